From an optimization exercise on the open Yosys and OpenROAD flow, aimed at small area, a short achievable clock period and few clock cycles per item; shortcuts taken in it are not production practice.
Where RTL was checked, it was by simulation tests only, not by an equivalence proof against the original.
Runs are listed by start time; runs that overlapped did not see each other's results, and the first one shown may already differ from the original design.
The series may have gaps, and a smaller design here may also do less where the tests do not look.
The RTL of runs 2 to 6, 8, 14, 27, 32, 37 to 39, 41, 42, 46, 48, 50, 51, 58, 61 and 62 was laid out without a check of its function.
Power is estimated from default activity; no workload was simulated.

==> design/flow/design.v <==
`timescale 1ns / 1ps
module regn(
    input [n-1:0] R,
    input Rin, Clock,
    output reg [n-1:0] Q
    );
parameter n = 16;
always@(posedge Clock)
    if(Rin)
        Q <= R;
endmodule
`timescale 1ns / 1ps
module upcount(
    input Clear, Clock,
    output reg [1:0] Q
    );
always@(posedge Clock)
    if(Clear)
        Q <= 2'b0;
    else
        Q <= Q + 1'b1;      
endmodule
`timescale 1ns / 1ps
module dec3to8(
    input [2:0] W,
    input En,
    output reg [7:0] Y
    );
always@(W or En)
begin
    if(En)
        case(W)
            3'b000: Y = 8'b00000001;
            3'b001: Y = 8'b00000010;
            3'b010: Y = 8'b00000100;
            3'b011: Y = 8'b00001000;
            3'b100: Y = 8'b00010000;
            3'b101: Y = 8'b00100000;
            3'b110: Y = 8'b01000000;
            3'b111: Y = 8'b10000000;
        endcase
    else
        Y = 8'b00000000;                    
end            
endmodule
`timescale 1ns / 1ps
module addsub(
    input [15:0] A, Buswires,
    input addsub_signal,
    output reg [15:0] sumdiff
    );
always@(*)
    case(addsub_signal)
        1'b0 : sumdiff <= A + Buswires;
        1'b1 : sumdiff <= A - Buswires;
    endcase
endmodule
`timescale 1ns / 1ps
module processor(
    input [15:0] DIN,
    input Resetn, Clock, Run,
    output reg Done,
    output reg [15:0] BusWires
    );
parameter MV = 3'h0;
parameter MVI = 3'h1;
parameter ADD = 3'h2;
parameter SUB = 3'h3;
parameter T0 = 2'b00;
parameter T1 = 2'b01;
parameter T2 = 2'b10;
parameter T3 = 2'b11;
parameter TRUE = 1'b1;
parameter FALSE = 1'b0;
parameter CLEAR = 1'b0;
parameter DIN_OUT = 2'b00;
parameter GOUT = 2'b01;
parameter RXOUT = 2'b10;
parameter RYOUT = 2'b11;
parameter OP_ADD = 1'b0;
parameter OP_SUB = 1'b1;
parameter WRITE = TRUE;
parameter REG_RESET = 8'b11111111;
reg IRin, Ain, Gin;
reg [1:0] BUS;
reg [7:0] Rin;
reg AddSub;
wire [7:0] Xreg, Yreg; 
wire [8:0] IR;
wire [15:0] R0,R1,R2,R3,R4,R5,R6,R7;    
wire [15:0] A, G, addsub_output;
wire [1:0] Tstep_Q;
wire [2:0] Instruction;
wire Clear = Done | ~Resetn | ~Run&~Tstep_Q[0]&~Tstep_Q[1];
upcount Tstep(Clear,Clock,Tstep_Q);
assign Instruction = IR[8:6];
dec3to8 decX(IR[5:3],1'b1,Xreg);   
dec3to8 decY(IR[2:0],1'b1,Yreg);
addsub mux0(A,BusWires,AddSub,addsub_output);
always@(Tstep_Q or Instruction or Xreg or Yreg)
begin   
Done = FALSE;
BUS = DIN_OUT;
Rin = 0;
IRin = CLEAR; 
Ain = CLEAR;
Gin = CLEAR;
AddSub = CLEAR;
    case(Tstep_Q)
        T0 :  
        begin
            IRin = WRITE;
        end 
        T1 :  
        case(Instruction)
            MV : 
                begin
                    Rin = Xreg; 
                    BUS = RYOUT;
                    Done = TRUE;
                end
            MVI : 
                begin
                    Rin = Xreg;
                    BUS = DIN_OUT;
                    Done = TRUE;
                end
            ADD : 
                begin
                    BUS = RXOUT;
                    Ain = WRITE;
                end
            SUB : 
                begin
                    BUS = RXOUT;
                    Ain = WRITE;
                end
       endcase   
       T2 :  
       case(Instruction)
            ADD : 
                begin
                    AddSub = OP_ADD;
                    BUS = RYOUT;
                    Gin = WRITE;
                end
            SUB : 
                begin
                    AddSub = OP_SUB;
                    BUS = RYOUT;
                    Gin = WRITE;
                end
      endcase                  
      T3 :  
      case(Instruction)
            ADD : 
                begin
                    BUS = GOUT;
                    Rin = Xreg;
                    Done = TRUE;
                end
            SUB : 
                begin
                    BUS = GOUT;
                    Rin = Xreg;
                    Done = TRUE;
                end
      endcase 
    endcase
end  
regn reg_0(BusWires,Rin[0],Clock,R0);
regn reg_1(BusWires,Rin[1],Clock,R1);
regn reg_2(BusWires,Rin[2],Clock,R2);
regn reg_3(BusWires,Rin[3],Clock,R3);
regn reg_4(BusWires,Rin[4],Clock,R4);
regn reg_5(BusWires,Rin[5],Clock,R5);
regn reg_6(BusWires,Rin[6],Clock,R6);
regn reg_7(BusWires,Rin[7],Clock,R7);
regn reg_A(BusWires,Ain,Clock,A);
regn reg_G(addsub_output,Gin,Clock,G);
regn #(.n(9)) reg_IR(DIN[15:7],IRin,Clock,IR);   
always@(*)
    case(BUS)
        DIN_OUT : BusWires <= DIN;   
        GOUT : BusWires <= G;        
        RXOUT :                      
        case(Xreg)
            8'b00000001 : BusWires = R0;
            8'b00000010 : BusWires = R1;
            8'b00000100 : BusWires = R2;
            8'b00001000 : BusWires = R3;
            8'b00010000 : BusWires = R4;
            8'b00100000 : BusWires = R5;
            8'b01000000 : BusWires = R6;
            8'b10000000 : BusWires = R7;
            default : BusWires = 16'h0000;
        endcase
        RYOUT :  
        case(Yreg)
            8'b00000001 : BusWires = R0;
            8'b00000010 : BusWires = R1;
            8'b00000100 : BusWires = R2;
            8'b00001000 : BusWires = R3;
            8'b00010000 : BusWires = R4;
            8'b00100000 : BusWires = R5;
            8'b01000000 : BusWires = R6;
            8'b10000000 : BusWires = R7;
            default : BusWires = 16'h0000;
        endcase    
    endcase
endmodule
==> design/flow/run.sh <==
#!/bin/bash
# synth_recipe.tcl (not shown) runs the flow's synth.tcl, then flattens the netlist and writes it again
# the make line also repeats each setting of config.mk as NAME=value (left out here)
make -C /OpenROAD-flow-scripts/flow DESIGN_CONFIG=/design/flow/config.mk WORK_HOME=/design/flow/orfs CLKGATE_MAP_FILE= SYNTH_SCRIPT=/design/flow/synth_recipe.tcl finish
==> design/flow/config.mk <==
export PLATFORM = sky130hd
export DESIGN_NAME = processor
export DESIGN_NICKNAME = processor
export VERILOG_FILES = /design/flow/design.v
export SDC_FILE = /design/flow/constraint.sdc
export NUM_CORES = 4
export LEC_CHECK = 0
export CAP_MARGIN = 20
export CORE_MARGIN = 2
export CORE_UTILIZATION = 40
export SLEW_MARGIN = 20
==> design/flow/constraint.sdc <==
create_clock -name core_clock -period 10.0 [get_ports {Clock}]
set_input_delay 2.0000 -clock core_clock [delete_from_list [all_inputs] [get_ports {Clock}]]
set_output_delay 2.0000 -clock core_clock [all_outputs]
set_load 0.01 [all_outputs]
==> impl_metrics.json, run 1 <==
{
  "io_pins": 36,
  "yosysTopAreaCell": "edfxtp_1",
  "final_cell_mix": "edfxtp_1, a22oi_1, nor2_1",
  "grt_max_degree": 35,
  "ys_ff_latch": 187,
  "worstHoldPathType": "flip-flop to flip-flop",
  "outcome": "finished clean",
  "fin_crit_ns": 6.99,
  "gr-total-overflow": 0,
  "htreeDepth": 4,
  "tns_ns": 0,
  "grt_pass1_wl_um": 44800,
  "num_rows": 55,
  "synth_top_area_frac": 0.543,
  "avgSynthCellArea_um2": 12.2,
  "syn_area_mm2": 0.00934,
  "drtAntennaViolNets": 0,
  "hold_viol": 0,
  "die_y_um": 157,
  "gp_congestion": 0.966,
  "firstDrtPassIters": 6,
  "p_leak_nw": 3.42,
  "setup_viol": 0,
  "post-dp-hpwl_um": 20400,
  "drv_slew": 0,
  "drt-initial-drc-count": 1012,
  "core_mm2": 0.0228,
  "antenna_found_initial": 0,
  "synthArstFlopShare": 0,
  "whs_ns": 0.553,
  "drc_errors": 0,
  "root_buffer": "clkbuf_16",
  "grt_usage": 0.253,
  "place_area_mm2": 0.0100,
  "arrival_ns": 4.99,
  "vias": 7096,
  "worst_pin_slew_ns": 1.25,
  "cellPowerDensity_mw_per_mm2": 184,
  "startpoint_type": "flip-flop",
  "die_w_um": 157,
  "yosysWarnings": 6,
  "syn2layout_area_growth_pct": 13.8,
  "totalWireLength_um": 30200,
  "cts_hold_buf": 0,
  "cts.sinks": 187,
  "finalClockSkew_ns": 0.0100,
  "cts_tree": "yes",
  "timing.setup.critical_path_class": "flip-flop to output port",
  "num-nets-final": 832,
  "max_slew_margin": 0.163,
  "clockBufferDepth": 2,
  "synth-edff-count": 169,
  "cts_setup_buffers": 0,
  "rsz0062_at_grt": "no",
  "worstSetupEndpointType": "output port",
  "routed_via_density": 6.35,
  "finish.instance_area_mm2": 0.0106,
  "yosys-top-cells-area": "edfxtp_1, a22oi_1, dfxtp_1",
  "insertion_delay_ns": 0.45,
  "fmax_mhz": 143,
  "drive_gt1_frac": 0.0970,
  "max-vdd-ir-drop_v": 0.000100,
  "die-area_mm2": 0.0246,
  "num_antenna_cells": 0,
  "crit_fanout": 19,
  "grt_pass1_vias": 7148,
  "cap_viol_max_count": 0,
  "seq_area_frac_synth": 0.582,
  "ys_types": 80,
  "ys.flop_type": "edfxtp_1",
  "port-buffer-count": 35,
  "fin_crit_sh": 0.699,
  "cts-resized-gates": 0,
  "final_common_cell": "edfxtp_1",
  "wire_per_inst_um": 27.0,
  "start_util": 0.410,
  "crit_required_ns": 8.00,
  "cts_inserted_buffers": 17,
  "clk_pin_slew_ns": 0.07,
  "syn_inst": 767
}
-- path summary, 6_finish.rpt --
kind | from | to | slack (ns) | cells past startpoint
hold reg to reg | Tstep.Q[1] | Tstep.Q[0] | 0.55 | 2
hold / removal | Tstep.Q[1] | Tstep.Q[0] | 0.55 | 2
setup reg to reg | Tstep.Q[0] | reg_G.Q[14] | 3.63 | 23
setup / recovery | Tstep.Q[0] | BusWires[11] | 3.01 | 10
-- kinds of logic after synthesis --
| kind of cell | Yosys count | share of synthesized area |
|---|---|---|
| mux | 6 | 0.00697 |
| compound gates | 252 | 0.204 |
| xor+xnor | 24 | 0.0225 |
| simple gates | 212 | 0.125 |
| buf+inv | 64 | 0.0292 |
| flops | 187 | 0.582 |
| fa+ha+maj | 22 | 0.0303 |
-- cell type report --
type	instances	area [um2]
clock buffer	18	429
sequential	187	5440
timing repair buffer	42	403
tap	313	392
fill	1988	12200
clock inverter	14	173
inverter	27	101
multi-input combinational	516	3690
-- through the flow --
step,power [mW],util,cells,worst slack [ns]
finish,1.95,0.466,1117,3.01
detailed placement,1.25,0.440,1085,3.59
global placement,1.25,0.440,1085,3.65
floorplan,1.13,-,767,4.86
CTS,1.94,0.466,1117,3.08
global route,2.01,0.466,1117,2.71
-- routing by layer --
| layer | GRT usage | wire length [um] |
|---|---|---|
| met3 | 0.0656 | 3310 |
| met1 | 0.329 | 11800 |
| met2 | 0.398 | 13900 |
| met5 | 0 | 0 |
| met4 | 0.116 | 1190 |
-- worst max-delay path: stages (launching register included) --
cell and delay [ns]:
dfxtp_1 0.44, inv_1 0.10, ha_1 0.21, and3b_1 0.47, a31oi_2 0.61, nor2_1 0.25
o211ai_2 0.48, a31oi_1 0.16, o41ai_1 0.77, inv_1 0.45, clkdlybuf4s50_1 0.59
-- registers in the layout, summed over array words and instances, names as in the netlist --
name / flops
reg_0.Q: 16
reg_IR.Q: 9
reg_G.Q: 16
reg_A.Q: 16
Tstep.Q: 2
reg_6.Q: 16
Yreg: 8
reg_3.Q: 16
reg_4.Q: 16
reg_1.Q: 16
reg_2.Q: 16
reg_7.Q: 16
Xreg: 8
reg_5.Q: 16
-- cell usage after synthesis (15+ instances only) --
cell / number
a21oi_1: 20
a22oi_1: 88
a31oi_1: 18
clkbuf_1: 20
dfxtp_1: 18
edfxtp_1: 169
ha_1: 21
inv_1: 26
nand2_1: 32
nor2_1: 76
nor2b_1: 20
o21ai_0: 15
o22ai_1: 23
xnor2_1: 16
-- report_power, final --
part / switching (mW) / internal [mW]
clock: 0.325 / 0.380
sequential: 0.0198 / 0.882
combinational: 0.224 / 0.119
total: 0.569 / 1.38
Testbench counts, summed over its fixed seeds: cycles 24,092, items 8,000.
==> run 2, diff against run 1 <==
==> design/flow/design.v (replaced) <==
module processor(
    input [15:0] DIN,
    input Resetn, Clock, Run,
    output reg Done,
    output reg [15:0] BusWires
    );
reg [127:0] rf;         
reg         pend;       
reg [2:0]   mvi_rx;     
wire [2:0] rx = DIN[12:10];
wire [2:0] ry = DIN[9:7];
wire is_mvi = ~DIN[14] & DIN[13];    
wire use_x  = DIN[14];               
wire sub    = DIN[13];               
wire [15:0] X = rf[16*rx +: 16];
wire [15:0] Y = rf[16*ry +: 16];
wire [15:0] alu = (X & {16{use_x}}) + (Y ^ {16{sub}}) + {15'd0, sub};
always @(*) begin
    BusWires = pend ? DIN : alu;
    Done = Resetn & (pend | (Run & ~is_mvi));
end
wire [2:0] wa = pend ? mvi_rx : rx;
integer i;
always @(posedge Clock) begin
    if (!pend) mvi_rx <= rx;
    pend <= Resetn & ~pend & Run & is_mvi;
    for (i = 0; i < 8; i = i + 1)
        if (Done && wa == i) rf[16*i +: 16] <= BusWires;
end
endmodule
==> run 2 against run 1 <==
Effect of this change:
- fmax fell by 21%
- routed wire length fell by 46%
- combinational power fell by 7.0%
- global-route usage fell by 6.3 points
- still clean on timing, DRC and antenna
- critical path depth rose by 4
- count of clock-buffer cells in the layout rose by 3
- largest power group unchanged
- synthesized area fell by 24%
==> impl_metrics.json, run 2 <==
{
  "outcome": "finished clean",
  "syn_inst": 439,
  "path_common_cell": "clkdlybuf4s50_1",
  "insertion_delay_ns": 0.42,
  "reg_top3": "rf x128, mvi_rx x3, pend x1",
  "dp_slack_ns": 1.20,
  "ys_types": 46,
  "synth_top_area_frac": 0.544,
  "place_area_mm2": 0.00769,
  "routed_via_density": 5.61,
  "drive_gt1_frac": 0.269,
  "rsz0062_at_grt": "no",
  "antenna_found_initial": 0,
  "synth_commonest_cells": "edfxtp_1, mux4_2, mux2i_1, nand2_1, xnor2_1",
  "syn_area_mm2": 0.00706,
  "whs_ns": 0.489,
  "seq_area_frac_synth": 0.555,
  "finish.instance_area_mm2": 0.00830,
  "min_delay_path_depth": 1,
  "cts.sinks": 132,
  "startpoint_type": "input pin",
  "yosysTopAreaCell": "edfxtp_1",
  "worstHoldPathType": "flip-flop to flip-flop",
  "cellPowerDensity_mw_per_mm2": 196,
  "root_buffer": "clkbuf_16",
  "die-area_mm2": 0.0187,
  "finalClockSkew_ns": 0.00982,
  "drt-initial-drc-count": 244,
  "syn2layout_area_growth_pct": 17.5,
  "port-buffer-count": 35,
  "r2r-start": "rf[96]",
  "synthArstFlopShare": 0,
  "crit_fanout": 11,
  "cts_hold_buf": 0,
  "fillers": 1472,
  "setup_viol": 0,
  "critPathBufInv": 3,
  "largest-register": "rf",
  "avgSynthCellArea_um2": 16.1,
  "yosys-top-cells-area": "edfxtp_1, mux4_2, mux2i_1",
  "final_cell_mix": "edfxtp_1, mux4_2, mux2i_1, clkdlybuf4s50_1, nand2_1",
  "num-nets-final": 516,
  "num_rows": 48,
  "max_stage_delay_ns": 0.93,
  "p_leak_nw": 2.79,
  "grt_usage": 0.190,
  "yosysWarnings": 1,
  "final_common_cell": "edfxtp_1",
  "fmax_mhz": 114,
  "synthXorXnorAreaFrac": 0.0335,
  "io_pins": 36,
  "die_w_um": 137,
  "synth-simple-area-share": 0.0538,
  "ys.flop_type": "edfxtp_1",
  "totalWireLength_um": 16300,
  "gp_congestion": 0.806,
  "cts_inserted_buffers": 17,
  "worstSetupEndpointType": "output port",
  "timing.setup.critical_path_class": "input pin to output port",
  "fin_crit_ns": 8.81,
  "synthMuxAreaShare": 0.258,
  "num_antenna_cells": 0,
  "die_y_um": 137,
  "synth-compound-area-share": 0.0494,
  "vias": 4042,
  "clockBufferDepth": 2,
  "crit_required_ns": 8.00,
  "max-vdd-ir-drop_v": 0.000129,
  "cap_viol_max_count": 0,
  "gr-total-overflow": 0,
  "ys_ff_latch": 132,
  "core_mm2": 0.0173,
  "clk_pin_slew_ns": 0.06,
  "start_util": 0.408,
  "grt_pass1_vias": 4277,
  "post-dp-hpwl_um": 10500,
  "largest_register_ffs": 128,
  "cts_tree": "yes",
  "total_power_mw": 1.62,
  "synth-edff-count": 128,
  "fin_ws_ns": 1.19,
  "slowest_stage": "clkdlybuf4s50_1",
  "r2r_end": "rf[14]",
  "drc_errors": 0,
  "dp_cells": 688,
  "grt_max_degree": 23,
  "min_from": "mvi_rx[2]",
  "hold_path_end": "mvi_rx[2]",
  "cts_setup_buffers": 0,
  "path_delay_family": "buffers and inverters",
  "htreeDepth": 4,
  "synth.most_common_cell": "edfxtp_1",
  "synth-adder-area-share": 0.0276,
  "fin_crit_sh": 0.881,
  "finalNonFillerCells": 720,
  "drv_slew": 0,
  "final_util": 0.480,
  "hold_viol": 0,
  "max_slew_margin": 0.343,
  "cts-resized-gates": 0,
  "tns_ns": 0,
  "arrival_ns": 6.81
}
[run 2: changes by cell type after synthesis, sizes merged, moves of 10 or more]
cell and change:
a21oi -14, a221oi -11, a22oi -87, a31oi -18, and2 -12, and3 -10
dfxtp -14, edfxtp -41, inv -16, mux2i +30, mux4 +64, nor2 -60
o22ai -24
[run 2: area by class of cell]
cell class                      instances  area (um2)  share of cell area
Clock buffer                           21         480              0.0579
Clock inverter                         11         125              0.0151
Inverter                               10        37.5             0.00452
Multi-Input combinational cell        269        2990               0.361
Sequential cell                       132        3920               0.473
Tap cell                              225         282              0.0339
Timing Repair Buffer                   52         458              0.0552
[run 2: layer usage]
metal | track usage | vias up | wire length [um]
met5 | 0 | - | 0
met3 | 0.0370 | 14 | 681
li1 | - | 1850 | -
met1 | 0.263 | 2089 | 7400
met4 | 0.0659 | 0 | 239
met2 | 0.301 | 89 | 7960
[run 2: power breakdown]
group,leakage [nW],switching [mW],internal [mW]
Clock,0.284,0.234,0.393
Sequential,1.19,0.00511,0.674
Combinational,1.31,0.180,0.139
Total,2.79,0.419,1.21
[run 2: how the worst max path moves through the flow]
stage / start / depth (start not counted) / endpoint / slack, ns
detailed placement: DIN[9] / 14 / BusWires[14] / 1.20
global placement: DIN[9] / 14 / BusWires[14] / 1.38
floorplan: DIN[10] / 12 / BusWires[10] / 2.67
global route: DIN[9] / 12 / BusWires[10] / 0.89
finish: DIN[9] / 14 / BusWires[14] / 1.19
CTS: DIN[9] / 14 / BusWires[14] / 1.19
[run 2: worst register-to-register path: stages, from the launching register on]
cell and delay [ns]:
edfxtp_1 0.39, mux4_2 0.52, mux2i_4 0.19, mux2i_1 0.47
inv_1 0.13, fa_1 0.42, nor2b_1 0.16, o31a_1 0.19
o41ai_1 0.13, a211oi_1 0.35, o21bai_1 0.17, a2111o_1 0.38
nand3_1 0.25
==> run 3, diff against run 2 <==
--- a/design/flow/config.mk
+++ b/design/flow/config.mk
@@ -9,3 +9,4 @@
 export CORE_MARGIN = 2
 export CORE_UTILIZATION = 40
+export SETUP_SLACK_MARGIN = 5
 export SLEW_MARGIN = 20
==> run 3 against run 2 <==
Effect of this change:
- first-iteration DRC count is 35% higher
- clock power decreased by 8.5%
- non-clock buffer count is 88 higher
- largest cell class unchanged
- largest power group unchanged
==> impl_metrics.json, run 3 <==
{
  "outcome": "finished clean",
  "fillers": 1362,
  "grt_usage": 0.207,
  "synth.most_common_cell": "edfxtp_1",
  "startpoint_type": "input pin",
  "cts.sinks": 132,
  "num_tap_cells": 225,
  "sh_seq_area": 0.410,
  "firstDrtPassIters": 4,
  "hold_viol": 0,
  "timing.critical_path.from": "DIN[7]",
  "final_common_cell": "edfxtp_1",
  "cts-resized-gates": 149,
  "seq_cells": 132,
  "finalClockSkew_ns": 0.0143,
  "multi_input_area_share": 0.349,
  "rsz0062_at_grt": "yes",
  "grt_pass1_vias": 4807,
  "finish.instance_area_mm2": 0.00958,
  "avgSynthCellArea_um2": 16.1,
  "gr-total-overflow": 0,
  "post-dp-hpwl_um": 10700,
  "dr_wl_met2_um": 9720,
  "ys_ff_latch": 132,
  "wire_per_inst_um": 23.2,
  "multiInputGateArea_mm2": 0.00335,
  "drv_slew": 0,
  "grt_pass1_wl_um": 27600,
  "whs_ns": 0.500,
  "htreeDepth": 4,
  "insertion_delay_ns": 0.41,
  "synthArstFlopShare": 0,
  "ys_types": 46,
  "clkCellAreaFrac": 0.0558,
  "root_buffer": "clkbuf_16",
  "cts_setup_buffers": 63,
  "nonClkBufAreaFrac": 0.151,
  "clock_buffers": 24,
  "drc_errors": 0,
  "gp_congestion": 0.885,
  "io_pins": 36,
  "p_leak_nw": 3.44,
  "clk_pin_slew_ns": 0.05,
  "seq_area_frac_synth": 0.555,
  "crit_required_ns": 8.00,
  "dr_wl_met3_um": 709,
  "worst_pin_slew_ns": 1.04,
  "core_mm2": 0.0173,
  "num-nets-final": 604,
  "routed_via_density": 5.56,
  "crit_fanout": 4,
  "worstHoldPathType": "flip-flop to flip-flop",
  "cts_hold_buf": 0,
  "die-area_mm2": 0.0187,
  "largest_register_ffs": 128,
  "cts_inserted_buffers": 17,
  "fin_crit_ns": 7.11,
  "syn_inst": 439,
  "buffers": 140,
  "grt.busiest_layer": "met2",
  "syn_area_mm2": 0.00706,
  "yosysWarnings": 1,
  "grt_max_degree": 40,
  "use_met1": 0.271,
  "regArea_mm2": 0.00393,
  "cellPowerDensity_mw_per_mm2": 183,
  "grt_use_met3": 0.0374,
  "cts_tree": "yes",
  "r2r-start": "rf[114]",
  "min_from": "mvi_rx[2]",
  "yosysTopAreaCell": "edfxtp_1",
  "arrival_ns": 5.11,
  "antenna_found_initial": 0,
  "num_rows": 48,
  "ys.flop_type": "edfxtp_1",
  "reg_top3": "rf x128, mvi_rx x3, pend x1",
  "clockBufferDepth": 2,
  "biggestCellCategory": "registers",
  "setup_viol": 0,
  "drtAntennaViolNets": 0,
  "synth_commonest_cells": "edfxtp_1, mux4_2, mux2i_1, nand2_1, xnor2_1",
  "die_w_um": 137,
  "max-vdd-ir-drop_v": 0.000130,
  "top_layer": "met4",
  "port-buffer-count": 35,
  "drt-met1-wl_um": 8110,
  "tns_ns": 0,
  "syn2layout_area_growth_pct": 35.6,
  "place_area_mm2": 0.00781,
  "fin_crit_sh": 0.711,
  "drive_gt1_frac": 0.497,
  "fmax_mhz": 141,
  "vias": 4488,
  "synth_top_area_frac": 0.544,
  "n_all_inverters": 10,
  "grt_use_met2": 0.355,
  "cap_viol_max_count": 0,
  "totalWireLength_um": 18700,
  "max_slew_margin": 0.308,
  "worstSetupEndpointType": "output port",
  "synth-edff-count": 128,
  "largest-register": "rf",
  "yosys-top-cells-area": "edfxtp_1, mux4_2, mux2i_1",
  "num_antenna_cells": 0,
  "die_y_um": 137,
  "start_util": 0.408,
  "final_cell_mix": "edfxtp_1, buf_4, mux4_2",
  "timing.setup.critical_path_class": "input pin to output port",
  "multi_input_cells": 269,
  "drt-initial-drc-count": 330
}
==> run 3: cell types whose count changed in the layout (fill, tap and decap cells not counted), sizes merged <==
cell           delta
inv               -1
clkinv            +2
clkbuf            +4
buf             +103
dlygate4sd2       +2
clkinvlp          -5
dlymetal6s2s      +1
bufbuf            +2
clkdlybuf4s50    -21
==> run 3: worst max-delay path, stage by stage <==
cell and delay (ns):
buf_16 0.10, buf_12 0.11, mux4_2 0.49, mux2i_1 0.19
xnor2_1 0.14, ha_1 0.28, a21o_1 0.23, a21o_1 0.22
a221oi_4 0.35, buf_6 0.17, buf_6 0.10, buf_6 0.09
o21ai_4 0.06, xnor2_1 0.13, mux2_4 0.31, buf_6 0.13
==> run 3: power by group <==
group | leakage [nW] | internal (mW) | switching, mW
clock network | 0.261 | 0.362 | 0.212
registers | 1.19 | 0.673 | 0.00628
logic | 1.99 | 0.254 | 0.245
total | 3.44 | 1.29 | 0.463
==> run 3: worst paths after layout <==
kind	to	cells after the start	slack [ns]
max	BusWires[15]	16	2.89
min	mvi_rx[2]	1	0.50
max reg2reg	rf[63]	14	6.46
min reg2reg	mvi_rx[2]	1	0.50
==> run 3: cells by family after synthesis <==
family	Yosys count	share of synthesized area
XOR/XNOR	27	0.0335
buffers and inverters	38	0.0227
multiplexers	100	0.258
AO/OA/AOI/OAI	50	0.0494
adder cells (fa/ha/maj)	15	0.0276
flip-flops	132	0.555
AND/OR/NAND/NOR	77	0.0538
==> run 3: stage by stage <==
stage / utilization / setup slack [ns] / power [mW] / instances
global placement: 0.451 / 1.79 / 1.03 / 687
finish: 0.554 / 2.89 / 1.75 / 807
global route: 0.554 / 2.79 / 1.81 / 807
floorplan: - / 3.13 / 0.920 / 439
CTS: 0.532 / 2.85 / 1.70 / 784
detailed placement: 0.451 / 1.72 / 1.03 / 687
==> run 4, diff against run 3 <==
--- a/design/flow/config.mk
+++ b/design/flow/config.mk
@@ -9,4 +9,4 @@
 export CORE_MARGIN = 2
 export CORE_UTILIZATION = 40
-export SETUP_SLACK_MARGIN = 5
+export SETUP_SLACK_MARGIN = 2
 export SLEW_MARGIN = 20
==> run 4 against run 3 <==
Effect of this change:
- setup slack got worse by 0.81 ns
- combinational power decreased by 34%
- design area decreased by 12%
- via count decreased by 9.4%
- clock skew decreased by 0.0058 ns
- worst hold slack got worse by 0.0096 ns
- sequential power about the same
- critical path depth decreased by 2
- largest power group unchanged
==> impl_metrics.json, run 4 <==
{
  "grt_max_degree": 23,
  "fin_crit_ns": 7.92,
  "grt_pass1_wl_um": 25400,
  "fmax_mhz": 126,
  "num-nets-final": 516,
  "finalNonFillerCells": 720,
  "vias": 4068,
  "wire_per_inst_um": 22.6,
  "gr-total-overflow": 0,
  "grt.busiest_layer": "met2",
  "cts_setup_buffers": 0,
  "worstSetupEndpointType": "output port",
  "fin_ws_ns": 2.08,
  "reg_top3": "rf x128, mvi_rx x3, pend x1",
  "cts.sinks": 132,
  "grt_pass1_vias": 4283,
  "core_mm2": 0.0173,
  "finalClockSkew_ns": 0.00851,
  "root_buffer": "clkbuf_16",
  "seq_area_frac_synth": 0.555,
  "yosys-top-cells-area": "edfxtp_1, mux4_2, mux2i_1",
  "synth_commonest_cells": "edfxtp_1, mux4_2, mux2i_1, nand2_1, xnor2_1",
  "clockBufferDepth": 2,
  "grt_use_met2": 0.304,
  "htreeDepth": 4,
  "syn2layout_area_growth_pct": 18.7,
  "start_util": 0.408,
  "final_common_cell": "edfxtp_1",
  "die_y_um": 137,
  "clk_pin_slew_ns": 0.06,
  "drtAntennaViolNets": 0,
  "cts_tree": "yes",
  "fin_crit_sh": 0.792,
  "num_rows": 48,
  "dp_cells": 688,
  "finish.instance_area_mm2": 0.00838,
  "die_w_um": 137,
  "synth-edff-count": 128,
  "ys.flop_type": "edfxtp_1",
  "grt_usage": 0.190,
  "setup_viol": 0,
  "ys_ff_latch": 132,
  "hold_viol": 0,
  "die-area_mm2": 0.0187,
  "crit_fanout": 20,
  "final_util": 0.485,
  "syn_inst": 439,
  "total_power_mw": 1.63,
  "final_cell_mix": "edfxtp_1, mux4_2, mux2i_1",
  "antenna_found_initial": 0,
  "drc_errors": 0,
  "dp_slack_ns": 1.20,
  "routed_via_density": 5.65,
  "gp_congestion": 0.806,
  "use_met1": 0.263,
  "io_pins": 36,
  "crit_required_ns": 8.00,
  "slowest_stage": "mux4_2",
  "max-vdd-ir-drop_v": 0.000128,
  "totalWireLength_um": 16300,
  "yosysWarnings": 1,
  "drive_gt1_frac": 0.293,
  "tns_ns": 0,
  "cap_viol_max_count": 0,
  "port-buffer-count": 35,
  "whs_ns": 0.491,
  "cellPowerDensity_mw_per_mm2": 195,
  "avgSynthCellArea_um2": 16.1,
  "max_stage_delay_ns": 0.58,
  "yosysTopAreaCell": "edfxtp_1",
  "max_slew_margin": 0.366,
  "syn_area_mm2": 0.00706,
  "p_leak_nw": 2.82,
  "ys_types": 46,
  "insertion_delay_ns": 0.42,
  "critPathBufInv": 3,
  "arrival_ns": 5.92,
  "path_common_cell": "mux2i_4",
  "grt_use_met3": 0.0370,
  "synthArstFlopShare": 0,
  "synth_top_area_frac": 0.544,
  "drt-initial-drc-count": 255,
  "rsz0062_at_grt": "yes",
  "largest_register_ffs": 128,
  "cts_inserted_buffers": 17,
  "largest-register": "rf",
  "worst_pin_slew_ns": 0.941,
  "outcome": "finished clean",
  "worstHoldPathType": "flip-flop to flip-flop",
  "firstDrtPassIters": 4,
  "place_area_mm2": 0.00769,
  "post-dp-hpwl_um": 10500,
  "startpoint_type": "input pin",
  "synth.most_common_cell": "edfxtp_1",
  "cts_hold_buf": 0,
  "timing.setup.critical_path_class": "input pin to output port",
  "crit_chain": "buf_6, mux4_2, mux2i_4, mux2i_4, inv_1, fa_1, nor2b_1, o31a_1, o41ai_2, a211oi_2, o21bai_1, a2111o_1, nand3_2, clkdlybuf4s50_1",
  "drv_slew": 0,
  "num_antenna_cells": 0,
  "path_delay_family": "compound AO/OA/AOI/OAI gates"
}
-- run 4: cell counts after synthesis --
No cell type changed its count.
-- run 4: cell families after synthesis --
kind of cell / after synthesis / share of synthesized area
XOR/XNOR: 27 / 0.0335
multiplexers: 100 / 0.258
AO/OA/AOI/OAI: 50 / 0.0494
AND/OR/NAND/NOR: 77 / 0.0538
adder cells (fa/ha/maj): 15 / 0.0276
buffers and inverters: 38 / 0.0227
flip-flops: 132 / 0.555
-- run 4: power by group --
group	internal [mW]	leakage [nW]	switching (mW)
Combinational	0.144	1.35	0.184
Clock	0.393	0.284	0.235
Sequential	0.674	1.19	0.00510
-- run 4: worst paths after layout --
| kind | from | to | slack [ns] | cells past startpoint |
|---|---|---|---|---|
| max reg2reg | rf[80] | rf[14] | 6.38 | 12 |
| min | mvi_rx[2] | mvi_rx[2] | 0.49 | 1 |
| min reg2reg | mvi_rx[2] | mvi_rx[2] | 0.49 | 1 |
| max | DIN[8] | BusWires[14] | 2.08 | 14 |
-- run 4: what timing repair did --
| item | in CTS | in global routing |
|---|---|---|
| gates resized for setup | 16 | 13 |
| setup endpoints to repair | 13 | 9 |
| pin swaps | 0 | 0 |
-- run 4: metal layers --
| metal | up-vias | wire [um] |
|---|---|---|
| met5 | - | 0 |
| met1 | 2081 | 7300 |
| met3 | 14 | 795 |
| met2 | 122 | 7950 |
| met4 | 0 | 224 |
| li1 | 1851 | - |
-- run 4: layout make-up --
cell class	instances	area (um2)
Timing Repair Buffer	52	484
Sequential cell	132	3920
Multi-Input combinational cell	269	3050
Fill cell	1469	8910
Tap cell	225	282
Clock inverter	11	125
Clock buffer	21	480
Inverter	10	37.5
==> run 5, diff against run 4 <==
--- a/design/flow/config.mk
+++ b/design/flow/config.mk
@@ -9,4 +9,4 @@
 export CORE_MARGIN = 2
 export CORE_UTILIZATION = 40
-export SETUP_SLACK_MARGIN = 2
+export SETUP_SLACK_MARGIN = 4
 export SLEW_MARGIN = 20
==> run 5 against run 4 <==
Effect of this change:
- count of clock-buffer cells in the layout is 4 lower
- non-clock buffer count is 81 higher
- core utilization is 6.5 points higher
- highest routed layer unchanged
- sequential share of layout area is 5.6 points lower
- synthesized area stayed put
- still clean
- die area stayed put
- critical path depth stayed put
==> impl_metrics.json, run 5 <==
{
  "outcome": "finished clean",
  "port-buffer-count": 35,
  "max_slew_margin": 0.339,
  "synth.most_common_cell": "edfxtp_1",
  "synthArstFlopShare": 0,
  "fin_ws_ns": 3.02,
  "drt-initial-drc-count": 386,
  "crit_required_ns": 8.00,
  "r2r-start": "rf[112]",
  "synthXorXnorAreaFrac": 0.0335,
  "ys_types": 46,
  "ys.flop_type": "edfxtp_1",
  "clk_pin_slew_ns": 0.06,
  "path_delay_family": "compound AO/OA/AOI/OAI gates",
  "ff2ff_setup_slack_ns": 6.34,
  "slowest_stage": "mux4_2",
  "drive_gt1_frac": 0.488,
  "max-vdd-ir-drop_v": 0.0000986,
  "ys_ff_latch": 132,
  "worstSetupEndpointType": "output port",
  "whs_ns": 0.490,
  "yosys-top-cells-area": "edfxtp_1, mux4_2, mux2i_1",
  "cts.sinks": 132,
  "wire_per_inst_um": 22.9,
  "reg_top3": "rf x128, mvi_rx x3, pend x1",
  "cts_hold_buf": 0,
  "total_power_mw": 1.82,
  "finalClockSkew_ns": 0.0111,
  "io_pins": 36,
  "totalWireLength_um": 18300,
  "fin_crit_ns": 6.98,
  "final_cell_mix": "edfxtp_1, buf_4, mux4_2",
  "final_util": 0.550,
  "timing.critical_path.from": "DIN[8]",
  "htreeDepth": 4,
  "vias": 4568,
  "grt_usage": 0.208,
  "min_from": "mvi_rx[2]",
  "grt_max_degree": 40,
  "num_rows": 48,
  "start_util": 0.408,
  "grt_pass1_wl_um": 28000,
  "path_common_cell": "mux2i_4",
  "startpoint_type": "input pin",
  "regArea_mm2": 0.00393,
  "seqPwrFrac": 0.372,
  "switching_share": 0.260,
  "p_leak_nw": 3.38,
  "timing.setup.critical_path_class": "input pin to output port",
  "gr-total-overflow": 0,
  "comb_power_share": 0.259,
  "syn2layout_area_growth_pct": 34.7,
  "fin_crit_sh": 0.698,
  "yosysTopAreaCell": "edfxtp_1",
  "r2r_end": "rf[12]",
  "dp_slack_ns": 1.60,
  "crit_fanout": 3,
  "p_int_mw": 1.35,
  "cap_viol_max_count": 0,
  "core_mm2": 0.0173,
  "antenna_found_initial": 0,
  "cts_inserted_buffers": 17,
  "rr_worst_depth": 14,
  "root_buffer": "clkbuf_16",
  "clockBufferDepth": 2,
  "synthMuxAreaShare": 0.258,
  "fmax_mhz": 143,
  "drc_errors": 0,
  "worst_pin_slew_ns": 0.992,
  "synth_top_family_by_area": "multiplexers",
  "synth-simple-area-share": 0.0538,
  "clockPowerShare": 0.368,
  "die-area_mm2": 0.0187,
  "worstHoldPathType": "flip-flop to flip-flop",
  "post-dp-hpwl_um": 10400,
  "finish.instance_area_mm2": 0.00951,
  "fillers": 1375,
  "yosysWarnings": 1,
  "arrival_ns": 4.98,
  "dp_cells": 684,
  "synth-compound-area-share": 0.0494,
  "synth_commonest_cells": "edfxtp_1, mux4_2, mux2i_1, nand2_1, xnor2_1",
  "drv_slew": 0,
  "setup_viol": 0,
  "die_y_um": 137,
  "synth-adder-area-share": 0.0276,
  "place_area_mm2": 0.00778,
  "num_antenna_cells": 0,
  "synth_top_area_frac": 0.544,
  "avgSynthCellArea_um2": 16.1,
  "die_w_um": 137,
  "cp-endpoint": "BusWires[14]",
  "drtAntennaViolNets": 0,
  "cts_tree": "yes",
  "firstDrtPassIters": 5,
  "crit_chain": "buf_16, mux4_2, mux2i_4, mux2i_4, inv_2, fa_2, nor2b_4, o31a_1, o41ai_4, a211oi_2, o21bai_1, a2111o_1, nand3_4, buf_6",
  "max_stage_delay_ns": 0.53,
  "p_switching_mw": 0.474,
  "largest_register_ffs": 128,
  "hold_viol": 0,
  "syn_inst": 439,
  "finalNonFillerCells": 801
}
## run 5: layer usage
layer  global-route usage  part of all wire  vias to the layer above
li1                     -                 -                     2009
met1                0.280              0.43                     2404
met2                0.345              0.51                      134
met3               0.0344             0.045                       21
met4               0.0687             0.016                        0
met5                    0                 0                        -
## run 5: area by class of cell
| cell class | instances | area share |
|---|---|---|
| clock buffer | 17 | 0.0447 |
| clock inverter | 15 | 0.0224 |
| inverter | 10 | 0.00395 |
| multi-input combinational | 269 | 0.349 |
| sequential | 132 | 0.413 |
| tap | 225 | 0.0296 |
| timing repair buffer | 133 | 0.138 |
## run 5: timing repair
item	in CTS	in global routing
gates resized for setup	111	47
buffers inserted	63	19
cloned	3	0
setup endpoints to repair	17	16
pin swaps	40	32
## run 5: cells by family (layout without fill, tap and decap cells)
logic type               count (synthesis)  in the layout
AO/OA/AOI/OAI                           50             50
XOR/XNOR                                27             27
adder cells (fa/ha/maj)                 15             15
buffers and inverters                   38            175
flip-flops                             132            132
multiplexers                           100            100
AND/OR/NAND/NOR                         77             77
## run 5: worst min path at each step
| stage | cells past startpoint | endpoint | slack (ns) |
|---|---|---|---|
| detailed placement | 1 | mvi_rx[2] | 0.47 |
| global route | 1 | mvi_rx[2] | 0.51 |
| CTS | 1 | mvi_rx[2] | 0.49 |
| floorplan | 1 | mvi_rx[2] | 0.46 |
| global placement | 1 | mvi_rx[2] | 0.47 |
| finish | 1 | mvi_rx[2] | 0.49 |
## run 5: power by group through the flow
stage	Clock [mW]	Combinational, mW	Sequential [mW]
3_5_place_dp	0	0.340	0.691
5_1_grt	0.702	0.510	0.680
4_1_cts	0.679	0.427	0.679
3_3_place_gp	0	0.335	0.690
2_1_floorplan	0	0.231	0.687
6_report	0.671	0.473	0.679
==> run 6, diff against run 5 <==
--- a/design/flow/config.mk
+++ b/design/flow/config.mk
@@ -9,4 +9,4 @@
 export CORE_MARGIN = 2
 export CORE_UTILIZATION = 40
-export SETUP_SLACK_MARGIN = 4
+export SETUP_SLACK_MARGIN = 3
 export SLEW_MARGIN = 20
==> run 6 against run 5 <==
Effect of this change:
- register-to-register slack improved by 0.05 ns
- non-clock buffer count fell by 25
- design area fell by 5.2%
- synthesized area did not move
- still clean on timing, DRC and antenna
- combinational power fell by 9.5%
- flip-flop and latch count did not move
- sequential power barely moved
- critical path depth did not move
- largest cell class unchanged
- clock power fell by 12%
- critical endpoint unchanged
- fmax fell by 1.9%
==> impl_metrics.json, run 6 <==
{
  "final_cell_mix": "edfxtp_1, buf_4, mux4_2",
  "comb_power_share": 0.252,
  "cts_hold_buf": 0,
  "grt_use_met2": 0.343,
  "clockBufferDepth": 2,
  "max-vdd-ir-drop_v": 0.000137,
  "port-buffer-count": 35,
  "max_stage_delay_ns": 0.53,
  "cts_tree": "yes",
  "outcome": "finished clean",
  "synth.most_common_cell": "edfxtp_1",
  "worstSetupEndpointType": "output port",
  "p_int_mw": 1.24,
  "fin_crit_ns": 7.12,
  "seq_area_frac_synth": 0.555,
  "startpoint_type": "input pin",
  "grt_use_met3": 0.0411,
  "use_met1": 0.257,
  "switching_share": 0.267,
  "ff2ff_setup_slack_ns": 6.39,
  "grt_max_degree": 35,
  "timing.setup.critical_path_class": "input pin to output port",
  "grt.busiest_layer": "met2",
  "yosys-top-cells-area": "edfxtp_1, mux4_2, mux2i_1",
  "path_common_cell": "mux2i_4",
  "start_util": 0.408,
  "arrival_ns": 5.12,
  "yosysWarnings": 1,
  "path_delay_family": "compound AO/OA/AOI/OAI gates",
  "reg_top3": "rf x128, mvi_rx x3, pend x1",
  "top_layer": "met4",
  "die_y_um": 137,
  "vias": 4422,
  "avgSynthCellArea_um2": 16.1,
  "worstHoldPathType": "flip-flop to flip-flop",
  "seqPwrFrac": 0.400,
  "cap_viol_max_count": 0,
  "clk_pin_slew_ns": 0.05,
  "syn2layout_area_growth_pct": 27.7,
  "firstDrtPassIters": 4,
  "cts_inserted_buffers": 17,
  "num_antenna_cells": 0,
  "clockPowerShare": 0.349,
  "cts.sinks": 132,
  "slowest_stage": "mux4_2",
  "htreeDepth": 4,
  "hold_viol": 0,
  "crit_chain": "buf_16, mux4_2, mux2i_4, mux2i_4, inv_1, fa_2, nor2b_2, o31a_1, o41ai_4, a211oi_2, o21bai_2, a2111o_1, nand3_4, buf_6",
  "final_common_cell": "edfxtp_1",
  "syn_inst": 439,
  "fin_crit_sh": 0.712,
  "p_leak_nw": 3.18,
  "setup_viol": 0,
  "grt_pass1_wl_um": 27100,
  "worst_pin_slew_ns": 0.897,
  "synthArstFlopShare": 0,
  "dr_wl_met2_um": 9210,
  "drc_errors": 0,
  "crit_fanout": 4,
  "die-area_mm2": 0.0187,
  "synth_top_area_frac": 0.544,
  "yosysTopAreaCell": "edfxtp_1",
  "ys.flop_type": "edfxtp_1",
  "wire_per_inst_um": 23.2,
  "ys_ff_latch": 132,
  "crit_required_ns": 8.00,
  "gr-total-overflow": 0,
  "whs_ns": 0.507,
  "post-dp-hpwl_um": 10900,
  "fillers": 1398,
  "dr_wl_met3_um": 857
}
-- run 6: area by class of cell --
type | count | area [um2] | area share
inverters | 10 | 37.5 | 0.00416
flip-flops and latches | 132 | 3920 | 0.435
well taps | 225 | 282 | 0.0312
repair buffers | 108 | 1040 | 0.115
clock inverters | 13 | 136 | 0.0151
multi-input cells | 269 | 3170 | 0.351
clock buffers | 19 | 433 | 0.0480
-- run 6: path summary, 6_finish.rpt --
| kind | start | end | cells past startpoint |
|---|---|---|---|
| worst max-delay path | DIN[8] | BusWires[14] | 14 |
| worst min-delay path | mvi_rx[2] | mvi_rx[2] | 1 |
| worst max register to register | rf[96] | rf[124] | 13 |
| worst min register to register | mvi_rx[2] | mvi_rx[2] | 1 |
-- run 6: kinds of logic after synthesis --
group,Yosys count,share of synthesized area
AOI/OAI and AO/OA,50,0.0494
xor gates and xnor gates,27,0.0335
adders and majority gates,15,0.0276
buffers and inverters,38,0.0227
DFF,132,0.555
muxes,100,0.258
and+or+nand+nor,77,0.0538
-- run 6: repair_timing --
action / in CTS / in global routing
setup endpoints to repair: 15 / 14
setup buffers: 40 / 16
gates resized for setup: 88 / 28
pin swaps: 22 / 18
cloned: 1 / 1
-- run 6: per-stage QoR --
step	setup slack [ns]	instance area (um2)	util	total power, mW	std cells
6_report	2.88	9020	0.521	1.70	776
5_1_grt	2.81	9020	0.521	1.77	776
4_1_cts	2.77	8810	0.509	1.68	759
3_5_place_dp	1.51	7720	0.446	1.02	686
3_3_place_gp	1.69	7720	0.446	1.01	686
2_1_floorplan	3.02	7130	-	0.901	439
-- run 6: power by group through the flow --
stage          sequential (mW)  combinational (mW)  clock [mW]
3_5_place_dp             0.690               0.330           0
3_3_place_gp             0.689               0.325           0
5_1_grt                  0.679               0.460       0.626
4_1_cts                  0.678               0.394       0.603
6_report                 0.678               0.428       0.592
2_1_floorplan            0.688               0.214           0
==> run 7, diff against run 6 <==
--- a/design/flow/design.v
+++ b/design/flow/design.v
@@ -11,15 +11,21 @@
 wire [2:0] ry = DIN[9:7];
 wire is_mvi = ~DIN[14] & DIN[13];    
-wire use_x  = DIN[14];               
-wire sub    = DIN[13];               
-wire [15:0] X = rf[16*rx +: 16];
-wire [15:0] Y = rf[16*ry +: 16];
-wire [15:0] alu = (X & {16{use_x}}) + (Y ^ {16{sub}}) + {15'd0, sub};
+wire use_x  = ~pend & DIN[14];       
+wire sub    = ~pend & DIN[13];       
+reg [15:0] X, Y;
+integer i;
 always @(*) begin
-    BusWires = pend ? DIN : alu;
+    X = 16'd0;
+    Y = DIN & {16{pend}};
+    for (i = 0; i < 8; i = i + 1) begin
+        X = X | (rf[16*i +: 16] & {16{use_x && rx == i}});
+        Y = Y | (rf[16*i +: 16] & {16{!pend && ry == i}});
+    end
+end
+always @(*) begin
+    BusWires = X + (Y ^ {16{sub}}) + {15'd0, sub};
     Done = Resetn & (pend | (Run & ~is_mvi));
 end
 wire [2:0] wa = pend ? mvi_rx : rx;
-integer i;
 always @(posedge Clock) begin
     if (!pend) mvi_rx <= rx;
--- a/design/flow/config.mk
+++ b/design/flow/config.mk
@@ -9,4 +9,4 @@
 export CORE_MARGIN = 2
 export CORE_UTILIZATION = 40
-export SETUP_SLACK_MARGIN = 3
+export SETUP_SLACK_MARGIN = 2
 export SLEW_MARGIN = 20
==> run 7 against run 6 <==
Effect of this change:
- highest routed layer unchanged
- still clean on timing, DRC and antenna
- clock power rose by 3.4%
- routed wire length rose by 18%
- largest power group unchanged
- total power rose by 0.55%
==> impl_metrics.json, run 7 <==
{
  "rsz0062_at_grt": "yes",
  "worst_pin_slew_ns": 0.857,
  "totalWireLength_um": 21300,
  "gp_congestion": 0.925,
  "arrival_ns": 5.91,
  "cap_viol_max_count": 0,
  "cts_tree": "yes",
  "p_leak_nw": 2.84,
  "largest-register": "rf",
  "hold_viol": 0,
  "antenna_found_initial": 0,
  "worstSetupEndpointType": "output port",
  "synthArstFlopShare": 0,
  "yosys-top-cells-area": "edfxtp_1, a22oi_1, xnor2_1",
  "firstDrtPassIters": 7,
  "grt_pass1_vias": 5157,
  "cts_setup_buffers": 11,
  "yosysWarnings": 1,
  "max_stage_delay_ns": 0.61,
  "routed_via_density": 6.47,
  "synth_top_area_frac": 0.577,
  "critPathBufInv": 4,
  "cts-resized-gates": 44,
  "synth-edff-count": 128,
  "grt_max_degree": 20,
  "num-nets-final": 625,
  "syn2layout_area_growth_pct": 24.5,
  "avgSynthCellArea_um2": 13.0,
  "dp_cells": 775,
  "clockPowerShare": 0.358,
  "insertion_delay_ns": 0.43,
  "total_power_mw": 1.71,
  "root_buffer": "clkbuf_16",
  "synth.most_common_cell": "edfxtp_1",
  "crit_required_ns": 8.00,
  "clockBufferDepth": 2,
  "port-buffer-count": 35,
  "ys.flop_type": "edfxtp_1",
  "max-vdd-ir-drop_v": 0.000145,
  "comb_power_share": 0.232,
  "drv_slew": 0,
  "grt_usage": 0.244,
  "htreeDepth": 4,
  "path_delay_family": "buffers and inverters",
  "syn_area_mm2": 0.00666,
  "reg_top3": "rf x128, mvi_rx x3, pend x1",
  "tns_ns": 0,
  "cts_inserted_buffers": 17,
  "syn_inst": 513,
  "drtAntennaViolNets": 0,
  "synth_commonest_cells": "edfxtp_1, a22oi_1, nor2_1, xnor2_1",
  "ys_ff_latch": 132,
  "seqPwrFrac": 0.410,
  "switching_share": 0.280,
  "finalNonFillerCells": 824,
  "p_int_mw": 1.23,
  "ys_types": 58,
  "wire_per_inst_um": 25.9,
  "worstHoldPathType": "flip-flop to flip-flop",
  "clk_pin_slew_ns": 0.06,
  "whs_ns": 0.489,
  "cts_hold_buf": 0,
  "drive_gt1_frac": 0.243,
  "cts.sinks": 132,
  "crit_fanout": 9,
  "fin_crit_ns": 7.91,
  "slowest_stage": "clkdlybuf4s50_1",
  "largest_register_ffs": 128,
  "die_y_um": 133,
  "timing.setup.critical_path_class": "input pin to output port",
  "die-area_mm2": 0.0177,
  "grt_pass1_wl_um": 31100,
  "num_rows": 47,
  "fin_crit_sh": 0.791,
  "finalClockSkew_ns": 0.00815,
  "seq_area_frac_synth": 0.589,
  "max_slew_margin": 0.428,
  "fmax_mhz": 126,
  "start_util": 0.406,
  "startpoint_type": "input pin",
  "num_antenna_cells": 0,
  "final_cell_mix": "edfxtp_1, a22oi_1, buf_4",
  "vias": 5329,
  "yosysTopAreaCell": "edfxtp_1",
  "crit_chain": "clkdlybuf4s15_2, or3b_4, nor3b_4, buf_4, buf_4, a22oi_1, nand4_1, ha_1, a21o_1, a21oi_1, o21bai_1, a21o_1, a31oi_1, o21bai_1, xor2_2, clkdlybuf4s50_1",
  "p_switching_mw": 0.478,
  "drt-initial-drc-count": 696,
  "gr-total-overflow": 0,
  "cellPowerDensity_mw_per_mm2": 206,
  "outcome": "finished clean",
  "io_pins": 36,
  "post-dp-hpwl_um": 13300,
  "setup_viol": 0,
  "die_w_um": 133,
  "final_common_cell": "edfxtp_1",
  "core_mm2": 0.0164,
  "drc_errors": 0
}
-- run 7: worst paths after layout --
path | from | end | slack [ns] | cells after the start
worst min-delay path | mvi_rx[2] | mvi_rx[2] | 0.49 | 1
worst min register to register | mvi_rx[2] | mvi_rx[2] | 0.49 | 1
worst max register to register | pend | rf[79] | 5.42 | 16
worst max-delay path | DIN[14] | BusWires[13] | 2.09 | 16
-- run 7: power groups by stage --
stage / Sequential [mW] / Combinational (mW) / Clock [mW]
6_report: 0.699 / 0.396 / 0.612
2_1_floorplan: 0.707 / 0.201 / 0
3_3_place_gp: 0.711 / 0.345 / 0
4_1_cts: 0.699 / 0.371 / 0.617
3_5_place_dp: 0.711 / 0.349 / 0
5_1_grt: 0.700 / 0.428 / 0.644
-- run 7: cells by family after synthesis --
logic type	count (synthesis)	synth area share
simple gates	125	0.107
flops	132	0.589
buf+inv	41	0.0270
mux	10	0.0190
fa+ha+maj	15	0.0293
compound gates	163	0.194
xor+xnor	27	0.0355
-- run 7: metrics by stage --
step	area [um2]	worst slack (ns)	util
after CTS	8210	1.98	0.500
after global routing	8290	1.99	0.505
after global placement	7470	1.06	0.455
after detailed placement	7470	0.976	0.455
after floorplan	6660	2.45	-
final	8290	2.09	0.505
-- run 7: metal layers --
metal	vias to the layer above	track usage	share of wire
met3	73	0.0533	0.089
met5	-	0	0
met2	394	0.366	0.44
li1	2229	-	-
met4	0	0.133	0.045
met1	2633	0.330	0.42
-- run 7: cell type report --
| cell class | instances | area (um2) |
|---|---|---|
| Clock buffer | 18 | 429 |
| Fill cell | 1360 | 8120 |
| Inverter | 13 | 48.8 |
| Timing Repair Buffer | 87 | 747 |
| Sequential cell | 132 | 3920 |
| Multi-Input combinational cell | 340 | 2710 |
| Clock inverter | 14 | 155 |
| Tap cell | 220 | 275 |
Testbench counts for the RTL of run 7, summed over its fixed seeds: cycles 9,996, items 8,000.
==> run 8, diff against run 7 <==
--- a/design/flow/design.v
+++ b/design/flow/design.v
@@ -11,18 +11,19 @@
 wire [2:0] ry = DIN[9:7];
 wire is_mvi = ~DIN[14] & DIN[13];    
-wire use_x  = ~pend & DIN[14];       
-wire sub    = ~pend & DIN[13];       
+wire use_x  = DIN[14];               
+wire sub    = DIN[13];               
 reg [15:0] X, Y;
 integer i;
 always @(*) begin
     X = 16'd0;
-    Y = DIN & {16{pend}};
+    Y = 16'd0;
     for (i = 0; i < 8; i = i + 1) begin
         X = X | (rf[16*i +: 16] & {16{use_x && rx == i}});
-        Y = Y | (rf[16*i +: 16] & {16{!pend && ry == i}});
+        Y = Y | (rf[16*i +: 16] & {16{ry == i}});
     end
 end
+wire [15:0] alu = X + (Y ^ {16{sub}}) + {15'd0, sub};
 always @(*) begin
-    BusWires = X + (Y ^ {16{sub}}) + {15'd0, sub};
+    BusWires = pend ? DIN : alu;
     Done = Resetn & (pend | (Run & ~is_mvi));
 end
==> run 8 against run 7 <==
Effect of this change:
- still clean on timing, DRC and antenna
- critical path depth stayed put
- die area is 4.5% higher
- setup slack better by 0.064 ns
- synthesized area is 4.7% higher
- global-route usage is 0.53 points lower
- combinational power is 4% lower
- routed wire length is 1.6% higher
- sequential share of layout area is 2.1 points lower
- design area is 4.7% higher
- count of clock-buffer cells in the layout stayed put
- largest power group unchanged
- highest routed layer unchanged
==> impl_metrics.json, run 8 <==
{
  "root_buffer": "clkbuf_16",
  "io_pins": 36,
  "fin_ws_ns": 2.15,
  "largest_register_ffs": 128,
  "clock_power_mw": 0.668,
  "synth_top_area_frac": 0.551,
  "crit_chain": "clkdlybuf4s15_2, inv_4, mux4_2, a221o_1, nand2_1, inv_1, fa_1, nor2b_1, o21ai_0, a211o_1, a21boi_2, buf_4, nor3_1, o31ai_1, buf_4, clkdlybuf4s50_1",
  "tns_ns": 0,
  "path_depth": 16,
  "arrival_ns": 5.85,
  "ys.flop_type": "edfxtp_1",
  "drtAntennaViolNets": 0,
  "powerComb_mw": 0.380,
  "r2r_end": "rf[46]",
  "outcome": "finished clean",
  "critPathBufInv": 6,
  "path_delay_family": "buffers and inverters",
  "fmax_mhz": 127,
  "drt-initial-drc-count": 705,
  "p_switching_mw": 0.453,
  "startpoint_type": "input pin",
  "cp-endpoint": "BusWires[8]",
  "min_delay_path_depth": 1,
  "yosysWarnings": 1,
  "max_slew_margin": 0.386,
  "comb_power_share": 0.220,
  "gp_congestion": 0.978,
  "largest-register": "rf",
  "final_common_cell": "edfxtp_1",
  "p_leak_nw": 3.07,
  "die_y_um": 136,
  "firstDrtPassIters": 6,
  "htreeDepth": 4,
  "p_int_mw": 1.28,
  "seq_area_frac_synth": 0.563,
  "fillers": 1478,
  "max_stage_delay_ns": 0.56,
  "cellPowerDensity_mw_per_mm2": 199,
  "clk_pin_slew_ns": 0.06,
  "clockBufferDepth": 2,
  "num_rows": 48,
  "dp_slack_ns": 0.731,
  "antenna_found_initial": 0,
  "crit_fanout": 9,
  "synthArstFlopShare": 0,
  "grt_max_degree": 39,
  "insertion_delay_ns": 0.43,
  "vias": 5513,
  "grt_pass1_vias": 5388,
  "drv_slew": 0,
  "ys_ff_latch": 132,
  "post-dp-hpwl_um": 14100,
  "max-vdd-ir-drop_v": 0.000115,
  "die_w_um": 136,
  "r2r-start": "rf[32]",
  "dr_wl_met2_um": 9920,
  "min_from": "mvi_rx[2]",
  "top_layer": "met4",
  "yosys-top-cells-area": "edfxtp_1, a22oi_1, mux4_2",
  "timing.setup.critical_path_class": "input pin to output port",
  "port-buffer-count": 35,
  "rr_worst_depth": 15,
  "worstHoldPathType": "flip-flop to flip-flop",
  "slowest_stage": "mux4_2",
  "grt_usage": 0.239,
  "grt_pass1_wl_um": 31900,
  "cts_tree": "yes",
  "die-area_mm2": 0.0185,
  "final_cell_mix": "edfxtp_1, a22oi_1, buf_4",
  "hold_viol": 0,
  "switching_share": 0.261
}
[run 8: changes by cell type in the layout (fill, tap and decap cells not counted), moves of 7 or more]
cell and delta:
a222oi_1 -8, mux2i_1 +17, mux4_2 +12, a21oi_1 +17, a22oi_1 -33, mux2_2 +7
nand2_1 +13
[run 8: cells by family (layout without fill, tap and decap cells)]
logic type / Yosys count / in the layout / synth area share
AO/OA/AOI/OAI: 162 / 162 / 0.167
XOR/XNOR: 24 / 24 / 0.0301
adder cells (fa/ha/maj): 15 / 15 / 0.0280
buffers and inverters: 47 / 131 / 0.0271
flip-flops: 132 / 132 / 0.563
multiplexers: 46 / 46 / 0.0926
AND/OR/NAND/NOR: 135 / 135 / 0.0924
[run 8: stage by stage]
| stage | util | instances | hold slack [ns] | area, um2 | power (mW) |
|---|---|---|---|---|---|
| 5_1_grt | 0.505 | 870 | 0.516 | 8680 | 1.79 |
| 4_1_cts | 0.501 | 867 | 0.496 | 8600 | 1.73 |
| 3_5_place_dp | 0.450 | 821 | 0.483 | 7730 | 1.03 |
| 3_3_place_gp | 0.450 | 821 | 0.473 | 7730 | 1.03 |
| 6_report | 0.505 | 870 | 0.490 | 8680 | 1.73 |
| 2_1_floorplan | - | 561 | 0.458 | 6970 | 0.890 |
[run 8: timing repair]
action / 4_1_cts / 5_1_grt
setup endpoints to repair: 14 / 10
buffers inserted: 14 / 3
pin swaps: 7 / 4
gates resized for setup: 45 / 13
cloned: 1 / 0
[run 8: cell type report]
cell class	instances	area, um2	share of cell area
Timing Repair Buffer	85	783	0.0902
Clock inverter	13	209	0.0241
Tap cell	225	282	0.0324
Clock buffer	18	429	0.0494
Inverter	15	58.8	0.00677
Multi-Input combinational cell	382	3000	0.345
Sequential cell	132	3920	0.452
[run 8: per-layer routing]
layer  up-vias  GRT usage
met4         0      0.115
li1       2361          -
met3        64     0.0496
met1      2744      0.323
met2       344      0.366
met5         -          0
==> run 9, diff against run 8 <==
--- a/design/flow/design.v
+++ b/design/flow/design.v
@@ -11,19 +11,18 @@
 wire [2:0] ry = DIN[9:7];
 wire is_mvi = ~DIN[14] & DIN[13];    
-wire use_x  = DIN[14];               
-wire sub    = DIN[13];               
+wire use_x  = ~pend & DIN[14];       
+wire sub    = ~pend & DIN[13];       
 reg [15:0] X, Y;
 integer i;
 always @(*) begin
     X = 16'd0;
-    Y = 16'd0;
+    Y = DIN & {16{pend}};
     for (i = 0; i < 8; i = i + 1) begin
         X = X | (rf[16*i +: 16] & {16{use_x && rx == i}});
-        Y = Y | (rf[16*i +: 16] & {16{ry == i}});
+        Y = Y | (rf[16*i +: 16] & {16{!pend && ry == i}});
     end
 end
-wire [15:0] alu = X + (Y ^ {16{sub}}) + {15'd0, sub};
 always @(*) begin
-    BusWires = pend ? DIN : alu;
+    BusWires = X + (Y ^ {16{sub}}) + {15'd0, sub};
     Done = Resetn & (pend | (Run & ~is_mvi));
 end
--- a/design/flow/config.mk
+++ b/design/flow/config.mk
@@ -9,4 +9,4 @@
 export CORE_MARGIN = 2
 export CORE_UTILIZATION = 40
-export SETUP_SLACK_MARGIN = 2
+export SETUP_SLACK_MARGIN = 3
 export SLEW_MARGIN = 20
==> run 9 against run 8 <==
Effect of this change:
- still clean
- flip-flop and latch count unchanged
- clock power decreased by 7.3%
- via count is 0.65% lower
- sequential share of layout area shrank 2.6 points
- fmax grew 10%
- die area fell by 4.3%
- first-iteration DRC count is 14% higher
- synthesized cell count fell by 8.6%
- core utilization grew 5.6 points
- register-to-register slack got worse by 0.31 ns
- setup slack gained 0.74 ns
- largest power group unchanged
- highest routed layer unchanged
==> impl_metrics.json, run 9 <==
{
  "tns_ns": 0,
  "antenna_found_initial": 0,
  "htreeDepth": 4,
  "firstDrtPassIters": 9,
  "worstHoldPathType": "flip-flop to flip-flop",
  "crit_chain": "buf_12, or3b_4, buf_6, buf_4, nor2b_4, a31oi_2, nor2b_4, nor2_2, inv_1, fa_2, nor2b_4, o21ai_4, a21boi_2, o21ai_2, a21boi_4, o21ai_2, a21oi_2, xor2_2, buf_2",
  "crit_fanout": 4,
  "die_w_um": 133,
  "max_slew_margin": 0.530,
  "drc_errors": 0,
  "fin_ws_ns": 2.89,
  "die-area_mm2": 0.0177,
  "grt_pass1_wl_um": 33200,
  "root_buffer": "clkbuf_16",
  "slowest_stage": "fa_2",
  "io_pins": 36,
  "path_delay_family": "simple AND/OR/NAND/NOR gates",
  "yosysTopAreaCell": "edfxtp_1",
  "path_depth": 19,
  "dp_cells": 770,
  "total_power_mw": 1.83,
  "max-vdd-ir-drop_v": 0.000154,
  "min_delay_path_depth": 1,
  "critPathBufInv": 5,
  "final_util": 0.561,
  "largest-register": "rf",
  "synth_top_area_frac": 0.577,
  "totalWireLength_um": 22600,
  "drv_slew": 0,
  "grt_pass1_vias": 5494,
  "finish.instance_area_mm2": 0.00920,
  "ys_types": 58,
  "avgSynthCellArea_um2": 13.0,
  "fmax_mhz": 141,
  "final_common_cell": "edfxtp_1",
  "drt-initial-drc-count": 806,
  "timing.setup.critical_path_class": "input pin to output port",
  "final_cell_mix": "edfxtp_1, buf_4, a22oi_1",
  "cts_tree": "yes",
  "outcome": "finished clean",
  "yosys-top-cells-area": "edfxtp_1, a22oi_1, xnor2_1",
  "ys_ff_latch": 132,
  "gp_congestion": 0.845,
  "port-buffer-count": 35,
  "whs_ns": 0.486,
  "max_stage_delay_ns": 0.42,
  "hold_viol": 0,
  "cellPowerDensity_mw_per_mm2": 199,
  "drtAntennaViolNets": 0,
  "dp_slack_ns": 0.865,
  "gr-total-overflow": 0,
  "fillers": 1283,
  "finalNonFillerCells": 881,
  "num-nets-final": 685,
  "grt_max_degree": 34,
  "insertion_delay_ns": 0.43,
  "num_rows": 47,
  "multiInputGateArea_mm2": 0.00304,
  "clk_pin_slew_ns": 0.06,
  "synthArstFlopShare": 0,
  "startpoint_type": "input pin",
  "regArea_mm2": 0.00392,
  "seq_area_frac_synth": 0.589,
  "place_area_mm2": 0.00747,
  "largest_register_ffs": 128,
  "cts_inserted_buffers": 17,
  "grt_usage": 0.259,
  "routed_via_density": 6.22,
  "rr_worst_depth": 21,
  "ys.flop_type": "edfxtp_1",
  "arrival_ns": 5.11
}
run 9: changes by cell type in the layout (fill, tap and decap cells not counted), sizes merged, moves of 12 or more:
cell	previous run	this run
mux4	14	2
a22oi	50	83
buf	52	126
nand2	35	21
mux2i	24	7
a21oi	25	9
run 9: logic make-up after synthesis:
| group | after synthesis | synth area share |
|---|---|---|
| xor gates and xnor gates | 27 | 0.0355 |
| buffers and inverters | 41 | 0.0270 |
| muxes | 10 | 0.0190 |
| adders and majority gates | 15 | 0.0293 |
| and+or+nand+nor | 125 | 0.107 |
| AOI/OAI and AO/OA | 163 | 0.194 |
| DFF | 132 | 0.589 |
run 9: final cells by class:
class                           count  area share
Sequential cell                   132       0.426
Tap cell                          220      0.0299
Inverter                           13     0.00530
Clock buffer                       17      0.0462
Multi-Input combinational cell    340       0.330
Clock inverter                     12      0.0174
Timing Repair Buffer              147       0.145
run 9: what timing repair did:
action,4_1_cts,5_1_grt
pin swaps,61,45
buffers inserted,66,15
resized for setup,164,36
gates cloned,1,0
endpoints found under the hold margin,0,0
setup endpoints to repair,16,14
run 9: final timing paths:
| kind | start | slack [ns] | endpoint |
|---|---|---|---|
| worst min-delay path | mvi_rx[2] | 0.49 | mvi_rx[2] |
| worst max-delay path | DIN[10] | 2.89 | BusWires[14] |
| worst max register to register | pend | 5.85 | rf[24] |
| worst min register to register | mvi_rx[2] | 0.49 | mvi_rx[2] |
run 9: where the power goes:
part           internal, mW  leakage, nW  total (mW)  switching, mW
Sequential            0.691         1.19       0.698        0.00727
Combinational         0.244         1.86       0.517          0.273
Clock                 0.388        0.273       0.619          0.231
run 9: routing by layer:
metal  global-route usage  vias up  routed length, um
li1                     -     2349                  -
met1                0.336     2686               8890
met2                0.404      373              10700
met3               0.0739       69               2230
met4                0.118        0                766
met5                    0        -                  0
Testbench counts for the RTL of run 9, summed over its fixed seeds: cycles 9,996, items 8,000.
==> run 10, diff against run 9 <==
--- a/design/flow/config.mk
+++ b/design/flow/config.mk
@@ -9,4 +9,5 @@
 export CORE_MARGIN = 2
 export CORE_UTILIZATION = 40
+export CTS_BUF_LIST = sky130_fd_sc_hd__clkbuf_4 sky130_fd_sc_hd__clkbuf_8
 export SETUP_SLACK_MARGIN = 3
 export SLEW_MARGIN = 20
==> run 10 against run 9 <==
Effect of this change:
- sequential power about the same
- combinational power is 3% higher
- final cell count rose by 1.1%
- global-route usage decreased by 0.11 points
- worst hold slack better by 0.0045 ns
- via count is 0.60% higher
- die area unchanged
- non-clock buffer count grew 10
- count of clock-buffer cells in the layout did not move
==> impl_metrics.json, run 10 <==
{
  "cts-resized-gates": 167,
  "final_cell_mix": "edfxtp_1, buf_4, a22oi_1",
  "path_delay_family": "simple AND/OR/NAND/NOR gates",
  "finish.instance_area_mm2": 0.00907,
  "routed_via_density": 6.18,
  "worst_pin_slew_ns": 0.712,
  "drt-initial-drc-count": 730,
  "finalClockSkew_ns": 0.0128,
  "io_pins": 36,
  "grt_pass1_wl_um": 33000,
  "timing.setup.critical_path_class": "input pin to output port",
  "ys_types": 58,
  "p_leak_nw": 3.27,
  "avgSynthCellArea_um2": 13.0,
  "drv_slew": 0,
  "antenna_found_initial": 0,
  "post-dp-hpwl_um": 12700,
  "drive_gt1_frac": 0.392,
  "insertion_delay_ns": 0.47,
  "crit_chain": "buf_12, or3b_4, buf_4, nor3b_2, buf_6, a22oi_1, nand2_1, or3_4, inv_2, fa_2, nor2b_1, o21ai_2, a21boi_2, o21ai_2, a21boi_4, o21ai_2, a21oi_2, xor2_2, buf_2",
  "synth-edff-count": 128,
  "seq_area_frac_synth": 0.589,
  "cts_tree": "yes",
  "largest-register": "rf",
  "synth_commonest_cells": "edfxtp_1, a22oi_1, nor2_1, xnor2_1",
  "syn_area_mm2": 0.00666,
  "tns_ns": 0,
  "totalWireLength_um": 22700,
  "path_common_cell": "o21ai_2",
  "reg_top3": "rf x128, mvi_rx x3, pend x1",
  "grt_pass1_vias": 5497,
  "grt_max_degree": 34,
  "num-nets-final": 695,
  "gp_congestion": 0.845,
  "fmax_mhz": 140,
  "gr-total-overflow": 0,
  "start_util": 0.406,
  "die-area_mm2": 0.0177,
  "crit_fanout": 4,
  "final_common_cell": "edfxtp_1",
  "firstDrtPassIters": 7,
  "synth_top_area_frac": 0.577,
  "wire_per_inst_um": 25.5,
  "rsz0062_at_grt": "yes",
  "hold_viol": 0,
  "vias": 5510,
  "critPathBufInv": 5,
  "place_area_mm2": 0.00747,
  "cts.sinks": 132,
  "arrival_ns": 5.14,
  "yosysTopAreaCell": "edfxtp_1",
  "startpoint_type": "input pin",
  "worstSetupEndpointType": "output port",
  "synth.most_common_cell": "edfxtp_1",
  "cap_viol_max_count": 0,
  "syn_inst": 513,
  "syn2layout_area_growth_pct": 36.2,
  "yosysWarnings": 1,
  "fin_crit_ns": 7.14,
  "clockBufferDepth": 2,
  "cts_inserted_buffers": 17,
  "setup_viol": 0,
  "fin_crit_sh": 0.714,
  "synthArstFlopShare": 0,
  "num_rows": 47,
  "worstHoldPathType": "flip-flop to flip-flop",
  "port-buffer-count": 35,
  "die_w_um": 133,
  "htreeDepth": 4,
  "yosys-top-cells-area": "edfxtp_1, a22oi_1, xnor2_1",
  "grt_usage": 0.258,
  "cts_hold_buf": 0,
  "ys.flop_type": "edfxtp_1",
  "die_y_um": 133,
  "clk_pin_slew_ns": 0.07,
  "largest_register_ffs": 128,
  "drtAntennaViolNets": 0,
  "max-vdd-ir-drop_v": 0.000103,
  "slowest_stage": "or3b_4",
  "max_slew_margin": 0.524,
  "cellPowerDensity_mw_per_mm2": 186,
  "cts_setup_buffers": 70,
  "ys_ff_latch": 132,
  "crit_required_ns": 8.00,
  "num_antenna_cells": 0,
  "drc_errors": 0,
  "max_stage_delay_ns": 0.39,
  "root_buffer": "clkbuf_8",
  "core_mm2": 0.0164,
  "outcome": "finished clean"
}
==> run 10: cell type report <==
cell class / instances / area, um2
timing repair buffer: 157 / 1400
inverter: 13 / 48.8
clock buffer: 17 / 234
tap: 220 / 275
multi-input combinational: 340 / 3030
fill: 1303 / 7340
sequential: 132 / 3920
clock inverter: 12 / 160
==> run 10: final timing paths <==
kind | startpoint | end | slack (ns) | cells after the start
setup / recovery | DIN[10] | BusWires[14] | 2.86 | 19
hold / removal | mvi_rx[2] | mvi_rx[2] | 0.49 | 1
setup reg to reg | pend | rf[105] | 5.78 | 21
hold reg to reg | mvi_rx[2] | mvi_rx[2] | 0.49 | 1
==> run 10: cell families after synthesis <==
group / after synthesis / synth area share
AO/OA/AOI/OAI: 163 / 0.194
flip-flops: 132 / 0.589
AND/OR/NAND/NOR: 125 / 0.107
buffers and inverters: 41 / 0.0270
XOR/XNOR: 27 / 0.0355
adder cells (fa/ha/maj): 15 / 0.0293
multiplexers: 10 / 0.0190
==> run 10: power breakdown <==
part | internal (mW) | switching, mW | leakage, nW
logic | 0.252 | 0.279 | 1.89
clock network | 0.243 | 0.214 | 0.186
registers | 0.690 | 0.00717 | 1.19
total | 1.18 | 0.500 | 3.27
==> run 10: per-layer routing <==
metal  track usage  vias to the layer above  share of wire
met5             0                        -              0
met4         0.118                        0          0.037
met1         0.324                     2686           0.39
met2         0.406                      381           0.47
met3        0.0854                       74           0.10
li1              -                     2369              -
==> run 10: through the flow <==
step                      setup slack, ns  std cells  power (mW)  utilization  hold slack, ns
after floorplan                      2.94        513       0.917            -           0.458
after global placement              0.977        770        1.06        0.455           0.469
after detailed placement            0.865        770        1.07        0.455           0.474
after CTS                            2.91        870        1.62        0.534           0.491
after global routing                 2.75        891        1.75        0.553           0.523
final                                2.86        891        1.68        0.553           0.490
==> run 11, diff against run 10 <==
==> design/flow/flow/run.sh (new file) <==
#!/bin/bash
# Standard ORFS layout, with the port buffers made from plain buffers
# (sky130_fd_sc_hd__buf_2) instead of the delay buffers buffer_ports picks.
set -euo pipefail
bash standard.sh BUFFER_PORTS_ARGS="-buffer_cell sky130_fd_sc_hd__buf_2" finish > orfs_make.log 2>&1
==> design/flow/standard.sh (new file) <==
#!/bin/bash
# synth_recipe.tcl (not shown) runs the flow's synth.tcl, then flattens the netlist and writes it again
# the make line also repeats each setting of config.mk as NAME=value (left out here)
make -C /OpenROAD-flow-scripts/flow DESIGN_CONFIG=/design/flow/config.mk WORK_HOME=/design/flow/orfs CLKGATE_MAP_FILE= SYNTH_SCRIPT=/design/flow/synth_recipe.tcl "${@:-finish}"
--- a/design/flow/config.mk
+++ b/design/flow/config.mk
@@ -9,5 +9,4 @@
 export CORE_MARGIN = 2
 export CORE_UTILIZATION = 40
-export CTS_BUF_LIST = sky130_fd_sc_hd__clkbuf_4 sky130_fd_sc_hd__clkbuf_8
 export SETUP_SLACK_MARGIN = 3
 export SLEW_MARGIN = 20
removed: design/flow/run.sh
==> run 11 against run 10 <==
Effect of this change:
- routed wire length is 1.3% higher
- combinational power is 8.3% lower
- critical endpoint is now BusWires[8]
- global-route usage is 0.21 points lower
- still clean on timing, DRC and antenna
- synthesized area stayed put
- largest power group is now clock
- critical path depth stayed put
- critical path type unchanged
- worst hold slack better by 0.00092 ns
==> impl_metrics.json, run 11 <==
{
  "synthArstFlopShare": 0,
  "grt_pass1_vias": 5552,
  "insertion_delay_ns": 0.43,
  "drive_gt1_frac": 0.421,
  "antenna_found_initial": 0,
  "synth_commonest_cells": "edfxtp_1, a22oi_1, nor2_1, xnor2_1",
  "largest_register_ffs": 128,
  "crit_fanout": 5,
  "final_util": 0.564,
  "start_util": 0.406,
  "synth.most_common_cell": "edfxtp_1",
  "final_common_cell": "edfxtp_1",
  "hold_viol": 0,
  "synth_top_area_frac": 0.577,
  "syn_inst": 513,
  "routed_via_density": 6.41,
  "timing.critical_path.from": "DIN[9]",
  "fin_ws_ns": 2.82,
  "post-dp-hpwl_um": 13300,
  "largest-register": "rf",
  "max_slew_margin": 0.534,
  "ys_ff_latch": 132,
  "multiInputGateArea_mm2": 0.00303,
  "drc_errors": 0,
  "grt_usage": 0.256,
  "totalWireLength_um": 23000,
  "wire_per_inst_um": 25.9,
  "cts_inserted_buffers": 17,
  "synthXorXnorAreaFrac": 0.0355,
  "root_buffer": "clkbuf_16",
  "dp_cells": 766,
  "synth-adder-area-share": 0.0293,
  "fmax_mhz": 139,
  "gr-total-overflow": 0,
  "finalNonFillerCells": 888,
  "drtAntennaViolNets": 0,
  "num_rows": 47,
  "cellPowerDensity_mw_per_mm2": 204,
  "timing.setup.critical_path_class": "input pin to output port",
  "drv_slew": 0,
  "yosysWarnings": 1,
  "die-area_mm2": 0.0177,
  "synth_top_family_by_area": "compound AO/OA/AOI/OAI gates",
  "ys_types": 58,
  "htreeDepth": 4,
  "whs_ns": 0.491,
  "firstDrtPassIters": 6,
  "finish.instance_area_mm2": 0.00925,
  "synth-simple-area-share": 0.106,
  "port-buffer-count": 35,
  "p_leak_nw": 3.38,
  "worstSetupEndpointType": "output port",
  "gp_congestion": 0.870,
  "crit_required_ns": 8.00,
  "grt_pass1_wl_um": 32800,
  "clockBufferDepth": 2,
  "final_cell_mix": "edfxtp_1, buf_4, a22oi_1",
  "core_mm2": 0.0164,
  "synthMuxAreaShare": 0.0190,
  "rsz0062_at_grt": "yes",
  "yosys-top-cells-area": "edfxtp_1, a22oi_1, xnor2_1",
  "synth-compound-area-share": 0.194,
  "max-vdd-ir-drop_v": 0.000171,
  "finalClockSkew_ns": 0.0106,
  "worst_pin_slew_ns": 0.694,
  "outcome": "finished clean",
  "arrival_ns": 5.18,
  "setup_viol": 0,
  "reg_top3": "rf x128, mvi_rx x3, pend x1",
  "drt-initial-drc-count": 749,
  "syn_area_mm2": 0.00666,
  "avgSynthCellArea_um2": 13.0,
  "ys.flop_type": "edfxtp_1",
  "cts_tree": "yes",
  "num_antenna_cells": 0,
  "regArea_mm2": 0.00392,
  "syn2layout_area_growth_pct": 38.8,
  "synth-edff-count": 128,
  "total_power_mw": 1.89,
  "die_y_um": 133,
  "yosysTopAreaCell": "edfxtp_1",
  "clk_pin_slew_ns": 0.06,
  "seq_area_frac_synth": 0.589,
  "num-nets-final": 690,
  "cts.sinks": 132,
  "min_from": "mvi_rx[2]",
  "tns_ns": 0,
  "die_w_um": 133,
  "grt_max_degree": 34,
  "io_pins": 36,
  "fin_crit_sh": 0.718,
  "vias": 5689,
  "dp_slack_ns": 1.92,
  "fin_crit_ns": 7.18,
  "worstHoldPathType": "flip-flop to flip-flop",
  "place_area_mm2": 0.00726,
  "startpoint_type": "input pin",
  "fillers": 1277,
  "r2r-start": "pend",
  "cap_viol_max_count": 0
}
[run 11: routing by layer]
| layer | vias to the layer above | global-route usage | wire (um) |
|---|---|---|---|
| li1 | 2360 | - | - |
| met1 | 2797 | 0.327 | 9130 |
| met2 | 442 | 0.399 | 10600 |
| met3 | 90 | 0.0682 | 2340 |
| met4 | 0 | 0.136 | 930 |
| met5 | - | 0 | 0 |
[run 11: worst paths after layout]
path	endpoint	slack [ns]	depth (start not counted)
setup / recovery	BusWires[8]	2.82	19
setup reg to reg	rf[31]	5.59	20
hold / removal	mvi_rx[2]	0.49	1
hold reg to reg	mvi_rx[2]	0.49	1
[run 11: timing repair]
action                                  CTS  global route
endpoints found under the setup margin   14            11
cloned                                    1             1
pin swaps                                50            26
hold buffers                              0             0
buffers inserted                         60            29
resized for setup                        88            45
[run 11: report_power, final]
| part | switching, mW | internal, mW |
|---|---|---|
| sequential | 0.00757 | 0.691 |
| clock | 0.235 | 0.466 |
| combinational | 0.270 | 0.217 |
| total | 0.513 | 1.37 |
[run 11: critical path: stages]
cell	delay, ns
buf_16	0.12
nor4b_4	0.14
buf_4	0.18
a222oi_1	0.29
nand3_1	0.13
nor2_2	0.16
xnor2_2	0.15
inv_2	0.06
fa_2	0.39
nor2b_4	0.13
o21ai_2	0.07
a21boi_2	0.18
o21ai_2	0.08
a21boi_2	0.24
buf_4	0.15
o21a_1	0.21
nor2_2	0.07
xnor2_2	0.23
buf_2	0.19
[run 11: layout make-up]
class	instances	share of cell area
clock buffer	18	0.0464
clock inverter	13	0.0250
inverter	13	0.00528
tap	220	0.0298
sequential	132	0.424
multi-input combinational	340	0.328
timing repair buffer	152	0.142
==> run 12, diff against run 11 <==
==> design/flow/run.sh (new file) <==
#!/bin/bash
# synth_recipe.tcl (not shown) runs the flow's synth.tcl, then flattens the netlist and writes it again
# the make line also repeats each setting of config.mk as NAME=value (left out here)
make -C /OpenROAD-flow-scripts/flow DESIGN_CONFIG=/design/flow/config.mk WORK_HOME=/design/flow/orfs CLKGATE_MAP_FILE= SYNTH_SCRIPT=/design/flow/synth_recipe.tcl finish
--- a/design/flow/config.mk
+++ b/design/flow/config.mk
@@ -8,5 +8,6 @@
 export CAP_MARGIN = 20
 export CORE_MARGIN = 2
-export CORE_UTILIZATION = 40
-export SETUP_SLACK_MARGIN = 3
+export CORE_UTILIZATION = 60
+export CTS_BUF_LIST = sky130_fd_sc_hd__clkbuf_4 sky130_fd_sc_hd__clkbuf_8
+export SETUP_SLACK_MARGIN = 2
 export SLEW_MARGIN = 20
removed: design/flow/flow/run.sh
removed: design/flow/standard.sh
==> run 12 against run 11 <==
Effect of this change:
- still clean on timing, DRC and antenna
- total power fell by 17%
- core utilization rose by 17 points
- clock skew rose by 0.0016 ns
- worst hold slack improved by 0.0011 ns
- register-to-register slack improved by 0.14 ns
- first-iteration DRC count rose by 5.9%
- critical path depth rose by 1
- setup slack got worse by 0.69 ns
==> impl_metrics.json, run 12 <==
{
  "outcome": "finished clean",
  "max-vdd-ir-drop_v": 0.000181,
  "crit_required_ns": 8.00,
  "synth-compound-area-share": 0.194,
  "clockBufferDepth": 2,
  "ys_ff_latch": 132,
  "num-nets-final": 620,
  "multiInputGateArea_mm2": 0.00269,
  "fillers": 737,
  "routed_via_density": 7.08,
  "syn_area_mm2": 0.00666,
  "finalNonFillerCells": 739,
  "post-dp-hpwl_um": 12500,
  "synthMuxAreaShare": 0.0190,
  "vias": 5231,
  "grt_use_met3": 0.110,
  "max_slew_margin": 0.488,
  "path_common_cell": "buf_4",
  "fmax_mhz": 127,
  "hold_viol": 0,
  "die_w_um": 109,
  "arrival_ns": 5.87,
  "cellPowerDensity_mw_per_mm2": 196,
  "synth_commonest_cells": "edfxtp_1, a22oi_1, nor2_1, xnor2_1",
  "crit_chain": "buf_4, buf_4, nor4b_4, buf_6, a222oi_1, nand3_1, nor2_1, xnor2_1, inv_1, fa_1, nor2b_1, o21ai_1, a21boi_2, o21ai_2, a21boi_2, o21ai_0, a21oi_1, xor2_1, buf_4, clkdlybuf4s50_1",
  "p_leak_nw": 2.77,
  "synth_top_area_frac": 0.577,
  "synth-edff-count": 128,
  "yosysTopAreaCell": "edfxtp_1",
  "grt_max_degree": 34,
  "path_delay_family": "buffers and inverters",
  "finalClockSkew_ns": 0.0122,
  "largest_register_ffs": 128,
  "grt_use_met2": 0.550,
  "setup_viol": 0,
  "fin_ws_ns": 2.13,
  "root_buffer": "clkbuf_8",
  "timing.setup.critical_path_class": "input pin to output port",
  "num_antenna_cells": 0,
  "rsz0062_at_grt": "yes",
  "max_stage_delay_ns": 0.54,
  "worstSetupEndpointType": "output port",
  "drv_slew": 0,
  "port-buffer-count": 35,
  "worstHoldPathType": "flip-flop to flip-flop",
  "start_util": 0.614,
  "total_power_mw": 1.56,
  "die_y_um": 109,
  "syn2layout_area_growth_pct": 19.9,
  "reg_top3": "rf x128, mvi_rx x3, pend x1",
  "grt_pass1_vias": 5155,
  "cts_hold_buf": 0,
  "final_common_cell": "edfxtp_1",
  "synth.most_common_cell": "edfxtp_1",
  "syn_inst": 513,
  "synthArstFlopShare": 0,
  "gr-total-overflow": 0,
  "grt_usage": 0.356,
  "synth_top_family_by_area": "compound AO/OA/AOI/OAI gates",
  "synth-simple-area-share": 0.106,
  "cts_tree": "yes",
  "largest-register": "rf",
  "yosysWarnings": 1,
  "grt.busiest_layer": "met2",
  "firstDrtPassIters": 6,
  "critPathBufInv": 6,
  "num_rows": 38,
  "die-area_mm2": 0.0120,
  "dp_slack_ns": 0.897,
  "grt_pass1_wl_um": 29800,
  "final_cell_mix": "edfxtp_1, a22oi_1, buf_4"
}
==> run 12: cell counts after synthesis <==
No cell type changed its count.
==> run 12: metal layers <==
layer  share of wire  routed length [um]  vias to the layer above
met3            0.12                2440                       93
li1                -                   -                     2219
met1            0.38                7650                     2513
met2            0.45                9270                      406
met4           0.050                1020                        0
met5               0                   0                        -
==> run 12: logic make-up after synthesis <==
family                   after synthesis
multiplexers                          10
adder cells (fa/ha/maj)               15
buffers and inverters                 41
XOR/XNOR                              27
flip-flops                           132
AND/OR/NAND/NOR                      125
AO/OA/AOI/OAI                        163
==> run 12: final timing paths <==
check | start | to | slack (ns) | cells past startpoint
setup / recovery | DIN[7] | BusWires[14] | 2.13 | 20
hold / removal | mvi_rx[2] | mvi_rx[2] | 0.49 | 1
setup reg to reg | pend | rf[88] | 5.73 | 19
hold reg to reg | mvi_rx[2] | mvi_rx[2] | 0.49 | 1
==> run 12: stage by stage <==
step | area, um2 | hold WS (ns) | util
2_1_floorplan | 6660 | 0.458 | -
3_3_place_gp | 7340 | 0.465 | 0.677
3_5_place_dp | 7350 | 0.473 | 0.678
4_1_cts | 7900 | 0.491 | 0.729
5_1_grt | 7990 | 0.520 | 0.737
6_report | 7990 | 0.492 | 0.737
==> run 12: timing repair <==
action | 4_1_cts | 5_1_grt
pin swaps | 5 | 4
cloned | 0 | 0
gates resized for setup | 48 | 10
buffers inserted | 9 | 6
endpoints found under the setup margin | 12 | 10
==> run 12: where the power goes <==
group / leakage, nW / switching (mW) / internal [mW]
sequential: 1.19 / 0.00703 / 0.690
combinational: 1.36 / 0.217 / 0.163
clock: 0.215 / 0.229 / 0.256
==> run 12: final cells by class <==
type                    count  share of cell area
multi-input cells         340               0.337
repair buffers             82              0.0902
clock buffers              18              0.0302
flip-flops and latches    132               0.491
clock inverters            14              0.0235
inverters                  13             0.00611
well taps                 140              0.0219
==> run 13, diff against run 12 <==
--- a/design/flow/config.mk
+++ b/design/flow/config.mk
@@ -8,6 +8,8 @@
 export CAP_MARGIN = 20
 export CORE_MARGIN = 2
-export CORE_UTILIZATION = 60
+export CORE_UTILIZATION = 40
 export CTS_BUF_LIST = sky130_fd_sc_hd__clkbuf_4 sky130_fd_sc_hd__clkbuf_8
+export CTS_CLUSTER_DIAMETER = 100
+export CTS_CLUSTER_SIZE = 50
 export SETUP_SLACK_MARGIN = 2
 export SLEW_MARGIN = 20
==> run 13 against run 12 <==
Effect of this change:
- design area is 1.4% higher
- global-route usage shrank 11 points
- register-to-register slack got worse by 0.28 ns
- critical path type unchanged
- largest power group unchanged
==> impl_metrics.json, run 13 <==
{
  "outcome": "finished clean",
  "insertion_delay_ns": 0.46,
  "max-vdd-ir-drop_v": 0.000131,
  "largest_register_ffs": 128,
  "fin_ws_ns": 2.13,
  "cts_hold_buf": 0,
  "yosysWarnings": 1,
  "seq_area_frac_synth": 0.589,
  "fmax_mhz": 127,
  "p_leak_nw": 2.76,
  "vias": 5261,
  "max_slew_margin": 0.424,
  "cp-endpoint": "BusWires[13]",
  "synthArstFlopShare": 0,
  "crit_required_ns": 8.00,
  "final_cell_mix": "edfxtp_1, a22oi_1, buf_4",
  "synth-edff-count": 128,
  "gp_congestion": 0.925,
  "cap_viol_max_count": 0,
  "die-area_mm2": 0.0177,
  "fin_crit_ns": 7.87,
  "drtAntennaViolNets": 0,
  "fin_crit_sh": 0.787,
  "avgSynthCellArea_um2": 13.0,
  "r2r_end": "rf[63]",
  "crit_fanout": 9,
  "reg_top3": "rf x128, mvi_rx x3, pend x1",
  "setup_viol": 0,
  "post-dp-hpwl_um": 13300,
  "clockBufferDepth": 2,
  "grt_pass1_vias": 5121,
  "pg_seq_mw": 0.698,
  "die_y_um": 133,
  "cellPowerDensity_mw_per_mm2": 190,
  "grt_usage": 0.242,
  "drv_slew": 0,
  "port-buffer-count": 35,
  "htreeDepth": 4,
  "timing.setup.critical_path_class": "input pin to output port",
  "p_int_mw": 1.09,
  "cts.sinks": 132,
  "timing.critical_path.from": "DIN[14]",
  "r2r-start": "pend",
  "ys_types": 58,
  "startpoint_type": "input pin",
  "finalClockSkew_ns": 0.0125,
  "final_common_cell": "edfxtp_1",
  "num_rows": 47,
  "grt_max_degree": 20,
  "drive_gt1_frac": 0.245,
  "ys.flop_type": "edfxtp_1",
  "hold_path_end": "mvi_rx[2]",
  "arrival_ns": 5.87,
  "synth.most_common_cell": "edfxtp_1",
  "dp_slack_ns": 0.976,
  "num_antenna_cells": 0,
  "min_from": "mvi_rx[2]",
  "syn_inst": 513,
  "cts_inserted_buffers": 17,
  "syn2layout_area_growth_pct": 21.6,
  "syn_area_mm2": 0.00666,
  "start_util": 0.406,
  "ys_ff_latch": 132,
  "clockPowerShare": 0.290,
  "tns_ns": 0,
  "routed_via_density": 6.38,
  "crit_chain": "clkdlybuf4s15_2, or3b_4, nor3b_4, buf_4, buf_4, a22oi_1, nand4_1, ha_1, a21o_1, a21oi_1, o21bai_1, a21o_1, a31oi_1, o21bai_1, xor2_2, clkdlybuf4s50_1",
  "seqPwrFrac": 0.454,
  "antenna_found_initial": 0,
  "rr_worst_depth": 16,
  "total_power_mw": 1.54,
  "cts_tree": "yes",
  "clock_power_mw": 0.447,
  "yosysTopAreaCell": "edfxtp_1",
  "wire_per_inst_um": 25.6,
  "min_delay_path_depth": 1,
  "die_w_um": 133,
  "worstSetupEndpointType": "output port",
  "gr-total-overflow": 0,
  "num-nets-final": 625,
  "p_switching_mw": 0.454,
  "drt-initial-drc-count": 700,
  "comb_power_share": 0.256,
  "switching_share": 0.295,
  "largest-register": "rf",
  "grt_pass1_wl_um": 30900,
  "power.group.top": "registers",
  "clk_pin_slew_ns": 0.08,
  "root_buffer": "clkbuf_8",
  "powerComb_mw": 0.395,
  "max_stage_delay_ns": 0.61,
  "firstDrtPassIters": 6,
  "synth_commonest_cells": "edfxtp_1, a22oi_1, nor2_1, xnor2_1",
  "drc_errors": 0,
  "synth_top_area_frac": 0.577,
  "slowest_stage": "clkdlybuf4s50_1",
  "worst_pin_slew_ns": 0.863,
  "yosys-top-cells-area": "edfxtp_1, a22oi_1, xnor2_1",
  "worstHoldPathType": "flip-flop to flip-flop",
  "rsz0062_at_grt": "yes",
  "ff2ff_setup_slack_ns": 5.45,
  "hold_viol": 0
}
-- run 13: changes by cell type in the layout (fill, tap and decap cells not counted), sizes merged --
cell | before | now
clkinv | 3 | 4
clkbuf | 18 | 21
dlymetal6s2s | 1 | 0
buf | 51 | 54
inv | 20 | 16
bufinv | 3 | 2
clkinvlp | 1 | 5
-- run 13: per-stage QoR --
step	instance area, um2	hold slack [ns]	cells	util
after floorplan	6660	0.458	513	-
after detailed placement	7470	0.476	775	0.455
after CTS	8020	0.496	818	0.489
after global routing	8100	0.518	824	0.494
after global placement	7470	0.465	775	0.455
final	8100	0.493	824	0.494
-- run 13: layer usage --
| layer | share of wire | GRT usage | wire length [um] | up-vias |
|---|---|---|---|---|
| met5 | 0 | 0 | 0 | - |
| li1 | - | - | - | 2229 |
| met4 | 0.033 | 0.119 | 705 | 0 |
| met1 | 0.40 | 0.323 | 8540 | 2575 |
| met2 | 0.45 | 0.369 | 9570 | 395 |
| met3 | 0.11 | 0.0605 | 2320 | 62 |
-- run 13: what timing repair did --
action / 4_1_cts / 5_1_grt
endpoints found under the setup margin: 12 / 9
gates resized for setup: 44 / 22
pin swaps: 7 / 5
setup buffers: 11 / 6
-- run 13: cell type report --
type	count	area (um2)
fillers	1366	8300
well taps	220	275
clock inverters	14	155
flip-flops and latches	132	3920
clock buffers	18	241
multi-input cells	340	2710
inverters	13	48.8
repair buffers	87	747
-- run 13: critical path: cells and delay by family --
kind                       cells  cell delay [ns]
xor gates and xnor gates       1             0.31
and+or+nand+nor                3             0.87
buffers and inverters          4             1.28
AOI/OAI and AO/OA              7             1.09
adders and majority gates      1             0.33
-- run 13: cells by family after synthesis --
logic type	after synthesis	synth area share
xor+xnor	27	0.0355
flops	132	0.589
buf+inv	41	0.0270
compound gates	163	0.194
fa+ha+maj	15	0.0293
mux	10	0.0190
simple gates	125	0.107
==> run 14, diff against run 13 <==
--- a/design/flow/design.v
+++ b/design/flow/design.v
@@ -23,6 +23,47 @@
     end
 end
+wire [15:0] b = Y ^ {16{sub}};
+wire [16:0] g0 = {X & b, sub};       
+wire [16:0] p0 = {X ^ b, 1'b0};
+wire [16:0] g1, p1, g2, p2, g3, p3, g4, p4, g5;
+genvar k;
+generate
+    for (k = 0; k < 17; k = k + 1) begin : ks
+        if (k >= 1) begin
+            assign g1[k] = g0[k] | (p0[k] & g0[k-1]);
+            assign p1[k] = p0[k] & p0[k-1];
+        end else begin
+            assign g1[k] = g0[k];
+            assign p1[k] = p0[k];
+        end
+        if (k >= 2) begin
+            assign g2[k] = g1[k] | (p1[k] & g1[k-2]);
+            assign p2[k] = p1[k] & p1[k-2];
+        end else begin
+            assign g2[k] = g1[k];
+            assign p2[k] = p1[k];
+        end
+        if (k >= 4) begin
+            assign g3[k] = g2[k] | (p2[k] & g2[k-4]);
+            assign p3[k] = p2[k] & p2[k-4];
+        end else begin
+            assign g3[k] = g2[k];
+            assign p3[k] = p2[k];
+        end
+        if (k >= 8) begin
+            assign g4[k] = g3[k] | (p3[k] & g3[k-8]);
+            assign p4[k] = p3[k] & p3[k-8];
+        end else begin
+            assign g4[k] = g3[k];
+            assign p4[k] = p3[k];
+        end
+        if (k >= 16)
+            assign g5[k] = g4[k] | (p4[k] & g4[k-16]);
+        else
+            assign g5[k] = g4[k];
+    end
+endgenerate
 always @(*) begin
-    BusWires = X + (Y ^ {16{sub}}) + {15'd0, sub};
+    BusWires = p0[16:1] ^ g5[15:0];
     Done = Resetn & (pend | (Run & ~is_mvi));
 end
--- a/design/flow/config.mk
+++ b/design/flow/config.mk
@@ -10,6 +10,4 @@
 export CORE_UTILIZATION = 40
 export CTS_BUF_LIST = sky130_fd_sc_hd__clkbuf_4 sky130_fd_sc_hd__clkbuf_8
-export CTS_CLUSTER_DIAMETER = 100
-export CTS_CLUSTER_SIZE = 50
 export SETUP_SLACK_MARGIN = 2
 export SLEW_MARGIN = 20
==> run 14 against run 13 <==
Effect of this change:
- combinational power is essentially flat
- first-iteration DRC count grew 12%
- critical path type unchanged
- total power grew 1.4%
- design area shrank 0.53%
- critical path depth shrank 2
- core utilization grew 1.2 points
==> impl_metrics.json, run 14 <==
{
  "outcome": "finished clean",
  "fin_crit_sh": 0.793,
  "cts.sinks": 132,
  "p_switching_mw": 0.456,
  "ys.flop_type": "edfxtp_1",
  "drtAntennaViolNets": 0,
  "drc_errors": 0,
  "slowest_stage": "clkdlybuf4s50_1",
  "crit_chain": "clkdlybuf4s15_2, nor4b_2, buf_4, a222oi_1, nand3_1, a221oi_2, xor2_1, ha_1, nand2_1, nand4bb_1, a21oi_2, nand2b_2, xor2_2, clkdlybuf4s50_1",
  "clockPowerShare": 0.298,
  "setup_viol": 0,
  "drv_slew": 0,
  "max_stage_delay_ns": 0.64,
  "htreeDepth": 4,
  "ys_ff_latch": 132,
  "crit_fanout": 15,
  "largest-register": "rf",
  "power.group.top": "registers",
  "grt_pass1_wl_um": 30500,
  "hold_viol": 0,
  "seq_area_frac_synth": 0.600,
  "p_leak_nw": 2.76,
  "die_y_um": 132,
  "gr-total-overflow": 0,
  "yosysTopAreaCell": "edfxtp_1",
  "powerComb_mw": 0.394,
  "reg_top3": "rf x128, mvi_rx x3, pend x1",
  "seqPwrFrac": 0.450,
  "fin_ws_ns": 2.07,
  "max-vdd-ir-drop_v": 0.0000904,
  "pg_seq_mw": 0.703,
  "fin_crit_ns": 7.93,
  "io_pins": 36,
  "fmax_mhz": 126,
  "largest_register_ffs": 128,
  "root_buffer": "clkbuf_8",
  "syn_area_mm2": 0.00654,
  "cts_tree": "yes",
  "cts_inserted_buffers": 17,
  "final_cell_mix": "edfxtp_1, a22oi_1, buf_4",
  "timing.setup.critical_path_class": "input pin to output port",
  "max_slew_margin": 0.520,
  "cap_viol_max_count": 0,
  "synth.most_common_cell": "edfxtp_1",
  "gp_congestion": 0.893,
  "vias": 5172,
  "die_w_um": 132,
  "core_mm2": 0.0159,
  "num-nets-final": 604,
  "num_rows": 46,
  "syn_inst": 494,
  "start_util": 0.410,
  "final_common_cell": "edfxtp_1",
  "firstDrtPassIters": 8,
  "yosys-top-cells-area": "edfxtp_1, a22oi_1, ha_1",
  "path_delay_family": "buffers and inverters",
  "wire_per_inst_um": 25.6,
  "finalClockSkew_ns": 0.0105,
  "num_antenna_cells": 0,
  "clockBufferDepth": 2,
  "die-area_mm2": 0.0174,
  "startpoint_type": "input pin",
  "antenna_found_initial": 0,
  "worstHoldPathType": "flip-flop to flip-flop",
  "port-buffer-count": 35,
  "ys_types": 60,
  "clk_pin_slew_ns": 0.08,
  "worst_pin_slew_ns": 0.718,
  "cellPowerDensity_mw_per_mm2": 194,
  "drt-initial-drc-count": 783,
  "syn2layout_area_growth_pct": 23.2,
  "dp_slack_ns": 1.12,
  "grt_max_degree": 39,
  "switching_share": 0.292,
  "clock_power_mw": 0.465,
  "grt_usage": 0.235,
  "cts_setup_buffers": 20,
  "p_int_mw": 1.11,
  "rsz0062_at_grt": "yes",
  "synthArstFlopShare": 0,
  "tns_ns": 0,
  "fillers": 1354,
  "critPathBufInv": 3,
  "insertion_delay_ns": 0.46,
  "cts_hold_buf": 0,
  "yosysWarnings": 1,
  "avgSynthCellArea_um2": 13.2,
  "drive_gt1_frac": 0.235,
  "synth_commonest_cells": "edfxtp_1, a22oi_1, nand2_1, nor2_1, xor2_1",
  "routed_via_density": 6.47,
  "crit_required_ns": 8.00,
  "synth-edff-count": 128,
  "worstSetupEndpointType": "output port",
  "arrival_ns": 5.93,
  "comb_power_share": 0.252,
  "totalWireLength_um": 20500,
  "synth_top_area_frac": 0.588,
  "grt_pass1_vias": 5152,
  "cts-resized-gates": 28,
  "post-dp-hpwl_um": 12400
}
==> run 14: changes by cell type after synthesis, sizes merged, moves of 6 or more <==
cell and delta:
xor2 +15, a22o -13, nor2 -11, xnor2 -11, o21ai -8, inv -7, a21oi +6, a31oi -6
==> run 14: layout make-up <==
| cell class | instances | area, um2 | share of cell area |
|---|---|---|---|
| multi-input combinational | 329 | 2680 | 0.333 |
| clock inverter | 15 | 181 | 0.0225 |
| tap | 216 | 270 | 0.0335 |
| inverter | 6 | 22.5 | 0.00279 |
| clock buffer | 17 | 234 | 0.0290 |
| sequential | 132 | 3920 | 0.487 |
| timing repair buffer | 84 | 744 | 0.0924 |
==> run 14: final timing paths <==
kind	endpoint	cells past startpoint	slack [ns]	start
setup reg to reg	rf[110]	17	5.66	pend
hold / removal	mvi_rx[0]	1	0.49	mvi_rx[0]
hold reg to reg	mvi_rx[0]	1	0.49	mvi_rx[0]
setup / recovery	BusWires[9]	14	2.07	DIN[9]
==> run 14: layer usage <==
metal | routed length [um] | GRT usage
met4 | 749 | 0.129
met3 | 2010 | 0.0488
met5 | 0 | 0
met2 | 9180 | 0.348
met1 | 8520 | 0.324
==> run 14: metrics by stage <==
stage | area (um2) | hold WS, ns | instances | total power, mW | util
after floorplan | 6540 | 0.458 | 494 | 0.910 | -
after global placement | 7240 | 0.467 | 740 | 1.05 | 0.454
after detailed placement | 7260 | 0.473 | 740 | 1.06 | 0.455
after CTS | 7930 | 0.492 | 792 | 1.54 | 0.497
after global routing | 8060 | 0.520 | 799 | 1.62 | 0.506
final | 8060 | 0.492 | 799 | 1.56 | 0.506
==> run 14: cells by family after synthesis <==
family / share of synthesized area
adders and majority gates: 0.0287
AOI/OAI and AO/OA: 0.186
buffers and inverters: 0.0230
and+or+nand+nor: 0.105
xor gates and xnor gates: 0.0427
muxes: 0.0143
DFF: 0.600
==> run 15, diff against run 14 <==
==> design/flow/design.v (replaced) <==
module processor(
    input [15:0] DIN,
    input Resetn, Clock, Run,
    output reg Done,
    output reg [15:0] BusWires
    );
reg [127:0] rf;         
reg         pend;       
reg [2:0]   mvi_rx;     
wire [2:0] rx = DIN[12:10];
wire [2:0] ry = DIN[9:7];
wire is_mvi = ~DIN[14] & DIN[13];    
wire use_x  = ~pend & DIN[14];       
wire sub    = ~pend & DIN[13];       
reg [15:0] X, Y;
integer i;
always @(*) begin
    X = 16'd0;
    Y = DIN & {16{pend}};
    for (i = 0; i < 8; i = i + 1) begin
        X = X | (rf[16*i +: 16] & {16{use_x && rx == i}});
        Y = Y | (rf[16*i +: 16] & {16{!pend && ry == i}});
    end
end
always @(*) begin
    BusWires = X + (Y ^ {16{sub}}) + {15'd0, sub};
    Done = Resetn & (pend | (Run & ~is_mvi));
end
wire [2:0] wa = pend ? mvi_rx : rx;
always @(posedge Clock) begin
    if (!pend) mvi_rx <= rx;
    pend <= Resetn & ~pend & Run & is_mvi;
    for (i = 0; i < 8; i = i + 1)
        if (Done && wa == i) rf[16*i +: 16] <= BusWires;
end
endmodule
==> design/flow/flow/run.sh (new file) <==
#!/bin/bash
# Standard ORFS layout, with the port buffers made from plain buffers
# (sky130_fd_sc_hd__buf_2) instead of the delay buffers buffer_ports picks.
set -euo pipefail
bash standard.sh BUFFER_PORTS_ARGS="-buffer_cell sky130_fd_sc_hd__buf_2" finish > orfs_make.log 2>&1
==> design/flow/standard.sh (new file) <==
#!/bin/bash
# synth_recipe.tcl (not shown) runs the flow's synth.tcl, then flattens the netlist and writes it again
# the make line also repeats each setting of config.mk as NAME=value (left out here)
make -C /OpenROAD-flow-scripts/flow DESIGN_CONFIG=/design/flow/config.mk WORK_HOME=/design/flow/orfs CLKGATE_MAP_FILE= SYNTH_SCRIPT=/design/flow/synth_recipe.tcl "${@:-finish}"
--- a/design/flow/config.mk
+++ b/design/flow/config.mk
@@ -6,4 +6,5 @@
 export NUM_CORES = 4
 export LEC_CHECK = 0
+export ABC_CLOCK_PERIOD_IN_PS = 3000
 export CAP_MARGIN = 20
 export CORE_MARGIN = 2
removed: design/flow/run.sh
==> run 15 against run 14 <==
Effect of this change:
- die area rose by 1.8%
- core utilization fell by 2.5 points
- clock skew barely moved
- total power fell by 0.16%
- first-iteration DRC count fell by 9.2%
- non-clock buffer count fell by 7
- critical path depth rose by 5
- synthesized area rose by 1.9%
- sequential share of layout area rose by 1.1 points
- count of clock-buffer cells in the layout rose by 4
- critical endpoint is now BusWires[14]
- highest routed layer unchanged
==> impl_metrics.json, run 15 <==
{
  "outcome": "finished clean",
  "clk_pin_slew_ns": 0.07,
  "r2r-start": "pend",
  "startpoint_type": "input pin",
  "reg_top3": "rf x128, mvi_rx x3, pend x1",
  "totalWireLength_um": 20100,
  "grt_pass1_vias": 5084,
  "cts_tree": "yes",
  "die-area_mm2": 0.0177,
  "drive_gt1_frac": 0.269,
  "final_util": 0.481,
  "fmax_mhz": 128,
  "min_from": "mvi_rx[2]",
  "max-vdd-ir-drop_v": 0.000114,
  "ys_types": 58,
  "cts_hold_buf": 0,
  "use_met1": 0.316,
  "finalClockSkew_ns": 0.0106,
  "synth-edff-count": 128,
  "yosysWarnings": 1,
  "syn2layout_area_growth_pct": 18.4,
  "wire_per_inst_um": 24.7,
  "drv_slew": 0,
  "cts_inserted_buffers": 17,
  "ys.flop_type": "edfxtp_1",
  "p_switching_mw": 0.425,
  "finish.instance_area_mm2": 0.00789,
  "final_common_cell": "edfxtp_1",
  "rsz0062_at_grt": "yes",
  "num_rows": 47,
  "worst_pin_slew_ns": 0.755,
  "p_leak_nw": 2.72,
  "crit_fanout": 18,
  "p_int_mw": 1.13,
  "cts.sinks": 132,
  "drt-met1-wl_um": 8370,
  "die_y_um": 133,
  "grt_pass1_wl_um": 30300,
  "gr-total-overflow": 0,
  "pg_seq_mw": 0.698,
  "grt_max_degree": 33,
  "timing.setup.critical_path_class": "input pin to output port",
  "power.group.top": "registers",
  "post-dp-hpwl_um": 12700,
  "clock_power_mw": 0.506,
  "num_antenna_cells": 0,
  "syn_inst": 513,
  "place_area_mm2": 0.00722,
  "worstSetupEndpointType": "output port",
  "drt-initial-drc-count": 711,
  "die_w_um": 133,
  "max_slew_margin": 0.494,
  "largest-register": "rf",
  "cap_viol_max_count": 0,
  "io_pins": 36,
  "yosysTopAreaCell": "edfxtp_1",
  "synth_commonest_cells": "edfxtp_1, a22oi_1, nor2_1, xnor2_1",
  "dr_wl_met2_um": 9350,
  "yosys-top-cells-area": "edfxtp_1, a22oi_1, xnor2_1",
  "clockBufferDepth": 2,
  "grt_use_met3": 0.0575,
  "synth_top_area_frac": 0.577,
  "seq_area_frac_synth": 0.589,
  "synth.most_common_cell": "edfxtp_1",
  "start_util": 0.406,
  "top_layer": "met4",
  "grt_usage": 0.234,
  "powerComb_mw": 0.356,
  "final_cell_mix": "edfxtp_1, a22oi_1, buf_4",
  "antenna_found_initial": 0,
  "core_mm2": 0.0164,
  "fillers": 1432,
  "grt.busiest_layer": "met2",
  "hold_viol": 0,
  "vias": 5104,
  "cellPowerDensity_mw_per_mm2": 198,
  "dr_wl_met3_um": 1810,
  "comb_power_share": 0.228,
  "synthArstFlopShare": 0,
  "firstDrtPassIters": 7,
  "port-buffer-count": 35,
  "gp_congestion": 0.921,
  "switching_share": 0.273,
  "ys_ff_latch": 132,
  "avgSynthCellArea_um2": 13.0,
  "syn_area_mm2": 0.00666,
  "timing.critical_path.from": "DIN[9]",
  "fin_crit_ns": 7.80,
  "arrival_ns": 5.80,
  "htreeDepth": 4,
  "drtAntennaViolNets": 0,
  "routed_via_density": 6.27,
  "seqPwrFrac": 0.448,
  "root_buffer": "clkbuf_8",
  "clockPowerShare": 0.324,
  "setup_viol": 0,
  "fin_crit_sh": 0.780,
  "num-nets-final": 615,
  "crit_required_ns": 8.00,
  "grt_use_met2": 0.363,
  "insertion_delay_ns": 0.45,
  "worstHoldPathType": "flip-flop to flip-flop"
}
run 15: final cells by class:
class / count / area [um2] / area share
repair buffers: 77 / 508 / 0.0644
clock inverters: 11 / 183 / 0.0232
clock buffers: 21 / 264 / 0.0335
inverters: 13 / 48.8 / 0.00619
well taps: 220 / 275 / 0.0349
multi-input cells: 340 / 2690 / 0.341
flip-flops and latches: 132 / 3920 / 0.497
run 15: what timing repair did:
item / 4_1_cts / 5_1_grt
setup buffers: 4 / 13
pin swaps: 1 / 5
resized for setup: 14 / 5
endpoints found under the setup margin: 6 / 7
run 15: final timing paths:
path	endpoint	depth (start not counted)	slack (ns)
max	BusWires[14]	19	2.20
min	mvi_rx[2]	1	0.49
max reg2reg	rf[92]	17	5.50
min reg2reg	mvi_rx[2]	1	0.49
run 15: per-stage QoR:
step           cells  setup WS, ns  hold slack [ns]  power [mW]
6_report         814          2.20            0.495        1.56
3_3_place_gp     765          1.63            0.467        1.01
5_1_grt          814          1.94            0.516        1.63
2_1_floorplan    513          2.45            0.458       0.909
3_5_place_dp     765          1.41            0.474        1.02
4_1_cts          801          2.01            0.494        1.53
run 15: logic make-up (layout without fill, tap and decap cells):
family,Yosys count,in the layout,share of synthesized area
xor+xnor,27,27,0.0355
flops,132,132,0.589
simple gates,125,125,0.107
buf+inv,41,122,0.0270
mux,10,10,0.0190
fa+ha+maj,15,15,0.0293
compound gates,163,163,0.194
run 15: worst max-delay path, stage by stage:
cell and delay, ns:
clkbuf_4 0.26, nand2b_1 0.20, nor3_2 0.05, buf_4 0.24
a222oi_1 0.39, nand3_1 0.12, nor2_1 0.15, xnor2_1 0.16
inv_1 0.09, fa_1 0.43, nor2b_1 0.13, o21ai_0 0.10
a21boi_0 0.25, o21ai_0 0.17, a21boi_2 0.24, o21ai_0 0.13
a21oi_2 0.21, xor2_2 0.28, buf_2 0.19
Testbench counts for the RTL of run 15, summed over its fixed seeds: cycles 9,996, items 8,000.
==> run 16, diff against run 15 <==
--- a/design/flow/config.mk
+++ b/design/flow/config.mk
@@ -6,9 +6,8 @@
 export NUM_CORES = 4
 export LEC_CHECK = 0
-export ABC_CLOCK_PERIOD_IN_PS = 3000
 export CAP_MARGIN = 20
 export CORE_MARGIN = 2
 export CORE_UTILIZATION = 40
 export CTS_BUF_LIST = sky130_fd_sc_hd__clkbuf_4 sky130_fd_sc_hd__clkbuf_8
-export SETUP_SLACK_MARGIN = 2
+export SETUP_SLACK_MARGIN = 1
 export SLEW_MARGIN = 20
==> run 16 against run 15 <==
Effect of this change:
- design area fell by 2.8%
- via count shrank 1.1%
- fmax decreased by 7.9%
- register-to-register slack lost 0.38 ns
- global-route usage shrank 0.34 points
- worst hold slack lost 0.0023 ns
- highest routed layer unchanged
- die area unchanged
- non-clock buffer count fell by 17
- synthesized cell count is the same
- critical path type unchanged
- critical endpoint is now BusWires[8]
==> impl_metrics.json, run 16 <==
{
  "synthArstFlopShare": 0,
  "max_slew_margin": 0.452,
  "dp_slack_ns": 1.41,
  "path_common_cell": "nor2_1",
  "outcome": "finished clean",
  "synth_commonest_cells": "edfxtp_1, a22oi_1, nor2_1, xnor2_1",
  "die_y_um": 133,
  "reg_top3": "rf x128, mvi_rx x3, pend x1",
  "syn2layout_area_growth_pct": 15.1,
  "max_stage_delay_ns": 0.62,
  "seq_area_frac_synth": 0.589,
  "htreeDepth": 4,
  "yosysWarnings": 1,
  "final_common_cell": "edfxtp_1",
  "num_rows": 47,
  "insertion_delay_ns": 0.46,
  "fin_ws_ns": 1.53,
  "crit_required_ns": 8.00,
  "cap_viol_max_count": 0,
  "dp_cells": 765,
  "drt-initial-drc-count": 725,
  "syn_inst": 513,
  "ys.flop_type": "edfxtp_1",
  "cts.sinks": 132,
  "ys_types": 58,
  "grt_use_met3": 0.0594,
  "timing.setup.critical_path_class": "input pin to output port",
  "worst_pin_slew_ns": 0.817,
  "finalNonFillerCells": 797,
  "worstSetupEndpointType": "output port",
  "ff2ff_setup_slack_ns": 5.12,
  "drv_slew": 0,
  "wire_per_inst_um": 25.0,
  "gr-total-overflow": 0,
  "p_leak_nw": 2.61,
  "grt_use_met2": 0.356,
  "grt.busiest_layer": "met2",
  "final_util": 0.467,
  "grt_max_degree": 33,
  "fin_crit_sh": 0.847,
  "r2r_end": "rf[56]",
  "whs_ns": 0.492,
  "worstHoldPathType": "flip-flop to flip-flop",
  "grt_pass1_vias": 4986,
  "slowest_stage": "xnor2_1",
  "port-buffer-count": 35,
  "synth.most_common_cell": "edfxtp_1",
  "yosys-top-cells-area": "edfxtp_1, a22oi_1, xnor2_1",
  "io_pins": 36,
  "place_area_mm2": 0.00722,
  "grt_usage": 0.231,
  "clk_pin_slew_ns": 0.07,
  "hold_path_end": "mvi_rx[2]",
  "post-dp-hpwl_um": 12700,
  "rr_worst_depth": 16,
  "startpoint_type": "input pin",
  "final_cell_mix": "edfxtp_1, a22oi_1, buf_2",
  "grt_pass1_wl_um": 29900,
  "syn_area_mm2": 0.00666,
  "cts_setup_buffers": 0,
  "totalWireLength_um": 20000,
  "hold_viol": 0,
  "antenna_found_initial": 0,
  "drtAntennaViolNets": 0,
  "vias": 5048,
  "fin_crit_ns": 8.47,
  "synth-edff-count": 128,
  "fmax_mhz": 118,
  "num-nets-final": 598,
  "synth_top_area_frac": 0.577,
  "cts_tree": "yes"
}
## run 16: worst max-delay path: cells and delay by family
family | cells | cell delay [ns]
fa+ha+maj | 1 | 0.43
simple gates | 6 | 1.12
xor+xnor | 2 | 0.81
compound gates | 6 | 1.15
buf+inv | 4 | 0.94
## run 16: area by class of cell
class / instances / area [um2]
fillers: 1450 / 8740
well taps: 220 / 275
clock inverters: 11 / 183
multi-input cells: 340 / 2610
repair buffers: 60 / 363
inverters: 13 / 48.8
flip-flops and latches: 132 / 3920
clock buffers: 21 / 264
## run 16: where the power goes
part | switching (mW) | internal (mW)
clock | 0.203 | 0.305
sequential | 0.00713 | 0.691
combinational | 0.205 | 0.103
total | 0.415 | 1.10
## run 16: how the worst max path moves through the flow
stage / from / to / slack (ns) / depth (start not counted)
finish: DIN[7] / BusWires[8] / 1.53 / 19
global route: DIN[7] / BusWires[8] / 1.16 / 19
CTS: DIN[7] / BusWires[10] / 1.39 / 19
detailed placement: DIN[7] / BusWires[10] / 1.41 / 19
global placement: DIN[7] / BusWires[10] / 1.63 / 17
floorplan: DIN[9] / BusWires[10] / 2.45 / 17
## run 16: what timing repair did
item                                   4_1_cts  5_1_grt
hold buffers                                 0        0
endpoints found under the hold margin        0        0
resized for setup                            0        1
setup endpoints to repair                    0        1
## run 16: cell families (layout without fill, tap and decap cells)
| logic type | after synthesis | count (layout) | share of synthesized area |
|---|---|---|---|
| AO/OA/AOI/OAI | 163 | 163 | 0.194 |
| buffers and inverters | 41 | 105 | 0.0270 |
| flip-flops | 132 | 132 | 0.589 |
| XOR/XNOR | 27 | 27 | 0.0355 |
| AND/OR/NAND/NOR | 125 | 125 | 0.107 |
| adder cells (fa/ha/maj) | 15 | 15 | 0.0293 |
| multiplexers | 10 | 10 | 0.0190 |
## run 16: routing by layer
metal	vias to the layer above	wire (um)
met5	-	0
met4	0	444
met3	41	1760
met2	338	9310
met1	2491	8440
li1	2178	-
==> run 17, diff against run 16 <==
--- a/design/flow/config.mk
+++ b/design/flow/config.mk
@@ -6,8 +6,9 @@
 export NUM_CORES = 4
 export LEC_CHECK = 0
+export ABC_AREA = 1
 export CAP_MARGIN = 20
 export CORE_MARGIN = 2
 export CORE_UTILIZATION = 40
 export CTS_BUF_LIST = sky130_fd_sc_hd__clkbuf_4 sky130_fd_sc_hd__clkbuf_8
-export SETUP_SLACK_MARGIN = 1
+export SETUP_SLACK_MARGIN = 2
 export SLEW_MARGIN = 20
==> run 17 against run 16 <==
Effect of this change:
- non-clock buffer count fell by 10
- total power shrank 4.8%
- first-iteration DRC count up 1.8%
- fmax up 11%
- routed wire length increased by 11%
- largest cell class unchanged
==> impl_metrics.json, run 17 <==
{
  "dp_slack_ns": 2.21,
  "cts.sinks": 132,
  "synth-edff-count": 128,
  "synth_top_area_frac": 0.560,
  "start_util": 0.411,
  "routed_via_density": 5.89,
  "seq_area_frac_synth": 0.572,
  "fmax_mhz": 132,
  "finish.instance_area_mm2": 0.00775,
  "totalWireLength_um": 22200,
  "insertion_delay_ns": 0.46,
  "hold_viol": 0,
  "use_met1": 0.329,
  "yosysWarnings": 1,
  "arrival_ns": 5.60,
  "reg_top3": "rf x128, mvi_rx x3, pend x1",
  "grt.busiest_layer": "met2",
  "switching_share": 0.301,
  "p_leak_nw": 3.10,
  "cts_hold_buf": 0,
  "synth_commonest_cells": "nand2_1, edfxtp_1, inv_1, nor2_1, a21oi_1",
  "grt_max_degree": 18,
  "p_int_mw": 1.01,
  "largest-register": "rf",
  "post-dp-hpwl_um": 14700,
  "cts_setup_buffers": 0,
  "crit_required_ns": 8.00,
  "grt_usage": 0.251,
  "grt_use_met2": 0.384,
  "io_pins": 36,
  "cts-resized-gates": 0,
  "ys_types": 44,
  "num-nets-final": 769,
  "worstSetupEndpointType": "output port",
  "die_y_um": 135,
  "synth.most_common_cell": "nand2_1",
  "rsz0062_at_grt": "no",
  "clockBufferDepth": 2,
  "worst_pin_slew_ns": 0.872,
  "outcome": "finished clean",
  "fillers": 1582,
  "grt_pass1_wl_um": 33100,
  "drv_slew": 0,
  "syn_inst": 683,
  "drtAntennaViolNets": 0,
  "drive_gt1_frac": 0.158,
  "gr-total-overflow": 0,
  "crit_fanout": 13,
  "final_cell_mix": "nand2_1, edfxtp_1, inv_1",
  "grt_use_met3": 0.0773,
  "root_buffer": "clkbuf_8",
  "fin_crit_ns": 7.60,
  "largest_register_ffs": 128,
  "vias": 5701,
  "yosys-top-cells-area": "edfxtp_1, nand2_1, inv_1",
  "cts_tree": "yes",
  "setup_viol": 0,
  "whs_ns": 0.476,
  "yosysTopAreaCell": "edfxtp_1",
  "num_antenna_cells": 0,
  "gp_congestion": 0.966,
  "drt-initial-drc-count": 738,
  "place_area_mm2": 0.00736,
  "fin_ws_ns": 2.40,
  "final_common_cell": "nand2_1",
  "port-buffer-count": 35,
  "antenna_found_initial": 2,
  "comb_power_share": 0.217,
  "regArea_mm2": 0.00392,
  "timing.setup.critical_path_class": "input pin to output port",
  "startpoint_type": "input pin",
  "htreeDepth": 4,
  "cts_inserted_buffers": 17,
  "syn_area_mm2": 0.00686,
  "ff2ff_setup_slack_ns": 5.77,
  "tns_ns": 0,
  "cellPowerDensity_mw_per_mm2": 186,
  "wire_per_inst_um": 22.9,
  "clk_pin_slew_ns": 0.08,
  "p_switching_mw": 0.434,
  "cap_viol_max_count": 0,
  "core_mm2": 0.0167,
  "synthArstFlopShare": 0,
  "num_rows": 47,
  "worstHoldPathType": "flip-flop to flip-flop",
  "final_util": 0.464,
  "multiInputGateArea_mm2": 0.00252,
  "max-vdd-ir-drop_v": 0.0000991,
  "die_w_um": 135,
  "fin_crit_sh": 0.760,
  "ys.flop_type": "edfxtp_1",
  "clockPowerShare": 0.301,
  "finalClockSkew_ns": 0.0130,
  "syn2layout_area_growth_pct": 13.0,
  "total_power_mw": 1.44,
  "seqPwrFrac": 0.482,
  "max_slew_margin": 0.418,
  "drc_errors": 0,
  "finalNonFillerCells": 968,
  "firstDrtPassIters": 7,
  "ys_ff_latch": 132,
  "grt_pass1_vias": 5667,
  "avgSynthCellArea_um2": 10.0,
  "die-area_mm2": 0.0182,
  "dp_cells": 936
}
run 17: changes by cell type after synthesis, sizes merged, moves of 18 or more:
cell and change:
a22oi -73, inv +83, a221oi +22, nand2 +123, xor2 +18, a21oi +24
o22ai +21, nor2 +36, xnor2 -20
run 17: worst paths after layout:
check,start,cells after the start,to
max,DIN[8],16,BusWires[12]
max reg2reg,pend,16,rf[12]
min,mvi_rx[2],2,mvi_rx[2]
min reg2reg,mvi_rx[2],2,mvi_rx[2]
run 17: metal layers:
metal  wire (um)  share of wire
met1        9030           0.41
met2        9980           0.45
met3        2440           0.11
met4         748          0.034
met5          10        0.00045
run 17: kinds of logic after synthesis:
| kind of cell | count (synthesis) | synth area share |
|---|---|---|
| AND/OR/NAND/NOR | 264 | 0.170 |
| AO/OA/AOI/OAI | 134 | 0.133 |
| flip-flops | 132 | 0.572 |
| buffers and inverters | 113 | 0.0656 |
| XOR/XNOR | 25 | 0.0319 |
| adder cells (fa/ha/maj) | 15 | 0.0284 |
run 17: area by class of cell:
type                    instances  share of cell area
repair buffers                 50              0.0371
flip-flops and latches        132               0.506
clock inverters                11              0.0144
clock buffers                  21              0.0340
inverters                      96              0.0474
multi-input cells             438               0.326
well taps                     220              0.0355
run 17: worst max-delay path: stages:
cell,delay [ns]
buf_2,0.12
inv_1,0.09
nor2_1,0.08
nand2_2,0.15
inv_1,0.35
a2111oi_0,0.49
nand2_1,0.12
xor2_1,0.19
fa_1,0.45
o21ai_1,0.24
a21boi_1,0.17
o21ai_1,0.21
a21boi_1,0.16
o21ai_1,0.22
xor2_2,0.35
buf_2,0.20
run 17: power by group through the flow:
stage | clock network, mW | logic (mW) | registers, mW
2_1_floorplan | 0 | 0.194 | 0.705
3_3_place_gp | 0 | 0.300 | 0.707
3_5_place_dp | 0 | 0.307 | 0.707
4_1_cts | 0.442 | 0.308 | 0.695
5_1_grt | 0.465 | 0.346 | 0.696
6_report | 0.434 | 0.313 | 0.695
==> run 18, diff against run 17 <==
==> design/flow/flow/run.sh (replaced) <==
#!/bin/bash
# Standard ORFS layout with two changes:
#  - port buffers are plain buffers (sky130_fd_sc_hd__buf_2), not delay buffers;
#  - clock tree from clkbuf_8 only, without dummy balancing loads.
set -euo pipefail
bash standard.sh \
  BUFFER_PORTS_ARGS="-buffer_cell sky130_fd_sc_hd__buf_2" \
  CTS_ARGS="-sink_clustering_enable -repair_clock_nets -dont_use_dummy_load -buf_list sky130_fd_sc_hd__clkbuf_8" \
  finish > orfs_make.log 2>&1
--- a/design/flow/config.mk
+++ b/design/flow/config.mk
@@ -6,9 +6,7 @@
 export NUM_CORES = 4
 export LEC_CHECK = 0
-export ABC_AREA = 1
 export CAP_MARGIN = 20
 export CORE_MARGIN = 2
 export CORE_UTILIZATION = 40
-export CTS_BUF_LIST = sky130_fd_sc_hd__clkbuf_4 sky130_fd_sc_hd__clkbuf_8
 export SETUP_SLACK_MARGIN = 2
 export SLEW_MARGIN = 20
==> run 18 against run 17 <==
Effect of this change:
- clock power fell by 26%
- die area fell by 2.8%
- design area fell by 0.98%
- count of clock-buffer cells in the layout fell by 4
- largest power group unchanged
==> impl_metrics.json, run 18 <==
{
  "num_rows": 47,
  "clk_pin_slew_ns": 0.05,
  "insertion_delay_ns": 0.45,
  "crit_required_ns": 8.00,
  "syn_inst": 513,
  "clock_power_mw": 0.320,
  "post-dp-hpwl_um": 12700,
  "r2r-start": "pend",
  "max_stage_delay_ns": 0.43,
  "vias": 5111,
  "syn_area_mm2": 0.00666,
  "io_pins": 36,
  "routed_via_density": 6.39,
  "fin_crit_sh": 0.781,
  "powerComb_mw": 0.358,
  "use_met1": 0.314,
  "worstSetupEndpointType": "output port",
  "ys.flop_type": "edfxtp_1",
  "clockPowerShare": 0.233,
  "die_w_um": 133,
  "max-vdd-ir-drop_v": 0.000110,
  "p_switching_mw": 0.396,
  "dp_cells": 765,
  "htreeDepth": 4,
  "p_leak_nw": 2.62,
  "drtAntennaViolNets": 0,
  "grt_max_degree": 33,
  "dr_wl_met2_um": 9240,
  "p_int_mw": 0.981,
  "whs_ns": 0.489,
  "grt_pass1_vias": 4999,
  "outcome": "finished clean",
  "synth.most_common_cell": "edfxtp_1",
  "timing.critical_path.from": "DIN[9]",
  "place_area_mm2": 0.00722,
  "cts_inserted_buffers": 17,
  "path_delay_family": "compound AO/OA/AOI/OAI gates",
  "finish.instance_area_mm2": 0.00768,
  "firstDrtPassIters": 8,
  "die-area_mm2": 0.0177,
  "ys_ff_latch": 132,
  "reg_top3": "rf x128, mvi_rx x3, pend x1",
  "grt_usage": 0.231,
  "rr_worst_depth": 18,
  "power.group.top": "registers",
  "port-buffer-count": 35,
  "critPathBufInv": 4,
  "cts_tree": "yes",
  "num_antenna_cells": 0,
  "drt-initial-drc-count": 684,
  "slowest_stage": "fa_1",
  "synth-edff-count": 128,
  "drt-met1-wl_um": 8380,
  "worstHoldPathType": "flip-flop to flip-flop",
  "ys_types": 58,
  "yosysTopAreaCell": "edfxtp_1",
  "start_util": 0.406,
  "cp-endpoint": "BusWires[14]",
  "timing.setup.critical_path_class": "input pin to output port",
  "r2r_end": "rf[90]",
  "setup_viol": 0,
  "yosys-top-cells-area": "edfxtp_1, a22oi_1, xnor2_1",
  "gr-total-overflow": 0,
  "avgSynthCellArea_um2": 13.0,
  "grt_use_met3": 0.0567,
  "final_util": 0.468,
  "totalWireLength_um": 19900,
  "synth_commonest_cells": "edfxtp_1, a22oi_1, nor2_1, xnor2_1",
  "drv_slew": 0,
  "antenna_found_initial": 0,
  "core_mm2": 0.0164,
  "top_layer": "met4",
  "die_y_um": 133,
  "largest_register_ffs": 128,
  "num-nets-final": 616,
  "worst_pin_slew_ns": 0.748,
  "hold_viol": 0,
  "drive_gt1_frac": 0.257,
  "root_buffer": "clkbuf_8",
  "seqPwrFrac": 0.507,
  "tns_ns": 0,
  "fmax_mhz": 128,
  "arrival_ns": 5.81,
  "startpoint_type": "input pin",
  "cellPowerDensity_mw_per_mm2": 179,
  "path_depth": 19,
  "switching_share": 0.288,
  "path_common_cell": "o21ai_0",
  "clockBufferDepth": 2,
  "gp_congestion": 0.921,
  "ff2ff_setup_slack_ns": 5.52,
  "final_common_cell": "edfxtp_1",
  "dr_wl_met3_um": 1760,
  "drc_errors": 0,
  "cts.sinks": 132,
  "comb_power_share": 0.260,
  "pg_seq_mw": 0.699,
  "crit_fanout": 18,
  "final_cell_mix": "edfxtp_1, a22oi_1, buf_4",
  "cap_viol_max_count": 0,
  "fin_crit_ns": 7.81,
  "grt_use_met2": 0.362
}
==> run 18: changes by cell type after synthesis, moves of 18 or more <==
| cell | change |
|---|---|
| o22ai_1 | -21 |
| inv_1 | -79 |
| xor2_1 | -18 |
| a221oi_1 | -22 |
| xnor2_1 | +20 |
| a21oi_1 | -25 |
| nor2_1 | -25 |
| nand2_1 | -114 |
| a22oi_1 | +73 |
==> run 18: worst min path at each step <==
stage | from | endpoint | slack (ns) | depth (start not counted)
global route | mvi_rx[2] | mvi_rx[2] | 0.51 | 1
finish | mvi_rx[2] | mvi_rx[2] | 0.49 | 1
floorplan | mvi_rx[2] | mvi_rx[2] | 0.46 | 1
detailed placement | mvi_rx[2] | mvi_rx[2] | 0.47 | 1
CTS | mvi_rx[2] | mvi_rx[2] | 0.49 | 1
global placement | mvi_rx[2] | mvi_rx[2] | 0.47 | 1
==> run 18: layout make-up <==
cell class / count / area (um2)
tap: 220 / 275
timing repair buffer: 78 / 503
fill: 1455 / 8730
inverter: 13 / 48.8
clock buffer: 17 / 234
sequential: 132 / 3920
multi-input combinational: 340 / 2690
==> run 18: cells by family after synthesis <==
| group | after synthesis | share of synthesized area |
|---|---|---|
| buffers and inverters | 41 | 0.0270 |
| DFF | 132 | 0.589 |
| AOI/OAI and AO/OA | 163 | 0.194 |
| and+or+nand+nor | 125 | 0.107 |
| xor gates and xnor gates | 27 | 0.0355 |
| adders and majority gates | 15 | 0.0293 |
| muxes | 10 | 0.0190 |
==> run 18: metrics by stage <==
stage	power (mW)	setup slack, ns
2_1_floorplan	0.909	2.45
3_3_place_gp	1.01	1.63
3_5_place_dp	1.02	1.41
4_1_cts	1.34	2.01
5_1_grt	1.44	1.93
6_report	1.38	2.19
==> run 18: timing repair <==
action / CTS / global route
gates resized for setup: 14 / 7
setup endpoints to repair: 6 / 7
setup buffers: 4 / 14
pin swaps: 1 / 5
hold buffers: 0 / 0
==> run 19, diff against run 18 <==
==> design/flow/flow/run.sh (replaced) <==
#!/bin/bash
# Standard ORFS layout, with the port buffers made from plain buffers
# (sky130_fd_sc_hd__buf_2) instead of the delay buffers buffer_ports picks.
set -euo pipefail
bash standard.sh BUFFER_PORTS_ARGS="-buffer_cell sky130_fd_sc_hd__buf_2" finish > orfs_make.log 2>&1
--- a/design/flow/config.mk
+++ b/design/flow/config.mk
@@ -9,4 +9,5 @@
 export CORE_MARGIN = 2
 export CORE_UTILIZATION = 40
+export CTS_BUF_LIST = sky130_fd_sc_hd__clkbuf_4 sky130_fd_sc_hd__clkbuf_8
 export SETUP_SLACK_MARGIN = 2
 export SLEW_MARGIN = 20
==> run 19 against run 18 <==
Effect of this change:
- global-route usage rose by 0.29 points
- final cell count rose by 1.8%
- synthesized cell count did not move
- critical path type unchanged
- critical endpoint unchanged
- largest power group unchanged
==> impl_metrics.json, run 19 <==
{
  "outcome": "finished clean",
  "fmax_mhz": 128,
  "drive_gt1_frac": 0.269,
  "cellPowerDensity_mw_per_mm2": 198,
  "worstSetupEndpointType": "output port",
  "synth_commonest_cells": "edfxtp_1, a22oi_1, nor2_1, xnor2_1",
  "max-vdd-ir-drop_v": 0.000114,
  "fin_crit_sh": 0.780,
  "routed_via_density": 6.27,
  "syn_inst": 513,
  "synth-edff-count": 128,
  "rr_worst_depth": 17,
  "slowest_stage": "fa_1",
  "num-nets-final": 615,
  "io_pins": 36,
  "largest_register_ffs": 128,
  "final_common_cell": "edfxtp_1",
  "synth.most_common_cell": "edfxtp_1",
  "max_stage_delay_ns": 0.43,
  "pg_seq_mw": 0.698,
  "cts_hold_buf": 0,
  "ys_types": 58,
  "place_area_mm2": 0.00722,
  "cts_setup_buffers": 4,
  "vias": 5104,
  "ff2ff_setup_slack_ns": 5.50,
  "tns_ns": 0,
  "yosysTopAreaCell": "edfxtp_1",
  "r2r_end": "rf[92]",
  "firstDrtPassIters": 7,
  "grt_max_degree": 33,
  "drtAntennaViolNets": 0,
  "worst_pin_slew_ns": 0.755,
  "die_y_um": 133,
  "grt_pass1_vias": 5084,
  "crit_fanout": 18,
  "top_layer": "met4",
  "dr_wl_met2_um": 9350,
  "dr_wl_met3_um": 1810,
  "synthMuxAreaShare": 0.0190,
  "min_from": "mvi_rx[2]",
  "final_cell_mix": "edfxtp_1, a22oi_1, buf_4",
  "drt-initial-drc-count": 711,
  "hold_viol": 0,
  "finish.instance_area_mm2": 0.00789,
  "hold_path_end": "mvi_rx[2]",
  "syn_area_mm2": 0.00666,
  "critPathBufInv": 4,
  "drv_slew": 0,
  "die_w_um": 133,
  "arrival_ns": 5.80,
  "cap_viol_max_count": 0,
  "die-area_mm2": 0.0177,
  "path_delay_family": "compound AO/OA/AOI/OAI gates",
  "synthXorXnorAreaFrac": 0.0355,
  "cts_inserted_buffers": 17,
  "drt-met1-wl_um": 8370,
  "seqPwrFrac": 0.448,
  "p_switching_mw": 0.425,
  "fillers": 1432,
  "p_int_mw": 1.13,
  "seq_area_frac_synth": 0.589,
  "grt_usage": 0.234,
  "synth-adder-area-share": 0.0293,
  "num_rows": 47,
  "p_leak_nw": 2.72,
  "fin_crit_ns": 7.80,
  "min_delay_path_depth": 1,
  "path_common_cell": "o21ai_0",
  "clockBufferDepth": 2,
  "synth-compound-area-share": 0.194,
  "htreeDepth": 4,
  "core_mm2": 0.0164,
  "post-dp-hpwl_um": 12700,
  "synth_top_family_by_area": "compound AO/OA/AOI/OAI gates",
  "cts-resized-gates": 14,
  "num_antenna_cells": 0,
  "start_util": 0.406,
  "ys_ff_latch": 132,
  "worstHoldPathType": "flip-flop to flip-flop",
  "crit_required_ns": 8.00,
  "antenna_found_initial": 0,
  "r2r-start": "pend",
  "timing.setup.critical_path_class": "input pin to output port",
  "clk_pin_slew_ns": 0.07,
  "ys.flop_type": "edfxtp_1",
  "gp_congestion": 0.921,
  "power.group.top": "registers",
  "avgSynthCellArea_um2": 13.0,
  "totalWireLength_um": 20100,
  "drc_errors": 0,
  "clock_power_mw": 0.506,
  "startpoint_type": "input pin",
  "powerComb_mw": 0.356,
  "insertion_delay_ns": 0.45,
  "comb_power_share": 0.228,
  "yosys-top-cells-area": "edfxtp_1, a22oi_1, xnor2_1",
  "gr-total-overflow": 0,
  "clockPowerShare": 0.324,
  "port-buffer-count": 35,
  "switching_share": 0.273,
  "cts_tree": "yes"
}
run 19: cell counts after synthesis:
No cell type changed its count.
run 19: final cells by class:
cell class | count | area [um2] | area share
sequential | 132 | 3920 | 0.497
multi-input combinational | 340 | 2690 | 0.341
timing repair buffer | 77 | 508 | 0.0644
tap | 220 | 275 | 0.0349
clock buffer | 21 | 264 | 0.0335
clock inverter | 11 | 183 | 0.0232
inverter | 13 | 48.8 | 0.00619
run 19: per-layer routing:
| metal | vias to the layer above | track usage |
|---|---|---|
| li1 | 2209 | - |
| met1 | 2499 | 0.316 |
| met2 | 333 | 0.363 |
| met3 | 63 | 0.0575 |
| met4 | 0 | 0.0956 |
| met5 | - | 0 |
run 19: cell families (layout without fill, tap and decap cells):
| kind of cell | count (synthesis) | in the layout |
|---|---|---|
| AO/OA/AOI/OAI | 163 | 163 |
| XOR/XNOR | 27 | 27 |
| adder cells (fa/ha/maj) | 15 | 15 |
| buffers and inverters | 41 | 122 |
| flip-flops | 132 | 132 |
| multiplexers | 10 | 10 |
| AND/OR/NAND/NOR | 125 | 125 |
run 19: how the worst max path moves through the flow:
stage,start,endpoint,slack (ns),cells past startpoint
final,DIN[9],BusWires[14],2.20,19
after global routing,DIN[9],BusWires[14],1.94,19
after CTS,DIN[9],BusWires[14],2.01,19
after detailed placement,DIN[7],BusWires[10],1.41,19
after global placement,DIN[7],BusWires[10],1.63,17
after floorplan,DIN[9],BusWires[10],2.45,17
run 19: stage by stage:
stage           util  hold slack, ns  std cells  setup WS (ns)  total power, mW
4_1_cts        0.474           0.494        801           2.01             1.53
3_3_place_gp   0.440           0.467        765           1.63             1.01
2_1_floorplan      -           0.458        513           2.45            0.909
6_report       0.481           0.495        814           2.20             1.56
3_5_place_dp   0.440           0.474        765           1.41             1.02
5_1_grt        0.481           0.516        814           1.94             1.63
==> run 20, diff against run 19 <==
--- a/design/flow/config.mk
+++ b/design/flow/config.mk
@@ -6,8 +6,9 @@
 export NUM_CORES = 4
 export LEC_CHECK = 0
+export ABC_AREA = 1
 export CAP_MARGIN = 20
 export CORE_MARGIN = 2
 export CORE_UTILIZATION = 40
 export CTS_BUF_LIST = sky130_fd_sc_hd__clkbuf_4 sky130_fd_sc_hd__clkbuf_8
-export SETUP_SLACK_MARGIN = 2
+export SETUP_SLACK_MARGIN = 2.5
 export SLEW_MARGIN = 20
==> run 20 against run 19 <==
Effect of this change:
- still clean
- combinational power shrank 4%
- sequential power hardly changed
- synthesized cell count increased by 33%
- clock power fell by 14%
- design area increased by 1.1%
- synthesized area rose by 3.0%
- total power decreased by 5.7%
- register-to-register slack better by 0.33 ns
- first-iteration DRC count grew 7.2%
- core utilization shrank 0.31 points
- setup slack better by 0.43 ns
- routed wire length is 12% higher
- critical endpoint is now BusWires[12]
- highest routed layer is now met5
==> impl_metrics.json, run 20 <==
{
  "r2r_end": "rf[44]",
  "critPathBufInv": 6,
  "finalNonFillerCells": 987,
  "yosysTopAreaCell": "edfxtp_1",
  "fin_crit_sh": 0.737,
  "dp_cells": 936,
  "outcome": "finished clean",
  "grt_pass1_vias": 5677,
  "fillers": 1570,
  "cellPowerDensity_mw_per_mm2": 184,
  "vias": 5827,
  "path_depth": 17,
  "synth.most_common_cell": "nand2_1",
  "regArea_mm2": 0.00392,
  "clk_pin_slew_ns": 0.08,
  "clockPowerShare": 0.295,
  "rr_worst_depth": 19,
  "grt_usage": 0.252,
  "io_pins": 36,
  "ff2ff_setup_slack_ns": 5.83,
  "synth_commonest_cells": "nand2_1, edfxtp_1, inv_1, nor2_1, a21oi_1",
  "clockBufferDepth": 2,
  "grt_max_degree": 18,
  "worstSetupEndpointType": "output port",
  "timing.critical_path.from": "DIN[10]",
  "cap_viol_max_count": 0,
  "drv_slew": 0,
  "firstDrtPassIters": 5,
  "p_leak_nw": 3.18,
  "yosys-top-cells-area": "edfxtp_1, nand2_1, inv_1",
  "totalWireLength_um": 22500,
  "die-area_mm2": 0.0182,
  "seq_area_frac_synth": 0.572,
  "final_cell_mix": "nand2_1, edfxtp_1, inv_1",
  "p_int_mw": 1.03,
  "whs_ns": 0.476,
  "final_common_cell": "nand2_1",
  "arrival_ns": 5.37,
  "avgSynthCellArea_um2": 10.0,
  "tns_ns": 0,
  "switching_share": 0.303,
  "min_from": "mvi_rx[2]",
  "hold_path_end": "mvi_rx[2]",
  "core_mm2": 0.0167,
  "insertion_delay_ns": 0.46,
  "path_delay_family": "compound AO/OA/AOI/OAI gates",
  "crit_required_ns": 8.00,
  "syn_area_mm2": 0.00686,
  "seqPwrFrac": 0.472,
  "cts_tree": "yes",
  "dp_slack_ns": 2.21,
  "p_switching_mw": 0.445,
  "min_delay_path_depth": 2,
  "drtAntennaViolNets": 0,
  "drc_errors": 0,
  "drt-initial-drc-count": 762,
  "htreeDepth": 4,
  "ys_ff_latch": 132,
  "fin_crit_ns": 7.37,
  "slowest_stage": "ha_1",
  "syn_inst": 683,
  "startpoint_type": "input pin",
  "ys.flop_type": "edfxtp_1",
  "cts_inserted_buffers": 17,
  "drive_gt1_frac": 0.198,
  "worstHoldPathType": "flip-flop to flip-flop",
  "antenna_found_initial": 2,
  "largest_register_ffs": 128,
  "num_rows": 47,
  "synth-edff-count": 128,
  "start_util": 0.411
}
==> run 20: how the worst max path moves through the flow <==
stage | end | slack (ns)
2_1_floorplan | BusWires[12] | 3.41
3_3_place_gp | BusWires[12] | 2.35
3_5_place_dp | BusWires[12] | 2.21
4_1_cts | BusWires[12] | 2.51
5_1_grt | BusWires[15] | 2.42
6_report | BusWires[12] | 2.63
==> run 20: through the flow <==
stage	util	power [mW]	area, um2
finish	0.478	1.47	7980
global route	0.478	1.54	7980
CTS	0.465	1.45	7770
detailed placement	0.441	1.01	7360
global placement	0.441	1.01	7360
floorplan	-	0.898	6860
==> run 20: area by class of cell <==
class	instances	share of cell area
Multi-Input combinational cell	438	0.323
Antenna cell	1	0.000314
Clock inverter	11	0.0140
Clock buffer	21	0.0331
Timing Repair Buffer	68	0.0546
Tap cell	220	0.0345
Sequential cell	132	0.492
Inverter	96	0.0485
==> run 20: power groups by stage <==
stage          combinational (mW)  sequential (mW)  clock [mW]
3_5_place_dp                0.307            0.707           0
2_1_floorplan               0.194            0.705           0
3_3_place_gp                0.300            0.707           0
5_1_grt                     0.375            0.696       0.464
6_report                    0.342            0.695       0.434
4_1_cts                     0.311            0.695       0.442
==> run 20: cell families after synthesis <==
kind of cell | after synthesis | share of synthesized area
AOI/OAI and AO/OA | 134 | 0.133
xor gates and xnor gates | 25 | 0.0319
DFF | 132 | 0.572
and+or+nand+nor | 264 | 0.170
adders and majority gates | 15 | 0.0284
buffers and inverters | 113 | 0.0656
==> run 20: what timing repair did <==
action	in CTS	in global routing
hold buffers	0	0
setup buffers	2	16
pin swaps	0	4
endpoints found under the setup margin	5	9
resized for setup	5	17
==> run 20: routing by layer <==
metal  wire length [um]  GRT usage  part of all wire  up-vias
li1                   -          -                 -     2555
met1               9240      0.331              0.41     2813
met2              10200      0.385              0.45      389
met3               2330     0.0755              0.10       68
met4                703      0.113             0.031        2
met5                 10          0           0.00044        -
==> run 21, diff against run 20 <==
--- a/design/flow/config.mk
+++ b/design/flow/config.mk
@@ -11,4 +11,4 @@
 export CORE_UTILIZATION = 40
 export CTS_BUF_LIST = sky130_fd_sc_hd__clkbuf_4 sky130_fd_sc_hd__clkbuf_8
-export SETUP_SLACK_MARGIN = 2.5
+export SETUP_SLACK_MARGIN = 3
 export SLEW_MARGIN = 20
==> run 21 against run 20 <==
Effect of this change:
- via count up 4.5%
- sequential power about the same
- critical path type unchanged
- highest routed layer unchanged
- critical endpoint unchanged
- clock power barely moved
==> impl_metrics.json, run 21 <==
{
  "yosys-top-cells-area": "edfxtp_1, nand2_1, inv_1",
  "num-nets-final": 828,
  "clockBufferDepth": 2,
  "dp_cells": 936,
  "dr_wl_met2_um": 10600,
  "seqPwrFrac": 0.444,
  "p_leak_nw": 3.44,
  "cts_setup_buffers": 20,
  "powerComb_mw": 0.436,
  "cts-resized-gates": 25,
  "worstSetupEndpointType": "output port",
  "gp_congestion": 0.966,
  "startpoint_type": "input pin",
  "timing.setup.critical_path_class": "input pin to output port",
  "fin_crit_sh": 0.694,
  "p_switching_mw": 0.482,
  "ys_ff_latch": 132,
  "min_delay_path_depth": 2,
  "yosysTopAreaCell": "edfxtp_1",
  "htreeDepth": 4,
  "drt-met1-wl_um": 9310,
  "grt_pass1_wl_um": 33500,
  "p_int_mw": 1.08,
  "clk_pin_slew_ns": 0.08,
  "firstDrtPassIters": 5,
  "yosysWarnings": 1,
  "arrival_ns": 4.94,
  "cts_inserted_buffers": 17,
  "start_util": 0.411,
  "rr_worst_depth": 18,
  "switching_share": 0.308,
  "cellPowerDensity_mw_per_mm2": 181,
  "cts_tree": "yes",
  "core_mm2": 0.0167,
  "whs_ns": 0.476,
  "final_cell_mix": "edfxtp_1, nand2_1, inv_1",
  "pg_seq_mw": 0.695,
  "drt-initial-drc-count": 852,
  "max_slew_margin": 0.522,
  "final_common_cell": "edfxtp_1",
  "max_stage_delay_ns": 0.39,
  "drtAntennaViolNets": 0,
  "comb_power_share": 0.279,
  "seq_area_frac_synth": 0.572,
  "hold_viol": 0,
  "cts.sinks": 132,
  "ff2ff_setup_slack_ns": 6.09,
  "drive_gt1_frac": 0.291,
  "r2r_end": "rf[108]",
  "ys.flop_type": "edfxtp_1",
  "min_from": "mvi_rx[2]",
  "post-dp-hpwl_um": 14700,
  "drc_errors": 0,
  "outcome": "finished clean",
  "dr_wl_met3_um": 2720,
  "insertion_delay_ns": 0.46,
  "num_rows": 47,
  "worstHoldPathType": "flip-flop to flip-flop",
  "fin_crit_ns": 6.94,
  "syn_inst": 683,
  "drv_slew": 0,
  "die-area_mm2": 0.0182,
  "root_buffer": "clkbuf_8",
  "vias": 6090,
  "syn_area_mm2": 0.00686,
  "cap_viol_max_count": 0,
  "synth-edff-count": 128,
  "antenna_found_initial": 2,
  "finalNonFillerCells": 1028,
  "grt_max_degree": 18,
  "tns_ns": 0,
  "dp_slack_ns": 2.21,
  "avgSynthCellArea_um2": 10.0,
  "final_util": 0.519,
  "synth_commonest_cells": "nand2_1, edfxtp_1, inv_1, nor2_1, a21oi_1",
  "crit_chain": "buf_2, inv_1, nand2_1, nor2_2, buf_8, clkinvlp_4, o22ai_1, a2111oi_2, nand2_1, xor2_2, fa_2, o21ai_2, a21boi_4, o21ai_4, a21boi_4, o21ai_2, xor2_2, buf_2",
  "cts_hold_buf": 0,
  "total_power_mw": 1.57,
  "setup_viol": 0,
  "finish.instance_area_mm2": 0.00866,
  "fmax_mhz": 144,
  "place_area_mm2": 0.00736,
  "hold_path_end": "mvi_rx[2]",
  "fin_ws_ns": 3.06,
  "slowest_stage": "fa_2",
  "synth.most_common_cell": "nand2_1",
  "path_delay_family": "compound AO/OA/AOI/OAI gates",
  "clock_power_mw": 0.435,
  "grt_pass1_vias": 5765,
  "path_depth": 18,
  "top_layer": "met5",
  "io_pins": 36,
  "largest_register_ffs": 128,
  "clockPowerShare": 0.278,
  "critPathBufInv": 5,
  "grt_usage": 0.255,
  "totalWireLength_um": 23400,
  "die_y_um": 135,
  "crit_required_ns": 8.00,
  "power.group.top": "registers",
  "finalClockSkew_ns": 0.0116,
  "routed_via_density": 5.92
}
-- run 21: worst register-to-register path: stages (launching register included) --
cell and delay [ns]:
dfxtp_1 0.32, buf_4 0.28, inv_8 0.13, nand2_1 0.10, nor2_2 0.07, nand2_2 0.38, o221ai_1 0.19, a221oi_1 0.26
o2111ai_1 0.17, ha_1 0.37, a21oi_1 0.17, o21ai_2 0.11, a21boi_4 0.20, o21ai_4 0.10, a21boi_4 0.24, o21ai_2 0.10
xor2_2 0.17, buf_4 0.16, buf_4 0.14
-- run 21: kinds of logic after synthesis --
kind of cell | share of synthesized area
adder cells (fa/ha/maj) | 0.0284
buffers and inverters | 0.0656
AND/OR/NAND/NOR | 0.170
XOR/XNOR | 0.0319
AO/OA/AOI/OAI | 0.133
flip-flops | 0.572
-- run 21: worst max-delay path by stage --
| stage | startpoint | endpoint | slack (ns) |
|---|---|---|---|
| floorplan | DIN[8] | BusWires[12] | 3.41 |
| global placement | DIN[12] | BusWires[12] | 2.35 |
| detailed placement | DIN[14] | BusWires[12] | 2.21 |
| CTS | DIN[9] | BusWires[12] | 2.88 |
| global route | DIN[7] | BusWires[12] | 2.91 |
| finish | DIN[8] | BusWires[12] | 3.06 |
-- run 21: routing by layer --
metal	vias up	track usage
met3	81	0.0739
met1	2902	0.336
li1	2639	-
met4	2	0.108
met2	466	0.395
met5	-	0
-- run 21: layout make-up --
| class | count | area, um2 |
|---|---|---|
| Antenna cell | 1 | 2.50 |
| Clock buffer | 21 | 264 |
| Clock inverter | 11 | 111 |
| Fill cell | 1486 | 8040 |
| Inverter | 96 | 397 |
| Multi-Input combinational cell | 438 | 2900 |
| Sequential cell | 132 | 3920 |
| Tap cell | 220 | 275 |
| Timing Repair Buffer | 108 | 785 |
| Timing Repair inverter | 1 | 7.51 |
==> run 22, diff against run 21 <==
==> design/flow/design.v (replaced) <==
module rdport8(
    input [127:0] rf,
    input [7:0] sel,
    output reg [15:0] q
    );
integer i;
always @(*) begin
    q = 16'd0;
    for (i = 0; i < 8; i = i + 1)
        q = q | (rf[16*i +: 16] & {16{sel[i]}});
end
endmodule
module rdport9(
    input [127:0] rf,
    input [7:0] sel,
    input [15:0] ext,
    input ext_sel,
    output reg [15:0] q
    );
integer i;
always @(*) begin
    q = ext & {16{ext_sel}};
    for (i = 0; i < 8; i = i + 1)
        q = q | (rf[16*i +: 16] & {16{sel[i]}});
end
endmodule
module addsub(
    input [15:0] a, b,
    input sub,
    output [15:0] s
    );
assign s = a + (b ^ {16{sub}}) + {15'd0, sub};
endmodule
module processor(
    input [15:0] DIN,
    input Resetn, Clock, Run,
    output reg Done,
    output [15:0] BusWires
    );
reg [127:0] rf;         
reg         pend;       
reg [2:0]   mvi_rx;     
wire [2:0] rx = DIN[12:10];
wire [2:0] ry = DIN[9:7];
wire is_mvi = ~DIN[14] & DIN[13];    
wire use_x  = ~pend & DIN[14];       
wire sub    = ~pend & DIN[13];       
reg [7:0] xsel, ysel;
integer i;
always @(*)
    for (i = 0; i < 8; i = i + 1) begin
        xsel[i] = use_x && rx == i;
        ysel[i] = !pend && ry == i;
    end
wire [15:0] X, Y;
rdport8 portx(.rf(rf), .sel(xsel), .q(X));
rdport9 porty(.rf(rf), .sel(ysel), .ext(DIN), .ext_sel(pend), .q(Y));
addsub alu(.a(X), .b(Y), .sub(sub), .s(BusWires));
always @(*)
    Done = Resetn & (pend | (Run & ~is_mvi));
wire [2:0] wa = pend ? mvi_rx : rx;
always @(posedge Clock) begin
    if (!pend) mvi_rx <= rx;
    pend <= Resetn & ~pend & Run & is_mvi;
    for (i = 0; i < 8; i = i + 1)
        if (Done && wa == i) rf[16*i +: 16] <= BusWires;
end
endmodule
--- a/design/flow/config.mk
+++ b/design/flow/config.mk
@@ -6,9 +6,9 @@
 export NUM_CORES = 4
 export LEC_CHECK = 0
-export ABC_AREA = 1
 export CAP_MARGIN = 20
 export CORE_MARGIN = 2
 export CORE_UTILIZATION = 40
 export CTS_BUF_LIST = sky130_fd_sc_hd__clkbuf_4 sky130_fd_sc_hd__clkbuf_8
-export SETUP_SLACK_MARGIN = 3
+export SETUP_SLACK_MARGIN = 2
 export SLEW_MARGIN = 20
+export SYNTH_HIERARCHICAL = 1
==> run 22 against run 21 <==
Effect of this change:
- combinational power fell by 28%
- synthesized cell count fell by 28%
- count of clock-buffer cells in the layout fell by 3
- worst hold slack improved by 0.0098 ns
- setup slack got worse by 0.96 ns
- flip-flop and latch count did not move
- die area fell by 2.9%
- clock power fell by 5.5%
- routed wire length fell by 14%
- sequential share of layout area rose by 7.3 points
- critical path type unchanged
==> impl_metrics.json, run 22 <==
{
  "startpoint_type": "input pin",
  "firstDrtPassIters": 5,
  "max_slew_margin": 0.341,
  "routed_via_density": 6.51,
  "hold_viol": 0,
  "io_pins": 36,
  "power.group.top": "registers",
  "worstSetupEndpointType": "output port",
  "grt_usage": 0.231,
  "post-dp-hpwl_um": 12700,
  "clockPowerShare": 0.289,
  "root_buffer": "clkbuf_8",
  "finalNonFillerCells": 768,
  "ys.flop_type": "edfxtp_1",
  "comb_power_share": 0.219,
  "grt_pass1_wl_um": 29900,
  "setup_viol": 0,
  "fillers": 1456,
  "ys_ff_latch": 132,
  "drv_slew": 0,
  "fin_crit_sh": 0.790,
  "grt_pass1_vias": 4887,
  "p_int_mw": 0.989,
  "ff2ff_setup_slack_ns": 5.56,
  "num_antenna_cells": 0,
  "drt-met1-wl_um": 8320,
  "dp_slack_ns": 2.00,
  "drtAntennaViolNets": 0,
  "clk_pin_slew_ns": 0.07,
  "worstHoldPathType": "flip-flop to flip-flop",
  "syn_area_mm2": 0.00666,
  "outcome": "finished clean",
  "insertion_delay_ns": 0.46,
  "p_leak_nw": 2.48,
  "clockBufferDepth": 2,
  "timing.setup.critical_path_class": "input pin to output port",
  "switching_share": 0.305,
  "fin_crit_ns": 7.90,
  "totalWireLength_um": 20200,
  "die_y_um": 133,
  "final_common_cell": "edfxtp_1",
  "syn_inst": 493,
  "num_rows": 47,
  "arrival_ns": 5.90,
  "crit_required_ns": 8.00,
  "start_util": 0.406,
  "slowest_stage": "nor3_2",
  "clock_power_mw": 0.411,
  "cts-resized-gates": 1,
  "dr_wl_met3_um": 2130,
  "fmax_mhz": 127,
  "drc_errors": 0,
  "core_mm2": 0.0164,
  "regArea_mm2": 0.00392,
  "top_layer": "met4",
  "cts_inserted_buffers": 17,
  "vias": 5000,
  "finalClockSkew_ns": 0.0154,
  "cts_hold_buf": 0,
  "cts.sinks": 132,
  "yosysWarnings": 9,
  "final_cell_mix": "edfxtp_1, a22oi_1, buf_2",
  "cts_tree": "yes",
  "htreeDepth": 4,
  "crit_chain": "buf_2, nand2_1, nor3_2, buf_4, a221oi_2, nand3_1, xor2_1, ha_1, nand2_1, o21ai_0, a211oi_1, a21oi_1, xor2_1, buf_2",
  "final_util": 0.455,
  "fin_ws_ns": 2.10,
  "die-area_mm2": 0.0177,
  "antenna_found_initial": 0,
  "grt_max_degree": 39,
  "tns_ns": 0
}
run 22: cells by family after synthesis:
logic type      synth area share
flops                      0.589
mux                      0.00432
xor+xnor                  0.0408
simple gates              0.0774
compound gates             0.208
fa+ha+maj                 0.0312
buf+inv                   0.0483
run 22: cell type report:
cell class / count / area share
clock inverter: 13 / 0.0149
timing repair buffer: 59 / 0.0476
tap: 220 / 0.0369
inverter: 4 / 0.00201
clock buffer: 18 / 0.0324
sequential: 132 / 0.526
multi-input combinational: 322 / 0.340
run 22: critical path, delay by kind of cell:
| family | cells | cell delay (ns) |
|---|---|---|
| AO/OA/AOI/OAI | 4 | 0.72 |
| XOR/XNOR | 2 | 0.70 |
| buffers and inverters | 3 | 0.85 |
| adder cells (fa/ha/maj) | 1 | 0.48 |
| AND/OR/NAND/NOR | 4 | 1.14 |
run 22: Yosys stat by module, one instance, submodules excluded:
| module | cell area [um2] | cells inside | flops+latches | times used |
|---|---|---|---|---|
| rdport9 | 801 | 93 | 0 | 1 |
| processor | 4240 | 189 | 132 | 1 |
| addsub | 860 | 115 | 0 | 1 |
| rdport8 | 758 | 96 | 0 | 1 |
run 22: per-layer routing:
| metal | vias to the layer above | global-route usage |
|---|---|---|
| met2 | 340 | 0.352 |
| li1 | 2131 | - |
| met5 | - | 0 |
| met3 | 52 | 0.0598 |
| met1 | 2477 | 0.320 |
| met4 | 0 | 0.0866 |
run 22: through the flow:
step	power, mW	area (um2)	hold WS, ns
finish	1.42	7460	0.486
global route	1.48	7460	0.499
CTS	1.42	7420	0.487
detailed placement	1.02	7060	0.466
global placement	1.01	7050	0.464
floorplan	0.909	6660	0.456
run 22: path summary, 6_finish.rpt:
kind              startpoint            to  cells after the start
setup / recovery      DIN[7]  BusWires[11]                     14
hold / removal     mvi_rx[1]     mvi_rx[1]                      1
setup reg to reg        pend        rf[89]                     13
hold reg to reg    mvi_rx[1]     mvi_rx[1]                      1
Testbench counts for the RTL of run 22, summed over its fixed seeds: cycles 9,996, items 8,000.
==> run 23, diff against run 22 <==
--- a/design/flow/config.mk
+++ b/design/flow/config.mk
@@ -6,4 +6,5 @@
 export NUM_CORES = 4
 export LEC_CHECK = 0
+export ABC_AREA = 1
 export CAP_MARGIN = 20
 export CORE_MARGIN = 2
==> run 23 against run 22 <==
Effect of this change:
- register-to-register slack better by 0.45 ns
- synthesized cell count is 85% higher
- clock skew is 0.0015 ns higher
- first-iteration DRC count is 21% lower
- combinational power is 1% higher
- worst hold slack better by 0.021 ns
- synthesized area is 16% higher
- setup slack better by 0.50 ns
- sequential power is 1% lower
- flip-flop and latch count stayed put
==> impl_metrics.json, run 23 <==
{
  "outcome": "finished clean",
  "cts.sinks": 132,
  "num_rows": 50,
  "cts_setup_buffers": 0,
  "place_area_mm2": 0.00802,
  "pg_seq_mw": 0.692,
  "final_cell_mix": "nand2_1, edfxtp_1, nor2_1",
  "grt_pass1_vias": 5779,
  "post-dp-hpwl_um": 13400,
  "ys.flop_type": "edfxtp_1",
  "yosysTopAreaCell": "edfxtp_1",
  "vias": 6100,
  "port-buffer-count": 35,
  "cellPowerDensity_mw_per_mm2": 176,
  "synth.most_common_cell": "nand2_1",
  "arrival_ns": 5.41,
  "grt_usage": 0.217,
  "cts_hold_buf": 0,
  "clk_pin_slew_ns": 0.08,
  "p_switching_mw": 0.458,
  "cts_tree": "yes",
  "routed_via_density": 5.00,
  "max-vdd-ir-drop_v": 0.000116,
  "num-nets-final": 983,
  "io_pins": 36,
  "ys_ff_latch": 132,
  "synthArstFlopShare": 0,
  "cts_inserted_buffers": 17,
  "syn2layout_area_growth_pct": 9.03,
  "finalClockSkew_ns": 0.0169,
  "largest-register": "rf",
  "seq_area_frac_synth": 0.507,
  "yosys-top-cells-area": "edfxtp_1, nand2_1, nor2_1",
  "fin_crit_sh": 0.741,
  "power.group.top": "registers",
  "timing.setup.critical_path_class": "input pin to output port",
  "largest_register_ffs": 128,
  "finish.instance_area_mm2": 0.00844,
  "multiInputGateArea_mm2": 0.00331,
  "drv_slew": 0,
  "setup_viol": 0,
  "switching_share": 0.308,
  "fin_ws_ns": 2.59,
  "clockPowerShare": 0.322,
  "num_antenna_cells": 0,
  "worstHoldPathType": "flip-flop to flip-flop",
  "grt_pass1_wl_um": 32400,
  "fillers": 1837,
  "rr_worst_depth": 17,
  "max_slew_margin": 0.206,
  "final_util": 0.448,
  "gr-total-overflow": 0,
  "tns_ns": 0,
  "powerComb_mw": 0.316,
  "dp_cells": 1189,
  "insertion_delay_ns": 0.46,
  "htreeDepth": 4,
  "final_common_cell": "nand2_1",
  "crit_required_ns": 8.00,
  "total_power_mw": 1.49,
  "drc_errors": 0,
  "start_util": 0.411,
  "die-area_mm2": 0.0205,
  "synth_commonest_cells": "nand2_1, edfxtp_1, nor2_1, nand2_2, nand3_1",
  "avgSynthCellArea_um2": 8.51,
  "root_buffer": "clkbuf_8",
  "startpoint_type": "input pin",
  "antenna_found_initial": 0,
  "drt-initial-drc-count": 482,
  "whs_ns": 0.507,
  "min_delay_path_depth": 2,
  "syn_area_mm2": 0.00774,
  "cap_viol_max_count": 0,
  "core_mm2": 0.0188,
  "worst_pin_slew_ns": 1.19,
  "ys_types": 29,
  "p_int_mw": 1.03,
  "hold_viol": 0,
  "synth-edff-count": 128,
  "fin_crit_ns": 7.41,
  "clockBufferDepth": 2,
  "rsz0062_at_grt": "no",
  "fmax_mhz": 135,
  "drtAntennaViolNets": 0,
  "cts-resized-gates": 0,
  "yosysWarnings": 9,
  "firstDrtPassIters": 5,
  "comb_power_share": 0.213,
  "seqPwrFrac": 0.465,
  "clock_power_mw": 0.479,
  "finalNonFillerCells": 1221,
  "crit_fanout": 9,
  "totalWireLength_um": 21300,
  "worstSetupEndpointType": "output port",
  "regArea_mm2": 0.00392,
  "wire_per_inst_um": 17.4,
  "grt_max_degree": 26,
  "syn_inst": 910,
  "dp_slack_ns": 2.71,
  "p_leak_nw": 3.81,
  "synth_top_area_frac": 0.496,
  "die_y_um": 143
}
[run 23: cell types whose count changed in the layout (fill, tap and decap cells not counted), moves of 16 or more]
| cell | before | now |
|---|---|---|
| nand2_1 | 15 | 436 |
| a22oi_1 | 80 | 0 |
| nor2_1 | 12 | 89 |
| nand2_2 | 0 | 57 |
| inv_1 | 4 | 25 |
| nand3_1 | 19 | 36 |
| nand4_1 | 17 | 0 |
| a222oi_1 | 16 | 0 |
[run 23: logic make-up after synthesis]
group / Yosys count / share of synthesized area
and+or+nand+nor: 650 / 0.353
DFF: 132 / 0.507
buffers and inverters: 67 / 0.0714
xor gates and xnor gates: 24 / 0.0271
AOI/OAI and AO/OA: 21 / 0.0150
adders and majority gates: 16 / 0.0268
[run 23: area by class of cell]
type | count | area share
Clock buffer | 18 | 0.0286
Clock inverter | 14 | 0.0210
Inverter | 30 | 0.0142
Multi-Input combinational cell | 711 | 0.393
Sequential cell | 132 | 0.465
Tap cell | 260 | 0.0385
Timing Repair Buffer | 56 | 0.0403
[run 23: path summary, 6_finish.rpt]
check / start / to / slack [ns]
setup / recovery: DIN[9] / BusWires[8] / 2.59
hold / removal: mvi_rx[1] / mvi_rx[1] / 0.51
setup reg to reg: pend / rf[102] / 6.01
hold reg to reg: mvi_rx[1] / mvi_rx[1] / 0.51
[run 23: layer usage]
layer	up-vias	GRT usage	share of wire
li1	2970	-	-
met1	2861	0.271	0.42
met2	225	0.368	0.49
met3	44	0.0456	0.063
met4	0	0.0839	0.031
met5	-	0	0
[run 23: critical path, stage by stage]
cell	delay, ns
buf_2	0.11
or2_1	0.25
nor2_1	0.71
buf_4	0.31
nand2_1	0.06
nand3_1	0.12
nor2_1	0.05
nand2_1	0.06
xor2_1	0.15
ha_1	0.29
a21oi_1	0.26
inv_1	0.07
nor2_1	0.10
nand2_1	0.12
xor2_1	0.49
buf_2	0.24
==> run 24, diff against run 23 <==
==> design/flow/flow/run.sh (replaced) <==
#!/bin/bash
# Standard ORFS layout with two changes:
#  - port buffers are plain buffers (sky130_fd_sc_hd__buf_2), not delay buffers;
#  - clock tree from clkbuf_8 only, without dummy balancing loads.
set -euo pipefail
bash standard.sh \
  BUFFER_PORTS_ARGS="-buffer_cell sky130_fd_sc_hd__buf_2" \
  CTS_ARGS="-sink_clustering_enable -repair_clock_nets -dont_use_dummy_load -buf_list sky130_fd_sc_hd__clkbuf_8" \
  finish > orfs_make.log 2>&1
--- a/design/flow/config.mk
+++ b/design/flow/config.mk
@@ -6,9 +6,7 @@
 export NUM_CORES = 4
 export LEC_CHECK = 0
-export ABC_AREA = 1
 export CAP_MARGIN = 20
 export CORE_MARGIN = 2
 export CORE_UTILIZATION = 40
-export CTS_BUF_LIST = sky130_fd_sc_hd__clkbuf_4 sky130_fd_sc_hd__clkbuf_8
 export SETUP_SLACK_MARGIN = 2
 export SLEW_MARGIN = 20
==> run 24 against run 23 <==
Effect of this change:
- via count fell by 21%
- setup slack worse by 0.39 ns
- critical endpoint is now BusWires[14]
- global-route usage grew 1.4 points
- non-clock buffer count increased by 3
- still clean on timing, DRC and antenna
- total power shrank 10%
==> impl_metrics.json, run 24 <==
{
  "dr_wl_met3_um": 2140,
  "fillers": 1468,
  "drc_errors": 0,
  "ys_ff_latch": 132,
  "worstHoldPathType": "flip-flop to flip-flop",
  "die-area_mm2": 0.0177,
  "clockBufferDepth": 2,
  "syn_area_mm2": 0.00666,
  "grt.busiest_layer": "met2",
  "use_met1": 0.322,
  "avgSynthCellArea_um2": 13.5,
  "cts-resized-gates": 1,
  "hold_viol": 0,
  "final_cell_mix": "edfxtp_1, a22oi_1, buf_2",
  "firstDrtPassIters": 7,
  "grt_pass1_vias": 4877,
  "syn2layout_area_growth_pct": 10.5,
  "synthArstFlopShare": 0,
  "post-dp-hpwl_um": 12700,
  "ys_types": 49,
  "fmax_mhz": 128,
  "critPathBufInv": 4,
  "startpoint_type": "input pin",
  "num-nets-final": 571,
  "slowest_stage": "fa_1",
  "ys.flop_type": "edfxtp_1",
  "drt-initial-drc-count": 586,
  "finalNonFillerCells": 754,
  "place_area_mm2": 0.00706,
  "htreeDepth": 4,
  "grt_usage": 0.231,
  "grt_pass1_wl_um": 29800,
  "finalClockSkew_ns": 0.0365,
  "start_util": 0.406,
  "clk_pin_slew_ns": 0.05,
  "port-buffer-count": 35,
  "cap_viol_max_count": 0,
  "regArea_mm2": 0.00392,
  "cts_tree": "yes",
  "crit_required_ns": 8.00,
  "syn_inst": 493,
  "grt_use_met2": 0.352,
  "finish.instance_area_mm2": 0.00735,
  "crit_fanout": 12,
  "rsz0062_at_grt": "yes",
  "worstSetupEndpointType": "output port",
  "gr-total-overflow": 0,
  "wire_per_inst_um": 26.5,
  "fin_crit_sh": 0.780,
  "insertion_delay_ns": 0.46,
  "die_y_um": 133,
  "max_slew_margin": 0.345,
  "grt_max_degree": 39,
  "final_common_cell": "edfxtp_1",
  "multiInputGateArea_mm2": 0.00255,
  "cellPowerDensity_mw_per_mm2": 182,
  "crit_chain": "buf_2, nand2b_1, nor2_1, buf_4, a22o_2, a221oi_1, nand3_1, mux2i_2, inv_1, fa_1, a21oi_1, o21bai_1, a21oi_1, o21ai_0, xor2_2, buf_2",
  "top_layer": "met4",
  "fin_ws_ns": 2.20,
  "io_pins": 36,
  "synth_top_area_frac": 0.577,
  "largest-register": "rf",
  "tns_ns": 0,
  "dr_wl_met2_um": 9180,
  "drv_slew": 0,
  "drt-met1-wl_um": 8210,
  "num_antenna_cells": 0,
  "core_mm2": 0.0164,
  "total_power_mw": 1.34,
  "cts_hold_buf": 0,
  "seq_area_frac_synth": 0.589,
  "totalWireLength_um": 20000,
  "fin_crit_ns": 7.80,
  "largest_register_ffs": 128,
  "synth.most_common_cell": "edfxtp_1",
  "p_leak_nw": 2.43,
  "setup_viol": 0,
  "synth_commonest_cells": "edfxtp_1, a22oi_1, xor2_1, nor2_1, nand3_1",
  "dp_slack_ns": 2.00,
  "dp_cells": 737,
  "vias": 4849,
  "worst_pin_slew_ns": 0.977,
  "final_util": 0.448,
  "routed_via_density": 6.43,
  "cts.sinks": 132,
  "whs_ns": 0.481,
  "yosysTopAreaCell": "edfxtp_1",
  "arrival_ns": 5.80,
  "cts_inserted_buffers": 17,
  "timing.setup.critical_path_class": "input pin to output port",
  "max-vdd-ir-drop_v": 0.0000999,
  "synth-edff-count": 128,
  "num_rows": 47,
  "yosys-top-cells-area": "edfxtp_1, a22oi_1, xor2_1",
  "drtAntennaViolNets": 0,
  "yosysWarnings": 9,
  "max_stage_delay_ns": 0.41,
  "grt_use_met3": 0.0571,
  "cts_setup_buffers": 0,
  "root_buffer": "clkbuf_8",
  "antenna_found_initial": 0,
  "outcome": "finished clean"
}
-- run 24: worst register-to-register path, stage by stage, from the launching register on --
cell and delay [ns]:
dfxtp_1 0.31, buf_4 0.44, nand2b_1 0.38, nor2_1 0.18, buf_4 0.25, a22o_2 0.25, a221oi_1 0.22, nand3_1 0.15
xor2_1 0.17, ha_1 0.38, nand4_1 0.14, o22ai_2 0.21, o21bai_2 0.13, a311o_1 0.34, xnor2_1 0.61
-- run 24: area by class of cell --
cell class                      instances  share of cell area
Sequential cell                       132               0.534
Timing Repair Buffer                   59              0.0483
Multi-Input combinational cell        322               0.347
Inverter                                4             0.00204
Tap cell                              220              0.0374
Clock buffer                           17              0.0318
-- run 24: power breakdown --
part | internal (mW) | total, mW | switching, mW | leakage [nW]
Clock | 0.149 | 0.321 | 0.172 | 0.122
Combinational | 0.100 | 0.314 | 0.214 | 1.12
Sequential | 0.694 | 0.701 | 0.00730 | 1.19
Total | 0.943 | 1.34 | 0.394 | 2.43
-- run 24: cells by family (layout without fill, tap and decap cells) --
family,Yosys count,in the layout,synth area share
flops,132,132,0.589
simple gates,100,100,0.0774
mux,2,2,0.00432
fa+ha+maj,16,16,0.0312
xor+xnor,31,31,0.0408
buf+inv,39,80,0.0483
compound gates,173,173,0.208
-- run 24: worst paths after layout --
kind / startpoint / to / slack, ns / cells after the start
max: DIN[8] / BusWires[14] / 2.20 / 16
min: mvi_rx[1] / mvi_rx[1] / 0.48 / 1
max reg2reg: pend / rf[41] / 5.56 / 14
min reg2reg: mvi_rx[1] / mvi_rx[1] / 0.48 / 1
-- run 24: per-module statistics from Yosys, one instance, submodules excluded --
| module | flip-flops and latches | area [um2] | copies in the design |
|---|---|---|---|
| rdport9 | 0 | 801 | 1 |
| processor | 132 | 4240 | 1 |
| addsub | 0 | 860 | 1 |
| rdport8 | 0 | 758 | 1 |
==> run 25, diff against run 24 <==
==> design/flow/flow/run.sh (replaced) <==
#!/bin/bash
# Standard ORFS layout with these changes:
#  - port buffers are plain buffers (sky130_fd_sc_hd__buf_2), not delay buffers;
#  - clock tree from clkbuf_8 only, without dummy balancing loads;
#  - setup repair limited to the moves: unbuffer,sizeup,swap
set -euo pipefail
bash standard.sh \
  BUFFER_PORTS_ARGS="-buffer_cell sky130_fd_sc_hd__buf_2" \
  CTS_ARGS="-sink_clustering_enable -repair_clock_nets -dont_use_dummy_load -buf_list sky130_fd_sc_hd__clkbuf_8" \
  SETUP_MOVE_SEQUENCE="unbuffer,sizeup,swap" \
  finish > orfs_make.log 2>&1
--- a/design/flow/config.mk
+++ b/design/flow/config.mk
@@ -9,5 +9,5 @@
 export CORE_MARGIN = 2
 export CORE_UTILIZATION = 40
-export SETUP_SLACK_MARGIN = 2
+export SETUP_SLACK_MARGIN = 4
 export SLEW_MARGIN = 20
 export SYNTH_HIERARCHICAL = 1
==> run 25 against run 24 <==
Effect of this change:
- flip-flop and latch count did not move
- largest power group unchanged
- routed wire length grew 2.5%
- highest routed layer is now met5
- total power is 8.7% higher
- critical path depth shrank 1
==> impl_metrics.json, run 25 <==
{
  "outcome": "finished clean",
  "insertion_delay_ns": 0.46,
  "root_buffer": "clkbuf_8",
  "final_common_cell": "edfxtp_1",
  "min_from": "mvi_rx[1]",
  "multiInputGateArea_mm2": 0.00319,
  "synthXorXnorAreaFrac": 0.0408,
  "regArea_mm2": 0.00393,
  "critPathBufInv": 3,
  "hold_viol": 0,
  "num-nets-final": 570,
  "avgSynthCellArea_um2": 13.5,
  "seq_area_frac_synth": 0.589,
  "cts.sinks": 132,
  "grt_max_degree": 39,
  "fmax_mhz": 141,
  "synth.most_common_cell": "edfxtp_1",
  "cts-resized-gates": 75,
  "firstDrtPassIters": 6,
  "timing.setup.critical_path_class": "input pin to output port",
  "rr_worst_depth": 12,
  "clockPowerShare": 0.221,
  "final_cell_mix": "edfxtp_1, a22oi_1, buf_2",
  "ys.flop_type": "edfxtp_1",
  "fin_crit_ns": 7.09,
  "max_slew_margin": 0.320,
  "p_int_mw": 1.01,
  "max_stage_delay_ns": 0.52,
  "routed_via_density": 6.64,
  "drv_slew": 0,
  "p_leak_nw": 2.58,
  "cts_tree": "yes",
  "total_power_mw": 1.45,
  "synth_top_area_frac": 0.577,
  "synth_top_family_by_area": "compound AO/OA/AOI/OAI gates",
  "cts_hold_buf": 0,
  "synth-compound-area-share": 0.208,
  "arrival_ns": 5.09,
  "drtAntennaViolNets": 0,
  "grt_pass1_wl_um": 30600,
  "r2r_end": "rf[9]",
  "die-area_mm2": 0.0177,
  "grt_pass1_vias": 5114,
  "worstSetupEndpointType": "output port",
  "gr-total-overflow": 0,
  "worstHoldPathType": "flip-flop to flip-flop",
  "slowest_stage": "nor2_4",
  "tns_ns": 0,
  "drc_errors": 0,
  "drt-initial-drc-count": 751,
  "totalWireLength_um": 20500,
  "clk_pin_slew_ns": 0.06,
  "port-buffer-count": 35,
  "antenna_found_initial": 1,
  "crit_required_ns": 8.00,
  "synth-simple-area-share": 0.0774,
  "ys_types": 49,
  "max-vdd-ir-drop_v": 0.0000947,
  "yosysWarnings": 9,
  "synthArstFlopShare": 0,
  "syn_inst": 493,
  "hold_path_end": "mvi_rx[1]",
  "final_util": 0.493,
  "cts_inserted_buffers": 17,
  "start_util": 0.406,
  "yosysTopAreaCell": "edfxtp_1",
  "fin_crit_sh": 0.709,
  "finalClockSkew_ns": 0.0275,
  "synth_commonest_cells": "edfxtp_1, a22oi_1, xor2_1, nor2_1, nand3_1",
  "p_switching_mw": 0.445,
  "cellPowerDensity_mw_per_mm2": 180,
  "vias": 5000,
  "r2r-start": "pend",
  "ff2ff_setup_slack_ns": 5.89,
  "clockBufferDepth": 2,
  "yosys-top-cells-area": "edfxtp_1, a22oi_1, xor2_1",
  "crit_chain": "buf_12, nand2b_4, nor2_4, a22o_4, a221oi_2, nand3_2, mux2i_4, inv_2, fa_2, a21oi_4, o21bai_4, a21oi_4, o31ai_4, xnor2_4, buf_2",
  "num_rows": 47,
  "crit_fanout": 16,
  "rsz0062_at_grt": "yes",
  "ys_ff_latch": 132,
  "synthMuxAreaShare": 0.00432,
  "seqPwrFrac": 0.483,
  "wire_per_inst_um": 27.2,
  "post-dp-hpwl_um": 12400,
  "core_mm2": 0.0164,
  "cap_viol_max_count": 0,
  "die_y_um": 133,
  "cts_setup_buffers": 0,
  "synth-adder-area-share": 0.0312,
  "startpoint_type": "input pin",
  "num_antenna_cells": 0,
  "syn_area_mm2": 0.00666,
  "largest-register": "rf",
  "switching_share": 0.306,
  "syn2layout_area_growth_pct": 21.5,
  "comb_power_share": 0.295,
  "worst_pin_slew_ns": 1.02,
  "whs_ns": 0.503,
  "grt_usage": 0.237,
  "io_pins": 36,
  "largest_register_ffs": 128
}
run 25: cell counts after synthesis:
Identical to the previous run, type by type.
run 25: cell type report:
type | count | area share
repair buffers | 58 | 0.0552
inverters | 4 | 0.00186
multi-input cells | 322 | 0.395
clock buffers | 17 | 0.0289
well taps | 220 | 0.0340
flip-flops and latches | 132 | 0.485
run 25: cells by family (layout without fill, tap and decap cells):
group	count (synthesis)	in the layout
adders and majority gates	16	16
buffers and inverters	39	79
DFF	132	132
muxes	2	2
AOI/OAI and AO/OA	173	173
xor gates and xnor gates	31	31
and+or+nand+nor	100	100
run 25: per-stage QoR:
step	cells	setup slack, ns	cell area [um2]
CTS	753	2.75	7940
global route	753	2.82	8090
floorplan	493	3.66	6910
detailed placement	736	2.30	7270
finish	753	2.91	8090
global placement	736	2.35	7260
run 25: worst max path at each step:
stage | startpoint | to | slack, ns | cells past startpoint
finish | DIN[7] | BusWires[12] | 2.91 | 15
global route | DIN[8] | BusWires[12] | 2.82 | 14
CTS | DIN[9] | BusWires[12] | 2.75 | 15
detailed placement | DIN[9] | BusWires[12] | 2.30 | 15
global placement | DIN[8] | BusWires[15] | 2.35 | 14
floorplan | DIN[7] | BusWires[9] | 3.66 | 13
run 25: power groups by stage:
stage | combinational, mW | sequential (mW) | clock [mW]
after floorplan | 0.236 | 0.709 | 0
after global placement | 0.329 | 0.713 | 0
after global routing | 0.464 | 0.703 | 0.351
after CTS | 0.404 | 0.702 | 0.328
after detailed placement | 0.335 | 0.713 | 0
final | 0.429 | 0.702 | 0.322
run 25: per-module statistics from Yosys (local to each module, per instance):
module | times used | cell area, um2
addsub | 1 | 860
processor | 1 | 4240
rdport8 | 1 | 758
rdport9 | 1 | 801
run 25: per-layer routing:
layer,GRT usage,wire length (um)
met2,0.356,9360
met1,0.312,8500
met3,0.0762,1980
met4,0.111,627
met5,0,21
==> run 26, diff against run 25 <==
--- a/design/flow/config.mk
+++ b/design/flow/config.mk
@@ -9,5 +9,5 @@
 export CORE_MARGIN = 2
 export CORE_UTILIZATION = 40
-export SETUP_SLACK_MARGIN = 4
+export SETUP_SLACK_MARGIN = 3
 export SLEW_MARGIN = 20
 export SYNTH_HIERARCHICAL = 1
==> run 26 against run 25 <==
Effect of this change:
- synthesized cell count unchanged
- core utilization down 0.83 points
- count of clock-buffer cells in the layout unchanged
- design area down 1.7%
- via count up 0.44%
- critical endpoint is now BusWires[9]
==> impl_metrics.json, run 26 <==
{
  "outcome": "finished clean",
  "grt_usage": 0.235,
  "yosysWarnings": 9,
  "syn2layout_area_growth_pct": 19.5,
  "crit_required_ns": 8.00,
  "drt-initial-drc-count": 733,
  "cts_inserted_buffers": 17,
  "dr_wl_met3_um": 2250,
  "num_rows": 47,
  "path_delay_family": "simple AND/OR/NAND/NOR gates",
  "die-area_mm2": 0.0177,
  "io_pins": 36,
  "cts_tree": "yes",
  "drv_slew": 0,
  "synth_commonest_cells": "edfxtp_1, a22oi_1, xor2_1, nor2_1, nand3_1",
  "finish.instance_area_mm2": 0.00795,
  "post-dp-hpwl_um": 12700,
  "num-nets-final": 571,
  "finalClockSkew_ns": 0.0340,
  "crit_chain": "buf_12, nor4_4, buf_6, a222oi_1, nand3_1, xor2_2, ha_1, nand4_1, o22ai_4, o21bai_4, a311o_1, xnor2_4, buf_2",
  "drtAntennaViolNets": 0,
  "worstSetupEndpointType": "output port",
  "gr-total-overflow": 0,
  "insertion_delay_ns": 0.45,
  "yosysTopAreaCell": "edfxtp_1",
  "wire_per_inst_um": 27.3,
  "final_cell_mix": "edfxtp_1, a22oi_1, buf_2",
  "seqPwrFrac": 0.485,
  "clockBufferDepth": 2,
  "yosys-top-cells-area": "edfxtp_1, a22oi_1, xor2_1",
  "grt_max_degree": 39,
  "ys_ff_latch": 132,
  "dr_wl_met2_um": 9580,
  "drc_errors": 0,
  "start_util": 0.406,
  "largest-register": "rf",
  "cellPowerDensity_mw_per_mm2": 181,
  "seq_area_frac_synth": 0.589,
  "worstHoldPathType": "flip-flop to flip-flop",
  "r2r-start": "pend",
  "cts_hold_buf": 0,
  "syn_area_mm2": 0.00666,
  "rr_worst_depth": 14,
  "fmax_mhz": 137,
  "arrival_ns": 5.31,
  "core_mm2": 0.0164,
  "clockPowerShare": 0.223,
  "fin_crit_ns": 7.31,
  "regArea_mm2": 0.00392,
  "cap_viol_max_count": 0,
  "tns_ns": 0,
  "path_depth": 13,
  "final_common_cell": "edfxtp_1",
  "fin_crit_sh": 0.731,
  "min_delay_path_depth": 1,
  "place_area_mm2": 0.00706,
  "largest_register_ffs": 128,
  "synth.most_common_cell": "edfxtp_1",
  "multiInputGateArea_mm2": 0.00305,
  "max_stage_delay_ns": 0.71,
  "synthArstFlopShare": 0,
  "ys_types": 49,
  "rsz0062_at_grt": "yes",
  "clk_pin_slew_ns": 0.05,
  "max-vdd-ir-drop_v": 0.000109,
  "avgSynthCellArea_um2": 13.5,
  "p_leak_nw": 2.55,
  "syn_inst": 493,
  "cts-resized-gates": 78,
  "die_y_um": 133,
  "drt-met1-wl_um": 8300,
  "routed_via_density": 6.66,
  "firstDrtPassIters": 6,
  "top_layer": "met4",
  "worst_pin_slew_ns": 0.802,
  "grt_pass1_vias": 4933,
  "ys.flop_type": "edfxtp_1",
  "synth_top_area_frac": 0.577,
  "cts_setup_buffers": 0,
  "timing.setup.critical_path_class": "input pin to output port",
  "timing.critical_path.from": "DIN[9]",
  "cts.sinks": 132,
  "vias": 5022,
  "comb_power_share": 0.292,
  "switching_share": 0.308,
  "startpoint_type": "input pin",
  "num_antenna_cells": 0,
  "p_int_mw": 1.00,
  "min_from": "mvi_rx[1]",
  "whs_ns": 0.481,
  "max_slew_margin": 0.461,
  "root_buffer": "clkbuf_8",
  "grt_pass1_wl_um": 30300,
  "hold_viol": 0,
  "antenna_found_initial": 0,
  "totalWireLength_um": 20600,
  "slowest_stage": "nor4_4",
  "critPathBufInv": 3,
  "port-buffer-count": 35,
  "final_util": 0.485,
  "crit_fanout": 9,
  "p_switching_mw": 0.444
}
## run 26: cell counts after synthesis
Identical to the previous run, type by type.
## run 26: final cells by class
| class | count | area share |
|---|---|---|
| clock buffer | 17 | 0.0294 |
| inverter | 4 | 0.00189 |
| multi-input combinational | 322 | 0.384 |
| sequential | 132 | 0.493 |
| tap | 220 | 0.0346 |
| timing repair buffer | 59 | 0.0569 |
## run 26: power by group through the flow
stage	Combinational, mW	Clock, mW	Sequential [mW]
after floorplan	0.199	0	0.710
final	0.422	0.322	0.700
after global routing	0.450	0.350	0.701
after global placement	0.297	0	0.712
after CTS	0.359	0.330	0.700
after detailed placement	0.305	0	0.712
## run 26: cells by family (layout without fill, tap and decap cells)
family,count (synthesis),after routing,synth area share
xor gates and xnor gates,31,31,0.0408
muxes,2,2,0.00432
buffers and inverters,39,80,0.0483
DFF,132,132,0.589
AOI/OAI and AO/OA,173,173,0.208
adders and majority gates,16,16,0.0312
and+or+nand+nor,100,100,0.0774
## run 26: stage by stage
stage,instances,setup WS [ns],total power [mW]
2_1_floorplan,493,3.21,0.909
3_3_place_gp,737,2.15,1.01
3_5_place_dp,737,2.00,1.02
4_1_cts,754,2.81,1.39
5_1_grt,754,2.62,1.50
6_report,754,2.69,1.44
## run 26: Yosys stat by module, one instance, submodules excluded
module     flops+latches  cells  times used
processor            132    189           1
addsub                 0    115           1
rdport9                0     93           1
rdport8                0     96           1
## run 26: final timing paths
kind	endpoint	slack [ns]
max	BusWires[9]	2.69
min	mvi_rx[1]	0.48
max reg2reg	rf[89]	5.98
min reg2reg	mvi_rx[1]	0.48
## run 26: layer usage
layer  global-route usage  vias to the layer above
met4               0.0824                        0
met2                0.365                      364
li1                     -                     2119
met3               0.0648                       46
met5                    0                        -
met1                0.318                     2493
==> run 27, diff against run 26 <==
==> design/flow/design.v (replaced) <==
module rdhalf_x(
    input [63:0] rf,
    input [2:0] a,
    input en,
    output reg [7:0] q
    );
integer i;
always @(*) begin
    q = 8'd0;
    for (i = 0; i < 8; i = i + 1)
        q = q | (rf[8*i +: 8] & {8{en && a == i}});
end
endmodule
module rdhalf_y(
    input [63:0] rf,
    input [2:0] a,
    input en,
    input [7:0] ext,
    input ext_sel,
    output reg [7:0] q
    );
integer i;
always @(*) begin
    q = ext & {8{ext_sel}};
    for (i = 0; i < 8; i = i + 1)
        q = q | (rf[8*i +: 8] & {8{en && a == i}});
end
endmodule
module addsub(
    input [15:0] a, b,
    input sub,
    output [15:0] p,
    output [15:0] c
    );
wire [15:0] bx = b ^ {16{sub}};
wire [16:0] g0 = {a & bx, sub};      
wire [16:0] p0 = {a ^ bx, 1'b0};
wire [16:0] g1, p1, g2, p2, g3, p3, g4;
genvar k;
generate
    for (k = 0; k < 17; k = k + 1) begin : ks
        if (k >= 1) begin
            assign g1[k] = g0[k] | (p0[k] & g0[k-1]);
            assign p1[k] = p0[k] & p0[k-1];
        end else begin
            assign g1[k] = g0[k];
            assign p1[k] = p0[k];
        end
        if (k >= 2) begin
            assign g2[k] = g1[k] | (p1[k] & g1[k-2]);
            assign p2[k] = p1[k] & p1[k-2];
        end else begin
            assign g2[k] = g1[k];
            assign p2[k] = p1[k];
        end
        if (k >= 4) begin
            assign g3[k] = g2[k] | (p2[k] & g2[k-4]);
            assign p3[k] = p2[k] & p2[k-4];
        end else begin
            assign g3[k] = g2[k];
            assign p3[k] = p2[k];
        end
        if (k >= 8)
            assign g4[k] = g3[k] | (p3[k] & g3[k-8]);
        else
            assign g4[k] = g3[k];
    end
endgenerate
assign p = p0[16:1];
assign c = g4[15:0];
endmodule
module sumxor(
    input [15:0] p, c,
    output [15:0] s
    );
assign s = p ^ c;
endmodule
module processor(
    input [15:0] DIN,
    input Resetn, Clock, Run,
    output reg Done,
    output [15:0] BusWires
    );
reg [127:0] rf;         
reg         pend;       
reg [2:0]   mvi_rx;     
wire [2:0] rx = DIN[12:10];
wire [2:0] ry = DIN[9:7];
wire is_mvi = ~DIN[14] & DIN[13];    
wire use_x  = ~pend & DIN[14];       
wire sub    = ~pend & DIN[13];       
reg [63:0] rf_lo, rf_hi;
integer i;
always @(*)
    for (i = 0; i < 8; i = i + 1) begin
        rf_lo[8*i +: 8] = rf[16*i +: 8];
        rf_hi[8*i +: 8] = rf[16*i + 8 +: 8];
    end
wire [15:0] X, Y;
rdhalf_x xlo(.rf(rf_lo), .a(rx), .en(use_x), .q(X[7:0]));
rdhalf_x xhi(.rf(rf_hi), .a(rx), .en(use_x), .q(X[15:8]));
rdhalf_y ylo(.rf(rf_lo), .a(ry), .en(~pend), .ext(DIN[7:0]), .ext_sel(pend), .q(Y[7:0]));
rdhalf_y yhi(.rf(rf_hi), .a(ry), .en(~pend), .ext(DIN[15:8]), .ext_sel(pend), .q(Y[15:8]));
wire [15:0] p, c, wdata;
addsub alu(.a(X), .b(Y), .sub(sub), .p(p), .c(c));
sumxor sum_out(.p(p), .c(c), .s(BusWires));
sumxor sum_reg(.p(p), .c(c), .s(wdata));
always @(*)
    Done = Resetn & (pend | (Run & ~is_mvi));
wire [2:0] wa = pend ? mvi_rx : rx;
always @(posedge Clock) begin
    if (!pend) mvi_rx <= rx;
    pend <= Resetn & ~pend & Run & is_mvi;
    for (i = 0; i < 8; i = i + 1)
        if (Done && wa == i) rf[16*i +: 16] <= wdata;
end
endmodule
==> design/flow/flow/run.sh (replaced) <==
#!/bin/bash
# Standard ORFS layout with two changes:
#  - port buffers are plain buffers (sky130_fd_sc_hd__buf_2), not delay buffers;
#  - clock tree from clkbuf_8 only, without dummy balancing loads.
set -euo pipefail
bash standard.sh \
  BUFFER_PORTS_ARGS="-buffer_cell sky130_fd_sc_hd__buf_2" \
  CTS_ARGS="-sink_clustering_enable -repair_clock_nets -dont_use_dummy_load -buf_list sky130_fd_sc_hd__clkbuf_8" \
  finish > orfs_make.log 2>&1
--- a/design/flow/config.mk
+++ b/design/flow/config.mk
@@ -9,5 +9,5 @@
 export CORE_MARGIN = 2
 export CORE_UTILIZATION = 40
-export SETUP_SLACK_MARGIN = 3
+export SETUP_SLACK_MARGIN = 2
 export SLEW_MARGIN = 20
 export SYNTH_HIERARCHICAL = 1
==> run 27 against run 26 <==
Effect of this change:
- via count increased by 5.4%
- flip-flop and latch count stayed put
- non-clock buffer count decreased by 11
- first-iteration DRC count is 10% lower
- count of clock-buffer cells in the layout unchanged
- total power fell by 3.9%
- final cell count grew 11%
- die area up 13%
- largest cell class unchanged
==> impl_metrics.json, run 27 <==
{
  "die_y_um": 141,
  "max_slew_margin": 0.412,
  "whs_ns": 0.489,
  "syn_area_mm2": 0.00755,
  "io_pins": 36,
  "p_switching_mw": 0.420,
  "clock_power_mw": 0.321,
  "timing.setup.critical_path_class": "input pin to output port",
  "synth_top_area_frac": 0.509,
  "crit_chain": "buf_4, buf_4, mux2_2, a221o_1, ha_1, a21o_1, a41o_1, o21a_1, a31oi_1, o21ai_0, xor2_1, buf_2",
  "p_int_mw": 0.967,
  "yosysWarnings": 9,
  "vias": 5294,
  "htreeDepth": 4,
  "final_cell_mix": "edfxtp_1, xor2_1, mux2i_1",
  "num-nets-final": 642,
  "critPathBufInv": 3,
  "drive_gt1_frac": 0.216,
  "fin_crit_sh": 0.782,
  "fmax_mhz": 128,
  "antenna_found_initial": 0,
  "seq_area_frac_synth": 0.520,
  "total_power_mw": 1.39,
  "rsz0062_at_grt": "no",
  "path_common_cell": "buf_4",
  "avgSynthCellArea_um2": 13.2,
  "post-dp-hpwl_um": 13400,
  "cts_setup_buffers": 0,
  "insertion_delay_ns": 0.45,
  "grt_usage": 0.215,
  "crit_fanout": 48,
  "worstHoldPathType": "flip-flop to flip-flop",
  "core_mm2": 0.0186,
  "cts_tree": "yes",
  "final_common_cell": "edfxtp_1",
  "place_area_mm2": 0.00790,
  "largest_register_ffs": 128,
  "max_stage_delay_ns": 0.60,
  "clockPowerShare": 0.231,
  "comb_power_share": 0.265,
  "dp_cells": 823,
  "grt_pass1_wl_um": 32000,
  "die-area_mm2": 0.0200,
  "grt_max_degree": 49,
  "seqPwrFrac": 0.504,
  "synthArstFlopShare": 0,
  "finalNonFillerCells": 840,
  "grt_pass1_vias": 5421,
  "pg_seq_mw": 0.699,
  "gr-total-overflow": 0,
  "wire_per_inst_um": 24.8,
  "port-buffer-count": 35,
  "synth-edff-count": 128,
  "startpoint_type": "input pin",
  "path_delay_family": "compound AO/OA/AOI/OAI gates",
  "cts_inserted_buffers": 17,
  "syn_inst": 570,
  "switching_share": 0.303,
  "clockBufferDepth": 2,
  "power.group.top": "registers",
  "crit_required_ns": 8.00,
  "cts_hold_buf": 0,
  "drv_slew": 0,
  "root_buffer": "clkbuf_8",
  "drc_errors": 0,
  "gp_congestion": 0.870,
  "p_leak_nw": 3.02,
  "worst_pin_slew_ns": 0.878,
  "worstSetupEndpointType": "output port",
  "num_antenna_cells": 0,
  "ys_ff_latch": 132,
  "arrival_ns": 5.82,
  "finalClockSkew_ns": 0.0201,
  "start_util": 0.406,
  "fin_crit_ns": 7.82,
  "cts.sinks": 132,
  "finish.instance_area_mm2": 0.00815,
  "slowest_stage": "buf_4",
  "clk_pin_slew_ns": 0.07,
  "totalWireLength_um": 20900,
  "ys.flop_type": "edfxtp_1",
  "cellPowerDensity_mw_per_mm2": 170,
  "ys_types": 62,
  "synth_commonest_cells": "edfxtp_1, xor2_1, mux2i_1, a22oi_1, o22ai_1",
  "syn2layout_area_growth_pct": 7.96,
  "max-vdd-ir-drop_v": 0.000120,
  "fillers": 1650,
  "yosysTopAreaCell": "edfxtp_1",
  "powerComb_mw": 0.368,
  "drt-initial-drc-count": 658,
  "yosys-top-cells-area": "edfxtp_1, mux2i_1, xor2_1",
  "cap_viol_max_count": 0,
  "largest-register": "rf",
  "hold_viol": 0,
  "firstDrtPassIters": 7,
  "tns_ns": 0,
  "routed_via_density": 6.30,
  "num_rows": 50,
  "drtAntennaViolNets": 0,
  "outcome": "finished clean",
  "cts-resized-gates": 0,
  "synth.most_common_cell": "edfxtp_1"
}
==> run 27: cell types whose count changed after synthesis, sizes merged, moves of 16 or more <==
cell	change
a221o	+16
a22o	-16
a22oi	-42
mux2	+34
mux2i	+45
o22ai	+19
xor2	+23
==> run 27: metrics by stage <==
step / setup slack (ns) / utilization
global placement: 2.25 / 0.425
finish: 2.18 / 0.438
CTS: 2.14 / 0.438
detailed placement: 2.16 / 0.425
floorplan: 3.41 / -
global route: 2.03 / 0.438
==> run 27: kinds of logic (layout without fill, tap and decap cells) <==
| kind of cell | count (synthesis) | after routing | synth area share |
|---|---|---|---|
| adder cells (fa/ha/maj) | 15 | 15 | 0.0249 |
| flip-flops | 132 | 132 | 0.520 |
| XOR/XNOR | 49 | 49 | 0.0569 |
| AO/OA/AOI/OAI | 165 | 165 | 0.169 |
| buffers and inverters | 38 | 74 | 0.0343 |
| AND/OR/NAND/NOR | 90 | 90 | 0.0749 |
| multiplexers | 81 | 81 | 0.120 |
==> run 27: final cells by class <==
type / count / area (um2) / share of cell area
tap: 234 / 293 / 0.0359
inverter: 9 / 33.8 / 0.00415
multi-input combinational: 400 / 3380 / 0.415
clock buffer: 17 / 234 / 0.0287
sequential: 132 / 3920 / 0.482
timing repair buffer: 48 / 278 / 0.0341
==> run 27: layer usage <==
layer	share of wire	up-vias	global-route usage
met4	0.021	0	0.0784
met2	0.48	253	0.357
li1	-	2366	-
met1	0.42	2642	0.280
met3	0.076	33	0.0439
met5	0	-	0
==> run 27: path summary, 6_finish.rpt <==
check                               endpoint  cells after the start      start  slack (ns)
worst max-delay path            BusWires[14]                     12    DIN[10]        2.18
worst min-delay path               mvi_rx[0]                      1  mvi_rx[0]        0.49
worst max register to register       rf[110]                     11       pend        5.51
worst min register to register     mvi_rx[0]                      1  mvi_rx[0]        0.49
==> run 28, diff against run 27 <==
==> design/flow/design.v (replaced) <==
module processor(
    input [15:0] DIN,
    input Resetn, Clock, Run,
    output reg Done,
    output reg [15:0] BusWires
    );
reg [127:0] rf;         
reg         pend;       
reg [2:0]   mvi_rx;     
wire [2:0] rx = DIN[12:10];
wire [2:0] ry = DIN[9:7];
wire is_mvi = ~DIN[14] & DIN[13];    
wire use_x  = ~pend & DIN[14];       
wire sub    = ~pend & DIN[13];       
reg [15:0] X, Y;
integer i;
always @(*) begin
    X = 16'd0;
    Y = DIN & {16{pend}};
    for (i = 0; i < 8; i = i + 1) begin
        X = X | (rf[16*i +: 16] & {16{use_x && rx == i}});
        Y = Y | (rf[16*i +: 16] & {16{!pend && ry == i}});
    end
end
always @(*) begin
    BusWires = X + (Y ^ {16{sub}}) + {15'd0, sub};
    Done = Resetn & (pend | (Run & ~is_mvi));
end
wire [2:0] wa = pend ? mvi_rx : rx;
always @(posedge Clock) begin
    if (!pend) mvi_rx <= rx;
    pend <= Resetn & ~pend & Run & is_mvi;
    for (i = 0; i < 8; i = i + 1)
        if (Done && wa == i) rf[16*i +: 16] <= BusWires;
end
endmodule
==> design/flow/flow/run.sh (replaced) <==
#!/bin/bash
# Standard ORFS layout with these changes:
#  - port buffers are plain buffers (sky130_fd_sc_hd__buf_2), not delay buffers;
#  - clock tree from clkbuf_8 only, without dummy balancing loads;
#  - setup repair limited to the moves: unbuffer,sizeup,swap
set -euo pipefail
bash standard.sh \
  BUFFER_PORTS_ARGS="-buffer_cell sky130_fd_sc_hd__buf_2" \
  CTS_ARGS="-sink_clustering_enable -repair_clock_nets -dont_use_dummy_load -buf_list sky130_fd_sc_hd__clkbuf_8" \
  SETUP_MOVE_SEQUENCE="unbuffer,sizeup,swap" \
  finish > orfs_make.log 2>&1
--- a/design/flow/config.mk
+++ b/design/flow/config.mk
@@ -9,5 +9,4 @@
 export CORE_MARGIN = 2
 export CORE_UTILIZATION = 40
-export SETUP_SLACK_MARGIN = 2
+export SETUP_SLACK_MARGIN = 4
 export SLEW_MARGIN = 20
-export SYNTH_HIERARCHICAL = 1
==> run 28 against run 27 <==
Effect of this change:
- die area shrank 11%
- setup slack lost 0.017 ns
- synthesized area shrank 12%
- largest power group unchanged
- still clean
- total power grew 2.9%
- highest routed layer unchanged
==> impl_metrics.json, run 28 <==
{
  "outcome": "finished clean",
  "drv_slew": 0,
  "yosys-top-cells-area": "edfxtp_1, a22oi_1, xnor2_1",
  "comb_power_share": 0.280,
  "grt_use_met3": 0.0751,
  "seq_area_frac_synth": 0.589,
  "arrival_ns": 5.84,
  "max_slew_margin": 0.303,
  "fmax_mhz": 128,
  "switching_share": 0.299,
  "yosysTopAreaCell": "edfxtp_1",
  "syn2layout_area_growth_pct": 18.7,
  "grt.busiest_layer": "met2",
  "rr_worst_depth": 14,
  "root_buffer": "clkbuf_8",
  "gr-total-overflow": 0,
  "ys_ff_latch": 132,
  "drt-met1-wl_um": 8480,
  "drtAntennaViolNets": 0,
  "drc_errors": 0,
  "largest_register_ffs": 128,
  "synth.most_common_cell": "edfxtp_1",
  "seqPwrFrac": 0.490,
  "timing.critical_path.from": "DIN[10]",
  "p_int_mw": 1.00,
  "synth-edff-count": 128,
  "crit_chain": "buf_8, or3b_4, nor3b_4, a22o_1, a221oi_2, nand3_1, ha_4, nor2b_2, o21ai_2, a21boi_2, o21ai_2, a21boi_4, or2_4, a21oi_2, xnor2_4, buf_2",
  "grt_max_degree": 34,
  "core_mm2": 0.0164,
  "vias": 4960,
  "top_layer": "met4",
  "num_rows": 47,
  "hold_path_end": "mvi_rx[2]",
  "syn_inst": 513,
  "drt-initial-drc-count": 785,
  "p_leak_nw": 2.62,
  "worstSetupEndpointType": "output port",
  "clockBufferDepth": 2,
  "dr_wl_met2_um": 9570,
  "io_pins": 36,
  "port-buffer-count": 35,
  "finalClockSkew_ns": 0.0334,
  "insertion_delay_ns": 0.46,
  "hold_viol": 0,
  "grt_usage": 0.239,
  "die-area_mm2": 0.0177,
  "path_common_cell": "o21ai_2",
  "worstHoldPathType": "flip-flop to flip-flop",
  "wire_per_inst_um": 26.6,
  "final_cell_mix": "edfxtp_1, a22oi_1, buf_2",
  "pg_seq_mw": 0.700,
  "timing.setup.critical_path_class": "input pin to output port",
  "cts_hold_buf": 0,
  "grt_use_met2": 0.371,
  "avgSynthCellArea_um2": 13.0,
  "firstDrtPassIters": 6,
  "max-vdd-ir-drop_v": 0.000110,
  "fin_crit_sh": 0.784,
  "synth_commonest_cells": "edfxtp_1, a22oi_1, nor2_1, xnor2_1",
  "dr_wl_met3_um": 2190,
  "powerComb_mw": 0.399,
  "startpoint_type": "input pin",
  "ys.flop_type": "edfxtp_1",
  "drive_gt1_frac": 0.288,
  "synth_top_area_frac": 0.577,
  "max_stage_delay_ns": 0.89,
  "cellPowerDensity_mw_per_mm2": 181,
  "largest-register": "rf",
  "clk_pin_slew_ns": 0.05,
  "cap_viol_max_count": 0,
  "num-nets-final": 592
}
run 28: cell types whose count changed in the layout (fill, tap and decap cells not counted), sizes merged, moves of 8 or more:
| cell | change |
|---|---|
| a22oi | +45 |
| nor2 | +15 |
| nand2 | +10 |
| o22a | -9 |
| mux2 | -34 |
| a221o | -16 |
| mux2i | -39 |
| xnor2 | +21 |
| a221oi | +9 |
| a22o | +14 |
| xor2 | -43 |
| a21oi | -8 |
| nand4 | +14 |
| o22ai | -20 |
run 28: worst max-delay path by stage:
stage / end / slack (ns) / cells after the start
after floorplan: BusWires[14] / 3.34 / 15
after global placement: BusWires[8] / 2.21 / 18
after detailed placement: BusWires[8] / 2.07 / 18
after CTS: BusWires[14] / 2.26 / 17
after global routing: BusWires[12] / 2.07 / 16
final: BusWires[12] / 2.16 / 16
run 28: cell type report:
class / count / area [um2]
Fill cell: 1428 / 8500
Sequential cell: 132 / 3930
Multi-Input combinational cell: 340 / 3010
Timing Repair Buffer: 54 / 407
Tap cell: 220 / 275
Clock buffer: 17 / 234
Inverter: 13 / 51.3
run 28: repair_timing:
action,CTS,global route
resized for setup,31,30
pin swaps,33,31
setup endpoints to repair,16,15
buffers inserted,0,0
run 28: through the flow:
stage	setup WS (ns)	power, mW
3_3_place_gp	2.21	1.04
4_1_cts	2.26	1.38
5_1_grt	2.07	1.49
6_report	2.16	1.43
3_5_place_dp	2.07	1.04
2_1_floorplan	3.34	0.941
run 28: critical path: cells and delay by family:
family / cells / cell delay (ns)
adders and majority gates: 1 / 0.23
buffers and inverters: 2 / 0.30
AOI/OAI and AO/OA: 7 / 1.15
and+or+nand+nor: 5 / 1.95
xor gates and xnor gates: 1 / 0.20
run 28: kinds of logic after synthesis:
group	synth area share
and+or+nand+nor	0.107
buffers and inverters	0.0270
muxes	0.0190
DFF	0.589
AOI/OAI and AO/OA	0.194
adders and majority gates	0.0293
xor gates and xnor gates	0.0355
Testbench counts for the RTL of run 28, summed over its fixed seeds: cycles 9,996, items 8,000.
==> run 29, diff against run 28 <==
==> design/flow/design.v (replaced) <==
module rdport8(
    input [127:0] rf,
    input [7:0] sel,
    output reg [15:0] q
    );
integer i;
always @(*) begin
    q = 16'd0;
    for (i = 0; i < 8; i = i + 1)
        q = q | (rf[16*i +: 16] & {16{sel[i]}});
end
endmodule
module rdport9(
    input [127:0] rf,
    input [7:0] sel,
    input [15:0] ext,
    input ext_sel,
    output reg [15:0] q
    );
integer i;
always @(*) begin
    q = ext & {16{ext_sel}};
    for (i = 0; i < 8; i = i + 1)
        q = q | (rf[16*i +: 16] & {16{sel[i]}});
end
endmodule
module addsub(
    input [15:0] a, b,
    input sub,
    output [15:0] s
    );
assign s = a + (b ^ {16{sub}}) + {15'd0, sub};
endmodule
module processor(
    input [15:0] DIN,
    input Resetn, Clock, Run,
    output reg Done,
    output [15:0] BusWires
    );
reg [127:0] rf;         
reg         pend;       
reg [2:0]   mvi_rx;     
wire [2:0] rx = DIN[12:10];
wire [2:0] ry = DIN[9:7];
wire is_mvi = ~DIN[14] & DIN[13];    
wire use_x  = ~pend & DIN[14];       
wire sub    = ~pend & DIN[13];       
reg [7:0] xsel, ysel;
integer i;
always @(*)
    for (i = 0; i < 8; i = i + 1) begin
        xsel[i] = use_x && rx == i;
        ysel[i] = !pend && ry == i;
    end
wire [15:0] X, Y;
rdport8 portx(.rf(rf), .sel(xsel), .q(X));
rdport9 porty(.rf(rf), .sel(ysel), .ext(DIN), .ext_sel(pend), .q(Y));
addsub alu(.a(X), .b(Y), .sub(sub), .s(BusWires));
always @(*)
    Done = Resetn & (pend | (Run & ~is_mvi));
wire [2:0] wa = pend ? mvi_rx : rx;
always @(posedge Clock) begin
    if (!pend) mvi_rx <= rx;
    pend <= Resetn & ~pend & Run & is_mvi;
    for (i = 0; i < 8; i = i + 1)
        if (Done && wa == i) rf[16*i +: 16] <= BusWires;
end
endmodule
--- a/design/flow/config.mk
+++ b/design/flow/config.mk
@@ -9,4 +9,5 @@
 export CORE_MARGIN = 2
 export CORE_UTILIZATION = 40
-export SETUP_SLACK_MARGIN = 4
+export SETUP_SLACK_MARGIN = 3.5
 export SLEW_MARGIN = 20
+export SYNTH_HIERARCHICAL = 1
==> run 29 against run 28 <==
Effect of this change:
- final cell count is 2.8% lower
- die area hardly changed
- first-iteration DRC count is 12% lower
- flip-flop and latch count stayed put
==> impl_metrics.json, run 29 <==
{
  "outcome": "finished clean",
  "tns_ns": 0,
  "clk_pin_slew_ns": 0.05,
  "buffers": 59,
  "regArea_mm2": 0.00392,
  "synth_commonest_cells": "edfxtp_1, a22oi_1, xor2_1, nor2_1, nand3_1",
  "num_tap_cells": 220,
  "n_all_inverters": 4,
  "gr-total-overflow": 0,
  "synth_top_area_frac": 0.577,
  "fin_crit_ns": 7.29,
  "largest_register_ffs": 128,
  "fin_crit_sh": 0.729,
  "finalNonFillerCells": 754,
  "cts_inserted_buffers": 17,
  "grt_usage": 0.231,
  "fillers": 1365,
  "core_mm2": 0.0164,
  "cts_setup_buffers": 0,
  "seqPwrFrac": 0.485,
  "port-buffer-count": 35,
  "syn2layout_area_growth_pct": 20.1,
  "synth-edff-count": 128,
  "cts_hold_buf": 0,
  "arrival_ns": 5.29,
  "ys_ff_latch": 132,
  "yosysTopAreaCell": "edfxtp_1",
  "multiInputGateArea_mm2": 0.00310,
  "multi_input_area_share": 0.388,
  "total_power_mw": 1.45,
  "whs_ns": 0.486,
  "max-vdd-ir-drop_v": 0.0000883,
  "fmax_mhz": 137,
  "hold_viol": 0,
  "drv_slew": 0,
  "cap_viol_max_count": 0,
  "clkCellAreaFrac": 0.0293,
  "drt-initial-drc-count": 687,
  "startpoint_type": "input pin",
  "firstDrtPassIters": 8,
  "dp_slack_ns": 2.19,
  "post-dp-hpwl_um": 12600,
  "path_depth": 13,
  "vias": 5052,
  "p_int_mw": 1.01,
  "largest-register": "rf",
  "finalClockSkew_ns": 0.0241,
  "syn_area_mm2": 0.00666,
  "die_w_um": 133,
  "dp_cells": 737,
  "biggestCellCategory": "registers",
  "multi_input_cells": 322,
  "slowest_stage": "nor3_4",
  "cts.sinks": 132,
  "path_delay_family": "simple AND/OR/NAND/NOR gates",
  "drtAntennaViolNets": 0,
  "yosysWarnings": 9,
  "seq_cells": 132,
  "clockBufferDepth": 2,
  "rr_worst_depth": 15,
  "wire_per_inst_um": 27.1,
  "p_leak_nw": 2.56,
  "clockPowerShare": 0.221,
  "die-area_mm2": 0.0177,
  "synth.most_common_cell": "edfxtp_1",
  "seq_area_frac_synth": 0.589,
  "rsz0062_at_grt": "yes",
  "avgSynthCellArea_um2": 13.5,
  "num-nets-final": 571,
  "ys_types": 49,
  "cellPowerDensity_mw_per_mm2": 181,
  "max_stage_delay_ns": 0.79,
  "place_area_mm2": 0.00712,
  "root_buffer": "clkbuf_8",
  "worstHoldPathType": "flip-flop to flip-flop",
  "max_slew_margin": 0.309,
  "final_cell_mix": "edfxtp_1, a22oi_1, buf_2",
  "num_antenna_cells": 0,
  "die_y_um": 133,
  "yosys-top-cells-area": "edfxtp_1, a22oi_1, xor2_1",
  "switching_share": 0.305,
  "ys.flop_type": "edfxtp_1",
  "drive_gt1_frac": 0.337,
  "worst_pin_slew_ns": 1.03,
  "num_rows": 47,
  "clock_buffers": 17,
  "fin_ws_ns": 2.71,
  "insertion_delay_ns": 0.46,
  "worstSetupEndpointType": "output port",
  "synthArstFlopShare": 0,
  "grt_max_degree": 21,
  "sh_seq_area": 0.491,
  "critPathBufInv": 2,
  "p_switching_mw": 0.442,
  "io_pins": 36,
  "nonClkBufAreaFrac": 0.0556,
  "timing.setup.critical_path_class": "input pin to output port",
  "crit_fanout": 16,
  "comb_power_share": 0.295,
  "syn_inst": 493,
  "crit_chain": "buf_12, nand2b_4, nor3_4, a222oi_1, nand3_1, xor2_2, ha_4, nand3_2, o31ai_2, a31oi_4, o211ai_1, xnor2_2, buf_2",
  "drc_errors": 0
}
## run 29: changes by cell type after synthesis, moves of 6 or more
cell / delta
buf_6: +16
a222oi_1: +8
inv_1: -9
mux2i_1: -7
xor2_1: +20
a221oi_2: +9
clkbuf_1: -17
xnor2_1: -16
a21oi_1: +9
nor2_1: -13
a22o_2: +6
buf_2: +7
## run 29: logic make-up (layout without fill, tap and decap cells)
kind of cell,after synthesis,after routing,synth area share
muxes,2,2,0.00432
xor gates and xnor gates,31,31,0.0408
and+or+nand+nor,100,100,0.0774
buffers and inverters,39,80,0.0483
DFF,132,132,0.589
AOI/OAI and AO/OA,173,173,0.208
adders and majority gates,16,16,0.0312
## run 29: worst reg2reg max path, delay by kind of cell, from the launching register on
kind / cells / cell delay, ns
multiplexers: 1 / 0.29
flip-flops: 1 / 0.78
XOR/XNOR: 1 / 0.20
adder cells (fa/ha/maj): 1 / 0.42
AND/OR/NAND/NOR: 3 / 0.53
AO/OA/AOI/OAI: 6 / 1.13
buffers and inverters: 3 / 0.71
## run 29: layer usage
metal	global-route usage	vias up	wire (um)
met5	0	-	0
met1	0.309	2490	8120
met2	0.365	373	9600
li1	-	2119	-
met4	0.0932	0	666
met3	0.0559	70	2040
## run 29: power by group through the flow
stage | combinational (mW) | sequential [mW] | clock (mW)
CTS | 0.373 | 0.701 | 0.325
detailed placement | 0.309 | 0.713 | 0
floorplan | 0.210 | 0.710 | 0
finish | 0.426 | 0.702 | 0.319
global placement | 0.303 | 0.713 | 0
global route | 0.457 | 0.702 | 0.348
## run 29: final timing paths
kind	start	to	slack (ns)
max	DIN[7]	BusWires[15]	2.71
min	mvi_rx[1]	mvi_rx[1]	0.49
max reg2reg	pend	rf[46]	5.66
min reg2reg	mvi_rx[1]	mvi_rx[1]	0.49
## run 29: timing repair
item | in CTS | in global routing
resized for setup | 75 | 40
endpoints found under the setup margin | 15 | 15
pin swaps | 28 | 29
Testbench counts for the RTL of run 29, summed over its fixed seeds: cycles 9,996, items 8,000.
==> run 30, diff against run 29 <==
--- a/design/flow/config.mk
+++ b/design/flow/config.mk
@@ -9,5 +9,6 @@
 export CORE_MARGIN = 2
 export CORE_UTILIZATION = 40
-export SETUP_SLACK_MARGIN = 3.5
+export PLACE_DENSITY = 0.85
+export SETUP_SLACK_MARGIN = 5
 export SLEW_MARGIN = 20
 export SYNTH_HIERARCHICAL = 1
==> run 30 against run 29 <==
Effect of this change:
- flip-flop and latch count unchanged
- setup slack lost 0.24 ns
- final cell count unchanged
- sequential power barely moved
- die area stayed put
- worst hold slack got worse by 0.00066 ns
- fmax fell by 3.2%
- count of clock-buffer cells in the layout unchanged
- synthesized area unchanged
- combinational power increased by 6.1%
- total power is 1.6% higher
- sequential share of layout area fell by 0.24 points
- critical endpoint unchanged
==> impl_metrics.json, run 30 <==
{
  "gp_congestion": 0.915,
  "synth_commonest_cells": "edfxtp_1, a22oi_1, xor2_1, nor2_1, nand3_1",
  "hold_viol": 0,
  "outcome": "finished clean",
  "syn_area_mm2": 0.00666,
  "comb_power_share": 0.307,
  "num_antenna_cells": 0,
  "crit_fanout": 16,
  "fin_ws_ns": 2.46,
  "die-area_mm2": 0.0177,
  "final_common_cell": "edfxtp_1",
  "die_w_um": 133,
  "max_slew_margin": 0.251,
  "yosys-top-cells-area": "edfxtp_1, a22oi_1, xor2_1",
  "avgSynthCellArea_um2": 13.5,
  "clk_pin_slew_ns": 0.07,
  "largest-register": "rf",
  "yosysWarnings": 9,
  "cts_inserted_buffers": 17,
  "crit_required_ns": 8.00,
  "pg_seq_mw": 0.700,
  "ys.flop_type": "edfxtp_1",
  "tns_ns": 0,
  "antenna_found_initial": 0,
  "clockBufferDepth": 2,
  "fmax_mhz": 133,
  "cap_viol_max_count": 0,
  "firstDrtPassIters": 8,
  "cts_setup_buffers": 0,
  "synth-edff-count": 128,
  "drc_errors": 0,
  "reg_top3": "rf x128, mvi_rx x3, pend x1",
  "worstSetupEndpointType": "output port",
  "rsz0062_at_grt": "yes",
  "syn2layout_area_growth_pct": 20.7,
  "syn_inst": 493,
  "drv_slew": 0,
  "ys_types": 49,
  "seq_area_frac_synth": 0.589,
  "dp_cells": 737,
  "worstHoldPathType": "flip-flop to flip-flop",
  "totalWireLength_um": 20100,
  "startpoint_type": "input pin",
  "htreeDepth": 4,
  "final_util": 0.490,
  "worst_pin_slew_ns": 1.12,
  "timing.setup.critical_path_class": "input pin to output port",
  "num-nets-final": 571,
  "ys_ff_latch": 132,
  "dp_slack_ns": 2.26,
  "drtAntennaViolNets": 0,
  "wire_per_inst_um": 26.7,
  "final_cell_mix": "edfxtp_1, a22oi_1, buf_2, buf_4",
  "total_power_mw": 1.47,
  "clock_power_mw": 0.318,
  "arrival_ns": 5.54,
  "power.group.top": "registers",
  "p_leak_nw": 2.57,
  "grt_max_degree": 39,
  "whs_ns": 0.485,
  "grt_usage": 0.220,
  "finalClockSkew_ns": 0.0233,
  "synth.most_common_cell": "edfxtp_1",
  "finalNonFillerCells": 754,
  "synth_top_area_frac": 0.577,
  "grt_pass1_vias": 5268,
  "clockPowerShare": 0.217,
  "vias": 5201,
  "fin_crit_sh": 0.754,
  "fin_crit_ns": 7.54,
  "root_buffer": "clkbuf_8",
  "switching_share": 0.307,
  "largest_register_ffs": 128,
  "seqPwrFrac": 0.476,
  "synthArstFlopShare": 0,
  "insertion_delay_ns": 0.44,
  "routed_via_density": 6.90,
  "drt-initial-drc-count": 1073,
  "gr-total-overflow": 0,
  "finish.instance_area_mm2": 0.00803,
  "cellPowerDensity_mw_per_mm2": 183,
  "drive_gt1_frac": 0.328,
  "cts_tree": "yes",
  "cts.sinks": 132,
  "port-buffer-count": 35,
  "cts_hold_buf": 0,
  "grt_pass1_wl_um": 29200,
  "num_rows": 47,
  "place_area_mm2": 0.00725,
  "start_util": 0.406,
  "core_mm2": 0.0164,
  "p_switching_mw": 0.451,
  "io_pins": 36,
  "yosysTopAreaCell": "edfxtp_1",
  "die_y_um": 133,
  "p_int_mw": 1.02,
  "fillers": 1311,
  "max-vdd-ir-drop_v": 0.0000835,
  "post-dp-hpwl_um": 11800,
  "powerComb_mw": 0.452,
  "setup_viol": 0
}
## run 30: per-module statistics from Yosys (local to each module, per instance)
module     cells inside  times used  flops+latches  cell area, um2
rdport8              96           1              0             758
processor           189           1            132            4240
rdport9              93           1              0             801
addsub              115           1              0             860
## run 30: layer usage
layer  up-vias  track usage  routed length [um]
met5         -            0                   0
met2       486        0.349                9430
li1       2107            -                   -
met1      2474        0.265                6690
met4         0        0.131                1200
met3       134       0.0659                2820
## run 30: worst max-delay path, cell delays in order
cell and delay (ns):
buf_12 0.11, nand2b_4 0.16, nor3_4 0.89, a22oi_1 0.20, nand3_1 0.16, xor2_1 0.09, ha_1 0.50, nand3_2 0.22
o31ai_4 0.30, a31oi_4 0.08, o211ai_1 0.36, xnor2_2 0.25, buf_2 0.21
## run 30: area by class of cell
| type | instances | area (um2) | area share |
|---|---|---|---|
| Multi-Input combinational cell | 322 | 3120 | 0.388 |
| Clock buffer | 17 | 234 | 0.0291 |
| Sequential cell | 132 | 3920 | 0.488 |
| Timing Repair Buffer | 59 | 467 | 0.0581 |
| Tap cell | 220 | 275 | 0.0343 |
| Inverter | 4 | 15.0 | 0.00187 |
## run 30: final timing paths
path / from / endpoint / slack (ns) / depth (start not counted)
max reg2reg: pend / rf[111] / 6.02 / 13
min reg2reg: mvi_rx[1] / mvi_rx[1] / 0.49 / 1
max: DIN[7] / BusWires[15] / 2.46 / 13
min: mvi_rx[1] / mvi_rx[1] / 0.49 / 1
## run 30: repair_timing
| item | in CTS | in global routing |
|---|---|---|
| resized for setup | 59 | 32 |
| endpoints found under the setup margin | 88 | 56 |
| pin swaps | 32 | 32 |
## run 30: cells by family after synthesis
family | count (synthesis) | share of synthesized area
AOI/OAI and AO/OA | 173 | 0.208
DFF | 132 | 0.589
and+or+nand+nor | 100 | 0.0774
buffers and inverters | 39 | 0.0483
xor gates and xnor gates | 31 | 0.0408
adders and majority gates | 16 | 0.0312
muxes | 2 | 0.00432
==> run 31, diff against run 30 <==
==> design/flow/flow/run.sh (replaced) <==
#!/bin/bash
# Standard ORFS layout with these changes:
#  - port buffers are plain buffers (sky130_fd_sc_hd__buf_2), not delay buffers;
#  - clock tree from clkbuf_8 only, without dummy balancing loads;
#  - power recovery (downsizing) on all paths after global route;
#  - setup repair limited to the moves: unbuffer,sizeup,swap
set -euo pipefail
bash standard.sh \
  BUFFER_PORTS_ARGS="-buffer_cell sky130_fd_sc_hd__buf_2" \
  CTS_ARGS="-sink_clustering_enable -repair_clock_nets -dont_use_dummy_load -buf_list sky130_fd_sc_hd__clkbuf_8" \
  RECOVER_POWER=100 \
  SETUP_MOVE_SEQUENCE="unbuffer,sizeup,swap" \
  finish > orfs_make.log 2>&1
--- a/design/flow/config.mk
+++ b/design/flow/config.mk
@@ -9,5 +9,4 @@
 export CORE_MARGIN = 2
 export CORE_UTILIZATION = 40
-export PLACE_DENSITY = 0.85
 export SETUP_SLACK_MARGIN = 5
 export SLEW_MARGIN = 20
==> run 31 against run 30 <==
Effect of this change:
- the layout now fails its checks (capacitance limit, slew limit)
- fmax is 9.9% lower
- via count decreased by 5.4%
- design area shrank 5.0%
- sequential share of layout area is 2.6 points higher
- critical path depth rose by 1
- worst hold slack improved by 0.0092 ns
- die area is the same
- largest power group unchanged
==> impl_metrics.json, run 31 <==
{
  "clk_pin_slew_ns": 0.05,
  "yosysWarnings": 9,
  "firstDrtPassIters": 6,
  "drt-initial-drc-count": 607,
  "gp_congestion": 0.903,
  "cts_inserted_buffers": 17,
  "finish.instance_area_mm2": 0.00763,
  "largest_register_ffs": 128,
  "cap_viol_max_count": 2,
  "ff2ff_setup_slack_ns": 5.40,
  "cts_hold_buf": 0,
  "fin_crit_sh": 0.837,
  "worstHoldPathType": "flip-flop to flip-flop",
  "die_w_um": 133,
  "worstSetupEndpointType": "output port",
  "r2r-start": "pend",
  "min_delay_path_depth": 2,
  "multiInputGateArea_mm2": 0.00281,
  "min_from": "mvi_rx[0]",
  "worst_pin_slew_ns": 2.06,
  "powerComb_mw": 0.355,
  "max-vdd-ir-drop_v": 0.0000964,
  "switching_share": 0.298,
  "die-area_mm2": 0.0177,
  "drv_slew": 34,
  "routed_via_density": 6.52,
  "clock_power_mw": 0.321,
  "setup_viol": 0,
  "violations": "capacitance limit, slew limit",
  "clockBufferDepth": 2,
  "comb_power_share": 0.257,
  "max_slew_margin": -0.377,
  "num_rows": 47,
  "syn2layout_area_growth_pct": 14.6,
  "hold_viol": 0,
  "synth_commonest_cells": "edfxtp_1, a22oi_1, xor2_1, nor2_1, nand3_1",
  "place_area_mm2": 0.00728,
  "die_y_um": 133,
  "seqPwrFrac": 0.509,
  "final_util": 0.465,
  "synth.most_common_cell": "edfxtp_1",
  "syn_inst": 493,
  "largest-register": "rf",
  "htreeDepth": 4,
  "synthArstFlopShare": 0,
  "final_cell_mix": "edfxtp_1, a22oi_1, clkbuf_1",
  "clockPowerShare": 0.233,
  "num-nets-final": 571,
  "yosys-top-cells-area": "edfxtp_1, a22oi_1, xor2_1",
  "finalClockSkew_ns": 0.0331,
  "fillers": 1445,
  "whs_ns": 0.494,
  "syn_area_mm2": 0.00666,
  "yosysTopAreaCell": "edfxtp_1",
  "cts.sinks": 132,
  "arrival_ns": 6.37,
  "crit_required_ns": 8.00,
  "avgSynthCellArea_um2": 13.5,
  "core_mm2": 0.0164,
  "insertion_delay_ns": 0.46,
  "fin_ws_ns": 1.63,
  "pg_seq_mw": 0.701,
  "grt_max_degree": 39,
  "crit_fanout": 9,
  "p_leak_nw": 2.43,
  "grt_usage": 0.228,
  "total_power_mw": 1.38,
  "drtAntennaViolNets": 0,
  "rr_worst_depth": 12,
  "wire_per_inst_um": 26.4,
  "r2r_end": "rf[24]",
  "grt_pass1_vias": 4952,
  "grt_pass1_wl_um": 29200,
  "p_switching_mw": 0.411,
  "post-dp-hpwl_um": 12500,
  "finalNonFillerCells": 754,
  "drc_errors": 0,
  "cts_tree": "yes",
  "p_int_mw": 0.967,
  "regArea_mm2": 0.00393,
  "cts_setup_buffers": 0,
  "timing.setup.critical_path_class": "input pin to output port",
  "startpoint_type": "input pin",
  "io_pins": 36,
  "totalWireLength_um": 19900,
  "start_util": 0.406,
  "ys_types": 49,
  "drive_gt1_frac": 0.234,
  "synth-edff-count": 128,
  "final_common_cell": "edfxtp_1",
  "root_buffer": "clkbuf_8",
  "vias": 4918,
  "dp_slack_ns": 2.45,
  "outcome": "complete, but fails checks",
  "seq_area_frac_synth": 0.589,
  "hold_path_end": "mvi_rx[0]",
  "synth_top_area_frac": 0.577,
  "reg_top3": "rf x128, mvi_rx x3, pend x1",
  "rsz0062_at_grt": "yes",
  "fin_crit_ns": 8.37,
  "antenna_found_initial": 0,
  "ys_ff_latch": 132
}
run 31: worst max-delay path, stage by stage:
cell      delay, ns
clkbuf_1       0.36
inv_1          0.17
or3_1          0.40
nor2_1         0.65
clkbuf_1       0.54
a22oi_1        0.18
nand4_1        0.14
ha_1           0.29
a21o_2         0.28
o21bai_4       0.19
a21oi_1        0.33
o21ai_4        0.08
xor2_1         0.56
buf_6          0.19
run 31: metal layers:
metal / GRT usage / wire, um
met5: 0 / 0
met4: 0.119 / 908
met3: 0.0667 / 2040
met2: 0.354 / 9060
met1: 0.291 / 7900
run 31: per-module statistics from Yosys, one instance, submodules excluded:
module | flip-flops and latches | copies in the design | cells | cell area, um2
addsub | 0 | 1 | 115 | 860
rdport9 | 0 | 1 | 93 | 801
rdport8 | 0 | 1 | 96 | 758
processor | 132 | 1 | 189 | 4240
run 31: logic make-up after synthesis:
logic type | after synthesis | synth area share
mux | 2 | 0.00432
flops | 132 | 0.589
compound gates | 173 | 0.208
simple gates | 100 | 0.0774
fa+ha+maj | 16 | 0.0312
buf+inv | 39 | 0.0483
xor+xnor | 31 | 0.0408
run 31: repair_timing:
item	in CTS	in global routing
gates resized for setup	38	44
setup endpoints to repair	72	16
pin swaps	18	26
run 31: cell type report:
cell class | instances | share of cell area
sequential | 132 | 0.515
tap | 220 | 0.0361
multi-input combinational | 322 | 0.368
clock buffer | 17 | 0.0307
inverter | 4 | 0.00197
timing repair buffer | 59 | 0.0484
run 31: worst max-delay path by stage:
stage,startpoint,to,slack (ns),depth (start not counted)
finish,DIN[12],BusWires[8],1.63,14
global route,DIN[12],BusWires[13],1.44,14
CTS,DIN[7],BusWires[13],2.93,14
detailed placement,DIN[8],BusWires[15],2.45,14
global placement,DIN[8],BusWires[15],2.45,14
floorplan,DIN[7],BusWires[9],3.66,13
==> run 32, diff against run 31 <==
--- a/design/flow/design.v
+++ b/design/flow/design.v
@@ -28,7 +28,49 @@
     input [15:0] a, b,
     input sub,
+    output [15:0] p,
+    output [15:0] c
+    );
+wire [15:0] bx = b ^ {16{sub}};
+wire [16:0] g0 = {a & bx, sub};      
+wire [16:0] p0 = {a ^ bx, 1'b0};
+wire [16:0] g1, p1, g2, p2, g3, p3, g4;
+genvar k;
+generate
+    for (k = 0; k < 17; k = k + 1) begin : ks
+        if (k >= 1) begin
+            assign g1[k] = g0[k] | (p0[k] & g0[k-1]);
+            assign p1[k] = p0[k] & p0[k-1];
+        end else begin
+            assign g1[k] = g0[k];
+            assign p1[k] = p0[k];
+        end
+        if (k >= 2) begin
+            assign g2[k] = g1[k] | (p1[k] & g1[k-2]);
+            assign p2[k] = p1[k] & p1[k-2];
+        end else begin
+            assign g2[k] = g1[k];
+            assign p2[k] = p1[k];
+        end
+        if (k >= 4) begin
+            assign g3[k] = g2[k] | (p2[k] & g2[k-4]);
+            assign p3[k] = p2[k] & p2[k-4];
+        end else begin
+            assign g3[k] = g2[k];
+            assign p3[k] = p2[k];
+        end
+        if (k >= 8)
+            assign g4[k] = g3[k] | (p3[k] & g3[k-8]);
+        else
+            assign g4[k] = g3[k];
+    end
+endgenerate
+assign p = p0[16:1];
+assign c = g4[15:0];
+endmodule
+module sumxor(
+    input [15:0] p, c,
     output [15:0] s
     );
-assign s = a + (b ^ {16{sub}}) + {15'd0, sub};
+assign s = p ^ c;
 endmodule
 module processor(
@@ -56,5 +98,8 @@
 rdport8 portx(.rf(rf), .sel(xsel), .q(X));
 rdport9 porty(.rf(rf), .sel(ysel), .ext(DIN), .ext_sel(pend), .q(Y));
-addsub alu(.a(X), .b(Y), .sub(sub), .s(BusWires));
+wire [15:0] p, c, wdata;
+addsub alu(.a(X), .b(Y), .sub(sub), .p(p), .c(c));
+sumxor sum_out(.p(p), .c(c), .s(BusWires));
+sumxor sum_reg(.p(p), .c(c), .s(wdata));
 always @(*)
     Done = Resetn & (pend | (Run & ~is_mvi));
@@ -64,5 +109,5 @@
     pend <= Resetn & ~pend & Run & is_mvi;
     for (i = 0; i < 8; i = i + 1)
-        if (Done && wa == i) rf[16*i +: 16] <= BusWires;
+        if (Done && wa == i) rf[16*i +: 16] <= wdata;
 end
 endmodule
==> design/flow/flow/run.sh (replaced) <==
#!/bin/bash
# Standard ORFS layout with these changes:
#  - port buffers are plain buffers (sky130_fd_sc_hd__buf_2), not delay buffers;
#  - clock tree from clkbuf_8 only, without dummy balancing loads;
#  - setup repair limited to the moves: unbuffer,sizeup,swap
set -euo pipefail
bash standard.sh \
  BUFFER_PORTS_ARGS="-buffer_cell sky130_fd_sc_hd__buf_2" \
  CTS_ARGS="-sink_clustering_enable -repair_clock_nets -dont_use_dummy_load -buf_list sky130_fd_sc_hd__clkbuf_8" \
  SETUP_MOVE_SEQUENCE="unbuffer,sizeup,swap" \
  finish > orfs_make.log 2>&1
==> run 32 against run 31 <==
Effect of this change:
- the run now finishes clean
- synthesized area is 3.2% higher
- synthesized cell count is 3.9% higher
- critical path type unchanged
- largest cell class unchanged
- critical endpoint is now BusWires[13]
- core utilization is 1.5 points higher
- combinational power is 24% higher
- global-route usage is 1.1 points higher
- design area is 5.1% higher
- largest power group unchanged
- via count is 4.5% higher
- total power is 6.5% higher
- setup slack better by 0.84 ns
==> impl_metrics.json, run 32 <==
{
  "die_y_um": 135,
  "final_util": 0.480,
  "worstHoldPathType": "flip-flop to flip-flop",
  "yosysWarnings": 9,
  "max_stage_delay_ns": 0.87,
  "synthArstFlopShare": 0,
  "drv_slew": 0,
  "cap_viol_max_count": 0,
  "syn_area_mm2": 0.00687,
  "ys_ff_latch": 132,
  "largest_register_ffs": 128,
  "startpoint_type": "input pin",
  "grt_use_met2": 0.396,
  "wire_per_inst_um": 27.5,
  "slowest_stage": "nor3_4",
  "finalNonFillerCells": 769,
  "timing.critical_path.from": "DIN[9]",
  "cts_hold_buf": 0,
  "clockPowerShare": 0.219,
  "hold_viol": 0,
  "r2r-start": "pend",
  "cts.sinks": 132,
  "whs_ns": 0.489,
  "use_met1": 0.297,
  "synth_top_area_frac": 0.560,
  "start_util": 0.411,
  "final_cell_mix": "edfxtp_1, a22oi_1, buf_2",
  "fin_crit_sh": 0.752,
  "crit_fanout": 16,
  "final_common_cell": "edfxtp_1",
  "fin_ws_ns": 2.48,
  "max_slew_margin": 0.233,
  "antenna_found_initial": 0,
  "synth-edff-count": 128,
  "seqPwrFrac": 0.480,
  "cts_inserted_buffers": 17,
  "regArea_mm2": 0.00392,
  "num-nets-final": 585,
  "totalWireLength_um": 21200,
  "synth.most_common_cell": "edfxtp_1",
  "place_area_mm2": 0.00739,
  "clockBufferDepth": 2,
  "routed_via_density": 6.68,
  "finish.instance_area_mm2": 0.00802,
  "outcome": "finished clean",
  "path_common_cell": "a21oi_4",
  "drtAntennaViolNets": 0,
  "setup_viol": 0,
  "path_delay_family": "simple AND/OR/NAND/NOR gates",
  "ys_types": 49,
  "fin_crit_ns": 7.52,
  "total_power_mw": 1.47,
  "reg_top3": "rf x128, mvi_rx x3, pend x1",
  "max-vdd-ir-drop_v": 0.0000867,
  "syn_inst": 512,
  "drt-initial-drc-count": 673,
  "p_switching_mw": 0.463,
  "yosysTopAreaCell": "edfxtp_1",
  "grt_use_met3": 0.0537,
  "largest-register": "rf",
  "p_int_mw": 1.00,
  "grt_max_degree": 34,
  "die_w_um": 135,
  "grt_pass1_vias": 5204,
  "cts_setup_buffers": 0,
  "drc_errors": 0,
  "synth_commonest_cells": "edfxtp_1, a22oi_1, xor2_1, nand3_1",
  "timing.setup.critical_path_class": "input pin to output port",
  "min_from": "mvi_rx[1]",
  "ff2ff_setup_slack_ns": 5.52,
  "root_buffer": "clkbuf_8"
}
run 32: path summary, 6_finish.rpt:
| path | endpoint | cells after the start |
|---|---|---|
| worst max-delay path | BusWires[13] | 14 |
| worst min-delay path | mvi_rx[1] | 1 |
| worst max register to register | rf[25] | 15 |
| worst min register to register | mvi_rx[1] | 1 |
run 32: power by group through the flow:
| stage | clock network, mW | logic (mW) | registers [mW] |
|---|---|---|---|
| global placement | 0 | 0.361 | 0.715 |
| floorplan | 0 | 0.254 | 0.712 |
| finish | 0.322 | 0.441 | 0.704 |
| global route | 0.352 | 0.475 | 0.705 |
| CTS | 0.328 | 0.417 | 0.703 |
| detailed placement | 0 | 0.370 | 0.716 |
run 32: cell families (layout without fill, tap and decap cells):
family	after synthesis	after routing	synth area share
compound gates	176	176	0.211
fa+ha+maj	15	15	0.0273
mux	2	2	0.00437
buf+inv	41	78	0.0486
flops	132	132	0.571
xor+xnor	49	49	0.0625
simple gates	97	97	0.0749
run 32: Yosys stat by module (local to each module, per instance):
module / cells inside / flip-flops and latches / copies in the design / cell area, um2
addsub: 102 / 0 / 1 / 791
processor: 189 / 132 / 1 / 4240
rdport8: 96 / 0 / 1 / 758
rdport9: 93 / 0 / 1 / 801
sumxor: 16 / 0 / 2 / 140
run 32: per-layer routing:
metal  up-vias  routed length [um]  part of all wire
met3        74                1700             0.080
met4         0                 930             0.044
met2       328               10300              0.49
met1      2575                8250              0.39
met5         -                   0                 0
li1       2160                   -                 -
run 32: cell type report:
| class | instances | area share |
|---|---|---|
| Tap cell | 220 | 0.0343 |
| Clock buffer | 17 | 0.0292 |
| Sequential cell | 132 | 0.489 |
| Multi-Input combinational cell | 339 | 0.399 |
| Timing Repair Buffer | 55 | 0.0451 |
| Inverter | 6 | 0.00281 |
run 32: timing repair:
action,4_1_cts,5_1_grt
gates resized for setup,44,25
endpoints found under the setup margin,104,104
pin swaps,27,13
==> run 33, diff against run 32 <==
==> design/flow/design.v (replaced) <==
module rdport8(
    input [127:0] rf,
    input [7:0] sel,
    output reg [15:0] q
    );
integer i;
always @(*) begin
    q = 16'd0;
    for (i = 0; i < 8; i = i + 1)
        q = q | (rf[16*i +: 16] & {16{sel[i]}});
end
endmodule
module rdport9(
    input [127:0] rf,
    input [7:0] sel,
    input [15:0] ext,
    input ext_sel,
    output reg [15:0] q
    );
integer i;
always @(*) begin
    q = ext & {16{ext_sel}};
    for (i = 0; i < 8; i = i + 1)
        q = q | (rf[16*i +: 16] & {16{sel[i]}});
end
endmodule
module addsub(
    input [15:0] a, b,
    input sub,
    output [15:0] s
    );
assign s = a + (b ^ {16{sub}}) + {15'd0, sub};
endmodule
module processor(
    input [15:0] DIN,
    input Resetn, Clock, Run,
    output reg Done,
    output [15:0] BusWires
    );
reg [127:0] rf;         
reg         pend;       
reg [2:0]   mvi_rx;     
wire [2:0] rx = DIN[12:10];
wire [2:0] ry = DIN[9:7];
wire is_mvi = ~DIN[14] & DIN[13];    
wire use_x  = ~pend & DIN[14];       
wire sub    = ~pend & DIN[13];       
reg [7:0] xsel, ysel;
integer i;
always @(*)
    for (i = 0; i < 8; i = i + 1) begin
        xsel[i] = use_x && rx == i;
        ysel[i] = !pend && ry == i;
    end
wire [15:0] X, Y;
rdport8 portx(.rf(rf), .sel(xsel), .q(X));
rdport9 porty(.rf(rf), .sel(ysel), .ext(DIN), .ext_sel(pend), .q(Y));
addsub alu(.a(X), .b(Y), .sub(sub), .s(BusWires));
always @(*)
    Done = Resetn & (pend | (Run & ~is_mvi));
wire [2:0] wa = pend ? mvi_rx : rx;
always @(posedge Clock) begin
    if (!pend) mvi_rx <= rx;
    pend <= Resetn & ~pend & Run & is_mvi;
    for (i = 0; i < 8; i = i + 1)
        if (Done && wa == i) rf[16*i +: 16] <= BusWires;
end
endmodule
==> run 33 against run 32 <==
Effect of this change:
- register-to-register slack better by 0.65 ns
- flip-flop and latch count unchanged
- total power down 1.6%
- sequential share of layout area up 0.23 points
- fmax up 5.9%
- setup slack better by 0.42 ns
- global-route usage down 1.1 points
- clock skew up 0.010 ns
- routed wire length down 5.1%
- worst hold slack better by 0.0047 ns
- critical path type unchanged
==> impl_metrics.json, run 33 <==
{
  "outcome": "finished clean",
  "grt_pass1_vias": 4952,
  "wire_per_inst_um": 26.6,
  "syn_inst": 493,
  "finish.instance_area_mm2": 0.00799,
  "final_common_cell": "edfxtp_1",
  "yosysTopAreaCell": "edfxtp_1",
  "fin_crit_sh": 0.710,
  "worstHoldPathType": "flip-flop to flip-flop",
  "gp_congestion": 0.903,
  "largest_register_ffs": 128,
  "synth_commonest_cells": "edfxtp_1, a22oi_1, xor2_1, nor2_1, nand3_1",
  "min_from": "mvi_rx[0]",
  "yosysWarnings": 9,
  "antenna_found_initial": 0,
  "total_power_mw": 1.44,
  "routed_via_density": 6.67,
  "drtAntennaViolNets": 0,
  "setup_viol": 0,
  "hold_viol": 0,
  "clockBufferDepth": 2,
  "die_y_um": 133,
  "drive_gt1_frac": 0.337,
  "timing.setup.critical_path_class": "input pin to output port",
  "port-buffer-count": 35,
  "cts.sinks": 132,
  "start_util": 0.406,
  "startpoint_type": "input pin",
  "die_w_um": 133,
  "final_util": 0.487,
  "num-nets-final": 571,
  "totalWireLength_um": 20100,
  "final_cell_mix": "edfxtp_1, a22oi_1, buf_2",
  "path_common_cell": "a21oi_4",
  "cp-endpoint": "BusWires[12]",
  "max-vdd-ir-drop_v": 0.000101,
  "drt-initial-drc-count": 572,
  "synthArstFlopShare": 0,
  "drc_errors": 0,
  "synth-edff-count": 128,
  "r2r_end": "rf[41]",
  "synth.most_common_cell": "edfxtp_1",
  "finalNonFillerCells": 754,
  "whs_ns": 0.494,
  "cap_viol_max_count": 0,
  "fin_ws_ns": 2.90,
  "fmax_mhz": 141,
  "tns_ns": 0,
  "reg_top3": "rf x128, mvi_rx x3, pend x1",
  "hold_path_end": "mvi_rx[0]",
  "max_stage_delay_ns": 0.54,
  "ff2ff_setup_slack_ns": 6.17,
  "cellPowerDensity_mw_per_mm2": 181,
  "cts_inserted_buffers": 17,
  "grt_max_degree": 39,
  "synth_top_area_frac": 0.577,
  "min_delay_path_depth": 2,
  "root_buffer": "clkbuf_8",
  "fin_crit_ns": 7.10,
  "max_slew_margin": 0.480,
  "largest-register": "rf",
  "syn_area_mm2": 0.00666,
  "ys_ff_latch": 132,
  "crit_fanout": 16,
  "r2r-start": "pend",
  "ys_types": 49,
  "drv_slew": 0,
  "slowest_stage": "nor2_4",
  "rr_worst_depth": 13,
  "place_area_mm2": 0.00728,
  "timing.critical_path.from": "DIN[7]"
}
run 33: routing by layer:
| layer | wire, um | GRT usage | vias up |
|---|---|---|---|
| met2 | 9280 | 0.354 | 357 |
| met5 | 0 | 0 | - |
| met1 | 8080 | 0.291 | 2489 |
| met3 | 2040 | 0.0667 | 73 |
| met4 | 697 | 0.119 | 0 |
| li1 | - | - | 2113 |
run 33: timing repair:
action | 4_1_cts | 5_1_grt
setup endpoints to repair | 72 | 16
pin swaps | 18 | 26
hold buffers | 0 | 0
setup buffers | 0 | 0
cloned | 0 | 0
gates resized for setup | 38 | 44
run 33: final cells by class:
class                   count  area (um2)
repair buffers             59         450
multi-input cells         322        3090
fillers                  1383        8420
clock buffers              17         234
flip-flops and latches    132        3930
well taps                 220         275
inverters                   4        15.0
run 33: logic make-up after synthesis:
kind of cell | Yosys count | synth area share
AO/OA/AOI/OAI | 173 | 0.208
adder cells (fa/ha/maj) | 16 | 0.0312
flip-flops | 132 | 0.589
AND/OR/NAND/NOR | 100 | 0.0774
buffers and inverters | 39 | 0.0483
multiplexers | 2 | 0.00432
XOR/XNOR | 31 | 0.0408
run 33: power by group:
| group | internal (mW) | leakage (nW) | switching, mW | total (mW) |
|---|---|---|---|---|
| Clock | 0.149 | 0.122 | 0.171 | 0.320 |
| Combinational | 0.165 | 1.26 | 0.257 | 0.422 |
| Sequential | 0.693 | 1.19 | 0.00771 | 0.700 |
| Total | 1.01 | 2.57 | 0.436 | 1.44 |
run 33: modules after synthesis, one instance, submodules excluded:
| module | area, um2 | flip-flops and latches | cells |
|---|---|---|---|
| rdport8 | 758 | 0 | 96 |
| rdport9 | 801 | 0 | 93 |
| addsub | 860 | 0 | 115 |
| processor | 4240 | 132 | 189 |
run 33: critical path, delay by kind of cell:
kind	cells	cell delay [ns]
fa+ha+maj	1	0.40
xor+xnor	1	0.30
buf+inv	3	0.34
compound gates	6	0.92
mux	1	0.32
simple gates	3	0.83
Testbench counts for the RTL of run 33, summed over its fixed seeds: cycles 9,996, items 8,000.
==> run 34, diff against run 33 <==
==> design/flow/flow/run.sh (replaced) <==
#!/bin/bash
# Standard ORFS layout with these changes:
#  - port buffers are plain buffers (sky130_fd_sc_hd__buf_2), not delay buffers;
#  - clock tree from clkbuf_16 only, sink clusters of up to 30, without dummy balancing loads;
#  - setup repair limited to the moves: unbuffer,sizeup,swap
set -euo pipefail
bash standard.sh \
  BUFFER_PORTS_ARGS="-buffer_cell sky130_fd_sc_hd__buf_2" \
  CTS_ARGS="-sink_clustering_enable -repair_clock_nets -dont_use_dummy_load -buf_list sky130_fd_sc_hd__clkbuf_16 -sink_clustering_size 30 -sink_clustering_max_diameter 150" \
  SETUP_MOVE_SEQUENCE="unbuffer,sizeup,swap" \
  finish > orfs_make.log 2>&1
==> run 34 against run 33 <==
Effect of this change:
- total power is 12% higher
- setup slack better by 0.029 ns
- via count is 1.4% lower
- fmax up 0.41%
- final cell count unchanged
- clock power increased by 51%
- first-iteration DRC count increased by 0.70%
- critical path type unchanged
==> impl_metrics.json, run 34 <==
{
  "syn_area_mm2": 0.00666,
  "root_buffer": "clkbuf_16",
  "use_met1": 0.290,
  "whs_ns": 0.492,
  "synthArstFlopShare": 0,
  "synth_top_area_frac": 0.577,
  "post-dp-hpwl_um": 12500,
  "path_delay_family": "compound AO/OA/AOI/OAI gates",
  "reg_top3": "rf x128, mvi_rx x3, pend x1",
  "place_area_mm2": 0.00728,
  "cp-endpoint": "BusWires[12]",
  "final_common_cell": "edfxtp_1",
  "grt_use_met3": 0.0621,
  "die_w_um": 133,
  "grt_use_met2": 0.361,
  "hold_viol": 0,
  "synth_commonest_cells": "edfxtp_1, a22oi_1, xor2_1, nor2_1, nand3_1",
  "gp_congestion": 0.903,
  "final_cell_mix": "edfxtp_1, a22oi_1, buf_2",
  "clockBufferDepth": 2,
  "seq_area_frac_synth": 0.589,
  "grt_max_degree": 39,
  "ys_ff_latch": 132,
  "drc_errors": 0,
  "switching_share": 0.283,
  "grt.busiest_layer": "met2",
  "num_antenna_cells": 0,
  "seqPwrFrac": 0.436,
  "top_layer": "met4",
  "ys_types": 49,
  "dr_wl_met2_um": 9410,
  "fin_ws_ns": 2.93,
  "finish.instance_area_mm2": 0.00821,
  "setup_viol": 0,
  "drive_gt1_frac": 0.345,
  "syn_inst": 493,
  "comb_power_share": 0.265,
  "fin_crit_ns": 7.07,
  "drv_slew": 0,
  "largest-register": "rf",
  "fin_crit_sh": 0.707,
  "cts_hold_buf": 0,
  "dp_slack_ns": 2.45,
  "timing.setup.critical_path_class": "input pin to output port",
  "max-vdd-ir-drop_v": 0.000134,
  "final_util": 0.500,
  "crit_fanout": 16,
  "worstHoldPathType": "flip-flop to flip-flop",
  "drtAntennaViolNets": 0,
  "max_slew_margin": 0.503,
  "antenna_found_initial": 0,
  "cts-resized-gates": 34,
  "drt-met1-wl_um": 7860,
  "synth-edff-count": 128,
  "finalNonFillerCells": 754,
  "crit_required_ns": 8.00,
  "cap_viol_max_count": 0,
  "worstSetupEndpointType": "output port",
  "yosysWarnings": 9,
  "totalWireLength_um": 20200,
  "synth.most_common_cell": "edfxtp_1",
  "p_switching_mw": 0.455,
  "r2r-start": "pend",
  "routed_via_density": 6.58,
  "grt_pass1_vias": 4946,
  "rsz0062_at_grt": "yes",
  "path_depth": 15,
  "ff2ff_setup_slack_ns": 6.24,
  "cts_inserted_buffers": 17,
  "cts.sinks": 132,
  "port-buffer-count": 35,
  "gr-total-overflow": 0,
  "p_int_mw": 1.15,
  "insertion_delay_ns": 0.42,
  "largest_register_ffs": 128,
  "critPathBufInv": 3,
  "avgSynthCellArea_um2": 13.5,
  "cts_setup_buffers": 0,
  "worst_pin_slew_ns": 0.744,
  "yosys-top-cells-area": "edfxtp_1, a22oi_1, xor2_1",
  "path_common_cell": "a21oi_4",
  "wire_per_inst_um": 26.7,
  "dr_wl_met3_um": 2140,
  "tns_ns": 0,
  "r2r_end": "rf[41]",
  "die_y_um": 133,
  "yosysTopAreaCell": "edfxtp_1",
  "outcome": "finished clean",
  "p_leak_nw": 2.66,
  "total_power_mw": 1.61,
  "max_stage_delay_ns": 0.53,
  "timing.critical_path.from": "DIN[7]",
  "fmax_mhz": 141,
  "start_util": 0.406,
  "startpoint_type": "input pin",
  "cellPowerDensity_mw_per_mm2": 196,
  "num-nets-final": 571,
  "rr_worst_depth": 13,
  "drt-initial-drc-count": 576,
  "clockPowerShare": 0.299,
  "slowest_stage": "nor2_4",
  "htreeDepth": 4
}
==> run 34: cell counts after synthesis <==
No cell type changed its count.
==> run 34: per-module statistics from Yosys (local to each module, per instance) <==
module,flops+latches,cells,cell area (um2)
processor,132,189,4240
addsub,0,115,860
rdport8,0,96,758
rdport9,0,93,801
==> run 34: kinds of logic (layout without fill, tap and decap cells) <==
group | count (synthesis) | after routing | synth area share
AO/OA/AOI/OAI | 173 | 173 | 0.208
flip-flops | 132 | 132 | 0.589
AND/OR/NAND/NOR | 100 | 100 | 0.0774
buffers and inverters | 39 | 80 | 0.0483
XOR/XNOR | 31 | 31 | 0.0408
adder cells (fa/ha/maj) | 16 | 16 | 0.0312
multiplexers | 2 | 2 | 0.00432
==> run 34: worst min path at each step <==
stage                    from         to  slack, ns  cells past startpoint
CTS                 mvi_rx[1]  mvi_rx[1]       0.49                      1
floorplan           mvi_rx[1]  mvi_rx[1]       0.46                      1
finish              mvi_rx[0]  mvi_rx[0]       0.49                      2
detailed placement  mvi_rx[1]  mvi_rx[1]       0.48                      1
global route        mvi_rx[1]  mvi_rx[1]       0.50                      1
global placement    mvi_rx[1]  mvi_rx[1]       0.47                      1
==> run 34: power groups by stage <==
| stage | clock network, mW | logic, mW | registers (mW) |
|---|---|---|---|
| 6_report | 0.482 | 0.426 | 0.702 |
| 4_1_cts | 0.490 | 0.360 | 0.701 |
| 2_1_floorplan | 0 | 0.236 | 0.709 |
| 3_5_place_dp | 0 | 0.335 | 0.712 |
| 5_1_grt | 0.513 | 0.462 | 0.702 |
| 3_3_place_gp | 0 | 0.329 | 0.711 |
==> run 34: final cells by class <==
cell class                 instances  area (um2)
sequential                       132        3930
inverter                           4        15.0
timing repair buffer              59         444
tap                              220         275
clock buffer                      17         425
multi-input combinational        322        3120
fill                            1367        8200
==> run 35, diff against run 34 <==
==> design/flow/flow/run.sh (replaced) <==
#!/bin/bash
# Standard ORFS layout with these changes:
#  - port buffers are plain buffers (sky130_fd_sc_hd__buf_2), not delay buffers;
#  - clock tree from clkbuf_8 only, without dummy balancing loads;
#  - setup repair limited to the moves: unbuffer,sizeup,swap,buffer
set -euo pipefail
bash standard.sh \
  BUFFER_PORTS_ARGS="-buffer_cell sky130_fd_sc_hd__buf_2" \
  CTS_ARGS="-sink_clustering_enable -repair_clock_nets -dont_use_dummy_load -buf_list sky130_fd_sc_hd__clkbuf_8" \
  SETUP_MOVE_SEQUENCE="unbuffer,sizeup,swap,buffer" \
  finish > orfs_make.log 2>&1
==> run 35 against run 34 <==
Effect of this change:
- still clean
- core utilization is 2.2 points higher
- routed wire length is 5.6% higher
- clock power is 33% lower
- count of clock-buffer cells in the layout stayed put
- via count is 5.3% higher
- largest power group unchanged
- highest routed layer is now met5
==> impl_metrics.json, run 35 <==
{
  "dp_slack_ns": 2.45,
  "drt-initial-drc-count": 718,
  "cts_hold_buf": 0,
  "die-area_mm2": 0.0177,
  "yosysTopAreaCell": "edfxtp_1",
  "largest_register_ffs": 128,
  "max-vdd-ir-drop_v": 0.000105,
  "synth.most_common_cell": "edfxtp_1",
  "multi_input_area_share": 0.366,
  "htreeDepth": 4,
  "insertion_delay_ns": 0.47,
  "ys_ff_latch": 132,
  "ff2ff_setup_slack_ns": 5.99,
  "min_from": "mvi_rx[0]",
  "final_cell_mix": "edfxtp_1, a22oi_1, buf_4",
  "tns_ns": 0,
  "seq_area_frac_synth": 0.589,
  "cp-endpoint": "BusWires[9]",
  "hold_viol": 0,
  "final_util": 0.522,
  "startpoint_type": "input pin",
  "cellPowerDensity_mw_per_mm2": 180,
  "start_util": 0.406,
  "timing.setup.critical_path_class": "input pin to output port",
  "nonClkBufAreaFrac": 0.114,
  "clkCellAreaFrac": 0.0273,
  "crit_required_ns": 8.00,
  "syn_area_mm2": 0.00666,
  "reg_top3": "rf x128, mvi_rx x3, pend x1",
  "finalNonFillerCells": 816,
  "biggestCellCategory": "registers",
  "drtAntennaViolNets": 0,
  "grt_use_met2": 0.381,
  "drt-met1-wl_um": 8240,
  "final_common_cell": "edfxtp_1",
  "antenna_found_initial": 1,
  "worstHoldPathType": "flip-flop to flip-flop",
  "place_area_mm2": 0.00728,
  "multiInputGateArea_mm2": 0.00314,
  "routed_via_density": 6.40,
  "whs_ns": 0.494,
  "firstDrtPassIters": 7,
  "drv_slew": 0,
  "clock_buffers": 17,
  "r2r_end": "rf[24]",
  "grt_use_met3": 0.0674,
  "fillers": 1338,
  "num_antenna_cells": 0,
  "cts.sinks": 132,
  "avgSynthCellArea_um2": 13.5,
  "cts-resized-gates": 68,
  "p_leak_nw": 2.92,
  "setup_viol": 0,
  "num_tap_cells": 220,
  "fin_crit_sh": 0.679,
  "clockBufferDepth": 2,
  "fin_crit_ns": 6.79,
  "root_buffer": "clkbuf_8",
  "n_all_inverters": 4,
  "finish.instance_area_mm2": 0.00856,
  "rr_worst_depth": 19,
  "grt.busiest_layer": "met2",
  "multi_input_cells": 322,
  "largest-register": "rf",
  "yosysWarnings": 9,
  "port-buffer-count": 35,
  "grt_pass1_vias": 5260,
  "yosys-top-cells-area": "edfxtp_1, a22oi_1, xor2_1",
  "die_y_um": 133,
  "dr_wl_met2_um": 10000,
  "total_power_mw": 1.54,
  "drive_gt1_frac": 0.424,
  "drc_errors": 0,
  "max_slew_margin": 0.506,
  "synth_top_area_frac": 0.577,
  "fmax_mhz": 147,
  "worst_pin_slew_ns": 0.739,
  "worstSetupEndpointType": "output port",
  "ys_types": 49,
  "rsz0062_at_grt": "yes",
  "use_met1": 0.307,
  "totalWireLength_um": 21300,
  "synth-edff-count": 128,
  "cts_setup_buffers": 44,
  "synthArstFlopShare": 0,
  "cap_viol_max_count": 0,
  "synth_commonest_cells": "edfxtp_1, a22oi_1, xor2_1, nor2_1, nand3_1",
  "crit_fanout": 13,
  "outcome": "finished clean",
  "dr_wl_met3_um": 2120,
  "seq_cells": 132,
  "fin_ws_ns": 3.21,
  "post-dp-hpwl_um": 12500,
  "sh_seq_area": 0.459,
  "r2r-start": "pend",
  "gp_congestion": 0.903,
  "num-nets-final": 633,
  "top_layer": "met5",
  "regArea_mm2": 0.00393,
  "vias": 5226,
  "cts_inserted_buffers": 17,
  "gr-total-overflow": 0
}
==> run 35: cell types whose count changed in the layout (fill, tap and decap cells not counted), moves of 3 or more <==
cell and change:
buf_6 +4, buf_12 +3, a21oi_2 +3, xor2_2 +3, clkbuf_16 -17, buf_4 +52
clkbuf_8 +17, a22o_2 -3
==> run 35: worst min-delay path by stage <==
| stage | to | slack [ns] | cells past startpoint |
|---|---|---|---|
| 3_3_place_gp | mvi_rx[1] | 0.47 | 1 |
| 3_5_place_dp | mvi_rx[1] | 0.48 | 1 |
| 4_1_cts | mvi_rx[0] | 0.49 | 2 |
| 5_1_grt | mvi_rx[1] | 0.50 | 1 |
| 2_1_floorplan | mvi_rx[1] | 0.46 | 1 |
| 6_report | mvi_rx[0] | 0.49 | 2 |
==> run 35: cell families (layout without fill, tap and decap cells) <==
family / count (synthesis) / count (layout) / synth area share
AND/OR/NAND/NOR: 100 / 100 / 0.0774
multiplexers: 2 / 2 / 0.00432
buffers and inverters: 39 / 142 / 0.0483
adder cells (fa/ha/maj): 16 / 16 / 0.0312
AO/OA/AOI/OAI: 173 / 173 / 0.208
flip-flops: 132 / 132 / 0.589
XOR/XNOR: 31 / 31 / 0.0408
==> run 35: critical path, cell delays in order <==
cell      delay [ns]
buf_12          0.10
nand2b_4        0.15
nor2_4          0.05
buf_12          0.15
a22o_2          0.24
a221oi_2        0.18
nand3_1         0.12
xor2_1          0.16
ha_2            0.40
nand4_1         0.16
o22ai_4         0.22
o21bai_4        0.12
a311o_1         0.40
xnor2_4         0.20
buf_6           0.13
==> run 35: report_power, final <==
group | internal, mW | switching (mW)
registers | 0.692 | 0.00785
logic | 0.239 | 0.284
clock network | 0.149 | 0.172
==> run 35: per-module statistics from Yosys (local to each module, per instance) <==
module	times used	cell area, um2
addsub	1	860
processor	1	4240
rdport8	1	758
rdport9	1	801
==> run 36, diff against run 35 <==
==> design/flow/flow/run.sh (replaced) <==
#!/bin/bash
# Standard ORFS layout with two changes:
#  - port buffers are plain buffers (sky130_fd_sc_hd__buf_2), not delay buffers;
#  - clock tree from clkbuf_8 only, without dummy balancing loads.
set -euo pipefail
bash standard.sh \
  BUFFER_PORTS_ARGS="-buffer_cell sky130_fd_sc_hd__buf_2" \
  CTS_ARGS="-sink_clustering_enable -repair_clock_nets -dont_use_dummy_load -buf_list sky130_fd_sc_hd__clkbuf_8" \
  finish > orfs_make.log 2>&1
==> run 36 against run 35 <==
Effect of this change:
- clock skew decreased by 0.0020 ns
- die area unchanged
- flip-flop and latch count unchanged
- synthesized area unchanged
- fmax hardly changed
- sequential share of layout area shrank 1.2 points
- setup slack better by 0.0065 ns
- global-route usage is 1.2 points higher
- count of clock-buffer cells in the layout stayed put
- sequential power is essentially flat
==> impl_metrics.json, run 36 <==
{
  "startpoint_type": "input pin",
  "fin_crit_sh": 0.679,
  "seq_area_frac_synth": 0.589,
  "critPathBufInv": 3,
  "setup_viol": 0,
  "num-nets-final": 644,
  "whs_ns": 0.494,
  "total_power_mw": 1.57,
  "outcome": "finished clean",
  "crit_fanout": 7,
  "antenna_found_initial": 1,
  "fin_ws_ns": 3.21,
  "start_util": 0.406,
  "largest_register_ffs": 128,
  "port-buffer-count": 35,
  "post-dp-hpwl_um": 12500,
  "dp_slack_ns": 2.45,
  "cellPowerDensity_mw_per_mm2": 178,
  "ys_types": 49,
  "final_util": 0.536,
  "crit_required_ns": 8.00,
  "cts_setup_buffers": 58,
  "die-area_mm2": 0.0177,
  "cap_viol_max_count": 0,
  "yosysWarnings": 9,
  "gr-total-overflow": 0,
  "cp-endpoint": "BusWires[9]",
  "rr_worst_depth": 15,
  "synth_top_area_frac": 0.577,
  "die_y_um": 133,
  "fmax_mhz": 147,
  "drive_gt1_frac": 0.440,
  "r2r_end": "rf[57]",
  "synth-edff-count": 128,
  "p_leak_nw": 3.00,
  "routed_via_density": 6.50,
  "synth.most_common_cell": "edfxtp_1",
  "drv_slew": 0,
  "final_common_cell": "edfxtp_1",
  "synthArstFlopShare": 0,
  "cts_inserted_buffers": 17,
  "rsz0062_at_grt": "yes",
  "fin_crit_ns": 6.79,
  "tns_ns": 0,
  "yosys-top-cells-area": "edfxtp_1, a22oi_1, xor2_1",
  "crit_chain": "buf_12, nand2b_4, nor2_4, buf_12, a22o_4, a221oi_2, nand3_1, xor2_1, ha_1, nand4_1, o22ai_4, o21bai_4, a311o_1, xnor2_4, buf_6",
  "synth_commonest_cells": "edfxtp_1, a22oi_1, xor2_1, nor2_1, nand3_1",
  "ff2ff_setup_slack_ns": 6.03,
  "grt_pass1_vias": 5422,
  "reg_top3": "rf x128, mvi_rx x3, pend x1",
  "yosysTopAreaCell": "edfxtp_1",
  "totalWireLength_um": 22600,
  "max_stage_delay_ns": 0.41,
  "avgSynthCellArea_um2": 13.5,
  "firstDrtPassIters": 6,
  "path_depth": 15,
  "max-vdd-ir-drop_v": 0.000106,
  "drt-initial-drc-count": 712,
  "syn_area_mm2": 0.00666,
  "finish.instance_area_mm2": 0.00880,
  "path_delay_family": "compound AO/OA/AOI/OAI gates",
  "finalNonFillerCells": 827,
  "drc_errors": 0,
  "ys_ff_latch": 132,
  "num_antenna_cells": 0,
  "worst_pin_slew_ns": 0.762,
  "path_common_cell": "buf_12",
  "r2r-start": "pend",
  "root_buffer": "clkbuf_8",
  "largest-register": "rf",
  "vias": 5372
}
==> run 36: power by group <==
part,switching (mW),leakage [nW],internal (mW)
Combinational,0.293,1.69,0.252
Sequential,0.00805,1.19,0.692
Clock,0.172,0.122,0.149
Total,0.473,3.00,1.09
==> run 36: routing by layer <==
| layer | vias up | wire length [um] | global-route usage |
|---|---|---|---|
| li1 | 2258 | - | - |
| met5 | - | 29 | 0 |
| met2 | 415 | 10500 | 0.403 |
| met3 | 98 | 2600 | 0.0770 |
| met4 | 2 | 1090 | 0.142 |
| met1 | 2599 | 8390 | 0.311 |
==> run 36: cells by family (layout without fill, tap and decap cells) <==
group                    count (synthesis)  after routing  synth area share
AO/OA/AOI/OAI                          173            173             0.208
flip-flops                             132            132             0.589
AND/OR/NAND/NOR                        100            100            0.0774
buffers and inverters                   39            153            0.0483
XOR/XNOR                                31             31            0.0408
adder cells (fa/ha/maj)                 16             16            0.0312
multiplexers                             2              2           0.00432
==> run 36: area by class of cell <==
class                      count  area [um2]
fill                        1321        7610
sequential                   132        3930
multi-input combinational    322        3200
timing repair buffer         132        1150
tap                          220         275
clock buffer                  17         234
inverter                       4        17.5
==> run 36: per-module statistics from Yosys, one instance, submodules excluded <==
module	flops+latches	area [um2]
processor	132	4240
addsub	0	860
rdport9	0	801
rdport8	0	758
==> run 36: how the worst min path moves through the flow <==
| stage | cells after the start | slack (ns) | from | to |
|---|---|---|---|---|
| floorplan | 1 | 0.46 | mvi_rx[1] | mvi_rx[1] |
| global placement | 1 | 0.47 | mvi_rx[1] | mvi_rx[1] |
| detailed placement | 1 | 0.48 | mvi_rx[1] | mvi_rx[1] |
| CTS | 2 | 0.49 | mvi_rx[0] | mvi_rx[0] |
| global route | 1 | 0.51 | mvi_rx[1] | mvi_rx[1] |
| finish | 2 | 0.49 | mvi_rx[0] | mvi_rx[0] |
==> run 37, diff against run 36 <==
--- a/design/flow/design.v
+++ b/design/flow/design.v
@@ -50,9 +50,10 @@
 always @(*)
     for (i = 0; i < 8; i = i + 1) begin
-        xsel[i] = use_x && rx == i;
+        xsel[i] = rx == i;
         ysel[i] = !pend && ry == i;
     end
-wire [15:0] X, Y;
-rdport8 portx(.rf(rf), .sel(xsel), .q(X));
+wire [15:0] Xr, X, Y;
+rdport8 portx(.rf(rf), .sel(xsel), .q(Xr));
+assign X = Xr & {16{use_x}};
 rdport9 porty(.rf(rf), .sel(ysel), .ext(DIN), .ext_sel(pend), .q(Y));
 addsub alu(.a(X), .b(Y), .sub(sub), .s(BusWires));
==> design/flow/flow/run.sh (replaced) <==
#!/bin/bash
# Standard ORFS layout with these changes:
#  - port buffers are plain buffers (sky130_fd_sc_hd__buf_2), not delay buffers;
#  - clock tree from clkbuf_8 only, without dummy balancing loads;
#  - setup repair limited to the moves: unbuffer,sizeup,swap
set -euo pipefail
bash standard.sh \
  BUFFER_PORTS_ARGS="-buffer_cell sky130_fd_sc_hd__buf_2" \
  CTS_ARGS="-sink_clustering_enable -repair_clock_nets -dont_use_dummy_load -buf_list sky130_fd_sc_hd__clkbuf_8" \
  SETUP_MOVE_SEQUENCE="unbuffer,sizeup,swap" \
  finish > orfs_make.log 2>&1
==> run 37 against run 36 <==
Effect of this change:
- still clean on timing, DRC and antenna
- worst hold slack worse by 0.0066 ns
- synthesized cell count is 3.0% higher
- register-to-register slack hardly changed
- first-iteration DRC count is 3.9% lower
- synthesized area is 1.5% higher
- setup slack worse by 0.64 ns
- global-route usage is 2.7 points lower
- non-clock buffer count is 78 lower
- design area is 8.3% lower
- clock power is 2% lower
- routed wire length is 12% lower
- largest power group unchanged
==> impl_metrics.json, run 37 <==
{
  "outcome": "finished clean",
  "worstSetupEndpointType": "output port",
  "cts_setup_buffers": 0,
  "vias": 4959,
  "cts_inserted_buffers": 17,
  "num-nets-final": 580,
  "crit_required_ns": 8.00,
  "synth_commonest_cells": "edfxtp_1, a22oi_1, xor2_1, nor2_1",
  "cts.sinks": 132,
  "io_pins": 36,
  "dp_cells": 746,
  "dr_wl_met2_um": 9380,
  "firstDrtPassIters": 7,
  "yosys-top-cells-area": "edfxtp_1, a22oi_1, buf_6",
  "total_power_mw": 1.43,
  "switching_share": 0.300,
  "post-dp-hpwl_um": 11700,
  "yosysTopAreaCell": "edfxtp_1",
  "dp_slack_ns": 2.33,
  "tns_ns": 0,
  "insertion_delay_ns": 0.45,
  "syn_inst": 508,
  "timing.setup.critical_path_class": "input pin to output port",
  "final_common_cell": "edfxtp_1",
  "ys_ff_latch": 132,
  "die_w_um": 134,
  "grt_pass1_vias": 4953,
  "crit_fanout": 16,
  "setup_viol": 0,
  "fin_crit_ns": 7.42,
  "routed_via_density": 6.50,
  "clockBufferDepth": 2,
  "synthArstFlopShare": 0,
  "drt-initial-drc-count": 684,
  "seqPwrFrac": 0.485,
  "avgSynthCellArea_um2": 13.3,
  "drt-met1-wl_um": 7820,
  "finalClockSkew_ns": 0.0229,
  "hold_viol": 0,
  "grt_pass1_wl_um": 29500,
  "drc_errors": 0,
  "drv_slew": 0,
  "ys.flop_type": "edfxtp_1",
  "wire_per_inst_um": 26.0,
  "gp_congestion": 0.835,
  "clockPowerShare": 0.221,
  "core_mm2": 0.0165,
  "synth_top_area_frac": 0.569,
  "final_util": 0.488,
  "use_met1": 0.299,
  "largest-register": "rf",
  "cts_hold_buf": 0,
  "die_y_um": 134,
  "grt_max_degree": 32,
  "p_leak_nw": 2.60,
  "worst_pin_slew_ns": 1.12,
  "grt.busiest_layer": "met2",
  "htreeDepth": 4,
  "port-buffer-count": 35,
  "totalWireLength_um": 19900,
  "fin_ws_ns": 2.58,
  "grt_usage": 0.227,
  "comb_power_share": 0.294,
  "max-vdd-ir-drop_v": 0.0000937,
  "top_layer": "met4",
  "num_rows": 47,
  "cap_viol_max_count": 0,
  "die-area_mm2": 0.0180,
  "startpoint_type": "input pin",
  "syn2layout_area_growth_pct": 19.3,
  "clk_pin_slew_ns": 0.06,
  "cts_tree": "yes",
  "synth.most_common_cell": "edfxtp_1",
  "rsz0062_at_grt": "yes",
  "cellPowerDensity_mw_per_mm2": 177,
  "final_cell_mix": "edfxtp_1, a22oi_1, buf_2",
  "antenna_found_initial": 0,
  "yosysWarnings": 9,
  "ys_types": 50,
  "p_switching_mw": 0.428,
  "drive_gt1_frac": 0.313,
  "num_antenna_cells": 0,
  "max_slew_margin": 0.253,
  "synth-edff-count": 128,
  "finalNonFillerCells": 763,
  "dr_wl_met3_um": 2000,
  "root_buffer": "clkbuf_8",
  "ff2ff_setup_slack_ns": 6.02,
  "fmax_mhz": 135,
  "reg_top3": "rf x128, mvi_rx x3, pend x1",
  "gr-total-overflow": 0,
  "seq_area_frac_synth": 0.581,
  "grt_use_met3": 0.0533,
  "fin_crit_sh": 0.742,
  "largest_register_ffs": 128,
  "start_util": 0.409,
  "p_int_mw": 1.00,
  "grt_use_met2": 0.360,
  "syn_area_mm2": 0.00676,
  "worstHoldPathType": "flip-flop to flip-flop",
  "arrival_ns": 5.42,
  "drtAntennaViolNets": 0
}
==> run 37: path summary, 6_finish.rpt <==
kind | startpoint | end | cells after the start
worst max-delay path | DIN[9] | BusWires[9] | 13
worst min-delay path | mvi_rx[0] | mvi_rx[0] | 1
worst max register to register | pend | rf[121] | 11
worst min register to register | mvi_rx[0] | mvi_rx[0] | 1
==> run 37: final cells by class <==
cell class                 count  area (um2)
inverter                       5        18.8
tap                          220         275
timing repair buffer          54         389
clock buffer                  17         234
sequential                   132        3920
fill                        1406        8460
multi-input combinational    335        3220
==> run 37: timing repair <==
| action | 4_1_cts | 5_1_grt |
|---|---|---|
| pin swaps | 30 | 27 |
| setup endpoints to repair | 96 | 88 |
| resized for setup | 49 | 31 |
==> run 37: through the flow <==
step	hold slack, ns	area, um2
floorplan	0.456	7020
global placement	0.467	7300
detailed placement	0.468	7310
CTS	0.486	7860
global route	0.515	8060
finish	0.488	8060
==> run 37: logic make-up (layout without fill, tap and decap cells) <==
group | count (synthesis) | in the layout | synth area share
xor+xnor | 31 | 31 | 0.0402
compound gates | 173 | 173 | 0.205
buf+inv | 41 | 76 | 0.0494
mux | 3 | 3 | 0.00592
flops | 132 | 132 | 0.581
simple gates | 112 | 112 | 0.0885
fa+ha+maj | 16 | 16 | 0.0307
==> run 37: critical path, stage by stage <==
cell	delay, ns
buf_12	0.12
nand2b_4	0.16
nor3_4	0.83
a222oi_1	0.27
nand3_1	0.20
xor2_2	0.13
ha_4	0.30
nand4_1	0.15
o22ai_4	0.24
o21bai_4	0.14
a311o_1	0.41
xnor2_4	0.29
buf_6	0.15
==> run 37: power by group through the flow <==
stage                     Clock [mW]  Combinational (mW)  Sequential [mW]
final                          0.316               0.419            0.692
after global routing           0.346               0.452            0.693
after CTS                      0.324               0.379            0.692
after detailed placement           0               0.320            0.704
after global placement             0               0.311            0.704
after floorplan                    0               0.224            0.702
==> run 38, diff against run 37 <==
--- a/design/flow/design.v
+++ b/design/flow/design.v
@@ -25,4 +25,14 @@
 end
 endmodule
+module dec3to8(
+    input [2:0] W,
+    input En,
+    output reg [7:0] Y
+    );
+integer i;
+always @(*)
+    for (i = 0; i < 8; i = i + 1)
+        Y[i] = En && W == i;
+endmodule
 module addsub(
     input [15:0] a, b,
@@ -46,14 +56,10 @@
 wire use_x  = ~pend & DIN[14];       
 wire sub    = ~pend & DIN[13];       
-reg [7:0] xsel, ysel;
+wire [7:0] xsel, ysel;
 integer i;
-always @(*)
-    for (i = 0; i < 8; i = i + 1) begin
-        xsel[i] = rx == i;
-        ysel[i] = !pend && ry == i;
-    end
-wire [15:0] Xr, X, Y;
-rdport8 portx(.rf(rf), .sel(xsel), .q(Xr));
-assign X = Xr & {16{use_x}};
+dec3to8 decx(.W(rx), .En(use_x), .Y(xsel));
+dec3to8 decy(.W(ry), .En(~pend), .Y(ysel));
+wire [15:0] X, Y;
+rdport8 portx(.rf(rf), .sel(xsel), .q(X));
 rdport9 porty(.rf(rf), .sel(ysel), .ext(DIN), .ext_sel(pend), .q(Y));
 addsub alu(.a(X), .b(Y), .sub(sub), .s(BusWires));
==> run 38 against run 37 <==
Effect of this change:
- still clean on timing, DRC and antenna
- non-clock buffer count down 7
- first-iteration DRC count decreased by 8.2%
- clock skew up 0.0019 ns
- sequential share of layout area grew 0.72 points
- total power up 1.2%
- critical endpoint is now BusWires[12]
==> impl_metrics.json, run 38 <==
{
  "outcome": "finished clean",
  "nonClkBufAreaFrac": 0.0431,
  "start_util": 0.407,
  "synthArstFlopShare": 0,
  "crit_required_ns": 8.00,
  "clock_buffers": 17,
  "totalWireLength_um": 20100,
  "buffers": 47,
  "seq_cells": 132,
  "multi_input_area_share": 0.397,
  "grt_pass1_wl_um": 30000,
  "final_common_cell": "edfxtp_1",
  "comb_power_share": 0.294,
  "drive_gt1_frac": 0.327,
  "cap_viol_max_count": 0,
  "crit_chain": "buf_12, and4b_4, a222oi_1, nand3_2, mux2i_4, inv_2, fa_2, a21oi_4, o21bai_4, a21oi_4, o31ai_4, xnor2_4, buf_2",
  "reg_top3": "rf x128, mvi_rx x3, pend x1",
  "cts_inserted_buffers": 17,
  "timing.setup.critical_path_class": "input pin to output port",
  "p_switching_mw": 0.436,
  "gr-total-overflow": 0,
  "worstSetupEndpointType": "output port",
  "clockBufferDepth": 2,
  "r2r-start": "pend",
  "die_w_um": 134,
  "num-nets-final": 551,
  "n_all_inverters": 5,
  "tns_ns": 0,
  "largest-register": "rf",
  "yosys-top-cells-area": "edfxtp_1, a22oi_1, xor2_1",
  "final_util": 0.481,
  "drc_errors": 0,
  "min_from": "mvi_rx[0]",
  "cts_hold_buf": 0,
  "p_leak_nw": 2.54,
  "dp_cells": 717,
  "final_cell_mix": "edfxtp_1, a22oi_1, buf_2",
  "rsz0062_at_grt": "yes",
  "gp_congestion": 0.913,
  "startpoint_type": "input pin",
  "cts.sinks": 132,
  "biggestCellCategory": "registers",
  "seqPwrFrac": 0.484,
  "grt_max_degree": 30,
  "clk_pin_slew_ns": 0.06,
  "die-area_mm2": 0.0179,
  "routed_via_density": 6.81,
  "syn_area_mm2": 0.00673,
  "grt.busiest_layer": "met2",
  "num_antenna_cells": 0,
  "cts_tree": "yes",
  "insertion_delay_ns": 0.44,
  "fin_crit_sh": 0.697,
  "drv_slew": 0,
  "core_mm2": 0.0165,
  "ys_types": 53,
  "critPathBufInv": 3,
  "yosysWarnings": 10,
  "multiInputGateArea_mm2": 0.00315,
  "cts_setup_buffers": 0,
  "ff2ff_setup_slack_ns": 6.53,
  "port-buffer-count": 35,
  "antenna_found_initial": 0,
  "rr_worst_depth": 12,
  "hold_path_end": "mvi_rx[0]",
  "clockPowerShare": 0.222,
  "htreeDepth": 4,
  "path_common_cell": "a21oi_4",
  "clkCellAreaFrac": 0.0294,
  "arrival_ns": 4.97,
  "vias": 4999,
  "largest_register_ffs": 128,
  "synth.most_common_cell": "edfxtp_1",
  "fin_crit_ns": 6.97,
  "use_met1": 0.309,
  "post-dp-hpwl_um": 11700,
  "drt-initial-drc-count": 628,
  "wire_per_inst_um": 27.4,
  "regArea_mm2": 0.00392,
  "drtAntennaViolNets": 0,
  "crit_fanout": 16,
  "ys.flop_type": "edfxtp_1",
  "synth_top_area_frac": 0.571,
  "fmax_mhz": 144,
  "hold_viol": 0,
  "num_rows": 47,
  "die_y_um": 134,
  "num_tap_cells": 220,
  "grt_usage": 0.230,
  "max_slew_margin": 0.524,
  "finalNonFillerCells": 734,
  "sh_seq_area": 0.494,
  "p_int_mw": 1.01,
  "synth-edff-count": 128,
  "ys_ff_latch": 132,
  "worstHoldPathType": "flip-flop to flip-flop",
  "fillers": 1369,
  "root_buffer": "clkbuf_8",
  "syn2layout_area_growth_pct": 18.1,
  "cts-resized-gates": 63,
  "r2r_end": "rf[124]",
  "worst_pin_slew_ns": 0.713
}
==> run 38: worst max-delay path by stage <==
stage                  from      endpoint  slack (ns)  depth (start not counted)
floorplan            DIN[8]  BusWires[12]        3.60                         13
global placement     DIN[9]  BusWires[12]        2.79                         13
detailed placement  DIN[14]  BusWires[12]        2.66                         14
CTS                  DIN[8]  BusWires[12]        2.92                         13
global route         DIN[7]  BusWires[13]        2.93                         12
finish               DIN[8]  BusWires[12]        3.03                         13
==> run 38: power by group through the flow <==
stage	clock (mW)	combinational [mW]	sequential [mW]
6_report	0.320	0.425	0.699
5_1_grt	0.349	0.458	0.700
4_1_cts	0.326	0.379	0.699
3_5_place_dp	0	0.325	0.711
3_3_place_gp	0	0.319	0.710
2_1_floorplan	0	0.230	0.708
==> run 38: metal layers <==
layer  share of wire  wire, um
met1            0.42      8380
met5               0         0
met4           0.031       629
met3            0.10      2050
met2            0.45      9080
==> run 38: per-module statistics from Yosys, one instance, submodules excluded <==
module | cell area [um2] | copies in the design | cells inside
processor | 4120 | 1 | 164
addsub | 860 | 1 | 115
rdport9 | 801 | 1 | 93
rdport8 | 758 | 1 | 96
dec3to8 | 96.3 | 2 | 8
==> run 38: cells by family (layout without fill, tap and decap cells) <==
group           after synthesis  after routing  share of synthesized area
mux                           3              3                    0.00595
buf+inv                      39             69                     0.0476
compound gates              172            172                      0.205
xor+xnor                     31             31                     0.0404
flops                       132            132                      0.583
simple gates                 91             91                     0.0865
fa+ha+maj                    16             16                     0.0309
==> run 38: stage by stage <==
step	hold slack, ns	total power [mW]	setup WS [ns]	cell area [um2]
2_1_floorplan	0.456	0.938	3.60	6930
3_3_place_gp	0.476	1.03	2.79	7160
3_5_place_dp	0.482	1.04	2.66	7160
4_1_cts	0.500	1.40	2.92	7710
5_1_grt	0.519	1.51	2.93	7950
6_report	0.495	1.44	3.03	7950
==> run 39, diff against run 38 <==
--- a/design/flow/design.v
+++ b/design/flow/design.v
@@ -59,9 +59,11 @@
 integer i;
 dec3to8 decx(.W(rx), .En(use_x), .Y(xsel));
-dec3to8 decy(.W(ry), .En(~pend), .Y(ysel));
+dec3to8 decy(.W(ry), .En(1'b1), .Y(ysel));
 wire [15:0] X, Y;
 rdport8 portx(.rf(rf), .sel(xsel), .q(X));
-rdport9 porty(.rf(rf), .sel(ysel), .ext(DIN), .ext_sel(pend), .q(Y));
-addsub alu(.a(X), .b(Y), .sub(sub), .s(BusWires));
+rdport8 porty(.rf(rf), .sel(ysel), .q(Y));
+wire [15:0] sum;
+addsub alu(.a(X), .b(Y), .sub(sub), .s(sum));
+assign BusWires = pend ? DIN : sum;
 always @(*)
     Done = Resetn & (pend | (Run & ~is_mvi));
==> run 39 against run 38 <==
Effect of this change:
- clock skew is 0.00099 ns lower
- die area is 2.7% higher
- clock power hardly changed
- sequential share of layout area is 1.4 points higher
- largest cell class unchanged
- critical endpoint is now BusWires[8]
- critical path type unchanged
- count of clock-buffer cells in the layout stayed put
- total power is 6.3% lower
==> impl_metrics.json, run 39 <==
{
  "grt_usage": 0.210,
  "synth_top_area_frac": 0.556,
  "p_leak_nw": 2.49,
  "arrival_ns": 5.21,
  "critPathBufInv": 4,
  "io_pins": 36,
  "gp_congestion": 0.849,
  "hold_path_end": "mvi_rx[1]",
  "top_layer": "met4",
  "synth_commonest_cells": "a22oi_1, edfxtp_1, nand4_1, buf_6, xor2_1",
  "path_common_cell": "buf_6",
  "die_w_um": 135,
  "drv_slew": 0,
  "outcome": "finished clean",
  "port-buffer-count": 35,
  "largest_register_ffs": 128,
  "rsz0062_at_grt": "yes",
  "synthArstFlopShare": 0,
  "yosys-top-cells-area": "edfxtp_1, a22oi_1, buf_6",
  "multiInputGateArea_mm2": 0.00294,
  "clk_pin_slew_ns": 0.06,
  "slowest_stage": "nor4b_4",
  "fin_crit_sh": 0.721,
  "largest-register": "rf",
  "place_area_mm2": 0.00727,
  "fin_crit_ns": 7.21,
  "grt_max_degree": 31,
  "drt-met1-wl_um": 7620,
  "antenna_found_initial": 0,
  "min_from": "mvi_rx[1]",
  "grt_use_met2": 0.351,
  "final_cell_mix": "edfxtp_1, a22oi_1, nand4_1",
  "num_rows": 48,
  "reg_top3": "rf x128, mvi_rx x3, pend x1",
  "ff2ff_setup_slack_ns": 6.02,
  "core_mm2": 0.0171,
  "drt-initial-drc-count": 393,
  "seq_area_frac_synth": 0.568,
  "r2r-start": "pend",
  "cp-endpoint": "BusWires[8]",
  "hold_viol": 0,
  "crit_fanout": 9,
  "fmax_mhz": 139,
  "crit_required_ns": 8.00,
  "wire_per_inst_um": 25.2,
  "startpoint_type": "input pin",
  "max_slew_margin": 0.384,
  "firstDrtPassIters": 5,
  "total_power_mw": 1.35,
  "path_delay_family": "simple AND/OR/NAND/NOR gates",
  "path_depth": 15,
  "rr_worst_depth": 13,
  "die_y_um": 135,
  "ys_ff_latch": 132,
  "grt_pass1_wl_um": 27800,
  "drive_gt1_frac": 0.287,
  "timing.setup.critical_path_class": "input pin to output port",
  "max_stage_delay_ns": 0.63,
  "cts.sinks": 132,
  "cts_tree": "yes",
  "htreeDepth": 4,
  "drtAntennaViolNets": 0,
  "gr-total-overflow": 0,
  "timing.critical_path.from": "DIN[7]",
  "drc_errors": 0,
  "clockBufferDepth": 2,
  "tns_ns": 0,
  "worst_pin_slew_ns": 0.923,
  "use_met1": 0.253,
  "dr_wl_met3_um": 1400,
  "cts_inserted_buffers": 17,
  "num_antenna_cells": 0,
  "yosysTopAreaCell": "edfxtp_1",
  "totalWireLength_um": 19100,
  "post-dp-hpwl_um": 11400,
  "syn_area_mm2": 0.00691,
  "routed_via_density": 6.43,
  "syn2layout_area_growth_pct": 11.9,
  "fillers": 1497,
  "dr_wl_met2_um": 9200,
  "final_common_cell": "edfxtp_1",
  "grt_pass1_vias": 4870,
  "crit_chain": "buf_12, nor4b_4, buf_6, a22oi_2, nand4_1, mux2i_2, inv_1, fa_2, a21oi_4, o21bai_4, a21oi_2, o21ai_1, xor2_1, mux2_4, buf_6",
  "ys_types": 52,
  "insertion_delay_ns": 0.44,
  "cts_setup_buffers": 0,
  "vias": 4892,
  "worstSetupEndpointType": "output port",
  "finish.instance_area_mm2": 0.00773,
  "synth-edff-count": 128,
  "root_buffer": "clkbuf_8",
  "r2r_end": "rf[24]",
  "yosysWarnings": 9,
  "cap_viol_max_count": 0,
  "start_util": 0.404,
  "ys.flop_type": "edfxtp_1",
  "regArea_mm2": 0.00393,
  "grt.busiest_layer": "met2",
  "worstHoldPathType": "flip-flop to flip-flop",
  "die-area_mm2": 0.0183,
  "final_util": 0.452,
  "num-nets-final": 573
}
run 39: cell types whose count changed after synthesis, sizes merged, moves of 2 or more:
| cell | delta |
|---|---|
| nand4 | +17 |
| a221oi | -16 |
| clkbuf | -4 |
| nand3 | -17 |
| o21a | +4 |
| a22o | -16 |
| mux2 | +15 |
| buf | +7 |
| a222oi | -16 |
| nor2 | -2 |
| a22oi | +48 |
run 39: through the flow:
stage	setup slack (ns)	hold slack (ns)	std cells
after global placement	2.40	0.466	743
after floorplan	3.63	0.456	512
after global routing	2.67	0.512	761
final	2.79	0.489	761
after detailed placement	2.34	0.472	743
after CTS	2.46	0.490	760
run 39: report_power, final:
part / total (mW) / internal, mW / leakage (nW) / switching, mW
combinational: 0.347 / 0.144 / 1.18 / 0.202
sequential: 0.688 / 0.680 / 1.19 / 0.00800
clock: 0.319 / 0.149 / 0.122 / 0.170
run 39: cell type report:
class                           instances  share of cell area
Multi-Input combinational cell        337               0.380
Inverter                                6             0.00291
Timing Repair Buffer                   44              0.0427
Tap cell                              225              0.0364
Sequential cell                       132               0.508
Clock buffer                           17              0.0303
run 39: timing repair:
action,CTS,global route
resized for setup,15,31
gates cloned,0,0
hold buffers,0,0
endpoints found under the setup margin,104,40
pin swaps,8,14
run 39: Yosys stat by module (local to each module, per instance):
module | cells inside | cell area (um2) | flip-flops and latches
addsub | 114 | 893 | 0
rdport8 | 96 | 758 | 0
processor | 183 | 4310 | 132
dec3to8 | 8 | 96.3 | 0
run 39: cell families (layout without fill, tap and decap cells):
logic type	count (synthesis)	count (layout)	share of synthesized area
other cells	1	8	0.000543
simple gates	92	92	0.0905
compound gates	173	173	0.185
mux	18	18	0.0297
flops	132	132	0.568
xor+xnor	30	30	0.0380
buf+inv	43	67	0.0587
fa+ha+maj	16	16	0.0301
==> run 40, diff against run 39 <==
--- a/design/flow/design.v
+++ b/design/flow/design.v
@@ -25,14 +25,4 @@
 end
 endmodule
-module dec3to8(
-    input [2:0] W,
-    input En,
-    output reg [7:0] Y
-    );
-integer i;
-always @(*)
-    for (i = 0; i < 8; i = i + 1)
-        Y[i] = En && W == i;
-endmodule
 module addsub(
     input [15:0] a, b,
@@ -56,8 +46,11 @@
 wire use_x  = ~pend & DIN[14];       
 wire sub    = ~pend & DIN[13];       
-wire [7:0] xsel, ysel;
+reg [7:0] xsel, ysel;
 integer i;
-dec3to8 decx(.W(rx), .En(use_x), .Y(xsel));
-dec3to8 decy(.W(ry), .En(1'b1), .Y(ysel));
+always @(*)
+    for (i = 0; i < 8; i = i + 1) begin
+        xsel[i] = use_x && rx == i;
+        ysel[i] = ry == i;
+    end
 wire [15:0] X, Y;
 rdport8 portx(.rf(rf), .sel(xsel), .q(X));
==> run 40 against run 39 <==
Effect of this change:
- largest cell class unchanged
- count of clock-buffer cells in the layout unchanged
- worst hold slack improved by 0.0081 ns
- routed wire length increased by 2.8%
- via count decreased by 0.76%
- critical endpoint is now BusWires[14]
- critical path depth decreased by 1
- synthesized cell count increased by 1.8%
- die area decreased by 0.88%
- sequential power increased by 1%
- fmax increased by 4.9%
==> impl_metrics.json, run 40 <==
{
  "seq_area_frac_synth": 0.573,
  "drt-met1-wl_um": 7970,
  "cts.sinks": 132,
  "largest-register": "rf",
  "start_util": 0.412,
  "p_int_mw": 0.998,
  "whs_ns": 0.497,
  "crit_fanout": 16,
  "reg_top3": "rf x128, mvi_rx x3, pend x1",
  "path_common_cell": "a21oi_2",
  "cts_setup_buffers": 0,
  "grt_pass1_vias": 4979,
  "startpoint_type": "input pin",
  "die_w_um": 135,
  "final_util": 0.478,
  "crit_chain": "buf_12, and3b_4, a22oi_2, nand4_1, mux2i_2, inv_1, fa_2, a21oi_2, o21bai_2, a21oi_2, or4b_1, o221ai_1, mux2_4, buf_2",
  "root_buffer": "clkbuf_8",
  "rsz0062_at_grt": "yes",
  "dr_wl_met3_um": 1300,
  "totalWireLength_um": 19700,
  "dr_wl_met2_um": 9950,
  "clk_pin_slew_ns": 0.06,
  "num-nets-final": 582,
  "synth_top_area_frac": 0.561,
  "synthArstFlopShare": 0,
  "synth-edff-count": 128,
  "final_cell_mix": "edfxtp_1, a22oi_1, nand4_1",
  "ys_ff_latch": 132,
  "insertion_delay_ns": 0.46,
  "dp_cells": 748,
  "gp_congestion": 0.859,
  "finish.instance_area_mm2": 0.00796,
  "num_rows": 47,
  "timing.setup.critical_path_class": "input pin to output port",
  "fillers": 1472,
  "core_mm2": 0.0166,
  "syn2layout_area_growth_pct": 16.2,
  "cap_viol_max_count": 0,
  "fin_crit_sh": 0.687,
  "drtAntennaViolNets": 0,
  "r2r-start": "pend",
  "crit_required_ns": 8.00,
  "timing.critical_path.from": "DIN[8]",
  "final_common_cell": "edfxtp_1",
  "wire_per_inst_um": 25.7,
  "routed_via_density": 6.35,
  "worstSetupEndpointType": "output port",
  "post-dp-hpwl_um": 12100,
  "dp_slack_ns": 2.68,
  "cts_inserted_buffers": 17,
  "fin_ws_ns": 3.13,
  "multiInputGateArea_mm2": 0.00299,
  "drt-initial-drc-count": 511,
  "fmax_mhz": 146,
  "p_leak_nw": 2.55,
  "grt_max_degree": 35,
  "clockBufferDepth": 2,
  "grt_pass1_wl_um": 29600,
  "yosys-top-cells-area": "edfxtp_1, a22oi_1, buf_6",
  "synth_commonest_cells": "a22oi_1, edfxtp_1, nand4_1, buf_6, xor2_1",
  "top_layer": "met4",
  "die-area_mm2": 0.0182,
  "max_stage_delay_ns": 0.53,
  "outcome": "finished clean",
  "num_antenna_cells": 0,
  "htreeDepth": 4,
  "gr-total-overflow": 0,
  "syn_area_mm2": 0.00685,
  "drive_gt1_frac": 0.306,
  "port-buffer-count": 35,
  "arrival_ns": 4.87
}
-- run 40: cell types whose count changed in the layout (fill, tap and decap cells not counted), moves of 5 or more --
cell	delta
buf_6	+8
conb_1	-8
nor2_1	+8
ha_4	+6
and4bb_4	-5
-- run 40: area by class of cell --
type / instances / area share
Sequential cell: 132 / 0.493
Multi-Input combinational cell: 335 / 0.375
Timing Repair Buffer: 55 / 0.0648
Tap cell: 220 / 0.0346
Clock buffer: 17 / 0.0294
Inverter: 6 / 0.00283
-- run 40: cell families after synthesis --
logic type,share of synthesized area
fa+ha+maj,0.0303
compound gates,0.186
simple gates,0.0802
mux,0.0316
buf+inv,0.0610
xor+xnor,0.0384
flops,0.573
-- run 40: critical path, delay by kind of cell --
kind            cells  cell delay (ns)
simple gates        3             0.81
mux                 2             0.63
fa+ha+maj           1             0.36
buf+inv             3             0.36
compound gates      5             0.67
-- run 40: power by group through the flow --
stage / registers [mW] / clock network, mW / logic, mW
after detailed placement: 0.706 / 0 / 0.344
after CTS: 0.695 / 0.327 / 0.377
after floorplan: 0.703 / 0 / 0.246
after global routing: 0.696 / 0.350 / 0.420
final: 0.695 / 0.323 / 0.389
after global placement: 0.706 / 0 / 0.335
-- run 40: final timing paths --
path | slack [ns] | end
worst min-delay path | 0.50 | mvi_rx[1]
worst min register to register | 0.50 | mvi_rx[1]
worst max-delay path | 3.13 | BusWires[14]
worst max register to register | 5.99 | rf[56]
-- run 40: modules after synthesis, one instance, submodules excluded --
module     cell area (um2)  times used
processor             4440           1
addsub                 893           1
rdport8                758           2
-- run 40: routing by layer --
layer	global-route usage	vias up
met5	0	-
met2	0.385	220
met3	0.0480	42
met4	0.0766	0
met1	0.278	2451
li1	-	2142
-- run 40: what timing repair did --
item	in CTS	in global routing
pin swaps	25	20
hold buffers	0	0
gates resized for setup	74	18
setup endpoints to repair	16	16
Testbench counts for the RTL of run 40, summed over its fixed seeds: cycles 9,996, items 8,000.
==> run 41, diff against run 40 <==
--- a/design/flow/design.v
+++ b/design/flow/design.v
@@ -25,10 +25,24 @@
 end
 endmodule
+module rdport8x(
+    input [127:0] rf,
+    input [7:0] sel,
+    input inv,
+    output reg [15:0] q
+    );
+integer i;
+always @(*) begin
+    q = 16'd0;
+    for (i = 0; i < 8; i = i + 1)
+        q = q | (rf[16*i +: 16] & {16{sel[i]}});
+    q = q ^ {16{inv}};
+end
+endmodule
 module addsub(
     input [15:0] a, b,
-    input sub,
+    input cin,
     output [15:0] s
     );
-assign s = a + (b ^ {16{sub}}) + {15'd0, sub};
+assign s = a + b + {15'd0, cin};
 endmodule
 module processor(
@@ -55,7 +69,7 @@
 wire [15:0] X, Y;
 rdport8 portx(.rf(rf), .sel(xsel), .q(X));
-rdport8 porty(.rf(rf), .sel(ysel), .q(Y));
+rdport8x porty(.rf(rf), .sel(ysel), .inv(sub), .q(Y));
 wire [15:0] sum;
-addsub alu(.a(X), .b(Y), .sub(sub), .s(sum));
+addsub alu(.a(X), .b(Y), .cin(sub), .s(sum));
 assign BusWires = pend ? DIN : sum;
 always @(*)
==> run 41 against run 40 <==
Effect of this change:
- still clean
- fmax shrank 3.6%
- synthesized area increased by 0.57%
- worst hold slack got worse by 0.010 ns
- core utilization decreased by 1.4 points
- clock power is essentially flat
==> impl_metrics.json, run 41 <==
{
  "outcome": "finished clean",
  "switching_share": 0.287,
  "gr-total-overflow": 0,
  "final_cell_mix": "edfxtp_1, a22oi_1, nand4_1",
  "seq_area_frac_synth": 0.570,
  "drt-initial-drc-count": 496,
  "start_util": 0.412,
  "grt_pass1_vias": 4960,
  "crit_chain": "buf_12, nor3b_4, a22oi_2, nand4_1, xor2_1, fa_2, inv_2, fa_2, nand2b_4, a21oi_4, o2111ai_4, nand2_2, a31oi_2, xnor2_1, mux2_4, buf_6",
  "cts_inserted_buffers": 17,
  "timing.setup.critical_path_class": "input pin to output port",
  "startpoint_type": "input pin",
  "grt_max_degree": 35,
  "grt_pass1_wl_um": 28700,
  "p_int_mw": 1.00,
  "power.group.top": "registers",
  "synth_commonest_cells": "edfxtp_1, a22oi_1, nand4_1, buf_6",
  "wire_per_inst_um": 24.7,
  "cap_viol_max_count": 0,
  "synth_top_area_frac": 0.558,
  "syn_inst": 516,
  "fin_ws_ns": 2.87,
  "arrival_ns": 5.13,
  "drive_gt1_frac": 0.269,
  "synth-adder-area-share": 0.0312,
  "rsz0062_at_grt": "yes",
  "syn2layout_area_growth_pct": 12.4,
  "drt-met1-wl_um": 7870,
  "final_common_cell": "edfxtp_1",
  "critPathBufInv": 3,
  "path_delay_family": "simple AND/OR/NAND/NOR gates",
  "pg_seq_mw": 0.698,
  "max_stage_delay_ns": 0.53,
  "insertion_delay_ns": 0.45,
  "dp_slack_ns": 2.48,
  "num_rows": 47,
  "num-nets-final": 583,
  "fmax_mhz": 140,
  "dr_wl_met2_um": 9110,
  "yosys-top-cells-area": "edfxtp_1, a22oi_1, buf_6",
  "top_layer": "met4",
  "cts_hold_buf": 0,
  "fin_crit_sh": 0.713,
  "clock_power_mw": 0.323,
  "worstSetupEndpointType": "output port",
  "r2r-start": "pend",
  "fillers": 1499,
  "synth-edff-count": 128,
  "timing.critical_path.from": "DIN[7]",
  "post-dp-hpwl_um": 12000,
  "syn_area_mm2": 0.00689,
  "num_antenna_cells": 0,
  "drtAntennaViolNets": 0,
  "totalWireLength_um": 19000,
  "die_y_um": 135,
  "ff2ff_setup_slack_ns": 5.98,
  "largest-register": "rf",
  "root_buffer": "clkbuf_8",
  "die_w_um": 135,
  "clk_pin_slew_ns": 0.05,
  "core_mm2": 0.0167,
  "r2r_end": "rf[126]",
  "reg_top3": "rf x128, mvi_rx x3, pend x1",
  "cp-endpoint": "BusWires[14]",
  "cts.sinks": 132,
  "synthMuxAreaShare": 0.0314,
  "synthArstFlopShare": 0,
  "gp_congestion": 0.897,
  "synth_top_family_by_area": "compound AO/OA/AOI/OAI gates",
  "ys_ff_latch": 132,
  "crit_required_ns": 8.00
}
==> run 41: changes by cell type in the layout (fill, tap and decap cells not counted), sizes merged, moves of 2 or more <==
cell	delta
a21o	+3
o31ai	-3
nand2b	+4
nand2	-3
nor2	+2
o21bai	-2
==> run 41: final cells by class <==
class | count | area [um2] | area share
Clock buffer | 17 | 234 | 0.0302
Timing Repair Buffer | 54 | 454 | 0.0587
Inverter | 6 | 22.5 | 0.00291
Tap cell | 220 | 275 | 0.0355
Sequential cell | 132 | 3930 | 0.507
Multi-Input combinational cell | 337 | 2830 | 0.366
==> run 41: how the worst min path moves through the flow <==
stage                     end  slack [ns]  depth (start not counted)
floorplan           mvi_rx[1]        0.46                          1
global placement    mvi_rx[1]        0.46                          1
detailed placement  mvi_rx[1]        0.48                          1
CTS                 mvi_rx[1]        0.49                          1
global route        mvi_rx[1]        0.52                          1
finish              mvi_rx[1]        0.49                          1
==> run 41: cells by family (layout without fill, tap and decap cells) <==
group           count (synthesis)  count (layout)
mux                            19              19
compound gates                169             169
xor+xnor                       30              30
fa+ha+maj                      16              16
flops                         132             132
simple gates                  103             103
buf+inv                        47              77
==> run 41: metal layers <==
metal / track usage / vias up
li1: - / 2142
met1: 0.276 / 2391
met2: 0.348 / 243
met3: 0.0516 / 57
met4: 0.0961 / 0
met5: 0 / -
==> run 41: metrics by stage <==
step	std cells	hold slack, ns	cell area, um2	utilization
final	766	0.487	7740	0.464
after global routing	766	0.519	7740	0.464
after CTS	765	0.492	7710	0.462
after detailed placement	748	0.478	7260	0.435
after global placement	748	0.462	7260	0.434
after floorplan	516	0.456	7040	-
==> run 41: per-module statistics from Yosys, one instance, submodules excluded <==
module / flip-flops and latches / cells
addsub: 0 / 98
processor: 132 / 208
rdport8x: 0 / 114
rdport8: 0 / 96
==> run 41: timing repair <==
item,CTS,global route
pin swaps,23,3
gates resized for setup,46,2
setup endpoints to repair,41,16
==> run 42, diff against run 41 <==
--- a/design/flow/design.v
+++ b/design/flow/design.v
@@ -23,18 +23,4 @@
     for (i = 0; i < 8; i = i + 1)
         q = q | (rf[16*i +: 16] & {16{sel[i]}});
-end
-endmodule
-module rdport8x(
-    input [127:0] rf,
-    input [7:0] sel,
-    input inv,
-    output reg [15:0] q
-    );
-integer i;
-always @(*) begin
-    q = 16'd0;
-    for (i = 0; i < 8; i = i + 1)
-        q = q | (rf[16*i +: 16] & {16{sel[i]}});
-    q = q ^ {16{inv}};
 end
 endmodule
@@ -69,7 +55,7 @@
 wire [15:0] X, Y;
 rdport8 portx(.rf(rf), .sel(xsel), .q(X));
-rdport8x porty(.rf(rf), .sel(ysel), .inv(sub), .q(Y));
+rdport8 porty(.rf(rf), .sel(ysel), .q(Y));
 wire [15:0] sum;
-addsub alu(.a(X), .b(Y), .cin(sub), .s(sum));
+addsub alu(.a(X), .b(Y ^ {16{sub}}), .cin(sub), .s(sum));
 assign BusWires = pend ? DIN : sum;
 always @(*)
==> run 42 against run 41 <==
Effect of this change:
- fmax fell by 1.2%
- critical path type unchanged
- non-clock buffer count grew 2
- still clean
- flip-flop and latch count did not move
- count of clock-buffer cells in the layout stayed put
- combinational power grew 5.7%
==> impl_metrics.json, run 42 <==
{
  "clk_pin_slew_ns": 0.07,
  "root_buffer": "clkbuf_8",
  "gr-total-overflow": 0,
  "cts_hold_buf": 0,
  "drive_gt1_frac": 0.271,
  "num_tap_cells": 220,
  "grt_use_met3": 0.0601,
  "grt_max_degree": 25,
  "setup_viol": 0,
  "n_all_inverters": 7,
  "synthMuxAreaShare": 0.0317,
  "largest_register_ffs": 128,
  "cap_viol_max_count": 0,
  "drt-initial-drc-count": 669,
  "r2r_end": "rf[30]",
  "ys.flop_type": "edfxtp_1",
  "insertion_delay_ns": 0.45,
  "drc_errors": 0,
  "final_util": 0.472,
  "grt_pass1_vias": 5080,
  "wire_per_inst_um": 25.5,
  "clkCellAreaFrac": 0.0298,
  "synth_commonest_cells": "a22oi_1, edfxtp_1, nand4_1, buf_6, xnor2_1",
  "synth-edff-count": 128,
  "buffers": 56,
  "start_util": 0.411,
  "multiInputGateArea_mm2": 0.00287,
  "hold_path_end": "mvi_rx[2]",
  "reg_top3": "rf x128, mvi_rx x3, pend x1",
  "regArea_mm2": 0.00393,
  "die_w_um": 135,
  "multi_input_cells": 337,
  "grt.busiest_layer": "met2",
  "core_mm2": 0.0166,
  "ys_types": 43,
  "num_rows": 47,
  "dr_wl_met2_um": 9570,
  "fmax_mhz": 139,
  "arrival_ns": 5.22,
  "total_power_mw": 1.42,
  "min_from": "mvi_rx[2]",
  "syn2layout_area_growth_pct": 14.9,
  "synth_top_family_by_area": "compound AO/OA/AOI/OAI gates",
  "rsz0062_at_grt": "yes",
  "final_common_cell": "edfxtp_1",
  "biggestCellCategory": "registers",
  "cts_inserted_buffers": 17,
  "timing.setup.critical_path_class": "input pin to output port",
  "yosys-top-cells-area": "edfxtp_1, a22oi_1, buf_6",
  "critPathBufInv": 3,
  "syn_inst": 515,
  "multi_input_area_share": 0.366,
  "use_met1": 0.274,
  "gp_congestion": 0.974,
  "synth-adder-area-share": 0.0315,
  "worstHoldPathType": "flip-flop to flip-flop",
  "top_layer": "met4",
  "seq_cells": 132,
  "crit_required_ns": 8.00,
  "seq_area_frac_synth": 0.574,
  "outcome": "finished clean",
  "final_cell_mix": "edfxtp_1, a22oi_1, nand4_1",
  "synth-compound-area-share": 0.179,
  "hold_viol": 0,
  "max_stage_delay_ns": 0.60,
  "synth-simple-area-share": 0.0833,
  "nonClkBufAreaFrac": 0.0660,
  "drtAntennaViolNets": 0,
  "cts.sinks": 132,
  "totalWireLength_um": 19600,
  "crit_chain": "buf_4, nand2_8, nor4_4, buf_6, a22oi_1, nand4_1, ha_1, a21oi_1, nand2_1, o2111ai_2, nand2_2, a31oi_1, xnor2_1, mux2_4, buf_6",
  "synthArstFlopShare": 0,
  "yosysTopAreaCell": "edfxtp_1",
  "r2r-start": "pend",
  "startpoint_type": "input pin",
  "min_delay_path_depth": 1,
  "ys_ff_latch": 132,
  "grt_use_met2": 0.354,
  "sh_seq_area": 0.500,
  "worstSetupEndpointType": "output port",
  "largest-register": "rf",
  "drv_slew": 0,
  "post-dp-hpwl_um": 12800,
  "worst_pin_slew_ns": 1.07,
  "synth_top_area_frac": 0.562,
  "crit_fanout": 10,
  "fillers": 1474,
  "cts_setup_buffers": 0,
  "die_y_um": 135,
  "clock_buffers": 17,
  "ff2ff_setup_slack_ns": 5.95,
  "num-nets-final": 586,
  "fin_crit_sh": 0.722,
  "grt_pass1_wl_um": 29100,
  "drt-met1-wl_um": 7850,
  "vias": 4940,
  "yosysWarnings": 8,
  "num_antenna_cells": 0,
  "syn_area_mm2": 0.00683,
  "path_delay_family": "simple AND/OR/NAND/NOR gates",
  "clockBufferDepth": 2,
  "rr_worst_depth": 16
}
run 42: cell types whose count changed after synthesis, moves of 3 or more:
cell      delta
xor2_1      -16
a22oi_1     +13
a22oi_2     -13
xnor2_1     +16
clkbuf_1     -3
run 42: what timing repair did:
item / 4_1_cts / 5_1_grt
setup endpoints to repair: 75 / 75
cloned: 0 / 0
resized for setup: 23 / 56
pin swaps: 16 / 15
run 42: power by group:
part | total (mW) | internal, mW | switching [mW] | leakage (nW)
Combinational | 0.406 | 0.173 | 0.233 | 1.24
Clock | 0.320 | 0.149 | 0.171 | 0.122
Sequential | 0.698 | 0.689 | 0.00835 | 1.19
run 42: through the flow:
stage                     instance area [um2]  setup slack [ns]  cells  hold slack [ns]
after floorplan                          6990              3.56    515            0.456
after global placement                   7200              2.40    747            0.475
after detailed placement                 7260              2.32    750            0.488
after CTS                                7610              2.43    767            0.508
after global routing                     7850              2.77    769            0.536
final                                    7850              2.78    769            0.503
run 42: per-module statistics from Yosys (local to each module, per instance):
module	flops+latches	times used
processor	132	1
addsub	0	1
rdport8	0	2
run 42: how the worst max path moves through the flow:
stage               startpoint  slack, ns            to
detailed placement     DIN[10]       2.32  BusWires[15]
CTS                    DIN[10]       2.43  BusWires[14]
finish                 DIN[14]       2.78  BusWires[14]
floorplan               DIN[7]       3.56  BusWires[12]
global route           DIN[14]       2.77  BusWires[14]
global placement       DIN[10]       2.40  BusWires[15]
run 42: worst reg2reg max path, cell delays in order (launching register included):
cell	delay, ns
dfxtp_2	0.57
buf_4	0.44
nand3b_1	0.30
nor2_4	0.12
buf_8	0.17
a22oi_2	0.15
nand4_1	0.14
fa_2	0.39
inv_2	0.07
fa_2	0.20
nand2b_4	0.15
a21oi_4	0.07
o2111ai_2	0.23
nand2_2	0.11
a31oi_1	0.24
xnor2_1	0.11
mux2_4	0.33
==> run 43, diff against run 42 <==
--- a/design/flow/design.v
+++ b/design/flow/design.v
@@ -27,8 +27,8 @@
 module addsub(
     input [15:0] a, b,
-    input cin,
+    input sub,
     output [15:0] s
     );
-assign s = a + b + {15'd0, cin};
+assign s = a + (b ^ {16{sub}}) + {15'd0, sub};
 endmodule
 module processor(
@@ -57,5 +57,5 @@
 rdport8 porty(.rf(rf), .sel(ysel), .q(Y));
 wire [15:0] sum;
-addsub alu(.a(X), .b(Y ^ {16{sub}}), .cin(sub), .s(sum));
+addsub alu(.a(X), .b(Y), .sub(sub), .s(sum));
 assign BusWires = pend ? DIN : sum;
 always @(*)
==> design/flow/flow/run.sh (replaced) <==
#!/bin/bash
# Standard ORFS layout with these changes:
#  - port buffers are plain buffers (sky130_fd_sc_hd__buf_2), not delay buffers;
#  - clock tree from clkbuf_8 only, without dummy balancing loads;
#  - setup repair limited to the moves: unbuffer,sizeup,swap,buffer
set -euo pipefail
bash standard.sh \
  BUFFER_PORTS_ARGS="-buffer_cell sky130_fd_sc_hd__buf_2" \
  CTS_ARGS="-sink_clustering_enable -repair_clock_nets -dont_use_dummy_load -buf_list sky130_fd_sc_hd__clkbuf_8" \
  SETUP_MOVE_SEQUENCE="unbuffer,sizeup,swap,buffer" \
  finish > orfs_make.log 2>&1
==> run 43 against run 42 <==
Effect of this change:
- count of clock-buffer cells in the layout did not move
- clock skew rose by 0.010 ns
- die area rose by 0.22%
- routed wire length rose by 12%
- via count rose by 8.3%
- critical path depth rose by 1
- core utilization rose by 7.7 points
- register-to-register slack got worse by 0.11 ns
- design area rose by 16%
- first-iteration DRC count fell by 27%
- synthesized cell count fell by 0.19%
- setup slack improved by 0.46 ns
- largest cell class unchanged
- highest routed layer unchanged
==> impl_metrics.json, run 43 <==
{
  "outcome": "finished clean",
  "rr_worst_depth": 14,
  "core_mm2": 0.0166,
  "grt_pass1_wl_um": 32200,
  "use_met1": 0.295,
  "grt_use_met2": 0.429,
  "fin_ws_ns": 3.24,
  "vias": 5348,
  "die_y_um": 135,
  "setup_viol": 0,
  "insertion_delay_ns": 0.46,
  "ys_ff_latch": 132,
  "cap_viol_max_count": 0,
  "syn_inst": 514,
  "totalWireLength_um": 21900,
  "timing.critical_path.from": "DIN[8]",
  "post-dp-hpwl_um": 12100,
  "grt.busiest_layer": "met2",
  "synth_top_area_frac": 0.561,
  "seq_area_frac_synth": 0.573,
  "yosysWarnings": 8,
  "ys.flop_type": "edfxtp_1",
  "root_buffer": "clkbuf_8",
  "clockBufferDepth": 2,
  "cts.sinks": 132,
  "yosysTopAreaCell": "edfxtp_1",
  "final_common_cell": "edfxtp_1",
  "drt-initial-drc-count": 486,
  "syn2layout_area_growth_pct": 33.4,
  "dp_slack_ns": 2.68,
  "ys_types": 50,
  "largest_register_ffs": 128,
  "wire_per_inst_um": 25.5,
  "synthArstFlopShare": 0,
  "num_rows": 47,
  "drive_gt1_frac": 0.470,
  "clk_pin_slew_ns": 0.07,
  "crit_required_ns": 8.00,
  "grt_pass1_vias": 5490,
  "startpoint_type": "input pin",
  "max_stage_delay_ns": 0.53,
  "worstHoldPathType": "flip-flop to flip-flop",
  "r2r-start": "pend",
  "reg_top3": "rf x128, mvi_rx x3, pend x1",
  "top_layer": "met4",
  "largest-register": "rf",
  "critPathBufInv": 4,
  "hold_viol": 0,
  "path_delay_family": "simple AND/OR/NAND/NOR gates",
  "r2r_end": "rf[9]",
  "crit_chain": "buf_12, nand2_1, nor2_1, buf_6, buf_6, a22oi_2, nand4_1, xor2_2, fa_2, a21oi_2, o21bai_2, a21oi_4, or4b_4, o221ai_2, mux2_4, buf_6",
  "dr_wl_met2_um": 11500,
  "worstSetupEndpointType": "output port",
  "drt-met1-wl_um": 8490,
  "num-nets-final": 678,
  "crit_fanout": 13,
  "final_cell_mix": "edfxtp_1, a22oi_1, buf_4",
  "grt_use_met3": 0.0495,
  "die_w_um": 135,
  "cts_inserted_buffers": 17,
  "grt_max_degree": 35,
  "synth-edff-count": 128,
  "gr-total-overflow": 0,
  "arrival_ns": 4.76,
  "num_antenna_cells": 0,
  "rsz0062_at_grt": "yes",
  "synth_commonest_cells": "a22oi_1, edfxtp_1, nand4_1, buf_6, xor2_1",
  "cp-endpoint": "BusWires[14]",
  "fin_crit_sh": 0.676,
  "max_slew_margin": 0.285,
  "drv_slew": 0
}
[run 43: how the worst min path moves through the flow]
stage                      to  slack [ns]  cells after the start
floorplan           mvi_rx[1]        0.46                      1
global placement    mvi_rx[1]        0.46                      1
detailed placement  mvi_rx[1]        0.48                      1
CTS                 mvi_rx[1]        0.49                      1
global route        mvi_rx[1]        0.52                      1
finish              mvi_rx[1]        0.50                      1
[run 43: repair_timing]
action / CTS / global route
gates resized for setup: 122 / 31
buffers inserted: 82 / 14
pin swaps: 56 / 34
endpoints found under the setup margin: 16 / 16
hold buffers: 0 / 0
[run 43: report_power, final]
part / internal [mW] / switching [mW] / total [mW]
clock: 0.149 / 0.172 / 0.321
sequential: 0.687 / 0.00916 / 0.696
combinational: 0.266 / 0.275 / 0.541
[run 43: cell families (layout without fill, tap and decap cells)]
kind of cell | Yosys count | count (layout) | share of synthesized area
simple gates | 98 | 98 | 0.0802
fa+ha+maj | 16 | 16 | 0.0303
compound gates | 172 | 172 | 0.186
flops | 132 | 132 | 0.573
buf+inv | 47 | 174 | 0.0610
mux | 19 | 19 | 0.0316
xor+xnor | 30 | 30 | 0.0384
[run 43: layout make-up]
| class | instances | area [um2] |
|---|---|---|
| Timing Repair Buffer | 151 | 1440 |
| Sequential cell | 132 | 3930 |
| Inverter | 6 | 22.5 |
| Multi-Input combinational cell | 335 | 3240 |
| Clock buffer | 17 | 234 |
| Fill cell | 1361 | 7500 |
| Tap cell | 220 | 275 |
[run 43: metrics by stage]
stage	hold slack (ns)	utilization	area (um2)	instances	power [mW]
final	0.500	0.549	9140	861	1.56
after global routing	0.518	0.549	9140	861	1.62
after CTS	0.495	0.532	8860	847	1.51
after detailed placement	0.479	0.438	7290	748	1.05
after global placement	0.465	0.435	7240	746	1.04
after floorplan	0.456	-	7050	514	0.949
Testbench counts for the RTL of run 43, summed over its fixed seeds: cycles 9,996, items 8,000.
==> run 44, diff against run 43 <==
==> design/flow/flow/run.sh (replaced) <==
#!/bin/bash
# Standard ORFS layout with these changes:
#  - port buffers are plain buffers (sky130_fd_sc_hd__buf_2), not delay buffers;
#  - clock tree from clkbuf_8 only, without dummy balancing loads;
#  - setup repair limited to the moves: unbuffer,sizeup,swap
set -euo pipefail
bash standard.sh \
  BUFFER_PORTS_ARGS="-buffer_cell sky130_fd_sc_hd__buf_2" \
  CTS_ARGS="-sink_clustering_enable -repair_clock_nets -dont_use_dummy_load -buf_list sky130_fd_sc_hd__clkbuf_8" \
  SETUP_MOVE_SEQUENCE="unbuffer,sizeup,swap" \
  finish > orfs_make.log 2>&1
--- a/design/flow/config.mk
+++ b/design/flow/config.mk
@@ -8,5 +8,5 @@
 export CAP_MARGIN = 20
 export CORE_MARGIN = 2
-export CORE_UTILIZATION = 40
+export CORE_UTILIZATION = 55
 export SETUP_SLACK_MARGIN = 5
 export SLEW_MARGIN = 20
==> run 44 against run 43 <==
Effect of this change:
- still clean
- fmax fell by 2.8%
- total power decreased by 9.8%
- largest power group unchanged
- via count down 9.3%
- sequential power about the same
- synthesized area stayed put
- sequential share of layout area rose by 7.2 points
- die area fell by 27%
- clock skew shrank 0.020 ns
==> impl_metrics.json, run 44 <==
{
  "outcome": "finished clean",
  "total_power_mw": 1.41,
  "cellPowerDensity_mw_per_mm2": 179,
  "fin_crit_sh": 0.696,
  "hold_viol": 0,
  "cts.sinks": 132,
  "root_buffer": "clkbuf_8",
  "ys_types": 50,
  "startpoint_type": "input pin",
  "dr_wl_met2_um": 9310,
  "grt_use_met3": 0.0528,
  "firstDrtPassIters": 6,
  "drv_slew": 0,
  "use_met1": 0.376,
  "crit_required_ns": 8.00,
  "ys_ff_latch": 132,
  "gr-total-overflow": 0,
  "routed_via_density": 6.81,
  "fin_crit_ns": 6.96,
  "max_slew_margin": 0.219,
  "synth_top_area_frac": 0.561,
  "die_y_um": 116,
  "drt-met1-wl_um": 7610,
  "rr_worst_depth": 14,
  "timing.critical_path.from": "DIN[12]",
  "dp_slack_ns": 2.52,
  "core_mm2": 0.0121,
  "whs_ns": 0.490,
  "finish.instance_area_mm2": 0.00783,
  "p_leak_nw": 2.53,
  "max-vdd-ir-drop_v": 0.000116,
  "insertion_delay_ns": 0.44,
  "top_layer": "met4",
  "worstSetupEndpointType": "output port",
  "synthArstFlopShare": 0,
  "io_pins": 36,
  "fmax_mhz": 144,
  "cts_setup_buffers": 0,
  "wire_per_inst_um": 26.6,
  "timing.setup.critical_path_class": "input pin to output port",
  "drive_gt1_frac": 0.314,
  "clk_pin_slew_ns": 0.06,
  "place_area_mm2": 0.00720,
  "syn_inst": 514,
  "setup_viol": 0,
  "r2r_end": "rf[60]",
  "grt.busiest_layer": "met2",
  "fin_ws_ns": 3.04,
  "worstHoldPathType": "flip-flop to flip-flop",
  "cap_viol_max_count": 0,
  "synth-edff-count": 128,
  "final_cell_mix": "edfxtp_1, a22oi_1, nand4_1",
  "crit_fanout": 9,
  "r2r-start": "pend",
  "seq_area_frac_synth": 0.573,
  "cts-resized-gates": 43,
  "die-area_mm2": 0.0134,
  "post-dp-hpwl_um": 11500,
  "vias": 4852,
  "yosysTopAreaCell": "edfxtp_1",
  "htreeDepth": 4,
  "drc_errors": 0,
  "avgSynthCellArea_um2": 13.3,
  "cts_inserted_buffers": 17,
  "cts_tree": "yes",
  "grt_pass1_wl_um": 27800,
  "grt_usage": 0.295,
  "gp_congestion": 0.895,
  "cts_hold_buf": 0,
  "final_util": 0.649,
  "die_w_um": 116,
  "largest-register": "rf",
  "ff2ff_setup_slack_ns": 5.99,
  "dr_wl_met3_um": 1280,
  "final_common_cell": "edfxtp_1",
  "drt-initial-drc-count": 417,
  "yosys-top-cells-area": "edfxtp_1, a22oi_1, buf_6",
  "largest_register_ffs": 128,
  "num-nets-final": 582,
  "finalNonFillerCells": 713,
  "reg_top3": "rf x128, mvi_rx x3, pend x1",
  "totalWireLength_um": 19000,
  "num_rows": 40,
  "dp_cells": 696,
  "synth_commonest_cells": "a22oi_1, edfxtp_1, nand4_1, buf_6, xor2_1",
  "finalClockSkew_ns": 0.0189,
  "syn_area_mm2": 0.00685,
  "start_util": 0.568,
  "ys.flop_type": "edfxtp_1",
  "worst_pin_slew_ns": 1.17,
  "grt_max_degree": 35,
  "grt_use_met2": 0.489,
  "rsz0062_at_grt": "yes",
  "arrival_ns": 4.96,
  "cp-endpoint": "BusWires[14]",
  "clockBufferDepth": 2,
  "port-buffer-count": 35,
  "tns_ns": 0,
  "num_antenna_cells": 0,
  "antenna_found_initial": 0,
  "drtAntennaViolNets": 0,
  "grt_pass1_vias": 4778,
  "yosysWarnings": 8,
  "syn2layout_area_growth_pct": 14.3
}
==> run 44: cell count changes in the layout (fill, tap and decap cells not counted), moves of 3 or more <==
cell,previous run,this run
ha_1,3,6
nor3b_4,3,0
a22oi_1,95,111
buf_2,16,23
ha_4,9,5
buf_4,81,6
a22oi_2,33,17
xor2_1,18,22
nor3b_2,0,3
buf_6,36,21
buf_12,15,2
xor2_2,6,2
==> run 44: cell type report <==
| type | count | area, um2 |
|---|---|---|
| Multi-Input combinational cell | 335 | 2970 |
| Sequential cell | 132 | 3930 |
| Fill cell | 917 | 4230 |
| Inverter | 6 | 22.5 |
| Timing Repair Buffer | 55 | 467 |
| Clock buffer | 17 | 234 |
| Tap cell | 168 | 210 |
==> run 44: cells by family after synthesis <==
family	share of synthesized area
mux	0.0316
flops	0.573
simple gates	0.0802
compound gates	0.186
xor+xnor	0.0384
buf+inv	0.0610
fa+ha+maj	0.0303
==> run 44: critical path: stages <==
cell      delay [ns]
buf_12          0.11
nand2b_4        0.17
nor3_4          0.49
buf_6           0.23
a22oi_2         0.08
nand4_1         0.15
mux2i_2         0.12
inv_1           0.11
fa_2            0.22
a21oi_2         0.07
o21bai_2        0.18
a21oi_2         0.10
or4b_4          0.52
o221ai_2        0.07
mux2_4          0.23
buf_6           0.11
==> run 44: worst min-delay path by stage <==
stage	cells past startpoint	to	slack [ns]	startpoint
6_report	1	mvi_rx[1]	0.49	mvi_rx[1]
5_1_grt	1	mvi_rx[1]	0.50	mvi_rx[1]
2_1_floorplan	1	mvi_rx[1]	0.46	mvi_rx[1]
4_1_cts	1	mvi_rx[1]	0.49	mvi_rx[1]
3_3_place_gp	1	mvi_rx[1]	0.47	mvi_rx[1]
3_5_place_dp	1	mvi_rx[1]	0.47	mvi_rx[1]
==> run 44: where the power goes <==
part | switching (mW) | internal [mW]
sequential | 0.00857 | 0.687
combinational | 0.227 | 0.164
clock | 0.170 | 0.149
==> run 45, diff against run 44 <==
==> design/flow/flow/run.sh (replaced) <==
#!/bin/bash
# Standard ORFS layout with these changes:
#  - port buffers are plain buffers (sky130_fd_sc_hd__buf_1), not delay buffers;
#  - clock tree from clkbuf_8 only, without dummy balancing loads;
#  - setup repair limited to the moves: unbuffer,sizeup,swap
set -euo pipefail
bash standard.sh \
  BUFFER_PORTS_ARGS="-buffer_cell sky130_fd_sc_hd__buf_1" \
  CTS_ARGS="-sink_clustering_enable -repair_clock_nets -dont_use_dummy_load -buf_list sky130_fd_sc_hd__clkbuf_8" \
  SETUP_MOVE_SEQUENCE="unbuffer,sizeup,swap" \
  finish > orfs_make.log 2>&1
--- a/design/flow/config.mk
+++ b/design/flow/config.mk
@@ -8,5 +8,5 @@
 export CAP_MARGIN = 20
 export CORE_MARGIN = 2
-export CORE_UTILIZATION = 55
+export CORE_UTILIZATION = 40
 export SETUP_SLACK_MARGIN = 5
 export SLEW_MARGIN = 20
==> run 45 against run 44 <==
Effect of this change:
- critical endpoint is now BusWires[10]
- combinational power shrank 1%
- routed wire length shrank 2.3%
- sequential power is essentially flat
- final cell count grew 7.0%
- critical path type unchanged
- non-clock buffer count shrank 2
- still clean
- core utilization shrank 18 points
==> impl_metrics.json, run 45 <==
{
  "outcome": "finished clean",
  "yosysTopAreaCell": "edfxtp_1",
  "port-buffer-count": 35,
  "synth-compound-area-share": 0.186,
  "gp_congestion": 0.832,
  "reg_top3": "rf x128, mvi_rx x3, pend x1",
  "grt_pass1_vias": 4837,
  "startpoint_type": "input pin",
  "syn_area_mm2": 0.00685,
  "num-nets-final": 580,
  "syn_inst": 514,
  "cts_tree": "yes",
  "drtAntennaViolNets": 0,
  "drt-initial-drc-count": 453,
  "cts.sinks": 132,
  "grt_usage": 0.210,
  "gr-total-overflow": 0,
  "post-dp-hpwl_um": 11700,
  "clk_pin_slew_ns": 0.07,
  "synthXorXnorAreaFrac": 0.0384,
  "path_common_cell": "a21oi_4",
  "fin_crit_ns": 6.98,
  "synth_commonest_cells": "a22oi_1, edfxtp_1, nand4_1, buf_6, xor2_1",
  "htreeDepth": 4,
  "die-area_mm2": 0.0182,
  "synth-edff-count": 128,
  "wire_per_inst_um": 24.3,
  "routed_via_density": 6.39,
  "synth_top_family_by_area": "compound AO/OA/AOI/OAI gates",
  "slowest_stage": "and3b_4",
  "num_rows": 47,
  "cap_viol_max_count": 0,
  "ys_types": 50,
  "root_buffer": "clkbuf_8",
  "io_pins": 36,
  "max_stage_delay_ns": 0.53,
  "ys_ff_latch": 132,
  "core_mm2": 0.0166,
  "setup_viol": 0,
  "crit_fanout": 16,
  "insertion_delay_ns": 0.44,
  "start_util": 0.412,
  "max-vdd-ir-drop_v": 0.000104,
  "worst_pin_slew_ns": 1.11,
  "synth-adder-area-share": 0.0303,
  "seq_area_frac_synth": 0.573,
  "critPathBufInv": 3,
  "worstHoldPathType": "flip-flop to flip-flop",
  "drive_gt1_frac": 0.260,
  "synth-simple-area-share": 0.0802,
  "hold_viol": 0,
  "num_antenna_cells": 0,
  "cellPowerDensity_mw_per_mm2": 179,
  "finalNonFillerCells": 763,
  "drc_errors": 0,
  "arrival_ns": 4.98,
  "crit_required_ns": 8.00,
  "p_leak_nw": 2.46,
  "grt_pass1_wl_um": 28100,
  "die_w_um": 135,
  "final_common_cell": "edfxtp_1",
  "vias": 4878,
  "ys.flop_type": "edfxtp_1",
  "worstSetupEndpointType": "output port",
  "tns_ns": 0,
  "grt_max_degree": 35,
  "yosysWarnings": 8,
  "max_slew_margin": 0.257,
  "cts_inserted_buffers": 17,
  "dp_cells": 745,
  "die_y_um": 135,
  "cts_setup_buffers": 0,
  "crit_chain": "buf_12, and3b_4, a22oi_2, nand4_1, mux2i_4, inv_2, fa_2, a21oi_4, o21bai_4, a21oi_4, nor2_2, xor2_1, mux2_4, buf_6",
  "yosys-top-cells-area": "edfxtp_1, a22oi_1, buf_6",
  "final_cell_mix": "edfxtp_1, a22oi_1, nand4_1",
  "firstDrtPassIters": 5,
  "whs_ns": 0.488,
  "largest_register_ffs": 128,
  "total_power_mw": 1.40,
  "cts_hold_buf": 0,
  "fmax_mhz": 143,
  "syn2layout_area_growth_pct": 13.9,
  "synthMuxAreaShare": 0.0316,
  "clockBufferDepth": 2,
  "totalWireLength_um": 18500,
  "timing.setup.critical_path_class": "input pin to output port",
  "path_delay_family": "simple AND/OR/NAND/NOR gates",
  "largest-register": "rf",
  "synthArstFlopShare": 0,
  "antenna_found_initial": 0,
  "avgSynthCellArea_um2": 13.3,
  "fin_crit_sh": 0.698,
  "finalClockSkew_ns": 0.0236,
  "drv_slew": 0,
  "rsz0062_at_grt": "yes",
  "synth_top_area_frac": 0.561
}
[run 45: report_power, final]
part / internal [mW] / switching [mW] / total (mW) / leakage (nW)
logic: 0.161 / 0.225 / 0.386 / 1.15
registers: 0.687 / 0.00843 / 0.695 / 1.19
clock network: 0.149 / 0.165 / 0.314 / 0.122
[run 45: worst paths after layout]
kind	startpoint	to	slack [ns]	cells past startpoint
max	DIN[8]	BusWires[10]	3.02	14
min	mvi_rx[1]	mvi_rx[1]	0.49	1
max reg2reg	pend	rf[74]	6.00	14
min reg2reg	mvi_rx[1]	mvi_rx[1]	0.49	1
[run 45: cell families after synthesis]
logic type,Yosys count
and+or+nand+nor,98
DFF,132
adders and majority gates,16
AOI/OAI and AO/OA,172
muxes,19
buffers and inverters,47
xor gates and xnor gates,30
[run 45: per-module statistics from Yosys, one instance, submodules excluded]
module / cells / times used
addsub: 114 / 1
processor: 208 / 1
rdport8: 96 / 2
[run 45: per-layer routing]
layer  up-vias  wire, um  part of all wire  GRT usage
li1       2140         -                 -          -
met1      2433      7610              0.41      0.269
met2       257      9060              0.49      0.343
met3        48      1390             0.075     0.0541
met4         0       477             0.026     0.0778
met5         -         0                 0          0
[run 45: cell type report]
class,instances,area [um2]
Multi-Input combinational cell,335,2930
Fill cell,1443,8840
Tap cell,220,275
Sequential cell,132,3930
Clock buffer,17,234
Timing Repair Buffer,53,410
Inverter,6,22.5
[run 45: metrics by stage]
stage	utilization	setup slack [ns]	cell area (um2)
3_5_place_dp	0.433	2.37	7210
2_1_floorplan	-	3.62	7050
3_3_place_gp	0.432	2.42	7190
6_report	0.469	3.02	7800
5_1_grt	0.469	2.91	7800
4_1_cts	0.458	3.05	7630
[run 45: what timing repair did]
item / in CTS / in global routing
resized for setup: 56 / 34
cloned: 0 / 0
pin swaps: 13 / 15
setup endpoints to repair: 104 / 16
endpoints found under the hold margin: 0 / 0
==> run 46, diff against run 45 <==
--- a/design/flow/design.v
+++ b/design/flow/design.v
@@ -28,7 +28,9 @@
     input [15:0] a, b,
     input sub,
+    input [15:0] d,
+    input dsel,
     output [15:0] s
     );
-assign s = a + (b ^ {16{sub}}) + {15'd0, sub};
+assign s = dsel ? d : a + (b ^ {16{sub}}) + {15'd0, sub};
 endmodule
 module processor(
@@ -56,7 +58,5 @@
 rdport8 portx(.rf(rf), .sel(xsel), .q(X));
 rdport8 porty(.rf(rf), .sel(ysel), .q(Y));
-wire [15:0] sum;
-addsub alu(.a(X), .b(Y), .sub(sub), .s(sum));
-assign BusWires = pend ? DIN : sum;
+addsub alu(.a(X), .b(Y), .sub(sub), .d(DIN), .dsel(pend), .s(BusWires));
 always @(*)
     Done = Resetn & (pend | (Run & ~is_mvi));
==> run 46 against run 45 <==
Effect of this change:
- still clean
- flip-flop and latch count is the same
- sequential share of layout area decreased by 1.5 points
- via count grew 4.7%
- fmax is 4.3% lower
- die area increased by 1.4%
==> impl_metrics.json, run 46 <==
{
  "outcome": "finished clean",
  "p_leak_nw": 2.47,
  "gr-total-overflow": 0,
  "worst_pin_slew_ns": 0.707,
  "dp_cells": 782,
  "yosysWarnings": 8,
  "clk_pin_slew_ns": 0.07,
  "largest_register_ffs": 128,
  "final_util": 0.470,
  "fillers": 1522,
  "num_rows": 48,
  "slowest_stage": "nor3b_4",
  "powerComb_mw": 0.390,
  "wire_per_inst_um": 24.2,
  "p_switching_mw": 0.424,
  "fin_crit_sh": 0.729,
  "clock_power_mw": 0.320,
  "cap_viol_max_count": 0,
  "ys_types": 61,
  "setup_viol": 0,
  "seq_area_frac_synth": 0.565,
  "root_buffer": "clkbuf_8",
  "die_y_um": 136,
  "cts_tree": "yes",
  "syn2layout_area_growth_pct": 15.7,
  "drc_errors": 0,
  "grt_pass1_vias": 5145,
  "syn_area_mm2": 0.00695,
  "finalClockSkew_ns": 0.0292,
  "critPathBufInv": 3,
  "avgSynthCellArea_um2": 12.7,
  "final_cell_mix": "edfxtp_1, a22oi_1, nand4_1",
  "max-vdd-ir-drop_v": 0.000115,
  "startpoint_type": "input pin",
  "clockPowerShare": 0.229,
  "comb_power_share": 0.279,
  "post-dp-hpwl_um": 12200,
  "whs_ns": 0.490,
  "p_int_mw": 0.975,
  "cts.sinks": 132,
  "path_delay_family": "compound AO/OA/AOI/OAI gates",
  "final_common_cell": "edfxtp_1",
  "syn_inst": 547,
  "drive_gt1_frac": 0.268,
  "ys_ff_latch": 132,
  "drv_slew": 0,
  "port-buffer-count": 35,
  "totalWireLength_um": 19300,
  "grt_pass1_wl_um": 29000,
  "insertion_delay_ns": 0.45,
  "synth-edff-count": 128,
  "synth_commonest_cells": "a22oi_1, edfxtp_1, nand4_1, buf_6, nand2_1",
  "synth_top_area_frac": 0.553,
  "largest-register": "rf",
  "reg_top3": "rf x128, mvi_rx x3, pend x1",
  "grt_usage": 0.216,
  "timing.setup.critical_path_class": "input pin to output port",
  "ys.flop_type": "edfxtp_1",
  "worstHoldPathType": "flip-flop to flip-flop",
  "cellPowerDensity_mw_per_mm2": 174,
  "dp_slack_ns": 1.88,
  "cts_inserted_buffers": 17,
  "gp_congestion": 0.890,
  "num-nets-final": 612,
  "hold_viol": 0,
  "arrival_ns": 5.29,
  "yosysTopAreaCell": "edfxtp_1",
  "die_w_um": 136,
  "fmax_mhz": 137,
  "fin_ws_ns": 2.71,
  "power.group.top": "registers",
  "rsz0062_at_grt": "yes",
  "finalNonFillerCells": 799,
  "die-area_mm2": 0.0184,
  "core_mm2": 0.0171,
  "cts_setup_buffers": 0,
  "pg_seq_mw": 0.688,
  "crit_chain": "buf_12, nor3b_4, a22oi_1, nand4_1, mux2i_4, inv_2, fa_2, a211oi_4, nor3_4, o32a_1, xnor2_1, o21ai_2, buf_2",
  "vias": 5107,
  "clockBufferDepth": 2,
  "antenna_found_initial": 0,
  "tns_ns": 0,
  "num_antenna_cells": 0,
  "max_stage_delay_ns": 0.58,
  "max_slew_margin": 0.527,
  "cts_hold_buf": 0,
  "start_util": 0.406,
  "htreeDepth": 4,
  "fin_crit_ns": 7.29,
  "worstSetupEndpointType": "output port",
  "drt-initial-drc-count": 455,
  "crit_required_ns": 8.00,
  "drtAntennaViolNets": 0,
  "seqPwrFrac": 0.492,
  "crit_fanout": 9,
  "switching_share": 0.303,
  "synthArstFlopShare": 0,
  "grt_max_degree": 51,
  "routed_via_density": 6.39,
  "yosys-top-cells-area": "edfxtp_1, a22oi_1, buf_6",
  "firstDrtPassIters": 5,
  "io_pins": 36
}
[run 46: cell families after synthesis]
logic type / synth area share
buffers and inverters: 0.0636
AO/OA/AOI/OAI: 0.207
XOR/XNOR: 0.0315
AND/OR/NAND/NOR: 0.0931
flip-flops: 0.565
multiplexers: 0.00864
adder cells (fa/ha/maj): 0.0317
[run 46: layout make-up]
| type | count | area, um2 | share of cell area |
|---|---|---|---|
| flip-flops and latches | 132 | 3930 | 0.488 |
| multi-input cells | 365 | 3210 | 0.399 |
| repair buffers | 52 | 362 | 0.0450 |
| well taps | 225 | 282 | 0.0350 |
| clock buffers | 17 | 234 | 0.0291 |
| inverters | 8 | 30.0 | 0.00374 |
[run 46: path summary, 6_finish.rpt]
| check | startpoint | endpoint | slack [ns] | cells past startpoint |
|---|---|---|---|---|
| worst max-delay path | DIN[7] | BusWires[10] | 2.71 | 13 |
| worst min-delay path | mvi_rx[1] | mvi_rx[1] | 0.49 | 1 |
| worst min register to register | mvi_rx[1] | mvi_rx[1] | 0.49 | 1 |
| worst max register to register | pend | rf[10] | 6.07 | 14 |
[run 46: what timing repair did]
action,CTS,global route
setup endpoints to repair,120,16
pin swaps,38,11
gates resized for setup,85,10
[run 46: routing by layer]
metal	GRT usage	wire length, um
met1	0.265	7860
met2	0.369	9730
met5	0	0
met4	0.0949	508
met3	0.0453	1210
[run 46: per-module statistics from Yosys, one instance, submodules excluded]
module	flip-flops and latches	times used	cells inside	cell area, um2
addsub	0	1	167	1180
processor	132	1	188	4250
rdport8	0	2	96	758
[run 46: stage by stage]
step                area, um2  power, mW
floorplan                7180      0.941
detailed placement       7370       1.03
finish                   8040       1.40
global route             8040       1.46
CTS                      8000       1.39
global placement         7350       1.02
==> run 47, diff against run 46 <==
--- a/design/flow/design.v
+++ b/design/flow/design.v
@@ -28,9 +28,7 @@
     input [15:0] a, b,
     input sub,
-    input [15:0] d,
-    input dsel,
     output [15:0] s
     );
-assign s = dsel ? d : a + (b ^ {16{sub}}) + {15'd0, sub};
+assign s = a + (b ^ {16{sub}}) + {15'd0, sub};
 endmodule
 module processor(
@@ -58,5 +56,7 @@
 rdport8 portx(.rf(rf), .sel(xsel), .q(X));
 rdport8 porty(.rf(rf), .sel(ysel), .q(Y));
-addsub alu(.a(X), .b(Y), .sub(sub), .d(DIN), .dsel(pend), .s(BusWires));
+wire [15:0] sum;
+addsub alu(.a(X), .b(Y), .sub(sub), .s(sum));
+assign BusWires = pend ? DIN : sum;
 always @(*)
     Done = Resetn & (pend | (Run & ~is_mvi));
--- a/design/flow/config.mk
+++ b/design/flow/config.mk
@@ -8,5 +8,5 @@
 export CAP_MARGIN = 20
 export CORE_MARGIN = 2
-export CORE_UTILIZATION = 40
+export CORE_UTILIZATION = 55
 export SETUP_SLACK_MARGIN = 5
 export SLEW_MARGIN = 20
==> run 47 against run 46 <==
Effect of this change:
- worst hold slack gained 0.0032 ns
- clock skew shrank 0.0075 ns
- still clean on timing, DRC and antenna
- non-clock buffer count grew 2
- largest cell class unchanged
- synthesized area shrank 1.4%
- first-iteration DRC count shrank 0.66%
- core utilization grew 18 points
- register-to-register slack lost 0.04 ns
- fmax grew 5.6%
- combinational power grew 1%
- via count shrank 4.9%
==> impl_metrics.json, run 47 <==
{
  "max_slew_margin": 0.325,
  "synthMuxAreaShare": 0.0316,
  "insertion_delay_ns": 0.45,
  "final_cell_mix": "edfxtp_1, a22oi_1, nand4_1",
  "synthXorXnorAreaFrac": 0.0384,
  "crit_required_ns": 8.00,
  "hold_viol": 0,
  "gp_congestion": 0.903,
  "antenna_found_initial": 0,
  "fin_crit_sh": 0.691,
  "htreeDepth": 4,
  "cts_tree": "yes",
  "post-dp-hpwl_um": 11600,
  "max_stage_delay_ns": 0.60,
  "crit_fanout": 11,
  "ys_ff_latch": 132,
  "cap_viol_max_count": 0,
  "yosysWarnings": 8,
  "num_antenna_cells": 0,
  "avgSynthCellArea_um2": 13.3,
  "p_leak_nw": 2.49,
  "wire_per_inst_um": 26.4,
  "final_common_cell": "edfxtp_1",
  "fmax_mhz": 145,
  "synth-compound-area-share": 0.186,
  "syn_area_mm2": 0.00685,
  "seq_area_frac_synth": 0.573,
  "synth_commonest_cells": "a22oi_1, edfxtp_1, nand4_1, buf_6, xor2_1",
  "fin_ws_ns": 3.09,
  "outcome": "finished clean",
  "crit_chain": "buf_12, nand2_8, nor3_4, a22oi_1, nand4_1, mux2i_2, inv_1, fa_2, a21oi_2, o21bai_2, a21oi_2, or4b_1, o221ai_1, mux2_4, buf_2",
  "num-nets-final": 581,
  "start_util": 0.568,
  "grt_max_degree": 35,
  "ys.flop_type": "edfxtp_1",
  "largest-register": "rf",
  "reg_top3": "rf x128, mvi_rx x3, pend x1",
  "yosysTopAreaCell": "edfxtp_1",
  "firstDrtPassIters": 5,
  "ys_types": 50,
  "die-area_mm2": 0.0134,
  "drc_errors": 0,
  "dp_slack_ns": 2.35,
  "total_power_mw": 1.41,
  "finish.instance_area_mm2": 0.00788,
  "synth_top_area_frac": 0.561,
  "synth-edff-count": 128,
  "grt_pass1_vias": 4947,
  "drt-initial-drc-count": 452,
  "gr-total-overflow": 0,
  "tns_ns": 0,
  "final_util": 0.654,
  "drtAntennaViolNets": 0,
  "max-vdd-ir-drop_v": 0.000104,
  "dp_cells": 695,
  "totalWireLength_um": 18800,
  "finalClockSkew_ns": 0.0217,
  "syn2layout_area_growth_pct": 15.1,
  "drv_slew": 0,
  "cellPowerDensity_mw_per_mm2": 179,
  "die_y_um": 116,
  "largest_register_ffs": 128,
  "yosys-top-cells-area": "edfxtp_1, a22oi_1, buf_6",
  "timing.setup.critical_path_class": "input pin to output port",
  "rsz0062_at_grt": "yes",
  "grt_pass1_wl_um": 27700,
  "synth_top_family_by_area": "compound AO/OA/AOI/OAI gates",
  "worstHoldPathType": "flip-flop to flip-flop",
  "setup_viol": 0,
  "grt_usage": 0.293,
  "finalNonFillerCells": 712
}
## run 47: changes by cell type after synthesis, sizes merged, moves of 6 or more
cell and change:
o21ai -10, xor2 +6, mux2 +15, nand2 -13
## run 47: final cells by class
cell class,instances,area (um2),share of cell area
Multi-Input combinational cell,335,3010,0.382
Sequential cell,132,3930,0.498
Tap cell,168,210,0.0267
Inverter,6,22.5,0.00286
Clock buffer,17,234,0.0297
Timing Repair Buffer,54,480,0.0610
## run 47: path summary, 6_finish.rpt
| check | from | to | slack, ns | cells past startpoint |
|---|---|---|---|---|
| worst min-delay path | mvi_rx[1] | mvi_rx[1] | 0.49 | 1 |
| worst min register to register | mvi_rx[1] | mvi_rx[1] | 0.49 | 1 |
| worst max register to register | pend | rf[56] | 6.03 | 14 |
| worst max-delay path | DIN[12] | BusWires[14] | 3.09 | 15 |
## run 47: what timing repair did
item | CTS | global route
resized for setup | 90 | 23
buffers inserted | 0 | 0
pin swaps | 35 | 15
endpoints found under the setup margin | 96 | 16
## run 47: power breakdown
group / leakage (nW) / total, mW / switching, mW / internal, mW
Combinational: 1.18 / 0.394 / 0.226 / 0.168
Sequential: 1.19 / 0.696 / 0.00907 / 0.687
Clock: 0.122 / 0.318 / 0.169 / 0.149
## run 47: metal layers
layer,global-route usage,vias to the layer above,share of wire
met3,0.0654,87,0.073
met5,0,-,0
li1,-,2138,-
met2,0.469,245,0.48
met4,0.190,0,0.056
met1,0.361,2389,0.39
## run 47: critical path, delay by kind of cell
family | cells | cell delay (ns)
buffers and inverters | 3 | 0.36
multiplexers | 2 | 0.35
AND/OR/NAND/NOR | 4 | 1.35
adder cells (fa/ha/maj) | 1 | 0.22
AO/OA/AOI/OAI | 5 | 0.63
## run 47: per-module statistics from Yosys, one instance, submodules excluded
module / times used / flops+latches / cells inside
processor: 1 / 132 / 208
rdport8: 2 / 0 / 96
addsub: 1 / 0 / 114
Testbench counts for the RTL of run 47, summed over its fixed seeds: cycles 9,996, items 8,000.
==> run 48, diff against run 47 <==
--- a/design/flow/design.v
+++ b/design/flow/design.v
@@ -44,6 +44,6 @@
 wire [2:0] ry = DIN[9:7];
 wire is_mvi = ~DIN[14] & DIN[13];    
-wire use_x  = ~pend & DIN[14];       
-wire sub    = ~pend & DIN[13];       
+wire use_x  = DIN[14];               
+wire sub    = DIN[13];               
 reg [7:0] xsel, ysel;
 integer i;
==> design/flow/flow/run.sh (replaced) <==
#!/bin/bash
# Standard ORFS layout with these changes:
#  - port buffers are plain buffers (sky130_fd_sc_hd__buf_2), not delay buffers;
#  - clock tree from clkbuf_8 only, without dummy balancing loads;
#  - setup repair limited to the moves: unbuffer,sizeup,swap
set -euo pipefail
bash standard.sh \
  BUFFER_PORTS_ARGS="-buffer_cell sky130_fd_sc_hd__buf_2" \
  CTS_ARGS="-sink_clustering_enable -repair_clock_nets -dont_use_dummy_load -buf_list sky130_fd_sc_hd__clkbuf_8" \
  SETUP_MOVE_SEQUENCE="unbuffer,sizeup,swap" \
  finish > orfs_make.log 2>&1
--- a/design/flow/config.mk
+++ b/design/flow/config.mk
@@ -8,6 +8,6 @@
 export CAP_MARGIN = 20
 export CORE_MARGIN = 2
-export CORE_UTILIZATION = 55
-export SETUP_SLACK_MARGIN = 5
+export CORE_UTILIZATION = 40
+export SETUP_SLACK_MARGIN = 4
 export SLEW_MARGIN = 20
 export SYNTH_HIERARCHICAL = 1
==> run 48 against run 47 <==
Effect of this change:
- clock skew is 0.015 ns higher
- final cell count rose by 7.3%
- register-to-register slack improved by 0.93 ns
- combinational power fell by 4%
- count of clock-buffer cells in the layout unchanged
- core utilization decreased by 19 points
- critical endpoint unchanged
- setup slack got worse by 0.074 ns
- still clean on timing, DRC and antenna
==> impl_metrics.json, run 48 <==
{
  "outcome": "finished clean",
  "cts_setup_buffers": 0,
  "ff2ff_setup_slack_ns": 6.96,
  "fmax_mhz": 143,
  "drt-met1-wl_um": 7780,
  "finalClockSkew_ns": 0.0365,
  "min_delay_path_depth": 2,
  "grt_pass1_vias": 4914,
  "cts_tree": "yes",
  "worstHoldPathType": "flip-flop to flip-flop",
  "hold_path_end": "mvi_rx[2]",
  "dp_slack_ns": 2.65,
  "synth_top_area_frac": 0.562,
  "setup_viol": 0,
  "num_antenna_cells": 0,
  "grt_use_met3": 0.0477,
  "timing.setup.critical_path_class": "input pin to output port",
  "max-vdd-ir-drop_v": 0.000106,
  "cap_viol_max_count": 0,
  "yosys-top-cells-area": "edfxtp_1, a22oi_1, buf_6",
  "ys.flop_type": "edfxtp_1",
  "yosysWarnings": 8,
  "grt_pass1_wl_um": 28200,
  "final_common_cell": "edfxtp_1",
  "grt_use_met2": 0.356,
  "die-area_mm2": 0.0182,
  "antenna_found_initial": 0,
  "post-dp-hpwl_um": 11400,
  "syn_area_mm2": 0.00685,
  "wire_per_inst_um": 24.6,
  "synth-edff-count": 128,
  "start_util": 0.411,
  "final_cell_mix": "edfxtp_1, a22oi_1, nand4_1",
  "regArea_mm2": 0.00392,
  "r2r-start": "rf[0]",
  "tns_ns": 0,
  "drt-initial-drc-count": 545,
  "finalNonFillerCells": 764,
  "htreeDepth": 4,
  "top_layer": "met4",
  "firstDrtPassIters": 6,
  "seq_area_frac_synth": 0.573,
  "ys_ff_latch": 132,
  "avgSynthCellArea_um2": 13.5,
  "largest-register": "rf",
  "insertion_delay_ns": 0.46,
  "fin_crit_sh": 0.698,
  "die_y_um": 135,
  "use_met1": 0.267,
  "grt_max_degree": 30,
  "p_leak_nw": 2.53,
  "critPathBufInv": 3,
  "path_delay_family": "simple AND/OR/NAND/NOR gates",
  "grt.busiest_layer": "met2",
  "totalWireLength_um": 18800,
  "gp_congestion": 0.872,
  "drtAntennaViolNets": 0,
  "synth_commonest_cells": "a22oi_1, edfxtp_1, nand4_1, buf_6, xor2_1",
  "max_slew_margin": 0.636,
  "grt_usage": 0.212,
  "finish.instance_area_mm2": 0.00779,
  "dr_wl_met2_um": 9310,
  "hold_viol": 0,
  "cellPowerDensity_mw_per_mm2": 179,
  "crit_required_ns": 8.00,
  "drv_slew": 0,
  "total_power_mw": 1.40,
  "r2r_end": "rf[12]",
  "gr-total-overflow": 0,
  "dp_cells": 747,
  "drc_errors": 0
}
run 48: changes by cell type after synthesis, moves of 2 or more:
| cell | delta |
|---|---|
| nor2b_1 | -2 |
| clkbuf_1 | -4 |
| o21a_1 | +2 |
| buf_6 | +3 |
| nor4_1 | -2 |
| buf_2 | -3 |
| nor2_1 | -9 |
| nor3_1 | +9 |
run 48: worst max path at each step:
| stage | start | depth (start not counted) | to | slack (ns) |
|---|---|---|---|---|
| floorplan | DIN[9] | 13 | BusWires[14] | 3.76 |
| global placement | DIN[7] | 14 | BusWires[12] | 2.74 |
| detailed placement | DIN[7] | 14 | BusWires[14] | 2.65 |
| CTS | DIN[7] | 14 | BusWires[14] | 3.08 |
| global route | DIN[9] | 15 | BusWires[12] | 2.91 |
| finish | DIN[8] | 14 | BusWires[14] | 3.02 |
run 48: worst register-to-register path, stage by stage (launching register included):
cell,delay (ns)
edfxtp_1,0.43
a22oi_1,0.23
nand4_1,0.18
mux2i_2,0.29
inv_1,0.11
fa_2,0.42
a21oi_2,0.19
o21bai_2,0.13
a21oi_4,0.20
o31ai_2,0.09
xor2_1,0.17
mux2_4,0.32
run 48: power breakdown:
group | internal, mW | switching [mW] | total, mW | leakage [nW]
clock network | 0.149 | 0.174 | 0.323 | 0.122
registers | 0.686 | 0.00724 | 0.693 | 1.19
logic | 0.157 | 0.222 | 0.380 | 1.22
total | 0.992 | 0.403 | 1.40 | 2.53
run 48: cells by family after synthesis:
logic type	count (synthesis)	share of synthesized area
simple gates	92	0.0751
buf+inv	45	0.0627
xor+xnor	30	0.0384
flops	132	0.573
fa+ha+maj	16	0.0303
compound gates	173	0.189
mux	19	0.0314
run 48: layout make-up:
type | instances | share of cell area
Clock buffer | 17 | 0.0300
Inverter | 8 | 0.00385
Multi-Input combinational cell | 330 | 0.366
Sequential cell | 132 | 0.503
Tap cell | 220 | 0.0353
Timing Repair Buffer | 57 | 0.0610
==> run 49, diff against run 48 <==
--- a/design/flow/design.v
+++ b/design/flow/design.v
@@ -44,6 +44,6 @@
 wire [2:0] ry = DIN[9:7];
 wire is_mvi = ~DIN[14] & DIN[13];    
-wire use_x  = DIN[14];               
-wire sub    = DIN[13];               
+wire use_x  = ~pend & DIN[14];       
+wire sub    = ~pend & DIN[13];       
 reg [7:0] xsel, ysel;
 integer i;
==> design/flow/flow/run.sh (replaced) <==
#!/bin/bash
# Standard ORFS layout with these changes:
#  - port buffers are plain buffers (sky130_fd_sc_hd__buf_1), not delay buffers;
#  - clock tree from clkbuf_8 only, without dummy balancing loads;
#  - setup repair limited to the moves: unbuffer,sizeup,swap
set -euo pipefail
bash standard.sh \
  BUFFER_PORTS_ARGS="-buffer_cell sky130_fd_sc_hd__buf_1" \
  CTS_ARGS="-sink_clustering_enable -repair_clock_nets -dont_use_dummy_load -buf_list sky130_fd_sc_hd__clkbuf_8" \
  SETUP_MOVE_SEQUENCE="unbuffer,sizeup,swap" \
  finish > orfs_make.log 2>&1
==> run 49 against run 48 <==
Effect of this change:
- final cell count down 0.26%
- synthesized cell count up 1.4%
- largest power group unchanged
- critical path depth up 2
- highest routed layer unchanged
- design area up 0.45%
- still clean
- non-clock buffer count down 5
==> impl_metrics.json, run 49 <==
{
  "fin_ws_ns": 3.09,
  "gp_congestion": 0.873,
  "routed_via_density": 6.40,
  "rr_worst_depth": 14,
  "cts.sinks": 132,
  "die_y_um": 135,
  "fmax_mhz": 145,
  "arrival_ns": 4.91,
  "yosysWarnings": 8,
  "min_delay_path_depth": 1,
  "wire_per_inst_um": 24.5,
  "largest-register": "rf",
  "total_power_mw": 1.39,
  "finish.instance_area_mm2": 0.00783,
  "fin_crit_sh": 0.691,
  "num_antenna_cells": 0,
  "dp_cells": 745,
  "worst_pin_slew_ns": 0.953,
  "core_mm2": 0.0166,
  "synth-edff-count": 128,
  "num-nets-final": 579,
  "seq_area_frac_synth": 0.573,
  "cts_inserted_buffers": 17,
  "post-dp-hpwl_um": 11500,
  "final_cell_mix": "edfxtp_1, a22oi_1, nand4_1",
  "ys.flop_type": "edfxtp_1",
  "firstDrtPassIters": 6,
  "whs_ns": 0.488,
  "clk_pin_slew_ns": 0.06,
  "worstSetupEndpointType": "output port",
  "die-area_mm2": 0.0182,
  "cts_tree": "yes",
  "max_slew_margin": 0.365,
  "yosysTopAreaCell": "edfxtp_1",
  "clockBufferDepth": 2,
  "grt_usage": 0.209,
  "cap_viol_max_count": 0,
  "regArea_mm2": 0.00393,
  "timing.setup.critical_path_class": "input pin to output port",
  "antenna_found_initial": 0,
  "root_buffer": "clkbuf_8",
  "tns_ns": 0,
  "syn_inst": 514,
  "syn2layout_area_growth_pct": 14.3,
  "cellPowerDensity_mw_per_mm2": 178,
  "crit_required_ns": 8.00,
  "outcome": "finished clean",
  "synthArstFlopShare": 0,
  "startpoint_type": "input pin",
  "hold_viol": 0,
  "insertion_delay_ns": 0.45,
  "rsz0062_at_grt": "yes",
  "grt_pass1_wl_um": 27400,
  "drtAntennaViolNets": 0,
  "synth_commonest_cells": "a22oi_1, edfxtp_1, nand4_1, buf_6, xor2_1",
  "largest_register_ffs": 128,
  "die_w_um": 135,
  "crit_chain": "buf_8, nand2b_4, nor4_2, buf_6, a22oi_2, nand4_1, mux2i_2, inv_1, fa_2, a21oi_2, o21bai_2, a21oi_4, or4b_1, o221ai_1, mux2_4, buf_1",
  "syn_area_mm2": 0.00685,
  "htreeDepth": 4,
  "finalNonFillerCells": 762,
  "totalWireLength_um": 18700,
  "drc_errors": 0,
  "io_pins": 36,
  "gr-total-overflow": 0,
  "p_leak_nw": 2.44,
  "fin_crit_ns": 6.91,
  "dp_slack_ns": 2.25,
  "yosys-top-cells-area": "edfxtp_1, a22oi_1, buf_6",
  "fillers": 1440,
  "max-vdd-ir-drop_v": 0.000108,
  "ys_ff_latch": 132,
  "grt_max_degree": 35,
  "synth_top_area_frac": 0.561,
  "setup_viol": 0,
  "worstHoldPathType": "flip-flop to flip-flop",
  "cts_setup_buffers": 0,
  "drv_slew": 0,
  "multiInputGateArea_mm2": 0.00295,
  "reg_top3": "rf x128, mvi_rx x3, pend x1",
  "max_stage_delay_ns": 0.53,
  "port-buffer-count": 35,
  "final_common_cell": "edfxtp_1",
  "finalClockSkew_ns": 0.0309,
  "crit_fanout": 16,
  "drive_gt1_frac": 0.256,
  "avgSynthCellArea_um2": 13.3,
  "grt_pass1_vias": 4731,
  "vias": 4879,
  "slowest_stage": "or4b_1",
  "place_area_mm2": 0.00720,
  "ys_types": 50,
  "num_rows": 47,
  "final_util": 0.470,
  "start_util": 0.412,
  "drt-initial-drc-count": 458
}
[run 49: layout make-up]
class,count,share of cell area
Tap cell,220,0.0352
Clock buffer,17,0.0299
Timing Repair Buffer,52,0.0540
Multi-Input combinational cell,335,0.377
Sequential cell,132,0.501
Inverter,6,0.00288
[run 49: worst paths after layout]
check,start,slack [ns],endpoint
max,DIN[12],3.09,BusWires[14]
min reg2reg,mvi_rx[1],0.49,mvi_rx[1]
max reg2reg,pend,6.10,rf[62]
min,mvi_rx[1],0.49,mvi_rx[1]
[run 49: logic make-up (layout without fill, tap and decap cells)]
group	count (synthesis)	after routing	synth area share
muxes	19	19	0.0316
AOI/OAI and AO/OA	172	172	0.186
buffers and inverters	47	75	0.0610
adders and majority gates	16	16	0.0303
DFF	132	132	0.573
xor gates and xnor gates	30	30	0.0384
and+or+nand+nor	98	98	0.0802
[run 49: layer usage]
layer  up-vias  GRT usage  share of wire
li1       2143          -              -
met1      2383      0.264           0.40
met2       275      0.336           0.48
met3        78     0.0454          0.072
met4         0      0.115          0.044
met5         -          0              0
[run 49: critical path, delay by kind of cell]
kind / cells / cell delay, ns
simple gates: 4 / 1.04
buf+inv: 4 / 0.68
compound gates: 5 / 0.59
mux: 2 / 0.37
fa+ha+maj: 1 / 0.22
[run 49: Yosys stat by module (local to each module, per instance)]
| module | flip-flops and latches | cells | area (um2) |
|---|---|---|---|
| processor | 132 | 208 | 4440 |
| addsub | 0 | 114 | 893 |
| rdport8 | 0 | 96 | 758 |
[run 49: power by group]
part / internal (mW) / switching [mW]
registers: 0.687 / 0.00849
clock network: 0.149 / 0.171
logic: 0.152 / 0.225
[run 49: timing repair]
action                     CTS  global route
gates resized for setup     54            42
setup endpoints to repair   16            15
pin swaps                   17            14
hold buffers                 0             0
Testbench counts for the RTL of run 49, summed over its fixed seeds: cycles 9,996, items 8,000.
==> run 50, diff against run 49 <==
--- a/design/flow/design.v
+++ b/design/flow/design.v
@@ -32,4 +32,11 @@
 assign s = a + (b ^ {16{sub}}) + {15'd0, sub};
 endmodule
+module bypass(
+    input sel,
+    input [15:0] d, s,
+    output [15:0] q
+    );
+assign q = sel ? d : s;
+endmodule
 module processor(
     input [15:0] DIN,
@@ -58,5 +65,7 @@
 wire [15:0] sum;
 addsub alu(.a(X), .b(Y), .sub(sub), .s(sum));
-assign BusWires = pend ? DIN : sum;
+wire [15:0] wdata;
+bypass out_mux(.sel(pend), .d(DIN), .s(sum), .q(BusWires));
+bypass wr_mux(.sel(pend), .d(DIN), .s(sum), .q(wdata));
 always @(*)
     Done = Resetn & (pend | (Run & ~is_mvi));
@@ -66,5 +75,5 @@
     pend <= Resetn & ~pend & Run & is_mvi;
     for (i = 0; i < 8; i = i + 1)
-        if (Done && wa == i) rf[16*i +: 16] <= BusWires;
+        if (Done && wa == i) rf[16*i +: 16] <= wdata;
 end
 endmodule
==> design/flow/flow/run.sh (replaced) <==
#!/bin/bash
# Standard ORFS layout with these changes:
#  - port buffers are plain buffers (sky130_fd_sc_hd__buf_2), not delay buffers;
#  - clock tree from clkbuf_8 only, without dummy balancing loads;
#  - setup repair limited to the moves: unbuffer,sizeup,swap
set -euo pipefail
bash standard.sh \
  BUFFER_PORTS_ARGS="-buffer_cell sky130_fd_sc_hd__buf_2" \
  CTS_ARGS="-sink_clustering_enable -repair_clock_nets -dont_use_dummy_load -buf_list sky130_fd_sc_hd__clkbuf_8" \
  SETUP_MOVE_SEQUENCE="unbuffer,sizeup,swap" \
  finish > orfs_make.log 2>&1
==> run 50 against run 49 <==
Effect of this change:
- largest cell class unchanged
- global-route usage is 1.2 points higher
- first-iteration DRC count increased by 11%
- non-clock buffer count grew 8
- worst hold slack barely moved
- setup slack worse by 0.28 ns
- clock skew down 0.0088 ns
- routed wire length grew 8.6%
- still clean on timing, DRC and antenna
- core utilization fell by 0.63 points
- sequential share of layout area is 1.6 points lower
- via count up 3.8%
==> impl_metrics.json, run 50 <==
{
  "outcome": "finished clean",
  "firstDrtPassIters": 5,
  "num_antenna_cells": 0,
  "powerComb_mw": 0.452,
  "routed_via_density": 6.40,
  "synth-edff-count": 128,
  "place_area_mm2": 0.00763,
  "totalWireLength_um": 20300,
  "worst_pin_slew_ns": 0.724,
  "final_cell_mix": "edfxtp_1, a22oi_1, nand4_1",
  "startpoint_type": "input pin",
  "fin_crit_sh": 0.719,
  "power.group.top": "registers",
  "cts_tree": "yes",
  "slowest_stage": "nor3b_4",
  "fin_ws_ns": 2.81,
  "drt-initial-drc-count": 510,
  "antenna_found_initial": 0,
  "reg_top3": "rf x128, mvi_rx x3, pend x1",
  "r2r_end": "rf[30]",
  "synth_top_area_frac": 0.537,
  "clockBufferDepth": 2,
  "whs_ns": 0.488,
  "finalNonFillerCells": 791,
  "max_stage_delay_ns": 0.62,
  "r2r-start": "pend",
  "pg_seq_mw": 0.694,
  "grt_max_degree": 51,
  "grt.busiest_layer": "met2",
  "root_buffer": "clkbuf_8",
  "p_switching_mw": 0.438,
  "grt_use_met3": 0.0493,
  "seqPwrFrac": 0.472,
  "comb_power_share": 0.308,
  "syn_area_mm2": 0.00716,
  "tns_ns": 0,
  "cts_setup_buffers": 0,
  "total_power_mw": 1.47,
  "avgSynthCellArea_um2": 13.5,
  "drv_slew": 0,
  "core_mm2": 0.0174,
  "drive_gt1_frac": 0.337,
  "start_util": 0.411,
  "ff2ff_setup_slack_ns": 6.09,
  "clock_power_mw": 0.324,
  "io_pins": 36,
  "top_layer": "met4",
  "wire_per_inst_um": 25.6,
  "crit_required_ns": 8.00,
  "drt-met1-wl_um": 8580,
  "port-buffer-count": 35,
  "p_int_mw": 1.03,
  "synthArstFlopShare": 0,
  "dp_slack_ns": 2.41,
  "seq_area_frac_synth": 0.548,
  "max_slew_margin": 0.518,
  "yosys-top-cells-area": "edfxtp_1, a22oi_1, buf_6",
  "insertion_delay_ns": 0.45,
  "rr_worst_depth": 15,
  "finish.instance_area_mm2": 0.00808,
  "cellPowerDensity_mw_per_mm2": 182,
  "final_common_cell": "edfxtp_1",
  "die-area_mm2": 0.0190,
  "cts_hold_buf": 0,
  "setup_viol": 0,
  "ys_types": 51,
  "syn_inst": 530,
  "num-nets-final": 603,
  "die_w_um": 138,
  "largest-register": "rf",
  "hold_viol": 0,
  "clk_pin_slew_ns": 0.05,
  "yosysWarnings": 8,
  "gp_congestion": 0.859,
  "fin_crit_ns": 7.19,
  "dr_wl_met2_um": 9130,
  "dr_wl_met3_um": 1960,
  "final_util": 0.464,
  "timing.setup.critical_path_class": "input pin to output port",
  "path_delay_family": "simple AND/OR/NAND/NOR gates",
  "vias": 5062,
  "critPathBufInv": 4,
  "hold_path_end": "mvi_rx[1]",
  "clockPowerShare": 0.220,
  "gr-total-overflow": 0,
  "min_delay_path_depth": 1,
  "crit_fanout": 10,
  "switching_share": 0.298,
  "post-dp-hpwl_um": 12500,
  "cap_viol_max_count": 0,
  "min_from": "mvi_rx[1]",
  "grt_use_met2": 0.337,
  "synth_commonest_cells": "a22oi_1, edfxtp_1, nand4_1, buf_6, xor2_1",
  "grt_pass1_vias": 5035,
  "largest_register_ffs": 128,
  "cts_inserted_buffers": 17,
  "rsz0062_at_grt": "yes",
  "max-vdd-ir-drop_v": 0.000116,
  "ys_ff_latch": 132,
  "htreeDepth": 4,
  "worstHoldPathType": "flip-flop to flip-flop",
  "arrival_ns": 5.19
}
run 50: changes by cell type after synthesis, sizes merged:
cell	change
mux2	+16
clkbuf	-2
buf	+2
run 50: cell type report:
| cell class | count | area (um2) |
|---|---|---|
| clock buffer | 17 | 234 |
| sequential | 132 | 3930 |
| fill | 1553 | 9330 |
| tap | 225 | 282 |
| inverter | 6 | 22.5 |
| timing repair buffer | 60 | 444 |
| multi-input combinational | 351 | 3180 |
run 50: how the worst max path moves through the flow:
| stage | start | endpoint | slack, ns | cells after the start |
|---|---|---|---|---|
| 5_1_grt | DIN[8] | BusWires[10] | 2.69 | 15 |
| 3_5_place_dp | DIN[9] | BusWires[10] | 2.41 | 15 |
| 3_3_place_gp | DIN[9] | BusWires[12] | 2.47 | 15 |
| 4_1_cts | DIN[7] | BusWires[10] | 2.84 | 15 |
| 6_report | DIN[8] | BusWires[8] | 2.81 | 15 |
| 2_1_floorplan | DIN[12] | BusWires[12] | 3.73 | 15 |
run 50: cells by family after synthesis:
family                     Yosys count  share of synthesized area
AOI/OAI and AO/OA                  172                      0.178
DFF                                132                      0.548
and+or+nand+nor                     98                     0.0768
buffers and inverters               47                     0.0656
muxes                               35                     0.0659
xor gates and xnor gates            30                     0.0367
adders and majority gates           16                     0.0290
run 50: worst register-to-register path, cell delays in order, from the launching register on:
cell	delay, ns
dfxtp_2	0.31
buf_4	0.58
nand2b_1	0.25
nor3_2	0.06
buf_4	0.23
a22oi_1	0.21
nand4_1	0.19
mux2i_2	0.25
inv_1	0.09
fa_2	0.39
a21oi_4	0.20
o21bai_4	0.10
a21oi_4	0.19
or4b_4	0.17
o221ai_4	0.11
mux2_4	0.34
run 50: per-module statistics from Yosys, one instance, submodules excluded:
module	times used	flip-flops and latches	cells inside	cell area (um2)
rdport8	2	0	96	758
processor	1	132	188	4250
addsub	1	0	114	893
bypass	2	0	18	249
==> run 51, diff against run 50 <==
==> design/flow/design.v (replaced) <==
module rdport8(
    input [127:0] rf,
    input [7:0] sel_lo, sel_hi,
    output reg [15:0] q
    );
integer i;
always @(*) begin
    q = 16'd0;
    for (i = 0; i < 8; i = i + 1)
        q = q | (rf[16*i +: 16] & {{8{sel_hi[i]}}, {8{sel_lo[i]}}});
end
endmodule
module dec3to8(
    input [2:0] W,
    input En,
    output reg [7:0] Y
    );
integer i;
always @(*)
    for (i = 0; i < 8; i = i + 1)
        Y[i] = En && W == i;
endmodule
module addsub(
    input [15:0] a, b,
    input sub,
    output [15:0] s
    );
assign s = a + (b ^ {16{sub}}) + {15'd0, sub};
endmodule
module processor(
    input [15:0] DIN,
    input Resetn, Clock, Run,
    output reg Done,
    output [15:0] BusWires
    );
reg [127:0] rf;         
reg         pend;       
reg [2:0]   mvi_rx;     
wire [2:0] rx = DIN[12:10];
wire [2:0] ry = DIN[9:7];
wire is_mvi = ~DIN[14] & DIN[13];    
wire use_x  = ~pend & DIN[14];       
wire sub    = ~pend & DIN[13];       
wire [7:0] xsel_lo, xsel_hi, ysel_lo, ysel_hi;
integer i;
dec3to8 decx_lo(.W(rx), .En(use_x), .Y(xsel_lo));
dec3to8 decx_hi(.W(rx), .En(use_x), .Y(xsel_hi));
dec3to8 decy_lo(.W(ry), .En(1'b1), .Y(ysel_lo));
dec3to8 decy_hi(.W(ry), .En(1'b1), .Y(ysel_hi));
wire [15:0] X, Y;
rdport8 portx(.rf(rf), .sel_lo(xsel_lo), .sel_hi(xsel_hi), .q(X));
rdport8 porty(.rf(rf), .sel_lo(ysel_lo), .sel_hi(ysel_hi), .q(Y));
wire [15:0] sum;
addsub alu(.a(X), .b(Y), .sub(sub), .s(sum));
assign BusWires = pend ? DIN : sum;
always @(*)
    Done = Resetn & (pend | (Run & ~is_mvi));
wire [2:0] wa = pend ? mvi_rx : rx;
always @(posedge Clock) begin
    if (!pend) mvi_rx <= rx;
    pend <= Resetn & ~pend & Run & is_mvi;
    for (i = 0; i < 8; i = i + 1)
        if (Done && wa == i) rf[16*i +: 16] <= BusWires;
end
endmodule
==> run 51 against run 50 <==
Effect of this change:
- design area decreased by 2.5%
- routed wire length decreased by 1.8%
- register-to-register slack improved by 0.48 ns
- largest cell class unchanged
- die area decreased by 3.9%
- first-iteration DRC count decreased by 5.9%
- highest routed layer unchanged
- critical path depth unchanged
- count of clock-buffer cells in the layout unchanged
- global-route usage increased by 0.47 points
- combinational power decreased by 23%
- via count increased by 0.71%
==> impl_metrics.json, run 51 <==
{
  "outcome": "finished clean",
  "vias": 5098,
  "whs_ns": 0.493,
  "arrival_ns": 5.12,
  "cts_tree": "yes",
  "finalNonFillerCells": 782,
  "firstDrtPassIters": 5,
  "grt_usage": 0.226,
  "clk_pin_slew_ns": 0.07,
  "htreeDepth": 4,
  "totalWireLength_um": 19900,
  "final_common_cell": "edfxtp_1",
  "setup_viol": 0,
  "ys_ff_latch": 132,
  "syn2layout_area_growth_pct": 14.7,
  "num_rows": 47,
  "wire_per_inst_um": 25.5,
  "num_antenna_cells": 0,
  "drtAntennaViolNets": 0,
  "dp_cells": 765,
  "rr_worst_depth": 11,
  "drc_errors": 0,
  "min_from": "mvi_rx[1]",
  "insertion_delay_ns": 0.44,
  "worstSetupEndpointType": "output port",
  "worst_pin_slew_ns": 0.662,
  "io_pins": 36,
  "num-nets-final": 599,
  "gp_congestion": 0.892,
  "place_area_mm2": 0.00743,
  "r2r-start": "pend",
  "finish.instance_area_mm2": 0.00788,
  "syn_inst": 521,
  "worstHoldPathType": "flip-flop to flip-flop",
  "synth-edff-count": 128,
  "syn_area_mm2": 0.00687,
  "clockBufferDepth": 2,
  "grt_pass1_wl_um": 29800,
  "core_mm2": 0.0167,
  "multiInputGateArea_mm2": 0.00307,
  "cts_inserted_buffers": 17,
  "cts-resized-gates": 32,
  "ys.flop_type": "edfxtp_1",
  "synth_top_area_frac": 0.560,
  "largest_register_ffs": 128,
  "routed_via_density": 6.52,
  "cts.sinks": 132,
  "fin_crit_sh": 0.712,
  "die_w_um": 135,
  "startpoint_type": "input pin",
  "gr-total-overflow": 0,
  "crit_fanout": 16,
  "tns_ns": 0,
  "yosysTopAreaCell": "edfxtp_1",
  "cts_setup_buffers": 0,
  "yosysWarnings": 9,
  "die-area_mm2": 0.0182,
  "regArea_mm2": 0.00392,
  "final_cell_mix": "edfxtp_1, a22oi_1, nand4_1",
  "synthArstFlopShare": 0,
  "max_slew_margin": 0.557,
  "antenna_found_initial": 0,
  "hold_path_end": "mvi_rx[1]",
  "start_util": 0.411,
  "r2r_end": "rf[45]",
  "fin_crit_ns": 7.12,
  "drv_slew": 0,
  "dp_slack_ns": 2.38,
  "seq_area_frac_synth": 0.571,
  "timing.setup.critical_path_class": "input pin to output port",
  "ys_types": 52,
  "ff2ff_setup_slack_ns": 6.57,
  "fin_ws_ns": 2.88,
  "hold_viol": 0,
  "yosys-top-cells-area": "edfxtp_1, a22oi_1, xor2_1",
  "root_buffer": "clkbuf_8",
  "crit_required_ns": 8.00,
  "drive_gt1_frac": 0.262,
  "final_util": 0.472,
  "cap_viol_max_count": 0,
  "largest-register": "rf",
  "fillers": 1506,
  "die_y_um": 135,
  "max-vdd-ir-drop_v": 0.0000912,
  "grt_pass1_vias": 5140,
  "min_delay_path_depth": 1,
  "avgSynthCellArea_um2": 13.2,
  "port-buffer-count": 35,
  "cellPowerDensity_mw_per_mm2": 172,
  "fmax_mhz": 140,
  "finalClockSkew_ns": 0.0237,
  "grt_max_degree": 30,
  "rsz0062_at_grt": "yes",
  "post-dp-hpwl_um": 12500,
  "drt-initial-drc-count": 480,
  "reg_top3": "rf x128, mvi_rx x3, pend x1",
  "total_power_mw": 1.35,
  "p_leak_nw": 2.61,
  "synth_commonest_cells": "a22oi_1, edfxtp_1, nand4_1, xor2_1, clkbuf_1",
  "cts_hold_buf": 0
}
[run 51: Yosys stat by module, one instance, submodules excluded]
| module | cells | flops+latches |
|---|---|---|
| addsub | 114 | 0 |
| dec3to8 | 8 | 0 |
| processor | 183 | 132 |
| rdport8 | 96 | 0 |
[run 51: layout make-up]
class | count | area share
clock buffer | 17 | 0.0297
sequential | 132 | 0.498
tap | 220 | 0.0349
inverter | 6 | 0.00286
timing repair buffer | 46 | 0.0443
multi-input combinational | 361 | 0.390
[run 51: worst max path at each step]
stage                       start      endpoint  slack (ns)  cells past startpoint
after global routing      DIN[14]  BusWires[14]        2.70                     15
after floorplan           DIN[14]  BusWires[12]        3.60                     14
final                     DIN[14]  BusWires[14]        2.88                     15
after detailed placement  DIN[14]  BusWires[14]        2.38                     15
after global placement    DIN[14]  BusWires[14]        2.56                     15
after CTS                 DIN[14]  BusWires[14]        2.85                     15
[run 51: logic make-up after synthesis]
kind of cell               Yosys count  synth area share
AOI/OAI and AO/OA                  173             0.186
DFF                                132             0.571
and+or+nand+nor                    108             0.119
buffers and inverters               43            0.0248
xor gates and xnor gates            30            0.0383
muxes                               18            0.0299
adders and majority gates           16            0.0302
other                                1          0.000546
[run 51: per-layer routing]
metal	global-route usage	up-vias	part of all wire
met4	0.101	0	0.031
met3	0.0623	54	0.074
met5	0	-	0
met2	0.384	285	0.50
met1	0.270	2544	0.40
li1	-	2215	-
[run 51: power by group]
part,internal (mW),switching [mW],leakage (nW)
Sequential,0.680,0.00659,1.19
Combinational,0.145,0.205,1.30
Clock,0.149,0.168,0.122
[run 51: worst max-delay path: stages]
cell and delay (ns):
buf_8 0.09, nor2b_4 0.30, nor4b_4 0.62, a22oi_1 0.19
nand4_1 0.17, mux2i_2 0.12, inv_1 0.10, fa_2 0.24
a21oi_4 0.07, o21bai_4 0.20, a21oi_4 0.10, or4b_1 0.49
o221ai_2 0.08, mux2_4 0.24, buf_6 0.12
==> run 52, diff against run 51 <==
--- a/design/flow/design.v
+++ b/design/flow/design.v
@@ -1,5 +1,5 @@
 module rdport8(
     input [127:0] rf,
-    input [7:0] sel_lo, sel_hi,
+    input [7:0] sel,
     output reg [15:0] q
     );
@@ -8,16 +8,20 @@
     q = 16'd0;
     for (i = 0; i < 8; i = i + 1)
-        q = q | (rf[16*i +: 16] & {{8{sel_hi[i]}}, {8{sel_lo[i]}}});
+        q = q | (rf[16*i +: 16] & {16{sel[i]}});
 end
 endmodule
-module dec3to8(
-    input [2:0] W,
-    input En,
-    output reg [7:0] Y
+module rdport9(
+    input [127:0] rf,
+    input [7:0] sel,
+    input [15:0] ext,
+    input ext_sel,
+    output reg [15:0] q
     );
 integer i;
-always @(*)
+always @(*) begin
+    q = ext & {16{ext_sel}};
     for (i = 0; i < 8; i = i + 1)
-        Y[i] = En && W == i;
+        q = q | (rf[16*i +: 16] & {16{sel[i]}});
+end
 endmodule
 module addsub(
@@ -42,13 +46,14 @@
 wire use_x  = ~pend & DIN[14];       
 wire sub    = ~pend & DIN[13];       
-wire [7:0] xsel_lo, xsel_hi, ysel_lo, ysel_hi;
+reg [7:0] xsel, ysel;
 integer i;
-dec3to8 decx_lo(.W(rx), .En(use_x), .Y(xsel_lo));
-dec3to8 decx_hi(.W(rx), .En(use_x), .Y(xsel_hi));
-dec3to8 decy_lo(.W(ry), .En(1'b1), .Y(ysel_lo));
-dec3to8 decy_hi(.W(ry), .En(1'b1), .Y(ysel_hi));
+always @(*)
+    for (i = 0; i < 8; i = i + 1) begin
+        xsel[i] = use_x && rx == i;
+        ysel[i] = ry == i;
+    end
 wire [15:0] X, Y;
-rdport8 portx(.rf(rf), .sel_lo(xsel_lo), .sel_hi(xsel_hi), .q(X));
-rdport8 porty(.rf(rf), .sel_lo(ysel_lo), .sel_hi(ysel_hi), .q(Y));
+rdport8 portx(.rf(rf), .sel(xsel), .q(X));
+rdport8 porty(.rf(rf), .sel(ysel), .q(Y));
 wire [15:0] sum;
 addsub alu(.a(X), .b(Y), .sub(sub), .s(sum));
==> run 52 against run 51 <==
Effect of this change:
- still clean on timing, DRC and antenna
- critical path depth fell by 1
- final cell count shrank 2.7%
- total power up 2.6%
- critical path type unchanged
- largest cell class unchanged
==> impl_metrics.json, run 52 <==
{
  "clk_pin_slew_ns": 0.06,
  "finalClockSkew_ns": 0.0307,
  "place_area_mm2": 0.00723,
  "synth-edff-count": 128,
  "max_stage_delay_ns": 0.49,
  "p_leak_nw": 2.49,
  "cap_viol_max_count": 0,
  "drive_gt1_frac": 0.281,
  "path_common_cell": "a21oi_2",
  "io_pins": 36,
  "final_common_cell": "edfxtp_1",
  "cts_tree": "yes",
  "use_met1": 0.270,
  "grt_pass1_wl_um": 28400,
  "total_power_mw": 1.39,
  "hold_viol": 0,
  "num_rows": 47,
  "yosysWarnings": 8,
  "cts.sinks": 132,
  "arrival_ns": 4.88,
  "grt_usage": 0.215,
  "dr_wl_met3_um": 1280,
  "die_w_um": 135,
  "tns_ns": 0,
  "htreeDepth": 4,
  "clockBufferDepth": 2,
  "die_y_um": 135,
  "largest-register": "rf",
  "port-buffer-count": 35,
  "regArea_mm2": 0.00393,
  "max_slew_margin": 0.277,
  "num-nets-final": 578,
  "antenna_found_initial": 0,
  "timing.setup.critical_path_class": "input pin to output port",
  "gp_congestion": 0.897,
  "multiInputGateArea_mm2": 0.00289,
  "grt_max_degree": 35,
  "wire_per_inst_um": 24.6,
  "routed_via_density": 6.37,
  "synth_commonest_cells": "a22oi_1, edfxtp_1, nand4_1, buf_6, xor2_1",
  "largest_register_ffs": 128,
  "synth_top_area_frac": 0.561,
  "fin_crit_ns": 6.88,
  "totalWireLength_um": 18700,
  "worst_pin_slew_ns": 1.08,
  "grt_use_met3": 0.0398,
  "path_delay_family": "simple AND/OR/NAND/NOR gates",
  "avgSynthCellArea_um2": 13.3,
  "grt.busiest_layer": "met2",
  "gr-total-overflow": 0,
  "num_antenna_cells": 0,
  "start_util": 0.412,
  "fmax_mhz": 145,
  "fillers": 1477,
  "dr_wl_met2_um": 9350,
  "reg_top3": "rf x128, mvi_rx x3, pend x1",
  "slowest_stage": "and3b_4",
  "cellPowerDensity_mw_per_mm2": 178,
  "ys_types": 50,
  "finish.instance_area_mm2": 0.00780,
  "crit_chain": "buf_12, and3b_4, a22oi_2, nand4_1, mux2i_2, inv_1, fa_2, a21oi_2, o21bai_2, a21oi_2, or4b_4, o221ai_2, mux2_4, buf_6",
  "die-area_mm2": 0.0182,
  "post-dp-hpwl_um": 11800,
  "drt-met1-wl_um": 7480,
  "yosys-top-cells-area": "edfxtp_1, a22oi_1, buf_6",
  "rsz0062_at_grt": "yes",
  "drtAntennaViolNets": 0,
  "cts_hold_buf": 0,
  "drv_slew": 0,
  "fin_crit_sh": 0.688,
  "top_layer": "met4",
  "grt_use_met2": 0.358,
  "drc_errors": 0,
  "syn_inst": 514,
  "startpoint_type": "input pin",
  "ys.flop_type": "edfxtp_1",
  "drt-initial-drc-count": 595,
  "vias": 4845,
  "setup_viol": 0,
  "syn_area_mm2": 0.00685,
  "syn2layout_area_growth_pct": 13.9,
  "worstHoldPathType": "flip-flop to flip-flop",
  "cts_inserted_buffers": 17,
  "yosysTopAreaCell": "edfxtp_1",
  "max-vdd-ir-drop_v": 0.0000944,
  "seq_area_frac_synth": 0.573,
  "whs_ns": 0.485,
  "final_cell_mix": "edfxtp_1, a22oi_1, nand4_1",
  "outcome": "finished clean",
  "ys_ff_latch": 132,
  "root_buffer": "clkbuf_8",
  "firstDrtPassIters": 7,
  "crit_required_ns": 8.00,
  "final_util": 0.469,
  "synthArstFlopShare": 0,
  "insertion_delay_ns": 0.46,
  "worstSetupEndpointType": "output port",
  "crit_fanout": 16,
  "grt_pass1_vias": 4961,
  "critPathBufInv": 3,
  "core_mm2": 0.0166
}
[run 52: changes by cell type in the layout (fill, tap and decap cells not counted), sizes merged, moves of 3 or more]
cell,previous run,this run
conb,16,0
and4b,13,1
and4bb,12,0
nor2,13,21
buf,46,51
and4,4,0
nor4b,4,0
nand2,13,16
nor3,2,5
nor3b,0,3
[run 52: layout make-up]
cell class | count | area share
multi-input cells | 335 | 0.371
inverters | 6 | 0.00289
clock buffers | 17 | 0.0300
well taps | 220 | 0.0353
repair buffers | 51 | 0.0574
flip-flops and latches | 132 | 0.503
[run 52: what timing repair did]
item | 4_1_cts | 5_1_grt
buffers inserted | 0 | 0
endpoints found under the setup margin | 15 | 15
pin swaps | 15 | 16
hold endpoints to repair | 0 | 0
resized for setup | 46 | 23
[run 52: cell families (layout without fill, tap and decap cells)]
logic type,Yosys count,after routing,share of synthesized area
flip-flops,132,132,0.573
adder cells (fa/ha/maj),16,16,0.0303
AO/OA/AOI/OAI,172,172,0.186
buffers and inverters,47,74,0.0610
multiplexers,19,19,0.0316
XOR/XNOR,30,30,0.0384
AND/OR/NAND/NOR,98,98,0.0802
[run 52: worst paths after layout]
path,from,end,slack [ns],cells after the start
worst max-delay path,DIN[8],BusWires[14],3.12,14
worst min-delay path,mvi_rx[1],mvi_rx[1],0.48,1
worst max register to register,pend,rf[94],6.08,14
worst min register to register,mvi_rx[1],mvi_rx[1],0.48,1
[run 52: per-module statistics from Yosys, one instance, submodules excluded]
module | cells | times used
processor | 208 | 1
rdport8 | 96 | 2
addsub | 114 | 1
[run 52: power by group]
group          switching (mW)  internal (mW)  total [mW]
Combinational           0.221          0.154       0.375
Clock                   0.170          0.149       0.319
Sequential            0.00846          0.687       0.695
[run 52: per-stage QoR]
stage | cells | worst slack [ns]
after floorplan | 514 | 3.62
after global placement | 742 | 2.77
after detailed placement | 744 | 2.77
after CTS | 761 | 3.08
after global routing | 761 | 2.95
final | 761 | 3.12
Testbench counts for the RTL of run 52, summed over its fixed seeds: cycles 9,996, items 8,000.
==> run 53, diff against run 52 <==
--- a/design/flow/config.mk
+++ b/design/flow/config.mk
@@ -9,5 +9,5 @@
 export CORE_MARGIN = 2
 export CORE_UTILIZATION = 40
-export SETUP_SLACK_MARGIN = 4
+export SETUP_SLACK_MARGIN = 4.5
 export SLEW_MARGIN = 20
 export SYNTH_HIERARCHICAL = 1
==> run 53 against run 52 <==
Effect of this change:
- sequential power hardly changed
- setup slack lost 0.057 ns
- register-to-register slack got worse by 0.06 ns
- routed wire length rose by 2.9%
- combinational power grew 7.5%
==> impl_metrics.json, run 53 <==
{
  "rr_worst_depth": 14,
  "cts.sinks": 132,
  "htreeDepth": 4,
  "largest_register_ffs": 128,
  "syn_inst": 514,
  "outcome": "finished clean",
  "reg_top3": "rf x128, mvi_rx x3, pend x1",
  "powerComb_mw": 0.403,
  "finish.instance_area_mm2": 0.00795,
  "ys_ff_latch": 132,
  "synth-edff-count": 128,
  "seqPwrFrac": 0.490,
  "p_int_mw": 1.01,
  "synthXorXnorAreaFrac": 0.0384,
  "drive_gt1_frac": 0.296,
  "insertion_delay_ns": 0.45,
  "cap_viol_max_count": 0,
  "yosys-top-cells-area": "edfxtp_1, a22oi_1, buf_6",
  "dp_cells": 743,
  "synth_top_area_frac": 0.561,
  "grt_usage": 0.219,
  "finalClockSkew_ns": 0.0213,
  "antenna_found_initial": 0,
  "cts-resized-gates": 63,
  "num_antenna_cells": 0,
  "arrival_ns": 4.93,
  "synth-simple-area-share": 0.0802,
  "synthMuxAreaShare": 0.0316,
  "grt_max_degree": 35,
  "die-area_mm2": 0.0182,
  "p_switching_mw": 0.411,
  "syn2layout_area_growth_pct": 16.0,
  "cp-endpoint": "BusWires[12]",
  "max_slew_margin": 0.338,
  "root_buffer": "clkbuf_8",
  "startpoint_type": "input pin",
  "clk_pin_slew_ns": 0.06,
  "io_pins": 36,
  "switching_share": 0.290,
  "grt_pass1_vias": 5011,
  "die_w_um": 135,
  "tns_ns": 0,
  "comb_power_share": 0.284,
  "drv_slew": 0,
  "yosysTopAreaCell": "edfxtp_1",
  "synthArstFlopShare": 0,
  "cts_setup_buffers": 0,
  "synth_commonest_cells": "a22oi_1, edfxtp_1, nand4_1, buf_6, xor2_1",
  "p_leak_nw": 2.53,
  "final_common_cell": "edfxtp_1",
  "max-vdd-ir-drop_v": 0.000106,
  "rsz0062_at_grt": "yes",
  "port-buffer-count": 35,
  "fin_crit_sh": 0.693,
  "clockBufferDepth": 2,
  "clockPowerShare": 0.226,
  "finalNonFillerCells": 760,
  "num-nets-final": 577,
  "grt_pass1_wl_um": 29100,
  "routed_via_density": 6.42,
  "largest-register": "rf",
  "final_cell_mix": "edfxtp_1, a22oi_1, nand4_1",
  "r2r_end": "rf[124]",
  "ys.flop_type": "edfxtp_1",
  "clock_power_mw": 0.320,
  "core_mm2": 0.0166,
  "ff2ff_setup_slack_ns": 6.02,
  "timing.setup.critical_path_class": "input pin to output port",
  "syn_area_mm2": 0.00685,
  "fmax_mhz": 144,
  "cts_hold_buf": 0,
  "avgSynthCellArea_um2": 13.3,
  "ys_types": 50,
  "worstHoldPathType": "flip-flop to flip-flop",
  "wire_per_inst_um": 25.4,
  "drc_errors": 0,
  "worstSetupEndpointType": "output port",
  "cts_inserted_buffers": 17,
  "power.group.top": "registers",
  "gp_congestion": 0.911,
  "r2r-start": "pend",
  "yosysWarnings": 8,
  "place_area_mm2": 0.00724,
  "vias": 4882,
  "pg_seq_mw": 0.695,
  "timing.critical_path.from": "DIN[8]",
  "die_y_um": 135,
  "fin_crit_ns": 6.93,
  "crit_required_ns": 8.00,
  "drtAntennaViolNets": 0,
  "firstDrtPassIters": 5,
  "cts_tree": "yes",
  "totalWireLength_um": 19300,
  "gr-total-overflow": 0,
  "start_util": 0.412,
  "post-dp-hpwl_um": 11500,
  "seq_area_frac_synth": 0.573,
  "crit_fanout": 16,
  "cellPowerDensity_mw_per_mm2": 178,
  "drt-initial-drc-count": 535,
  "num_rows": 47,
  "setup_viol": 0
}
run 53: cell counts after synthesis:
No cell type changed its count.
run 53: final cells by class:
cell class,instances,area (um2),area share
timing repair buffer,50,488,0.0614
clock buffer,17,234,0.0294
tap,220,275,0.0346
multi-input combinational,335,3000,0.378
inverter,6,22.5,0.00283
sequential,132,3930,0.494
run 53: through the flow:
step                hold WS, ns   util  power [mW]  worst slack [ns]
floorplan                 0.456      -       0.948              3.62
global placement          0.462  0.434        1.04              2.66
detailed placement        0.472  0.435        1.05              2.60
CTS                       0.486  0.466        1.40              3.06
global route              0.509  0.478        1.48              2.96
finish                    0.487  0.478        1.42              3.07
run 53: layer usage:
layer | GRT usage | routed length (um) | up-vias
met4 | 0.107 | 788 | 0
met2 | 0.364 | 9510 | 250
met1 | 0.269 | 7750 | 2425
met5 | 0 | 0 | -
met3 | 0.0495 | 1220 | 76
li1 | - | - | 2131
run 53: how the worst min path moves through the flow:
stage | start | endpoint | slack, ns | depth (start not counted)
6_report | mvi_rx[1] | mvi_rx[1] | 0.49 | 1
5_1_grt | mvi_rx[1] | mvi_rx[1] | 0.51 | 1
4_1_cts | mvi_rx[1] | mvi_rx[1] | 0.49 | 1
3_5_place_dp | mvi_rx[1] | mvi_rx[1] | 0.47 | 1
3_3_place_gp | mvi_rx[1] | mvi_rx[1] | 0.46 | 1
2_1_floorplan | mvi_rx[1] | mvi_rx[1] | 0.46 | 1
run 53: modules after synthesis (local to each module, per instance):
module	cell area (um2)	copies in the design
addsub	893	1
processor	4440	1
rdport8	758	2
run 53: worst max-delay path: stages:
cell	delay [ns]
buf_12	0.12
and3b_4	0.53
a22oi_2	0.10
nand4_1	0.17
mux2i_2	0.31
inv_1	0.09
fa_2	0.38
a21oi_4	0.19
o21bai_4	0.11
a21oi_4	0.17
o31ai_1	0.11
xor2_1	0.16
mux2_4	0.34
buf_2	0.15
==> run 54, diff against run 53 <==
--- a/design/flow/config.mk
+++ b/design/flow/config.mk
@@ -6,8 +6,9 @@
 export NUM_CORES = 4
 export LEC_CHECK = 0
+export ABC_AREA = 1
 export CAP_MARGIN = 20
 export CORE_MARGIN = 2
 export CORE_UTILIZATION = 40
-export SETUP_SLACK_MARGIN = 4.5
+export SETUP_SLACK_MARGIN = 4
 export SLEW_MARGIN = 20
 export SYNTH_HIERARCHICAL = 1
==> run 54 against run 53 <==
Effect of this change:
- via count grew 26%
- worst hold slack improved by 0.069 ns
- synthesized area grew 14%
- largest cell class unchanged
- still clean on timing, DRC and antenna
- setup slack got worse by 0.094 ns
- critical path depth is 6 higher
==> impl_metrics.json, run 54 <==
{
  "r2r_end": "rf[94]",
  "synth-edff-count": 128,
  "total_power_mw": 1.44,
  "use_met1": 0.288,
  "avgSynthCellArea_um2": 8.36,
  "seq_cells": 132,
  "top_layer": "met4",
  "min_from": "mvi_rx[1]",
  "dr_wl_met2_um": 10300,
  "nonClkBufAreaFrac": 0.0571,
  "rr_worst_depth": 21,
  "reg_top3": "rf x128, mvi_rx x3, pend x1",
  "dr_wl_met3_um": 1210,
  "num_antenna_cells": 0,
  "grt_use_met2": 0.365,
  "vias": 6166,
  "antenna_found_initial": 0,
  "multi_input_area_share": 0.422,
  "yosysTopAreaCell": "edfxtp_1",
  "drc_errors": 0,
  "power.group.top": "registers",
  "final_cell_mix": "nand2_1, edfxtp_1, nor2_1",
  "max-vdd-ir-drop_v": 0.0000989,
  "yosys-top-cells-area": "edfxtp_1, nand2_1, buf_6",
  "cap_viol_max_count": 0,
  "gr-total-overflow": 0,
  "setup_viol": 0,
  "p_switching_mw": 0.455,
  "clkCellAreaFrac": 0.0263,
  "slowest_stage": "nor3_4",
  "timing.setup.critical_path_class": "input pin to output port",
  "syn_inst": 935,
  "start_util": 0.404,
  "ys_ff_latch": 132,
  "whs_ns": 0.555,
  "final_common_cell": "nand2_1",
  "max_slew_margin": 0.527,
  "synth_top_area_frac": 0.492,
  "fin_crit_ns": 7.03,
  "fin_crit_sh": 0.703,
  "wire_per_inst_um": 17.5,
  "startpoint_type": "input pin",
  "die_y_um": 144,
  "cts_tree": "yes",
  "powerComb_mw": 0.427,
  "synth_commonest_cells": "nand2_1, edfxtp_1, nor2_1, nand2_2, buf_6",
  "totalWireLength_um": 21700,
  "insertion_delay_ns": 0.45,
  "die-area_mm2": 0.0207,
  "grt.busiest_layer": "met2",
  "crit_required_ns": 8.00,
  "syn_area_mm2": 0.00782,
  "ys_types": 27,
  "clockBufferDepth": 2,
  "routed_via_density": 4.98,
  "yosysWarnings": 8,
  "comb_power_share": 0.297,
  "worstSetupEndpointType": "output port",
  "grt_pass1_wl_um": 33100,
  "fmax_mhz": 142,
  "crit_fanout": 10,
  "min_delay_path_depth": 2,
  "biggestCellCategory": "registers",
  "multi_input_cells": 731,
  "switching_share": 0.316,
  "finalClockSkew_ns": 0.0208,
  "die_w_um": 144,
  "gp_congestion": 0.869,
  "root_buffer": "clkbuf_8",
  "outcome": "finished clean",
  "path_common_cell": "nand2_1"
}
run 54: cell types whose count changed in the layout (fill, tap and decap cells not counted), sizes merged, moves of 5 or more:
| cell | before | now |
|---|---|---|
| a22oi | 128 | 0 |
| buf | 50 | 61 |
| inv | 6 | 30 |
| mux2 | 18 | 0 |
| nand2 | 16 | 534 |
| nand3 | 0 | 21 |
| nand4 | 34 | 0 |
| nor2 | 21 | 99 |
| xnor2 | 6 | 1 |
run 54: what timing repair did:
item / in CTS / in global routing
hold buffers: 0 / 0
endpoints found under the setup margin: 16 / 16
endpoints found under the hold margin: 0 / 0
pin swaps: 27 / 25
gates resized for setup: 80 / 42
run 54: cell families after synthesis:
kind of cell / share of synthesized area
AND/OR/NAND/NOR: 0.348
flip-flops: 0.502
AO/OA/AOI/OAI: 0.0202
adder cells (fa/ha/maj): 0.0266
XOR/XNOR: 0.0269
buffers and inverters: 0.0766
run 54: critical path, delay by kind of cell:
kind | cells | cell delay, ns
buffers and inverters | 6 | 0.97
adders and majority gates | 1 | 0.27
and+or+nand+nor | 10 | 1.28
AOI/OAI and AO/OA | 2 | 0.29
xor gates and xnor gates | 1 | 0.22
run 54: modules after synthesis (local to each module, per instance):
module,copies in the design,cells inside
processor,1,252
addsub,1,171
rdport8,2,256
run 54: worst max path at each step:
stage,depth (start not counted),to,slack [ns],startpoint
global placement,18,BusWires[14],2.63,DIN[9]
finish,20,BusWires[9],2.97,DIN[8]
floorplan,19,BusWires[9],4.00,DIN[7]
global route,23,BusWires[15],2.74,DIN[8]
detailed placement,22,BusWires[15],2.61,DIN[9]
CTS,21,BusWires[11],3.03,DIN[9]
run 54: through the flow:
step | instance area, um2 | cells
2_1_floorplan | 7840 | 935
6_report | 8890 | 1239
5_1_grt | 8890 | 1239
3_3_place_gp | 8130 | 1222
3_5_place_dp | 8130 | 1222
4_1_cts | 8710 | 1239
==> run 55, diff against run 54 <==
--- a/design/flow/config.mk
+++ b/design/flow/config.mk
@@ -6,5 +6,4 @@
 export NUM_CORES = 4
 export LEC_CHECK = 0
-export ABC_AREA = 1
 export CAP_MARGIN = 20
 export CORE_MARGIN = 2
@@ -12,3 +11,2 @@
 export SETUP_SLACK_MARGIN = 4
 export SLEW_MARGIN = 20
-export SYNTH_HIERARCHICAL = 1
==> run 55 against run 54 <==
Effect of this change:
- non-clock buffer count shrank 8
- routed wire length shrank 8.3%
- flip-flop and latch count is the same
- worst hold slack lost 0.064 ns
- synthesized area shrank 11%
- fmax shrank 8.8%
- clock skew grew 0.0065 ns
- final cell count shrank 35%
- total power shrank 5.5%
- critical endpoint is now BusWires[12]
- clock power shrank 2%
- core utilization grew 0.56 points
- register-to-register slack lost 0.59 ns
- largest cell class unchanged
==> impl_metrics.json, run 55 <==
{
  "insertion_delay_ns": 0.45,
  "outcome": "finished clean",
  "cap_viol_max_count": 0,
  "hold_path_end": "mvi_rx[0]",
  "root_buffer": "clkbuf_8",
  "cts.sinks": 132,
  "synth-edff-count": 128,
  "ys_types": 53,
  "reg_top3": "rf x128, mvi_rx x3, pend x1",
  "setup_viol": 0,
  "cellPowerDensity_mw_per_mm2": 171,
  "yosys-top-cells-area": "edfxtp_1, a22oi_1, mux4_2",
  "die-area_mm2": 0.0184,
  "crit_required_ns": 8.00,
  "yosysTopAreaCell": "edfxtp_1",
  "drt-initial-drc-count": 528,
  "clockBufferDepth": 2,
  "vias": 5100,
  "cts_hold_buf": 0,
  "gp_congestion": 0.883,
  "fmax_mhz": 130,
  "num_antenna_cells": 0,
  "critPathBufInv": 3,
  "fin_crit_sh": 0.770,
  "startpoint_type": "input pin",
  "min_from": "mvi_rx[0]",
  "start_util": 0.404,
  "r2r_end": "rf[14]",
  "worstSetupEndpointType": "output port",
  "final_common_cell": "edfxtp_1",
  "max-vdd-ir-drop_v": 0.0000672,
  "max_slew_margin": 0.467,
  "cts_tree": "yes",
  "die_y_um": 136,
  "final_cell_mix": "edfxtp_1, a22oi_1, nand2_1",
  "grt_pass1_vias": 5102,
  "totalWireLength_um": 19900,
  "dp_cells": 789,
  "syn_inst": 543,
  "grt_usage": 0.226,
  "synth_top_area_frac": 0.555,
  "min_delay_path_depth": 1,
  "p_switching_mw": 0.398,
  "rr_worst_depth": 14,
  "crit_fanout": 15,
  "avgSynthCellArea_um2": 12.7,
  "path_delay_family": "compound AO/OA/AOI/OAI gates",
  "ys_ff_latch": 132,
  "post-dp-hpwl_um": 13000,
  "timing.setup.critical_path_class": "input pin to output port",
  "r2r-start": "pend",
  "switching_share": 0.293,
  "synth_commonest_cells": "edfxtp_1, a22oi_1, nand2_1, nor2_1, xnor2_1",
  "grt_pass1_wl_um": 30200,
  "fin_crit_ns": 7.70,
  "gr-total-overflow": 0,
  "yosysWarnings": 2,
  "finalClockSkew_ns": 0.0272,
  "largest-register": "rf",
  "whs_ns": 0.491,
  "comb_power_share": 0.260,
  "cts_inserted_buffers": 17,
  "wire_per_inst_um": 24.6,
  "seq_area_frac_synth": 0.567,
  "finalNonFillerCells": 806,
  "p_int_mw": 0.962,
  "drc_errors": 0,
  "cts-resized-gates": 30,
  "routed_via_density": 6.33,
  "die_w_um": 136,
  "antenna_found_initial": 0
}
run 55: power by group through the flow:
| stage | Combinational (mW) | Clock (mW) | Sequential, mW |
|---|---|---|---|
| 2_1_floorplan | 0.241 | 0 | 0.695 |
| 5_1_grt | 0.387 | 0.348 | 0.687 |
| 3_3_place_gp | 0.329 | 0 | 0.698 |
| 3_5_place_dp | 0.337 | 0 | 0.698 |
| 4_1_cts | 0.352 | 0.327 | 0.686 |
| 6_report | 0.354 | 0.319 | 0.687 |
run 55: how the worst max path moves through the flow:
stage	startpoint	slack [ns]	to
final	DIN[12]	2.30	BusWires[12]
after global routing	DIN[12]	2.20	BusWires[14]
after CTS	DIN[12]	2.40	BusWires[14]
after detailed placement	DIN[8]	1.76	BusWires[14]
after global placement	DIN[8]	1.89	BusWires[14]
after floorplan	DIN[7]	2.96	BusWires[14]
run 55: per-stage QoR:
step	utilization	power [mW]	setup slack, ns	area, um2
after floorplan	-	0.936	2.96	7250
after global placement	0.444	1.03	1.89	7590
after detailed placement	0.444	1.03	1.76	7590
after CTS	0.465	1.36	2.40	7950
after global routing	0.466	1.42	2.20	7970
final	0.466	1.36	2.30	7970
run 55: final cells by class:
type	instances	area, um2
inverter	12	45.0
tap	225	282
fill	1547	9150
timing repair buffer	53	369
sequential	132	3930
clock buffer	17	234
multi-input combinational	367	3110
run 55: kinds of logic after synthesis:
group           Yosys count  share of synthesized area
flops                   132                      0.567
buf+inv                  44                     0.0249
simple gates            131                     0.0991
fa+ha+maj                15                     0.0282
xor+xnor                 26                     0.0329
mux                      44                     0.0945
compound gates          151                      0.153
run 55: metal layers:
layer / vias up / track usage / wire (um)
met5: - / 0 / 0
met4: 0 / 0.117 / 795
met3: 57 / 0.0498 / 1570
met2: 270 / 0.350 / 9250
met1: 2537 / 0.300 / 8250
li1: 2236 / - / -
==> run 56, diff against run 55 <==
--- a/design/flow/config.mk
+++ b/design/flow/config.mk
@@ -6,7 +6,8 @@
 export NUM_CORES = 4
 export LEC_CHECK = 0
-export CAP_MARGIN = 20
+export CAP_MARGIN = 0
 export CORE_MARGIN = 2
 export CORE_UTILIZATION = 40
 export SETUP_SLACK_MARGIN = 4
-export SLEW_MARGIN = 20
+export SLEW_MARGIN = 0
+export SYNTH_HIERARCHICAL = 1
==> run 56 against run 55 <==
Effect of this change:
- highest routed layer unchanged
- register-to-register slack improved by 0.05 ns
- critical path type unchanged
- die area decreased by 1.0%
- sequential power increased by 1%
- critical endpoint is now BusWires[14]
- total power increased by 1.9%
- routed wire length decreased by 7.1%
==> impl_metrics.json, run 56 <==
{
  "final_cell_mix": "edfxtp_1, a22oi_1, nand4_1",
  "cellPowerDensity_mw_per_mm2": 179,
  "die_y_um": 135,
  "syn_inst": 514,
  "max-vdd-ir-drop_v": 0.000104,
  "finish.instance_area_mm2": 0.00775,
  "gr-total-overflow": 0,
  "cap_viol_max_count": 0,
  "clockPowerShare": 0.231,
  "final_common_cell": "edfxtp_1",
  "place_area_mm2": 0.00720,
  "final_util": 0.466,
  "total_power_mw": 1.39,
  "worstSetupEndpointType": "output port",
  "crit_required_ns": 8.00,
  "post-dp-hpwl_um": 11400,
  "drc_errors": 0,
  "crit_fanout": 16,
  "dr_wl_met3_um": 1210,
  "grt_max_degree": 35,
  "powerComb_mw": 0.370,
  "yosysTopAreaCell": "edfxtp_1",
  "wire_per_inst_um": 24.3,
  "dp_cells": 742,
  "min_from": "mvi_rx[1]",
  "synth-edff-count": 128,
  "drtAntennaViolNets": 0,
  "drt-initial-drc-count": 542,
  "cts.sinks": 132,
  "finalClockSkew_ns": 0.0301,
  "comb_power_share": 0.267,
  "fin_ws_ns": 3.11,
  "drv_slew": 0,
  "ys_types": 50,
  "largest-register": "rf",
  "use_met1": 0.258,
  "setup_viol": 0,
  "cts_hold_buf": 0,
  "tns_ns": 0,
  "routed_via_density": 6.32,
  "drt-met1-wl_um": 7540,
  "antenna_found_initial": 0,
  "p_int_mw": 0.987,
  "startpoint_type": "input pin",
  "avgSynthCellArea_um2": 13.3,
  "firstDrtPassIters": 5,
  "worst_pin_slew_ns": 1.18,
  "num_rows": 47,
  "fmax_mhz": 145,
  "worstHoldPathType": "flip-flop to flip-flop",
  "grt_pass1_vias": 4982,
  "grt_usage": 0.209,
  "grt_use_met3": 0.0443,
  "fin_crit_ns": 6.89,
  "die_w_um": 135,
  "clock_power_mw": 0.320,
  "rr_worst_depth": 14,
  "hold_path_end": "mvi_rx[1]",
  "power.group.top": "registers",
  "vias": 4798,
  "min_delay_path_depth": 1,
  "synth_top_area_frac": 0.561,
  "start_util": 0.412,
  "num_antenna_cells": 0,
  "root_buffer": "clkbuf_8",
  "largest_register_ffs": 128,
  "yosysWarnings": 8,
  "dp_slack_ns": 2.77,
  "grt_use_met2": 0.352,
  "outcome": "finished clean",
  "max_slew_margin": 0.211,
  "p_switching_mw": 0.398,
  "cts_tree": "yes",
  "totalWireLength_um": 18500,
  "ys_ff_latch": 132,
  "yosys-top-cells-area": "edfxtp_1, a22oi_1, buf_6",
  "r2r-start": "pend",
  "syn2layout_area_growth_pct": 13.2,
  "synthArstFlopShare": 0,
  "clockBufferDepth": 2,
  "synth_commonest_cells": "a22oi_1, edfxtp_1, nand4_1, buf_6, xor2_1",
  "cts_inserted_buffers": 17,
  "r2r_end": "rf[78]",
  "gp_congestion": 0.897,
  "dr_wl_met2_um": 9220,
  "finalNonFillerCells": 759,
  "grt.busiest_layer": "met2",
  "seqPwrFrac": 0.502,
  "fin_crit_sh": 0.689,
  "die-area_mm2": 0.0182,
  "insertion_delay_ns": 0.46,
  "pg_seq_mw": 0.695,
  "clk_pin_slew_ns": 0.08,
  "ff2ff_setup_slack_ns": 6.07,
  "whs_ns": 0.486,
  "reg_top3": "rf x128, mvi_rx x3, pend x1",
  "hold_viol": 0,
  "top_layer": "met4",
  "grt_pass1_wl_um": 27900,
  "seq_area_frac_synth": 0.573,
  "switching_share": 0.288,
  "timing.setup.critical_path_class": "input pin to output port"
}
[run 56: kinds of logic (layout without fill, tap and decap cells)]
| family | Yosys count | in the layout | share of synthesized area |
|---|---|---|---|
| mux | 19 | 19 | 0.0316 |
| simple gates | 98 | 98 | 0.0802 |
| xor+xnor | 30 | 30 | 0.0384 |
| compound gates | 172 | 172 | 0.186 |
| fa+ha+maj | 16 | 16 | 0.0303 |
| buf+inv | 47 | 72 | 0.0610 |
| flops | 132 | 132 | 0.573 |
[run 56: critical path: stages]
cell and delay, ns:
buf_12 0.12, and3b_4 0.50, a22oi_2 0.09, nand4_1 0.18
mux2i_2 0.29, inv_1 0.09, fa_2 0.37, a21oi_2 0.18
o21bai_2 0.11, a21oi_2 0.18, or4b_1 0.15, o221ai_1 0.12
mux2_4 0.35, buf_2 0.16
[run 56: how the worst max path moves through the flow]
stage	startpoint	end	slack [ns]	cells after the start
2_1_floorplan	DIN[7]	BusWires[14]	3.62	14
3_3_place_gp	DIN[8]	BusWires[13]	2.77	13
3_5_place_dp	DIN[8]	BusWires[14]	2.77	14
4_1_cts	DIN[9]	BusWires[14]	3.15	14
5_1_grt	DIN[10]	BusWires[14]	3.00	16
6_report	DIN[8]	BusWires[14]	3.11	14
[run 56: per-module statistics from Yosys (local to each module, per instance)]
module,flops+latches,cells inside,copies in the design,cell area [um2]
addsub,0,114,1,893
processor,132,208,1,4440
rdport8,0,96,2,758
[run 56: cell type report]
class	count	area (um2)
fillers	1450	8890
flip-flops and latches	132	3930
multi-input cells	335	2880
repair buffers	49	417
well taps	220	275
clock buffers	17	234
inverters	6	22.5
[run 56: repair_timing]
item / in CTS / in global routing
gates resized for setup: 43 / 30
pin swaps: 12 / 15
setup buffers: 0 / 0
endpoints found under the setup margin: 15 / 15
==> run 57, diff against run 56 <==
--- a/design/flow/config.mk
+++ b/design/flow/config.mk
@@ -6,8 +6,8 @@
 export NUM_CORES = 4
 export LEC_CHECK = 0
-export CAP_MARGIN = 0
+export CAP_MARGIN = 5
 export CORE_MARGIN = 2
 export CORE_UTILIZATION = 40
 export SETUP_SLACK_MARGIN = 4
-export SLEW_MARGIN = 0
+export SLEW_MARGIN = 5
 export SYNTH_HIERARCHICAL = 1
==> run 57 against run 56 <==
Effect of this change:
- total power unchanged
- critical endpoint unchanged
- design area is the same
- non-clock buffer count unchanged
- fmax did not move
- worst hold slack unchanged
- setup slack did not move
- count of clock-buffer cells in the layout did not move
==> impl_metrics.json, run 57 <==
{
  "fin_crit_sh": 0.689,
  "vias": 4798,
  "hold_path_end": "mvi_rx[1]",
  "num_rows": 47,
  "totalWireLength_um": 18500,
  "startpoint_type": "input pin",
  "worst_pin_slew_ns": 1.18,
  "crit_fanout": 16,
  "drt-met1-wl_um": 7540,
  "seq_area_frac_synth": 0.573,
  "multiInputGateArea_mm2": 0.00288,
  "start_util": 0.412,
  "largest_register_ffs": 128,
  "use_met1": 0.258,
  "drc_errors": 0,
  "dp_slack_ns": 2.77,
  "gr-total-overflow": 0,
  "timing.setup.critical_path_class": "input pin to output port",
  "clockBufferDepth": 2,
  "synthArstFlopShare": 0,
  "die-area_mm2": 0.0182,
  "yosysTopAreaCell": "edfxtp_1",
  "crit_required_ns": 8.00,
  "ff2ff_setup_slack_ns": 6.07,
  "r2r-start": "pend",
  "worstHoldPathType": "flip-flop to flip-flop",
  "grt.busiest_layer": "met2",
  "drtAntennaViolNets": 0,
  "reg_top3": "rf x128, mvi_rx x3, pend x1",
  "synth_top_area_frac": 0.561,
  "top_layer": "met4",
  "tns_ns": 0,
  "worstSetupEndpointType": "output port",
  "dr_wl_met3_um": 1210,
  "outcome": "finished clean",
  "post-dp-hpwl_um": 11400,
  "final_cell_mix": "edfxtp_1, a22oi_1, nand4_1",
  "finish.instance_area_mm2": 0.00775,
  "rr_worst_depth": 14,
  "fin_ws_ns": 3.11,
  "routed_via_density": 6.32,
  "timing.critical_path.from": "DIN[8]",
  "setup_viol": 0,
  "fillers": 1450,
  "p_leak_nw": 2.47,
  "wire_per_inst_um": 24.3,
  "final_util": 0.466,
  "largest-register": "rf",
  "finalClockSkew_ns": 0.0301,
  "dr_wl_met2_um": 9220,
  "grt_pass1_wl_um": 27900,
  "grt_max_degree": 35,
  "ys_types": 50,
  "num_antenna_cells": 0,
  "die_w_um": 135,
  "antenna_found_initial": 0,
  "min_delay_path_depth": 1,
  "total_power_mw": 1.39,
  "grt_use_met3": 0.0443,
  "max-vdd-ir-drop_v": 0.000104,
  "die_y_um": 135,
  "core_mm2": 0.0166,
  "clk_pin_slew_ns": 0.08,
  "firstDrtPassIters": 5,
  "drive_gt1_frac": 0.284,
  "port-buffer-count": 35,
  "synth_commonest_cells": "a22oi_1, edfxtp_1, nand4_1, buf_6, xor2_1",
  "whs_ns": 0.486,
  "synth-edff-count": 128,
  "grt_pass1_vias": 4982,
  "grt_usage": 0.209,
  "drv_slew": 0,
  "rsz0062_at_grt": "yes",
  "fin_crit_ns": 6.89,
  "ys.flop_type": "edfxtp_1",
  "insertion_delay_ns": 0.46,
  "syn_area_mm2": 0.00685,
  "root_buffer": "clkbuf_8",
  "num-nets-final": 576,
  "final_common_cell": "edfxtp_1",
  "cts_tree": "yes",
  "min_from": "mvi_rx[1]",
  "gp_congestion": 0.897,
  "io_pins": 36,
  "yosys-top-cells-area": "edfxtp_1, a22oi_1, buf_6",
  "fmax_mhz": 145,
  "syn_inst": 514,
  "hold_viol": 0,
  "cts.sinks": 132,
  "arrival_ns": 4.89,
  "cts_inserted_buffers": 17,
  "htreeDepth": 4,
  "finalNonFillerCells": 759,
  "syn2layout_area_growth_pct": 13.2,
  "dp_cells": 742,
  "drt-initial-drc-count": 542,
  "cellPowerDensity_mw_per_mm2": 179,
  "max_slew_margin": 0.211,
  "grt_use_met2": 0.352,
  "ys_ff_latch": 132,
  "place_area_mm2": 0.00720,
  "cap_viol_max_count": 0,
  "avgSynthCellArea_um2": 13.3,
  "r2r_end": "rf[78]",
  "yosysWarnings": 8,
  "regArea_mm2": 0.00393
}
==> run 57: repair_timing <==
action	CTS	global route
setup endpoints to repair	15	15
resized for setup	43	30
gates cloned	0	0
buffers inserted	0	0
hold buffers	0	0
pin swaps	12	15
==> run 57: cell families after synthesis <==
logic type | share of synthesized area
DFF | 0.573
AOI/OAI and AO/OA | 0.186
xor gates and xnor gates | 0.0384
and+or+nand+nor | 0.0802
adders and majority gates | 0.0303
muxes | 0.0316
buffers and inverters | 0.0610
==> run 57: area by class of cell <==
type                    count  area share
flip-flops and latches    132       0.506
well taps                 220      0.0355
inverters                   6     0.00291
repair buffers             49      0.0538
clock buffers              17      0.0302
multi-input cells         335       0.371
==> run 57: report_power, final <==
group | switching (mW) | total (mW) | internal, mW
registers | 0.00839 | 0.695 | 0.687
logic | 0.219 | 0.370 | 0.151
clock network | 0.171 | 0.320 | 0.149
total | 0.398 | 1.39 | 0.987
==> run 57: modules after synthesis, one instance, submodules excluded <==
module	cells inside	flops+latches
rdport8	96	0
processor	208	132
addsub	114	0
==> run 57: worst max path at each step <==
| stage | end | slack (ns) | depth (start not counted) |
|---|---|---|---|
| 2_1_floorplan | BusWires[14] | 3.62 | 14 |
| 3_3_place_gp | BusWires[13] | 2.77 | 13 |
| 3_5_place_dp | BusWires[14] | 2.77 | 14 |
| 4_1_cts | BusWires[14] | 3.15 | 14 |
| 5_1_grt | BusWires[14] | 3.00 | 16 |
| 6_report | BusWires[14] | 3.11 | 14 |
==> run 57: worst max-delay path: stages <==
cell and delay [ns]:
buf_12 0.12, and3b_4 0.50, a22oi_2 0.09, nand4_1 0.18, mux2i_2 0.29, inv_1 0.09, fa_2 0.37, a21oi_2 0.18
o21bai_2 0.11, a21oi_2 0.18, or4b_1 0.15, o221ai_1 0.12, mux2_4 0.35, buf_2 0.16
==> run 58, diff against run 57 <==
--- a/design/flow/design.v
+++ b/design/flow/design.v
@@ -1,5 +1,6 @@
 module rdport8(
     input [127:0] rf,
-    input [7:0] sel,
+    input [2:0] a,
+    input en,
     output reg [15:0] q
     );
@@ -8,19 +9,5 @@
     q = 16'd0;
     for (i = 0; i < 8; i = i + 1)
-        q = q | (rf[16*i +: 16] & {16{sel[i]}});
-end
-endmodule
-module rdport9(
-    input [127:0] rf,
-    input [7:0] sel,
-    input [15:0] ext,
-    input ext_sel,
-    output reg [15:0] q
-    );
-integer i;
-always @(*) begin
-    q = ext & {16{ext_sel}};
-    for (i = 0; i < 8; i = i + 1)
-        q = q | (rf[16*i +: 16] & {16{sel[i]}});
+        q = q | (rf[16*i +: 16] & {16{en && a == i}});
 end
 endmodule
@@ -46,14 +33,8 @@
 wire use_x  = ~pend & DIN[14];       
 wire sub    = ~pend & DIN[13];       
-reg [7:0] xsel, ysel;
 integer i;
-always @(*)
-    for (i = 0; i < 8; i = i + 1) begin
-        xsel[i] = use_x && rx == i;
-        ysel[i] = ry == i;
-    end
 wire [15:0] X, Y;
-rdport8 portx(.rf(rf), .sel(xsel), .q(X));
-rdport8 porty(.rf(rf), .sel(ysel), .q(Y));
+rdport8 portx(.rf(rf), .a(rx), .en(use_x), .q(X));
+rdport8 porty(.rf(rf), .a(ry), .en(1'b1), .q(Y));
 wire [15:0] sum;
 addsub alu(.a(X), .b(Y), .sub(sub), .s(sum));
==> run 58 against run 57 <==
Effect of this change:
- still clean
- combinational power rose by 3%
- sequential power down 2%
- register-to-register slack worse by 0.41 ns
- routed wire length shrank 0.50%
- synthesized area is 7.6% higher
- first-iteration DRC count shrank 49%
- total power decreased by 0.37%
- count of clock-buffer cells in the layout stayed put
- critical endpoint is now BusWires[12]
- highest routed layer unchanged
==> impl_metrics.json, run 58 <==
{
  "top_layer": "met4",
  "drt-initial-drc-count": 277,
  "slowest_stage": "nand3b_1",
  "clk_pin_slew_ns": 0.07,
  "grt_use_met3": 0.0454,
  "ys_ff_latch": 132,
  "fmax_mhz": 135,
  "finalNonFillerCells": 788,
  "port-buffer-count": 35,
  "max_slew_margin": 0.190,
  "hold_viol": 0,
  "r2r-start": "pend",
  "yosysTopAreaCell": "edfxtp_1",
  "cts_tree": "yes",
  "dr_wl_met2_um": 9200,
  "num_antenna_cells": 0,
  "die_y_um": 140,
  "dp_slack_ns": 2.29,
  "worstHoldPathType": "flip-flop to flip-flop",
  "fin_crit_ns": 7.42,
  "min_delay_path_depth": 1,
  "synth-edff-count": 128,
  "yosys-top-cells-area": "edfxtp_1, mux2i_1, o221ai_2",
  "syn_area_mm2": 0.00737,
  "setup_viol": 0,
  "clockBufferDepth": 2,
  "cts.sinks": 132,
  "syn2layout_area_growth_pct": 14.9,
  "syn_inst": 521,
  "dr_wl_met3_um": 611,
  "largest-register": "rf",
  "arrival_ns": 5.42,
  "totalWireLength_um": 18400,
  "synth_top_area_frac": 0.521,
  "use_met1": 0.247,
  "grt_max_degree": 55,
  "ys_types": 50,
  "grt_pass1_wl_um": 27800,
  "finalClockSkew_ns": 0.0229,
  "total_power_mw": 1.38,
  "yosysWarnings": 8,
  "die_w_um": 140,
  "root_buffer": "clkbuf_8",
  "drtAntennaViolNets": 0,
  "rr_worst_depth": 13,
  "final_util": 0.470,
  "r2r_end": "rf[60]",
  "wire_per_inst_um": 23.3,
  "num-nets-final": 596,
  "drc_errors": 0,
  "drv_slew": 0,
  "crit_chain": "buf_8, nand3b_1, o22a_1, o221ai_4, mux2i_4, inv_2, fa_2, a21oi_4, o21bai_4, a21oi_2, o31ai_2, xor2_1, mux2_4, buf_6",
  "cellPowerDensity_mw_per_mm2": 163,
  "startpoint_type": "input pin",
  "grt_usage": 0.190,
  "vias": 4643,
  "firstDrtPassIters": 5,
  "post-dp-hpwl_um": 11400,
  "place_area_mm2": 0.00792,
  "cts_hold_buf": 0,
  "ys.flop_type": "edfxtp_1",
  "max_stage_delay_ns": 0.74,
  "final_cell_mix": "edfxtp_1, mux2i_1, o22a_1",
  "finish.instance_area_mm2": 0.00847,
  "dp_cells": 771,
  "critPathBufInv": 3,
  "grt_use_met2": 0.321,
  "fin_ws_ns": 2.58,
  "antenna_found_initial": 0,
  "whs_ns": 0.490,
  "gp_congestion": 0.850,
  "max-vdd-ir-drop_v": 0.0000887,
  "outcome": "finished clean",
  "io_pins": 36,
  "reg_top3": "rf x128, mvi_rx x3, pend x1",
  "min_from": "mvi_rx[1]",
  "avgSynthCellArea_um2": 14.1,
  "grt.busiest_layer": "met2",
  "path_delay_family": "compound AO/OA/AOI/OAI gates",
  "gr-total-overflow": 0,
  "rsz0062_at_grt": "yes",
  "largest_register_ffs": 128,
  "die-area_mm2": 0.0195,
  "insertion_delay_ns": 0.44,
  "ff2ff_setup_slack_ns": 5.66,
  "drt-met1-wl_um": 8440,
  "grt_pass1_vias": 4772,
  "worst_pin_slew_ns": 1.21,
  "drive_gt1_frac": 0.288,
  "htreeDepth": 4,
  "crit_required_ns": 8.00,
  "routed_via_density": 5.89,
  "tns_ns": 0,
  "p_leak_nw": 3.09,
  "hold_path_end": "mvi_rx[1]",
  "synthArstFlopShare": 0,
  "start_util": 0.409,
  "num_rows": 49,
  "timing.setup.critical_path_class": "input pin to output port",
  "seq_area_frac_synth": 0.532,
  "fin_crit_sh": 0.742,
  "synth_commonest_cells": "mux2i_1, edfxtp_1, o22a_1, xor2_1, o221ai_2"
}
## run 58: cell types whose count changed after synthesis, sizes merged, moves of 8 or more
| cell | previous run | this run |
|---|---|---|
| a22oi | 128 | 0 |
| buf | 37 | 27 |
| mux2i | 1 | 129 |
| nand4 | 34 | 2 |
| nor2 | 21 | 13 |
| o221ai | 1 | 33 |
| o22a | 1 | 32 |
## run 58: power by group
part | switching [mW] | internal [mW] | leakage, nW
clock network | 0.169 | 0.149 | 0.122
logic | 0.215 | 0.165 | 1.78
registers | 0.00714 | 0.675 | 1.19
## run 58: area by class of cell
type	instances	area [um2]
multi-input cells	357	3630
clock buffers	17	234
fillers	1597	9550
repair buffers	47	370
inverters	6	22.5
flip-flops and latches	132	3930
well taps	229	287
## run 58: what timing repair did
item,in CTS,in global routing
pin swaps,22,20
endpoints found under the setup margin,16,16
gates resized for setup,34,24
## run 58: how the worst max path moves through the flow
stage	from	to	slack, ns	cells after the start
floorplan	DIN[9]	BusWires[12]	3.49	13
global placement	DIN[10]	BusWires[8]	2.38	15
detailed placement	DIN[10]	BusWires[15]	2.29	13
CTS	DIN[14]	BusWires[14]	2.52	15
global route	DIN[8]	BusWires[12]	2.42	14
finish	DIN[8]	BusWires[12]	2.58	14
## run 58: Yosys stat by module, one instance, submodules excluded
module	times used	area [um2]	flip-flops and latches	cells
addsub	1	893	0	114
processor	1	4310	132	183
rdport8	2	1080	0	112
## run 58: kinds of logic after synthesis
group,share of synthesized area
AOI/OAI and AO/OA,0.136
xor gates and xnor gates,0.0356
adders and majority gates,0.0282
buffers and inverters,0.0265
DFF,0.532
muxes,0.202
other,0.000509
and+or+nand+nor,0.0394
==> run 59, diff against run 58 <==
--- a/design/flow/design.v
+++ b/design/flow/design.v
@@ -1,6 +1,5 @@
 module rdport8(
     input [127:0] rf,
-    input [2:0] a,
-    input en,
+    input [7:0] sel,
     output reg [15:0] q
     );
@@ -9,5 +8,19 @@
     q = 16'd0;
     for (i = 0; i < 8; i = i + 1)
-        q = q | (rf[16*i +: 16] & {16{en && a == i}});
+        q = q | (rf[16*i +: 16] & {16{sel[i]}});
+end
+endmodule
+module rdport9(
+    input [127:0] rf,
+    input [7:0] sel,
+    input [15:0] ext,
+    input ext_sel,
+    output reg [15:0] q
+    );
+integer i;
+always @(*) begin
+    q = ext & {16{ext_sel}};
+    for (i = 0; i < 8; i = i + 1)
+        q = q | (rf[16*i +: 16] & {16{sel[i]}});
 end
 endmodule
@@ -33,8 +46,14 @@
 wire use_x  = ~pend & DIN[14];       
 wire sub    = ~pend & DIN[13];       
+reg [7:0] xsel, ysel;
 integer i;
+always @(*)
+    for (i = 0; i < 8; i = i + 1) begin
+        xsel[i] = use_x && rx == i;
+        ysel[i] = ry == i;
+    end
 wire [15:0] X, Y;
-rdport8 portx(.rf(rf), .a(rx), .en(use_x), .q(X));
-rdport8 porty(.rf(rf), .a(ry), .en(1'b1), .q(Y));
+rdport8 portx(.rf(rf), .sel(xsel), .q(X));
+rdport8 porty(.rf(rf), .sel(ysel), .q(Y));
 wire [15:0] sum;
 addsub alu(.a(X), .b(Y), .sub(sub), .s(sum));
--- a/design/flow/config.mk
+++ b/design/flow/config.mk
@@ -9,4 +9,5 @@
 export CORE_MARGIN = 2
 export CORE_UTILIZATION = 40
+export PLACE_DENSITY = 0.7
 export SETUP_SLACK_MARGIN = 4
 export SLEW_MARGIN = 5
==> run 59 against run 58 <==
Effect of this change:
- still clean
- synthesized cell count down 1.3%
- non-clock buffer count up 11
- routed wire length is 2.5% higher
- critical path type unchanged
- critical endpoint is now BusWires[10]
==> impl_metrics.json, run 59 <==
{
  "outcome": "finished clean",
  "crit_required_ns": 8.00,
  "fmax_mhz": 145,
  "max_stage_delay_ns": 0.51,
  "path_depth": 14,
  "start_util": 0.412,
  "crit_chain": "buf_12, and3b_4, a22oi_2, nand4_1, mux2i_2, inv_1, fa_2, a21oi_2, o21bai_2, a21oi_2, nor2_1, xor2_1, mux2_4, buf_2",
  "p_leak_nw": 2.52,
  "syn2layout_area_growth_pct": 14.0,
  "num_rows": 47,
  "core_mm2": 0.0166,
  "ys_types": 50,
  "final_util": 0.469,
  "totalWireLength_um": 18800,
  "r2r_end": "rf[12]",
  "regArea_mm2": 0.00393,
  "num_antenna_cells": 0,
  "syn_inst": 514,
  "cts_hold_buf": 0,
  "multiInputGateArea_mm2": 0.00288,
  "yosysTopAreaCell": "edfxtp_1",
  "finalNonFillerCells": 768,
  "largest_register_ffs": 128,
  "yosysWarnings": 8,
  "reg_top3": "rf x128, mvi_rx x3, pend x1",
  "insertion_delay_ns": 0.46,
  "grt_usage": 0.210,
  "post-dp-hpwl_um": 11700,
  "min_delay_path_depth": 1,
  "cellPowerDensity_mw_per_mm2": 177,
  "worst_pin_slew_ns": 1.17,
  "timing.setup.critical_path_class": "input pin to output port",
  "rr_worst_depth": 14,
  "cts_tree": "yes",
  "fin_ws_ns": 3.12,
  "finalClockSkew_ns": 0.0285,
  "r2r-start": "pend",
  "critPathBufInv": 3,
  "grt_pass1_vias": 5188,
  "min_from": "mvi_rx[1]",
  "worstHoldPathType": "flip-flop to flip-flop",
  "die-area_mm2": 0.0182,
  "gr-total-overflow": 0,
  "setup_viol": 0,
  "ff2ff_setup_slack_ns": 6.10,
  "cp-endpoint": "BusWires[10]",
  "max_slew_margin": 0.217,
  "rsz0062_at_grt": "yes",
  "dp_cells": 751,
  "finish.instance_area_mm2": 0.00781,
  "path_common_cell": "a21oi_2",
  "synthArstFlopShare": 0,
  "clockBufferDepth": 2,
  "tns_ns": 0,
  "ys.flop_type": "edfxtp_1",
  "drive_gt1_frac": 0.288,
  "routed_via_density": 6.50,
  "whs_ns": 0.488,
  "drt-initial-drc-count": 533,
  "antenna_found_initial": 0,
  "num-nets-final": 585,
  "drv_slew": 0,
  "ys_ff_latch": 132,
  "die_w_um": 135,
  "cts.sinks": 132,
  "port-buffer-count": 35,
  "synth-edff-count": 128,
  "largest-register": "rf",
  "final_cell_mix": "edfxtp_1, a22oi_1, nand4_1",
  "fin_crit_ns": 6.88,
  "synth_commonest_cells": "a22oi_1, edfxtp_1, nand4_1, buf_6, xor2_1",
  "grt_max_degree": 35,
  "root_buffer": "clkbuf_8",
  "seq_area_frac_synth": 0.573,
  "io_pins": 36,
  "fillers": 1432,
  "grt_pass1_wl_um": 28200,
  "vias": 4991,
  "firstDrtPassIters": 8,
  "avgSynthCellArea_um2": 13.3,
  "slowest_stage": "and3b_4",
  "path_delay_family": "simple AND/OR/NAND/NOR gates",
  "die_y_um": 135,
  "place_area_mm2": 0.00724,
  "hold_viol": 0,
  "htreeDepth": 4,
  "startpoint_type": "input pin",
  "drtAntennaViolNets": 0,
  "hold_path_end": "mvi_rx[1]",
  "clk_pin_slew_ns": 0.07,
  "dp_slack_ns": 2.53,
  "timing.critical_path.from": "DIN[8]",
  "drc_errors": 0,
  "yosys-top-cells-area": "edfxtp_1, a22oi_1, buf_6",
  "synth_top_area_frac": 0.561,
  "total_power_mw": 1.39,
  "gp_congestion": 0.911,
  "arrival_ns": 4.88,
  "fin_crit_sh": 0.688,
  "syn_area_mm2": 0.00685,
  "max-vdd-ir-drop_v": 0.000101,
  "wire_per_inst_um": 24.5
}
[run 59: changes by cell type in the layout (fill, tap and decap cells not counted), moves of 5 or more]
| cell | change |
|---|---|
| nand4_1 | +32 |
| a22oi_1 | +112 |
| a22oi_2 | +16 |
| nor2_1 | +15 |
| o221ai_1 | -9 |
| buf_6 | +5 |
| nor2_2 | -8 |
| mux2i_1 | -127 |
| o221ai_2 | -21 |
| o22a_1 | -31 |
[run 59: cell type report]
| class | count | share of cell area |
|---|---|---|
| timing repair buffer | 58 | 0.0607 |
| sequential | 132 | 0.503 |
| inverter | 6 | 0.00288 |
| tap | 220 | 0.0352 |
| clock buffer | 17 | 0.0300 |
| multi-input combinational | 335 | 0.369 |
[run 59: logic make-up (layout without fill, tap and decap cells)]
family | Yosys count | after routing | synth area share
AO/OA/AOI/OAI | 172 | 172 | 0.186
flip-flops | 132 | 132 | 0.573
adder cells (fa/ha/maj) | 16 | 16 | 0.0303
XOR/XNOR | 30 | 30 | 0.0384
buffers and inverters | 47 | 81 | 0.0610
multiplexers | 19 | 19 | 0.0316
AND/OR/NAND/NOR | 98 | 98 | 0.0802
[run 59: modules after synthesis (local to each module, per instance)]
module,cell area (um2),flip-flops and latches,cells inside,times used
processor,4440,132,208,1
addsub,893,0,114,1
rdport8,758,0,96,2
[run 59: routing by layer]
| metal | share of wire | GRT usage |
|---|---|---|
| met4 | 0.033 | 0.113 |
| met1 | 0.39 | 0.258 |
| met5 | 0 | 0 |
| met3 | 0.091 | 0.0563 |
| met2 | 0.49 | 0.338 |
[run 59: report_power, final]
group	total [mW]	internal [mW]	switching, mW
clock network	0.317	0.149	0.169
logic	0.373	0.152	0.220
registers	0.696	0.687	0.00888
[run 59: repair_timing]
item	in CTS	in global routing
pin swaps	28	10
gates resized for setup	52	21
setup endpoints to repair	16	15
Testbench counts for the RTL of run 59, summed over its fixed seeds: cycles 9,996, items 8,000.
==> run 60, diff against run 59 <==
--- a/design/flow/config.mk
+++ b/design/flow/config.mk
@@ -9,5 +9,5 @@
 export CORE_MARGIN = 2
 export CORE_UTILIZATION = 40
-export PLACE_DENSITY = 0.7
+export GPL_ROUTABILITY_DRIVEN = 0
 export SETUP_SLACK_MARGIN = 4
 export SLEW_MARGIN = 5
==> run 60 against run 59 <==
Effect of this change:
- setup slack lost 0.0086 ns
- sequential power is essentially flat
- clock power is essentially flat
- core utilization shrank 0.35 points
- die area is the same
- largest cell class unchanged
- worst hold slack lost 0.0019 ns
- total power is essentially flat
- register-to-register slack lost 0.03 ns
- critical endpoint is now BusWires[14]
==> impl_metrics.json, run 60 <==
{
  "routed_via_density": 6.32,
  "p_leak_nw": 2.47,
  "tns_ns": 0,
  "gr-total-overflow": 0,
  "syn_area_mm2": 0.00685,
  "num_rows": 47,
  "post-dp-hpwl_um": 11400,
  "drt-initial-drc-count": 542,
  "worstSetupEndpointType": "output port",
  "startpoint_type": "input pin",
  "max-vdd-ir-drop_v": 0.000104,
  "cts_tree": "yes",
  "ys_types": 50,
  "yosysTopAreaCell": "edfxtp_1",
  "cts-resized-gates": 43,
  "cts_inserted_buffers": 17,
  "crit_required_ns": 8.00,
  "drv_slew": 0,
  "drc_errors": 0,
  "die-area_mm2": 0.0182,
  "p_switching_mw": 0.398,
  "grt_pass1_vias": 4982,
  "drive_gt1_frac": 0.284,
  "setup_viol": 0,
  "syn_inst": 514,
  "crit_fanout": 16,
  "largest_register_ffs": 128,
  "port-buffer-count": 35,
  "ys.flop_type": "edfxtp_1",
  "vias": 4798,
  "largest-register": "rf",
  "drtAntennaViolNets": 0,
  "grt_pass1_wl_um": 27900,
  "num_antenna_cells": 0,
  "synth-simple-area-share": 0.0802,
  "synth-adder-area-share": 0.0303,
  "fin_crit_ns": 6.89,
  "worst_pin_slew_ns": 1.18,
  "total_power_mw": 1.39,
  "syn2layout_area_growth_pct": 13.2,
  "cts_setup_buffers": 0,
  "clockBufferDepth": 2,
  "cts.sinks": 132,
  "outcome": "finished clean",
  "grt_max_degree": 35,
  "yosys-top-cells-area": "edfxtp_1, a22oi_1, buf_6",
  "cap_viol_max_count": 0,
  "synth-compound-area-share": 0.186,
  "antenna_found_initial": 0,
  "avgSynthCellArea_um2": 13.3,
  "synth_commonest_cells": "a22oi_1, edfxtp_1, nand4_1, buf_6, xor2_1",
  "start_util": 0.412,
  "synthXorXnorAreaFrac": 0.0384,
  "insertion_delay_ns": 0.46,
  "seq_area_frac_synth": 0.573,
  "synthMuxAreaShare": 0.0316,
  "fillers": 1450,
  "ys_ff_latch": 132,
  "reg_top3": "rf x128, mvi_rx x3, pend x1",
  "io_pins": 36,
  "synthArstFlopShare": 0,
  "yosysWarnings": 8,
  "root_buffer": "clkbuf_8",
  "max_slew_margin": 0.211,
  "fmax_mhz": 145,
  "ff2ff_setup_slack_ns": 6.07,
  "finish.instance_area_mm2": 0.00775,
  "core_mm2": 0.0166,
  "p_int_mw": 0.987,
  "final_cell_mix": "edfxtp_1, a22oi_1, nand4_1",
  "grt_usage": 0.209,
  "fin_crit_sh": 0.689,
  "die_w_um": 135,
  "clockPowerShare": 0.231,
  "cts_hold_buf": 0,
  "htreeDepth": 4,
  "place_area_mm2": 0.00720,
  "rsz0062_at_grt": "yes",
  "synth_top_area_frac": 0.561,
  "totalWireLength_um": 18500,
  "timing.setup.critical_path_class": "input pin to output port",
  "firstDrtPassIters": 5,
  "num-nets-final": 576,
  "synth_top_family_by_area": "compound AO/OA/AOI/OAI gates",
  "synth-edff-count": 128,
  "die_y_um": 135,
  "arrival_ns": 4.89,
  "worstHoldPathType": "flip-flop to flip-flop",
  "finalClockSkew_ns": 0.0301,
  "final_common_cell": "edfxtp_1",
  "clk_pin_slew_ns": 0.08,
  "comb_power_share": 0.267,
  "switching_share": 0.288,
  "cellPowerDensity_mw_per_mm2": 179,
  "seqPwrFrac": 0.502,
  "hold_viol": 0,
  "wire_per_inst_um": 24.3
}
==> run 60: layout make-up <==
| type | instances | area (um2) | area share |
|---|---|---|---|
| well taps | 220 | 275 | 0.0355 |
| inverters | 6 | 22.5 | 0.00291 |
| multi-input cells | 335 | 2880 | 0.371 |
| flip-flops and latches | 132 | 3930 | 0.506 |
| repair buffers | 49 | 417 | 0.0538 |
| clock buffers | 17 | 234 | 0.0302 |
==> run 60: metrics by stage <==
step           setup WS, ns  hold WS (ns)  instances  utilization
4_1_cts                3.15         0.487        759        0.456
5_1_grt                3.00         0.521        759        0.466
3_3_place_gp           2.77         0.462        742        0.432
3_5_place_dp           2.77         0.468        742        0.432
6_report               3.11         0.486        759        0.466
2_1_floorplan          3.62         0.456        514            -
==> run 60: final timing paths <==
kind / from / to / cells after the start
worst max-delay path: DIN[8] / BusWires[14] / 14
worst min register to register: mvi_rx[1] / mvi_rx[1] / 1
worst max register to register: pend / rf[78] / 14
worst min-delay path: mvi_rx[1] / mvi_rx[1] / 1
==> run 60: power groups by stage <==
stage          clock network [mW]  registers (mW)  logic [mW]
4_1_cts                     0.326           0.695       0.352
3_3_place_gp                    0           0.706       0.327
6_report                    0.320           0.695       0.370
5_1_grt                     0.352           0.696       0.403
2_1_floorplan                   0           0.703       0.242
3_5_place_dp                    0           0.706       0.335
==> run 60: worst max-delay path: stages <==
cell      delay [ns]
buf_12          0.12
and3b_4         0.50
a22oi_2         0.09
nand4_1         0.18
mux2i_2         0.29
inv_1           0.09
fa_2            0.37
a21oi_2         0.18
o21bai_2        0.11
a21oi_2         0.18
or4b_1          0.15
o221ai_1        0.12
mux2_4          0.35
buf_2           0.16
==> run 60: layer usage <==
layer,up-vias,routed length (um),track usage
met1,2394,7540,0.258
met2,224,9220,0.352
met5,-,0,0
met3,45,1210,0.0443
li1,2135,-,-
met4,0,484,0.0924
==> run 61, diff against run 60 <==
--- a/design/flow/design.v
+++ b/design/flow/design.v
@@ -25,10 +25,24 @@
 end
 endmodule
+module rdport8x(
+    input [127:0] rf,
+    input [7:0] sel,
+    input inv,
+    output reg [15:0] q
+    );
+integer i;
+always @(*) begin
+    q = 16'd0;
+    for (i = 0; i < 8; i = i + 1)
+        q = q | (rf[16*i +: 16] & {16{sel[i]}});
+    q = q ^ {16{inv}};
+end
+endmodule
 module addsub(
     input [15:0] a, b,
-    input sub,
+    input cin,
     output [15:0] s
     );
-assign s = a + (b ^ {16{sub}}) + {15'd0, sub};
+assign s = a + b + {15'd0, cin};
 endmodule
 module processor(
@@ -55,7 +69,7 @@
 wire [15:0] X, Y;
 rdport8 portx(.rf(rf), .sel(xsel), .q(X));
-rdport8 porty(.rf(rf), .sel(ysel), .q(Y));
+rdport8x porty(.rf(rf), .sel(ysel), .inv(sub), .q(Y));
 wire [15:0] sum;
-addsub alu(.a(X), .b(Y), .sub(sub), .s(sum));
+addsub alu(.a(X), .b(Y), .cin(sub), .s(sum));
 assign BusWires = pend ? DIN : sum;
 always @(*)
--- a/design/flow/config.mk
+++ b/design/flow/config.mk
@@ -9,5 +9,4 @@
 export CORE_MARGIN = 2
 export CORE_UTILIZATION = 40
-export GPL_ROUTABILITY_DRIVEN = 0
 export SETUP_SLACK_MARGIN = 4
 export SLEW_MARGIN = 5
==> run 61 against run 60 <==
Effect of this change:
- still clean
- register-to-register slack worse by 0.03 ns
- worst hold slack worse by 0.0060 ns
- clock skew is 0.0065 ns lower
- count of clock-buffer cells in the layout stayed put
- via count is 0.79% higher
- combinational power hardly changed
- synthesized area is 0.57% higher
- sequential share of layout area is 0.24 points higher
- setup slack worse by 0.15 ns
- fmax is 2.2% lower
- total power is 0.39% higher
- flip-flop and latch count stayed put
- critical path type unchanged
- highest routed layer unchanged
==> impl_metrics.json, run 61 <==
{
  "startpoint_type": "input pin",
  "finish.instance_area_mm2": 0.00771,
  "dp_cells": 747,
  "slowest_stage": "nor3_4",
  "fmax_mhz": 142,
  "crit_chain": "buf_12, nor3_4, a22oi_2, nand4_1, xor2_1, fa_2, inv_2, fa_2, nand2b_4, a21oi_4, o2111ai_2, nand2_1, a31oi_1, xnor2_1, mux2_4, buf_6",
  "dr_wl_met2_um": 8930,
  "max-vdd-ir-drop_v": 0.0000973,
  "tns_ns": 0,
  "avgSynthCellArea_um2": 13.3,
  "worstHoldPathType": "flip-flop to flip-flop",
  "die-area_mm2": 0.0183,
  "rsz0062_at_grt": "yes",
  "finalNonFillerCells": 764,
  "final_util": 0.462,
  "path_delay_family": "simple AND/OR/NAND/NOR gates",
  "top_layer": "met4",
  "max_stage_delay_ns": 0.44,
  "finalClockSkew_ns": 0.0236,
  "post-dp-hpwl_um": 11700,
  "syn2layout_area_growth_pct": 12.0,
  "fin_ws_ns": 2.96,
  "worstSetupEndpointType": "output port",
  "dp_slack_ns": 2.49,
  "drc_errors": 0,
  "cts_setup_buffers": 0,
  "synth_top_area_frac": 0.558,
  "num-nets-final": 581,
  "cts_tree": "yes",
  "cap_viol_max_count": 0,
  "vias": 4836,
  "wire_per_inst_um": 24.2,
  "totalWireLength_um": 18500,
  "timing.setup.critical_path_class": "input pin to output port",
  "die_w_um": 135,
  "start_util": 0.412,
  "largest-register": "rf",
  "core_mm2": 0.0167,
  "grt_usage": 0.207,
  "drive_gt1_frac": 0.272,
  "seq_area_frac_synth": 0.570,
  "arrival_ns": 5.04,
  "htreeDepth": 4,
  "cellPowerDensity_mw_per_mm2": 180,
  "drtAntennaViolNets": 0,
  "routed_via_density": 6.33,
  "syn_area_mm2": 0.00689,
  "worst_pin_slew_ns": 1.17,
  "yosys-top-cells-area": "edfxtp_1, a22oi_1, buf_6",
  "antenna_found_initial": 0,
  "cts_inserted_buffers": 17,
  "hold_viol": 0,
  "path_common_cell": "fa_2",
  "final_common_cell": "edfxtp_1",
  "die_y_um": 135,
  "crit_required_ns": 8.00,
  "max_slew_margin": 0.221,
  "whs_ns": 0.480,
  "clk_pin_slew_ns": 0.06,
  "fin_crit_sh": 0.704,
  "ys_ff_latch": 132,
  "drv_slew": 0,
  "outcome": "finished clean",
  "setup_viol": 0,
  "syn_inst": 516,
  "grt_pass1_vias": 4855,
  "grt_pass1_wl_um": 27700,
  "drt-met1-wl_um": 7860,
  "ys_types": 46,
  "io_pins": 36,
  "firstDrtPassIters": 5
}
==> run 61: changes by cell type after synthesis, moves of 2 or more <==
cell	change
a21o_1	+4
a21oi_1	-3
a21oi_2	+3
a22oi_1	-13
a22oi_2	+13
nand2_1	-3
nand2b_1	+4
nor2_1	+2
o21ai_0	+2
o21ai_1	-3
o31ai_2	-2
==> run 61: modules after synthesis, one instance, submodules excluded <==
module,area (um2),cells,times used
rdport8,758,96,1
processor,4440,208,1
rdport8x,966,114,1
addsub,724,98,1
==> run 61: repair_timing <==
| item | in CTS | in global routing |
|---|---|---|
| pin swaps | 13 | 7 |
| endpoints found under the hold margin | 0 | 0 |
| hold buffers | 0 | 0 |
| resized for setup | 48 | 9 |
| endpoints found under the setup margin | 16 | 16 |
==> run 61: logic make-up after synthesis <==
family,share of synthesized area
AO/OA/AOI/OAI,0.187
flip-flops,0.570
AND/OR/NAND/NOR,0.0826
buffers and inverters,0.0596
XOR/XNOR,0.0381
multiplexers,0.0314
adder cells (fa/ha/maj),0.0312
==> run 61: where the power goes <==
group	internal, mW	switching (mW)
Combinational	0.151	0.216
Sequential	0.689	0.00866
Clock	0.149	0.177
Total	0.989	0.402
==> run 61: area by class of cell <==
class / instances / area, um2
clock buffer: 17 / 234
fill: 1504 / 8990
inverter: 6 / 22.5
multi-input combinational: 337 / 2810
sequential: 132 / 3930
tap: 220 / 275
timing repair buffer: 52 / 450
==> run 61: worst paths after layout <==
path / startpoint / end / slack (ns) / depth (start not counted)
setup / recovery: DIN[9] / BusWires[14] / 2.96 / 16
setup reg to reg: pend / rf[126] / 6.04 / 15
hold reg to reg: mvi_rx[1] / mvi_rx[1] / 0.48 / 1
hold / removal: mvi_rx[1] / mvi_rx[1] / 0.48 / 1
==> run 61: metal layers <==
layer  up-vias  GRT usage
met1      2413      0.265
met2       242      0.340
li1       2137          -
met3        44     0.0434
met5         -          0
met4         0     0.0920
==> run 62, diff against run 61 <==
--- a/design/flow/design.v
+++ b/design/flow/design.v
@@ -25,24 +25,10 @@
 end
 endmodule
-module rdport8x(
-    input [127:0] rf,
-    input [7:0] sel,
-    input inv,
-    output reg [15:0] q
-    );
-integer i;
-always @(*) begin
-    q = 16'd0;
-    for (i = 0; i < 8; i = i + 1)
-        q = q | (rf[16*i +: 16] & {16{sel[i]}});
-    q = q ^ {16{inv}};
-end
-endmodule
 module addsub(
     input [15:0] a, b,
-    input cin,
+    input sub,
     output [15:0] s
     );
-assign s = a + b + {15'd0, cin};
+assign s = a + (b ^ {16{sub}}) + {15'd0, sub};
 endmodule
 module processor(
@@ -58,6 +44,6 @@
 wire [2:0] ry = DIN[9:7];
 wire is_mvi = ~DIN[14] & DIN[13];    
-wire use_x  = ~pend & DIN[14];       
-wire sub    = ~pend & DIN[13];       
+wire use_x  = DIN[14];               
+wire sub    = DIN[13];               
 reg [7:0] xsel, ysel;
 integer i;
@@ -69,7 +55,7 @@
 wire [15:0] X, Y;
 rdport8 portx(.rf(rf), .sel(xsel), .q(X));
-rdport8x porty(.rf(rf), .sel(ysel), .inv(sub), .q(Y));
+rdport8 porty(.rf(rf), .sel(ysel), .q(Y));
 wire [15:0] sum;
-addsub alu(.a(X), .b(Y), .cin(sub), .s(sum));
+addsub alu(.a(X), .b(Y), .sub(sub), .s(sum));
 assign BusWires = pend ? DIN : sum;
 always @(*)
==> run 62 against run 61 <==
Effect of this change:
- still clean
- die area shrank 0.61%
- routed wire length up 1.3%
- global-route usage grew 0.52 points
- sequential power is 0.7% lower
- count of clock-buffer cells in the layout unchanged
==> impl_metrics.json, run 62 <==
{
  "seq_area_frac_synth": 0.573,
  "min_delay_path_depth": 2,
  "num-nets-final": 581,
  "syn_area_mm2": 0.00685,
  "crit_chain": "buf_6, and3b_4, a22oi_2, nand4_1, mux2i_2, inv_1, fa_2, a21oi_2, o21bai_2, a21oi_4, or4b_4, o221ai_2, mux2_4, buf_2",
  "clk_pin_slew_ns": 0.06,
  "setup_viol": 0,
  "timing.setup.critical_path_class": "input pin to output port",
  "timing.critical_path.from": "DIN[8]",
  "grt_pass1_wl_um": 28200,
  "cap_viol_max_count": 0,
  "die_w_um": 135,
  "hold_viol": 0,
  "path_depth": 14,
  "comb_power_share": 0.272,
  "start_util": 0.411,
  "largest-register": "rf",
  "vias": 4880,
  "final_common_cell": "edfxtp_1",
  "die-area_mm2": 0.0182,
  "synth_top_family_by_area": "compound AO/OA/AOI/OAI gates",
  "synthMuxAreaShare": 0.0314,
  "antenna_found_initial": 0,
  "clockPowerShare": 0.231,
  "die_y_um": 135,
  "finish.instance_area_mm2": 0.00779,
  "crit_required_ns": 8.00,
  "startpoint_type": "input pin",
  "cts_tree": "yes",
  "drv_slew": 0,
  "worstSetupEndpointType": "output port",
  "arrival_ns": 4.98,
  "path_delay_family": "simple AND/OR/NAND/NOR gates",
  "powerComb_mw": 0.380,
  "core_mm2": 0.0166,
  "routed_via_density": 6.39,
  "synth-adder-area-share": 0.0303,
  "max-vdd-ir-drop_v": 0.000106,
  "drtAntennaViolNets": 0,
  "worst_pin_slew_ns": 0.546,
  "syn_inst": 507,
  "htreeDepth": 4,
  "seqPwrFrac": 0.497,
  "firstDrtPassIters": 6,
  "rr_worst_depth": 11,
  "grt_usage": 0.212,
  "synth_top_area_frac": 0.562,
  "synth-compound-area-share": 0.189,
  "cellPowerDensity_mw_per_mm2": 179,
  "syn2layout_area_growth_pct": 13.9,
  "cts_inserted_buffers": 17,
  "switching_share": 0.289,
  "yosys-top-cells-area": "edfxtp_1, a22oi_1, buf_6",
  "min_from": "mvi_rx[2]",
  "p_switching_mw": 0.403,
  "totalWireLength_um": 18800,
  "outcome": "finished clean",
  "grt_use_met2": 0.356,
  "r2r-start": "rf[0]",
  "rsz0062_at_grt": "yes",
  "slowest_stage": "and3b_4",
  "tns_ns": 0,
  "grt.busiest_layer": "met2",
  "max_slew_margin": 0.636,
  "wire_per_inst_um": 24.6,
  "use_met1": 0.267,
  "cts_hold_buf": 0,
  "power.group.top": "registers",
  "drive_gt1_frac": 0.296,
  "fmax_mhz": 143,
  "synthXorXnorAreaFrac": 0.0384
}
## run 62: cell types whose count changed in the layout (fill, tap and decap cells not counted), moves of 6 or more
cell     previous run  this run
nor2_2              8         1
nor3_2              2        10
buf_4               7        13
a22oi_2            20        11
a22oi_1           108       117
## run 62: cell type report
type | count | area, um2
Clock buffer | 17 | 234
Fill cell | 1450 | 8850
Inverter | 8 | 30.0
Multi-Input combinational cell | 330 | 2860
Sequential cell | 132 | 3920
Tap cell | 220 | 275
Timing Repair Buffer | 57 | 475
## run 62: metrics by stage
step	cells	setup slack (ns)	hold slack, ns	total power, mW
floorplan	507	3.76	0.485	0.937
global placement	747	2.74	0.509	1.03
detailed placement	747	2.65	0.534	1.04
CTS	764	3.08	0.539	1.39
global route	764	2.91	0.607	1.46
finish	764	3.02	0.543	1.40
## run 62: worst paths after layout
kind	slack (ns)	endpoint
worst max-delay path	3.02	BusWires[14]
worst min-delay path	0.54	mvi_rx[2]
worst min register to register	0.54	mvi_rx[2]
worst max register to register	6.96	rf[12]
## run 62: cells by family (layout without fill, tap and decap cells)
logic type | count (synthesis) | after routing
xor+xnor | 30 | 30
simple gates | 92 | 92
buf+inv | 45 | 82
mux | 19 | 19
fa+ha+maj | 16 | 16
flops | 132 | 132
compound gates | 173 | 173
## run 62: metal layers
metal	up-vias	routed length [um]
li1	2133	-
met1	2449	7780
met2	249	9310
met3	49	1230
met4	0	459
met5	-	0
## run 62: worst register-to-register path: cells and delay by family (launching register included)
| family | cells | cell delay (ns) |
|---|---|---|
| compound gates | 5 | 0.84 |
| mux | 2 | 0.61 |
| flops | 1 | 0.43 |
| fa+ha+maj | 1 | 0.42 |
| simple gates | 1 | 0.18 |
| xor+xnor | 1 | 0.17 |
| buf+inv | 1 | 0.11 |
## run 62: timing repair
item / 4_1_cts / 5_1_grt
pin swaps: 15 / 13
endpoints found under the setup margin: 15 / 15
resized for setup: 52 / 24
==> run 63, diff against run 62 <==
--- a/design/flow/design.v
+++ b/design/flow/design.v
@@ -44,6 +44,6 @@
 wire [2:0] ry = DIN[9:7];
 wire is_mvi = ~DIN[14] & DIN[13];    
-wire use_x  = DIN[14];               
-wire sub    = DIN[13];               
+wire use_x  = ~pend & DIN[14];       
+wire sub    = ~pend & DIN[13];       
 reg [7:0] xsel, ysel;
 integer i;
==> design/flow/flow/run.sh (replaced) <==
#!/bin/bash
# Standard ORFS layout with these changes:
#  - port buffers are plain buffers (sky130_fd_sc_hd__buf_2), not delay buffers;
#  - clock tree from clkbuf_8 only, without dummy balancing loads;
#  - setup repair limited to the moves: unbuffer,sizeup,swap,clone
set -euo pipefail
bash standard.sh \
  BUFFER_PORTS_ARGS="-buffer_cell sky130_fd_sc_hd__buf_2" \
  CTS_ARGS="-sink_clustering_enable -repair_clock_nets -dont_use_dummy_load -buf_list sky130_fd_sc_hd__clkbuf_8" \
  SETUP_MOVE_SEQUENCE="unbuffer,sizeup,swap,clone" \
  finish > orfs_make.log 2>&1
==> run 63 against run 62 <==
Effect of this change:
- clock skew decreased by 0.0062 ns
- design area increased by 2.2%
- register-to-register slack got worse by 1.1 ns
- final cell count increased by 1.6%
- global-route usage increased by 1.4 points
- via count increased by 3.0%
- sequential power about the same
- die area about the same
- worst hold slack got worse by 0.058 ns
- critical endpoint unchanged
- synthesized area about the same
==> impl_metrics.json, run 63 <==
{
  "power.group.top": "registers",
  "cp-endpoint": "BusWires[14]",
  "outcome": "finished clean",
  "clockPowerShare": 0.227,
  "fmax_mhz": 145,
  "fillers": 1450,
  "max_slew_margin": 0.163,
  "antenna_found_initial": 0,
  "crit_required_ns": 8.00,
  "synthArstFlopShare": 0,
  "worstSetupEndpointType": "output port",
  "drtAntennaViolNets": 0,
  "num_antenna_cells": 0,
  "pg_seq_mw": 0.695,
  "die-area_mm2": 0.0182,
  "cts_hold_buf": 0,
  "powerComb_mw": 0.403,
  "tns_ns": 0,
  "cts_setup_buffers": 0,
  "num_rows": 47,
  "cts_inserted_buffers": 17,
  "grt.busiest_layer": "met2",
  "syn_area_mm2": 0.00685,
  "drc_errors": 0,
  "path_common_cell": "a21oi_2",
  "die_y_um": 135,
  "ys.flop_type": "edfxtp_1",
  "cap_viol_max_count": 0,
  "firstDrtPassIters": 5,
  "arrival_ns": 4.88,
  "r2r-start": "pend",
  "drt-met1-wl_um": 8300,
  "hold_viol": 0,
  "port-buffer-count": 35,
  "synth-edff-count": 128,
  "synth_commonest_cells": "a22oi_1, edfxtp_1, nand4_1, buf_6, xor2_1",
  "io_pins": 36,
  "top_layer": "met4",
  "timing.critical_path.from": "DIN[9]",
  "syn2layout_area_growth_pct": 16.3,
  "clk_pin_slew_ns": 0.08,
  "use_met1": 0.277,
  "r2r_end": "rf[124]",
  "max-vdd-ir-drop_v": 0.000104,
  "totalWireLength_um": 20900,
  "wire_per_inst_um": 27.0,
  "setup_viol": 0,
  "grt_use_met2": 0.373,
  "total_power_mw": 1.42,
  "cts.sinks": 132,
  "largest_register_ffs": 128,
  "fin_ws_ns": 3.12,
  "start_util": 0.412,
  "yosys-top-cells-area": "edfxtp_1, a22oi_1, buf_6",
  "grt_max_degree": 40,
  "drt-initial-drc-count": 575,
  "syn_inst": 514,
  "final_common_cell": "edfxtp_1",
  "grt_usage": 0.226,
  "ys_ff_latch": 132,
  "root_buffer": "clkbuf_8",
  "dr_wl_met3_um": 1560,
  "drv_slew": 0,
  "slowest_stage": "fa_2",
  "core_mm2": 0.0166,
  "rr_worst_depth": 14,
  "seq_area_frac_synth": 0.573,
  "avgSynthCellArea_um2": 13.3,
  "drive_gt1_frac": 0.318,
  "htreeDepth": 4,
  "dp_cells": 742,
  "rsz0062_at_grt": "yes",
  "synth_top_area_frac": 0.561,
  "ff2ff_setup_slack_ns": 5.88,
  "cellPowerDensity_mw_per_mm2": 178,
  "die_w_um": 135,
  "dr_wl_met2_um": 10100,
  "startpoint_type": "input pin",
  "p_switching_mw": 0.419,
  "vias": 5027,
  "dp_slack_ns": 2.77,
  "grt_pass1_wl_um": 29900,
  "fin_crit_ns": 6.88,
  "yosysWarnings": 8,
  "gr-total-overflow": 0,
  "clock_power_mw": 0.322,
  "num-nets-final": 593,
  "crit_chain": "buf_12, nor3_2, buf_6, a22oi_1, nand4_1, mux2i_2, inv_1, fa_2, a21oi_2, o21bai_2, a21oi_2, or4b_4, o221ai_2, mux2_4, buf_2",
  "switching_share": 0.295,
  "routed_via_density": 6.48,
  "worst_pin_slew_ns": 1.25,
  "post-dp-hpwl_um": 11400,
  "finalNonFillerCells": 776,
  "timing.setup.critical_path_class": "input pin to output port",
  "comb_power_share": 0.283,
  "whs_ns": 0.485,
  "seqPwrFrac": 0.490,
  "yosysTopAreaCell": "edfxtp_1",
  "cts_tree": "yes",
  "final_cell_mix": "edfxtp_1, a22oi_1, nand4_1",
  "worstHoldPathType": "flip-flop to flip-flop",
  "largest-register": "rf"
}
[run 63: logic make-up after synthesis]
family	Yosys count	synth area share
DFF	132	0.573
adders and majority gates	16	0.0303
buffers and inverters	47	0.0610
muxes	19	0.0316
xor gates and xnor gates	30	0.0384
and+or+nand+nor	98	0.0802
AOI/OAI and AO/OA	172	0.186
[run 63: worst min path at each step]
stage | start | end | cells after the start
floorplan | mvi_rx[1] | mvi_rx[1] | 1
global placement | mvi_rx[1] | mvi_rx[1] | 1
detailed placement | mvi_rx[1] | mvi_rx[1] | 1
CTS | mvi_rx[1] | mvi_rx[1] | 1
global route | mvi_rx[1] | mvi_rx[1] | 1
finish | mvi_rx[1] | mvi_rx[1] | 1
[run 63: critical path: cells and delay by family]
family          cells  cell delay (ns)
buf+inv             4             0.61
simple gates        3             0.54
compound gates      5             0.73
mux                 2             0.62
fa+ha+maj           1             0.37
[run 63: Yosys stat by module, one instance, submodules excluded]
module / flip-flops and latches / cell area (um2)
addsub: 0 / 893
processor: 132 / 4440
rdport8: 0 / 758
[run 63: metrics by stage]
step	cell area, um2	utilization
2_1_floorplan	7030	-
3_3_place_gp	7200	0.432
3_5_place_dp	7200	0.432
4_1_cts	7780	0.468
5_1_grt	7970	0.479
6_report	7970	0.479
[run 63: area by class of cell]
type | instances | area [um2] | share of cell area
sequential | 132 | 3930 | 0.493
multi-input combinational | 343 | 2990 | 0.375
timing repair buffer | 58 | 523 | 0.0657
tap | 220 | 275 | 0.0346
clock buffer | 17 | 234 | 0.0294
inverter | 6 | 22.5 | 0.00283
[run 63: repair_timing]
| action | in CTS | in global routing |
|---|---|---|
| pin swaps | 9 | 10 |
| gates resized for setup | 65 | 30 |
| cloned | 10 | 7 |
| setup endpoints to repair | 15 | 15 |
Testbench counts for the RTL of run 63, summed over its fixed seeds: cycles 9,996, items 8,000.
==> run 64, diff against run 63 <==
==> design/flow/flow/run.sh (replaced) <==
#!/bin/bash
# Standard ORFS layout with these changes:
#  - port buffers are plain buffers (sky130_fd_sc_hd__buf_2), not delay buffers;
#  - clock tree from clkbuf_8 only, without dummy balancing loads;
#  - setup repair limited to the moves: unbuffer,sizeup,swap
set -euo pipefail
bash standard.sh \
  BUFFER_PORTS_ARGS="-buffer_cell sky130_fd_sc_hd__buf_2" \
  CTS_ARGS="-sink_clustering_enable -repair_clock_nets -dont_use_dummy_load -buf_list sky130_fd_sc_hd__clkbuf_8" \
  SETUP_MOVE_SEQUENCE="unbuffer,sizeup,swap" \
  finish > orfs_make.log 2>&1
--- a/design/flow/config.mk
+++ b/design/flow/config.mk
@@ -9,5 +9,5 @@
 export CORE_MARGIN = 2
 export CORE_UTILIZATION = 40
-export SETUP_SLACK_MARGIN = 4
+export SETUP_SLACK_MARGIN = 3.5
 export SLEW_MARGIN = 5
 export SYNTH_HIERARCHICAL = 1
==> run 64 against run 63 <==
Effect of this change:
- design area is 1.2% lower
- combinational power down 2%
- register-to-register slack gained 0.45 ns
- synthesized area unchanged
- critical path depth up 2
- sequential power is essentially flat
- flip-flop and latch count unchanged
- synthesized cell count did not move
- clock power hardly changed
- worst hold slack better by 0.0029 ns
- via count decreased by 0.62%
- critical endpoint unchanged
- highest routed layer unchanged
==> impl_metrics.json, run 64 <==
{
  "syn_area_mm2": 0.00685,
  "synth_commonest_cells": "a22oi_1, edfxtp_1, nand4_1, buf_6, xor2_1",
  "powerComb_mw": 0.394,
  "seq_area_frac_synth": 0.573,
  "drt-initial-drc-count": 510,
  "final_util": 0.473,
  "yosysTopAreaCell": "edfxtp_1",
  "final_common_cell": "edfxtp_1",
  "final_cell_mix": "edfxtp_1, a22oi_1, nand4_1",
  "cts.sinks": 132,
  "critPathBufInv": 4,
  "port-buffer-count": 35,
  "cts_inserted_buffers": 17,
  "outcome": "finished clean",
  "core_mm2": 0.0166,
  "cellPowerDensity_mw_per_mm2": 179,
  "clk_pin_slew_ns": 0.06,
  "drc_errors": 0,
  "ys_ff_latch": 132,
  "routed_via_density": 6.48,
  "start_util": 0.412,
  "vias": 4996,
  "drtAntennaViolNets": 0,
  "switching_share": 0.297,
  "comb_power_share": 0.279,
  "largest_register_ffs": 128,
  "grt_use_met2": 0.352,
  "io_pins": 36,
  "grt_max_degree": 35,
  "die_y_um": 135,
  "power.group.top": "registers",
  "seqPwrFrac": 0.491,
  "worstSetupEndpointType": "output port",
  "firstDrtPassIters": 5,
  "max_slew_margin": 0.657,
  "rsz0062_at_grt": "yes",
  "clockPowerShare": 0.230,
  "arrival_ns": 4.86,
  "synth-edff-count": 128,
  "cts_hold_buf": 0,
  "die-area_mm2": 0.0182,
  "path_delay_family": "simple AND/OR/NAND/NOR gates",
  "hold_viol": 0,
  "totalWireLength_um": 19900,
  "wire_per_inst_um": 25.8,
  "max-vdd-ir-drop_v": 0.0000815,
  "cts_tree": "yes",
  "grt.busiest_layer": "met2",
  "root_buffer": "clkbuf_8",
  "slowest_stage": "or4b_1",
  "synthArstFlopShare": 0,
  "antenna_found_initial": 0,
  "fin_ws_ns": 3.14,
  "whs_ns": 0.488,
  "avgSynthCellArea_um2": 13.3,
  "r2r-start": "pend",
  "num_rows": 47,
  "yosysWarnings": 8,
  "cts_setup_buffers": 0,
  "crit_required_ns": 8.00,
  "syn2layout_area_growth_pct": 14.9,
  "p_switching_mw": 0.419,
  "startpoint_type": "input pin",
  "grt_usage": 0.225,
  "cap_viol_max_count": 0,
  "min_from": "mvi_rx[1]",
  "ys.flop_type": "edfxtp_1",
  "timing.critical_path.from": "DIN[11]",
  "num_antenna_cells": 0,
  "worstHoldPathType": "flip-flop to flip-flop",
  "synth_top_area_frac": 0.561
}
## run 64: cell counts after synthesis
Identical to the previous run, type by type.
## run 64: stage by stage
stage,cells,area [um2],power [mW]
floorplan,514,6870,0.927
global placement,754,7180,1.03
detailed placement,754,7180,1.04
CTS,771,7820,1.41
global route,771,7870,1.48
finish,771,7870,1.41
## run 64: kinds of logic (layout without fill, tap and decap cells)
| kind of cell | after synthesis | in the layout | synth area share |
|---|---|---|---|
| compound gates | 172 | 172 | 0.186 |
| xor+xnor | 30 | 30 | 0.0384 |
| fa+ha+maj | 16 | 16 | 0.0303 |
| buf+inv | 47 | 84 | 0.0610 |
| flops | 132 | 132 | 0.573 |
| mux | 19 | 19 | 0.0316 |
| simple gates | 98 | 98 | 0.0802 |
## run 64: Yosys stat by module, one instance, submodules excluded
module	cells inside	cell area [um2]	copies in the design
processor	208	4440	1
addsub	114	893	1
rdport8	96	758	2
## run 64: metal layers
layer / wire length [um] / vias up / part of all wire
li1: - / 2154 / -
met3: 1780 / 55 / 0.090
met1: 8170 / 2486 / 0.41
met4: 512 / 0 / 0.026
met5: 0 / - / 0
met2: 9390 / 301 / 0.47
## run 64: layout make-up
| class | instances | area, um2 | share of cell area |
|---|---|---|---|
| repair buffers | 61 | 543 | 0.0690 |
| well taps | 220 | 275 | 0.0350 |
| multi-input cells | 335 | 2870 | 0.365 |
| inverters | 6 | 22.5 | 0.00286 |
| clock buffers | 17 | 234 | 0.0297 |
| flip-flops and latches | 132 | 3920 | 0.499 |
## run 64: repair_timing
item,in CTS,in global routing
gates cloned,0,0
resized for setup,97,10
setup endpoints to repair,15,13
pin swaps,25,5
## run 64: final timing paths
path,endpoint,slack (ns),depth (start not counted)
max,BusWires[14],3.14,17
min,mvi_rx[1],0.49,1
max reg2reg,rf[8],6.33,16
min reg2reg,mvi_rx[1],0.49,1

static timing again, ports no longer ideal:
The results above use ideal ports. As a check the final layouts listed here were re-extracted and re-timed, cells and wires unchanged.
Step 1 (the two cells are an assumption about what drives the block):
set clk [get_ports {Clock}]
set_driving_cell -lib_cell sky130_fd_sc_hd__clkbuf_16 $clk
set_driving_cell -lib_cell sky130_fd_sc_hd__buf_2 [delete_from_list [all_inputs] $clk]
Step 2 also shifts input and output timing later by t, the mid clock arrival at the registers, as if the neighbouring blocks saw the same clock.
Three values: no drivers, after step 1, after step 2; two values: the first two.
| run | shift t [ns] | setup WS [ns] | worst slew at a driven data input, ns |
|---|---|---|---|
| run 1 | 0.491 | 3.006 / 2.957 / 3.448 | 0.05 |
| run 2 | 0.460 | 1.192 / 1.164 / 1.164 | 0.04 |
| run 3 | 0.450 | 2.885 / 2.760 / 2.760 | 0.12 |
| run 4 | 0.463 | 2.080 / 2.036 / 2.036 | 0.04 |
| run 5 | 0.460 | 3.021 / 2.932 / 2.932 | 0.15 |
| run 6 | 0.454 | 2.883 / 2.793 / 2.793 | 0.09 |
| run 7 | 0.466 | 2.086 / 2.063 / 2.063 | 0.04 |
| run 8 | 0.462 | 2.150 / 2.128 / 2.128 | 0.04 |
| run 9 | 0.465 | 2.885 / 2.822 / 2.822 | 0.07 |
| run 10 | 0.500 | 2.858 / 2.811 / 2.811 | 0.07 |
| run 11 | 0.472 | 2.816 / 2.716 / 2.716 | 0.15 |
| run 12 | 0.490 | 2.125 / 2.098 / 2.098 | 0.04 |
| run 13 | 0.488 | 2.127 / 2.103 / 2.103 | 0.04 |
| run 14 | 0.491 | 2.075 / 2.046 / 2.046 | 0.04 |
| run 15 | 0.486 | 2.199 / 2.170 / 2.170 | 0.03 |
| run 16 | 0.489 | 1.530 / 1.503 / 1.503 | 0.03 |
| run 17 | 0.489 | 2.397 / 2.375 / 2.375 | 0.03 |
| run 18 | 0.477 | 2.192 / 2.162 / 2.162 | 0.03 |
| run 19 | 0.486 | 2.199 / 2.170 / 2.170 | 0.03 |
| run 20 | 0.494 | 2.627 / 2.600 / 2.600 | 0.03 |
| run 21 | 0.494 | 3.059 / 3.036 / 3.036 | 0.03 |
| run 22 | 0.488 | 2.095 / 2.073 / 2.073 | 0.04 |
| run 23 | 0.489 | 2.590 / 2.572 / 2.572 | 0.04 |
| run 24 | 0.476 | 2.201 / 2.154 / 2.154 | 0.04 |
| run 25 | 0.484 | 2.905 / 2.858 / 2.858 | 0.07 |
| run 26 | 0.471 | 2.686 / 2.639 / 2.639 | 0.07 |
| run 27 | 0.477 | 2.176 / 2.145 / 2.145 | 0.04 |
| run 28 | 0.483 | 2.158 / 2.114 / 2.114 | 0.06 |
| run 29 | 0.480 | 2.707 / 2.632 / 2.632 | 0.10 |
| run 30 | 0.464 | 2.465 / 2.414 / 2.414 | 0.07 |
| run 31 | 0.485 | 1.635 / 1.608 / 1.608 | 0.06 |
| run 32 | 0.469 | 2.479 / 2.448 / 2.448 | 0.08 |
| run 33 | 0.481 | 2.897 / 2.848 / 2.848 | 0.06 |
| run 34 | 0.450 | 2.926 / 2.877 / 2.877 | 0.06 |
| run 35 | 0.490 | 3.205 / 3.139 / 3.139 | 0.06 |
| run 36 | 0.484 | 3.212 / 3.146 / 3.146 | 0.06 |
| run 37 | 0.469 | 2.576 / 2.512 / 2.512 | 0.09 |
| run 38 | 0.466 | 3.035 / 2.984 / 2.984 | 0.07 |
| run 39 | 0.468 | 2.792 / 2.740 / 2.740 | 0.07 |
| run 40 | 0.478 | 3.129 / 3.082 / 3.082 | 0.06 |
| run 41 | 0.475 | 2.870 / 2.806 / 2.806 | 0.06 |
| run 42 | 0.474 | 2.780 / 2.734 / 2.734 | 0.08 |
| run 43 | 0.478 | 3.242 / 3.179 / 3.179 | 0.06 |
| run 44 | 0.472 | 3.044 / 2.997 / 2.997 | 0.06 |
| run 45 | 0.469 | 3.024 / 2.978 / 2.978 | 0.06 |
| run 46 | 0.475 | 2.712 / 2.654 / 2.654 | 0.07 |
| run 47 | 0.477 | 3.095 / 3.027 / 3.027 | 0.06 |
| run 48 | 0.482 | 3.021 / 2.989 / 2.989 | 0.06 |
| run 49 | 0.473 | 3.092 / 3.046 / 3.046 | 0.06 |
| run 50 | 0.470 | 2.807 / 2.715 / 2.715 | 0.10 |
| run 51 | 0.470 | 2.882 / 2.831 / 2.831 | 0.06 |
| run 52 | 0.480 | 3.124 / 3.078 / 3.078 | 0.06 |
| run 53 | 0.484 | 3.067 / 3.020 / 3.020 | 0.07 |
| run 54 | 0.478 | 2.973 / 2.908 / 2.908 | 0.06 |
| run 55 | 0.479 | 2.295 / 2.256 / 2.256 | 0.05 |
| run 56 | 0.482 | 3.114 / 3.068 / 3.068 | 0.06 |
| run 57 | 0.482 | 3.114 / 3.068 / 3.068 | 0.06 |
| run 58 | 0.468 | 2.583 / 2.544 / 2.544 | 0.06 |
| run 59 | 0.481 | 3.122 / 3.074 / 3.074 | 0.06 |
| run 60 | 0.482 | 3.114 / 3.068 / 3.068 | 0.06 |
| run 61 | 0.491 | 2.960 / 2.911 / 2.911 | 0.06 |
| run 62 | 0.482 | 3.021 / 2.989 / 2.989 | 0.06 |
| run 63 | 0.487 | 3.120 / 3.051 / 3.051 | 0.11 |
| run 64 | 0.480 | 3.138 / 3.105 / 3.105 | 0.06 |
The setup slack of run 3, which loses most, moves by -0.125 ns with the drivers and by -0.125 ns with both steps.
